From an optimization exercise on the open Yosys and OpenROAD flow, aimed at small area and a short achievable clock period; shortcuts taken in it are not production practice.
Where RTL was checked, it was by simulation tests only, not by an equivalence proof against the original.
The runs stand in the order in which they began. Some may have run side by side, so a run need not build on the results above it, and the first need not be the original design.
Not every run is shown, and edits may drop behaviour that the tests do not exercise.
The RTL of runs 3 to 8, 14, 15, 20 to 22, 24 to 26, 33, 34, 36, 37, 40 and 41 was laid out without a check of its function.

$ cat flow/run.sh
#!/bin/bash
# synth_recipe.tcl (not shown) runs the flow's synth.tcl, then flattens the netlist and writes it again
# the make line also repeats each setting of config.mk as NAME=value (left out here)
make -C /OpenROAD-flow-scripts/flow DESIGN_CONFIG=/design/flow/config.mk WORK_HOME=/design/flow/orfs CLKGATE_MAP_FILE= SYNTH_SCRIPT=/design/flow/synth_recipe.tcl finish
$ cat flow/config.mk
export PLATFORM = sky130hd
export DESIGN_NAME = izhikevich_neuron
export DESIGN_NICKNAME = izhikevich_neuron
export VERILOG_FILES = /design/flow/design.v
export SDC_FILE = /design/flow/constraint.sdc
export NUM_CORES = 4
export LEC_CHECK = 0
export CAP_MARGIN = 20
export CORE_MARGIN = 2
export CORE_UTILIZATION = 40
export PLACE_DENSITY = 0.6
export SLEW_MARGIN = 20
$ cat flow/constraint.sdc
create_clock -name core_clock -period 12.0 [get_ports {clk}]
set_input_delay 2.4000 -clock core_clock [delete_from_list [all_inputs] [get_ports {clk}]]
set_output_delay 2.4000 -clock core_clock [all_outputs]
set_load 0.01 [all_outputs]
$ cat flow/design.v
module izhikevich_neuron #(parameter DT = 16'h0100)  
(
    input wire clk,
    input wire rst,
    input wire [15:0] I,           
    output reg spike               
);
    reg signed [15:0] v, u;
    wire signed [15:0] a = 16'h0051;    
    wire signed [15:0] b = 16'h0200;    
    wire signed [15:0] c = -16'sd16640;  
    wire signed [15:0] d = 16'h0800;    
    wire signed [15:0] v_sq;
    wire signed [15:0] term1, term2, term3, dv_raw, du_raw;
    wire signed [15:0] bv;
    localparam signed [15:0] V_THRESH = 16'd7680;  
    cordic_mult sq_v (.x(v), .y(v), .out(v_sq));
    cordic_mult mul_004 (.x(16'h0148), .y(v_sq), .out(term1));
    cordic_mult mul_5v (.x(16'h0500), .y(v), .out(term2));
    assign term3 = 16'd35840;  
    assign dv_raw = term1 + term2 + term3 - u + I;
    cordic_mult mul_bv (.x(b), .y(v), .out(bv));
    assign du_raw = (bv - u);
    wire signed [15:0] du;
    cordic_mult mul_a (.x(a), .y(du_raw), .out(du));
    wire signed [31:0] dv_dt = dv_raw * $signed(DT);
    wire signed [31:0] du_dt = du * $signed(DT);
    always @(posedge clk or posedge rst) begin
        if (rst) begin
            v <= c;
            u <= 0;
            spike <= 0;
        end else begin
            if (v >= V_THRESH) begin
                v <= c;
                u <= u + d;
                spike <= 1;
            end else begin
                v <= v + dv_dt[23:8];  
                u <= u + du_dt[23:8];
                spike <= 0;
            end
        end
    end
endmodule
module cordic_mult(
    input signed [15:0] x,
    input signed [15:0] y,
    output signed [15:0] out
);
    wire signed [31:0] temp;
    assign temp = x * y;
    assign out = temp[23:8];  
endmodule
==> results.txt, run 1 <==
Setup-failing EPs final: 0
Via count: 10,490
# placed instances: 2,136
Yosys reg bits: 33
Synth area leader: fa_1
First-pass GRT wire length: 55,880 um
CP top delay family: adder cells
TritonCTS clock tree: yes
R2r startpoint: v[5]$_DFF_PP0_
Run status: timing/DRC/antenna clean
Mapped Nets: 2,156
Via/cell ratio: 4.847
DRT Pass-1 Iters: 4
Max-slew violation count: 0
Hold Vio Cnt, Final: 0
Worst Path Buf+Inv: 9
Library cells used by synthesis: 56
Post-synthesis xor/xnor area fraction: 7.092%
GP Congestion: 0.8420
Dpl hpwl: 27,400 um
Final period util: 96.33%
Cell Area, Placed: 15,590 um^2
Largest family of logic cells by synthesized area: adder cells
Post-Route Utilization: 44.57%
RR Endpoint: v[15]$_DFF_PP1_
I/O Pins: 19
Async SR Flop Fraction: 100.0%
CTS Hold Bufs: 0
Slew margin rel.: 33.00%
DRT antenna net count: 0
Port buffer count: 18
Hold depth: 2
Worst Tran Pin Value: 0.9989 ns
Htree depth: 2
Die Footprint: 38,150 um^2
Mean Syn Cell Area: 8.945 um^2
Die Wd: 195.3 um
Synth area leaders: fa_1 (34%), ha_1 (21%), inv_1 (12%)
Starting Density: 40.29%
Reg2Reg Setup Slack: 0.44 ns
Yosys Warn Count: 1
Area Growth Syn to Fin: 10.64%
Finished Layout Cells: 2,164
Clk_skew: 0.007784 ns
Simple-Gate Fraction of Synth Area: 10.40%
Setup TNS: 0 ns
Mapped Cells: 1,637
CP Max Fanout: 5
TritonCTS Buffers: 5
Post-Synth Adder-Cell Area: 55.73%
Avg WL per Cell: 14.89 um
Max Clk Rate: 0.08651 GHz
CP Capture Type: flip-flop
Worst path max stage delay: 0.55 ns
Post-synthesis sequential area ratio: 5.699%
Startpoint types: flip-flop
Grt total ovfl: 0
WP data arrival: 11.77 ns
List of most frequent post-synthesis cells: inv_1 (467), fa_1 (252), ha_1 (249)
Synth top area share: 34.45%
Min-Delay Startpoint: u[9]$_DFFE_PP0P_
All-Layer GR Usage: 18.19%
Antenna diodes: 0
Vias in the first global route: 11,440
Root Driver: clkbuf_16
Mux contribution to synthesized area: 0.2905%
Post-route cell area: 16,200 um^2
Reg2reg path depth: 46
Fin crit period: 11.56 ns
Drt total wl: 32,220 um
DIE HEIGHT: 195.3 um
Largest net degree at the start of global routing: 34
Max clock buf depth: 2
Most frequent CP cell: fa_1
Synth Area in Compound Gates: 8.075%
Nets@finish: 2,214
Initial antenna violation count: 1
Clock Latency Late Sink: 0.29 ns
Fill cells: 3,557
Slowest cell on the critical path: fa_1
HP Class: flip-flop to flip-flop
Remaining DRCs: 0
Worst EP required: 12.21 ns
Worst Hold End: u[9]$_DFFE_PP0P_
Number of synthesized flops with an enable pin: 0
Synth Cell Area: 14,640 um^2
Max cap viols: 0
Row Count: 70
Most common cell in the netlist: inv_1
DR iter-0 viols: 419
Share of cells above drive strength 1: 7.842%
Post-synth top flop: dfrtp_1
Clock Pin Slew Worst Setup and Hold Paths: 0.06 ns
Clock Sinks: 33
Core region area: 36,350 um^2
Critical path type: flip-flop to flip-flop
## worst register-to-register path, delay by kind of cell (launching register included)
family                   cells  cell delay, ns
flip-flops                   1            0.42
buffers and inverters        9            0.63
AO/OA/AOI/OAI                8            1.25
XOR/XNOR                     4            0.64
adder cells (fa/ha/maj)     16            6.53
AND/OR/NAND/NOR              9            2.03
## flip-flops by register name, indices dropped and copies added, names as in the netlist
| register | count |
|---|---|
| spike | 1 |
| u | 16 |
| v | 16 |
## cell families after synthesis
logic type | after synthesis
buffers and inverters | 494
adders and majority gates | 501
AOI/OAI and AO/OA | 177
DFF | 33
and+or+nand+nor | 311
xor gates and xnor gates | 117
muxes | 4
## placed cells by master (no fill, tap or decap), drive strengths merged, types with 23 or more instances in the layout
master,synthesis,layout
a21o,23,23
xor2,25,25
nor2,64,64
xnor2,91,91
a21oi,53,53
and2,47,47
dfrtp,26,26
ha,249,249
inv,467,467
buf,1,58
fa,252,252
nand2,93,93
o21ai,30,30
## how the worst max path moves through the flow
stage	from	to	slack [ns]	depth (start not counted)
5_1_grt	v[1]$_DFF_PP0_	v[15]$_DFF_PP1_	-0.06	45
2_1_floorplan	v[11]$_DFF_PP1_	v[15]$_DFF_PP1_	0.45	46
4_1_cts	v[1]$_DFF_PP0_	v[15]$_DFF_PP1_	0.04	45
3_5_place_dp	v[3]$_DFF_PP0_	v[15]$_DFF_PP1_	0.03	44
6_report	v[5]$_DFF_PP0_	v[15]$_DFF_PP1_	0.44	46
3_3_place_gp	v[3]$_DFF_PP0_	v[15]$_DFF_PP1_	0.17	45
## cell type report
class | count | area, um^2 | area share, %
clock buffers | 8 | 136.4 | 0.8418
inverters | 469 | 1760 | 10.87
multi-input cells | 1110 | 12220 | 75.45
flip-flops and latches | 33 | 845.8 | 5.221
well taps | 468 | 585.6 | 3.614
repair buffers | 76 | 649.4 | 4.008
## stage by stage
| step | hold slack (ns) | worst slack, ns |
|---|---|---|
| 2_1_floorplan | 0.4772 | 0.4547 |
| 3_3_place_gp | 0.5126 | 0.1727 |
| 3_5_place_dp | 0.5202 | 0.03231 |
| 4_1_cts | 0.5327 | 0.03978 |
| 5_1_grt | 0.5569 | -0.05867 |
| 6_report | 0.5274 | 0.4408 |
## per-layer routing
metal | GRT usage (%) | part of all wire (%)
met4 | 4.015 | 2.3
met5 | 0 | 0
met2 | 32.16 | 50
met3 | 1.572 | 2.0
met1 | 24.28 | 46
## timing repair
item                                    4_1_cts  5_1_grt
resized for setup                             4       66
hold endpoints to repair                      0        0
endpoints found under the setup margin        1        3
pin swaps                                     0       22
buffers inserted                              0       20
Power of run 1 is left out: the tool's default activity adds up to more than one toggle a clock period on the data nets, which glitch-free logic cannot reach.
==> run 2, diff against run 1 <==
==> flow/design.v (replaced) <==
module izhikevich_neuron #(parameter DT = 16'h0100)
(
    input wire clk,
    input wire rst,
    input wire [15:0] I,
    output reg spike
);
    reg [15:0] v, u;
    wire sp = ~v[15] & (v[14:0] >= 15'd7680);
  wire pp1 = v[0] & v[1];
  wire pp2 = v[0] & v[2];
  wire pp3 = v[0] & v[3];
  wire pp4 = v[0] & v[4];
  wire pp5 = v[0] & v[5];
  wire pp6 = v[0] & v[6];
  wire pp7 = v[0] & v[7];
  wire pp8 = v[0] & v[8];
  wire pp9 = v[0] & v[9];
  wire pp10 = v[0] & v[10];
  wire pp11 = v[0] & v[11];
  wire pp12 = v[0] & v[12];
  wire pp13 = v[0] & v[13];
  wire pp14 = v[0] & v[14];
  wire pp15 = v[1] & v[2];
  wire pp16 = v[1] & v[3];
  wire pp17 = v[1] & v[4];
  wire pp18 = v[1] & v[5];
  wire pp19 = v[1] & v[6];
  wire pp20 = v[1] & v[7];
  wire pp21 = v[1] & v[8];
  wire pp22 = v[1] & v[9];
  wire pp23 = v[1] & v[10];
  wire pp24 = v[1] & v[11];
  wire pp25 = v[1] & v[12];
  wire pp26 = v[1] & v[13];
  wire pp27 = v[1] & v[14];
  wire pp28 = v[2] & v[3];
  wire pp29 = v[2] & v[4];
  wire pp30 = v[2] & v[5];
  wire pp31 = v[2] & v[6];
  wire pp32 = v[2] & v[7];
  wire pp33 = v[2] & v[8];
  wire pp34 = v[2] & v[9];
  wire pp35 = v[2] & v[10];
  wire pp36 = v[2] & v[11];
  wire pp37 = v[2] & v[12];
  wire pp38 = v[2] & v[13];
  wire pp39 = v[2] & v[14];
  wire pp40 = v[3] & v[4];
  wire pp41 = v[3] & v[5];
  wire pp42 = v[3] & v[6];
  wire pp43 = v[3] & v[7];
  wire pp44 = v[3] & v[8];
  wire pp45 = v[3] & v[9];
  wire pp46 = v[3] & v[10];
  wire pp47 = v[3] & v[11];
  wire pp48 = v[3] & v[12];
  wire pp49 = v[3] & v[13];
  wire pp50 = v[3] & v[14];
  wire pp51 = v[4] & v[5];
  wire pp52 = v[4] & v[6];
  wire pp53 = v[4] & v[7];
  wire pp54 = v[4] & v[8];
  wire pp55 = v[4] & v[9];
  wire pp56 = v[4] & v[10];
  wire pp57 = v[4] & v[11];
  wire pp58 = v[4] & v[12];
  wire pp59 = v[4] & v[13];
  wire pp60 = v[4] & v[14];
  wire pp61 = v[5] & v[6];
  wire pp62 = v[5] & v[7];
  wire pp63 = v[5] & v[8];
  wire pp64 = v[5] & v[9];
  wire pp65 = v[5] & v[10];
  wire pp66 = v[5] & v[11];
  wire pp67 = v[5] & v[12];
  wire pp68 = v[5] & v[13];
  wire pp69 = v[5] & v[14];
  wire pp70 = v[6] & v[7];
  wire pp71 = v[6] & v[8];
  wire pp72 = v[6] & v[9];
  wire pp73 = v[6] & v[10];
  wire pp74 = v[6] & v[11];
  wire pp75 = v[6] & v[12];
  wire pp76 = v[6] & v[13];
  wire pp77 = v[6] & v[14];
  wire pp78 = v[7] & v[8];
  wire pp79 = v[7] & v[9];
  wire pp80 = v[7] & v[10];
  wire pp81 = v[7] & v[11];
  wire pp82 = v[7] & v[12];
  wire pp83 = v[7] & v[13];
  wire pp84 = v[7] & v[14];
  wire pp85 = v[8] & v[9];
  wire pp86 = v[8] & v[10];
  wire pp87 = v[8] & v[11];
  wire pp88 = v[8] & v[12];
  wire pp89 = v[8] & v[13];
  wire pp90 = v[8] & v[14];
  wire pp91 = v[9] & v[10];
  wire pp92 = v[9] & v[11];
  wire pp93 = v[9] & v[12];
  wire pp94 = v[9] & v[13];
  wire pp95 = v[10] & v[11];
  wire pp96 = v[10] & v[12];
  wire pn97 = ~(v[15] & v[0]);
  wire pn98 = ~(v[15] & v[1]);
  wire pn99 = ~(v[15] & v[2]);
  wire pn100 = ~(v[15] & v[3]);
  wire pn101 = ~(v[15] & v[4]);
  wire pn102 = ~(v[15] & v[5]);
  wire pn103 = ~(v[15] & v[6]);
  wire pn104 = ~(v[15] & v[7]);
  wire qs105 = v[2] ^ pp3 ^ pp15;
  wire qc106 = (v[2] & pp3) | (v[2] & pp15) | (pp3 & pp15);
  wire qs107 = pp4 ^ pp16 ^ qc106;
  wire qc108 = (pp4 & pp16) | (pp4 & qc106) | (pp16 & qc106);
  wire qs109 = v[3] ^ pp5 ^ pp17;
  wire qc110 = (v[3] & pp5) | (v[3] & pp17) | (pp5 & pp17);
  wire qs111 = pp28 ^ qs109 ^ qc108;
  wire qc112 = (pp28 & qs109) | (pp28 & qc108) | (qs109 & qc108);
  wire qs113 = pp6 ^ pp18 ^ pp29;
  wire qc114 = (pp6 & pp18) | (pp6 & pp29) | (pp18 & pp29);
  wire qs115 = qc110 ^ qs113 ^ qc112;
  wire qc116 = (qc110 & qs113) | (qc110 & qc112) | (qs113 & qc112);
  wire qs117 = v[4] ^ pp7 ^ pp19;
  wire qc118 = (v[4] & pp7) | (v[4] & pp19) | (pp7 & pp19);
  wire qs119 = pp30 ^ pp40 ^ qc114;
  wire qc120 = (pp30 & pp40) | (pp30 & qc114) | (pp40 & qc114);
  wire qs121 = qs117 ^ qs119 ^ qc116;
  wire qc122 = (qs117 & qs119) | (qs117 & qc116) | (qs119 & qc116);
  wire qs123 = pp8 ^ pp20 ^ pp31;
  wire qc124 = (pp8 & pp20) | (pp8 & pp31) | (pp20 & pp31);
  wire qs125 = pp41 ^ qc118 ^ qs123;
  wire qc126 = (pp41 & qc118) | (pp41 & qs123) | (qc118 & qs123);
  wire qs127 = qc120 ^ qs125 ^ qc122;
  wire qc128 = (qc120 & qs125) | (qc120 & qc122) | (qs125 & qc122);
  wire qs129 = v[5] ^ pp9 ^ pp21;
  wire qc130 = (v[5] & pp9) | (v[5] & pp21) | (pp9 & pp21);
  wire qs131 = pp32 ^ pp42 ^ pp51;
  wire qc132 = (pp32 & pp42) | (pp32 & pp51) | (pp42 & pp51);
  wire qs133 = qc124 ^ qs129 ^ qs131;
  wire qc134 = (qc124 & qs129) | (qc124 & qs131) | (qs129 & qs131);
  wire qs135 = qc126 ^ qs133 ^ qc128;
  wire qc136 = (qc126 & qs133) | (qc126 & qc128) | (qs133 & qc128);
  wire qs137 = pp10 ^ pp22 ^ pp33;
  wire qc138 = (pp10 & pp22) | (pp10 & pp33) | (pp22 & pp33);
  wire qs139 = pp43 ^ pp52 ^ qc130;
  wire qc140 = (pp43 & pp52) | (pp43 & qc130) | (pp52 & qc130);
  wire qs141 = qc132 ^ qs137 ^ qc134;
  wire qc142 = (qc132 & qs137) | (qc132 & qc134) | (qs137 & qc134);
  wire qs143 = qs139 ^ qs141 ^ qc136;
  wire qc144 = (qs139 & qs141) | (qs139 & qc136) | (qs141 & qc136);
  wire qs145 = v[6] ^ pp11 ^ pp23;
  wire qc146 = (v[6] & pp11) | (v[6] & pp23) | (pp11 & pp23);
  wire qs147 = pp34 ^ pp44 ^ pp53;
  wire qc148 = (pp34 & pp44) | (pp34 & pp53) | (pp44 & pp53);
  wire qs149 = pp61 ^ qc138 ^ qs145;
  wire qc150 = (pp61 & qc138) | (pp61 & qs145) | (qc138 & qs145);
  wire qs151 = qs147 ^ qc140 ^ qs149;
  wire qc152 = (qs147 & qc140) | (qs147 & qs149) | (qc140 & qs149);
  wire qs153 = qc142 ^ qs151 ^ qc144;
  wire qc154 = (qc142 & qs151) | (qc142 & qc144) | (qs151 & qc144);
  wire qs155 = pp12 ^ pp24 ^ pp35;
  wire qc156 = (pp12 & pp24) | (pp12 & pp35) | (pp24 & pp35);
  wire qs157 = pp45 ^ pp54 ^ pp62;
  wire qc158 = (pp45 & pp54) | (pp45 & pp62) | (pp54 & pp62);
  wire qs159 = qc146 ^ qc148 ^ qs155;
  wire qc160 = (qc146 & qc148) | (qc146 & qs155) | (qc148 & qs155);
  wire qs161 = qs157 ^ qc150 ^ qs159;
  wire qc162 = (qs157 & qc150) | (qs157 & qs159) | (qc150 & qs159);
  wire qs163 = qc152 ^ qs161 ^ qc154;
  wire qc164 = (qc152 & qs161) | (qc152 & qc154) | (qs161 & qc154);
  wire qs165 = v[7] ^ pp13 ^ pp25;
  wire qc166 = (v[7] & pp13) | (v[7] & pp25) | (pp13 & pp25);
  wire qs167 = pp36 ^ pp46 ^ pp55;
  wire qc168 = (pp36 & pp46) | (pp36 & pp55) | (pp46 & pp55);
  wire qs169 = pp63 ^ pp70 ^ qc156;
  wire qc170 = (pp63 & pp70) | (pp63 & qc156) | (pp70 & qc156);
  wire qs171 = qc158 ^ qs165 ^ qs167;
  wire qc172 = (qc158 & qs165) | (qc158 & qs167) | (qs165 & qs167);
  wire qs173 = qc160 ^ qs169 ^ qs171;
  wire qc174 = (qc160 & qs169) | (qc160 & qs171) | (qs169 & qs171);
  wire qs175 = qc162 ^ qs173 ^ qc164;
  wire qc176 = (qc162 & qs173) | (qc162 & qc164) | (qs173 & qc164);
  wire qs177 = pp14 ^ pp26 ^ pp37;
  wire qc178 = (pp14 & pp26) | (pp14 & pp37) | (pp26 & pp37);
  wire qs179 = pp47 ^ pp56 ^ pp64;
  wire qc180 = (pp47 & pp56) | (pp47 & pp64) | (pp56 & pp64);
  wire qs181 = pp71 ^ qc166 ^ qc168;
  wire qc182 = (pp71 & qc166) | (pp71 & qc168) | (qc166 & qc168);
  wire qs183 = qs177 ^ qs179 ^ qc170;
  wire qc184 = (qs177 & qs179) | (qs177 & qc170) | (qs179 & qc170);
  wire qs185 = qc172 ^ qs181 ^ qc174;
  wire qc186 = (qc172 & qs181) | (qc172 & qc174) | (qs181 & qc174);
  wire qs187 = qs183 ^ qs185 ^ qc176;
  wire qc188 = (qs183 & qs185) | (qs183 & qc176) | (qs185 & qc176);
  wire qs189 = 1'b1 ^ v[8] ^ pp27;
  wire qc190 = (1'b1 & v[8]) | (1'b1 & pp27) | (v[8] & pp27);
  wire qs191 = pp38 ^ pp48 ^ pp57;
  wire qc192 = (pp38 & pp48) | (pp38 & pp57) | (pp48 & pp57);
  wire qs193 = pp65 ^ pp72 ^ pp78;
  wire qc194 = (pp65 & pp72) | (pp65 & pp78) | (pp72 & pp78);
  wire qs195 = pn97 ^ qc178 ^ qc180;
  wire qc196 = (pn97 & qc178) | (pn97 & qc180) | (qc178 & qc180);
  wire qs197 = qs189 ^ qs191 ^ qs193;
  wire qc198 = (qs189 & qs191) | (qs189 & qs193) | (qs191 & qs193);
  wire qs199 = qc182 ^ qs195 ^ qs197;
  wire qc200 = (qc182 & qs195) | (qc182 & qs197) | (qs195 & qs197);
  wire qs201 = qc184 ^ qs199 ^ qc186;
  wire qc202 = (qc184 & qs199) | (qc184 & qc186) | (qs199 & qc186);
  wire qs203 = pp39 ^ pp49 ^ pp58;
  wire qc204 = (pp39 & pp49) | (pp39 & pp58) | (pp49 & pp58);
  wire qs205 = pp66 ^ pp73 ^ pp79;
  wire qc206 = (pp66 & pp73) | (pp66 & pp79) | (pp73 & pp79);
  wire qs207 = pn98 ^ qc190 ^ qc192;
  wire qc208 = (pn98 & qc190) | (pn98 & qc192) | (qc190 & qc192);
  wire qs209 = qc194 ^ qs203 ^ qs205;
  wire qc210 = (qc194 & qs203) | (qc194 & qs205) | (qs203 & qs205);
  wire qs211 = qc196 ^ qc198 ^ qs207;
  wire qc212 = (qc196 & qc198) | (qc196 & qs207) | (qc198 & qs207);
  wire qs213 = qs209 ^ qc200 ^ qs211;
  wire qc214 = (qs209 & qc200) | (qs209 & qs211) | (qc200 & qs211);
  wire qs215 = v[9] ^ pp50 ^ pp59;
  wire qc216 = (v[9] & pp50) | (v[9] & pp59) | (pp50 & pp59);
  wire qs217 = pp67 ^ pp74 ^ pp80;
  wire qc218 = (pp67 & pp74) | (pp67 & pp80) | (pp74 & pp80);
  wire qs219 = pp85 ^ pn99 ^ qc204;
  wire qc220 = (pp85 & pn99) | (pp85 & qc204) | (pn99 & qc204);
  wire qs221 = qc206 ^ qs215 ^ qs217;
  wire qc222 = (qc206 & qs215) | (qc206 & qs217) | (qs215 & qs217);
  wire qs223 = qc208 ^ qc210 ^ qs219;
  wire qc224 = (qc208 & qc210) | (qc208 & qs219) | (qc210 & qs219);
  wire qs225 = qs221 ^ qc212 ^ qs223;
  wire qc226 = (qs221 & qc212) | (qs221 & qs223) | (qc212 & qs223);
  wire qs227 = pp60 ^ pp68 ^ pp75;
  wire qc228 = (pp60 & pp68) | (pp60 & pp75) | (pp68 & pp75);
  wire qs229 = pp81 ^ pp86 ^ pn100;
  wire qc230 = (pp81 & pp86) | (pp81 & pn100) | (pp86 & pn100);
  wire qs231 = qc216 ^ qc218 ^ qs227;
  wire qc232 = (qc216 & qc218) | (qc216 & qs227) | (qc218 & qs227);
  wire qs233 = qs229 ^ qc220 ^ qc222;
  wire qc234 = (qs229 & qc220) | (qs229 & qc222) | (qc220 & qc222);
  wire qs235 = qs231 ^ qc224 ^ qs233;
  wire qc236 = (qs231 & qc224) | (qs231 & qs233) | (qc224 & qs233);
  wire qs237 = v[10] ^ pp69 ^ pp76;
  wire qc238 = (v[10] & pp69) | (v[10] & pp76) | (pp69 & pp76);
  wire qs239 = pp82 ^ pp87 ^ pp91;
  wire qc240 = (pp82 & pp87) | (pp82 & pp91) | (pp87 & pp91);
  wire qs241 = pn101 ^ qc228 ^ qc230;
  wire qc242 = (pn101 & qc228) | (pn101 & qc230) | (qc228 & qc230);
  wire qs243 = qs237 ^ qs239 ^ qc232;
  wire qc244 = (qs237 & qs239) | (qs237 & qc232) | (qs239 & qc232);
  wire qs245 = qs241 ^ qc234 ^ qs243;
  wire qc246 = (qs241 & qc234) | (qs241 & qs243) | (qc234 & qs243);
  wire qs247 = pp77 ^ pp83 ^ pp88;
  wire qc248 = (pp77 & pp83) | (pp77 & pp88) | (pp83 & pp88);
  wire qs249 = pp92 ^ pn102 ^ qc238;
  wire qc250 = (pp92 & pn102) | (pp92 & qc238) | (pn102 & qc238);
  wire qs251 = qc240 ^ qs247 ^ qc242;
  wire qc252 = (qc240 & qs247) | (qc240 & qc242) | (qs247 & qc242);
  wire qs253 = qs249 ^ qc244 ^ qs251;
  wire qc254 = (qs249 & qc244) | (qs249 & qs251) | (qc244 & qs251);
  wire qs255 = v[11] ^ pp84 ^ pp89;
  wire qc256 = (v[11] & pp84) | (v[11] & pp89) | (pp84 & pp89);
  wire qs257 = pp93 ^ pp95 ^ pn103;
  wire qc258 = (pp93 & pp95) | (pp93 & pn103) | (pp95 & pn103);
  wire qs259 = qc248 ^ qs255 ^ qs257;
  wire qc260 = (qc248 & qs255) | (qc248 & qs257) | (qs255 & qs257);
  wire qs261 = qc250 ^ qs259 ^ qc252;
  wire qc262 = (qc250 & qs259) | (qc250 & qc252) | (qs259 & qc252);
  wire qs263 = pp90 ^ pp94 ^ pp96;
  wire qc264 = (pp90 & pp94) | (pp90 & pp96) | (pp94 & pp96);
  wire qs265 = pn104 ^ qc256 ^ qc258;
  wire qc266 = (pn104 & qc256) | (pn104 & qc258) | (qc256 & qc258);
  wire qs267 = qs263 ^ qc260 ^ qs265;
  wire qc268 = (qs263 & qc260) | (qs263 & qs265) | (qc260 & qs265);
  wire [23:0] psq = {qc262, qc254, qc246, qc236, qc226, qc214, qc202, qc188, qs187, qs175, qs163, qs153, qs143, qs135, qs127, qs121, qs115, qs111, qs107, qs105, pp2, pp1, 1'b0, v[0]} + {qs267, qs261, qs253, qs245, qs235, qs225, qs213, qs201, 1'b0, 1'b0, 1'b0, 1'b0, 1'b0, 1'b0, 1'b0, 1'b0, 1'b0, 1'b0, 1'b0, 1'b0, 1'b0, v[1], 1'b0, 1'b0};
  wire [15:0] vsq = psq[23:8];
  wire [15:0] x = {v[14:0], 1'b0} - u;
  wire ws269 = x[0] ^ I[0] ^ vsq[0];
  wire wc270 = (x[0] & I[0]) | (x[0] & vsq[0]) | (I[0] & vsq[0]);
  wire ws271 = vsq[2] ^ vsq[5] ^ ws269;
  wire wc272 = (vsq[2] & vsq[5]) | (vsq[2] & ws269) | (vsq[5] & ws269);
  wire ws273 = x[1] ^ I[1] ^ vsq[1];
  wire wc274 = (x[1] & I[1]) | (x[1] & vsq[1]) | (I[1] & vsq[1]);
  wire ws275 = vsq[3] ^ vsq[6] ^ wc270;
  wire wc276 = (vsq[3] & vsq[6]) | (vsq[3] & wc270) | (vsq[6] & wc270);
  wire ws277 = ws273 ^ wc272 ^ ws275;
  wire wc278 = (ws273 & wc272) | (ws273 & ws275) | (wc272 & ws275);
  wire ws279 = v[0] ^ x[2] ^ I[2];
  wire wc280 = (v[0] & x[2]) | (v[0] & I[2]) | (x[2] & I[2]);
  wire ws281 = ws279 ^ vsq[2] ^ vsq[4];
  wire wc282 = (ws279 & vsq[2]) | (ws279 & vsq[4]) | (vsq[2] & vsq[4]);
  wire ws283 = vsq[7] ^ wc274 ^ ws281;
  wire wc284 = (vsq[7] & wc274) | (vsq[7] & ws281) | (wc274 & ws281);
  wire ws285 = wc276 ^ ws283 ^ wc278;
  wire wc286 = (wc276 & ws283) | (wc276 & wc278) | (ws283 & wc278);
  wire ws287 = v[1] ^ x[3] ^ I[3];
  wire wc288 = (v[1] & x[3]) | (v[1] & I[3]) | (x[3] & I[3]);
  wire ws289 = wc280 ^ ws287 ^ vsq[3];
  wire wc290 = (wc280 & ws287) | (wc280 & vsq[3]) | (ws287 & vsq[3]);
  wire ws291 = vsq[5] ^ vsq[8] ^ wc282;
  wire wc292 = (vsq[5] & vsq[8]) | (vsq[5] & wc282) | (vsq[8] & wc282);
  wire ws293 = ws289 ^ wc284 ^ ws291;
  wire wc294 = (ws289 & wc284) | (ws289 & ws291) | (wc284 & ws291);
  wire ws295 = v[2] ^ x[4] ^ I[4];
  wire wc296 = (v[2] & x[4]) | (v[2] & I[4]) | (x[4] & I[4]);
  wire ws297 = wc288 ^ ws295 ^ vsq[4];
  wire wc298 = (wc288 & ws295) | (wc288 & vsq[4]) | (ws295 & vsq[4]);
  wire ws299 = vsq[6] ^ vsq[9] ^ wc290;
  wire wc300 = (vsq[6] & vsq[9]) | (vsq[6] & wc290) | (vsq[9] & wc290);
  wire ws301 = ws297 ^ wc292 ^ ws299;
  wire wc302 = (ws297 & wc292) | (ws297 & ws299) | (wc292 & ws299);
  wire ws303 = v[3] ^ x[5] ^ I[5];
  wire wc304 = (v[3] & x[5]) | (v[3] & I[5]) | (x[5] & I[5]);
  wire ws305 = wc296 ^ ws303 ^ vsq[5];
  wire wc306 = (wc296 & ws303) | (wc296 & vsq[5]) | (ws303 & vsq[5]);
  wire ws307 = vsq[7] ^ vsq[10] ^ wc298;
  wire wc308 = (vsq[7] & vsq[10]) | (vsq[7] & wc298) | (vsq[10] & wc298);
  wire ws309 = ws305 ^ wc300 ^ ws307;
  wire wc310 = (ws305 & wc300) | (ws305 & ws307) | (wc300 & ws307);
  wire ws311 = v[4] ^ x[6] ^ I[6];
  wire wc312 = (v[4] & x[6]) | (v[4] & I[6]) | (x[6] & I[6]);
  wire ws313 = wc304 ^ ws311 ^ vsq[6];
  wire wc314 = (wc304 & ws311) | (wc304 & vsq[6]) | (ws311 & vsq[6]);
  wire ws315 = vsq[8] ^ vsq[11] ^ wc306;
  wire wc316 = (vsq[8] & vsq[11]) | (vsq[8] & wc306) | (vsq[11] & wc306);
  wire ws317 = ws313 ^ wc308 ^ ws315;
  wire wc318 = (ws313 & wc308) | (ws313 & ws315) | (wc308 & ws315);
  wire ws319 = v[5] ^ x[7] ^ I[7];
  wire wc320 = (v[5] & x[7]) | (v[5] & I[7]) | (x[7] & I[7]);
  wire ws321 = wc312 ^ ws319 ^ vsq[7];
  wire wc322 = (wc312 & ws319) | (wc312 & vsq[7]) | (ws319 & vsq[7]);
  wire ws323 = vsq[9] ^ vsq[12] ^ wc314;
  wire wc324 = (vsq[9] & vsq[12]) | (vsq[9] & wc314) | (vsq[12] & wc314);
  wire ws325 = ws321 ^ wc316 ^ ws323;
  wire wc326 = (ws321 & wc316) | (ws321 & ws323) | (wc316 & ws323);
  wire ws327 = v[6] ^ x[8] ^ I[8];
  wire wc328 = (v[6] & x[8]) | (v[6] & I[8]) | (x[8] & I[8]);
  wire ws329 = wc320 ^ ws327 ^ vsq[8];
  wire wc330 = (wc320 & ws327) | (wc320 & vsq[8]) | (ws327 & vsq[8]);
  wire ws331 = vsq[10] ^ vsq[13] ^ wc322;
  wire wc332 = (vsq[10] & vsq[13]) | (vsq[10] & wc322) | (vsq[13] & wc322);
  wire ws333 = ws329 ^ wc324 ^ ws331;
  wire wc334 = (ws329 & wc324) | (ws329 & ws331) | (wc324 & ws331);
  wire ws335 = v[7] ^ x[9] ^ I[9];
  wire wc336 = (v[7] & x[9]) | (v[7] & I[9]) | (x[9] & I[9]);
  wire ws337 = wc328 ^ ws335 ^ vsq[9];
  wire wc338 = (wc328 & ws335) | (wc328 & vsq[9]) | (ws335 & vsq[9]);
  wire ws339 = vsq[11] ^ vsq[14] ^ wc330;
  wire wc340 = (vsq[11] & vsq[14]) | (vsq[11] & wc330) | (vsq[14] & wc330);
  wire ws341 = ws337 ^ wc332 ^ ws339;
  wire wc342 = (ws337 & wc332) | (ws337 & ws339) | (wc332 & ws339);
  wire ws343 = v[8] ^ x[10] ^ I[10];
  wire wc344 = (v[8] & x[10]) | (v[8] & I[10]) | (x[10] & I[10]);
  wire ws345 = wc336 ^ ws343 ^ vsq[10];
  wire wc346 = (wc336 & ws343) | (wc336 & vsq[10]) | (ws343 & vsq[10]);
  wire ws347 = vsq[12] ^ ~vsq[15] ^ wc338;
  wire wc348 = (vsq[12] & ~vsq[15]) | (vsq[12] & wc338) | (~vsq[15] & wc338);
  wire ws349 = ws345 ^ wc340 ^ ws347;
  wire wc350 = (ws345 & wc340) | (ws345 & ws347) | (wc340 & ws347);
  wire ws351 = 1'b1 ^ v[9] ^ x[11];
  wire wc352 = (1'b1 & v[9]) | (1'b1 & x[11]) | (v[9] & x[11]);
  wire ws353 = I[11] ^ ws351 ^ wc344;
  wire wc354 = (I[11] & ws351) | (I[11] & wc344) | (ws351 & wc344);
  wire ws355 = ws353 ^ vsq[11] ^ vsq[13];
  wire wc356 = (ws353 & vsq[11]) | (ws353 & vsq[13]) | (vsq[11] & vsq[13]);
  wire ws357 = wc346 ^ ws355 ^ wc348;
  wire wc358 = (wc346 & ws355) | (wc346 & wc348) | (ws355 & wc348);
  wire ws359 = v[10] ^ x[12] ^ I[12];
  wire wc360 = (v[10] & x[12]) | (v[10] & I[12]) | (x[12] & I[12]);
  wire ws361 = wc352 ^ ws359 ^ wc354;
  wire wc362 = (wc352 & ws359) | (wc352 & wc354) | (ws359 & wc354);
  wire ws363 = ws361 ^ vsq[12] ^ vsq[14];
  wire wc364 = (ws361 & vsq[12]) | (ws361 & vsq[14]) | (vsq[12] & vsq[14]);
  wire ws365 = wc356 ^ ws363 ^ wc358;
  wire wc366 = (wc356 & ws363) | (wc356 & wc358) | (ws363 & wc358);
  wire ws367 = 1'b1 ^ v[11] ^ x[13];
  wire wc368 = (1'b1 & v[11]) | (1'b1 & x[13]) | (v[11] & x[13]);
  wire ws369 = I[13] ^ ws367 ^ wc360;
  wire wc370 = (I[13] & ws367) | (I[13] & wc360) | (ws367 & wc360);
  wire ws371 = ws369 ^ wc362 ^ vsq[13];
  wire wc372 = (ws369 & wc362) | (ws369 & vsq[13]) | (wc362 & vsq[13]);
  wire ws373 = ~vsq[15] ^ wc364 ^ ws371;
  wire wc374 = (~vsq[15] & wc364) | (~vsq[15] & ws371) | (wc364 & ws371);
  wire ws375 = 1'b1 ^ v[12] ^ x[14];
  wire wc376 = (1'b1 & v[12]) | (1'b1 & x[14]) | (v[12] & x[14]);
  wire ws377 = I[14] ^ wc368 ^ ws375;
  wire wc378 = (I[14] & wc368) | (I[14] & ws375) | (wc368 & ws375);
  wire ws379 = ws377 ^ wc370 ^ vsq[14];
  wire wc380 = (ws377 & wc370) | (ws377 & vsq[14]) | (wc370 & vsq[14]);
  wire ws381 = wc372 ^ ws379 ^ wc374;
  wire wc382 = (wc372 & ws379) | (wc372 & wc374) | (ws379 & wc374);
  wire ws383 = 1'b1 ^ v[13] ^ x[15];
  wire wc384 = (1'b1 & v[13]) | (1'b1 & x[15]) | (v[13] & x[15]);
  wire ws385 = I[15] ^ wc376 ^ ws383;
  wire wc386 = (I[15] & wc376) | (I[15] & ws383) | (wc376 & ws383);
  wire ws387 = wc378 ^ ws385 ^ ~vsq[15];
  wire wc388 = (wc378 & ws385) | (wc378 & ~vsq[15]) | (ws385 & ~vsq[15]);
  wire ws389 = wc380 ^ ws387 ^ wc382;
  wire wc390 = (wc380 & ws387) | (wc380 & wc382) | (ws387 & wc382);
  wire [20:0] vt = {ws389, ws381, wc366, ws365, wc350, wc342, wc334, wc326, wc318, wc310, wc302, wc294, wc286, ws285, ws277, ws271, vsq[1], vsq[0], vsq[2], vsq[1], vsq[0]} + {1'b0, 1'b0, ws373, 1'b0, ws357, ws349, ws341, ws333, ws325, ws317, ws309, ws301, ws293, 1'b0, 1'b0, 1'b0, vsq[4], vsq[3], 1'b0, 1'b0, 1'b0};
  wire [15:0] vn = vt[20:5];
  wire [15:0] xg = x & {16{~sp}};
  wire ys391 = xg[0] ^ xg[2] ^ xg[6];
  wire yc392 = (xg[0] & xg[2]) | (xg[0] & xg[6]) | (xg[2] & xg[6]);
  wire ys393 = xg[1] ^ xg[3] ^ xg[7];
  wire yc394 = (xg[1] & xg[3]) | (xg[1] & xg[7]) | (xg[3] & xg[7]);
  wire ys395 = u[0] ^ xg[2] ^ xg[4];
  wire yc396 = (u[0] & xg[2]) | (u[0] & xg[4]) | (xg[2] & xg[4]);
  wire ys397 = xg[8] ^ yc394 ^ ys395;
  wire yc398 = (xg[8] & yc394) | (xg[8] & ys395) | (yc394 & ys395);
  wire ys399 = u[1] ^ xg[3] ^ xg[5];
  wire yc400 = (u[1] & xg[3]) | (u[1] & xg[5]) | (xg[3] & xg[5]);
  wire ys401 = xg[9] ^ yc396 ^ ys399;
  wire yc402 = (xg[9] & yc396) | (xg[9] & ys399) | (yc396 & ys399);
  wire ys403 = u[2] ^ xg[4] ^ xg[6];
  wire yc404 = (u[2] & xg[4]) | (u[2] & xg[6]) | (xg[4] & xg[6]);
  wire ys405 = xg[10] ^ yc400 ^ ys403;
  wire yc406 = (xg[10] & yc400) | (xg[10] & ys403) | (yc400 & ys403);
  wire ys407 = u[3] ^ xg[5] ^ xg[7];
  wire yc408 = (u[3] & xg[5]) | (u[3] & xg[7]) | (xg[5] & xg[7]);
  wire ys409 = xg[11] ^ yc404 ^ ys407;
  wire yc410 = (xg[11] & yc404) | (xg[11] & ys407) | (yc404 & ys407);
  wire ys411 = u[4] ^ xg[6] ^ xg[8];
  wire yc412 = (u[4] & xg[6]) | (u[4] & xg[8]) | (xg[6] & xg[8]);
  wire ys413 = xg[12] ^ yc408 ^ ys411;
  wire yc414 = (xg[12] & yc408) | (xg[12] & ys411) | (yc408 & ys411);
  wire ys415 = u[5] ^ xg[7] ^ xg[9];
  wire yc416 = (u[5] & xg[7]) | (u[5] & xg[9]) | (xg[7] & xg[9]);
  wire ys417 = xg[13] ^ yc412 ^ ys415;
  wire yc418 = (xg[13] & yc412) | (xg[13] & ys415) | (yc412 & ys415);
  wire ys419 = u[6] ^ xg[8] ^ xg[10];
  wire yc420 = (u[6] & xg[8]) | (u[6] & xg[10]) | (xg[8] & xg[10]);
  wire ys421 = xg[14] ^ yc416 ^ ys419;
  wire yc422 = (xg[14] & yc416) | (xg[14] & ys419) | (yc416 & ys419);
  wire ys423 = 1'b1 ^ u[7] ^ xg[9];
  wire yc424 = (1'b1 & u[7]) | (1'b1 & xg[9]) | (u[7] & xg[9]);
  wire ys425 = xg[11] ^ ~xg[15] ^ yc420;
  wire yc426 = (xg[11] & ~xg[15]) | (xg[11] & yc420) | (~xg[15] & yc420);
  wire ys427 = ys423 ^ yc422 ^ ys425;
  wire yc428 = (ys423 & yc422) | (ys423 & ys425) | (yc422 & ys425);
  wire ys429 = 1'b1 ^ u[8] ^ xg[10];
  wire yc430 = (1'b1 & u[8]) | (1'b1 & xg[10]) | (u[8] & xg[10]);
  wire ys431 = xg[12] ^ yc424 ^ ys429;
  wire yc432 = (xg[12] & yc424) | (xg[12] & ys429) | (yc424 & ys429);
  wire ys433 = yc426 ^ ys431 ^ yc428;
  wire yc434 = (yc426 & ys431) | (yc426 & yc428) | (ys431 & yc428);
  wire ys435 = 1'b1 ^ u[9] ^ xg[11];
  wire yc436 = (1'b1 & u[9]) | (1'b1 & xg[11]) | (u[9] & xg[11]);
  wire ys437 = xg[13] ^ yc430 ^ ys435;
  wire yc438 = (xg[13] & yc430) | (xg[13] & ys435) | (yc430 & ys435);
  wire ys439 = yc432 ^ ys437 ^ yc434;
  wire yc440 = (yc432 & ys437) | (yc432 & yc434) | (ys437 & yc434);
  wire ys441 = 1'b1 ^ u[10] ^ xg[12];
  wire yc442 = (1'b1 & u[10]) | (1'b1 & xg[12]) | (u[10] & xg[12]);
  wire ys443 = xg[14] ^ yc436 ^ ys441;
  wire yc444 = (xg[14] & yc436) | (xg[14] & ys441) | (yc436 & ys441);
  wire ys445 = yc438 ^ ys443 ^ yc440;
  wire yc446 = (yc438 & ys443) | (yc438 & yc440) | (ys443 & yc440);
  wire ys447 = u[11] ^ sp ^ xg[13];
  wire yc448 = (u[11] & sp) | (u[11] & xg[13]) | (sp & xg[13]);
  wire ys449 = ~xg[15] ^ yc442 ^ ys447;
  wire yc450 = (~xg[15] & yc442) | (~xg[15] & ys447) | (yc442 & ys447);
  wire ys451 = yc444 ^ ys449 ^ yc446;
  wire yc452 = (yc444 & ys449) | (yc444 & yc446) | (ys449 & yc446);
  wire ys453 = 1'b1 ^ u[12] ^ xg[14];
  wire yc454 = (1'b1 & u[12]) | (1'b1 & xg[14]) | (u[12] & xg[14]);
  wire ys455 = yc448 ^ ys453 ^ yc450;
  wire yc456 = (yc448 & ys453) | (yc448 & yc450) | (ys453 & yc450);
  wire ys457 = u[13] ^ ~xg[15] ^ yc454;
  wire yc458 = (u[13] & ~xg[15]) | (u[13] & yc454) | (~xg[15] & yc454);
  wire ys459 = 1'b1 ^ u[14] ^ yc458;
  wire yc460 = (1'b1 & u[14]) | (1'b1 & yc458) | (u[14] & yc458);
  wire ys461 = 1'b1 ^ u[15] ^ yc460;
  wire yc462 = (1'b1 & u[15]) | (1'b1 & yc460) | (u[15] & yc460);
  wire [23:0] ut = {ys461, ys459, yc456, yc452, ys451, ys445, ys439, ys433, ys427, yc418, yc414, yc410, yc406, yc402, yc398, ys397, yc392, ys391, xg[1], xg[0], xg[3], xg[2], xg[1], xg[0]} + {1'b0, 1'b0, ys457, ys455, 1'b0, 1'b0, 1'b0, 1'b0, 1'b0, ys421, ys417, ys413, ys409, ys405, ys401, 1'b0, ys393, 1'b0, xg[5], xg[4], 1'b0, 1'b0, 1'b0, 1'b0};
  wire [15:0] un = ut[23:8];
    always @(posedge clk or posedge rst) begin
        if (rst) begin
            v <= 16'hBF00;
            u <= 16'h0000;
            spike <= 1'b0;
        end else begin
            v <= sp ? 16'hBF00 : vn;
            u <= un;
            spike <= sp;
        end
    end
endmodule
==> results.txt, run 2 <==
DIE HEIGHT: 144.8 um (-26%)
Synth Area in Compound Gates: 7.697% (-0.38 points)
Vias in the first global route: 5,942 (-48%)
Post-Synth Adder-Cell Area: 48.99% (-6.7 points)
Critical path type: flip-flop to flip-flop
Post-synth top flop: dfrtp_1
Mean Syn Cell Area: 9.289 um^2 (+3.8%)
Yosys Warn Count: 1 (unchanged)
Remaining DRCs: 0 (unchanged)
Root Driver: clkbuf_16
Setup-failing EPs final: 0 (unchanged)
Max Clk Rate: 0.09578 GHz (+11%)
Worst EP required: 12.22 ns (about the same)
Drt total wl: 17,800 um (-45%)
Post-route cell area: 8526 um^2 (-47%)
Mux contribution to synthesized area: 0% (-0.29 points)
Library cells used by synthesis: 56 (unchanged)
Core region area: 19,460 um^2 (-46%)
Mapped Nets: 1,086 (-50%)
Dpl hpwl: 15,200 um (-45%)
GP Congestion: 0.8619 (+2.4%)
Most common cell after layout, fill and taps aside: inv_1
Via/cell ratio: 4.795 (-1.1%)
Via count: 5,414 (-48%)
Avg WL per Cell: 15.77 um (+5.9%)
Grt met3 use: 2.238% (+0.67 points)
Clock Sinks: 33 (unchanged)
CP Max Fanout: 13 (+8)
Max-slew violation count: 0 (unchanged)
Yosys reg bits: 33 (unchanged)
Largest family of logic cells by synthesized area: adder cells
Worst path max stage delay: 0.57 ns (+0.02 ns)
Antenna diodes: 0 (unchanged)
Row Count: 51 (-27%)
Async SR Flop Fraction: 100.0% (unchanged)
Clock Pin Slew Worst Setup and Hold Paths: 0.06 ns (about the same)
Cell Area, Placed: 8387 um^2 (-46%)
Worst Tran Pin Value: 0.9239 ns (-0.07494 ns)
Busiest grt layer: met2
Met1 usage in global routing: 27.89% (+3.6 points)
Initial antenna violation count: 0 (-1)
Post-synthesis sequential area ratio: 10.52% (+4.8 points)
Most frequent cells in the layout: inv_1 (219), fa_1 (161), nand2_1 (60)
Port buffer count: 18 (unchanged)
Hold Vio Cnt, Final: 0 (unchanged)
Clock Latency Late Sink: 0.29 ns (about the same)
TritonCTS Buffers: 5 (unchanged)
RSZ-0062 raised after global routing: false
DR iter-0 viols: 242 (-42%)
Run status: timing/DRC/antenna clean
R2r startpoint: v[3]$_DFF_PP0_
Mapped Cells: 854 (-48%)
Simple-Gate Fraction of Synth Area: 14.32% (+3.9 points)
Post-synthesis xor/xnor area fraction: 7.240% (+0.15 points)
Setup TNS: 0 ns (unchanged)
Max clock buf depth: 2 (unchanged)
Final period util: 87.01% (-9.3 points)
CTS Hold Bufs: 0 (unchanged)
Share of cells above drive strength 1: 3.009% (-4.8 points)
Largest net degree at the start of global routing: 34 (unchanged)
Grt total ovfl: 0 (unchanged)
Synth area leader: fa_1
Largest regs: u: 16 flops, v: 16 flops, spike: 1 flops
Slowest cell on the critical path: dfrtp_1
First-pass GRT wire length: 30,890 um (-45%)
DRT antenna net count: 0 (unchanged)
Fin crit period: 10.44 ns (-1.118 ns)
Min-Delay Startpoint: u[15]$_DFF_PP0_
Post-CTS sizing: 0 (-4)
Most frequent CP cell: fa_1
Number of synthesized flops with an enable pin: 0 (unchanged)
Most common cell in the netlist: inv_1
HP Class: flip-flop to flip-flop
Starting Density: 40.76% (+0.47 points)
Die Wd: 144.8 um (-26%)
Post-Route Utilization: 43.81% (-0.77 points)
Die Footprint: 20,970 um^2 (-45%)
Critical Path Source: v[3]$_DFF_PP0_
Clk_skew: 0.008445 ns (+0.0006607 ns)
List of most frequent post-synthesis cells: inv_1 (219), fa_1 (161), nand2_1 (60)
Nets@finish: 1,095 (-51%)
I/O Pins: 19 (unchanged)
TritonCTS clock tree: yes
Htree depth: 2 (unchanged)
Startpoint types: flip-flop
WP data arrival: 10.66 ns (-1.11 ns)
Synth area leaders: fa_1 (41%), inv_1 (10%), ha_1 (8.4%)
Slew margin rel.: 38.40% (+5.4 points)
All-Layer GR Usage: 19.22% (+1.0 points)
Synth Cell Area: 7933 um^2 (-46%)
DRT Pass-1 Iters: 4 (unchanged)
Area Growth Syn to Fin: 7.476%
Synth top area share: 40.63% (+6.2 points)
CP Capture Type: flip-flop
Max cap viols: 0 (unchanged)
Post-CTS Setup Bufs: 0 (unchanged)
Met2 usage in global routing: 31.73% (-0.43 points)
## run 2: changes by cell type in the layout (fill, tap and decap cells not counted), sizes merged, moves of 14 or more
cell	before	now
a21oi	53	18
buf	58	1
fa	252	161
ha	249	53
inv	467	220
nand2	93	60
nor2	64	50
nor2b	20	5
xnor2	91	37
## run 2: cell type report
class                      instances  area (um^2)
clock buffer                       6        128.9
clock inverter                     2        10.01
fill                            1923        10940
inverter                         220        825.8
multi-input combinational        584         6207
sequential                        33        834.6
tap                              265        331.6
timing repair buffer              19        187.7
## run 2: routing by layer
metal | part of all wire [%] | vias up
li1 | - | 2581
met1 | 47 | 2714
met2 | 48 | 103
met3 | 3.9 | 16
met4 | 1.1 | 0
met5 | 0 | -
## run 2: path summary, 6_finish.rpt
path                                   end  depth (start not counted)  slack [ns]
min                        u[15]$_DFF_PP0_                          2        0.62
min reg2reg                u[15]$_DFF_PP0_                          2        0.62
max in group asynchronous   v[8]$_DFF_PP1_                          3        9.13
min in group asynchronous  u[13]$_DFF_PP0_                          3        2.52
max reg2reg                v[15]$_DFF_PP1_                         41        1.56
max                        v[15]$_DFF_PP1_                         41        1.56
## run 2: logic make-up (layout without fill, tap and decap cells)
group           count (synthesis)  after routing
compound gates                 85             85
xor+xnor                       64             64
fa+ha+maj                     214            214
buf+inv                       237            247
flops                          33             33
simple gates                  221            221
## run 2: per-stage QoR
stage          setup slack [ns]  std cells  hold WS (ns)
3_5_place_dp              1.558       1121        0.6030
5_1_grt                  0.8939       1129        0.6767
3_3_place_gp              1.858       1121        0.6074
4_1_cts                   1.549       1129        0.6171
2_1_floorplan             2.367        854        0.5854
6_report                  1.559       1129        0.6153
## run 2: worst max-delay path, delay by kind of cell (launching register included)
family	cells	cell delay [ns]
adders and majority gates	15	5.29
and+or+nand+nor	9	1.60
DFF	1	0.57
xor gates and xnor gates	3	0.64
buffers and inverters	8	0.79
AOI/OAI and AO/OA	6	1.45
Power of run 2 is left out for the same reason.
--- run 3: outline of the changes from run 2 ---
flow/design.v: 491 -> 1045 lines; modules unchanged: 0
  izhikevich_neuron: edited, 491 -> 1045 lines, shown in part
==> module izhikevich_neuron as of run 3, first 53 of 1045 lines <==
module izhikevich_neuron #(parameter DT = 16'h0100)
(
    input wire clk,
    input wire rst,
    input wire [15:0] I,
    output reg spike
);
    reg [15:0] v, u;
    wire sp = ~v[15] & (v[14:0] >= 15'd7680);
  wire pp1 = v[0] & v[1];
  wire pp2 = v[0] & v[2];
  wire pp3 = v[0] & v[3];
  wire pp4 = v[0] & v[4];
  wire pp5 = v[0] & v[5];
  wire pp6 = v[0] & v[6];
  wire pp7 = v[0] & v[7];
  wire pp8 = v[0] & v[8];
  wire pp9 = v[0] & v[9];
  wire pp10 = v[0] & v[10];
  wire pp11 = v[0] & v[11];
  wire pp12 = v[0] & v[12];
  wire pp13 = v[0] & v[13];
  wire pp14 = v[0] & v[14];
  wire pp15 = v[1] & v[2];
  wire pp16 = v[1] & v[3];
  wire pp17 = v[1] & v[4];
  wire pp18 = v[1] & v[5];
  wire pp19 = v[1] & v[6];
  wire pp20 = v[1] & v[7];
  wire pp21 = v[1] & v[8];
  wire pp22 = v[1] & v[9];
  wire pp23 = v[1] & v[10];
  wire pp24 = v[1] & v[11];
  wire pp25 = v[1] & v[12];
  wire pp26 = v[1] & v[13];
  wire pp27 = v[1] & v[14];
  wire pp28 = v[2] & v[3];
  wire pp29 = v[2] & v[4];
  wire pp30 = v[2] & v[5];
  wire pp31 = v[2] & v[6];
  wire pp32 = v[2] & v[7];
  wire pp33 = v[2] & v[8];
  wire pp34 = v[2] & v[9];
  wire pp35 = v[2] & v[10];
  wire pp36 = v[2] & v[11];
  wire pp37 = v[2] & v[12];
  wire pp38 = v[2] & v[13];
  wire pp39 = v[2] & v[14];
  wire pp40 = v[3] & v[4];
  wire pp41 = v[3] & v[5];
  wire pp42 = v[3] & v[6];
  wire pp43 = v[3] & v[7];
  wire pp44 = v[3] & v[8];
==> results.txt, run 3 <==
Run status: timing/DRC/antenna clean
Fill cells: 2,046 (+6.4%)
Max Clk Rate: 0.1152 GHz (+20%)
Number of synthesized flops with an enable pin: 0 (unchanged)
Storage cell area: 834.6 um^2 (unchanged)
Htree depth: 2 (unchanged)
Clk_skew: 0.003583 ns (-0.004862 ns)
Share of cells above drive strength 1: 4.735% (+1.7 points)
Async SR Flop Fraction: 100.0% (unchanged)
Largest regs: u: 16 flops, v: 16 flops, spike: 1 flops
Drt total wl: 18,220 um (+2.3%)
Initial antenna violation count: 0 (unchanged)
Worst path depth: 28 (-32%)
Vias in the first global route: 6,145 (+3.4%)
CP Capture Type: flip-flop
GP Congestion: 0.8383 (-2.7%)
Clock Pin Slew Worst Setup and Hold Paths: 0.06 ns (about the same)
CP Max Fanout: 12 (-1)
Max cap viols: 0 (unchanged)
Most frequent cells in the layout: inv_1 (180), fa_1 (148), ha_1 (100)
Post-synth top flop: dfrtp_1
Starting Density: 41.01% (+0.25 points)
Area Growth Syn to Fin: 7.260%
CTS Hold Bufs: 0 (unchanged)
Setup TNS: 0 ns (unchanged)
Clock Sinks: 33 (unchanged)
Reg2Reg Setup Slack: 3.32 ns (+1.76 ns)
Via/cell ratio: 4.923 (+2.7%)
Critical Path Source: v[7]$_DFF_PP0_
Mapped Nets: 1,142 (+5.2%)
Synth top area share: 35.59% (-5.0 points)
Library cells used by synthesis: 66 (+18%)
CP top delay family: adder cells
Reg2reg path depth: 28 (-32%)
Max-slew violation count: 0 (unchanged)
Yosys reg bits: 33 (unchanged)
Startpoint types: flip-flop
Worst path max stage delay: 0.63 ns (+0.06 ns)
Critical path type: flip-flop to flip-flop
Root Driver: clkbuf_16
Row Count: 52 (+2.0%)
Most frequent CP cell: fa_1
Synth area leader: fa_1
Worst EP required: 12.20 ns (-0.02 ns)
Mapped Cells: 876 (+2.6%)
Largest net degree at the start of global routing: 34 (unchanged)
Nets@finish: 1,152 (+5.2%)
Crit path to: v[12]$_DFF_PP1_
Grt total ovfl: 0 (unchanged)
Hold Vio Cnt, Final: 0 (unchanged)
Synth Cell Area: 8324 um^2 (+4.9%)
Post-CTS Setup Bufs: 0 (unchanged)
All-Layer GR Usage: 18.26% (-0.96 points)
Worst Tran Pin Value: 0.8059 ns (-0.1180 ns)
Antenna diodes: 0 (unchanged)
Die Wd: 148.3 um (+2.4%)
Most common cell after layout, fill and taps aside: inv_1
Area occupied by multi-input gates: 6731 um^2 (+8.4%)
Yosys Warn Count: 1 (unchanged)
Most common cell in the netlist: inv_1
TritonCTS clock tree: yes
Fin crit period: 8.677 ns (-1.763 ns)
DRT antenna net count: 0 (unchanged)
Slowest cell on the critical path: dfrtp_1
Synth area leaders: fa_1 (36%), ha_1 (15%), inv_1 (8.1%)
Avg WL per Cell: 15.74 um (-0.15%)
Final period util: 72.31% (-15 points)
Port buffer count: 18 (unchanged)
First-pass GRT wire length: 31,450 um (+1.8%)
Slew margin rel.: 46.27% (+7.9 points)
Setup-failing EPs final: 0 (unchanged)
WP data arrival: 8.87 ns (-1.79 ns)
R2r startpoint: v[7]$_DFF_PP0_
Dpl hpwl: 15,520 um (+2.1%)
Worst Path Buf+Inv: 5 (-3)
Post-synthesis sequential area ratio: 10.03% (-0.49 points)
RSZ-0062 raised after global routing: false
DRT Pass-1 Iters: 4 (unchanged)
Via count: 5,696 (+5.2%)
DIE HEIGHT: 148.3 um (+2.4%)
Die Footprint: 21,980 um^2 (+4.8%)
Mean Syn Cell Area: 9.503 um^2 (+2.3%)
List of most frequent post-synthesis cells: inv_1 (180), fa_1 (148), ha_1 (100)
I/O Pins: 19 (unchanged)
HP Class: flip-flop to flip-flop
RR Endpoint: v[12]$_DFF_PP1_
DR iter-0 viols: 250 (+3.3%)
TritonCTS Buffers: 5 (unchanged)
Core region area: 20,300 um^2 (+4.3%)
Remaining DRCs: 0 (unchanged)
Post-CTS sizing: 0 (unchanged)
Clock Latency Late Sink: 0.29 ns (about the same)
Max clock buf depth: 2 (unchanged)
==> run 3: cell families after synthesis <==
family / Yosys count / synth area share [%]
XOR/XNOR: 59 / 6.553
AO/OA/AOI/OAI: 90 / 8.327
buffers and inverters: 200 / 9.109
flip-flops: 33 / 10.03
AND/OR/NAND/NOR: 244 / 15.11
multiplexers: 1 / 0.1203
adder cells (fa/ha/maj): 249 / 50.76
==> run 3: metrics by stage <==
step / cell area (um^2) / hold slack, ns / setup slack, ns / utilization (%) / instances
after floorplan: 8324 / 0.5720 / 3.930 / - / 876
after global placement: 8786 / 0.5998 / 3.529 / 43.28 / 1149
after detailed placement: 8786 / 0.5933 / 3.344 / 43.28 / 1149
after CTS: 8929 / 0.6110 / 3.309 / 43.98 / 1157
after global routing: 8929 / 0.6283 / 2.727 / 43.98 / 1157
final: 8929 / 0.6082 / 3.323 / 43.98 / 1157
==> run 3: how the worst min path moves through the flow <==
stage / from / endpoint / depth (start not counted)
floorplan: u[14]$_DFF_PP0_ / u[15]$_DFF_PP0_ / 2
global placement: u[14]$_DFF_PP0_ / u[15]$_DFF_PP0_ / 2
detailed placement: u[14]$_DFF_PP0_ / u[15]$_DFF_PP0_ / 2
CTS: u[14]$_DFF_PP0_ / u[15]$_DFF_PP0_ / 2
global route: u[14]$_DFF_PP0_ / u[15]$_DFF_PP0_ / 2
finish: u[14]$_DFF_PP0_ / u[15]$_DFF_PP0_ / 2
==> run 3: cell type report <==
type	instances	area share [%]
multi-input combinational	643	75.39
sequential	33	9.347
clock inverter	3	0.1962
inverter	183	7.693
tap	270	3.784
timing repair buffer	20	2.186
clock buffer	5	1.401
==> run 3: layer usage <==
layer	global-route usage (%)	wire [um]	vias up
met4	3.286	214	0
met2	30.58	8749	66
met1	25.96	8743	2859
met3	2.086	509	15
met5	0	0	-
li1	-	-	2756
==> run 3: worst register-to-register path: cells and delay by family, from the launching register on <==
family                     cells  cell delay, ns
adders and majority gates     11            5.11
AOI/OAI and AO/OA              6            1.31
and+or+nand+nor                5            0.78
buffers and inverters          5            0.64
DFF                            1            0.63
xor gates and xnor gates       1            0.14
Power of run 3 is left out for the same reason.
## Run 4: large edit since run 3, in outline
flow/design.v: 1045 -> 917 lines; modules unchanged: 0
  izhikevich_neuron: edited, 1045 -> 917 lines, shown in part
==> module izhikevich_neuron as of run 4, first 53 of 917 lines <==
module izhikevich_neuron #(parameter DT = 16'h0100)
(
    input wire clk,
    input wire rst,
    input wire [15:0] I,
    output reg spike
);
    reg [15:0] v, u;
    wire sp = ~v[15] & (v[14:0] >= 15'd7680);
  wire pp1 = v[0] & v[1];
  wire pp2 = v[0] & v[2];
  wire pp3 = v[0] & v[3];
  wire pp4 = v[0] & v[4];
  wire pp5 = v[0] & v[5];
  wire pp6 = v[0] & v[6];
  wire pp7 = v[0] & v[7];
  wire pp8 = v[0] & v[8];
  wire pp9 = v[0] & v[9];
  wire pp10 = v[0] & v[10];
  wire pp11 = v[0] & v[11];
  wire pp12 = v[0] & v[12];
  wire pp13 = v[0] & v[13];
  wire pp14 = v[0] & v[14];
  wire pp15 = v[1] & v[2];
  wire pp16 = v[1] & v[3];
  wire pp17 = v[1] & v[4];
  wire pp18 = v[1] & v[5];
  wire pp19 = v[1] & v[6];
  wire pp20 = v[1] & v[7];
  wire pp21 = v[1] & v[8];
  wire pp22 = v[1] & v[9];
  wire pp23 = v[1] & v[10];
  wire pp24 = v[1] & v[11];
  wire pp25 = v[1] & v[12];
  wire pp26 = v[1] & v[13];
  wire pp27 = v[1] & v[14];
  wire pp28 = v[2] & v[3];
  wire pp29 = v[2] & v[4];
  wire pp30 = v[2] & v[5];
  wire pp31 = v[2] & v[6];
  wire pp32 = v[2] & v[7];
  wire pp33 = v[2] & v[8];
  wire pp34 = v[2] & v[9];
  wire pp35 = v[2] & v[10];
  wire pp36 = v[2] & v[11];
  wire pp37 = v[2] & v[12];
  wire pp38 = v[2] & v[13];
  wire pp39 = v[2] & v[14];
  wire pp40 = v[3] & v[4];
  wire pp41 = v[3] & v[5];
  wire pp42 = v[3] & v[6];
  wire pp43 = v[3] & v[7];
  wire pp44 = v[3] & v[8];
==> results.txt, run 4 <==
Clock Pin Slew Worst Setup and Hold Paths: 0.06 ns (about the same)
Post-synthesis xor/xnor area fraction: 8.516% (+2.0 points)
Mean Syn Cell Area: 9.441 um^2 (-0.64%)
Via count: 5,162 (-9.4%)
Largest regs: u: 16 flops, v: 16 flops, spike: 1 flops
Vias in the first global route: 5,619 (-8.6%)
Setup-failing EPs final: 0 (unchanged)
Simple-Gate Fraction of Synth Area: 12.85% (-2.3 points)
Remaining DRCs: 0 (unchanged)
Port buffer count: 18 (unchanged)
Area Growth Syn to Fin: 7.818%
Reg2reg path depth: 36 (+29%)
Clk_skew: 0.005997 ns (+0.002413 ns)
Run status: timing/DRC/antenna clean
Mux contribution to synthesized area: 0.2758% (+0.16 points)
All-Layer GR Usage: 18.61% (+0.35 points)
Clock Latency Late Sink: 0.28 ns (about the same)
Initial antenna violation count: 0 (unchanged)
CTS Hold Bufs: 0 (unchanged)
Yosys Warn Count: 1 (unchanged)
Hold depth: 2 (unchanged)
Antenna diodes: 0 (unchanged)
Library cells used by synthesis: 56 (-15%)
Final period util: 79.13% (+6.8 points)
Slew margin rel.: 47.70% (+1.4 points)
Synth Cell Area: 7714 um^2 (-7.3%)
Most common cell after layout, fill and taps aside: inv_1
Synth area leader: fa_1
Avg WL per Cell: 15.59 um (-1.0%)
DRT antenna net count: 0 (unchanged)
GP Congestion: 0.8169 (-2.6%)
Synth top area share: 41.01% (+5.4 points)
CP Capture Type: flip-flop
Fin worst setup slack: 2.504 ns (-0.8184 ns)
Place WS: 2.553 ns (-0.7916 ns)
TritonCTS Buffers: 5 (unchanged)
Share of cells above drive strength 1: 3.507% (-1.2 points)
Starting Density: 40.96% (-0.044 points)
I/O Pins: 19 (unchanged)
DR iter-0 viols: 182 (-27%)
Worst path max stage delay: 0.83 ns (+0.20 ns)
Mapped Nets: 1,049 (-8.1%)
Max Clk Rate: 0.1053 GHz (-8.6%)
List of most frequent post-synthesis cells: inv_1 (206), fa_1 (158), nand2_1 (61)
Number of synthesized flops with an enable pin: 0 (unchanged)
Nets@finish: 1,058 (-8.2%)
TritonCTS clock tree: yes
Post-CTS sizing: 0 (unchanged)
Async SR Flop Fraction: 100.0% (unchanged)
Hold Vio Cnt, Final: 0 (unchanged)
CP Max Fanout: 18 (+6)
Max-slew violation count: 0 (unchanged)
Post-Synth Adder-Cell Area: 50.48% (-0.28 points)
DRT Pass-1 Iters: 4 (unchanged)
Dpl hpwl: 14,050 um (-9.5%)
RSZ-0062 raised after global routing: false
Clock Sinks: 33 (unchanged)
Die Footprint: 20,410 um^2 (-7.1%)
Post-synth top flop: dfrtp_1
Drt total wl: 16,940 um (-7.0%)
Mapped Cells: 817 (-6.7%)
Most frequent cells in the layout: inv_1 (206), fa_1 (158), nand2_1 (61)
Worst Tran Pin Value: 0.7844 ns (-0.02151 ns)
HP Class: flip-flop to flip-flop
First-pass GRT wire length: 29,370 um (-6.6%)
Critical path type: flip-flop to flip-flop
Yosys reg bits: 33 (unchanged)
Slowest cell on the critical path: dfrtp_1
Startpoint types: flip-flop
Die Wd: 142.9 um (-3.6%)
Grt total ovfl: 0 (unchanged)
Row Count: 50 (-3.8%)
Htree depth: 2 (unchanged)
Max cap viols: 0 (unchanged)
Post-CTS Setup Bufs: 0 (unchanged)
Fin crit period: 9.496 ns (+0.8184 ns)
Max clock buf depth: 2 (unchanged)
Synth area leaders: fa_1 (41%), inv_1 (10%), ha_1 (9.1%)
Core region area: 18,830 um^2 (-7.2%)
Via/cell ratio: 4.749 (-3.5%)
Post-Route Utilization: 44.17% (+0.18 points)
Worst EP required: 12.19 ns (about the same)
Setup TNS: 0 ns (unchanged)
Most common cell in the netlist: inv_1
Root Driver: clkbuf_16
WP data arrival: 9.68 ns (+0.81 ns)
DIE HEIGHT: 142.9 um (-3.6%)
Most frequent CP cell: fa_1
Largest family of logic cells by synthesized area: adder cells
Synth Area in Compound Gates: 6.115% (-2.2 points)
Post-synthesis sequential area ratio: 10.82% (+0.79 points)
Largest net degree at the start of global routing: 34 (unchanged)
[run 4: cell type report]
type                       instances  area (um^2)
sequential                        33        834.6
multi-input combinational        560         6035
timing repair buffer              19        187.7
fill                            1859        10510
clock inverter                     1        5.005
clock buffer                       7        152.6
tap                              260        325.3
inverter                         207        777.0
[run 4: critical path: cells and delay by family, from the launching register on]
kind / cells / cell delay, ns
adders and majority gates: 14 / 5.18
AOI/OAI and AO/OA: 7 / 1.45
and+or+nand+nor: 6 / 0.85
DFF: 1 / 0.83
xor gates and xnor gates: 2 / 0.57
buffers and inverters: 7 / 0.49
[run 4: cells by family after synthesis]
group / Yosys count
AO/OA/AOI/OAI: 69
buffers and inverters: 224
flip-flops: 33
multiplexers: 2
adder cells (fa/ha/maj): 217
XOR/XNOR: 71
AND/OR/NAND/NOR: 201
[run 4: worst paths after layout]
path / end / from / slack [ns]
max: v[12]$_DFF_PP1_ / v[5]$_DFF_PP0_ / 2.50
min: u[15]$_DFF_PP0_ / u[15]$_DFF_PP0_ / 0.62
max reg2reg: v[12]$_DFF_PP1_ / v[5]$_DFF_PP0_ / 2.50
min reg2reg: u[15]$_DFF_PP0_ / u[15]$_DFF_PP0_ / 0.62
max in group asynchronous: v[15]$_DFF_PP1_ / rst / 9.12
min in group asynchronous: u[6]$_DFF_PP0_ / rst / 2.52
[run 4: per-layer routing]
metal | share of wire, % | GRT usage, % | vias up
li1 | - | - | 2462
met1 | 48 | 27.00 | 2597
met2 | 47 | 30.92 | 90
met3 | 3.8 | 1.878 | 13
met4 | 1.1 | 2.970 | 0
met5 | 0 | 0 | -
[run 4: through the flow]
step / hold WS [ns] / cell area, um^2 / std cells
after global placement: 0.6190 / 8159 / 1079
after detailed placement: 0.6188 / 8159 / 1079
final: 0.6231 / 8317 / 1087
after global routing: 0.6700 / 8317 / 1087
after CTS: 0.6294 / 8317 / 1087
after floorplan: 0.5926 / 7714 / 817
Power of run 4 is left out for the same reason.
==> run 5, diff against run 4 <==
==> flow/design.v: back to that of run 3 <==
--- a/flow/config.mk
+++ b/flow/config.mk
@@ -9,4 +9,5 @@
 export CORE_MARGIN = 2
 export CORE_UTILIZATION = 40
 export PLACE_DENSITY = 0.6
+export SETUP_SLACK_MARGIN = 3
 export SLEW_MARGIN = 20
==> results.txt, run 5 <==
Run status: timing/DRC/antenna clean
Yosys Warn Count: 1 (unchanged)
Hold Vio Cnt, Final: 0 (unchanged)
Vias in the first global route: 6,145 (+9.4%)
Final period util: 70.77% (-8.4 points)
List of most frequent post-synthesis cells: inv_1 (180), fa_1 (148), ha_1 (100)
Worst Tran Pin Value: 0.7900 ns (+0.005545 ns)
DRT Pass-1 Iters: 4 (unchanged)
DRT antenna net count: 0 (unchanged)
Post-CTS Setup Bufs: 0 (unchanged)
Htree depth: 2 (unchanged)
RSZ-0062 raised after global routing: false
CP Capture Type: flip-flop
Most frequent CP cell: fa_1
Synth top area share: 35.59% (-5.4 points)
Avg WL per Cell: 15.74 um (+1.0%)
Async SR Flop Fraction: 100.0% (unchanged)
Fin crit period: 8.492 ns (-1.004 ns)
Row Count: 52 (+4.0%)
Core region area: 20,300 um^2 (+7.8%)
All-Layer GR Usage: 18.26% (-0.35 points)
Grt total ovfl: 0 (unchanged)
Storage cell area: 837.1 um^2 (+0.30%)
Root Driver: clkbuf_16
Clock Latency Late Sink: 0.29 ns (about the same)
Synth area leader: fa_1
Worst EP required: 12.20 ns (about the same)
Most common cell in the netlist: inv_1
Max-slew violation count: 0 (unchanged)
Largest net degree at the start of global routing: 34 (unchanged)
Via/cell ratio: 4.914 (+3.5%)
Max Clk Rate: 0.1178 GHz (+12%)
First-pass GRT wire length: 31,450 um (+7.1%)
Antenna diodes: 0 (unchanged)
CP Max Fanout: 12 (-6)
Startpoint types: flip-flop
Synth Area in Compound Gates: 8.327% (+2.2 points)
Setup-failing EPs final: 0 (unchanged)
TritonCTS clock tree: yes
Initial antenna violation count: 0 (unchanged)
Drt total wl: 18,220 um (+7.5%)
Cell Area, Placed: 8786 um^2 (+7.7%)
Post-Route Utilization: 44.05% (-0.11 points)
Simple-Gate Fraction of Synth Area: 15.11% (+2.3 points)
Largest family of logic cells by synthesized area: adder cells
Fill cells: 2,042 (+9.8%)
HP Class: flip-flop to flip-flop
Critical Path Source: v[7]$_DFF_PP0_
Worst path max stage delay: 0.59 ns (-0.24 ns)
Max clock buf depth: 2 (unchanged)
Slew margin rel.: 47.33% (-0.37 points)
DIE HEIGHT: 148.3 um (+3.8%)
Remaining DRCs: 0 (unchanged)
Synth Cell Area: 8324 um^2 (+7.9%)
Mux contribution to synthesized area: 0.1202% (-0.16 points)
Synth area leaders: fa_1 (36%), ha_1 (15%), inv_1 (8.1%)
GP Congestion: 0.8383 (+2.6%)
Mapped Nets: 1,142 (+8.9%)
Via count: 5,686 (+10%)
Setup TNS: 0 ns (unchanged)
Mapped Cells: 876 (+7.2%)
Yosys reg bits: 33 (unchanged)
I/O Pins: 19 (unchanged)
Area Growth Syn to Fin: 7.425%
Starting Density: 41.01% (+0.044 points)
Post-synthesis sequential area ratio: 10.03% (-0.79 points)
Die Footprint: 21,980 um^2 (+7.7%)
Post-synthesis xor/xnor area fraction: 6.553% (-2.0 points)
Clk_skew: 0.003206 ns (-0.002790 ns)
Number of synthesized flops with an enable pin: 0 (unchanged)
Mean Syn Cell Area: 9.503 um^2 (+0.65%)
Critical path type: flip-flop to flip-flop
Min-Delay Startpoint: u[14]$_DFF_PP0_
Die Wd: 148.3 um (+3.8%)
Post-route cell area: 8942 um^2 (+7.5%)
Max cap viols: 0 (unchanged)
Most common cell after layout, fill and taps aside: inv_1
Nets@finish: 1,152 (+8.9%)
TritonCTS Buffers: 5 (unchanged)
Clock Pin Slew Worst Setup and Hold Paths: 0.06 ns (about the same)
Share of cells above drive strength 1: 5.186% (+1.7 points)
Largest regs: u: 16 flops, v: 16 flops, spike: 1 flops
Port buffer count: 18 (unchanged)
Library cells used by synthesis: 66 (+18%)
Clock Sinks: 33 (unchanged)
Post-synth top flop: dfrtp_1
WP data arrival: 8.69 ns (-0.99 ns)
R2r startpoint: v[7]$_DFF_PP0_
Area occupied by multi-input gates: 6739 um^2 (+12%)
DR iter-0 viols: 233 (+28%)
Post-Synth Adder-Cell Area: 50.76% (+0.28 points)
Most frequent cells in the layout: inv_1 (180), fa_1 (148), ha_1 (100)
Dpl hpwl: 15,520 um (+10%)
Slowest cell on the critical path: fa_1
## run 5: cell count changes after synthesis, moves of 7 or more
cell      before  now
o21a_1         2   14
ha_1          56  100
nand2_1       61   51
fa_1         158  148
nor2_1        46   63
nand2b_1       4   11
inv_1        206  180
nor3_1        10   21
xor2_1        21   14
## run 5: timing repair
action	in CTS	in global routing
gates resized for setup	0	4
hold buffers	0	0
endpoints found under the setup margin	0	3
## run 5: per-stage QoR
| stage | hold WS [ns] | setup slack [ns] | instances |
|---|---|---|---|
| floorplan | 0.5720 | 3.930 | 876 |
| global placement | 0.5998 | 3.529 | 1149 |
| detailed placement | 0.5933 | 3.344 | 1149 |
| CTS | 0.6110 | 3.309 | 1157 |
| global route | 0.6283 | 3.028 | 1157 |
| finish | 0.6082 | 3.508 | 1157 |
## run 5: final timing paths
path                                   end  slack (ns)  depth (start not counted)
min in group asynchronous  spike$_DFF_PP0_        2.50                          3
max                        v[12]$_DFF_PP1_        3.51                         28
min reg2reg                u[15]$_DFF_PP0_        0.61                          2
max reg2reg                v[12]$_DFF_PP1_        3.51                         28
max in group asynchronous   v[3]$_DFF_PP0_        9.13                          3
min                        u[15]$_DFF_PP0_        0.61                          2
## run 5: cells by family (layout without fill, tap and decap cells)
| logic type | after synthesis | count (layout) |
|---|---|---|
| adder cells (fa/ha/maj) | 249 | 249 |
| AND/OR/NAND/NOR | 244 | 244 |
| buffers and inverters | 200 | 211 |
| AO/OA/AOI/OAI | 90 | 90 |
| XOR/XNOR | 59 | 59 |
| flip-flops | 33 | 33 |
| multiplexers | 1 | 1 |
## run 5: final cells by class
cell class              count  share of cell area [%]
well taps                 270                   3.778
clock buffers               5                   1.399
clock inverters             3                  0.1959
multi-input cells         643                   75.36
inverters                 183                   7.724
flip-flops and latches     33                   9.361
repair buffers             20                   2.183
## run 5: worst max-delay path, delay by kind of cell, from the launching register on
| family | cells | cell delay [ns] |
|---|---|---|
| buf+inv | 5 | 0.57 |
| compound gates | 6 | 1.31 |
| fa+ha+maj | 11 | 5.09 |
| xor+xnor | 1 | 0.14 |
| flops | 1 | 0.52 |
| simple gates | 5 | 0.78 |
## run 5: layer usage
layer  global-route usage (%)  part of all wire [%]
met2                    30.58                    48
met3                    2.086                   3.0
met5                        0                     0
met1                    25.96                    48
met4                    3.286                   1.2
Power of run 5 is left out for the same reason.
==> run 6, diff against run 5 <==
--- a/flow/config.mk
+++ b/flow/config.mk
@@ -9,5 +9,5 @@
 export CORE_MARGIN = 2
 export CORE_UTILIZATION = 40
 export PLACE_DENSITY = 0.6
-export SETUP_SLACK_MARGIN = 3
+export SETUP_SLACK_MARGIN = 5
 export SLEW_MARGIN = 20
==> results.txt, run 6 <==
Largest regs: u: 16 flops, v: 16 flops, spike: 1 flops
Most frequent CP cell: fa_1
Die Footprint: 21,980 um^2 (unchanged)
Dpl hpwl: 15,540 um (+0.14%)
Yosys reg bits: 33 (unchanged)
Final period util: 64.52% (-6.2 points)
First-pass GRT wire length: 32,710 um (+4.0%)
Reg2Reg Setup Slack: 4.26 ns (+0.75 ns)
Starting Density: 41.01% (unchanged)
Vias in the first global route: 6,370 (+3.7%)
CP Capture Type: flip-flop
DIE HEIGHT: 148.3 um (unchanged)
Largest net degree at the start of global routing: 34 (unchanged)
Mapped Cells: 876 (unchanged)
Share of cells above drive strength 1: 17.86% (+13 points)
Worst Tran Pin Value: 0.6508 ns (-0.1392 ns)
Min-Delay Startpoint: u[14]$_DFF_PP0_
R2r startpoint: v[12]$_DFF_PP1_
Initial antenna violation count: 0 (unchanged)
Max Clk Rate: 0.1292 GHz (+9.7%)
Fill cells: 1,983 (-2.9%)
Max-slew violation count: 0 (unchanged)
Reg2reg path depth: 27 (-3.6%)
Port buffer count: 18 (unchanged)
Yosys Warn Count: 1 (unchanged)
Async SR Flop Fraction: 100.0% (unchanged)
Grt total ovfl: 0 (unchanged)
Library cells used by synthesis: 66 (unchanged)
Hold_ws: 0.6064 ns (-0.001734 ns)
Startpoint types: flip-flop
All-Layer GR Usage: 19.15% (+0.89 points)
DRT antenna net count: 0 (unchanged)
GP Congestion: 0.8297 (-1.0%)
Area occupied by multi-input gates: 7092 um^2 (+5.2%)
Clock Sinks: 33 (unchanged)
WP data arrival: 7.96 ns (-0.73 ns)
Worst Hold End: u[15]$_DFF_PP0_
Via count: 6,026 (+6.0%)
Busiest grt layer: met2
Slowest cell on the critical path: dfstp_2
Drt total wl: 19,870 um (+9.1%)
CTS Hold Bufs: 0 (unchanged)
Synth area leaders: fa_1 (36%), ha_1 (15%), inv_1 (8.1%)
Row Count: 52 (unchanged)
List of most frequent post-synthesis cells: inv_1 (180), fa_1 (148), ha_1 (100)
Synth area leader: fa_1
Max cap viols: 0 (unchanged)
Remaining DRCs: 0 (unchanged)
Grt met3 use: 2.607% (+0.52 points)
Slew margin rel.: 56.62% (+9.3 points)
Worst path max stage delay: 0.62 ns (+0.03 ns)
Post-Route Utilization: 48.22% (+4.2 points)
Post-synthesis sequential area ratio: 10.03% (unchanged)
Post-route cell area: 9789 um^2 (+9.5%)
Synth top area share: 35.59% (unchanged)
Mean Syn Cell Area: 9.503 um^2 (unchanged)
Nets@finish: 1,211 (+5.1%)
I/O Pins: 19 (unchanged)
Post-synth top flop: dfrtp_1
Htree depth: 2 (unchanged)
Mapped Nets: 1,142 (unchanged)
Critical path type: flip-flop to flip-flop
Run status: timing/DRC/antenna clean
Via/cell ratio: 4.956 (+0.84%)
Setup TNS: 0 ns (unchanged)
Cell Area, Placed: 8843 um^2 (+0.66%)
Setup-failing EPs final: 0 (unchanged)
TritonCTS clock tree: yes
Fin crit period: 7.743 ns (-0.7497 ns)
RSZ-0062 raised after global routing: true
Root Driver: clkbuf_16
Clock Latency Late Sink: 0.29 ns (about the same)
TritonCTS Buffers: 5 (unchanged)
Clock Pin Slew Worst Setup and Hold Paths: 0.06 ns (about the same)
HP Class: flip-flop to flip-flop
Area Growth Syn to Fin: 17.60%
DRT Pass-1 Iters: 4 (unchanged)
Worst EP required: 12.22 ns (+0.02 ns)
Core region area: 20,300 um^2 (unchanged)
Most common cell in the netlist: inv_1
RR Endpoint: v[11]$_DFF_PP1_
Storage cell area: 864.6 um^2 (+3.3%)
Clk_skew: 0.005871 ns (+0.002664 ns)
Hold depth: 2 (unchanged)
Die Wd: 148.3 um (unchanged)
Most common cell after layout, fill and taps aside: inv_1
Number of synthesized flops with an enable pin: 0 (unchanged)
Synth Cell Area: 8324 um^2 (unchanged)
Met1 usage in global routing: 26.40% (+0.44 points)
Max clock buf depth: 2 (unchanged)
CP Max Fanout: 5 (-7)
Avg WL per Cell: 16.34 um (+3.8%)
Antenna diodes: 0 (unchanged)
Most frequent cells in the layout: inv_1 (167), fa_1 (142), ha_1 (85)
Met2 usage in global routing: 32.71% (+2.1 points)
DR iter-0 viols: 330 (+42%)
Hold Vio Cnt, Final: 0 (unchanged)
run 6: cell types whose count changed in the layout (fill, tap and decap cells not counted), sizes merged:
cell | before | now
inv | 182 | 179
clkinv | 2 | 3
clkbuf | 5 | 6
clkinvlp | 2 | 3
buf | 2 | 61
run 6: final cells by class:
class | instances | share of cell area (%)
Clock buffer | 6 | 1.316
Clock inverter | 2 | 0.1022
Inverter | 183 | 7.170
Multi-Input combinational cell | 643 | 72.44
Sequential cell | 33 | 8.832
Tap cell | 270 | 3.451
Timing Repair Buffer | 79 | 6.685
run 6: kinds of logic (layout without fill, tap and decap cells):
family          after synthesis  after routing  synth area share [%]
fa+ha+maj                   249            249                 50.76
xor+xnor                     59             59                 6.553
buf+inv                     200            270                 9.109
compound gates               90             90                 8.327
mux                           1              1                0.1203
flops                        33             33                 10.03
simple gates                244            244                 15.11
run 6: worst max path at each step:
stage               slack [ns]            start  depth (start not counted)         endpoint
finish                    4.26  v[12]$_DFF_PP1_                         27  v[11]$_DFF_PP1_
global route              4.04  v[11]$_DFF_PP1_                         29  v[11]$_DFF_PP1_
CTS                       4.19  v[12]$_DFF_PP1_                         27  v[11]$_DFF_PP1_
detailed placement        3.61   v[7]$_DFF_PP0_                         28  v[11]$_DFF_PP1_
global placement          3.67   v[7]$_DFF_PP0_                         28  v[11]$_DFF_PP1_
floorplan                 4.53  v[13]$_DFF_PP1_                         28  v[11]$_DFF_PP1_
run 6: repair_timing:
| item | 4_1_cts | 5_1_grt |
|---|---|---|
| buffers inserted | 33 | 27 |
| cloned | 0 | 0 |
| pin swaps | 15 | 20 |
| endpoints found under the setup margin | 12 | 12 |
| resized for setup | 43 | 32 |
run 6: critical path, delay by kind of cell (launching register included):
family	cells	cell delay (ns)
flip-flops	1	0.62
AO/OA/AOI/OAI	6	1.13
adder cells (fa/ha/maj)	11	4.78
buffers and inverters	4	0.25
AND/OR/NAND/NOR	6	0.86
run 6: metrics by stage:
stage	setup WS, ns	cells
global placement	3.668	1148
floorplan	4.527	876
detailed placement	3.609	1148
CTS	4.191	1189
global route	4.045	1216
finish	4.258	1216
run 6: metal layers:
metal  vias up  share of wire, %
met2       112                49
met1      3014                46
met4         0               1.5
li1       2881                 -
met5         -                 0
met3        19               3.9
Power of run 6 is left out for the same reason.
==> run 7: too many edits to list; what changed since run 6 <==
flow/design.v: 1045 -> 1013 lines; modules unchanged: 0
  izhikevich_neuron: edited, 1045 -> 1013 lines, shown in part
==> module izhikevich_neuron as of run 7, first 15 of 1013 lines <==
module izhikevich_neuron #(parameter DT = 16'h0100)
(
    input wire clk,
    input wire rst,
    input wire [15:0] I,
    output reg spike
);
    reg [15:0] v, u;
    wire sp = ~v[15] & (v[14:0] >= 15'd7680);
  wire pp1 = v[0] & v[1];
  wire pp2 = v[0] & v[2];
  wire pp3 = v[0] & v[3];
  wire pp4 = v[0] & v[4];
  wire pp5 = v[0] & v[5];
  wire pp6 = v[0] & v[6];
new, not shown: flow/flow/polar.py
removed: flow/run.sh
==> flow/flow/run.sh (new file) <==
#!/bin/bash
# Standard ORFS layout, plus one netlist pass between synthesis and floorplan:
# flow/polar.py re-chooses the polarity of the full-adder cells that Yosys's
# extract_fa left behind, removing redundant inverters (see polar.py).
set -euo pipefail
W=$(pwd)
R=$W/orfs/results/${FLOW_PLATFORM}/izhikevich_neuron/base
bash standard.sh synth > $W/log_synth.txt 2>&1
cp $R/1_2_yosys.v $W/netlist_standard.v
python3 $W/flow/polar.py $W/netlist_standard.v $W/netlist_polar.v > $W/log_polar.txt 2>&1
cp $W/netlist_polar.v $R/1_2_yosys.v
touch $R/1_2_yosys.v
bash standard.sh finish > $W/log_finish.txt 2>&1
==> flow/standard.sh (new file) <==
#!/bin/bash
# synth_recipe.tcl (not shown) runs the flow's synth.tcl, then flattens the netlist and writes it again
# the make line also repeats each setting of config.mk as NAME=value (left out here)
make -C /OpenROAD-flow-scripts/flow DESIGN_CONFIG=/design/flow/config.mk WORK_HOME=/design/flow/orfs CLKGATE_MAP_FILE= SYNTH_SCRIPT=/design/flow/synth_recipe.tcl "${@:-finish}"
--- a/flow/config.mk
+++ b/flow/config.mk
@@ -9,5 +9,4 @@
 export CORE_MARGIN = 2
 export CORE_UTILIZATION = 40
 export PLACE_DENSITY = 0.6
-export SETUP_SLACK_MARGIN = 5
 export SLEW_MARGIN = 20
==> results.txt, run 7 <==
GP Congestion: 0.8277 (-0.24%)
Grt total ovfl: 0 (unchanged)
All-Layer GR Usage: 19.03% (-0.11 points)
Hold Vio Cnt, Final: 0 (unchanged)
Max Clk Rate: 0.1190 GHz (-7.9%)
Reg2reg path depth: 24 (-11%)
Finished Layout Cells: 1,022 (-16%)
Mapped Nets: 1,020 (-11%)
Vias in the first global route: 5,698 (-11%)
Fin worst setup slack: 3.593 ns (-0.6644 ns)
Critical path type: flip-flop to flip-flop
Slew margin rel.: 42.10% (-15 points)
Run status: timing/DRC/antenna clean
Fin crit period: 8.407 ns (+0.6644 ns)
Most frequent cells in the layout: fa_1 (158), ha_1 (98), inv_1 (87)
Critical Path Source: v[7]$_DFF_PP0_
Mean Syn Cell Area: 10.48 um^2 (+10%)
# placed instances: 1,014 (-12%)
First-pass GRT wire length: 30,100 um (-8.0%)
Setup TNS: 0 ns (unchanged)
Final period util: 70.06% (+5.5 points)
Crit path to: v[15]$_DFF_PP1_
Max-slew violation count: 0 (unchanged)
Share of cells above drive strength 1: 3.303% (-15 points)
Remaining DRCs: 0 (unchanged)
CP Max Fanout: 13 (+8)
Largest net degree at the start of global routing: 34 (unchanged)
Die Wd: 143.8 um (-3.0%)
Root Driver: clkbuf_16
DRT antenna net count: 0 (unchanged)
Post-CTS sizing: 0 (-100%)
Yosys Warn Count: 1 (unchanged)
CTS Hold Bufs: 0 (unchanged)
I/O Pins: 19 (unchanged)
Reg2Reg Setup Slack: 3.59 ns (-0.66 ns)
Clock Latency Late Sink: 0.29 ns (about the same)
WP data arrival: 8.63 ns (+0.67 ns)
Hold_ws: 0.5804 ns (-0.02606 ns)
Initial antenna violation count: 0 (unchanged)
Drt total wl: 17,600 um (-11%)
Largest regs: u: 16 flops, v: 16 flops, spike: 1 flops
Row Count: 51 (-1.9%)
Clk_skew: 0.004310 ns (-0.001561 ns)
Max clock buf depth: 2 (unchanged)
R2r startpoint: v[7]$_DFF_PP0_
TritonCTS clock tree: yes
Setup-failing EPs final: 0 (unchanged)
Via/cell ratio: 5.047 (+1.8%)
DIE HEIGHT: 143.8 um (-3.0%)
TritonCTS Buffers: 5 (unchanged)
Most common cell after layout, fill and taps aside: fa_1
Dpl hpwl: 14,620 um (-5.9%)
Mapped Cells: 746 (-15%)
Antenna diodes: 0 (unchanged)
Synth Cell Area: 7820 um^2 (-6.1%)
CP Capture Type: flip-flop
Avg WL per Cell: 17.22 um (+5.4%)
Nets@finish: 1,030 (-15%)
Via count: 5,158 (-14%)
Core region area: 19,330 um^2 (-4.8%)
DRT Pass-1 Iters: 5 (+1)
Startpoint types: flip-flop
HP Class: flip-flop to flip-flop
Worst EP required: 12.22 ns (about the same)
RSZ-0062 raised after global routing: false
RR Endpoint: v[15]$_DFF_PP1_
Port buffer count: 18 (unchanged)
Area Growth Syn to Fin: 8.112%
Place WS: 3.660 ns (+0.05140 ns)
Clock Pin Slew Worst Setup and Hold Paths: 0.06 ns (about the same)
Die Footprint: 20,680 um^2 (-5.9%)
Post-CTS Setup Bufs: 0 (-100%)
Worst Tran Pin Value: 0.8684 ns (+0.2177 ns)
Starting Density: 40.45% (-0.56 points)
Clock Sinks: 33 (unchanged)
Max cap viols: 0 (unchanged)
DR iter-0 viols: 247 (-25%)
Htree depth: 2 (unchanged)
-- run 7: cell type report --
cell class | instances | area (um^2)
tap | 265 | 331.6
multi-input combinational | 609 | 6594
timing repair buffer | 20 | 195.2
clock inverter | 1 | 30.03
sequential | 33 | 834.6
fill | 1888 | 10880
clock buffer | 7 | 142.6
inverter | 87 | 326.6
-- run 7: per-stage QoR --
| stage | area [um^2] | util [%] |
|---|---|---|
| global route | 8454 | 43.73 |
| global placement | 8282 | 42.83 |
| finish | 8454 | 43.73 |
| CTS | 8454 | 43.73 |
| detailed placement | 8282 | 42.83 |
| floorplan | 7820 | - |
-- run 7: worst min-delay path by stage --
stage	from	endpoint	slack, ns	cells past startpoint
after floorplan	u[14]$_DFF_PP0_	u[15]$_DFF_PP0_	0.56	2
after global placement	u[14]$_DFF_PP0_	u[15]$_DFF_PP0_	0.58	2
after detailed placement	u[14]$_DFF_PP0_	u[15]$_DFF_PP0_	0.58	2
after CTS	u[14]$_DFF_PP0_	u[15]$_DFF_PP0_	0.59	2
after global routing	u[14]$_DFF_PP0_	u[15]$_DFF_PP0_	0.63	2
final	u[14]$_DFF_PP0_	u[15]$_DFF_PP0_	0.58	2
-- run 7: critical path, cell delays in order (launching register included) --
cell and delay, ns:
dfrtp_1 0.79, inv_1 0.33, fa_1 0.59, inv_1 0.05, fa_1 0.44, fa_1 0.51, fa_1 0.49, ha_1 0.37
a21oi_1 0.23, and2_1 0.18, inv_1 0.06, fa_1 0.61, fa_1 0.47, fa_1 0.51, fa_1 0.41, ha_1 0.34
a21o_1 0.21, a21o_1 0.19, a211o_1 0.32, a21o_1 0.22, a22oi_1 0.23, nand2_2 0.10, o41ai_4 0.24, xnor3_1 0.36
nand2_1 0.07
-- run 7: layer usage --
layer / GRT usage, % / vias to the layer above / part of all wire (%)
li1: - / 2426 / -
met1: 27.83 / 2629 / 49
met2: 31.15 / 86 / 47
met3: 2.066 / 17 / 3.1
met4: 3.096 / 0 / 1.1
met5: 0 / - / 0
Power of run 7 is left out for the same reason.
==> run 8, diff against run 7 <==
==> flow/run.sh (new file) <==
#!/bin/bash
# synth_recipe.tcl (not shown) runs the flow's synth.tcl, then flattens the netlist and writes it again
# the make line also repeats each setting of config.mk as NAME=value (left out here)
make -C /OpenROAD-flow-scripts/flow DESIGN_CONFIG=/design/flow/config.mk WORK_HOME=/design/flow/orfs CLKGATE_MAP_FILE= SYNTH_SCRIPT=/design/flow/synth_recipe.tcl finish
removed: flow/flow/run.sh
removed: flow/flow/polar.py
removed: flow/standard.sh
==> results.txt, run 8 <==
Library cells used by synthesis: 56
List of most frequent post-synthesis cells: inv_1 (183), fa_1 (158), ha_1 (98)
DRT antenna net count: 0 (unchanged)
Grt total ovfl: 0 (unchanged)
Via count: 5,492 (+6.5%)
CP top delay family: adder cells
Largest regs: u: 16 flops, v: 16 flops, spike: 1 flops
Post-CTS sizing: 0 (unchanged)
Most common cell after layout, fill and taps aside: inv_1
I/O Pins: 19 (unchanged)
Setup-failing EPs final: 0 (unchanged)
Clock Latency Late Sink: 0.29 ns (about the same)
Die Footprint: 21,620 um^2 (+4.5%)
Worst Tran Pin Value: 0.8016 ns (-0.06680 ns)
Critical path type: flip-flop to flip-flop
Port buffer count: 18 (unchanged)
TritonCTS Buffers: 5 (unchanged)
RSZ-0062 raised after global routing: false
Async SR Flop Fraction: 100.0%
Antenna diodes: 0 (unchanged)
Run status: timing/DRC/antenna clean
Synth area leaders: fa_1 (39%), ha_1 (15%), inv_1 (8.4%)
Post-synthesis sequential area ratio: 10.20%
Slew margin rel.: 46.56% (+4.5 points)
Clock Sinks: 33 (unchanged)
Worst EP required: 12.22 ns (about the same)
Final period util: 70.61% (+0.56 points)
Most common cell in the netlist: inv_1
All-Layer GR Usage: 18.46% (-0.57 points)
Yosys Warn Count: 1 (unchanged)
Max-slew violation count: 0 (unchanged)
Synth Cell Area: 8184 um^2 (+4.7%)
Dpl hpwl: 15,460 um (+5.7%)
DR iter-0 viols: 267 (+8.1%)
Drt total wl: 18,420 um (+4.6%)
Slowest cell on the critical path: dfrtp_1
HP Class: flip-flop to flip-flop
Area Growth Syn to Fin: 7.507%
Initial antenna violation count: 0 (unchanged)
Starting Density: 40.58% (+0.13 points)
CTS Hold Bufs: 0 (unchanged)
Post-synth top flop: dfrtp_1
Core region area: 20,170 um^2 (+4.3%)
Via/cell ratio: 4.882 (-3.3%)
Startpoint types: flip-flop
Synth top area share: 38.65%
Mapped Cells: 843 (+13%)
DRT Pass-1 Iters: 4 (-1)
Synth area leader: fa_1
CP Capture Type: flip-flop
DIE HEIGHT: 147.0 um (+2.2%)
Htree depth: 2 (unchanged)
Setup TNS: 0 ns (unchanged)
Fin crit period: 8.474 ns (+0.06682 ns)
Nets@finish: 1,128 (+9.5%)
Yosys reg bits: 33
Mapped Nets: 1,117 (+9.5%)
Largest net degree at the start of global routing: 34 (unchanged)
Fin worst setup slack: 3.526 ns (-0.06682 ns)
Max Clk Rate: 0.1180 GHz (-0.79%)
Worst path max stage delay: 0.72 ns (-0.07 ns)
Most frequent CP cell: fa_1
Remaining DRCs: 0 (unchanged)
Cell Area, Placed: 8660 um^2 (+4.6%)
Root Driver: clkbuf_16
Place WS: 3.464 ns (-0.1957 ns)
GP Congestion: 0.8689 (+5.0%)
Die Wd: 147.0 um (+2.2%)
Worst Path Buf+Inv: 3 (unchanged)
Row Count: 52 (+2.0%)
First-pass GRT wire length: 31,060 um (+3.2%)
Share of cells above drive strength 1: 3.041% (-0.26 points)
Finished Layout Cells: 1,125 (+10%)
# placed instances: 1,117 (+10%)
Post-route cell area: 8798 um^2 (+4.1%)
Post-CTS Setup Bufs: 0 (unchanged)
Mean Syn Cell Area: 9.708 um^2 (-7.4%)
Max clock buf depth: 2 (unchanged)
TritonCTS clock tree: yes
WP data arrival: 8.69 ns (+0.06 ns)
Number of synthesized flops with an enable pin: 0
CP Max Fanout: 12 (-1)
Avg WL per Cell: 16.37 um (-4.9%)
Max cap viols: 0 (unchanged)
Hold Vio Cnt, Final: 0 (unchanged)
Most frequent cells in the layout: inv_1 (183), fa_1 (158), ha_1 (98)
Clock Pin Slew Worst Setup and Hold Paths: 0.06 ns (about the same)
Clk_skew: 0.007312 ns (+0.003003 ns)
Vias in the first global route: 5,983 (+5.0%)
-- run 8: final timing paths --
| path | from | slack, ns | end | depth (start not counted) |
|---|---|---|---|---|
| worst max-delay path | v[7]$_DFF_PP0_ | 3.53 | v[15]$_DFF_PP1_ | 25 |
| worst min-delay path | u[14]$_DFF_PP0_ | 0.59 | u[15]$_DFF_PP0_ | 2 |
| worst max register to register | v[7]$_DFF_PP0_ | 3.53 | v[15]$_DFF_PP1_ | 25 |
| worst min register to register | u[14]$_DFF_PP0_ | 0.59 | u[15]$_DFF_PP0_ | 2 |
| max in group asynchronous | rst | 9.12 | v[8]$_DFF_PP1_ | 3 |
| min in group asynchronous | rst | 2.52 | u[10]$_DFF_PP0_ | 3 |
-- run 8: worst min-delay path, cell delays in order (launching register included) --
cell and delay, ns:
dfrtp_1 0.32, inv_1 0.09, xnor2_1 0.14
-- run 8: metal layers --
metal | GRT usage, % | up-vias | wire length, um
met3 | 1.646 | 18 | 745
met4 | 2.837 | 0 | 208
met2 | 32.13 | 83 | 9119
met5 | 0 | - | 0
met1 | 25.76 | 2767 | 8344
li1 | - | 2624 | -
-- run 8: layout make-up --
| cell class | instances | area (um^2) |
|---|---|---|
| flip-flops and latches | 33 | 834.6 |
| multi-input cells | 609 | 6594 |
| clock buffers | 6 | 128.9 |
| inverters | 184 | 690.7 |
| well taps | 270 | 337.8 |
| fillers | 2023 | 11370 |
| clock inverters | 2 | 10.01 |
| repair buffers | 21 | 202.7 |
-- run 8: metrics by stage --
step / util (%) / hold slack [ns]
floorplan: - / 0.5558
global placement: 42.93 / 0.5746
detailed placement: 42.93 / 0.5813
CTS: 43.62 / 0.5927
global route: 43.62 / 0.6416
finish: 43.62 / 0.5919
-- run 8: cells by family after synthesis --
group | share of synthesized area [%]
buffers and inverters | 9.234
AND/OR/NAND/NOR | 12.52
adder cells (fa/ha/maj) | 53.63
multiplexers | 0.3057
AO/OA/AOI/OAI | 7.843
XOR/XNOR | 6.268
flip-flops | 10.20
Power of run 8 is left out for the same reason.
## Run 9: large edit since run 8, in outline
flow/design.v: 1013 -> 962 lines; modules unchanged: 0
  izhikevich_neuron: edited, 1013 -> 962 lines, not shown
removed: flow/run.sh
==> flow/flow/run.sh (new file) <==
#!/bin/bash
# Standard ORFS layout, plus one netlist pass between synthesis and floorplan:
# flow/polar.py re-chooses the polarity of the full-adder cells that Yosys's
# extract_fa left behind, removing redundant inverters (see polar.py).
set -euo pipefail
W=$(pwd)
R=$W/orfs/results/${FLOW_PLATFORM}/izhikevich_neuron/base
bash standard.sh synth > $W/log_synth.txt 2>&1
cp $R/1_2_yosys.v $W/netlist_standard.v
python3 $W/flow/polar.py $W/netlist_standard.v $W/netlist_polar.v > $W/log_polar.txt 2>&1
cp $W/netlist_polar.v $R/1_2_yosys.v
touch $R/1_2_yosys.v
bash standard.sh finish > $W/log_finish.txt 2>&1
==> flow/flow/polar.py: back to that of run 7 <==
==> flow/standard.sh (new file) <==
#!/bin/bash
# synth_recipe.tcl (not shown) runs the flow's synth.tcl, then flattens the netlist and writes it again
# the make line also repeats each setting of config.mk as NAME=value (left out here)
make -C /OpenROAD-flow-scripts/flow DESIGN_CONFIG=/design/flow/config.mk WORK_HOME=/design/flow/orfs CLKGATE_MAP_FILE= SYNTH_SCRIPT=/design/flow/synth_recipe.tcl "${@:-finish}"
==> results.txt, run 9 <==
Starting Density: 40.45% (-0.12 points)
Most common cell after layout, fill and taps aside: fa_1
Most frequent CP cell: fa_1
RSZ-0062 raised after global routing: false
GP Congestion: 0.7782 (-10%)
Worst path max stage delay: 0.72 ns (about the same)
I/O Pins: 19 (unchanged)
Clock Sinks: 33 (unchanged)
Clk_skew: 0.005381 ns (-0.001931 ns)
Max clock buf depth: 2 (unchanged)
Reg2reg path depth: 28 (+12%)
First-pass GRT wire length: 28,630 um (-7.8%)
Mapped Cells: 717 (-15%)
Clock Pin Slew Worst Setup and Hold Paths: 0.06 ns (about the same)
Fin crit period: 8.272 ns (-0.2012 ns)
Grt total ovfl: 0 (unchanged)
Mapped Nets: 961 (-14%)
TritonCTS Buffers: 5 (unchanged)
CP Max Fanout: 16 (+4)
Finished Layout Cells: 959 (-15%)
Critical Path Source: v[3]$_DFF_PP0_
Post-CTS sizing: 0 (unchanged)
Max Clk Rate: 0.1209 GHz (+2.4%)
Antenna diodes: 0 (unchanged)
Reg2Reg Setup Slack: 3.73 ns (+0.20 ns)
CTS Hold Bufs: 0 (unchanged)
Worst EP required: 12.21 ns (about the same)
Root Driver: clkbuf_16
Final period util: 68.94% (-1.7 points)
Nets@finish: 968 (-14%)
Cell Area, Placed: 7893 um^2 (-8.9%)
Worst path depth: 28 (+12%)
# placed instances: 951 (-15%)
Largest regs: u: 16 flops, v: 16 flops, spike: 1 flops
Remaining DRCs: 0 (unchanged)
CP top delay family: adder cells
Dpl hpwl: 13,660 um (-12%)
Largest net degree at the start of global routing: 34 (unchanged)
DR iter-0 viols: 168 (-37%)
Drt total wl: 16,560 um (-10%)
All-Layer GR Usage: 18.52% (+0.057 points)
TritonCTS clock tree: yes
Max cap viols: 0 (unchanged)
HP Class: flip-flop to flip-flop
Most frequent cells in the layout: fa_1 (166), inv_1 (109), nand2_1 (60), ha_1 (60), and2_1 (53)
Via count: 4,777 (-13%)
RR Endpoint: v[15]$_DFF_PP1_
DIE HEIGHT: 140.8 um (-4.2%)
Yosys Warn Count: 1 (unchanged)
Share of cells above drive strength 1: 4.276% (+1.2 points)
Die Wd: 140.8 um (-4.2%)
Core region area: 18,520 um^2 (-8.2%)
Post-route cell area: 8035 um^2 (-8.7%)
Post-Route Utilization: 43.39% (-0.23 points)
Startpoint types: flip-flop
Initial antenna violation count: 0 (unchanged)
Setup-failing EPs final: 0 (unchanged)
Slowest cell on the critical path: dfrtp_1
CP Capture Type: flip-flop
Synth Cell Area: 7491 um^2 (-8.5%)
Avg WL per Cell: 17.26 um (+5.5%)
Vias in the first global route: 5,394 (-9.8%)
Row Count: 50 (-3.8%)
Hold Vio Cnt, Final: 0 (unchanged)
Clock Latency Late Sink: 0.28 ns (about the same)
Die Footprint: 19,840 um^2 (-8.2%)
DRT antenna net count: 0 (unchanged)
Critical path type: flip-flop to flip-flop
R2r startpoint: v[3]$_DFF_PP0_
WP data arrival: 8.49 ns (-0.20 ns)
Port buffer count: 18 (unchanged)
DRT Pass-1 Iters: 4 (unchanged)
Slew margin rel.: 43.44% (-3.1 points)
Max-slew violation count: 0 (unchanged)
Worst Tran Pin Value: 0.8484 ns (+0.04680 ns)
Via/cell ratio: 4.981 (+2.0%)
Crit path to: v[15]$_DFF_PP1_
Post-CTS Setup Bufs: 0 (unchanged)
Setup TNS: 0 ns (unchanged)
Mean Syn Cell Area: 10.45 um^2 (+7.6%)
Worst Path Buf+Inv: 4 (+1)
Area Growth Syn to Fin: 7.266%
Htree depth: 2 (unchanged)
Run status: timing/DRC/antenna clean
-- run 9: per-stage QoR --
step,hold WS (ns),setup WS (ns)
final,0.5887,3.728
after global placement,0.5848,3.732
after global routing,0.6119,3.170
after floorplan,0.5558,4.542
after detailed placement,0.5864,3.650
after CTS,0.5987,3.637
-- run 9: area by class of cell --
cell class / instances / area (um^2)
flip-flops and latches: 33 / 834.6
clock buffers: 5 / 125.1
repair buffers: 19 / 187.7
fillers: 1820 / 10480
inverters: 109 / 409.1
clock inverters: 3 / 17.52
multi-input cells: 556 / 6168
well taps: 234 / 292.8
-- run 9: tightest hold or removal path: cells and delay by family, from the launching register on --
kind	cells	cell delay, ns
XOR/XNOR	1	0.14
buffers and inverters	1	0.09
flip-flops	1	0.32
-- run 9: layer usage --
| metal | vias up | global-route usage (%) | wire [um] |
|---|---|---|---|
| met5 | - | 0 | 0 |
| li1 | 2234 | - | - |
| met4 | 0 | 2.579 | 200 |
| met2 | 63 | 31.73 | 8260 |
| met1 | 2465 | 26.10 | 7684 |
| met3 | 15 | 2.208 | 411 |
-- run 9: how the worst min path moves through the flow --
| stage | cells past startpoint | slack (ns) | endpoint | startpoint |
|---|---|---|---|---|
| floorplan | 2 | 0.56 | u[15]$_DFF_PP0_ | u[14]$_DFF_PP0_ |
| global placement | 2 | 0.58 | u[15]$_DFF_PP0_ | u[14]$_DFF_PP0_ |
| detailed placement | 2 | 0.59 | u[15]$_DFF_PP0_ | u[14]$_DFF_PP0_ |
| CTS | 2 | 0.60 | u[15]$_DFF_PP0_ | u[14]$_DFF_PP0_ |
| global route | 2 | 0.61 | u[15]$_DFF_PP0_ | u[14]$_DFF_PP0_ |
| finish | 2 | 0.59 | u[15]$_DFF_PP0_ | u[14]$_DFF_PP0_ |
Power of run 9 is left out for the same reason.
==> run 10, diff against run 9 <==
--- a/flow/config.mk
+++ b/flow/config.mk
@@ -9,4 +9,5 @@
 export CORE_MARGIN = 2
 export CORE_UTILIZATION = 40
 export PLACE_DENSITY = 0.6
+export SETUP_SLACK_MARGIN = 4
 export SLEW_MARGIN = 20
==> results.txt, run 10 <==
Run status: timing/DRC/antenna clean
Via count: 4,854 (+1.6%)
Max Clk Rate: 0.1303 GHz (+7.8%)
Htree depth: 2 (unchanged)
HP Class: flip-flop to flip-flop
Worst EP required: 12.21 ns (about the same)
Min-Delay Startpoint: u[14]$_DFF_PP0_
Yosys Warn Count: 1 (unchanged)
CTS Hold Bufs: 0 (unchanged)
Hold Vio Cnt, Final: 0 (unchanged)
CP Capture Type: flip-flop
Largest regs: u: 16 flops, v: 16 flops, spike: 1 flops
Setup TNS: 0 ns (unchanged)
Avg WL per Cell: 17.27 um (about the same)
Root Driver: clkbuf_16
Critical path type: flip-flop to flip-flop
Reg2reg path depth: 27 (-3.6%)
Final period util: 63.96% (-5.0 points)
# placed instances: 951 (unchanged)
TritonCTS clock tree: yes
Place WS: 3.650 ns (unchanged)
Grt total ovfl: 0 (unchanged)
Fin worst setup slack: 4.325 ns (+0.5973 ns)
Met1 usage in global routing: 25.99% (-0.11 points)
Synth Cell Area: 7491 um^2 (unchanged)
Worst Tran Pin Value: 0.6623 ns (-0.1861 ns)
Mapped Cells: 717 (unchanged)
Max clock buf depth: 2 (unchanged)
Antenna diodes: 0 (unchanged)
Hold depth: 2 (unchanged)
Slew margin rel.: 55.84% (+12 points)
GP Congestion: 0.7782 (unchanged)
Nets@finish: 989 (+2.2%)
Share of cells above drive strength 1: 10.19% (+5.9 points)
Met2 usage in global routing: 32.12% (+0.39 points)
Setup-failing EPs final: 0 (unchanged)
Reg2Reg Setup Slack: 4.32 ns (+0.60 ns)
Starting Density: 40.45% (unchanged)
Slowest cell on the critical path: fa_1
Most frequent CP cell: fa_1
Die Wd: 140.8 um (unchanged)
Busiest grt layer: met2
RSZ-0062 raised after global routing: true
TritonCTS Buffers: 5 (unchanged)
Startpoint types: flip-flop
Max-slew violation count: 0 (unchanged)
DR iter-0 viols: 204 (+21%)
R2r startpoint: v[9]$_DFF_PP1_
Most frequent cells in the layout: fa_1 (166), inv_1 (106), ha_1 (60)
DRT Pass-1 Iters: 4 (unchanged)
RR Endpoint: v[15]$_DFF_PP1_
Vias in the first global route: 5,432 (+0.70%)
Area Growth Syn to Fin: 11.64%
Worst path max stage delay: 0.58 ns (-0.14 ns)
Core region area: 18,520 um^2 (unchanged)
Mapped Nets: 961 (unchanged)
Clk_skew: 0.007003 ns (+0.001622 ns)
DIE HEIGHT: 140.8 um (unchanged)
Die Footprint: 19,840 um^2 (unchanged)
Clock Latency Late Sink: 0.28 ns (about the same)
Fin crit period: 7.675 ns (-0.5973 ns)
Clock Pin Slew Worst Setup and Hold Paths: 0.06 ns (about the same)
Grt met3 use: 2.310% (+0.10 points)
Fill cells: 1,792 (-1.5%)
Port buffer count: 18 (unchanged)
Largest net degree at the start of global routing: 34 (unchanged)
Worst Hold End: u[15]$_DFF_PP0_
Hold_ws: 0.5896 ns (+0.0008800 ns)
DRT antenna net count: 0 (unchanged)
Remaining DRCs: 0 (unchanged)
Finished Layout Cells: 980 (+2.2%)
Most common cell after layout, fill and taps aside: fa_1
Initial antenna violation count: 0 (unchanged)
Drt total wl: 16,920 um (+2.2%)
Mean Syn Cell Area: 10.45 um^2 (unchanged)
First-pass GRT wire length: 28,680 um (+0.19%)
All-Layer GR Usage: 18.55% (+0.037 points)
WP data arrival: 7.89 ns (-0.60 ns)
CP Max Fanout: 13 (-3)
Via/cell ratio: 4.953 (-0.57%)
Max cap viols: 0 (unchanged)
Clock Sinks: 33 (unchanged)
Dpl hpwl: 13,660 um (unchanged)
Row Count: 50 (unchanged)
I/O Pins: 19 (unchanged)
[run 10: worst max path at each step]
stage	startpoint	end	slack [ns]
after floorplan	v[10]$_DFF_PP1_	v[12]$_DFF_PP1_	4.54
after global placement	v[3]$_DFF_PP0_	v[15]$_DFF_PP1_	3.73
after detailed placement	v[3]$_DFF_PP0_	v[15]$_DFF_PP1_	3.65
after CTS	v[5]$_DFF_PP0_	v[15]$_DFF_PP1_	4.00
after global routing	v[8]$_DFF_PP1_	v[15]$_DFF_PP1_	3.99
final	v[9]$_DFF_PP1_	v[15]$_DFF_PP1_	4.32
[run 10: cell type report]
class	count	area, um^2	area share [%]
Inverter	109	416.7	4.982
Tap cell	234	292.8	3.501
Clock inverter	3	17.52	0.2095
Clock buffer	5	125.1	1.496
Multi-Input combinational cell	556	6267	74.94
Timing Repair Buffer	40	374.1	4.473
Sequential cell	33	869.6	10.40
[run 10: per-stage QoR]
step / cell area [um^2] / utilization [%]
after floorplan: 7491 / -
after global placement: 7893 / 42.62
after detailed placement: 7893 / 42.62
after CTS: 8122 / 43.86
after global routing: 8363 / 45.16
final: 8363 / 45.16
[run 10: per-layer routing]
layer | up-vias | share of wire, % | wire, um
met5 | - | 0 | 0
met4 | 0 | 0.46 | 78
met3 | 6 | 2.4 | 408
met2 | 60 | 51 | 8639
met1 | 2511 | 46 | 7794
li1 | 2277 | - | -
[run 10: worst max-delay path, delay by kind of cell (launching register included)]
| family | cells | cell delay, ns |
|---|---|---|
| AND/OR/NAND/NOR | 6 | 1.43 |
| adder cells (fa/ha/maj) | 10 | 3.94 |
| flip-flops | 1 | 0.55 |
| XOR/XNOR | 6 | 1.06 |
| multiplexers | 2 | 0.46 |
| buffers and inverters | 3 | 0.18 |
[run 10: repair_timing]
item,in CTS,in global routing
setup endpoints to repair,4,5
gates cloned,0,0
resized for setup,8,26
setup buffers,7,14
pin swaps,3,3
Power of run 10 is left out for the same reason.
==> run 11, diff against run 10 <==
--- a/flow/config.mk
+++ b/flow/config.mk
@@ -9,5 +9,5 @@
 export CORE_MARGIN = 2
 export CORE_UTILIZATION = 40
 export PLACE_DENSITY = 0.6
-export SETUP_SLACK_MARGIN = 4
+export SETUP_SLACK_MARGIN = 5
 export SLEW_MARGIN = 20
==> results.txt, run 11 <==
CP Capture Type: flip-flop
Clock Sinks: 33 (unchanged)
Max cap viols: 0 (unchanged)
Worst EP required: 12.21 ns (about the same)
Startpoint types: flip-flop
DR WL met2: 10,370 um (+20%)
Antenna diodes: 0 (unchanged)
Max-slew violation count: 0 (unchanged)
CTS Hold Bufs: 0 (unchanged)
Htree depth: 2 (unchanged)
Fill cells: 1,667 (-7.0%)
Worst path max stage delay: 0.71 ns (+0.13 ns)
DRT Pass-1 Iters: 4 (unchanged)
Nets@finish: 1,039 (+5.1%)
Vias in the first global route: 6,148 (+13%)
Mean Syn Cell Area: 10.45 um^2 (unchanged)
Via/cell ratio: 5.111 (+3.2%)
DRT antenna net count: 0 (unchanged)
Worst Path Buf+Inv: 3 (unchanged)
Starting Density: 40.45% (unchanged)
Hold Vio Cnt, Final: 0 (unchanged)
Run status: timing/DRC/antenna clean
Final period util: 60.06% (-3.9 points)
Setup TNS: 0 ns (unchanged)
Fin crit period: 7.207 ns (-0.4684 ns)
DRT met1 WL: 7716 um (-1.0%)
Dpl hpwl: 14,330 um (+4.9%)
Drt total wl: 19,180 um (+13%)
Critical path type: flip-flop to flip-flop
Worst Tran Pin Value: 0.6684 ns (+0.006060 ns)
RSZ-0062 raised after global routing: true
Grt total ovfl: 0 (unchanged)
TritonCTS clock tree: yes
Core region area: 18,520 um^2 (unchanged)
Area Growth Syn to Fin: 24.12%
Port buffer count: 18 (unchanged)
Max Clk Rate: 0.1388 GHz (+6.5%)
Area occupied by multi-input gates: 6764 um^2 (+7.9%)
Most frequent cells in the layout: fa_1 (141), inv_1 (102), buf_4 (61)
Avg WL per Cell: 18.62 um (+7.8%)
I/O Pins: 19 (unchanged)
Storage cell area: 877.1 um^2 (+0.86%)
Most common cell after layout, fill and taps aside: fa_1
DR top layer: met4
WP data arrival: 7.41 ns (-0.48 ns)
Row Count: 50 (unchanged)
DR iter-0 viols: 193 (-5.4%)
Max clock buf depth: 2 (unchanged)
DIE HEIGHT: 140.8 um (unchanged)
Die Wd: 140.8 um (unchanged)
Met3 Wirelength: 693 um (+70%)
Yosys Warn Count: 1 (unchanged)
All-Layer GR Usage: 20.77% (+2.2 points)
Mapped Nets: 961 (unchanged)
Initial antenna violation count: 0 (unchanged)
Mapped Cells: 717 (unchanged)
CP Max Fanout: 7 (-6)
Clock Latency Late Sink: 0.28 ns (about the same)
Root Driver: clkbuf_16
Most frequent CP cell: fa_1
Share of cells above drive strength 1: 26.26% (+16 points)
Largest regs: u: 16 flops, v: 16 flops, spike: 1 flops
TritonCTS Buffers: 5 (unchanged)
Setup-failing EPs final: 0 (unchanged)
Slew margin rel.: 55.39% (-0.45 points)
Clk_skew: 0.007065 ns (+0.00006162 ns)
Clock Pin Slew Worst Setup and Hold Paths: 0.06 ns (about the same)
GP Congestion: 0.8905 (+14%)
CP top delay family: adder cells
First-pass GRT wire length: 31,830 um (+11%)
Via count: 5,264 (+8.4%)
HP Class: flip-flop to flip-flop
Synth Cell Area: 7491 um^2 (unchanged)
Largest net degree at the start of global routing: 34 (unchanged)
Remaining DRCs: 0 (unchanged)
Die Footprint: 19,840 um^2 (unchanged)
Slowest cell on the critical path: dfstp_4
[run 11: changes by cell type in the layout (fill, tap and decap cells not counted), sizes merged]
cell / previous run / this run
clkbuf: 5 / 6
buf: 22 / 72
inv: 107 / 106
[run 11: worst register-to-register path: cells and delay by family, from the launching register on]
family / cells / cell delay (ns)
muxes: 1 / 0.27
AOI/OAI and AO/OA: 5 / 0.91
xor gates and xnor gates: 1 / 0.24
and+or+nand+nor: 6 / 1.15
buffers and inverters: 3 / 0.26
DFF: 1 / 0.71
adders and majority gates: 9 / 3.61
[run 11: path summary, 6_finish.rpt]
| path | to | from | slack [ns] | cells after the start |
|---|---|---|---|---|
| max in group asynchronous | v[3]$_DFF_PP0_ | rst | 9.07 | 3 |
| min in group asynchronous | u[12]$_DFF_PP0_ | rst | 2.55 | 3 |
| worst min-delay path | u[15]$_DFF_PP0_ | u[14]$_DFF_PP0_ | 0.60 | 2 |
| worst min register to register | u[15]$_DFF_PP0_ | u[14]$_DFF_PP0_ | 0.60 | 2 |
| worst max-delay path | v[15]$_DFF_PP1_ | v[9]$_DFF_PP1_ | 4.79 | 25 |
| worst max register to register | v[15]$_DFF_PP1_ | v[9]$_DFF_PP1_ | 4.79 | 25 |
[run 11: repair_timing]
item,CTS,global route
pin swaps,33,45
gates cloned,0,0
setup buffers,51,19
setup endpoints to repair,14,10
gates resized for setup,72,44
[run 11: metal layers]
metal  vias to the layer above  GRT usage, %
met5                         -             0
met4                         0         5.211
met3                        32         2.582
met2                       101         38.20
met1                      2750         26.00
li1                       2381             -
[run 11: cell type report]
| type | count | area share, % |
|---|---|---|
| Clock buffer | 6 | 1.386 |
| Clock inverter | 2 | 0.1077 |
| Inverter | 109 | 4.575 |
| Multi-Input combinational cell | 556 | 72.75 |
| Sequential cell | 33 | 9.433 |
| Tap cell | 234 | 3.149 |
| Timing Repair Buffer | 90 | 8.599 |
[run 11: stage by stage]
stage / util (%) / hold WS (ns) / instances / setup slack [ns] / instance area [um^2]
global route: 50.21 / 0.6699 / 1030 / 4.539 / 9298
detailed placement: 43.45 / 0.6302 / 952 / 3.845 / 8045
CTS: 48.39 / 0.6189 / 1011 / 4.791 / 8960
finish: 50.21 / 0.6034 / 1030 / 4.793 / 9298
global placement: 43.45 / 0.5825 / 952 / 3.911 / 8045
floorplan: - / 0.5558 / 717 / 5.001 / 7670
Power of run 11 is left out for the same reason.
==> run 12, diff against run 11 <==
==> flow/flow/run.sh (replaced) <==
#!/bin/bash
# Standard ORFS layout with two changes:
#  * between synthesis and floorplan, flow/polar.py re-chooses the polarity of
#    the full-adder cells that Yosys's extract_fa left behind, removing
#    redundant inverters (registers and all other cells untouched);
#  * ports are still all buffered, but with the small buf_1 cell.
# Each tool's output goes to a log file of its own in this folder.
set -euo pipefail
W=$(pwd)
R=$W/orfs/results/${FLOW_PLATFORM}/izhikevich_neuron/base
bash standard.sh synth > $W/log_synth.txt 2>&1
cp $R/1_2_yosys.v $W/netlist_standard.v
python3 $W/flow/polar.py $W/netlist_standard.v $W/netlist_polar.v > $W/log_polar.txt 2>&1
cp $W/netlist_polar.v $R/1_2_yosys.v
touch $R/1_2_yosys.v
export BUFFER_PORTS_ARGS="-buffer_cell sky130_fd_sc_hd__buf_1"
bash standard.sh finish > $W/log_finish.txt 2>&1
--- a/flow/config.mk
+++ b/flow/config.mk
@@ -8,6 +8,7 @@
 export CAP_MARGIN = 20
 export CORE_MARGIN = 2
 export CORE_UTILIZATION = 40
+export CTS_BUF_LIST = sky130_fd_sc_hd__clkbuf_4
 export PLACE_DENSITY = 0.6
-export SETUP_SLACK_MARGIN = 5
+export SETUP_SLACK_MARGIN = 4
 export SLEW_MARGIN = 20
==> results.txt, run 12 <==
Run status: timing/DRC/antenna clean
Clock Sinks: 33 (unchanged)
Clk_skew: 0.01539 ns (+0.008321 ns)
Clock Latency Late Sink: 0.37 ns (+0.09 ns)
Hold Vio Cnt, Final: 0 (unchanged)
Root Driver: clkbuf_4
Starting Density: 40.45% (unchanged)
Largest net degree at the start of global routing: 34 (unchanged)
CP Max Fanout: 13 (+6)
Dpl hpwl: 13,410 um (-6.4%)
WP data arrival: 7.94 ns (+0.53 ns)
I/O Pins: 19 (unchanged)
Yosys Warn Count: 1 (unchanged)
Die Footprint: 19,840 um^2 (unchanged)
Row Count: 50 (unchanged)
Grt total ovfl: 0 (unchanged)
GP Congestion: 0.7681 (-14%)
CTS Hold Bufs: 0 (unchanged)
Setup-failing EPs final: 0 (unchanged)
Core region area: 18,520 um^2 (unchanged)
Most frequent cells in the layout: fa_1 (166), inv_1 (106), ha_1 (60)
Max cap viols: 0 (unchanged)
Avg WL per Cell: 16.99 um (-8.8%)
Via/cell ratio: 4.992 (-2.3%)
Most common cell after layout, fill and taps aside: fa_1
Die Wd: 140.8 um (unchanged)
Max Clk Rate: 0.1311 GHz (-5.5%)
Max clock buf depth: 2 (unchanged)
Nets@finish: 990 (-4.7%)
Fin crit period: 7.626 ns (+0.4195 ns)
Via count: 4,902 (-6.9%)
First-pass GRT wire length: 28,590 um (-10%)
CP Capture Type: flip-flop
Area Growth Syn to Fin: 9.303%
Critical path type: flip-flop to flip-flop
Vias in the first global route: 5,457 (-11%)
All-Layer GR Usage: 18.45% (-2.3 points)
Slew margin rel.: 54.61% (-0.78 points)
Remaining DRCs: 0 (unchanged)
DRT Pass-1 Iters: 5 (+1)
Mapped Cells: 717 (unchanged)
Mapped Nets: 961 (unchanged)
Final period util: 63.55% (+3.5 points)
Initial antenna violation count: 1 (+1)
DR iter-0 viols: 169 (-12%)
Worst Tran Pin Value: 0.6801 ns (+0.01166 ns)
Worst EP required: 12.31 ns (+0.10 ns)
Htree depth: 2 (unchanged)
TritonCTS Buffers: 5 (unchanged)
HP Class: flip-flop to flip-flop
Drt total wl: 16,680 um (-13%)
Largest regs: u: 16 flops, v: 16 flops, spike: 1 flops
Startpoint types: flip-flop
Port buffer count: 18 (unchanged)
Max-slew violation count: 0 (unchanged)
DRT antenna net count: 0 (unchanged)
Synth Cell Area: 7491 um^2 (unchanged)
RSZ-0062 raised after global routing: false
Share of cells above drive strength 1: 10.31% (-16 points)
Clock Pin Slew Worst Setup and Hold Paths: 0.12 ns (+0.06 ns)
DIE HEIGHT: 140.8 um (unchanged)
Setup TNS: 0 ns (unchanged)
Mean Syn Cell Area: 10.45 um^2 (unchanged)
TritonCTS clock tree: yes
==> run 12: timing repair <==
action / 4_1_cts / 5_1_grt
setup buffers: 4 / 18
gates resized for setup: 9 / 29
setup endpoints to repair: 4 / 5
pin swaps: 2 / 4
==> run 12: layer usage <==
| layer | track usage [%] | vias to the layer above | wire [um] |
|---|---|---|---|
| met4 | 2.895 | 0 | 162 |
| met1 | 26.26 | 2544 | 7894 |
| met3 | 2.378 | 12 | 400 |
| li1 | - | 2286 | - |
| met2 | 31.01 | 60 | 8223 |
| met5 | 0 | - | 0 |
==> run 12: worst max-delay path, cell delays in order, from the launching register on <==
cell and delay [ns]:
dfrtp_4 0.60, clkinvlp_4 0.17, buf_4 0.15, nor2_1 0.07
fa_1 0.46, fa_1 0.48, fa_1 0.52, fa_1 0.47
fa_1 0.46, fa_1 0.55, and2_1 0.22, a32oi_2 0.34
nand2_4 0.15, xor2_4 0.20, maj3_1 0.37, fa_1 0.40
inv_1 0.08, fa_1 0.17, xor2_1 0.17, xnor2_1 0.10
xnor2_1 0.23, xnor2_2 0.15, nor3b_1 0.20, mux2i_1 0.10
and4b_1 0.19, xnor2_1 0.20, mux2_2 0.36
==> run 12: layout make-up <==
| cell class | instances | area (um^2) |
|---|---|---|
| inverter | 109 | 420.4 |
| antenna | 1 | 2.502 |
| fill | 1807 | 10330 |
| clock buffer | 6 | 45.04 |
| tap | 234 | 292.8 |
| clock inverter | 2 | 33.78 |
| timing repair buffer | 41 | 244.0 |
| sequential | 33 | 877.1 |
| multi-input combinational | 556 | 6272 |
==> run 12: path summary, 6_finish.rpt <==
path,cells after the start,slack [ns],to,start
setup / recovery,26,4.37,v[15]$_DFF_PP1_,v[7]$_DFF_PP0_
hold / removal,2,0.60,u[15]$_DFF_PP0_,u[14]$_DFF_PP0_
setup reg to reg,26,4.37,v[15]$_DFF_PP1_,v[7]$_DFF_PP0_
hold reg to reg,2,0.60,u[15]$_DFF_PP0_,u[14]$_DFF_PP0_
max in group asynchronous,3,9.54,v[7]$_DFF_PP0_,rst
min in group asynchronous,3,2.08,u[11]$_DFF_PP0_,rst
==> run 12: per-stage QoR <==
stage          util [%]  hold WS [ns]  worst slack, ns  cell area (um^2)  cells
6_report          44.22        0.6042            4.374              8188    982
5_1_grt           44.22        0.6546            3.997              8188    982
4_1_cts           42.79        0.6120            4.027              7924    963
3_5_place_dp      42.01        0.5925            3.703              7780    951
3_3_place_gp      42.01        0.5845            3.761              7780    951
2_1_floorplan         -        0.5558            4.542              7491    717
Power of run 12 is left out for the same reason.
==> run 13: too many edits to list; what changed since run 12 <==
flow/design.v: 962 -> 1031 lines; modules unchanged: 0
  izhikevich_neuron: edited, 962 -> 1031 lines, not shown
new, not shown: flow/flow/gen2.py
==> flow/flow/run.sh (replaced) <==
#!/bin/bash
# Layout flow for the hand-mapped datapath.
#  1. the standard synthesis of the RTL (kept for its flip-flops: their
#     names, cell types and reset nets are reused unchanged);
#  2. flow/gen2.py, the same generator that wrote the RTL (same options, see
#     flow/gen_args), writes the same circuit mapped by hand onto sky130 cells:
#     full-adder trees and parallel-prefix adders as designed, instead of
#     Yosys/ABC's re-mapping of them;
#  3. flow/polar.py re-chooses the polarity of the full-adder cells to drop
#     redundant inverters;
#  4. the standard ORFS flow from floorplan on, with every port buffered by a
#     buf_1 cell.
# Each tool's output goes to a log file of its own in this folder.
set -euo pipefail
W=$(pwd)
R=$W/orfs/results/${FLOW_PLATFORM}/izhikevich_neuron/base
bash standard.sh synth > $W/log_synth.txt 2>&1
cp $R/1_2_yosys.v $W/netlist_standard.v
python3 $W/flow/gen2.py $(cat $W/flow/gen_args) --net $W/netlist_hand.v --std $W/netlist_standard.v > $W/log_gen2.txt 2>&1
python3 $W/flow/polar.py $W/netlist_hand.v $W/netlist_polar.v > $W/log_polar.txt 2>&1
cp $W/netlist_polar.v $R/1_2_yosys.v
touch $R/1_2_yosys.v
export BUFFER_PORTS_ARGS="-buffer_cell sky130_fd_sc_hd__buf_1"
bash standard.sh finish > $W/log_finish.txt 2>&1
==> flow/flow/gen_args (new file) <==
--redq dadda
--- a/flow/config.mk
+++ b/flow/config.mk
@@ -8,7 +8,6 @@
 export CAP_MARGIN = 20
 export CORE_MARGIN = 2
 export CORE_UTILIZATION = 40
-export CTS_BUF_LIST = sky130_fd_sc_hd__clkbuf_4
 export PLACE_DENSITY = 0.6
 export SETUP_SLACK_MARGIN = 4
 export SLEW_MARGIN = 20
==> results.txt, run 13 <==
Remaining DRCs: 0 (unchanged)
Clock Pin Slew Worst Setup and Hold Paths: 0.06 ns (-0.06 ns)
Mean Syn Cell Area: 8.887 um^2 (-15%)
Share of cells above drive strength 1: 2.857% (-7.5 points)
WP data arrival: 7.57 ns (-0.37 ns)
CP Cell Sequence: nand2_1 -> fa_1 -> fa_1 -> fa_1 -> fa_1 -> xor2_1 -> nand2_1 -> nor2_1 -> nand2_1 -> o21ai_1 -> a21oi_1 -> xnor2_1 -> fa_1 -> fa_1 -> fa_1 -> xor2_1 -> nand2_1 -> nor2_1 -> nand2_1 -> o21bai_1 -> a21boi_0 -> xnor2_1 -> or2_1
Nets@finish: 1,045 (+5.6%)
GP Congestion: 0.7980 (+3.9%)
HP Class: flip-flop to flip-flop
Worst EP required: 12.23 ns (-0.08 ns)
Most frequent CP cell: fa_1
DR iter-0 viols: 224 (+33%)
Starting Density: 40.37% (-0.082 points)
Clk_skew: 0.01110 ns (-0.004290 ns)
Slowest cell on the critical path: dfstp_2
Worst Tran Pin Value: 0.9673 ns (+0.2872 ns)
Root Driver: clkbuf_16
Port buffer count: 18 (unchanged)
Clock Sinks: 33 (unchanged)
Hold depth: 2 (unchanged)
RSZ-0062 raised after global routing: false
Mapped Cells: 844 (+18%)
Finished Layout Cells: 1,109 (+13%)
Vias in the first global route: 5,679 (+4.1%)
Run status: timing/DRC/antenna clean
Antenna diodes: 0 (-1)
Max clock buf depth: 2 (unchanged)
Largest net degree at the start of global routing: 35 (+2.9%)
Largest regs: u: 16 flops, v: 16 flops, spike: 1 flops
CP Max Fanout: 14 (+1)
Core region area: 18,580 um^2 (+0.34%)
Via count: 5,452 (+11%)
Most frequent cells in the layout: nand2_1 (177), fa_1 (153), inv_1 (97)
Max cap viols: 0 (unchanged)
TritonCTS clock tree: yes
CP Capture Type: flip-flop
Htree depth: 2 (unchanged)
Synth Cell Area: 7501 um^2 (+0.13%)
Fin crit period: 7.335 ns (-0.2917 ns)
Post-CTS Setup Bufs: 0 (-4)
# placed instances: 1,101 (+16%)
Die Wd: 140.9 um (about the same)
Final period util: 61.12% (-2.4 points)
I/O Pins: 19 (unchanged)
Slew margin rel.: 35.52% (-19 points)
Initial antenna violation count: 0 (-1)
Drt total wl: 16,720 um (+0.23%)
Worst path max stage delay: 0.73 ns (+0.13 ns)
Row Count: 50 (unchanged)
All-Layer GR Usage: 18.38% (-0.064 points)
TritonCTS Buffers: 5 (unchanged)
Via/cell ratio: 4.916 (-1.5%)
Hold Vio Cnt, Final: 0 (unchanged)
DRT antenna net count: 0 (unchanged)
Critical path type: flip-flop to flip-flop
Setup TNS: 0 ns (unchanged)
Max-slew violation count: 0 (unchanged)
Clock Latency Late Sink: 0.30 ns (-0.07 ns)
Die Footprint: 19,860 um^2 (+0.14%)
Mapped Nets: 1,015 (+5.6%)
Avg WL per Cell: 15.08 um (-11%)
Yosys Warn Count: 1 (unchanged)
Max Clk Rate: 0.1363 GHz (+4.0%)
DIE HEIGHT: 140.9 um (about the same)
Grt total ovfl: 0 (unchanged)
DRT Pass-1 Iters: 4 (-1)
Startpoint types: flip-flop
Area Growth Syn to Fin: 7.590%
First-pass GRT wire length: 28,690 um (+0.34%)
Dpl hpwl: 13,450 um (+0.33%)
Setup-failing EPs final: 0 (unchanged)
Reg2reg path depth: 23 (-12%)
Most common cell after layout, fill and taps aside: nand2_1
==> run 13: final cells by class <==
class / instances / area (um^2)
well taps: 234 / 292.8
multi-input cells: 714 / 6312
clock inverters: 1 / 5.005
repair buffers: 23 / 105.1
clock buffers: 7 / 152.6
flip-flops and latches: 33 / 838.3
inverters: 97 / 364.1
fillers: 1826 / 10510
==> run 13: metrics by stage <==
stage	worst slack, ns	util, %	hold slack [ns]	cell area [um^2]
finish	4.665	43.43	0.6466	8070
global route	4.033	43.43	0.6910	8070
CTS	4.445	43.37	0.6518	8059
detailed placement	4.449	42.53	0.6335	7901
global placement	4.460	42.53	0.6223	7901
floorplan	5.529	-	0.6016	7501
==> run 13: worst paths after layout <==
| path | from | to | slack, ns |
|---|---|---|---|
| max reg2reg | v[13]$_DFF_PP1_ | v[12]$_DFF_PP1_ | 4.67 |
| min reg2reg | u[15]$_DFF_PP0_ | u[15]$_DFF_PP0_ | 0.65 |
| max in group asynchronous | rst | v[1]$_DFF_PP0_ | 9.44 |
| min | u[15]$_DFF_PP0_ | u[15]$_DFF_PP0_ | 0.65 |
| min in group asynchronous | rst | u[15]$_DFF_PP0_ | 2.18 |
| max | v[13]$_DFF_PP1_ | v[12]$_DFF_PP1_ | 4.67 |
==> run 13: critical path: cells and delay by family, from the launching register on <==
kind / cells / cell delay, ns
compound gates: 4 / 1.19
xor+xnor: 4 / 1.21
fa+ha+maj: 7 / 3.16
flops: 1 / 0.73
simple gates: 8 / 0.99
==> run 13: layer usage <==
layer / track usage [%] / part of all wire [%] / vias to the layer above
met5: 0 / 0 / -
met3: 2.412 / 2.4 / 15
met2: 32.58 / 51 / 51
met4: 3.158 / 0.98 / 0
li1: - / - / 2621
met1: 24.56 / 45 / 2765
==> run 13: timing repair <==
action,4_1_cts,5_1_grt
endpoints found under the setup margin,0,4
gates resized for setup,0,4
hold buffers,0,0
Power of run 13 is left out for the same reason.
==> run 14, diff against run 13 <==
--- a/flow/design.v
+++ b/flow/design.v
@@ -147,107 +147,107 @@
   wire w379 = ~w378;
   wire w382 = v[15] & v[7];
   wire w383 = ~w382;
-  wire w386 = w52 ^ w92;
-  wire w389 = w52 & w92;
+  wire w386 = w52 & w92;
+  wire w389 = w52 ^ w92;
   wire fs393 = w55 ^ w95 ^ w132;
   wire fc394 = (w55 & w95) | (w55 & w132) | (w95 & w132);
   wire fs398 = w58 ^ w98 ^ w135;
   wire fc399 = (w58 & w98) | (w58 & w135) | (w98 & w135);
-  wire w402 = w169 ^ w200;
-  wire w405 = w169 & w200;
+  wire w402 = w169 & w200;
+  wire w405 = w169 ^ w200;
   wire w408 = w101 ^ w138;
   wire w409 = ~w408;
   wire w412 = w101 | w138;
   wire fs416 = w172 ^ w203 ^ w231;
   wire fc417 = (w172 & w203) | (w172 & w231) | (w203 & w231);
-  wire w420 = w256 ^ w355;
-  wire w423 = w256 & w355;
+  wire w420 = w256 & w355;
+  wire w423 = w256 ^ w355;
   wire fs427 = w141 ^ w175 ^ w206;
   wire fc428 = (w141 & w175) | (w141 & w206) | (w175 & w206);
   wire fs432 = w234 ^ w259 ^ w281;
   wire fc433 = (w234 & w259) | (w234 & w281) | (w259 & w281);
-  wire w436 = w303 ^ w359;
-  wire w439 = w303 & w359;
+  wire w436 = w303 & w359;
+  wire w439 = w303 ^ w359;
   wire fs443 = w178 ^ w209 ^ w237;
   wire fc444 = (w178 & w209) | (w178 & w237) | (w209 & w237);
   wire fs450 = w262 ^ w284 ^ w363;
   wire fc451 = (w262 & w284) | (w262 & w363) | (w284 & w363);
   wire fs455 = w212 ^ w240 ^ w265;
   wire fc456 = (w212 & w240) | (w212 & w265) | (w240 & w265);
-  wire w459 = w287 ^ w306;
-  wire w462 = w287 & w306;
+  wire w459 = w287 & w306;
+  wire w462 = w287 ^ w306;
   wire fs466 = w243 ^ w268 ^ w290;
   wire fc467 = (w243 & w268) | (w243 & w290) | (w268 & w290);
-  wire w470 = w271 ^ w293;
-  wire w473 = w271 & w293;
-  wire w476 = w40 ^ w80;
-  wire w479 = w40 & w80;
+  wire w470 = w271 & w293;
+  wire w473 = w271 ^ w293;
+  wire w476 = w40 & w80;
+  wire w479 = w40 ^ w80;
   wire fs483 = w43 ^ w83 ^ w120;
   wire fc484 = (w43 & w83) | (w43 & w120) | (w83 & w120);
   wire fs488 = w46 ^ w86 ^ w123;
   wire fc489 = (w46 & w86) | (w46 & w123) | (w86 & w123);
-  wire w492 = w157 ^ w188;
-  wire w495 = w157 & w188;
+  wire w492 = w157 & w188;
+  wire w495 = w157 ^ w188;
   wire fs499 = w49 ^ w89 ^ w126;
   wire fc500 = (w49 & w89) | (w49 & w126) | (w89 & w126);
   wire fs506 = w160 ^ w191 ^ w247;
   wire fc507 = (w160 & w191) | (w160 & w247) | (w191 & w247);
   wire fs511 = w129 ^ w163 ^ w194;
   wire fc512 = (w129 & w163) | (w129 & w194) | (w163 & w194);
-  wire fs518 = w222 ^ w250 ^ w386;
-  wire fc519 = (w222 & w250) | (w222 & w386) | (w250 & w386);
+  wire fs518 = w222 ^ w250 ^ w389;
+  wire fc519 = (w222 & w250) | (w222 & w389) | (w250 & w389);
   wire fs523 = w166 ^ w197 ^ w225;
   wire fc524 = (w166 & w197) | (w166 & w225) | (w197 & w225);
-  wire fs530 = w275 ^ w389 ^ fs393;
-  wire fc531 = (w275 & w389) | (w275 & fs393) | (w389 & fs393);
+  wire fs530 = w275 ^ w386 ^ fs393;
+  wire fc531 = (w275 & w386) | (w275 & fs393) | (w386 & fs393);
   wire fs535 = w228 ^ w253 ^ w278;
   wire fc536 = (w228 & w253) | (w228 & w278) | (w253 & w278);
-  wire fs542 = w402 ^ fc394 ^ fs398;
-  wire fc543 = (w402 & fc394) | (w402 & fs398) | (fc394 & fs398);
-  wire fs549 = w300 ^ w405 ^ w409;
-  wire fc550 = (w300 & w405) | (w300 & w409) | (w405 & w409);
-  wire fs556 = w420 ^ fc399 ^ fs416;
-  wire fc557 = (w420 & fc399) | (w420 & fs416) | (fc399 & fs416);
-  wire fs561 = w412 ^ w423 ^ w436;
-  wire fc562 = (w412 & w423) | (w412 & w436) | (w423 & w436);
+  wire fs542 = w405 ^ fc394 ^ fs398;
+  wire fc543 = (w405 & fc394) | (w405 & fs398) | (fc394 & fs398);
+  wire fs549 = w300 ^ w402 ^ w409;
+  wire fc550 = (w300 & w402) | (w300 & w409) | (w402 & w409);
+  wire fs556 = w423 ^ fc399 ^ fs416;
+  wire fc557 = (w423 & fc399) | (w423 & fs416) | (fc399 & fs416);
+  wire fs561 = w412 ^ w420 ^ w439;
+  wire fc562 = (w412 & w420) | (w412 & w439) | (w420 & w439);
   wire fs566 = fc417 ^ fs427 ^ fs432;
   wire fc567 = (fc417 & fs427) | (fc417 & fs432) | (fs427 & fs432);
-  wire fs573 = w322 ^ w439 ^ fc428;
-  wire fc574 = (w322 & w439) | (w322 & fc428) | (w439 & fc428);
+  wire fs573 = w322 ^ w436 ^ fc428;
+  wire fc574 = (w322 & w436) | (w322 & fc428) | (w436 & fc428);
   wire fs578 = fc433 ^ fs443 ^ fs450;
   wire fc579 = (fc433 & fs443) | (fc433 & fs450) | (fs443 & fs450);
-  wire fs585 = w325 ^ w367 ^ w459;
-  wire fc586 = (w325 & w367) | (w325 & w459) | (w367 & w459);
+  wire fs585 = w325 ^ w367 ^ w462;
+  wire fc586 = (w325 & w367) | (w325 & w462) | (w367 & w462);
   wire fs590 = fc444 ^ fc451 ^ fs455;
   wire fc591 = (fc444 & fc451) | (fc444 & fs455) | (fc451 & fs455);
   wire fs597 = w309 ^ w371 ^ w338;
   wire fc598 = (w309 & w371) | (w309 & w338) | (w371 & w338);
-  wire fs604 = w462 ^ fc456 ^ fs466;
-  wire fc605 = (w462 & fc456) | (w462 & fs466) | (fc456 & fs466);
+  wire fs604 = w459 ^ fc456 ^ fs466;
+  wire fc605 = (w459 & fc456) | (w459 & fs466) | (fc456 & fs466);
   wire fs609 = w312 ^ w328 ^ w341;
   wire fc610 = (w312 & w328) | (w312 & w341) | (w328 & w341);
-  wire fs616 = w375 ^ w470 ^ fc467;
-  wire fc617 = (w375 & w470) | (w375 & fc467) | (w470 & fc467);
+  wire fs616 = w375 ^ w473 ^ fc467;
+  wire fc617 = (w375 & w473) | (w375 & fc467) | (w473 & fc467);
   wire fs621 = w296 ^ w315 ^ w331;
   wire fc622 = (w296 & w315) | (w296 & w331) | (w315 & w331);
-  wire fs626 = w379 ^ w348 ^ w473;
-  wire fc627 = (w379 & w348) | (w379 & w473) | (w348 & w473);
+  wire fs626 = w379 ^ w348 ^ w470;
+  wire fc627 = (w379 & w348) | (w379 & w470) | (w348 & w470);
   wire fs631 = w318 ^ w334 ^ w344;
   wire fc632 = (w318 & w334) | (w318 & w344) | (w334 & w344);
-  wire w635 = w351 ^ w383;
-  wire w638 = w351 & w383;
-  wire w641 = w34 ^ w74;
-  wire w644 = w34 & w74;
+  wire w635 = w351 & w383;
+  wire w638 = w351 ^ w383;
+  wire w641 = w34 & w74;
+  wire w644 = w34 ^ w74;
   wire fs648 = w37 ^ w77 ^ w114;
   wire fc649 = (w37 & w77) | (w37 & w114) | (w77 & w114);
   wire fs653 = w117 ^ w151 ^ w185;
   wire fc654 = (w117 & w151) | (w117 & w185) | (w151 & w185);
-  wire fs660 = w154 ^ w216 ^ w479;
-  wire fc661 = (w154 & w216) | (w154 & w479) | (w216 & w479);
-  wire fs667 = w219 ^ w492 ^ fc484;
-  wire fc668 = (w219 & w492) | (w219 & fc484) | (w492 & fc484);
-  wire fs674 = w495 ^ fc489 ^ fs499;
-  wire fc675 = (w495 & fc489) | (w495 & fs499) | (fc489 & fs499);
+  wire fs660 = w154 ^ w216 ^ w476;
+  wire fc661 = (w154 & w216) | (w154 & w476) | (w216 & w476);
+  wire fs667 = w219 ^ w495 ^ fc484;
+  wire fc668 = (w219 & w495) | (w219 & fc484) | (w495 & fc484);
+  wire fs674 = w492 ^ fc489 ^ fs499;
+  wire fc675 = (w492 & fc489) | (w492 & fs499) | (fc489 & fs499);
   wire fs679 = fc500 ^ fc507 ^ fs511;
   wire fc680 = (fc500 & fc507) | (fc500 & fs511) | (fc507 & fs511);
   wire fs684 = fc512 ^ fs523 ^ fc519;
@@ -268,18 +268,18 @@
   wire fc734 = (fc598 & fs609) | (fc598 & fc605) | (fs609 & fc605);
   wire fs740 = fc610 ^ fs621 ^ fs626;
   wire fc741 = (fc610 & fs621) | (fc610 & fs626) | (fs621 & fs626);
-  wire fs747 = w635 ^ fc622 ^ fc627;
-  wire fc748 = (w635 & fc622) | (w635 & fc627) | (fc622 & fc627);
-  wire w751 = w28 ^ w68;
-  wire w754 = w28 & w68;
+  wire fs747 = w638 ^ fc622 ^ fc627;
+  wire fc748 = (w638 & fc622) | (w638 & fc627) | (fc622 & fc627);
+  wire w751 = w28 & w68;
+  wire w754 = w28 ^ w68;
   wire fs760 = w31 ^ w71 ^ w145;
   wire fc761 = (w31 & w71) | (w31 & w145) | (w71 & w145);
-  wire fs767 = w111 ^ w148 ^ w641;
-  wire fc768 = (w111 & w148) | (w111 & w641) | (w148 & w641);
-  wire fs774 = w182 ^ w644 ^ fs648;
-  wire fc775 = (w182 & w644) | (w182 & fs648) | (w644 & fs648);
-  wire fs781 = w476 ^ fc649 ^ fs653;
-  wire fc782 = (w476 & fc649) | (w476 & fs653) | (fc649 & fs653);
+  wire fs767 = w111 ^ w148 ^ w644;
+  wire fc768 = (w111 & w148) | (w111 & w644) | (w148 & w644);
+  wire fs774 = w182 ^ w641 ^ fs648;
+  wire fc775 = (w182 & w641) | (w182 & fs648) | (w641 & fs648);
+  wire fs781 = w479 ^ fc649 ^ fs653;
+  wire fc782 = (w479 & fc649) | (w479 & fs653) | (fc649 & fs653);
   wire fs788 = fc654 ^ fs483 ^ fs660;
   wire fc789 = (fc654 & fs483) | (fc654 & fs660) | (fs483 & fs660);
   wire fs795 = fc661 ^ fs488 ^ fs667;
@@ -310,8 +310,8 @@
   wire fc872 = (fs631 & fc741) | (fs631 & fs747) | (fc741 & fs747);
   wire w875 = w22 & w65;
   wire w878 = w25 & w105;
-  wire w881 = w751 & w108;
-  wire w884 = w754 & fs760;
+  wire w881 = w754 & w108;
+  wire w884 = w751 & fs760;
   wire w887 = fc761 & fs767;
   wire w890 = fc768 & fs774;
   wire w893 = fc775 & fs781;
@@ -331,8 +331,8 @@
   wire w935 = fc865 & fs871;
   wire w938 = w22 ^ w65;
   wire w941 = w25 ^ w105;
-  wire w944 = w751 ^ w108;
-  wire w947 = w754 ^ fs760;
+  wire w944 = w754 ^ w108;
+  wire w947 = w751 ^ fs760;
   wire w950 = fc761 ^ fs767;
   wire w953 = fc768 ^ fs774;
   wire w956 = fc775 ^ fs781;
@@ -867,14 +867,14 @@
   wire w2504 = u[10] | w2342;
   wire fs2510 = w2348 ^ w2483 ^ w2501;
   wire fc2511 = (w2348 & w2483) | (w2348 & w2501) | (w2483 & w2501);
-  wire w2514 = fc2490 ^ fs2510;
-  wire w2517 = fc2490 & fs2510;
+  wire w2514 = fc2490 & fs2510;
+  wire w2517 = fc2490 ^ fs2510;
   wire fs2523 = u[11] ^ w19 ^ w2504;
   wire fc2524 = (u[11] & w19) | (u[11] & w2504) | (w19 & w2504);
   wire fs2528 = w2345 ^ w2353 ^ fs2523;
   wire fc2529 = (w2345 & w2353) | (w2345 & fs2523) | (w2353 & fs2523);
-  wire fs2535 = fc2511 ^ w2517 ^ fs2528;
-  wire fc2536 = (fc2511 & w2517) | (fc2511 & fs2528) | (w2517 & fs2528);
+  wire fs2535 = fc2511 ^ w2514 ^ fs2528;
+  wire fc2536 = (fc2511 & w2514) | (fc2511 & fs2528) | (w2514 & fs2528);
   wire w2539 = u[12] ^ w2348;
   wire w2540 = ~w2539;
   wire w2543 = u[12] | w2348;
@@ -895,7 +895,7 @@
   wire w2586 = fc2404 & fs2413;
   wire w2589 = fc2414 & fs2423;
   wire w2592 = fc2424 & fs2433;
-  wire w2595 = fc2497 & w2514;
+  wire w2595 = fc2497 & w2517;
   wire w2598 = fc2536 & fs2549;
   wire w2601 = fc2550 & fs2556;
   wire w2604 = fc2557 & w2558;
@@ -908,7 +908,7 @@
   wire w2625 = fc2404 ^ fs2413;
   wire w2628 = fc2414 ^ fs2423;
   wire w2631 = fc2424 ^ fs2433;
-  wire w2634 = fc2497 ^ w2514;
+  wire w2634 = fc2497 ^ w2517;
   wire w2637 = fc2536 ^ fs2549;
   wire w2640 = fc2550 ^ fs2556;
   wire w2643 = fc2557 ^ w2558;
--- a/flow/flow/run.sh
+++ b/flow/flow/run.sh
@@ -6,7 +6,8 @@
 #     flow/gen_args), writes the same circuit mapped by hand onto sky130 cells:
 #     full-adder trees and parallel-prefix adders as designed, instead of
 #     Yosys/ABC's re-mapping of them;
-#  3. flow/polar.py re-chooses the polarity of the full-adder cells to drop
+#  3. flow/polar.py re-chooses the polarity of the full-adder cells (and picks
+#     between a gate and its complement) to drop
 #     redundant inverters;
 #  4. the standard ORFS flow from floorplan on, with every port buffered by a
 #     buf_1 cell.
@@ -17,7 +18,7 @@
 bash standard.sh synth > $W/log_synth.txt 2>&1
 cp $R/1_2_yosys.v $W/netlist_standard.v
 python3 $W/flow/gen2.py $(cat $W/flow/gen_args) --net $W/netlist_hand.v --std $W/netlist_standard.v > $W/log_gen2.txt 2>&1
-python3 $W/flow/polar.py $W/netlist_hand.v $W/netlist_polar.v > $W/log_polar.txt 2>&1
+python3 $W/flow/polar.py --gates $W/netlist_hand.v $W/netlist_polar.v > $W/log_polar.txt 2>&1
 cp $W/netlist_polar.v $R/1_2_yosys.v
 touch $R/1_2_yosys.v
 export BUFFER_PORTS_ARGS="-buffer_cell sky130_fd_sc_hd__buf_1"
--- a/flow/flow/gen2.py
+++ b/flow/flow/gen2.py
@@ -28,6 +28,8 @@
 ap.add_argument('--haxor', type=int, default=1)
 ap.add_argument('--xpol', type=int, default=1)
 ap.add_argument('--redq', default='tdm')
+ap.add_argument('--stats', type=int, default=0)
+ap.add_argument('--hapol', type=int, default=1)
 args = ap.parse_args()
 
 # ----------------------------------------------------------------------------
@@ -94,7 +96,10 @@
     return f"{p}{cnt[0]}"
 def esc(n):
     return n + ' ' if n.startswith('\\') else n
+CTX = ['misc']
+STATS = {}
 def inst(cname, pins):
+    STATS[(CTX[0], cname)] = STATS.get((CTX[0], cname), 0) + 1
     AREA[0] += CELLS[cname]['area'] if cname in CELLS else {'inv_1': 3.754, 'fa_1': 20.019, 'ha_1': 12.512}[cname]
     nm = new('_h') + '_'
     ps = ", ".join(f".{p}({esc(n)})" for p, n in pins)
@@ -169,7 +174,7 @@
     name = new('w')
     R.append(f"  wire {name} = ~{a.rtl};")
     return Sig(name, a.net, not a.inv, a.t)
-def XOR(a, b):
+def XOR(a, b, want=None):
     if a in (0, 1) and b in (0, 1): return a ^ b
     if a == 0: return b
     if b == 0: return a
@@ -178,13 +183,15 @@
     # xor2 / xnor2 on the physical nets, polarity folded in
     o = newnet('x')
     t = max(a.t, b.t)
-    if a.inv ^ b.inv and args.xpol:
+    if want is None:
+        want = (a.inv ^ b.inv) and not args.xpol
+    if a.inv ^ b.inv ^ want:
         inst('xnor2_1', [('A', a.net), ('B', b.net), ('Y', o)])
     else:
         inst('xor2_1', [('A', a.net), ('B', b.net), ('X', o)])
     name = new('w')
     R.append(f"  wire {name} = {a.rtl} ^ {b.rtl};")
-    return Sig(name, o, (a.inv ^ b.inv) and not args.xpol, t + 0.22)
+    return Sig(name, o, want, t + 0.22)
 def AO21(a, b, c):   # (a & b) | c
     if c == 1: return 1
     if c == 0: return AND(a, b)
@@ -198,7 +205,8 @@
 def HA(a, b):
     if a in (0, 1) or b in (0, 1):
         return XOR(a, b), AND(a, b)
-    return XOR(a, b), AND(a, b)
+    co = AND(a, b)
+    return XOR(a, b, co.inv if args.hapol else None), co
 
 def FA(a, b, c):
     ins = [a, b, c]
@@ -340,6 +348,7 @@
 t1 = AND(AND(v[12], v[11]), AND(v[10], v[9]))
 sp = AND(NOT(v[15]), OR(OR(v[14], v[13]), t1))
 
+CTX[0] = 'sqpp'
 # squarer: P = v*v mod 2^24 (v = v_low - 2^15 v15)
 NS = 24
 cols = [[] for _ in range(NS)]
@@ -358,9 +367,12 @@
 const = 1 << 16
 for i in range(8):
     cols[16 + i].append(NOT(AND(v[15], v[i])))
+CTX[0] = 'sqtree'
 ra, rb = reduce(cols, NS, const, args.redq)
+CTX[0] = 'cpa_a'
 vsq = cpa(ra, rb, 8, args.ka)
 
+CTX[0] = 'x'
 # x = 2v - u = 2v + ~u + 1 ; x[0] = u[0], carry-in ~u[0]
 xs = cpa(v[0:15], [NOT(u[i + 1]) for i in range(15)], 0, args.kx, cin=NOT(u[0]))
 x = [u[0]] + xs
@@ -378,6 +390,7 @@
             cols[k].append(b)
     return c
 
+CTX[0] = 'vtree'
 # v tree
 NV = 21
 cols = [[] for _ in range(NV)]
@@ -390,8 +403,10 @@
 addrow(cols, NV, I, 5, False)
 const += 0x8C00 << 5
 ra, rb = reduce(cols, NV, const)
+CTX[0] = 'cpa_b'
 vn = cpa(ra, rb, 5, args.kb)
 
+CTX[0] = 'utree'
 # u tree (x gated off while spiking; then + d)
 NU = 24
 cols = [[] for _ in range(NU)]
@@ -404,8 +419,10 @@
 const += addrow(cols, NU, xg, 0, True)
 cols[19].append(sp)
 ra, rb = reduce(cols, NU, const)
+CTX[0] = 'cpa_c'
 un = cpa(ra, rb, 8, args.kc)
 
+CTX[0] = 'mux'
 # next v: c = 0xBF00 while spiking
 C = 0xBF00
 vnext = []
@@ -505,3 +522,5 @@
     open(args.net, 'w').write("\n".join(out) + "\n")
 
 print(f"area (no flops) {AREA[0]:.1f}", file=sys.stderr)
+if args.stats:
+    for k in sorted(STATS): print(k, STATS[k], file=sys.stderr)
--- a/flow/flow/polar.py
+++ b/flow/flow/polar.py
@@ -10,6 +10,9 @@
 """
 import re, sys, random
 
+GATEFLIP = '--gates' in sys.argv
+if GATEFLIP:
+    sys.argv.remove('--gates')
 src = open(sys.argv[1]).read()
 m = re.search(r'^\s*module\s+(\S+)\s*\(', src, re.M)
 body_start = src.index(';', m.end()) + 1
@@ -43,6 +46,22 @@
     else:
         out_ports.add(mm.group(4))
 
+A_ = {'and2_1': 6.256, 'nand2_1': 3.7536, 'or2_1': 6.256, 'nor2_1': 3.7536,
+      'and2b_1': 7.5072, 'nand2b_1': 6.256, 'or2b_1': 7.5072, 'nor2b_1': 6.256,
+      'xor2_1': 8.7584, 'xnor2_1': 8.7584, 'a21o_1': 7.5072, 'a21oi_1': 5.0048,
+      'o21a_1': 7.5072, 'o21ai_1': 5.0048, 'o21ai_0': 5.0048, 'a21bo_1': 10.0096,
+      'a21boi_0': 7.5072, 'o21ba_1': 10.0096, 'o21bai_1': 7.5072}
+PAIRS = [('and2_1', 'nand2_1'), ('or2_1', 'nor2_1'), ('and2b_1', 'nand2b_1'),
+         ('or2b_1', 'nor2b_1'), ('xor2_1', 'xnor2_1'), ('a21o_1', 'a21oi_1'),
+         ('o21a_1', 'o21ai_1'), ('o21a_1', 'o21ai_0'), ('a21bo_1', 'a21boi_0'),
+         ('o21ba_1', 'o21bai_1')]
+COMP = {}
+for x, y in PAIRS:
+    COMP.setdefault(x, y)
+    COMP.setdefault(y, x)
+def out_pin(t):
+    return 'X' if t in ('and2_1', 'or2_1', 'and2b_1', 'or2b_1', 'xor2_1', 'a21o_1', 'o21a_1', 'a21bo_1', 'o21ba_1') else 'Y'
+
 def is_inv(t):
     return re.fullmatch(r'sky130_fd_sc_hd__(clk)?inv_\d+', t) is not None
 
@@ -92,13 +111,23 @@
     assert par == 0 and r == net
     cons.setdefault(r, []).append((-1, 0))
 
+gate_idx = []
+if GATEFLIP:
+    for ci, (t, n, conns) in enumerate(cells):
+        short = t[len('sky130_fd_sc_hd__'):]
+        if ci not in removable and short in COMP:
+            gate_idx.append(ci)
+gate_set = set(gate_idx)
+def gdelta(ci):
+    short = cells[ci][0][len('sky130_fd_sc_hd__'):]
+    return A_[COMP[short]] - A_[short]
 def drv_fa(r):
     d = driver.get(r)
-    if d is not None and d[0] in fa_set:
+    if d is not None and (d[0] in fa_set or d[0] in gate_set):
         return d[0]
     return None
 
-flip = {ci: 0 for ci in fa_idx}
+flip = {ci: 0 for ci in fa_idx + gate_idx}
 def root_cost(r):
     f = drv_fa(r)
     nat = flip[f] if f is not None else 0
@@ -118,8 +147,14 @@
             rs.add(root(net)[0])
     roots_of_fa[ci] = rs
 all_roots = set(cons)
+for ci in gate_idx:
+    for p, net in cells[ci][2]:
+        if p in OUTPINS:
+            roots_of_fa[ci] = {net}
+def gcost():
+    return sum(gdelta(ci) / 3.7536 for ci in gate_idx if flip[ci])
 def total():
-    return sum(root_cost(r) for r in all_roots)
+    return sum(root_cost(r) for r in all_roots) + gcost()
 
 before = len(removable)
 best = total()
@@ -130,11 +165,12 @@
     improved = True
     while improved:
         improved = False
-        for ci in fa_idx:
+        for ci in fa_idx + gate_idx:
             rs = roots_of_fa[ci]
-            c0 = sum(root_cost(r) for r in rs)
+            gd = gdelta(ci) / 3.7536 if ci in gate_set else 0.0
+            c0 = sum(root_cost(r) for r in rs) + (gd if flip[ci] else 0.0)
             flip[ci] ^= 1
-            c1 = sum(root_cost(r) for r in rs)
+            c1 = sum(root_cost(r) for r in rs) + (gd if flip[ci] else 0.0)
             if c1 < c0:
                 cur += c1 - c0
                 improved = True
@@ -145,12 +181,13 @@
         best_flip = dict(flip)
     flip = dict(best_flip)
     cur = best
-    for ci in random.sample(fa_idx, max(1, len(fa_idx) // 10)):
+    pool = fa_idx + gate_idx
+    for ci in random.sample(pool, max(1, len(pool) // 10)):
         flip[ci] ^= 1
     cur = total()
 flip = best_flip
-print(f"polar: {len(fa_idx)} fa cells, {before} inverters removed, {best} inserted, "
-      f"{sum(flip.values())} fa cells flipped", file=sys.stderr)
+print(f"polar: {len(fa_idx)} fa cells, {len(gate_idx)} gates, {before} inverters removed, cost {best:.2f}, "
+      f"{sum(flip[c] for c in fa_idx)} fa cells and {sum(flip[c] for c in gate_idx)} gates flipped", file=sys.stderr)
 
 def esc(n):
     return n + ' ' if n.startswith('\\') else n
@@ -174,6 +211,14 @@
 out.append(''.join(decl_lines).rstrip('\n') + '\n')
 for nn in newnets:
     out.append(f"  wire {nn};\n")
+for ci in gate_idx:
+    if flip[ci]:
+        t = cells[ci][0]
+        short = t[len('sky130_fd_sc_hd__'):]
+        nt = 'sky130_fd_sc_hd__' + COMP[short]
+        op, np_ = out_pin(short), out_pin(COMP[short])
+        cells[ci][0] = nt
+        cells[ci][2] = [((np_ if p == op else p), net) for p, net in cells[ci][2]]
 for ci, (t, n, conns) in enumerate(cells):
     if ci in removable:
         continue
==> results.txt, run 14 <==
WP data arrival: 7.64 ns (+0.07 ns)
Fill cells: 1,745 (-4.4%)
Vias in the first global route: 5,730 (+0.90%)
Die Footprint: 19,640 um^2 (-1.1%)
Worst EP required: 12.22 ns (about the same)
Reg2reg path depth: 22 (-4.3%)
TritonCTS Buffers: 5 (unchanged)
Synth Cell Area: 7415 um^2 (-1.2%)
Worst path max stage delay: 0.97 ns (+0.24 ns)
Slew margin rel.: 35.93% (+0.41 points)
Mean Syn Cell Area: 9.165 um^2 (+3.1%)
Worst Tran Pin Value: 0.9611 ns (-0.006167 ns)
Clock Latency Late Sink: 0.29 ns (about the same)
Row Count: 49 (-2.0%)
CP Capture Type: flip-flop
Run status: timing/DRC/antenna clean
Nets@finish: 1,010 (-3.3%)
Max-slew violation count: 0 (unchanged)
Yosys Warn Count: 1 (unchanged)
Clock Pin Slew Worst Setup and Hold Paths: 0.06 ns (about the same)
Most common cell after layout, fill and taps aside: nand2_1
DIE HEIGHT: 140.2 um (-0.56%)
Reg2Reg Setup Slack: 4.58 ns (-0.09 ns)
Starting Density: 41.00% (+0.63 points)
Final period util: 61.86% (+0.74 points)
Fin crit period: 7.423 ns (+0.08845 ns)
Die Wd: 140.2 um (-0.56%)
Largest net degree at the start of global routing: 35 (unchanged)
Htree depth: 2 (unchanged)
I/O Pins: 19 (unchanged)
Share of cells above drive strength 1: 2.738% (-0.12 points)
Area occupied by multi-input gates: 6350 um^2 (+0.59%)
Max cap viols: 0 (unchanged)
Dpl hpwl: 12,990 um (-3.4%)
RR Endpoint: v[12]$_DFF_PP1_
Remaining DRCs: 0 (unchanged)
Max clock buf depth: 2 (unchanged)
Area Growth Syn to Fin: 7.695% (about the same)
Clock Sinks: 33 (unchanged)
Via/cell ratio: 4.931 (+0.30%)
CTS Hold Bufs: 0 (unchanged)
Max Clk Rate: 0.1347 GHz (-1.2%)
CP Cell Sequence: or2b_1 -> fa_1 -> fa_1 -> fa_1 -> xor2_1 -> nand2_1 -> nor2_1 -> nand2_1 -> o21ai_1 -> a21oi_1 -> xnor2_1 -> fa_1 -> fa_1 -> fa_1 -> xor2_1 -> nand2_1 -> nor2_1 -> nand2_1 -> o21bai_1 -> a21boi_0 -> xnor2_1 -> or2_1
HP Class: flip-flop to flip-flop
Most frequent CP cell: fa_1
Grt total ovfl: 0 (unchanged)
TritonCTS clock tree: yes
Avg WL per Cell: 15.10 um (+0.15%)
Clk_skew: 0.007575 ns (-0.003522 ns)
Initial antenna violation count: 0 (unchanged)
Crit path to: v[12]$_DFF_PP1_
Storage cell area: 838.3 um^2 (unchanged)
CP Max Fanout: 20 (+6)
R2r startpoint: v[6]$_DFF_PP0_
Mapped Cells: 809 (-4.1%)
DRT antenna net count: 0 (unchanged)
Hold Vio Cnt, Final: 0 (unchanged)
Slowest cell on the critical path: dfrtp_1
Most frequent cells in the layout: nand2_1 (172), fa_1 (153), xnor2_1 (79)
Largest regs: u: 16 flops, v: 16 flops, spike: 1 flops
First-pass GRT wire length: 28,410 um (-0.96%)
All-Layer GR Usage: 18.09% (-0.29 points)
DR iter-0 viols: 244 (+8.9%)
Antenna diodes: 0 (unchanged)
Critical path type: flip-flop to flip-flop
Setup-failing EPs final: 0 (unchanged)
Mapped Nets: 980 (-3.4%)
GP Congestion: 0.8168 (+2.4%)
Critical Path Source: v[6]$_DFF_PP0_
Setup TNS: 0 ns (unchanged)
Startpoint types: flip-flop
Core region area: 18,090 um^2 (-2.7%)
RSZ-0062 raised after global routing: false
Drt total wl: 16,140 um (-3.5%)
Port buffer count: 18 (unchanged)
Root Driver: clkbuf_16
Via count: 5,271 (-3.3%)
DRT Pass-1 Iters: 7 (+3)
==> run 14: metal layers <==
metal	GRT usage (%)	up-vias	wire, um
met1	24.74	2644	7459
met5	0	-	0
met3	2.120	10	409
met4	1.754	0	92
li1	-	2552	-
met2	32.22	65	8179
==> run 14: through the flow <==
step           worst slack (ns)  hold slack [ns]  util, %  instance area (um^2)  instances
2_1_floorplan             5.530           0.6016        -                  7415        809
3_3_place_gp              4.467           0.6232    43.18                  7809       1061
3_5_place_dp              4.391           0.6228    43.18                  7809       1061
4_1_cts                   4.379           0.6485    44.13                  7981       1069
5_1_grt                   4.008           0.6737    44.15                  7985       1069
6_report                  4.577           0.6468    44.15                  7985       1069
==> run 14: cell type report <==
type / count / share of cell area, %
clock inverters: 1 / 0.3761
multi-input cells: 714 / 79.52
inverters: 62 / 2.914
repair buffers: 23 / 1.316
flip-flops and latches: 33 / 10.50
clock buffers: 7 / 1.786
well taps: 229 / 3.588
==> run 14: worst max-delay path, delay by kind of cell, from the launching register on <==
kind	cells	cell delay, ns
compound gates	4	1.17
xor+xnor	4	1.30
fa+ha+maj	6	2.71
flops	1	0.97
simple gates	8	1.21
==> run 14: how the worst min path moves through the flow <==
stage | end | slack (ns) | startpoint | cells after the start
after global placement | u[15]$_DFF_PP0_ | 0.62 | u[15]$_DFF_PP0_ | 2
after CTS | u[15]$_DFF_PP0_ | 0.65 | u[15]$_DFF_PP0_ | 2
final | u[15]$_DFF_PP0_ | 0.65 | u[15]$_DFF_PP0_ | 2
after global routing | u[15]$_DFF_PP0_ | 0.67 | u[15]$_DFF_PP0_ | 2
after detailed placement | u[15]$_DFF_PP0_ | 0.62 | u[15]$_DFF_PP0_ | 2
after floorplan | u[15]$_DFF_PP0_ | 0.60 | u[15]$_DFF_PP0_ | 2
==> run 14: repair_timing <==
item / in CTS / in global routing
buffers inserted: 0 / 0
gates resized for setup: 0 / 3
endpoints found under the setup margin: 0 / 4
Power of run 14 is left out for the same reason.
==> run 15: too many edits to list; what changed since run 14 <==
flow/design.v: 1031 -> 971 lines; modules unchanged: 0
  izhikevich_neuron: edited, 1031 -> 971 lines, shown in part
==> module izhikevich_neuron as of run 15, first 17 of 971 lines <==
module izhikevich_neuron #(parameter DT = 16'h0100)
(
    input wire clk,
    input wire rst,
    input wire [15:0] I,
    output reg spike
);
    reg [15:0] v, u;
  wire w3 = v[12] & v[11];
  wire w6 = v[10] & v[9];
  wire w9 = w3 & w6;
  wire w10 = ~v[15];
  wire w13 = v[14] | v[13];
  wire w16 = w13 | w9;
  wire w19 = w10 & w16;
  wire w22 = v[0] & v[2];
  wire w25 = v[0] & v[3];
--- a/flow/flow/gen2.py
+++ b/flow/flow/gen2.py
@@ -30,6 +30,7 @@
 ap.add_argument('--redq', default='tdm')
 ap.add_argument('--stats', type=int, default=0)
 ap.add_argument('--hapol', type=int, default=1)
+ap.add_argument('--split', type=int, default=0)
 args = ap.parse_args()
 
 # ----------------------------------------------------------------------------
@@ -302,7 +303,25 @@
     rb = [c[1] if len(c) > 1 else 0 for c in cols]
     return ra, rb
 
+def carry_out(ra, rb):
+    """carry out of ra + rb (Sklansky group generate)"""
+    n = len(ra)
+    G = [AND(a, b) for a, b in zip(ra, rb)]
+    Pp = [XOR(a, b) for a, b in zip(ra, rb)]
+    d = 1
+    while d < n:
+        for i in range(n):
+            if (i // d) % 2 == 1:
+                j = (i // d) * d - 1
+                G[i] = AO21(Pp[i], G[j], G[i])
+                Pp[i] = AND(Pp[i], Pp[j])
+        d *= 2
+    return G[n - 1]
+
 def cpa(ra, rb, lo_keep, kind, cin=None):
+    if args.split and lo_keep > 0 and cin is None:
+        c = carry_out(ra[:lo_keep], rb[:lo_keep])
+        return cpa(ra[lo_keep:], rb[lo_keep:], 0, kind, cin=c)
     n = len(ra)
     g = [AND(a, b) for a, b in zip(ra, rb)]
     p = [XOR(a, b) for a, b in zip(ra, rb)]
==> flow/flow/gen_args (replaced) <==
--redq dadda --split 1
==> results.txt, run 15 <==
Mean Syn Cell Area: 9.250 um^2 (+0.93%)
Setup TNS: 0 ns (unchanged)
Port buffer count: 18 (unchanged)
TritonCTS Buffers: 5 (unchanged)
Most common cell after layout, fill and taps aside: nand2_1
Max clock buf depth: 2 (unchanged)
Starting Density: 40.73% (-0.26 points)
Post-route cell area: 7846 um^2 (-1.7%)
Max cap viols: 0 (unchanged)
WP data arrival: 7.39 ns (-0.25 ns)
Largest net degree at the start of global routing: 35 (unchanged)
Reg2Reg Setup Slack: 4.83 ns (+0.25 ns)
Finished Layout Cells: 1,048 (-2.0%)
Clk_skew: 0.003695 ns (-0.003879 ns)
Critical path type: flip-flop to flip-flop
Clock Sinks: 33 (unchanged)
Avg WL per Cell: 14.59 um (-3.3%)
Vias in the first global route: 5,476 (-4.4%)
Most frequent CP cell: fa_1
Core region area: 17,960 um^2 (-0.68%)
# placed instances: 1,040 (-2.0%)
Most frequent cells in the layout: nand2_1 (166), fa_1 (153), xnor2_1 (80)
GP Congestion: 0.8093 (-0.92%)
Final period util: 59.78% (-2.1 points)
Fin crit period: 7.173 ns (-0.2495 ns)
Mapped Nets: 962 (-1.8%)
All-Layer GR Usage: 17.08% (-1.0 points)
Dpl hpwl: 12,440 um (-4.3%)
Run status: timing/DRC/antenna clean
Mapped Cells: 791 (-2.2%)
CTS Hold Bufs: 0 (unchanged)
Die Wd: 139.3 um (-0.64%)
Worst EP required: 12.21 ns (about the same)
Worst Path Buf+Inv: 4 (+4)
Drt total wl: 15,290 um (-5.2%)
Remaining DRCs: 0 (unchanged)
Htree depth: 2 (unchanged)
Clock Pin Slew Worst Setup and Hold Paths: 0.06 ns (about the same)
Fill cells: 1,778 (+1.9%)
Post-CTS Setup Bufs: 0 (unchanged)
First-pass GRT wire length: 27,070 um (-4.7%)
DIE HEIGHT: 139.3 um (-0.64%)
Setup-failing EPs final: 0 (unchanged)
DRT Pass-1 Iters: 6 (-1)
Clock Latency Late Sink: 0.28 ns (about the same)
CP Capture Type: flip-flop
Yosys Warn Count: 1 (unchanged)
I/O Pins: 19 (unchanged)
Share of cells above drive strength 1: 2.198% (-0.54 points)
Via count: 5,141 (-2.5%)
CP top delay family: adder cells
Worst path max stage delay: 0.97 ns (about the same)
DR iter-0 viols: 188 (-23%)
Slowest cell on the critical path: dfrtp_1
Area Growth Syn to Fin: 7.233%
Via/cell ratio: 4.906 (-0.51%)
Initial antenna violation count: 0 (unchanged)
RSZ-0062 raised after global routing: false
Grt total ovfl: 0 (unchanged)
Hold Vio Cnt, Final: 0 (unchanged)
Worst Tran Pin Value: 0.9557 ns (-0.005382 ns)
Slew margin rel.: 36.29% (+0.36 points)
Hold_ws: 0.6238 ns (-0.02304 ns)
DRT antenna net count: 0 (unchanged)
Die Footprint: 19,390 um^2 (-1.3%)
CP Cell Sequence: nand2_1 -> fa_1 -> fa_1 -> inv_1 -> fa_1 -> inv_1 -> fa_1 -> xor2_1 -> nand2_1 -> o21ai_1 -> a21oi_1 -> xnor2_1 -> fa_1 -> fa_1 -> xor2_1 -> nand2_1 -> inv_1 -> a21oi_1 -> a21boi_1 -> inv_1 -> a21oi_1 -> xnor2_1 -> or2_1
Synth Cell Area: 7317 um^2 (-1.3%)
Cell Area, Placed: 7689 um^2 (-1.5%)
Post-CTS sizing: 0 (unchanged)
Startpoint types: flip-flop
Max-slew violation count: 0 (unchanged)
Antenna diodes: 0 (unchanged)
Max Clk Rate: 0.1394 GHz (+3.5%)
Row Count: 49 (unchanged)
CP Max Fanout: 20 (unchanged)
Root Driver: clkbuf_16
Nets@finish: 989 (-2.1%)
HP Class: flip-flop to flip-flop
TritonCTS clock tree: yes
Largest regs: u: 16 flops, v: 16 flops, spike: 1 flops
run 15: routing by layer:
layer,GRT usage (%),part of all wire (%)
met4,1.595,0.46
met3,1.755,2.5
met1,24.71,48
met2,29.02,49
met5,0,0
run 15: final timing paths:
check                                start              end  cells after the start
max in group asynchronous              rst   v[8]$_DFF_PP1_                      3
setup reg to reg            v[4]$_DFF_PP0_  v[13]$_DFF_PP1_                     23
hold / removal             u[15]$_DFF_PP0_  u[15]$_DFF_PP0_                      2
setup / recovery            v[4]$_DFF_PP0_  v[13]$_DFF_PP1_                     23
min in group asynchronous              rst  u[11]$_DFF_PP0_                      3
hold reg to reg            u[15]$_DFF_PP0_  u[15]$_DFF_PP0_                      2
run 15: area by class of cell:
type                       count  area (um^2)  share of cell area (%)
tap                          229        286.5                   3.652
sequential                    33        834.6                   10.64
timing repair buffer          20        82.58                   1.052
multi-input combinational    699         6264                   79.83
inverter                      59        221.5                   2.823
clock inverter                 1        5.005                 0.06379
clock buffer                   7        152.6                   1.945
run 15: metrics by stage:
step | utilization [%] | worst slack (ns)
finish | 43.68 | 4.827
detailed placement | 42.80 | 4.850
floorplan | - | 5.733
global placement | 42.80 | 4.506
CTS | 43.68 | 4.819
global route | 43.68 | 4.195
run 15: worst reg2reg max path, cell delays in order (launching register included):
cell,delay (ns)
dfrtp_1,0.97
nand2_1,0.17
fa_1,0.51
fa_1,0.37
inv_1,0.07
fa_1,0.40
inv_1,0.07
fa_1,0.43
xor2_1,0.32
nand2_1,0.12
o21ai_1,0.36
a21oi_1,0.10
xnor2_1,0.50
fa_1,0.53
fa_1,0.47
xor2_1,0.20
nand2_1,0.10
inv_1,0.04
a21oi_1,0.11
a21boi_1,0.69
inv_1,0.09
a21oi_1,0.20
xnor2_1,0.07
or2_1,0.21
Power of run 15 is left out for the same reason.
--- run 16: outline of the changes from run 15 ---
flow/design.v: 971 -> 947 lines; modules unchanged: 0
  izhikevich_neuron: edited, 971 -> 947 lines, shown in part
==> module izhikevich_neuron as of run 16, first 25 of 947 lines <==
module izhikevich_neuron #(parameter DT = 16'h0100)
(
    input wire clk,
    input wire rst,
    input wire [15:0] I,
    output reg spike
);
    reg [15:0] v, u;
  wire w3 = v[12] & v[11];
  wire w6 = v[10] & v[9];
  wire w9 = w3 & w6;
  wire w10 = ~v[15];
  wire w13 = v[14] | v[13];
  wire w16 = w13 | w9;
  wire w19 = w10 & w16;
  wire w22 = v[0] & v[2];
  wire w25 = v[0] & v[3];
  wire w28 = v[0] & v[4];
  wire w31 = v[0] & v[5];
  wire w34 = v[0] & v[6];
  wire w37 = v[0] & v[7];
  wire w40 = v[0] & v[8];
  wire w43 = v[0] & v[9];
  wire w46 = v[0] & v[10];
  wire w49 = v[0] & v[11];
--- a/flow/flow/gen2.py
+++ b/flow/flow/gen2.py
@@ -31,6 +31,8 @@
 ap.add_argument('--stats', type=int, default=0)
 ap.add_argument('--hapol', type=int, default=1)
 ap.add_argument('--split', type=int, default=0)
+ap.add_argument('--redv', default='tdm')
+ap.add_argument('--redu', default='tdm')
 args = ap.parse_args()
 
 # ----------------------------------------------------------------------------
@@ -421,7 +423,7 @@
 addrow(cols, NV, x, 5, False)
 addrow(cols, NV, I, 5, False)
 const += 0x8C00 << 5
-ra, rb = reduce(cols, NV, const)
+ra, rb = reduce(cols, NV, const, args.redv)
 CTX[0] = 'cpa_b'
 vn = cpa(ra, rb, 5, args.kb)
 
@@ -437,7 +439,7 @@
 const += addrow(cols, NU, xg, 4, True)
 const += addrow(cols, NU, xg, 0, True)
 cols[19].append(sp)
-ra, rb = reduce(cols, NU, const)
+ra, rb = reduce(cols, NU, const, args.redu)
 CTX[0] = 'cpa_c'
 un = cpa(ra, rb, 8, args.kc)
 
==> flow/flow/gen_args (replaced) <==
--redq dadda --split 1 --ka bk --kb bk
==> results.txt, run 16 <==
Largest net degree at the start of global routing: 35 (unchanged)
Remaining DRCs: 0 (unchanged)
Vias in the first global route: 5,369 (-2.0%)
Antenna diodes: 0 (unchanged)
CP Capture Type: flip-flop
Clock Latency Late Sink: 0.28 ns (about the same)
Run status: timing/DRC/antenna clean
Mean Syn Cell Area: 9.374 um^2 (+1.3%)
Slew margin rel.: 36.43% (+0.14 points)
Largest regs: u: 16 flops, v: 16 flops, spike: 1 flops
RSZ-0062 raised after global routing: false
Clock Pin Slew Worst Setup and Hold Paths: 0.06 ns (about the same)
Area Growth Syn to Fin: 7.530%
Mapped Nets: 935 (-2.8%)
Setup-failing EPs final: 0 (unchanged)
Via/cell ratio: 4.938 (+0.66%)
Setup TNS: 0 ns (unchanged)
Root Driver: clkbuf_16
Max cap viols: 0 (unchanged)
DRT antenna net count: 0 (unchanged)
Via count: 5,022 (-2.3%)
Die Wd: 137.8 um (-1.0%)
Reg2Reg Setup Slack: 4.67 ns (-0.16 ns)
Starting Density: 41.12% (+0.39 points)
Max clock buf depth: 2 (unchanged)
GP Congestion: 0.8135 (+0.52%)
Mapped Cells: 764 (-3.4%)
DRT Pass-1 Iters: 7 (+1)
Yosys Warn Count: 1 (unchanged)
Startpoint types: flip-flop
All-Layer GR Usage: 18.70% (+1.6 points)
TritonCTS Buffers: 5 (unchanged)
Critical path type: flip-flop to flip-flop
First-pass GRT wire length: 27,390 um (+1.2%)
Dpl hpwl: 12,750 um (+2.5%)
Hold Vio Cnt, Final: 0 (unchanged)
Most common cell after layout, fill and taps aside: nand2_1
Clock Sinks: 33 (unchanged)
Initial antenna violation count: 0 (unchanged)
TritonCTS clock tree: yes
Grt total ovfl: 0 (unchanged)
Port buffer count: 18 (unchanged)
Post-CTS Setup Bufs: 0 (unchanged)
Nets@finish: 962 (-2.7%)
HP Class: flip-flop to flip-flop
Max Clk Rate: 0.1364 GHz (-2.2%)
Core region area: 17,420 um^2 (-3.0%)
DIE HEIGHT: 137.8 um (-1.0%)
Final period util: 61.11% (+1.3 points)
Max-slew violation count: 0 (unchanged)
CTS Hold Bufs: 0 (unchanged)
Most frequent cells in the layout: nand2_1 (161), fa_1 (153), xnor2_1 (82)
Fin crit period: 7.334 ns (+0.1602 ns)
WP data arrival: 7.49 ns (+0.10 ns)
Clk_skew: 0.005696 ns (+0.002001 ns)
Avg WL per Cell: 15.56 um (+6.6%)
Die Footprint: 18,990 um^2 (-2.1%)
Worst Tran Pin Value: 0.9536 ns (-0.002129 ns)
I/O Pins: 19 (unchanged)
Post-CTS sizing: 0 (unchanged)
Worst EP required: 12.16 ns (-0.05 ns)
Row Count: 48 (-2.0%)
DR iter-0 viols: 298 (+59%)
Htree depth: 2 (unchanged)
Share of cells above drive strength 1: 2.146% (-0.051 points)
Drt total wl: 15,830 um (+3.5%)
CP Max Fanout: 20 (unchanged)
Synth Cell Area: 7162 um^2 (-2.1%)
## run 16: cell types whose count changed in the layout (fill, tap and decap cells not counted), moves of 2 or more
cell / change
a21boi_0: -5
nor2b_1: -6
inv_1: -3
o21ai_1: -3
xnor2_1: +2
o21bai_1: -3
nand2_1: -5
xor2_1: -2
## run 16: path summary, 6_finish.rpt
kind / startpoint / to / cells past startpoint
worst max-delay path: v[7]$_DFF_PP0_ / v[14]$_DFF_PP0_ / 23
worst min-delay path: u[15]$_DFF_PP0_ / u[15]$_DFF_PP0_ / 2
worst max register to register: v[7]$_DFF_PP0_ / v[14]$_DFF_PP0_ / 23
worst min register to register: u[15]$_DFF_PP0_ / u[15]$_DFF_PP0_ / 2
max in group asynchronous: rst / v[8]$_DFF_PP1_ / 3
min in group asynchronous: rst / u[12]$_DFF_PP0_ / 3
## run 16: final cells by class
type | count | area, um^2
Clock inverter | 1 | 30.03
Timing Repair Buffer | 20 | 82.58
Sequential cell | 33 | 834.6
Tap cell | 225 | 281.5
Clock buffer | 7 | 142.6
Multi-Input combinational cell | 675 | 6120
Fill cell | 1688 | 9716
Inverter | 56 | 210.2
## run 16: worst max-delay path: stages, from the launching register on
cell      delay [ns]
dfrtp_1         0.97
nand2_1         0.18
or2_1           0.26
fa_1            0.45
fa_1            0.53
xor2_1          0.25
nand2_1         0.08
o21ai_1         0.31
inv_1           0.07
o21ai_1         0.19
xor2_1          0.51
fa_1            0.53
fa_1            0.46
fa_1            0.42
xor2_1          0.21
inv_1           0.07
o21ai_1         0.08
a21oi_1         0.14
a21boi_0        0.66
o21ai_1         0.21
a21oi_1         0.28
o21ai_1         0.10
xor2_1          0.13
nor2b_1         0.12
## run 16: stage by stage
step	std cells	util [%]	worst slack [ns]	hold WS (ns)	instance area (um^2)
after CTS	1017	44.22	4.697	0.6328	7701
after detailed placement	1009	43.23	4.711	0.6196	7528
after floorplan	764	-	5.691	0.5873	7162
after global placement	1009	43.23	4.837	0.6200	7528
final	1017	44.22	4.666	0.6307	7701
after global routing	1017	44.22	4.092	0.6730	7701
## run 16: routing by layer
layer	track usage, %	share of wire, %
met2	32.70	50
met4	1.984	0.58
met1	26.03	47
met3	2.024	3.1
met5	0	0
Power of run 16 is left out for the same reason.
==> run 17, diff against run 16 <==
--- a/flow/config.mk
+++ b/flow/config.mk
@@ -9,5 +9,5 @@
 export CORE_MARGIN = 2
 export CORE_UTILIZATION = 40
 export PLACE_DENSITY = 0.6
-export SETUP_SLACK_MARGIN = 4
+export SETUP_SLACK_MARGIN = 5
 export SLEW_MARGIN = 20
==> results.txt, run 17 <==
Run status: timing/DRC/antenna clean
Antenna diodes: 0 (unchanged)
Finished Layout Cells: 1,021 (+0.39%)
RSZ-0062 raised after global routing: true
Grt total ovfl: 0 (unchanged)
Via/cell ratio: 4.946 (+0.16%)
HP Class: flip-flop to flip-flop
Die Footprint: 18,990 um^2 (unchanged)
Clock Pin Slew Worst Setup and Hold Paths: 0.06 ns (about the same)
Max clock buf depth: 2 (unchanged)
Via count: 5,050 (+0.56%)
Share of cells above drive strength 1: 6.030% (+3.9 points)
Largest regs: u: 16 flops, v: 16 flops, spike: 1 flops
Most frequent cells in the layout: nand2_1 (161), fa_1 (153), xnor2_1 (76)
CTS Hold Bufs: 0 (unchanged)
CP Capture Type: flip-flop
Reg2reg path depth: 22 (-4.3%)
Nets@finish: 966 (+0.42%)
DRT antenna net count: 0 (unchanged)
Mapped Nets: 935 (unchanged)
Area Growth Syn to Fin: 10.27%
Worst EP required: 12.21 ns (+0.05 ns)
Fin crit period: 6.557 ns (-0.7764 ns)
Setup-failing EPs final: 0 (unchanged)
Worst Hold End: u[15]$_DFF_PP0_
Clock Latency Late Sink: 0.28 ns (about the same)
Hold depth: 2 (unchanged)
Hold Vio Cnt, Final: 0 (unchanged)
Post-route cell area: 7898 um^2 (+2.6%)
Most frequent CP cell: fa_1
TritonCTS clock tree: yes
DR iter-0 viols: 273 (-8.4%)
Root Driver: clkbuf_16
All-Layer GR Usage: 18.72% (about the same)
Max-slew violation count: 0 (unchanged)
Worst path max stage delay: 0.75 ns (-0.22 ns)
Reg2Reg Setup Slack: 5.44 ns (+0.78 ns)
Clk_skew: 0.007081 ns (+0.001385 ns)
Initial antenna violation count: 0 (unchanged)
DRT Pass-1 Iters: 5 (-2)
Cell Area, Placed: 7528 um^2 (unchanged)
TritonCTS Buffers: 5 (unchanged)
CP Cell Sequence: nand2_1 -> fa_1 -> fa_1 -> fa_1 -> xor2_1 -> nand2_1 -> o21ai_1 -> a21oi_2 -> o21ai_1 -> xor2_2 -> fa_1 -> fa_1 -> fa_1 -> fa_1 -> xor2_1 -> nand2_1 -> nor2_1 -> inv_1 -> o21ai_1 -> o21bai_1 -> xor2_1 -> or2_1
Row Count: 48 (unchanged)
Drt total wl: 16,000 um (+1.1%)
Largest net degree at the start of global routing: 35 (unchanged)
RR Endpoint: v[15]$_DFF_PP1_
Worst Tran Pin Value: 0.7385 ns (-0.2151 ns)
Slew margin rel.: 50.32% (+14 points)
Vias in the first global route: 5,370 (+0.019%)
Max cap viols: 0 (unchanged)
Remaining DRCs: 0 (unchanged)
Die Wd: 137.8 um (unchanged)
I/O Pins: 19 (unchanged)
Mapped Cells: 764 (unchanged)
Fill cells: 1,675 (-0.77%)
Most common cell after layout, fill and taps aside: nand2_1
Mean Syn Cell Area: 9.374 um^2 (unchanged)
Final period util: 54.64% (-6.5 points)
Critical path type: flip-flop to flip-flop
WP data arrival: 6.77 ns (-0.72 ns)
Port buffer count: 18 (unchanged)
Htree depth: 2 (unchanged)
Startpoint types: flip-flop
Core region area: 17,420 um^2 (unchanged)
Min-Delay Startpoint: u[15]$_DFF_PP0_
Max Clk Rate: 0.1525 GHz (+12%)
Starting Density: 41.12% (unchanged)
Synth Cell Area: 7162 um^2 (unchanged)
# placed instances: 1,009 (unchanged)
Avg WL per Cell: 15.67 um (+0.70%)
Yosys Warn Count: 1 (unchanged)
Clock Sinks: 33 (unchanged)
DIE HEIGHT: 137.8 um (unchanged)
R2r startpoint: v[10]$_DFF_PP1_
First-pass GRT wire length: 27,400 um (about the same)
Dpl hpwl: 12,750 um (unchanged)
Setup TNS: 0 ns (unchanged)
Slowest cell on the critical path: dfstp_4
CP Max Fanout: 18 (-10%)
GP Congestion: 0.8135 (unchanged)
[run 17: cell count changes in the layout (fill, tap and decap cells not counted), sizes merged]
cell and delta:
buf +4
[run 17: worst max-delay path: cells and delay by family (launching register included)]
family	cells	cell delay (ns)
fa+ha+maj	7	3.23
buf+inv	1	0.05
simple gates	5	0.74
compound gates	5	0.78
flops	1	0.75
xor+xnor	4	0.93
[run 17: final cells by class]
| class | instances | area [um^2] | area share, % |
|---|---|---|---|
| multi-input combinational | 675 | 6251 | 79.15 |
| clock inverter | 1 | 30.03 | 0.3802 |
| clock buffer | 7 | 142.6 | 1.806 |
| tap | 225 | 281.5 | 3.565 |
| timing repair buffer | 24 | 112.6 | 1.426 |
| sequential | 33 | 869.6 | 11.01 |
| inverter | 56 | 210.2 | 2.662 |
[run 17: worst max path at each step]
stage                    startpoint              end  slack, ns  cells past startpoint
global route         v[4]$_DFF_PP0_  v[14]$_DFF_PP0_       4.97                     24
global placement     v[0]$_DFF_PP0_  v[14]$_DFF_PP0_       4.84                     21
floorplan            v[8]$_DFF_PP1_  v[14]$_DFF_PP0_       5.69                     23
CTS                  v[6]$_DFF_PP0_  v[15]$_DFF_PP1_       5.01                     23
detailed placement   v[7]$_DFF_PP0_  v[14]$_DFF_PP0_       4.71                     23
finish              v[10]$_DFF_PP1_  v[15]$_DFF_PP1_       5.44                     22
[run 17: layer usage]
layer / track usage, % / up-vias / part of all wire [%]
met5: 0 / - / 0
met4: 2.211 / 0 / 0.61
met2: 32.59 / 83 / 50
met3: 2.060 / 8 / 2.9
met1: 26.06 / 2551 / 46
li1: - / 2408 / -
[run 17: timing repair]
item | CTS | global route
pin swaps | 0 | 1
cloned | 0 | 0
buffers inserted | 0 | 4
resized for setup | 8 | 28
setup endpoints to repair | 7 | 8
[run 17: per-stage QoR]
step                utilization [%]  worst slack, ns  hold slack, ns
floorplan                         -            5.691          0.5873
global placement              43.23            4.837          0.6200
detailed placement            43.23            4.711          0.6196
CTS                           44.27            5.015          0.6328
global route                  45.34            4.975          0.6729
finish                        45.34            5.443          0.6325
Power of run 17 is left out for the same reason.
==> run 18, diff against run 17 <==
--- a/flow/flow/run.sh
+++ b/flow/flow/run.sh
@@ -10,7 +10,8 @@
 #     between a gate and its complement) to drop
 #     redundant inverters;
 #  4. the standard ORFS flow from floorplan on, with every port buffered by a
-#     buf_1 cell.
+#     buf_1 cell and the make settings in flow/make_args (the timing repair's
+#     setup-slack target).
 # Each tool's output goes to a log file of its own in this folder.
 set -euo pipefail
 W=$(pwd)
@@ -22,4 +23,5 @@
 cp $W/netlist_polar.v $R/1_2_yosys.v
 touch $R/1_2_yosys.v
 export BUFFER_PORTS_ARGS="-buffer_cell sky130_fd_sc_hd__buf_1"
-bash standard.sh finish > $W/log_finish.txt 2>&1
+# extra make settings for the layout steps (flow/make_args, may be empty)
+bash standard.sh $(cat $W/flow/make_args 2>/dev/null) finish > $W/log_finish.txt 2>&1
--- a/flow/flow/gen2.py
+++ b/flow/flow/gen2.py
@@ -31,6 +31,7 @@
 ap.add_argument('--stats', type=int, default=0)
 ap.add_argument('--hapol', type=int, default=1)
 ap.add_argument('--split', type=int, default=0)
+ap.add_argument('--vx', type=int, default=0)
 ap.add_argument('--redv', default='tdm')
 ap.add_argument('--redu', default='tdm')
 args = ap.parse_args()
@@ -361,7 +362,12 @@
 
 # ----------------------------------------------------------------------------
 T0 = 0.6
-v = [inp(f"v[{i}]", T0) for i in range(16)]
+VC = 0xBF00
+if args.vx:
+    # state register vx = v ^ c: every flip-flop resets to 0
+    v = [Sig(f"v[{i}]", f"vx[{i}]", bool((VC >> i) & 1), T0) for i in range(16)]
+else:
+    v = [inp(f"v[{i}]", T0) for i in range(16)]
 u = [inp(f"u[{i}]", T0) for i in range(16)]
 I = [inp(f"I[{i}]", 2.6) for i in range(16)]
 
@@ -449,16 +455,16 @@
 vnext = []
 for i in range(16):
     if (C >> i) & 1:
-        vnext.append(gate(lambda a, b: a | b, [sp, vn[i]], f"{sp.rtl} | {vn[i].rtl}", want=False))
+        vnext.append(gate(lambda a, b: a | b, [sp, vn[i]], f"{sp.rtl} | {vn[i].rtl}", want=bool(args.vx)))
     else:
         vnext.append(gate(lambda a, b: (1 - a) & b, [sp, vn[i]], f"~{sp.rtl} & {vn[i].rtl}", want=False))
 unext = un
 
-def dnet(s):
-    """true-polarity net for a flip-flop D pin"""
+def dnet(s, inv=False):
+    """net for a flip-flop D pin (inv: the register holds the complement)"""
     if s in (0, 1):
         raise SystemExit('constant next state')
-    return phys(s, False)[0]
+    return phys(s, inv)[0]
 
 # ----------------------------------------------------------------------------
 if args.rtl:
@@ -472,21 +478,25 @@
 );
     reg [15:0] v, u;
 """
+    if args.vx:
+        hdr = hdr.replace("    reg [15:0] v, u;\n", "    // state: vx = v ^ c, so that every register resets to 0\n"
+                          "    reg [15:0] vx, u;\n    wire [15:0] v = vx ^ 16'hBF00;\n")
     def r(s):
         return s.rtl if s not in (0, 1) else f"1'b{s}"
     body = "\n".join(R)
     vn_e = "{" + ", ".join(r(s) for s in reversed(vnext)) + "}"
     un_e = "{" + ", ".join(r(s) for s in reversed(unext)) + "}"
+    VREG, VRST, VNXT = ("vx", "16'h0000", "v_next ^ 16'hBF00") if args.vx else ("v", "16'hBF00", "v_next")
     ftr = f"""
     wire [15:0] v_next = {vn_e};
     wire [15:0] u_next = {un_e};
     always @(posedge clk or posedge rst) begin
         if (rst) begin
-            v <= 16'hBF00;
+            {VREG} <= {VRST};
             u <= 16'h0000;
             spike <= 1'b0;
         end else begin
-            v <= v_next;
+            {VREG} <= {VNXT};
             u <= u_next;
             spike <= {r(sp)};
         end
@@ -499,24 +509,34 @@
     std = open(args.std).read()
     flops = re.findall(r'^\s*(sky130_fd_sc_hd__df\w+)\s+(\S+)\s*\((.*?)\);', std, re.S | re.M)
     assert len(flops) == 33, len(flops)
+    # D nets wanted per register bit, keyed by the flip-flop's instance name
+    vname = 'vx' if args.vx else 'v'
     want = {}
     for i in range(16):
-        want[f"\\v[{i}]"] = dnet(vnext[i])
-        want[f"\\u[{i}]"] = dnet(unext[i])
+        if args.vx:
+            want[f"{vname}[{i}]"] = dnet(vnext[i], bool((VC >> i) & 1))
+        else:
+            want[f"{vname}[{i}]"] = dnet(vnext[i])
+        want[f"u[{i}]"] = dnet(unext[i])
     want["spike"] = dnet(sp)
+    qnet = {}
     rnets = set()
     lines = []
     for typ, name, pins in flops:
         pd = dict((p, n.strip()) for p, n in re.findall(r'\.(\w+)\(\s*(.*?)\s*\)', pins, re.S))
-        q = pd['Q']
-        assert q in want, q
+        m = re.fullmatch(r'\\?(\w+(?:\[\d+\])?)\$_DFF_\w+', name.strip())
+        assert m, name
+        key = m.group(1)
+        assert key in want, key
         assert pd['CLK'] == 'clk'
+        qnet[key] = pd['Q']
         rn = pd.get('RESET_B', pd.get('SET_B'))
         rnets.add(rn)
-        pd['D'] = want.pop(q)
+        pd['D'] = want.pop(key)
         ps = ", ".join(f".{p}({esc(n)})" for p, n in pd.items())
         lines.append(f"  {typ} {name} ({ps});")
-    assert not want
+    assert not want, want
+    assert qnet['spike'] == 'spike'
     for rn in rnets:
         # the standard netlist drives the flip-flops' reset pins with ~rst
         m = re.search(r'sky130_fd_sc_hd__(?:clk)?inv_\d+\s+\S+\s*\(\s*\.A\(rst\),\s*\.Y\(' + re.escape(rn.strip()) + r'\s*\)', std)
@@ -528,16 +548,16 @@
            "  wire [15:0] v;", "  wire [15:0] u;"]
     out = ["module izhikevich_neuron(clk, rst, I, spike);",
            "  input clk;", "  input rst;", "  input [15:0] I;", "  output spike;"]
-    for i in range(16):
-        out.append(f"  wire \\v[{i}] ;")
-        out.append(f"  wire \\u[{i}] ;")
+    for k, q in qnet.items():
+        if q != 'spike':
+            out.append(f"  wire {esc(q)};")
     for rn in rnets:
         out.append(f"  wire {esc(rn)};")
     for n in NETS:
         out.append(f"  wire {n};")
     body = "\n".join(N + lines)
-    # netlist refers to v[i]/u[i] as the flip-flop output nets
-    body = re.sub(r'\(([vu])\[(\d+)\]\)', r'(\\\1[\2] )', body)
+    # the datapath refers to the register outputs as v[i]/vx[i]/u[i]
+    body = re.sub(r'\((vx|v|u)\[(\d+)\]\)', lambda m: '(' + esc(qnet[f"{m.group(1)}[{m.group(2)}]"]) + ')', body)
     out.append(body)
     out.append("endmodule")
     open(args.net, 'w').write("\n".join(out) + "\n")
==> flow/flow/make_args (new file) <==
SETUP_SLACK_MARGIN=6.5
--- a/flow/config.mk
+++ b/flow/config.mk
@@ -9,5 +9,4 @@
 export CORE_MARGIN = 2
 export CORE_UTILIZATION = 40
 export PLACE_DENSITY = 0.6
-export SETUP_SLACK_MARGIN = 5
 export SLEW_MARGIN = 20
==> results.txt, run 18 <==
DR top layer: met4
Most common cell after layout, fill and taps aside: nand2_1
Via count: 5,551 (+9.9%)
Max-slew violation count: 0 (unchanged)
Max cap viols: 0 (unchanged)
Fin crit period: 6.361 ns (-0.1960 ns)
Root Driver: clkbuf_16
Run status: timing/DRC/antenna clean
RSZ-0062 raised after global routing: true
Core region area: 17,420 um^2 (unchanged)
Die Wd: 137.8 um (unchanged)
WP data arrival: 6.57 ns (-0.20 ns)
First-pass GRT wire length: 28,950 um (+5.6%)
Clk_skew: 0.008322 ns (+0.001241 ns)
DIE HEIGHT: 137.8 um (unchanged)
DR WL met2: 9760 um (+22%)
Port buffer count: 18 (unchanged)
Vias in the first global route: 5,732 (+6.7%)
Mean Syn Cell Area: 9.374 um^2 (unchanged)
Clock Latency Late Sink: 0.29 ns (about the same)
I/O Pins: 19 (unchanged)
Htree depth: 2 (unchanged)
All-Layer GR Usage: 20.10% (+1.4 points)
Critical path type: flip-flop to flip-flop
CP Capture Type: flip-flop
Clock Pin Slew Worst Setup and Hold Paths: 0.06 ns (about the same)
Die Footprint: 18,990 um^2 (unchanged)
Final period util: 53.01% (-1.6 points)
# placed instances: 1,009 (unchanged)
Slew margin rel.: 67.65% (+17 points)
Hold Vio Cnt, Final: 0 (unchanged)
Startpoint types: flip-flop
Starting Density: 41.12% (unchanged)
Mapped Nets: 935 (unchanged)
Share of cells above drive strength 1: 30.67% (+25 points)
Setup TNS: 0 ns (unchanged)
Most frequent cells in the layout: nand2_1 (144), fa_1 (126), buf_4 (81)
Dpl hpwl: 12,720 um (-0.23%)
Finished Layout Cells: 1,115 (+9.2%)
Largest regs: u: 16 flops, v: 16 flops, spike: 1 flops
HP Class: flip-flop to flip-flop
Synth Cell Area: 7162 um^2 (unchanged)
Via/cell ratio: 4.978 (+0.65%)
Row Count: 48 (unchanged)
DR iter-0 viols: 212 (-22%)
DRT Pass-1 Iters: 4 (-1)
Met3 Wirelength: 624 um (+33%)
Setup-failing EPs final: 0 (unchanged)
TritonCTS clock tree: yes
DRT antenna net count: 0 (unchanged)
Area Growth Syn to Fin: 32.20%
Drt total wl: 18,720 um (+17%)
Yosys Warn Count: 1 (unchanged)
Worst EP required: 12.21 ns (about the same)
Max Clk Rate: 0.1572 GHz (+3.1%)
TritonCTS Buffers: 5 (unchanged)
Avg WL per Cell: 16.79 um (+7.1%)
Grt total ovfl: 0 (unchanged)
Mapped Cells: 764 (unchanged)
Antenna diodes: 0 (unchanged)
CTS Hold Bufs: 0 (unchanged)
Initial antenna violation count: 0 (unchanged)
Worst Tran Pin Value: 0.4853 ns (-0.2532 ns)
GP Congestion: 0.7748 (-4.8%)
Clock Sinks: 33 (unchanged)
CP Max Fanout: 4 (-14)
Remaining DRCs: 0 (unchanged)
Nets@finish: 1,060 (+9.7%)
Largest net degree at the start of global routing: 35 (unchanged)
DRT met1 WL: 8101 um (+9.4%)
Max clock buf depth: 2 (unchanged)
-- run 18: layout make-up --
cell class	count	area, um^2
Timing Repair Buffer	118	950.9
Tap cell	225	281.5
Inverter	56	210.2
Clock buffer	7	142.6
Multi-Input combinational cell	675	6964
Fill cell	1530	7949
Sequential cell	33	888.4
Clock inverter	1	30.03
-- run 18: final timing paths --
kind / slack, ns / cells after the start / start / endpoint
worst max-delay path: 5.64 / 26 / v[12]$_DFF_PP1_ / v[15]$_DFF_PP1_
worst max register to register: 5.64 / 26 / v[12]$_DFF_PP1_ / v[15]$_DFF_PP1_
worst min register to register: 0.63 / 2 / u[15]$_DFF_PP0_ / u[15]$_DFF_PP0_
min in group asynchronous: 2.18 / 3 / rst / u[14]$_DFF_PP0_
max in group asynchronous: 9.43 / 3 / rst / v[2]$_DFF_PP0_
worst min-delay path: 0.63 / 2 / u[15]$_DFF_PP0_ / u[15]$_DFF_PP0_
-- run 18: metrics by stage --
stage | cell area, um^2 | util [%] | hold WS (ns) | worst slack (ns)
finish | 9468 | 54.36 | 0.6349 | 5.639
CTS | 8533 | 48.99 | 0.6433 | 5.767
global placement | 7736 | 44.42 | 0.6267 | 5.245
global route | 9468 | 54.36 | 0.6628 | 5.382
floorplan | 7370 | - | 0.5873 | 6.071
detailed placement | 7736 | 44.42 | 0.6314 | 5.294
-- run 18: worst max-delay path: stages, from the launching register on --
cell and delay [ns]:
dfstp_4 0.64, buf_12 0.11, buf_12 0.10, nand2_1 0.07, fa_2 0.44, fa_1 0.43
fa_2 0.56, fa_2 0.47, xor2_2 0.19, nand2_2 0.13, nor2_4 0.17, a21oi_4 0.10
buf_4 0.15, o21ai_4 0.16, xor2_4 0.25, fa_1 0.48, fa_2 0.60, xnor2_2 0.14
inv_2 0.07, nand2_2 0.10, inv_1 0.06, a21oi_2 0.17, buf_4 0.13, o21ai_1 0.06
o21bai_4 0.18, xor2_1 0.14, or2_1 0.20
-- run 18: routing by layer --
layer	track usage [%]	vias up
met5	0	-
met3	2.686	17
met1	27.53	2878
li1	-	2570
met2	35.38	86
met4	2.098	0
-- run 18: timing repair --
| item | CTS | global route |
|---|---|---|
| pin swaps | 46 | 94 |
| buffers inserted | 47 | 51 |
| setup endpoints to repair | 18 | 20 |
| resized for setup | 53 | 120 |
Power of run 18 is left out for the same reason.
==> run 19, diff against run 18 <==
==> flow/flow/make_args (replaced) <==
SETUP_SLACK_MARGIN=5.5
==> results.txt, run 19 <==
All-Layer GR Usage: 19.31% (-0.79 points)
Nets@finish: 1,004 (-5.3%)
Hold Vio Cnt, Final: 0 (unchanged)
Slew margin rel.: 50.62% (-17 points)
Most frequent cells in the layout: nand2_1 (156), fa_1 (142), xnor2_1 (70)
DR WL met2: 9144 um (-6.3%)
Htree depth: 2 (unchanged)
Place WS: 4.711 ns (-0.5837 ns)
Drt total wl: 17,810 um (-4.8%)
RSZ-0062 raised after global routing: true
Initial antenna violation count: 0 (unchanged)
Port buffer count: 18 (unchanged)
Startpoint types: flip-flop
Run status: timing/DRC/antenna clean
CTS Hold Bufs: 0 (unchanged)
DRT antenna net count: 0 (unchanged)
Setup TNS: 0 ns (unchanged)
Setup-failing EPs final: 0 (unchanged)
TritonCTS clock tree: yes
Dpl hpwl: 12,750 um (+0.23%)
Max-slew violation count: 0 (unchanged)
I/O Pins: 19 (unchanged)
Post-route cell area: 8591 um^2 (-9.3%)
GP Congestion: 0.8135 (+5.0%)
Met3 Wirelength: 698 um (+12%)
Synth Cell Area: 7162 um^2 (unchanged)
Die Wd: 137.8 um (unchanged)
Fin worst setup slack: 5.653 ns (+0.01390 ns)
CP top delay family: adder cells
Most common cell after layout, fill and taps aside: nand2_1
CP Max Fanout: 7 (+3)
Row Count: 48 (unchanged)
Grt total ovfl: 0 (unchanged)
WP data arrival: 6.56 ns (about the same)
Remaining DRCs: 0 (unchanged)
DIE HEIGHT: 137.8 um (unchanged)
First-pass GRT wire length: 28,100 um (-2.9%)
Mapped Nets: 935 (unchanged)
Max cap viols: 0 (unchanged)
Clock Latency Late Sink: 0.28 ns (about the same)
Core region area: 17,420 um^2 (unchanged)
CP Capture Type: flip-flop
Die Footprint: 18,990 um^2 (unchanged)
Critical path type: flip-flop to flip-flop
Largest net degree at the start of global routing: 35 (unchanged)
Mapped Cells: 764 (unchanged)
DR top layer: met4
Worst Tran Pin Value: 0.7341 ns (+0.2488 ns)
Fin crit period: 6.347 ns (-0.01390 ns)
Starting Density: 41.12% (unchanged)
Worst path max stage delay: 0.68 ns (+0.04 ns)
Vias in the first global route: 5,464 (-4.7%)
DRT met1 WL: 7784 um (-3.9%)
Final period util: 52.89% (-0.12 points)
Clk_skew: 0.006181 ns (-0.002141 ns)
Mean Syn Cell Area: 9.374 um^2 (unchanged)
Clock Pin Slew Worst Setup and Hold Paths: 0.06 ns (about the same)
Clock Sinks: 33 (unchanged)
Max clock buf depth: 2 (unchanged)
Area Growth Syn to Fin: 19.95%
Root Driver: clkbuf_16
DRT Pass-1 Iters: 5 (+1)
Via count: 5,321 (-4.1%)
Antenna diodes: 0 (unchanged)
HP Class: flip-flop to flip-flop
Worst Path Buf+Inv: 5 (-1)
Cell Area, Placed: 7528 um^2 (-2.7%)
Avg WL per Cell: 16.82 um (+0.20%)
Slowest cell on the critical path: dfstp_4
Worst EP required: 12.21 ns (about the same)
Share of cells above drive strength 1: 17.27% (-13 points)
Largest regs: u: 16 flops, v: 16 flops, spike: 1 flops
Yosys Warn Count: 1 (unchanged)
Via/cell ratio: 5.025 (+0.93%)
Most frequent CP cell: fa_1
TritonCTS Buffers: 5 (unchanged)
DR iter-0 viols: 258 (+22%)
Max Clk Rate: 0.1575 GHz (+0.22%)
[run 19: cell count changes in the layout (fill, tap and decap cells not counted), sizes merged]
cell / delta
buf: -57
clkbuf: +1
[run 19: tightest hold or removal path, stage by stage (launching register included)]
cell,delay (ns)
dfrtp_1,0.38
xor2_1,0.09
xnor2_1,0.12
[run 19: area by class of cell]
type                            count  area [um^2]
Clock buffer                        7        142.6
Clock inverter                      1        30.03
Fill cell                        1621         8826
Inverter                           56        210.2
Multi-Input combinational cell    675         6618
Sequential cell                    33        888.4
Tap cell                          225        281.5
Timing Repair Buffer               62        420.4
[run 19: routing by layer]
metal	global-route usage, %	up-vias
li1	-	2465
met1	26.88	2725
met2	33.69	114
met3	2.097	17
met4	2.268	0
met5	0	-
[run 19: worst paths after layout]
check / start / end / slack (ns) / cells after the start
max: v[13]$_DFF_PP1_ / v[13]$_DFF_PP1_ / 5.65 / 25
min: u[15]$_DFF_PP0_ / u[15]$_DFF_PP0_ / 0.63 / 2
max reg2reg: v[13]$_DFF_PP1_ / v[13]$_DFF_PP1_ / 5.65 / 25
min reg2reg: u[15]$_DFF_PP0_ / u[15]$_DFF_PP0_ / 0.63 / 2
max in group asynchronous: rst / v[4]$_DFF_PP0_ / 9.41 / 3
min in group asynchronous: rst / u[12]$_DFF_PP0_ / 2.19 / 3
[run 19: stage by stage]
| step | util [%] | std cells | hold WS [ns] |
|---|---|---|---|
| 2_1_floorplan | - | 764 | 0.5873 |
| 3_3_place_gp | 43.23 | 1009 | 0.6200 |
| 3_5_place_dp | 43.23 | 1009 | 0.6196 |
| 4_1_cts | 46.13 | 1031 | 0.6328 |
| 5_1_grt | 49.32 | 1059 | 0.6729 |
| 6_report | 49.32 | 1059 | 0.6326 |
[run 19: what timing repair did]
item | CTS | global route
hold endpoints to repair | 0 | 0
resized for setup | 45 | 72
buffers inserted | 14 | 28
setup endpoints to repair | 9 | 8
pin swaps | 2 | 41
Power of run 19 is left out for the same reason.
==> run 20, diff against run 19 <==
==> flow/design.v: back to that of run 15 <==
==> flow/flow/gen_args (replaced) <==
--redq dadda --split 1
==> flow/flow/make_args (replaced) <==
SETUP_SLACK_MARGIN=5
==> results.txt, run 20 <==
Run status: timing/DRC/antenna clean
DRT antenna net count: 0 (unchanged)
Core region area: 17,960 um^2 (+3.1%)
I/O Pins: 19 (unchanged)
Most frequent cells in the layout: nand2_1 (166), fa_1 (153), xnor2_1 (77)
Slew margin rel.: 52.76% (+2.1 points)
Max Clk Rate: 0.1513 GHz (-3.9%)
Hold Vio Cnt, Final: 0 (unchanged)
DIE HEIGHT: 139.3 um (+1.0%)
Critical Path Source: v[13]$_DFF_PP1_
TritonCTS clock tree: yes
Remaining DRCs: 0 (unchanged)
Clock Pin Slew Worst Setup and Hold Paths: 0.06 ns (about the same)
Grt total ovfl: 0 (unchanged)
Dpl hpwl: 12,440 um (-2.4%)
Post-Route Utilization: 44.41% (-4.9 points)
Row Count: 49 (+2.1%)
Yosys Warn Count: 1 (unchanged)
Crit path to: v[15]$_DFF_PP1_
RSZ-0062 raised after global routing: true
Htree depth: 2 (unchanged)
Clock Sinks: 33 (unchanged)
R2r startpoint: v[13]$_DFF_PP1_
Mean Syn Cell Area: 9.250 um^2 (-1.3%)
Die Footprint: 19,390 um^2 (+2.1%)
Avg WL per Cell: 14.63 um (-13%)
Fill cells: 1,755 (+8.3%)
Final period util: 55.06% (+2.2 points)
Mapped Cells: 791 (+3.5%)
Fin crit period: 6.608 ns (+0.2604 ns)
RR Endpoint: v[15]$_DFF_PP1_
Mapped Nets: 962 (+2.9%)
Max-slew violation count: 0 (unchanged)
Startpoint types: flip-flop
First-pass GRT wire length: 27,140 um (-3.4%)
Port buffer count: 18 (unchanged)
Drt total wl: 15,340 um (-14%)
Root Driver: clkbuf_16
Largest net degree at the start of global routing: 35 (unchanged)
Max cap viols: 0 (unchanged)
Via/cell ratio: 4.904 (-2.4%)
Worst EP required: 12.21 ns (about the same)
Synth Cell Area: 7317 um^2 (+2.2%)
Die Wd: 139.3 um (+1.0%)
CP Max Fanout: 14 (+7)
Via count: 5,139 (-3.4%)
Starting Density: 40.73% (-0.39 points)
Clk_skew: 0.003618 ns (-0.002564 ns)
GP Congestion: 0.8093 (-0.52%)
Most common cell after layout, fill and taps aside: nand2_1
Largest regs: u: 16 flops, v: 16 flops, spike: 1 flops
Reg2reg path depth: 22 (-12%)
Reg2Reg Setup Slack: 5.39 ns (-0.26 ns)
WP data arrival: 6.82 ns (+0.26 ns)
Vias in the first global route: 5,506 (+0.77%)
DR iter-0 viols: 203 (-21%)
HP Class: flip-flop to flip-flop
DRT Pass-1 Iters: 4 (-1)
Worst Tran Pin Value: 0.7035 ns (-0.03060 ns)
TritonCTS Buffers: 5 (unchanged)
All-Layer GR Usage: 17.10% (-2.2 points)
Setup TNS: 0 ns (unchanged)
Clock Latency Late Sink: 0.28 ns (about the same)
Area Growth Syn to Fin: 9.029%
Setup-failing EPs final: 0 (unchanged)
Post-CTS Setup Bufs: 0 (-14)
Share of cells above drive strength 1: 5.128% (-12 points)
Nets@finish: 989 (-1.5%)
Critical path type: flip-flop to flip-flop
Antenna diodes: 0 (unchanged)
Max clock buf depth: 2 (unchanged)
CP Capture Type: flip-flop
Initial antenna violation count: 0 (unchanged)
-- run 20: how the worst min path moves through the flow --
stage                          startpoint         endpoint  slack (ns)  depth (start not counted)
after global placement    u[15]$_DFF_PP0_  u[15]$_DFF_PP0_        0.61                          2
after CTS                 u[15]$_DFF_PP0_  u[15]$_DFF_PP0_        0.63                          2
final                     u[15]$_DFF_PP0_  u[15]$_DFF_PP0_        0.62                          2
after global routing      u[15]$_DFF_PP0_  u[15]$_DFF_PP0_        0.68                          2
after detailed placement  u[15]$_DFF_PP0_  u[15]$_DFF_PP0_        0.61                          2
after floorplan           u[15]$_DFF_PP0_  u[15]$_DFF_PP0_        0.59                          2
-- run 20: cell type report --
cell class / count / area (um^2) / share of cell area [%]
multi-input cells: 699 / 6366 / 79.80
flip-flops and latches: 33 / 863.3 / 10.82
well taps: 229 / 286.5 / 3.592
inverters: 59 / 221.5 / 2.776
clock buffers: 7 / 152.6 / 1.913
repair buffers: 20 / 82.58 / 1.035
clock inverters: 1 / 5.005 / 0.06274
-- run 20: worst max-delay path, cell delays in order, from the launching register on --
cell and delay (ns):
dfstp_2 0.74, nand2_1 0.13, fa_1 0.47, fa_1 0.44
fa_1 0.46, fa_1 0.53, xor2_1 0.33, a21oi_1 0.19
o21ai_2 0.26, a21oi_1 0.10, o21ai_1 0.14, xor2_2 0.29
fa_1 0.49, fa_1 0.41, fa_1 0.43, xor2_2 0.26
nand2_1 0.10, nor2_1 0.13, inv_1 0.05, o21ai_1 0.13
o21bai_1 0.14, xor2_1 0.08, or2_1 0.21
-- run 20: per-layer routing --
metal	track usage [%]	part of all wire (%)	routed length (um)	up-vias
li1	-	-	-	2490
met2	29.02	50	7691	52
met1	24.71	47	7140	2587
met3	1.755	2.7	408	10
met4	1.754	0.62	95	0
met5	0	0	0	-
-- run 20: through the flow --
stage                     cells  setup slack, ns  area [um^2]  hold slack [ns]
after floorplan             791            5.733         7317           0.5873
after global placement     1040            4.506         7689           0.6131
after detailed placement   1040            4.850         7689           0.6134
after CTS                  1048            5.011         7860           0.6273
after global routing       1048            4.990         7978           0.6824
final                      1048            5.392         7978           0.6238
-- run 20: timing repair --
action,CTS,global route
cloned,0,0
setup endpoints to repair,8,9
gates resized for setup,7,23
hold buffers,0,0
Power of run 20 is left out for the same reason.
==> run 21: too many edits to list; what changed since run 20 <==
flow/design.v: 971 -> 959 lines; modules unchanged: 0
  izhikevich_neuron: edited, 971 -> 959 lines, shown in part
==> module izhikevich_neuron as of run 21, first 53 of 959 lines <==
module izhikevich_neuron #(parameter DT = 16'h0100)
(
    input wire clk,
    input wire rst,
    input wire [15:0] I,
    output reg spike
);
    reg [15:0] v, u;
  wire w3 = v[12] & v[11];
  wire w6 = v[10] & v[9];
  wire w9 = w3 & w6;
  wire w10 = ~v[15];
  wire w13 = v[14] | v[13];
  wire w16 = w13 | w9;
  wire w19 = w10 & w16;
  wire w22 = v[0] & v[2];
  wire w25 = v[0] & v[3];
  wire w28 = v[0] & v[4];
  wire w31 = v[0] & v[5];
  wire w34 = v[0] & v[6];
  wire w37 = v[0] & v[7];
  wire w40 = v[0] & v[8];
  wire w43 = v[0] & v[9];
  wire w46 = v[0] & v[10];
  wire w49 = v[0] & v[11];
  wire w52 = v[0] & v[12];
  wire w55 = v[0] & v[13];
  wire w58 = v[0] & v[14];
  wire w59 = ~v[0];
  wire w62 = v[1] & w59;
  wire w65 = v[1] & v[0];
  wire w68 = v[1] & v[3];
  wire w71 = v[1] & v[4];
  wire w74 = v[1] & v[5];
  wire w77 = v[1] & v[6];
  wire w80 = v[1] & v[7];
  wire w83 = v[1] & v[8];
  wire w86 = v[1] & v[9];
  wire w89 = v[1] & v[10];
  wire w92 = v[1] & v[11];
  wire w95 = v[1] & v[12];
  wire w98 = v[1] & v[13];
  wire w101 = v[1] & v[14];
  wire w102 = ~v[1];
  wire w105 = v[2] & w102;
  wire w108 = v[2] & v[1];
  wire w111 = v[2] & v[4];
  wire w114 = v[2] & v[5];
  wire w117 = v[2] & v[6];
  wire w120 = v[2] & v[7];
  wire w123 = v[2] & v[8];
  wire w126 = v[2] & v[9];
  wire w129 = v[2] & v[10];
changed, not shown: flow/flow/gen2.py
==> flow/flow/gen_args (replaced) <==
--redq dadda --split 1 --ka bk --kb sk
==> results.txt, run 21 <==
GP Congestion: 0.8217 (+1.5%)
Mapped Cells: 776 (-1.9%)
Avg WL per Cell: 15.27 um (+4.3%)
Dpl hpwl: 12,570 um (+1.1%)
HP Class: flip-flop to flip-flop
Final period util: 54.58% (-0.49 points)
Max clock buf depth: 2 (unchanged)
Worst path max stage delay: 0.78 ns (+0.04 ns)
Most common cell after layout, fill and taps aside: nand2_1
Area occupied by multi-input gates: 6312 um^2 (-0.85%)
Fin crit period: 6.549 ns (-0.05844 ns)
Htree depth: 2 (unchanged)
Drt total wl: 15,790 um (+2.9%)
TritonCTS Buffers: 5 (unchanged)
Max-slew violation count: 0 (unchanged)
Startpoint types: flip-flop
Max cap viols: 0 (unchanged)
RSZ-0062 raised after global routing: false
First-pass GRT wire length: 27,180 um (+0.15%)
Most frequent cells in the layout: nand2_1 (163), fa_1 (153), xnor2_1 (77)
Synth Cell Area: 7238 um^2 (-1.1%)
DIE HEIGHT: 138.5 um (-0.52%)
Cell Area, Placed: 7610 um^2 (-1.0%)
# placed instances: 1,025 (-1.4%)
I/O Pins: 19 (unchanged)
Worst Path Buf+Inv: 2 (+1)
Slew margin rel.: 56.04% (+3.3 points)
All-Layer GR Usage: 17.56% (+0.46 points)
Clock Latency Late Sink: 0.28 ns (about the same)
Most frequent CP cell: fa_1
CP Max Fanout: 18 (+4)
Core region area: 17,840 um^2 (-0.68%)
Clock Sinks: 33 (unchanged)
WP data arrival: 6.76 ns (-0.06 ns)
Port buffer count: 18 (unchanged)
Fill cells: 1,729 (-1.5%)
Worst Tran Pin Value: 0.6548 ns (-0.04874 ns)
Starting Density: 40.57% (-0.16 points)
Mapped Nets: 947 (-1.6%)
Largest regs: u: 16 flops, v: 16 flops, spike: 1 flops
Yosys Warn Count: 1 (unchanged)
DR iter-0 viols: 195 (-3.9%)
Storage cell area: 870.8 um^2 (+0.87%)
Antenna diodes: 0 (unchanged)
Largest net degree at the start of global routing: 35 (unchanged)
Root Driver: clkbuf_16
Die Footprint: 19,190 um^2 (-1.0%)
Share of cells above drive strength 1: 5.590% (+0.46 points)
Clk_skew: 0.004115 ns (+0.0004976 ns)
Nets@finish: 975 (-1.4%)
TritonCTS clock tree: yes
Mean Syn Cell Area: 9.328 um^2 (+0.83%)
Setup TNS: 0 ns (unchanged)
CP top delay family: adder cells
Max Clk Rate: 0.1527 GHz (+0.89%)
CP Cell Sequence: nand2_1 -> fa_1 -> fa_1 -> fa_1 -> xor2_1 -> nand2_1 -> o21ai_1 -> a21oi_2 -> o21ai_1 -> xor2_2 -> fa_1 -> fa_1 -> fa_1 -> xnor2_1 -> inv_1 -> nand2_1 -> inv_1 -> a21oi_2 -> o21ai_1 -> o21bai_1 -> xor2_1 -> or2_1
Slowest cell on the critical path: dfstp_4
Hold Vio Cnt, Final: 0 (unchanged)
Remaining DRCs: 0 (unchanged)
Via count: 5,143 (+0.078%)
Finished Layout Cells: 1,034 (-1.3%)
Initial antenna violation count: 0 (unchanged)
DRT Pass-1 Iters: 5 (+1)
Run status: timing/DRC/antenna clean
Critical path type: flip-flop to flip-flop
Area Growth Syn to Fin: 9.265%
Worst EP required: 12.21 ns (about the same)
DRT antenna net count: 0 (unchanged)
Vias in the first global route: 5,447 (-1.1%)
Via/cell ratio: 4.974 (+1.4%)
CP Capture Type: flip-flop
Die Wd: 138.5 um (-0.52%)
Row Count: 49 (unchanged)
CTS Hold Bufs: 0 (unchanged)
Grt total ovfl: 0 (unchanged)
Post-route cell area: 7909 um^2 (-0.86%)
Setup-failing EPs final: 0 (unchanged)
Clock Pin Slew Worst Setup and Hold Paths: 0.06 ns (about the same)
## run 21: tightest hold or removal path, delay by kind of cell (launching register included)
| family | cells | cell delay (ns) |
|---|---|---|
| xor+xnor | 2 | 0.21 |
| flops | 1 | 0.37 |
## run 21: repair_timing
item	CTS	global route
cloned	0	0
setup buffers	0	1
gates resized for setup	8	26
setup endpoints to repair	8	9
pin swaps	0	1
## run 21: path summary, 6_finish.rpt
kind / from / end / slack, ns / cells after the start
min: u[15]$_DFF_PP0_ / u[15]$_DFF_PP0_ / 0.62 / 2
max in group asynchronous: rst / v[2]$_DFF_PP0_ / 9.44 / 3
max reg2reg: v[10]$_DFF_PP1_ / v[15]$_DFF_PP1_ / 5.45 / 22
min in group asynchronous: rst / u[15]$_DFF_PP0_ / 2.20 / 3
max: v[10]$_DFF_PP1_ / v[15]$_DFF_PP1_ / 5.45 / 22
min reg2reg: u[15]$_DFF_PP0_ / u[15]$_DFF_PP0_ / 0.62 / 2
## run 21: layer usage
metal / GRT usage (%) / vias up / wire length [um]
li1: - / 2436 / -
met1: 24.54 / 2637 / 7434
met2: 30.67 / 62 / 7947
met3: 1.732 / 8 / 326
met4: 2.148 / 0 / 80
met5: 0 / - / 0
## run 21: through the flow
step	worst slack, ns	hold slack (ns)	util [%]
6_report	5.451	0.6215	44.33
5_1_grt	4.996	0.6445	44.33
4_1_cts	5.034	0.6289	43.49
3_5_place_dp	4.919	0.6186	42.65
3_3_place_gp	4.738	0.6125	42.65
2_1_floorplan	5.740	0.5873	-
## run 21: layout make-up
type	instances	area share, %
multi-input combinational	687	79.81
sequential	33	11.01
tap	229	3.623
inverter	56	2.658
clock buffer	6	1.629
timing repair buffer	21	1.139
clock inverter	2	0.1266
Power of run 21 is left out for the same reason.
## Run 22: large edit since run 21, in outline
flow/design.v: 959 -> 965 lines; modules unchanged: 0
  izhikevich_neuron: edited, 959 -> 965 lines, shown in part
==> module izhikevich_neuron as of run 22, first 53 of 965 lines <==
module izhikevich_neuron #(parameter DT = 16'h0100)
(
    input wire clk,
    input wire rst,
    input wire [15:0] I,
    output reg spike
);
    reg [15:0] v, u;
  wire w3 = v[12] & v[11];
  wire w6 = v[10] & v[9];
  wire w9 = w3 & w6;
  wire w10 = ~v[15];
  wire w13 = v[14] | v[13];
  wire w16 = w13 | w9;
  wire w19 = w10 & w16;
  wire w22 = v[0] & v[2];
  wire w25 = v[0] & v[3];
  wire w28 = v[0] & v[4];
  wire w31 = v[0] & v[5];
  wire w34 = v[0] & v[6];
  wire w37 = v[0] & v[7];
  wire w40 = v[0] & v[8];
  wire w43 = v[0] & v[9];
  wire w46 = v[0] & v[10];
  wire w49 = v[0] & v[11];
  wire w52 = v[0] & v[12];
  wire w55 = v[0] & v[13];
  wire w58 = v[0] & v[14];
  wire w59 = ~v[0];
  wire w62 = v[1] & w59;
  wire w65 = v[1] & v[0];
  wire w68 = v[1] & v[3];
  wire w71 = v[1] & v[4];
  wire w74 = v[1] & v[5];
  wire w77 = v[1] & v[6];
  wire w80 = v[1] & v[7];
  wire w83 = v[1] & v[8];
  wire w86 = v[1] & v[9];
  wire w89 = v[1] & v[10];
  wire w92 = v[1] & v[11];
  wire w95 = v[1] & v[12];
  wire w98 = v[1] & v[13];
  wire w101 = v[1] & v[14];
  wire w102 = ~v[1];
  wire w105 = v[2] & w102;
  wire w108 = v[2] & v[1];
  wire w111 = v[2] & v[4];
  wire w114 = v[2] & v[5];
  wire w117 = v[2] & v[6];
  wire w120 = v[2] & v[7];
  wire w123 = v[2] & v[8];
  wire w126 = v[2] & v[9];
  wire w129 = v[2] & v[10];
==> flow/flow/gen_args (replaced) <==
--redq dadda --split 1 --ka bk --kb bk --redv two
==> results.txt, run 22 <==
Final period util: 55.31% (+0.74 points)
Via/cell ratio: 4.966 (-0.16%)
Drt total wl: 15,680 um (-0.67%)
Yosys Warn Count: 1 (unchanged)
GP Congestion: 0.7856 (-4.4%)
Reg2Reg Setup Slack: 5.36 ns (-0.09 ns)
Max cap viols: 0 (unchanged)
Initial antenna violation count: 0 (unchanged)
Largest regs: u: 16 flops, v: 16 flops, spike: 1 flops
Worst Tran Pin Value: 0.6584 ns (+0.003629 ns)
Grt total ovfl: 0 (unchanged)
Die Footprint: 19,180 um^2 (about the same)
First-pass GRT wire length: 27,040 um (-0.51%)
Slew margin rel.: 55.71% (-0.32 points)
RSZ-0062 raised after global routing: false
Setup TNS: 0 ns (unchanged)
Clock Sinks: 33 (unchanged)
Vias in the first global route: 5,523 (+1.4%)
Clock Pin Slew Worst Setup and Hold Paths: 0.06 ns (about the same)
RR Endpoint: v[14]$_DFF_PP0_
Share of cells above drive strength 1: 7.385% (+1.8 points)
Largest net degree at the start of global routing: 35 (unchanged)
Clock Latency Late Sink: 0.29 ns (about the same)
R2r startpoint: v[10]$_DFF_PP1_
Antenna diodes: 0 (unchanged)
Worst Hold End: u[15]$_DFF_PP0_
Hold Vio Cnt, Final: 0 (unchanged)
Startpoint types: flip-flop
Max-slew violation count: 0 (unchanged)
Area Growth Syn to Fin: 11.45%
Fin crit period: 6.638 ns (+0.08831 ns)
Mean Syn Cell Area: 9.184 um^2 (-1.5%)
All-Layer GR Usage: 17.32% (-0.23 points)
Dpl hpwl: 12,400 um (-1.4%)
TritonCTS Buffers: 5 (unchanged)
Clk_skew: 0.01328 ns (+0.009161 ns)
Row Count: 49 (unchanged)
DR iter-0 viols: 211 (+8.2%)
DRT antenna net count: 0 (unchanged)
Starting Density: 40.56% (about the same)
I/O Pins: 19 (unchanged)
TritonCTS clock tree: yes
Max Clk Rate: 0.1507 GHz (-1.3%)
Via count: 5,239 (+1.9%)
Htree depth: 2 (unchanged)
Core region area: 17,840 um^2 (unchanged)
Nets@finish: 990 (+1.5%)
HP Class: flip-flop to flip-flop
CP Capture Type: flip-flop
Root Driver: clkbuf_16
Setup-failing EPs final: 0 (unchanged)
Port buffer count: 18 (unchanged)
Die Wd: 138.5 um (about the same)
Fill cells: 1,713 (-0.93%)
CP Max Fanout: 18 (unchanged)
Worst EP required: 12.15 ns (-0.06 ns)
Mapped Cells: 788 (+1.5%)
DIE HEIGHT: 138.5 um (about the same)
Synth Cell Area: 7237 um^2 (about the same)
Hold depth: 2 (unchanged)
Reg2reg path depth: 24 (+9.1%)
Min-Delay Startpoint: u[15]$_DFF_PP0_
Most frequent cells in the layout: nand2_1 (163), fa_1 (147), xnor2_1 (87)
Remaining DRCs: 0 (unchanged)
DRT Pass-1 Iters: 4 (-1)
Mapped Nets: 953 (+0.63%)
Max clock buf depth: 2 (unchanged)
Most common cell after layout, fill and taps aside: nand2_1
Run status: timing/DRC/antenna clean
WP data arrival: 6.78 ns (+0.02 ns)
Critical path type: flip-flop to flip-flop
Avg WL per Cell: 14.86 um (-2.6%)
[run 22: changes by cell type in the layout (fill, tap and decap cells not counted), sizes merged, moves of 2 or more]
| cell | before | now |
|---|---|---|
| xnor2 | 83 | 94 |
| o21bai | 6 | 2 |
| fa | 153 | 147 |
| a21oi | 46 | 50 |
| clkinv | 2 | 0 |
| and2 | 6 | 8 |
| inv | 56 | 61 |
| buf | 21 | 30 |
| xor2 | 61 | 63 |
[run 22: worst max-delay path: stages (launching register included)]
cell	delay, ns
dfstp_4	0.75
nand2_1	0.11
fa_1	0.58
fa_1	0.43
fa_1	0.53
xor2_1	0.36
nand2_1	0.16
nor2_1	0.16
a21oi_2	0.12
o21ai_1	0.30
xor2_2	0.11
buf_4	0.17
fa_1	0.39
fa_1	0.49
fa_1	0.52
xor2_1	0.27
nand2_1	0.12
nor2_1	0.15
inv_1	0.06
o21ai_2	0.19
a21oi_1	0.12
inv_1	0.06
a21oi_1	0.07
xnor2_1	0.13
nor2b_1	0.13
[run 22: worst max-delay path by stage]
stage | endpoint | cells after the start | start
5_1_grt | v[14]$_DFF_PP0_ | 25 | v[8]$_DFF_PP1_
3_5_place_dp | v[14]$_DFF_PP0_ | 25 | v[7]$_DFF_PP0_
2_1_floorplan | v[14]$_DFF_PP0_ | 25 | v[8]$_DFF_PP1_
4_1_cts | v[14]$_DFF_PP0_ | 25 | v[9]$_DFF_PP1_
6_report | v[14]$_DFF_PP0_ | 24 | v[10]$_DFF_PP1_
3_3_place_gp | v[14]$_DFF_PP0_ | 25 | v[7]$_DFF_PP0_
[run 22: through the flow]
stage          util [%]  hold WS [ns]  cells  setup slack (ns)  cell area, um^2
5_1_grt           45.21        0.6394   1055             4.960             8065
3_3_place_gp      42.65        0.6052   1037             4.572             7609
3_5_place_dp      42.65        0.6066   1037             4.518             7609
4_1_cts           43.97        0.6196   1045             5.016             7844
2_1_floorplan         -        0.5873    788             5.525             7237
6_report          45.21        0.6174   1055             5.362             8065
[run 22: what timing repair did]
action	in CTS	in global routing
buffers inserted	0	10
pin swaps	0	4
setup endpoints to repair	8	6
gates resized for setup	17	27
hold buffers	0	0
[run 22: cell type report]
type                    instances  area (um^2)  share of cell area, %
flip-flops and latches         33        874.6                  10.84
well taps                     229        286.5                  3.553
clock buffers                   7        142.6                  1.769
multi-input cells             694         6345                  78.67
repair buffers                 30        157.7                  1.955
clock inverters                 1        30.03                 0.3723
inverters                      61        229.0                  2.839
[run 22: layer usage]
layer  vias up  global-route usage [%]  share of wire (%)
li1       2484                       -                  -
met1      2679                   24.16                 45
met2        62                   29.70                 51
met3        14                   1.870                2.6
met4         0                   3.276                1.3
met5         -                       0                  0
Power of run 22 is left out for the same reason.
==> run 23, diff against run 22 <==
==> flow/design.v: back to that of run 16 <==
==> flow/flow/gen_args (replaced) <==
--redq dadda --split 1 --ka bk --kb bk
--- a/flow/config.mk
+++ b/flow/config.mk
@@ -8,5 +8,5 @@
 export CAP_MARGIN = 20
 export CORE_MARGIN = 2
 export CORE_UTILIZATION = 40
-export PLACE_DENSITY = 0.6
+export PLACE_DENSITY = 0.8
 export SLEW_MARGIN = 20
==> results.txt, run 23 <==
Run status: timing/DRC/antenna clean
Reg2reg path depth: 25 (+4.2%)
DIE HEIGHT: 137.8 um (-0.50%)
Row Count: 48 (-2.0%)
Critical path type: flip-flop to flip-flop
CP Max Fanout: 16 (-2)
Most common cell after layout, fill and taps aside: nand2_1
Htree depth: 2 (unchanged)
Nets@finish: 968 (-2.2%)
Grt total ovfl: 0 (unchanged)
Via count: 5,246 (+0.13%)
Root Driver: clkbuf_16
Antenna diodes: 0 (unchanged)
Startpoint types: flip-flop
Area Growth Syn to Fin: 11.04%
Post-route cell area: 7953 um^2 (-1.4%)
Area occupied by multi-input gates: 6292 um^2 (-0.83%)
TritonCTS clock tree: yes
Hold depth: 2 (unchanged)
Most frequent CP cell: fa_1
Port buffer count: 18 (unchanged)
TritonCTS Buffers: 5 (unchanged)
Final period util: 55.54% (+0.23 points)
Share of cells above drive strength 1: 7.143% (-0.24 points)
Hold Vio Cnt, Final: 0 (unchanged)
Dpl hpwl: 12,570 um (+1.4%)
Clock Latency Late Sink: 0.29 ns (about the same)
HP Class: flip-flop to flip-flop
Max clock buf depth: 2 (unchanged)
Core region area: 17,420 um^2 (-2.4%)
Most frequent cells in the layout: nand2_1 (161), fa_1 (153), xnor2_1 (73)
Setup TNS: 0 ns (unchanged)
Yosys Warn Count: 1 (unchanged)
Largest regs: u: 16 flops, v: 16 flops, spike: 1 flops
Drt total wl: 16,030 um (+2.2%)
CTS Hold Bufs: 0 (unchanged)
Die Wd: 137.8 um (-0.50%)
Slowest cell on the critical path: dfstp_4
Max Clk Rate: 0.1500 GHz (-0.41%)
Largest net degree at the start of global routing: 35 (unchanged)
Storage cell area: 868.3 um^2 (-0.72%)
Fin crit period: 6.665 ns (+0.02740 ns)
WP data arrival: 6.88 ns (+0.10 ns)
Clock Pin Slew Worst Setup and Hold Paths: 0.06 ns (about the same)
Initial antenna violation count: 0 (unchanged)
Mapped Nets: 935 (-1.9%)
Clock Sinks: 33 (unchanged)
Worst Path Buf+Inv: 3 (unchanged)
GP Congestion: 0.8857 (+13%)
Starting Density: 41.12% (+0.56 points)
Worst Tran Pin Value: 0.6612 ns (+0.002766 ns)
CP top delay family: adder cells
Synth Cell Area: 7162 um^2 (-1.0%)
All-Layer GR Usage: 18.56% (+1.2 points)
Min-Delay Startpoint: u[15]$_DFF_PP0_
Clk_skew: 0.005314 ns (-0.007962 ns)
Fill cells: 1,619 (-5.5%)
Worst path max stage delay: 0.74 ns (about the same)
R2r startpoint: v[12]$_DFF_PP1_
Remaining DRCs: 0 (unchanged)
Slew margin rel.: 55.53% (-0.19 points)
Mapped Cells: 764 (-3.0%)
Worst Hold End: u[15]$_DFF_PP0_
I/O Pins: 19 (unchanged)
DRT antenna net count: 0 (unchanged)
Die Footprint: 18,990 um^2 (-1.0%)
Vias in the first global route: 5,632 (+2.0%)
Worst EP required: 12.22 ns (+0.07 ns)
DRT Pass-1 Iters: 5 (+1)
First-pass GRT wire length: 27,300 um (+0.97%)
Reg2Reg Setup Slack: 5.34 ns (-0.03 ns)
RSZ-0062 raised after global routing: false
Avg WL per Cell: 15.67 um (+5.4%)
Via/cell ratio: 5.128 (+3.3%)
CP Capture Type: flip-flop
DR iter-0 viols: 354 (+68%)
Max cap viols: 0 (unchanged)
Cell Area, Placed: 7528 um^2 (-1.1%)
Setup-failing EPs final: 0 (unchanged)
Max-slew violation count: 0 (unchanged)
RR Endpoint: v[14]$_DFF_PP0_
Mean Syn Cell Area: 9.374 um^2 (+2.1%)
[run 23: cell type report]
cell class                      instances  share of cell area (%)
Clock inverter                          1                  0.3776
Inverter                               56                   2.643
Clock buffer                            7                   1.794
Sequential cell                        33                   10.92
Tap cell                              225                   3.540
Timing Repair Buffer                   26                   1.605
Multi-Input combinational cell        675                   79.12
[run 23: through the flow]
stage	std cells	setup slack, ns	utilization (%)	hold slack [ns]
5_1_grt	1023	4.950	45.66	0.6682
6_report	1023	5.335	45.66	0.6331
3_3_place_gp	1009	4.839	43.23	0.6093
2_1_floorplan	764	5.691	-	0.5873
4_1_cts	1017	5.004	44.31	0.6303
3_5_place_dp	1009	4.704	43.23	0.6196
[run 23: worst max path at each step]
| stage | start | end | slack [ns] | cells after the start |
|---|---|---|---|---|
| 3_5_place_dp | v[7]$_DFF_PP0_ | v[14]$_DFF_PP0_ | 4.70 | 23 |
| 3_3_place_gp | v[7]$_DFF_PP0_ | v[14]$_DFF_PP0_ | 4.84 | 23 |
| 5_1_grt | v[12]$_DFF_PP1_ | v[15]$_DFF_PP1_ | 4.95 | 24 |
| 4_1_cts | v[6]$_DFF_PP0_ | v[14]$_DFF_PP0_ | 5.00 | 24 |
| 6_report | v[12]$_DFF_PP1_ | v[14]$_DFF_PP0_ | 5.34 | 25 |
| 2_1_floorplan | v[8]$_DFF_PP1_ | v[14]$_DFF_PP0_ | 5.69 | 23 |
[run 23: repair_timing]
| item | 4_1_cts | 5_1_grt |
|---|---|---|
| resized for setup | 9 | 33 |
| pin swaps | 0 | 2 |
| endpoints found under the setup margin | 6 | 9 |
| buffers inserted | 0 | 6 |
[run 23: worst min-delay path, cell delays in order, from the launching register on]
cell and delay [ns]:
dfrtp_1 0.38, xor2_1 0.09, xnor2_1 0.12
[run 23: metal layers]
metal | wire (um) | track usage [%]
met5 | 0 | 0
met3 | 808 | 2.539
met2 | 8040 | 31.21
met4 | 422 | 5.556
met1 | 6755 | 25.10
Power of run 23 is left out for the same reason.
--- run 24: outline of the changes from run 23 ---
flow/design.v: 947 -> 917 lines; modules unchanged: 0
  izhikevich_neuron: edited, 947 -> 917 lines, shown in part
==> module izhikevich_neuron as of run 24, first 41 of 917 lines <==
module izhikevich_neuron #(parameter DT = 16'h0100)
(
    input wire clk,
    input wire rst,
    input wire [15:0] I,
    output reg spike
);
    reg [15:0] v, u;
  wire w3 = v[12] & v[11];
  wire w6 = v[10] & v[9];
  wire w9 = w3 & w6;
  wire w10 = ~v[15];
  wire w13 = v[14] | v[13];
  wire w16 = w13 | w9;
  wire w19 = w10 & w16;
  wire w22 = v[0] & v[2];
  wire w25 = v[0] & v[3];
  wire w28 = v[0] & v[4];
  wire w31 = v[0] & v[5];
  wire w34 = v[0] & v[6];
  wire w37 = v[0] & v[7];
  wire w40 = v[0] & v[8];
  wire w43 = v[0] & v[9];
  wire w46 = v[0] & v[10];
  wire w49 = v[0] & v[11];
  wire w52 = v[0] & v[12];
  wire w55 = v[0] & v[13];
  wire w58 = v[0] & v[14];
  wire w59 = ~v[0];
  wire w62 = v[1] & w59;
  wire w65 = v[1] & v[0];
  wire w68 = v[1] & v[3];
  wire w71 = v[1] & v[4];
  wire w74 = v[1] & v[5];
  wire w77 = v[1] & v[6];
  wire w80 = v[1] & v[7];
  wire w83 = v[1] & v[8];
  wire w86 = v[1] & v[9];
  wire w89 = v[1] & v[10];
  wire w92 = v[1] & v[11];
  wire w95 = v[1] & v[12];
==> flow/flow/gen_args (replaced) <==
--redq tdm --split 1 --ka bk --kb bk
--- a/flow/config.mk
+++ b/flow/config.mk
@@ -8,5 +8,8 @@
 export CAP_MARGIN = 20
 export CORE_MARGIN = 2
 export CORE_UTILIZATION = 40
-export PLACE_DENSITY = 0.8
+export CTS_BUF_LIST = sky130_fd_sc_hd__clkbuf_8
+export CTS_CLUSTER_DIAMETER = 150
+export CTS_CLUSTER_SIZE = 40
+export PLACE_DENSITY = 0.6
 export SLEW_MARGIN = 20
==> results.txt, run 24 <==
Most frequent cells in the layout: fa_1 (149), nand2_1 (146), nor2b_1 (57), xnor2_1 (57), xor2_1 (42)
Row Count: 48 (unchanged)
Worst EP required: 12.21 ns (about the same)
GP Congestion: 0.8076 (-8.8%)
Max cap viols: 0 (unchanged)
Worst path max stage delay: 0.65 ns (-0.09 ns)
I/O Pins: 19 (unchanged)
Remaining DRCs: 0 (unchanged)
Clock Sinks: 33 (unchanged)
CP top delay family: adder cells
Max clock buf depth: 2 (unchanged)
CP Max Fanout: 4 (-12)
Grt total ovfl: 0 (unchanged)
Avg WL per Cell: 16.67 um (+6.4%)
R2r startpoint: v[10]$_DFF_PP1_
DRT antenna net count: 0 (unchanged)
Vias in the first global route: 5,497 (-2.4%)
Via count: 5,021 (-4.3%)
Slew margin rel.: 55.55% (about the same)
Run status: timing/DRC/antenna clean
CP Capture Type: flip-flop
DR iter-0 viols: 203 (-43%)
Most frequent CP cell: fa_1
Critical Path Source: v[10]$_DFF_PP1_
Max Clk Rate: 0.1440 GHz (-4.0%)
Share of cells above drive strength 1: 17.79% (+11 points)
Worst path depth: 24 (-4.0%)
Starting Density: 40.66% (-0.46 points)
Yosys Warn Count: 1 (unchanged)
Clock Pin Slew Worst Setup and Hold Paths: 0.07 ns (about the same)
Nets@finish: 968 (unchanged)
Hold Vio Cnt, Final: 0 (unchanged)
Crit path to: v[11]$_DFF_PP1_
Die Wd: 136.4 um (-1.0%)
Antenna diodes: 0 (unchanged)
CTS Hold Bufs: 0 (unchanged)
Drt total wl: 16,870 um (+5.2%)
Worst Tran Pin Value: 0.6609 ns (-0.0002803 ns)
Hold_ws: 0.6287 ns (-0.004388 ns)
Initial antenna violation count: 0 (unchanged)
Largest regs: u: 16 flops, v: 16 flops, spike: 1 flops
HP Class: flip-flop to flip-flop
Max-slew violation count: 0 (unchanged)
Core region area: 17,240 um^2 (-1.0%)
Slowest cell on the critical path: dfstp_4
Area Growth Syn to Fin: 18.96%
Reg2reg path depth: 24 (-4.0%)
CP Cell Sequence: buf_6 -> nand2_4 -> fa_1 -> fa_1 -> fa_1 -> fa_2 -> fa_2 -> fa_2 -> xor2_2 -> buf_4 -> xor2_4 -> fa_1 -> fa_1 -> fa_1 -> xor2_2 -> buf_4 -> inv_1 -> o21ai_2 -> a21oi_4 -> o21ai_4 -> buf_6 -> buf_6 -> xor2_2 -> or2_1
Startpoint types: flip-flop
Clock Latency Late Sink: 0.29 ns (about the same)
Root Driver: clkbuf_8
Via/cell ratio: 4.961 (-3.2%)
Largest net degree at the start of global routing: 34 (-2.9%)
Reg2Reg Setup Slack: 5.06 ns (-0.28 ns)
Mapped Nets: 891 (-4.7%)
Clk_skew: 0.01349 ns (+0.008176 ns)
Htree depth: 2 (unchanged)
Mapped Cells: 709 (-7.2%)
Most common cell after layout, fill and taps aside: fa_1
Die Footprint: 18,600 um^2 (-2.1%)
DRT Pass-1 Iters: 4 (-1)
Final period util: 57.86% (+2.3 points)
Worst Path Buf+Inv: 6 (+3)
RR Endpoint: v[11]$_DFF_PP1_
Mean Syn Cell Area: 9.886 um^2 (+5.5%)
Dpl hpwl: 13,050 um (+3.8%)
TritonCTS clock tree: yes
Fin crit period: 6.943 ns (+0.2777 ns)
WP data arrival: 7.16 ns (+0.28 ns)
Synth Cell Area: 7009 um^2 (-2.1%)
DIE HEIGHT: 136.4 um (-1.0%)
All-Layer GR Usage: 19.70% (+1.1 points)
Setup-failing EPs final: 0 (unchanged)
Critical path type: flip-flop to flip-flop
RSZ-0062 raised after global routing: true
Port buffer count: 18 (unchanged)
Post-Route Utilization: 48.37% (+2.7 points)
First-pass GRT wire length: 28,000 um (+2.6%)
Setup TNS: 0 ns (unchanged)
TritonCTS Buffers: 5 (unchanged)
run 24: what timing repair did:
action,4_1_cts,5_1_grt
endpoints found under the hold margin,0,0
setup endpoints to repair,8,8
setup buffers,27,22
resized for setup,52,59
pin swaps,14,32
run 24: area by class of cell:
type                       instances  area, um^2
inverter                          40       150.1
clock inverter                     3       12.51
tap                              225       281.5
sequential                        33       885.9
multi-input combinational        636        6425
timing repair buffer              70       514.2
clock buffer                       5       68.82
fill                            1628        8899
run 24: how the worst min path moves through the flow:
| stage | start | endpoint | cells after the start |
|---|---|---|---|
| 2_1_floorplan | u[15]$_DFF_PP0_ | u[15]$_DFF_PP0_ | 2 |
| 3_3_place_gp | u[15]$_DFF_PP0_ | u[15]$_DFF_PP0_ | 2 |
| 3_5_place_dp | u[15]$_DFF_PP0_ | u[15]$_DFF_PP0_ | 2 |
| 4_1_cts | u[15]$_DFF_PP0_ | u[15]$_DFF_PP0_ | 2 |
| 5_1_grt | u[15]$_DFF_PP0_ | u[15]$_DFF_PP0_ | 2 |
| 6_report | u[15]$_DFF_PP0_ | u[15]$_DFF_PP0_ | 2 |
run 24: per-layer routing:
layer  track usage, %  vias up  share of wire, %
li1                 -     2305                 -
met3            3.430       13               4.9
met1            25.87     2612                41
met5                0        -                 0
met4            4.051        0               1.2
met2            34.34       91                53
run 24: worst reg2reg max path: stages, from the launching register on:
cell	delay, ns
dfstp_4	0.65
buf_6	0.14
nand2_4	0.05
fa_1	0.53
fa_1	0.58
fa_1	0.45
fa_2	0.37
fa_2	0.37
fa_2	0.37
xor2_2	0.16
buf_4	0.16
xor2_4	0.22
fa_1	0.47
fa_1	0.57
fa_1	0.46
xor2_2	0.19
buf_4	0.14
inv_1	0.06
o21ai_2	0.08
a21oi_4	0.17
o21ai_4	0.10
buf_6	0.12
buf_6	0.10
xor2_2	0.14
or2_1	0.24
run 24: metrics by stage:
stage,cell area [um^2],worst slack (ns),cells
floorplan,7017,4.960,709
global placement,7391,4.208,955
detailed placement,7391,4.100,955
CTS,7911,5.024,990
global route,8338,4.839,1012
finish,8338,5.057,1012
Power of run 24 is left out for the same reason.
==> run 25: too many edits to list; what changed since run 24 <==
flow/design.v: 917 -> 948 lines; modules unchanged: 0
  izhikevich_neuron: edited, 917 -> 948 lines, shown in part
==> module izhikevich_neuron as of run 25, first 52 of 948 lines <==
module izhikevich_neuron #(parameter DT = 16'h0100)
(
    input wire clk,
    input wire rst,
    input wire [15:0] I,
    output reg spike
);
    reg [15:0] vx, u;
    wire [15:0] v = vx ^ 16'hBF00;
  wire w3 = v[12] & v[11];
  wire w6 = v[10] & v[9];
  wire w9 = w3 & w6;
  wire w10 = ~v[15];
  wire w13 = v[14] | v[13];
  wire w16 = w13 | w9;
  wire w19 = w10 & w16;
  wire w22 = v[0] & v[2];
  wire w25 = v[0] & v[3];
  wire w28 = v[0] & v[4];
  wire w31 = v[0] & v[5];
  wire w34 = v[0] & v[6];
  wire w37 = v[0] & v[7];
  wire w40 = v[0] & v[8];
  wire w43 = v[0] & v[9];
  wire w46 = v[0] & v[10];
  wire w49 = v[0] & v[11];
  wire w52 = v[0] & v[12];
  wire w55 = v[0] & v[13];
  wire w58 = v[0] & v[14];
  wire w59 = ~v[0];
  wire w62 = v[1] & w59;
  wire w65 = v[1] & v[0];
  wire w68 = v[1] & v[3];
  wire w71 = v[1] & v[4];
  wire w74 = v[1] & v[5];
  wire w77 = v[1] & v[6];
  wire w80 = v[1] & v[7];
  wire w83 = v[1] & v[8];
  wire w86 = v[1] & v[9];
  wire w89 = v[1] & v[10];
  wire w92 = v[1] & v[11];
  wire w95 = v[1] & v[12];
  wire w98 = v[1] & v[13];
  wire w101 = v[1] & v[14];
  wire w102 = ~v[1];
  wire w105 = v[2] & w102;
  wire w108 = v[2] & v[1];
  wire w111 = v[2] & v[4];
  wire w114 = v[2] & v[5];
  wire w117 = v[2] & v[6];
  wire w120 = v[2] & v[7];
  wire w123 = v[2] & v[8];
==> flow/flow/gen_args (replaced) <==
--redq dadda --split 1 --ka bk --kb bk --vx 1
==> results.txt, run 25 <==
Hold_ws: 0.6280 ns (-0.0007130 ns)
Reg2reg path depth: 23 (-4.2%)
Via count: 4,931 (-1.8%)
Nets@finish: 968 (unchanged)
Startpoint types: flip-flop
Drt total wl: 15,260 um (-9.5%)
Clock Sinks: 33 (unchanged)
Fill cells: 1,769 (+8.7%)
Max Clk Rate: 0.1522 GHz (+5.7%)
Largest net degree at the start of global routing: 34 (unchanged)
Worst path max stage delay: 0.57 ns (-0.08 ns)
Hold Vio Cnt, Final: 0 (unchanged)
Most frequent cells in the layout: fa_1 (153), nand2_1 (101), nor2b_1 (81)
Die Footprint: 19,220 um^2 (+3.4%)
Row Count: 49 (+2.1%)
CP Max Fanout: 19 (+15)
Vias in the first global route: 5,113 (-7.0%)
I/O Pins: 19 (unchanged)
Slew margin rel.: 40.56% (-15 points)
Yosys Warn Count: 1 (unchanged)
Final period util: 54.76% (-3.1 points)
Mean Syn Cell Area: 9.480 um^2 (-4.1%)
Max cap viols: 0 (unchanged)
Setup-failing EPs final: 0 (unchanged)
CTS Hold Bufs: 0 (unchanged)
Area Growth Syn to Fin: 9.161%
Worst Path Buf+Inv: 2 (-4)
All-Layer GR Usage: 16.89% (-2.8 points)
Avg WL per Cell: 14.86 um (-11%)
CP Capture Type: flip-flop
Core region area: 17,900 um^2 (+3.9%)
Clock Pin Slew Worst Setup and Hold Paths: 0.08 ns (about the same)
TritonCTS clock tree: yes
Die Wd: 138.6 um (+1.7%)
First-pass GRT wire length: 26,210 um (-6.4%)
Worst path depth: 23 (-4.2%)
Synth Cell Area: 7252 um^2 (+3.5%)
CP top delay family: adder cells
Hold depth: 2 (unchanged)
Finished Layout Cells: 1,027 (+1.5%)
Remaining DRCs: 0 (unchanged)
Antenna diodes: 0 (unchanged)
Most common cell after layout, fill and taps aside: fa_1
Worst Tran Pin Value: 0.8894 ns (+0.2286 ns)
CP Cell Sequence: or2b_1 -> fa_1 -> fa_1 -> fa_1 -> fa_1 -> xnor2_1 -> a21oi_1 -> o21ai_1 -> a21oi_2 -> o21bai_1 -> xor2_2 -> fa_1 -> fa_1 -> fa_1 -> xnor2_1 -> inv_1 -> nand2_1 -> inv_1 -> a21oi_1 -> o21ai_1 -> o21bai_1 -> xor2_1 -> nor2_1
TritonCTS Buffers: 5 (unchanged)
Htree depth: 2 (unchanged)
Setup TNS: 0 ns (unchanged)
Post-Route Utilization: 44.22% (-4.2 points)
Mapped Cells: 765 (+7.9%)
Initial antenna violation count: 0 (unchanged)
HP Class: flip-flop to flip-flop
Run status: timing/DRC/antenna clean
Mapped Nets: 936 (+5.1%)
Most frequent CP cell: fa_1
Port buffer count: 18 (unchanged)
Dpl hpwl: 12,550 um (-3.9%)
Max-slew violation count: 0 (unchanged)
GP Congestion: 0.7991 (-1.1%)
Max clock buf depth: 2 (unchanged)
Clk_skew: 0.004875 ns (-0.008616 ns)
Worst EP required: 12.17 ns (-0.04 ns)
Via/cell ratio: 4.801 (-3.2%)
Share of cells above drive strength 1: 6.140% (-12 points)
Largest regs: u: 16 flops, vx: 16 flops, spike: 1 flops
Root Driver: clkbuf_8
Grt total ovfl: 0 (unchanged)
Critical path type: flip-flop to flip-flop
DR iter-0 viols: 216 (+6.4%)
Slowest cell on the critical path: dfrtp_4
Starting Density: 40.51% (-0.16 points)
DRT Pass-1 Iters: 4 (unchanged)
# placed instances: 1,014 (+6.2%)
Clock Latency Late Sink: 0.29 ns (about the same)
Fin crit period: 6.571 ns (-0.3716 ns)
DIE HEIGHT: 138.6 um (+1.7%)
RSZ-0062 raised after global routing: false
WP data arrival: 6.74 ns (-0.42 ns)
DRT antenna net count: 0 (unchanged)
[run 25: final timing paths]
kind                                 start          endpoint  slack, ns
max in group asynchronous              rst   vx[2]$_DFF_PP0_       9.45
setup reg to reg           vx[1]$_DFF_PP0_  vx[15]$_DFF_PP0_       5.43
min in group asynchronous              rst   u[14]$_DFF_PP0_       2.18
hold reg to reg            u[15]$_DFF_PP0_   u[15]$_DFF_PP0_       0.63
hold / removal             u[15]$_DFF_PP0_   u[15]$_DFF_PP0_       0.63
setup / recovery           vx[1]$_DFF_PP0_  vx[15]$_DFF_PP0_       5.43
[run 25: per-layer routing]
layer	vias up	part of all wire [%]	global-route usage [%]
li1	2400	-	-
met1	2473	45	24.25
met2	52	51	29.36
met3	6	2.6	1.761
met4	0	0.65	1.010
met5	-	0	0
[run 25: area by class of cell]
type	count	area [um^2]	share of cell area, %
sequential	33	862.1	10.89
tap	229	286.5	3.619
timing repair buffer	25	120.1	1.517
clock inverter	3	17.52	0.2213
multi-input combinational	675	6347	80.18
clock buffer	5	68.82	0.8693
inverter	57	214.0	2.703
[run 25: worst min-delay path, cell delays in order, from the launching register on]
cell     delay, ns
dfrtp_1       0.38
xor2_1        0.09
xnor2_1       0.12
[run 25: per-stage QoR]
stage / worst slack, ns / instance area [um^2]
after floorplan: 5.740 / 7252
after global placement: 4.723 / 7621
after detailed placement: 4.681 / 7621
after CTS: 5.050 / 7746
after global routing: 4.996 / 7916
final: 5.429 / 7916
[run 25: repair_timing]
action / CTS / global route
setup endpoints to repair: 5 / 6
pin swaps: 0 / 0
gates resized for setup: 17 / 26
setup buffers: 0 / 5
hold endpoints to repair: 0 / 0
cloned: 0 / 0
Power of run 25 is left out for the same reason.
--- run 26: outline of the changes from run 25 ---
flow/design.v: 948 -> 977 lines; modules unchanged: 0
  izhikevich_neuron: edited, 948 -> 977 lines, shown in part
==> module izhikevich_neuron as of run 26, first 53 of 977 lines <==
module izhikevich_neuron #(parameter DT = 16'h0100)
(
    input wire clk,
    input wire rst,
    input wire [15:0] I,
    output reg spike
);
    reg [15:0] v, u;
  wire w3 = v[12] & v[11];
  wire w6 = v[10] & v[9];
  wire w9 = w3 & w6;
  wire w10 = ~v[15];
  wire w13 = v[14] | v[13];
  wire w16 = w13 | w9;
  wire w19 = w10 & w16;
  wire w22 = v[0] & v[2];
  wire w25 = v[0] & v[3];
  wire w28 = v[0] & v[4];
  wire w31 = v[0] & v[5];
  wire w34 = v[0] & v[6];
  wire w37 = v[0] & v[7];
  wire w40 = v[0] & v[8];
  wire w43 = v[0] & v[9];
  wire w46 = v[0] & v[10];
  wire w49 = v[0] & v[11];
  wire w52 = v[0] & v[12];
  wire w55 = v[0] & v[13];
  wire w58 = v[0] & v[14];
  wire w59 = ~v[0];
  wire w62 = v[1] & w59;
  wire w65 = v[1] & v[0];
  wire w68 = v[1] & v[3];
  wire w71 = v[1] & v[4];
  wire w74 = v[1] & v[5];
  wire w77 = v[1] & v[6];
  wire w80 = v[1] & v[7];
  wire w83 = v[1] & v[8];
  wire w86 = v[1] & v[9];
  wire w89 = v[1] & v[10];
  wire w92 = v[1] & v[11];
  wire w95 = v[1] & v[12];
  wire w98 = v[1] & v[13];
  wire w101 = v[1] & v[14];
  wire w102 = ~v[1];
  wire w105 = v[2] & w102;
  wire w108 = v[2] & v[1];
  wire w111 = v[2] & v[4];
  wire w114 = v[2] & v[5];
  wire w117 = v[2] & v[6];
  wire w120 = v[2] & v[7];
  wire w123 = v[2] & v[8];
  wire w126 = v[2] & v[9];
  wire w129 = v[2] & v[10];
changed, not shown: flow/flow/gen2.py
==> flow/flow/gen_args (replaced) <==
--redq dadda --split 1 --ka bk --kb sk --redv two
==> results.txt, run 26 <==
Startpoint types: flip-flop
Clk_skew: 0.01029 ns (+0.005416 ns)
Avg WL per Cell: 14.99 um (+0.88%)
Slew margin rel.: 49.26% (+8.7 points)
Critical path type: flip-flop to flip-flop
Root Driver: clkbuf_8
WP data arrival: 6.84 ns (+0.10 ns)
Vias in the first global route: 5,501 (+7.6%)
Clock Pin Slew Worst Setup and Hold Paths: 0.08 ns (about the same)
Htree depth: 2 (unchanged)
Initial antenna violation count: 0 (unchanged)
Clock Latency Late Sink: 0.30 ns (about the same)
Remaining DRCs: 0 (unchanged)
Setup-failing EPs final: 0 (unchanged)
Nets@finish: 995 (+2.8%)
Mapped Nets: 965 (+3.1%)
TritonCTS clock tree: yes
Max cap viols: 0 (unchanged)
CP Max Fanout: 16 (-3)
Antenna diodes: 0 (unchanged)
Largest regs: u: 16 flops, v: 16 flops, spike: 1 flops
Synth Cell Area: 7308 um^2 (+0.78%)
DR iter-0 viols: 256 (+19%)
TritonCTS Buffers: 5 (unchanged)
GP Congestion: 0.8530 (+6.7%)
DRT antenna net count: 0 (unchanged)
First-pass GRT wire length: 27,610 um (+5.3%)
Die Footprint: 19,370 um^2 (+0.76%)
Most common cell after layout, fill and taps aside: nand2_1
Dpl hpwl: 12,930 um (+3.1%)
Grt total ovfl: 0 (unchanged)
Setup TNS: 0 ns (unchanged)
Max clock buf depth: 2 (unchanged)
Final period util: 55.21% (+0.45 points)
Worst Tran Pin Value: 0.7557 ns (-0.1337 ns)
DRT Pass-1 Iters: 4 (unchanged)
Core region area: 17,960 um^2 (+0.34%)
Share of cells above drive strength 1: 5.054% (-1.1 points)
HP Class: flip-flop to flip-flop
I/O Pins: 19 (unchanged)
CP Capture Type: flip-flop
Drt total wl: 15,890 um (+4.1%)
Mapped Cells: 800 (+4.6%)
Via/cell ratio: 4.843 (+0.88%)
Row Count: 49 (unchanged)
Port buffer count: 18 (unchanged)
Run status: timing/DRC/antenna clean
Area Growth Syn to Fin: 8.731%
RSZ-0062 raised after global routing: false
Worst EP required: 12.22 ns (+0.05 ns)
Starting Density: 40.68% (+0.18 points)
Fill cells: 1,714 (-3.1%)
Max Clk Rate: 0.1509 GHz (-0.82%)
Mean Syn Cell Area: 9.135 um^2 (-3.6%)
Hold Vio Cnt, Final: 0 (unchanged)
Max-slew violation count: 0 (unchanged)
All-Layer GR Usage: 17.70% (+0.81 points)
Most frequent cells in the layout: nand2_1 (165), fa_1 (147), xnor2_1 (83)
Die Wd: 139.2 um (+0.38%)
Fin crit period: 6.625 ns (+0.05414 ns)
Clock Sinks: 33 (unchanged)
DIE HEIGHT: 139.2 um (+0.38%)
Largest net degree at the start of global routing: 35 (+2.9%)
Via count: 5,134 (+4.1%)
Yosys Warn Count: 1 (unchanged)
-- run 26: area by class of cell --
type / instances / area [um^2] / share of cell area, %
clock buffers: 6 / 82.58 / 1.039
multi-input cells: 706 / 6329 / 79.64
inverters: 61 / 229.0 / 2.881
clock inverters: 2 / 33.78 / 0.4251
well taps: 229 / 286.5 / 3.606
flip-flops and latches: 33 / 880.8 / 11.08
repair buffers: 23 / 105.1 / 1.323
-- run 26: worst max-delay path: stages (launching register included) --
cell      delay [ns]
dfstp_4         0.75
nand2_1         0.10
fa_1            0.46
fa_1            0.41
fa_1            0.49
inv_1           0.05
fa_1            0.52
xor2_1          0.36
nand2_1         0.13
nor2_1          0.23
nand2_1         0.07
o21ai_1         0.28
xor2_1          0.31
inv_1           0.17
fa_1            0.41
fa_1            0.54
xor2_1          0.33
nand2_1         0.17
nor2b_1         0.17
inv_1           0.05
o21ai_1         0.14
o21bai_1        0.13
xor2_1          0.14
nor2b_1         0.13
-- run 26: path summary, 6_finish.rpt --
kind / from / to / slack, ns / cells past startpoint
max: v[12]$_DFF_PP1_ / v[14]$_DFF_PP0_ / 5.37 / 23
min: u[15]$_DFF_PP0_ / u[15]$_DFF_PP0_ / 0.63 / 2
max reg2reg: v[12]$_DFF_PP1_ / v[14]$_DFF_PP0_ / 5.37 / 23
min reg2reg: u[15]$_DFF_PP0_ / u[15]$_DFF_PP0_ / 0.63 / 2
max in group asynchronous: rst / v[4]$_DFF_PP0_ / 9.45 / 3
min in group asynchronous: rst / u[6]$_DFF_PP0_ / 2.17 / 3
-- run 26: through the flow --
| stage | util (%) | instances | setup WS (ns) | hold WS [ns] | instance area (um^2) |
|---|---|---|---|---|---|
| after floorplan | - | 800 | 5.671 | 0.5873 | 7308 |
| after global placement | 42.79 | 1050 | 4.993 | 0.6159 | 7687 |
| after detailed placement | 42.79 | 1050 | 4.984 | 0.6173 | 7687 |
| after CTS | 43.52 | 1058 | 5.034 | 0.6337 | 7818 |
| after global routing | 44.24 | 1060 | 4.987 | 0.6507 | 7946 |
| final | 44.24 | 1060 | 5.375 | 0.6322 | 7946 |
-- run 26: layer usage --
| layer | global-route usage (%) | wire [um] | share of wire [%] | vias to the layer above |
|---|---|---|---|---|
| met5 | 0 | 0 | 0 | - |
| met4 | 2.233 | 90 | 0.57 | 0 |
| met3 | 2.037 | 467 | 2.9 | 9 |
| met2 | 29.79 | 7815 | 49 | 64 |
| met1 | 25.51 | 7518 | 47 | 2550 |
| li1 | - | - | - | 2511 |
-- run 26: timing repair --
item | CTS | global route
pin swaps | 0 | 1
gates resized for setup | 6 | 28
cloned | 0 | 0
hold buffers | 0 | 0
setup buffers | 0 | 2
endpoints found under the setup margin | 8 | 9
Power of run 26 is left out for the same reason.
==> run 27, diff against run 26 <==
==> flow/design.v: back to that of run 16 <==
==> flow/flow/gen_args (replaced) <==
--redq dadda --split 1 --ka bk --kb bk
==> flow/flow/make_args (replaced) <==
SETUP_SLACK_MARGIN=5.25
==> results.txt, run 27 <==
Run status: timing/DRC/antenna clean
WP data arrival: 6.67 ns (-0.17 ns)
Clock Pin Slew Worst Setup and Hold Paths: 0.08 ns (about the same)
Core region area: 17,420 um^2 (-3.0%)
Slew margin rel.: 50.45% (+1.2 points)
Initial antenna violation count: 0 (unchanged)
DRT Pass-1 Iters: 7 (+3)
Avg WL per Cell: 15.74 um (+5.0%)
Final period util: 53.58% (-1.6 points)
Via/cell ratio: 4.976 (+2.7%)
Share of cells above drive strength 1: 10.00% (+4.9 points)
Reg2Reg Setup Slack: 5.57 ns (+0.20 ns)
Dpl hpwl: 12,750 um (-1.4%)
Worst EP required: 12.24 ns (+0.02 ns)
GP Congestion: 0.8135 (-4.6%)
Yosys Warn Count: 1 (unchanged)
Worst path max stage delay: 0.66 ns (-0.09 ns)
Min-Delay Startpoint: u[15]$_DFF_PP0_
Clk_skew: 0.01107 ns (+0.0007758 ns)
Most frequent cells in the layout: nand2_1 (161), fa_1 (153), xnor2_1 (73)
Largest net degree at the start of global routing: 35 (unchanged)
HP Class: flip-flop to flip-flop
Max clock buf depth: 2 (unchanged)
RR Endpoint: v[15]$_DFF_PP1_
Mapped Cells: 764 (-4.5%)
Storage cell area: 874.6 um^2 (-0.71%)
Reg2reg path depth: 22 (-4.3%)
Area occupied by multi-input gates: 6374 um^2 (+0.71%)
Port buffer count: 18 (unchanged)
Area Growth Syn to Fin: 12.74%
Clock Sinks: 33 (unchanged)
Max-slew violation count: 0 (unchanged)
DR iter-0 viols: 265 (+3.5%)
Most frequent CP cell: fa_1
CP Max Fanout: 11 (-5)
TritonCTS Buffers: 5 (unchanged)
Die Footprint: 18,990 um^2 (-1.9%)
Worst Tran Pin Value: 0.7367 ns (-0.01902 ns)
Remaining DRCs: 0 (unchanged)
Slowest cell on the critical path: dfrtp_1
Via count: 5,150 (+0.31%)
Die Wd: 137.8 um (-0.98%)
Critical path type: flip-flop to flip-flop
Setup TNS: 0 ns (unchanged)
All-Layer GR Usage: 18.99% (+1.3 points)
Setup-failing EPs final: 0 (unchanged)
Fill cells: 1,671 (-2.5%)
Synth Cell Area: 7162 um^2 (-2.0%)
Htree depth: 2 (unchanged)
Row Count: 48 (-2.0%)
DRT antenna net count: 0 (unchanged)
Mean Syn Cell Area: 9.374 um^2 (+2.6%)
Grt total ovfl: 0 (unchanged)
TritonCTS clock tree: yes
Root Driver: clkbuf_8
Clock Latency Late Sink: 0.31 ns (about the same)
Largest regs: u: 16 flops, v: 16 flops, spike: 1 flops
Max cap viols: 0 (unchanged)
CP Cell Sequence: nand2_1 -> fa_1 -> fa_1 -> fa_1 -> fa_1 -> xor2_2 -> a21oi_1 -> o21ai_2 -> a21oi_4 -> o21ai_1 -> xor2_2 -> buf_4 -> fa_1 -> fa_1 -> fa_1 -> nand2_1 -> nor2_1 -> inv_1 -> o21ai_1 -> o21bai_1 -> xor2_1 -> or2_1
Vias in the first global route: 5,402 (-1.8%)
Mapped Nets: 935 (-3.1%)
I/O Pins: 19 (unchanged)
Antenna diodes: 0 (unchanged)
Startpoint types: flip-flop
R2r startpoint: v[14]$_DFF_PP0_
RSZ-0062 raised after global routing: true
Most common cell after layout, fill and taps aside: nand2_1
CP Capture Type: flip-flop
Drt total wl: 16,290 um (+2.5%)
First-pass GRT wire length: 27,610 um (about the same)
Starting Density: 41.12% (+0.44 points)
Worst Hold End: u[15]$_DFF_PP0_
DIE HEIGHT: 137.8 um (-0.98%)
CTS Hold Bufs: 0 (unchanged)
Hold depth: 2 (unchanged)
Max Clk Rate: 0.1555 GHz (+3.0%)
Fin crit period: 6.430 ns (-0.1952 ns)
Hold Vio Cnt, Final: 0 (unchanged)
Nets@finish: 980 (-1.5%)
-- run 27: critical path: cells and delay by family (launching register included) --
family | cells | cell delay (ns)
AO/OA/AOI/OAI | 6 | 1.00
flip-flops | 1 | 0.66
XOR/XNOR | 3 | 0.56
buffers and inverters | 2 | 0.22
adder cells (fa/ha/maj) | 7 | 3.33
AND/OR/NAND/NOR | 4 | 0.62
-- run 27: cell type report --
| type | instances | area share (%) |
|---|---|---|
| Multi-Input combinational cell | 675 | 78.94 |
| Clock inverter | 2 | 0.4184 |
| Clock buffer | 6 | 1.023 |
| Inverter | 56 | 2.603 |
| Timing Repair Buffer | 38 | 2.696 |
| Sequential cell | 33 | 10.83 |
| Tap cell | 225 | 3.487 |
-- run 27: through the flow --
| stage | setup WS [ns] | hold slack, ns | cells | utilization [%] | cell area, um^2 |
|---|---|---|---|---|---|
| after global placement | 4.837 | 0.6200 | 1009 | 43.23 | 7528 |
| after CTS | 5.227 | 0.6362 | 1018 | 44.58 | 7764 |
| final | 5.570 | 0.6322 | 1035 | 46.36 | 8074 |
| after floorplan | 5.691 | 0.5873 | 764 | - | 7162 |
| after global routing | 5.202 | 0.6766 | 1035 | 46.36 | 8074 |
| after detailed placement | 4.711 | 0.6196 | 1009 | 43.23 | 7528 |
-- run 27: layer usage --
layer  vias to the layer above  GRT usage, %  wire length, um
met3                        13         2.060              611
met2                       101         32.67             8147
met5                         -             0                0
met4                         0         3.515              157
li1                       2425             -                -
met1                      2611         26.28             7369
-- run 27: what timing repair did --
action / CTS / global route
resized for setup: 26 / 33
setup endpoints to repair: 9 / 9
buffers inserted: 1 / 17
pin swaps: 1 / 6
-- run 27: worst max-delay path by stage --
stage               startpoint         endpoint  cells past startpoint
2_1_floorplan   v[8]$_DFF_PP1_  v[14]$_DFF_PP0_                     23
3_3_place_gp    v[0]$_DFF_PP0_  v[14]$_DFF_PP0_                     21
3_5_place_dp    v[7]$_DFF_PP0_  v[14]$_DFF_PP0_                     23
4_1_cts        v[11]$_DFF_PP1_  v[14]$_DFF_PP0_                     21
5_1_grt         v[3]$_DFF_PP0_  v[14]$_DFF_PP0_                     24
6_report       v[14]$_DFF_PP0_  v[15]$_DFF_PP1_                     22
Power of run 27 is left out for the same reason.
==> run 28, diff against run 27 <==
==> flow/flow/make_args (replaced) <==
SETUP_SLACK_MARGIN=4.75
==> results.txt, run 28 <==
Nets@finish: 963 (-1.7%)
DR iter-0 viols: 281 (+6.0%)
Grt total ovfl: 0 (unchanged)
Run status: timing/DRC/antenna clean
Fin crit period: 6.701 ns (+0.2706 ns)
Mean Syn Cell Area: 9.374 um^2 (unchanged)
Setup-failing EPs final: 0 (unchanged)
Most common cell after layout, fill and taps aside: nand2_1
Worst path depth: 22 (unchanged)
Fin worst setup slack: 5.299 ns (-0.2706 ns)
Reg2Reg Setup Slack: 5.30 ns (-0.27 ns)
Most frequent cells in the layout: nand2_1 (161), fa_1 (153), xnor2_1 (77)
RSZ-0062 raised after global routing: false
Die Footprint: 18,990 um^2 (unchanged)
Avg WL per Cell: 15.65 um (-0.54%)
Max-slew violation count: 0 (unchanged)
Largest net degree at the start of global routing: 35 (unchanged)
Slew margin rel.: 50.92% (+0.47 points)
Starting Density: 41.12% (unchanged)
Share of cells above drive strength 1: 4.540% (-5.5 points)
Crit path to: v[15]$_DFF_PP1_
Most frequent CP cell: fa_1
DIE HEIGHT: 137.8 um (unchanged)
Clock Sinks: 33 (unchanged)
Initial antenna violation count: 0 (unchanged)
Area Growth Syn to Fin: 8.281%
R2r startpoint: v[13]$_DFF_PP1_
DRT antenna net count: 0 (unchanged)
Place WS: 4.711 ns (unchanged)
Remaining DRCs: 0 (unchanged)
Max clock buf depth: 2 (unchanged)
Core region area: 17,420 um^2 (unchanged)
Antenna diodes: 0 (unchanged)
Hold_ws: 0.6323 ns (+0.00008300 ns)
Port buffer count: 18 (unchanged)
Mapped Nets: 935 (unchanged)
Drt total wl: 15,930 um (-2.2%)
CP Max Fanout: 14 (+3)
Final period util: 55.84% (+2.3 points)
Critical Path Source: v[13]$_DFF_PP1_
First-pass GRT wire length: 27,520 um (-0.32%)
GP Congestion: 0.8135 (unchanged)
Clk_skew: 0.01121 ns (+0.0001446 ns)
Synth Cell Area: 7162 um^2 (unchanged)
CTS Hold Bufs: 0 (unchanged)
Worst Path Buf+Inv: 1 (-1)
Cell Area, Placed: 7528 um^2 (unchanged)
HP Class: flip-flop to flip-flop
Worst Tran Pin Value: 0.7297 ns (-0.006979 ns)
CP Capture Type: flip-flop
Worst path max stage delay: 0.74 ns (+0.08 ns)
Largest regs: u: 16 flops, v: 16 flops, spike: 1 flops
DRT Pass-1 Iters: 8 (+1)
TritonCTS Buffers: 5 (unchanged)
CP Cell Sequence: nand2_1 -> fa_1 -> fa_1 -> fa_1 -> fa_1 -> xor2_2 -> a21oi_1 -> o21ai_1 -> a21oi_1 -> o21ai_1 -> xor2_2 -> fa_1 -> fa_1 -> fa_1 -> xor2_1 -> nand2_1 -> nor2_1 -> inv_1 -> o21ai_1 -> o21bai_1 -> xor2_1 -> or2_1
Mapped Cells: 764 (unchanged)
Critical path type: flip-flop to flip-flop
Setup TNS: 0 ns (unchanged)
Row Count: 48 (unchanged)
Yosys Warn Count: 1 (unchanged)
Post-route cell area: 7755 um^2 (-4.0%)
Worst EP required: 12.24 ns (about the same)
RR Endpoint: v[15]$_DFF_PP1_
Via/cell ratio: 4.970 (-0.13%)
TritonCTS clock tree: yes
WP data arrival: 6.94 ns (+0.27 ns)
Via count: 5,059 (-1.8%)
Htree depth: 2 (unchanged)
Hold Vio Cnt, Final: 0 (unchanged)
Slowest cell on the critical path: dfstp_4
Dpl hpwl: 12,750 um (unchanged)
Die Wd: 137.8 um (unchanged)
Vias in the first global route: 5,365 (-0.68%)
Clock Pin Slew Worst Setup and Hold Paths: 0.08 ns (about the same)
All-Layer GR Usage: 18.93% (-0.061 points)
Reg2reg path depth: 22 (unchanged)
Root Driver: clkbuf_8
CP top delay family: adder cells
Max Clk Rate: 0.1492 GHz (-4.0%)
Max cap viols: 0 (unchanged)
Clock Latency Late Sink: 0.31 ns (about the same)
I/O Pins: 19 (unchanged)
Startpoint types: flip-flop
[run 28: layout make-up]
class                           instances  area [um^2]
Clock inverter                          2        33.78
Fill cell                            1695         9662
Sequential cell                        33        869.6
Timing Repair Buffer                   21        90.09
Clock buffer                            6        82.58
Inverter                               56        210.2
Multi-Input combinational cell        675         6187
Tap cell                              225        281.5
[run 28: layer usage]
layer / global-route usage, % / vias up / share of wire [%]
met5: 0 / - / 0
met4: 3.175 / 0 / 0.79
met3: 2.024 / 9 / 3.4
met2: 32.78 / 93 / 50
met1: 26.15 / 2547 / 46
li1: - / 2410 / -
[run 28: repair_timing]
action / CTS / global route
resized for setup: 1 / 25
endpoints found under the setup margin: 1 / 9
setup buffers: 0 / 1
hold endpoints to repair: 0 / 0
pin swaps: 0 / 1
[run 28: per-stage QoR]
step / cells / util [%]
2_1_floorplan: 764 / -
3_3_place_gp: 1009 / 43.23
3_5_place_dp: 1009 / 43.23
4_1_cts: 1017 / 43.90
5_1_grt: 1018 / 44.53
6_report: 1018 / 44.53
[run 28: worst reg2reg max path: cells and delay by family, from the launching register on]
kind,cells,cell delay [ns]
buffers and inverters,1,0.05
flip-flops,1,0.74
adder cells (fa/ha/maj),7,3.30
AND/OR/NAND/NOR,4,0.61
AO/OA/AOI/OAI,6,0.95
XOR/XNOR,4,0.97
[run 28: worst min-delay path by stage]
stage	end	slack (ns)	cells past startpoint	startpoint
6_report	u[15]$_DFF_PP0_	0.63	2	u[15]$_DFF_PP0_
5_1_grt	u[15]$_DFF_PP0_	0.68	2	u[15]$_DFF_PP0_
4_1_cts	u[15]$_DFF_PP0_	0.64	2	u[15]$_DFF_PP0_
3_5_place_dp	u[15]$_DFF_PP0_	0.62	2	u[15]$_DFF_PP0_
3_3_place_gp	u[15]$_DFF_PP0_	0.62	2	u[15]$_DFF_PP0_
2_1_floorplan	u[15]$_DFF_PP0_	0.59	2	u[15]$_DFF_PP0_
Power of run 28 is left out for the same reason.
==> run 29, diff against run 28 <==
==> flow/flow/make_args (replaced) <==
SETUP_SLACK_MARGIN=5
--- a/flow/config.mk
+++ b/flow/config.mk
@@ -11,5 +11,5 @@
 export CTS_BUF_LIST = sky130_fd_sc_hd__clkbuf_8
 export CTS_CLUSTER_DIAMETER = 150
 export CTS_CLUSTER_SIZE = 40
-export PLACE_DENSITY = 0.6
+export PLACE_DENSITY = 0.5
 export SLEW_MARGIN = 20
==> results.txt, run 29 <==
TritonCTS clock tree: yes
Most common cell after layout, fill and taps aside: nand2_1
Fin crit period: 6.631 ns (-0.06959 ns)
Startpoint types: flip-flop
DRT Pass-1 Iters: 4 (-4)
Clk_skew: 0.01575 ns (+0.004541 ns)
Largest net degree at the start of global routing: 35 (unchanged)
RSZ-0062 raised after global routing: true
GP Congestion: 0.8234 (+1.2%)
Clock Sinks: 33 (unchanged)
Largest regs: u: 16 flops, v: 16 flops, spike: 1 flops
Critical path type: flip-flop to flip-flop
Clock Latency Late Sink: 0.30 ns (about the same)
Clock Pin Slew Worst Setup and Hold Paths: 0.09 ns (about the same)
CP Max Fanout: 19 (+5)
Dpl hpwl: 13,500 um (+5.9%)
Htree depth: 2 (unchanged)
Nets@finish: 967 (+0.42%)
CP Capture Type: flip-flop
First-pass GRT wire length: 28,580 um (+3.9%)
Mapped Cells: 764 (unchanged)
WP data arrival: 6.80 ns (-0.14 ns)
Worst EP required: 12.17 ns (-0.07 ns)
All-Layer GR Usage: 19.46% (+0.53 points)
Starting Density: 41.12% (unchanged)
Root Driver: clkbuf_8
Synth Cell Area: 7162 um^2 (unchanged)
Setup TNS: 0 ns (unchanged)
Mapped Nets: 935 (unchanged)
Setup-failing EPs final: 0 (unchanged)
Final period util: 55.26% (-0.58 points)
Max Clk Rate: 0.1508 GHz (+1.0%)
DIE HEIGHT: 137.8 um (unchanged)
Most frequent cells in the layout: nand2_1 (161), fa_1 (153), xnor2_1 (76)
Via count: 5,123 (+1.3%)
Share of cells above drive strength 1: 6.650% (+2.1 points)
Worst Tran Pin Value: 0.6395 ns (-0.09019 ns)
Core region area: 17,420 um^2 (unchanged)
Remaining DRCs: 0 (unchanged)
Area Growth Syn to Fin: 9.836%
Antenna diodes: 0 (unchanged)
Hold Vio Cnt, Final: 0 (unchanged)
Run status: timing/DRC/antenna clean
Grt total ovfl: 0 (unchanged)
DR iter-0 viols: 206 (-27%)
Vias in the first global route: 5,674 (+5.8%)
DRT antenna net count: 0 (unchanged)
Via/cell ratio: 5.013 (+0.87%)
Avg WL per Cell: 16.04 um (+2.5%)
Port buffer count: 18 (unchanged)
Row Count: 48 (unchanged)
I/O Pins: 19 (unchanged)
Die Footprint: 18,990 um^2 (unchanged)
Max cap viols: 0 (unchanged)
Initial antenna violation count: 0 (unchanged)
TritonCTS Buffers: 5 (unchanged)
Die Wd: 137.8 um (unchanged)
HP Class: flip-flop to flip-flop
Max clock buf depth: 2 (unchanged)
Drt total wl: 16,390 um (+2.9%)
Slew margin rel.: 57.06% (+6.1 points)
Mean Syn Cell Area: 9.374 um^2 (unchanged)
Yosys Warn Count: 1 (unchanged)
Max-slew violation count: 0 (unchanged)
-- run 29: what timing repair did --
action                     4_1_cts  5_1_grt
setup buffers                    0        5
pin swaps                        0        3
hold buffers                     0        0
resized for setup               10       31
setup endpoints to repair        8        8
-- run 29: metal layers --
metal  vias up  wire length, um  GRT usage [%]
li1       2399                -              -
met1      2645             7696          26.74
met2        66             8211          33.67
met3        13              349          2.281
met4         0              135          3.288
met5         -                0              0
-- run 29: stage by stage --
step	instances	setup slack, ns	util, %	area [um^2]	hold WS (ns)
final	1022	5.369	45.17	7866	0.6417
after detailed placement	1009	4.637	43.23	7528	0.6259
after global placement	1009	4.823	43.23	7528	0.6114
after global routing	1022	4.972	45.17	7866	0.6688
after floorplan	764	5.691	-	7162	0.5873
after CTS	1017	5.042	44.03	7669	0.6443
-- run 29: worst paths after layout --
| check | startpoint | end | slack, ns | cells past startpoint |
|---|---|---|---|---|
| min reg2reg | u[15]$_DFF_PP0_ | u[15]$_DFF_PP0_ | 0.64 | 2 |
| min in group asynchronous | rst | u[7]$_DFF_PP0_ | 2.18 | 3 |
| max | v[8]$_DFF_PP1_ | v[14]$_DFF_PP0_ | 5.37 | 24 |
| max in group asynchronous | rst | v[3]$_DFF_PP0_ | 9.43 | 3 |
| min | u[15]$_DFF_PP0_ | u[15]$_DFF_PP0_ | 0.64 | 2 |
| max reg2reg | v[8]$_DFF_PP1_ | v[14]$_DFF_PP0_ | 5.37 | 24 |
-- run 29: area by class of cell --
| type | count | area [um^2] |
|---|---|---|
| multi-input combinational | 675 | 6262 |
| inverter | 56 | 210.2 |
| fill | 1728 | 9550 |
| clock inverter | 2 | 33.78 |
| sequential | 33 | 875.8 |
| timing repair buffer | 25 | 120.1 |
| clock buffer | 6 | 82.58 |
| tap | 225 | 281.5 |
-- run 29: worst max-delay path, cell delays in order, from the launching register on --
cell and delay (ns):
dfstp_4 0.78, nand2_1 0.12, or2_1 0.27, fa_1 0.45
fa_1 0.53, xor2_1 0.27, nand2_1 0.11, o21ai_2 0.26
inv_1 0.09, o21ai_2 0.19, a21oi_1 0.13, xnor2_2 0.24
fa_1 0.46, fa_1 0.55, fa_1 0.45, xor2_1 0.20
nand2_1 0.11, inv_1 0.05, a21oi_1 0.15, a21boi_2 0.34
o21ai_1 0.15, a21oi_1 0.25, o21ai_1 0.10, xor2_1 0.14
nor2b_1 0.13
Power of run 29 is left out for the same reason.
==> run 30, diff against run 29 <==
--- a/flow/config.mk
+++ b/flow/config.mk
@@ -11,5 +11,6 @@
 export CTS_BUF_LIST = sky130_fd_sc_hd__clkbuf_8
 export CTS_CLUSTER_DIAMETER = 150
 export CTS_CLUSTER_SIZE = 40
-export PLACE_DENSITY = 0.5
+export GPL_TIMING_DRIVEN = 1
+export PLACE_DENSITY = 0.6
 export SLEW_MARGIN = 20
==> results.txt, run 30 <==
Largest net degree at the start of global routing: 35 (unchanged)
RSZ-0062 raised after global routing: false
GP Congestion: 0.8135 (-1.2%)
Clock Latency Late Sink: 0.31 ns (about the same)
DRT Pass-1 Iters: 7 (+3)
First-pass GRT wire length: 27,490 um (-3.8%)
DIE HEIGHT: 137.8 um (unchanged)
Core region area: 17,420 um^2 (unchanged)
Post-route cell area: 7868 um^2 (about the same)
Run status: timing/DRC/antenna clean
Mapped Cells: 764 (unchanged)
Die Footprint: 18,990 um^2 (unchanged)
Root Driver: clkbuf_8
TritonCTS Buffers: 5 (unchanged)
Most frequent cells in the layout: nand2_1 (161), fa_1 (153), xnor2_1 (75)
Synth Cell Area: 7162 um^2 (unchanged)
I/O Pins: 19 (unchanged)
Drt total wl: 16,080 um (-1.9%)
Avg WL per Cell: 15.75 um (-1.8%)
Hold_ws: 0.6307 ns (-0.01098 ns)
Grt total ovfl: 0 (unchanged)
WP data arrival: 6.79 ns (about the same)
Worst Tran Pin Value: 0.7333 ns (+0.09374 ns)
Yosys Warn Count: 1 (unchanged)
Clock Pin Slew Worst Setup and Hold Paths: 0.08 ns (about the same)
Critical path type: flip-flop to flip-flop
Share of cells above drive strength 1: 6.407% (-0.24 points)
CP Max Fanout: 14 (-5)
Row Count: 48 (unchanged)
HP Class: flip-flop to flip-flop
Via/cell ratio: 4.956 (-1.1%)
TritonCTS clock tree: yes
Max-slew violation count: 0 (unchanged)
Port buffer count: 18 (unchanged)
Max clock buf depth: 2 (unchanged)
Clock Sinks: 33 (unchanged)
Initial antenna violation count: 0 (unchanged)
Slew margin rel.: 50.68% (-6.4 points)
Most common cell after layout, fill and taps aside: nand2_1
Hold Vio Cnt, Final: 0 (unchanged)
Final period util: 54.55% (-0.71 points)
Setup-failing EPs final: 0 (unchanged)
Via count: 5,060 (-1.2%)
Remaining DRCs: 0 (unchanged)
Starting Density: 41.12% (unchanged)
Max cap viols: 0 (unchanged)
Max Clk Rate: 0.1528 GHz (+1.3%)
Antenna diodes: 0 (unchanged)
Reg2reg path depth: 21 (-13%)
Vias in the first global route: 5,370 (-5.4%)
DRT antenna net count: 0 (unchanged)
DR iter-0 viols: 289 (+40%)
Die Wd: 137.8 um (unchanged)
Clk_skew: 0.01087 ns (-0.004881 ns)
Area Growth Syn to Fin: 9.853% (about the same)
Hold depth: 2 (unchanged)
Setup TNS: 0 ns (unchanged)
CP Capture Type: flip-flop
Worst EP required: 12.24 ns (+0.07 ns)
Cell Area, Placed: 7528 um^2 (unchanged)
All-Layer GR Usage: 18.90% (-0.55 points)
Fin crit period: 6.546 ns (-0.08528 ns)
Dpl hpwl: 12,750 um (-5.6%)
Startpoint types: flip-flop
Mapped Nets: 935 (unchanged)
Nets@finish: 966 (-0.10%)
Htree depth: 2 (unchanged)
Mean Syn Cell Area: 9.374 um^2 (unchanged)
Largest regs: u: 16 flops, v: 16 flops, spike: 1 flops
## run 30: through the flow
stage                     setup slack, ns  instances  util [%]
after CTS                           5.016       1017     43.94
after detailed placement            4.711       1009     43.23
final                               5.454       1021     45.17
after global placement              4.837       1009     43.23
after global routing                4.989       1021     45.17
after floorplan                     5.691        764         -
## run 30: worst paths after layout
check / from / end / slack [ns]
min in group asynchronous: rst / u[12]$_DFF_PP0_ / 2.17
hold / removal: u[15]$_DFF_PP0_ / u[15]$_DFF_PP0_ / 0.63
max in group asynchronous: rst / v[4]$_DFF_PP0_ / 9.44
setup reg to reg: v[13]$_DFF_PP1_ / v[15]$_DFF_PP1_ / 5.45
setup / recovery: v[13]$_DFF_PP1_ / v[15]$_DFF_PP1_ / 5.45
hold reg to reg: u[15]$_DFF_PP0_ / u[15]$_DFF_PP0_ / 0.63
## run 30: layer usage
metal / vias to the layer above / share of wire, % / global-route usage [%]
met3: 13 / 3.2 / 2.060
met1: 2558 / 46 / 26.13
met2: 82 / 50 / 32.59
met5: - / 0 / 0
li1: 2407 / - / -
met4: 0 / 1.0 / 3.401
## run 30: cell type report
cell class,count,area [um^2]
clock buffer,6,82.58
fill,1683,9549
tap,225,281.5
clock inverter,2,33.78
inverter,56,210.2
multi-input combinational,675,6277
sequential,33,869.6
timing repair buffer,24,112.6
## run 30: critical path: stages (launching register included)
cell and delay, ns:
dfstp_4 0.74, nand2_1 0.11, fa_1 0.52, fa_1 0.39
fa_1 0.45, fa_1 0.55, xor2_1 0.28, nand2_1 0.12
o21ai_1 0.26, xor2_2 0.19, fa_1 0.44, fa_1 0.42
fa_1 0.41, fa_1 0.42, xor2_1 0.27, nand2_1 0.11
nor2_1 0.16, inv_1 0.05, o21ai_1 0.11, o21bai_1 0.16
xor2_1 0.09, or2_1 0.21
## run 30: repair_timing
action                                  in CTS  in global routing
endpoints found under the setup margin       7                  8
setup buffers                                0                  4
gates resized for setup                      8                 31
pin swaps                                    0                  1
hold buffers                                 0                  0
Power of run 30 is left out for the same reason.
==> run 31, diff against run 30 <==
==> flow/flow/make_args (replaced) <==
SETUP_SLACK_MARGIN=5.5
--- a/flow/config.mk
+++ b/flow/config.mk
@@ -11,6 +11,6 @@
 export CTS_BUF_LIST = sky130_fd_sc_hd__clkbuf_8
 export CTS_CLUSTER_DIAMETER = 150
 export CTS_CLUSTER_SIZE = 40
-export GPL_TIMING_DRIVEN = 1
 export PLACE_DENSITY = 0.6
 export SLEW_MARGIN = 20
+export TNS_END_PERCENT = 5
==> results.txt, run 31 <==
Run status: timing/DRC/antenna clean
Most common cell after layout, fill and taps aside: nand2_1
Dpl hpwl: 12,750 um (unchanged)
Antenna diodes: 0 (unchanged)
Area occupied by multi-input gates: 6675 um^2 (+6.3%)
Hold Vio Cnt, Final: 0 (unchanged)
WP data arrival: 6.60 ns (-0.19 ns)
Yosys Warn Count: 1 (unchanged)
I/O Pins: 19 (unchanged)
Reg2reg path depth: 24 (+14%)
Core region area: 17,420 um^2 (unchanged)
Share of cells above drive strength 1: 18.04% (+12 points)
Most frequent cells in the layout: nand2_1 (156), fa_1 (136), xnor2_1 (71)
HP Class: flip-flop to flip-flop
Critical path type: flip-flop to flip-flop
GP Congestion: 0.8135 (unchanged)
Fill cells: 1,615 (-4.0%)
DR iter-0 viols: 238 (-18%)
Clock Latency Late Sink: 0.31 ns (about the same)
Mapped Cells: 764 (unchanged)
Fin crit period: 6.358 ns (-0.1878 ns)
DRT antenna net count: 0 (unchanged)
Worst Tran Pin Value: 0.7300 ns (-0.003218 ns)
Mean Syn Cell Area: 9.374 um^2 (unchanged)
Setup TNS: 0 ns (unchanged)
Avg WL per Cell: 16.78 um (+6.5%)
Slew margin rel.: 50.89% (+0.22 points)
Reg2Reg Setup Slack: 5.64 ns (+0.19 ns)
R2r startpoint: v[9]$_DFF_PP1_
First-pass GRT wire length: 28,190 um (+2.5%)
Max Clk Rate: 0.1573 GHz (+3.0%)
Critical Path Source: v[9]$_DFF_PP1_
Clock Pin Slew Worst Setup and Hold Paths: 0.08 ns (about the same)
CP Max Fanout: 6 (-8)
Mapped Nets: 935 (unchanged)
Via count: 5,319 (+5.1%)
RR Endpoint: v[13]$_DFF_PP1_
Post-route cell area: 8631 um^2 (+9.7%)
Place WS: 4.711 ns (unchanged)
Post-Route Utilization: 49.55% (+4.4 points)
Htree depth: 2 (unchanged)
Crit path to: v[13]$_DFF_PP1_
Drt total wl: 17,820 um (+11%)
Grt total ovfl: 0 (unchanged)
Clk_skew: 0.01066 ns (-0.0002130 ns)
Startpoint types: flip-flop
Initial antenna violation count: 0 (unchanged)
Storage cell area: 888.4 um^2 (+2.2%)
Max clock buf depth: 2 (unchanged)
CTS Hold Bufs: 0 (unchanged)
Row Count: 48 (unchanged)
Die Footprint: 18,990 um^2 (unchanged)
Largest regs: u: 16 flops, v: 16 flops, spike: 1 flops
CP Capture Type: flip-flop
DRT Pass-1 Iters: 6 (-1)
Cell Area, Placed: 7528 um^2 (unchanged)
Port buffer count: 18 (unchanged)
RSZ-0062 raised after global routing: true
TritonCTS clock tree: yes
Worst EP required: 12.24 ns (about the same)
Starting Density: 41.12% (unchanged)
Remaining DRCs: 0 (unchanged)
Final period util: 52.98% (-1.6 points)
DIE HEIGHT: 137.8 um (unchanged)
TritonCTS Buffers: 5 (unchanged)
Max cap viols: 0 (unchanged)
Via/cell ratio: 5.008 (+1.1%)
Largest net degree at the start of global routing: 35 (unchanged)
Max-slew violation count: 0 (unchanged)
Area Growth Syn to Fin: 20.51%
Vias in the first global route: 5,478 (+2.0%)
Setup-failing EPs final: 0 (unchanged)
Die Wd: 137.8 um (unchanged)
Fin worst setup slack: 5.642 ns (+0.1878 ns)
All-Layer GR Usage: 19.50% (+0.59 points)
Clock Sinks: 33 (unchanged)
Synth Cell Area: 7162 um^2 (unchanged)
Nets@finish: 1,007 (+4.2%)
Root Driver: clkbuf_8
## run 31: layer usage
layer	share of wire (%)	track usage, %	wire length (um)	up-vias
met5	0	0	0	-
met4	1.6	3.685	292	0
met3	4.3	2.281	774	21
met2	51	33.61	9085	120
met1	43	26.80	7668	2694
li1	-	-	-	2484
## run 31: how the worst min path moves through the flow
stage | startpoint | endpoint | slack [ns] | cells after the start
after floorplan | u[15]$_DFF_PP0_ | u[15]$_DFF_PP0_ | 0.59 | 2
after global placement | u[15]$_DFF_PP0_ | u[15]$_DFF_PP0_ | 0.62 | 2
after detailed placement | u[15]$_DFF_PP0_ | u[15]$_DFF_PP0_ | 0.62 | 2
after CTS | u[15]$_DFF_PP0_ | u[15]$_DFF_PP0_ | 0.64 | 2
after global routing | u[15]$_DFF_PP0_ | u[15]$_DFF_PP0_ | 0.68 | 2
final | u[15]$_DFF_PP0_ | u[15]$_DFF_PP0_ | 0.64 | 2
## run 31: layout make-up
type | instances | share of cell area (%)
Sequential cell | 33 | 10.29
Inverter | 56 | 2.435
Timing Repair Buffer | 65 | 5.320
Clock inverter | 2 | 0.3914
Multi-Input combinational cell | 675 | 77.34
Clock buffer | 6 | 0.9568
Tap cell | 225 | 3.262
## run 31: worst max-delay path: stages, from the launching register on
cell and delay [ns]:
dfstp_4 0.69, buf_6 0.15, nand2_1 0.08, fa_1 0.42, fa_1 0.54, fa_2 0.51, xor2_4 0.23, a21oi_2 0.17
o21ai_1 0.09, a21oi_2 0.31, inv_2 0.13, a21oi_4 0.20, xnor2_4 0.13, fa_2 0.38, fa_1 0.51, fa_2 0.59
xor2_2 0.19, nand2_2 0.10, nor2_4 0.12, inv_1 0.05, o21ai_2 0.17, a21oi_2 0.08, buf_4 0.14, xnor2_1 0.11
or2_1 0.21
## run 31: what timing repair did
action	in CTS	in global routing
hold endpoints to repair	0	0
endpoints found under the setup margin	9	8
cloned	0	0
buffers inserted	14	31
gates resized for setup	41	88
pin swaps	1	43
## run 31: metrics by stage
step	hold WS [ns]	cells
floorplan	0.5873	764
global placement	0.6200	1009
detailed placement	0.6196	1009
CTS	0.6362	1031
global route	0.6767	1062
finish	0.6390	1062
Power of run 31 is left out for the same reason.
==> run 32, diff against run 31 <==
--- a/flow/flow/gen2.py
+++ b/flow/flow/gen2.py
@@ -32,7 +32,6 @@
 ap.add_argument('--hapol', type=int, default=1)
 ap.add_argument('--split', type=int, default=0)
 ap.add_argument('--vx', type=int, default=0)
-ap.add_argument('--opol', type=int, default=0)
 ap.add_argument('--redv2', default='dadda')
 ap.add_argument('--dsc', type=float, default=0.42)
 ap.add_argument('--dcc', type=float, default=0.32)
@@ -325,10 +324,10 @@
         d *= 2
     return G[n - 1]
 
-def cpa(ra, rb, lo_keep, kind, cin=None, opol=None):
+def cpa(ra, rb, lo_keep, kind, cin=None):
     if args.split and lo_keep > 0 and cin is None:
         c = carry_out(ra[:lo_keep], rb[:lo_keep])
-        return cpa(ra[lo_keep:], rb[lo_keep:], 0, kind, cin=c, opol=opol)
+        return cpa(ra[lo_keep:], rb[lo_keep:], 0, kind, cin=c)
     n = len(ra)
     g = [AND(a, b) for a, b in zip(ra, rb)]
     p = [XOR(a, b) for a, b in zip(ra, rb)]
@@ -361,7 +360,7 @@
             comb(i, i - 1)
     out = []
     for i in range(lo_keep, n):
-        out.append(p[i] if i == 0 else XOR(p[i], G[i - 1], opol))
+        out.append(p[i] if i == 0 else XOR(p[i], G[i - 1]))
     return out
 
 # ----------------------------------------------------------------------------
@@ -377,11 +376,7 @@
 
 # spike condition: v >= 30.0 (signed) = ~v15 & (v14 | v13 | v12&v11&v10&v9)
 t1 = AND(AND(v[12], v[11]), AND(v[10], v[9]))
-if args.opol:
-    _a, _b = NOT(v[15]), OR(OR(v[14], v[13]), t1)
-    sp = gate(lambda a, b: a & b, [_a, _b], f"{_a.rtl} & {_b.rtl}", want=False)
-else:
-    sp = AND(NOT(v[15]), OR(OR(v[14], v[13]), t1))
+sp = AND(NOT(v[15]), OR(OR(v[14], v[13]), t1))
 
 CTX[0] = 'sqpp'
 # squarer: P = v*v mod 2^24 (v = v_low - 2^15 v15)
@@ -409,7 +404,7 @@
 
 CTX[0] = 'x'
 # x = 2v - u = 2v + ~u + 1 ; x[0] = u[0], carry-in ~u[0]
-xs = cpa(v[0:15], [NOT(u[i + 1]) for i in range(15)], 0, args.kx, cin=NOT(u[0]), opol=True if args.opol else None)
+xs = cpa(v[0:15], [NOT(u[i + 1]) for i in range(15)], 0, args.kx, cin=NOT(u[0]))
 x = [u[0]] + xs
 
 def addrow(cols, ncol, bits, shift, signed):
@@ -456,7 +451,7 @@
 else:
     ra, rb = reduce(cols, NV, const, args.redv)
 CTX[0] = 'cpa_b'
-vn = cpa(ra, rb, 5, args.kb, opol=True if args.opol else None)
+vn = cpa(ra, rb, 5, args.kb)
 
 CTX[0] = 'utree'
 # u tree (x gated off while spiking; then + d)
==> flow/flow/make_args (replaced) <==
SETUP_SLACK_MARGIN=5
--- a/flow/config.mk
+++ b/flow/config.mk
@@ -13,4 +13,3 @@
 export CTS_CLUSTER_SIZE = 40
 export PLACE_DENSITY = 0.6
 export SLEW_MARGIN = 20
-export TNS_END_PERCENT = 5
==> results.txt, run 32 <==
Run status: timing/DRC/antenna clean
Dpl hpwl: 12,750 um (unchanged)
Fill cells: 1,683 (+4.2%)
Grt total ovfl: 0 (unchanged)
Core region area: 17,420 um^2 (unchanged)
Worst EP required: 12.24 ns (about the same)
Hold_ws: 0.6307 ns (-0.008281 ns)
Antenna diodes: 0 (unchanged)
Synth Cell Area: 7162 um^2 (unchanged)
Via/cell ratio: 4.956 (-1.0%)
All-Layer GR Usage: 18.90% (-0.59 points)
Met1 usage in global routing: 26.13% (-0.67 points)
GP Congestion: 0.8135 (unchanged)
Clock Pin Slew Worst Setup and Hold Paths: 0.08 ns (about the same)
DRT Pass-1 Iters: 7 (+1)
Post-Route Utilization: 45.17% (-4.4 points)
Max-slew violation count: 0 (unchanged)
CP Capture Type: flip-flop
RSZ-0062 raised after global routing: false
Worst Tran Pin Value: 0.7333 ns (+0.003218 ns)
Mean Syn Cell Area: 9.374 um^2 (unchanged)
Slew margin rel.: 50.68% (-0.22 points)
Avg WL per Cell: 15.75 um (-6.1%)
Storage cell area: 869.6 um^2 (-2.1%)
Htree depth: 2 (unchanged)
Max cap viols: 0 (unchanged)
Critical path type: flip-flop to flip-flop
TritonCTS clock tree: yes
Max clock buf depth: 2 (unchanged)
Fin worst setup slack: 5.454 ns (-0.1878 ns)
DR iter-0 viols: 289 (+21%)
Mapped Cells: 764 (unchanged)
HP Class: flip-flop to flip-flop
Final period util: 54.55% (+1.6 points)
Largest regs: u: 16 flops, v: 16 flops, spike: 1 flops
Die Wd: 137.8 um (unchanged)
Remaining DRCs: 0 (unchanged)
Via count: 5,060 (-4.9%)
CP Max Fanout: 14 (+8)
Setup-failing EPs final: 0 (unchanged)
TritonCTS Buffers: 5 (unchanged)
Drt total wl: 16,080 um (-9.8%)
Port buffer count: 18 (unchanged)
Share of cells above drive strength 1: 6.407% (-12 points)
CTS Hold Bufs: 0 (unchanged)
Largest net degree at the start of global routing: 35 (unchanged)
Most frequent cells in the layout: nand2_1 (161), fa_1 (153), xnor2_1 (75)
Area occupied by multi-input gates: 6277 um^2 (-6.0%)
Yosys Warn Count: 1 (unchanged)
I/O Pins: 19 (unchanged)
DRT antenna net count: 0 (unchanged)
Hold Vio Cnt, Final: 0 (unchanged)
Setup TNS: 0 ns (unchanged)
Most common cell after layout, fill and taps aside: nand2_1
Area Growth Syn to Fin: 9.853%
Die Footprint: 18,990 um^2 (unchanged)
Clk_skew: 0.01087 ns (+0.0002130 ns)
Initial antenna violation count: 0 (unchanged)
Nets@finish: 966 (-4.1%)
WP data arrival: 6.79 ns (+0.19 ns)
Met2 usage in global routing: 32.59% (-1.0 points)
Clock Sinks: 33 (unchanged)
DIE HEIGHT: 137.8 um (unchanged)
Busiest grt layer: met2
Mapped Nets: 935 (unchanged)
Place WS: 4.711 ns (unchanged)
Starting Density: 41.12% (unchanged)
Max Clk Rate: 0.1528 GHz (-2.9%)
Vias in the first global route: 5,370 (-2.0%)
First-pass GRT wire length: 27,490 um (-2.5%)
Root Driver: clkbuf_8
Grt met3 use: 2.060% (-0.22 points)
Fin crit period: 6.546 ns (+0.1878 ns)
Row Count: 48 (unchanged)
Clock Latency Late Sink: 0.31 ns (about the same)
Startpoint types: flip-flop
run 32: what timing repair did:
action | 4_1_cts | 5_1_grt
endpoints found under the setup margin | 7 | 8
gates resized for setup | 8 | 31
pin swaps | 0 | 1
setup buffers | 0 | 4
run 32: worst paths after layout:
check                                start               to  slack (ns)  cells after the start
setup / recovery           v[13]$_DFF_PP1_  v[15]$_DFF_PP1_        5.45                     21
hold / removal             u[15]$_DFF_PP0_  u[15]$_DFF_PP0_        0.63                      2
setup reg to reg           v[13]$_DFF_PP1_  v[15]$_DFF_PP1_        5.45                     21
hold reg to reg            u[15]$_DFF_PP0_  u[15]$_DFF_PP0_        0.63                      2
max in group asynchronous              rst   v[4]$_DFF_PP0_        9.44                      3
min in group asynchronous              rst  u[12]$_DFF_PP0_        2.17                      3
run 32: area by class of cell:
type                       count  area share (%)
clock buffer                   6           1.050
clock inverter                 2          0.4294
inverter                      56           2.672
multi-input combinational    675           79.79
sequential                    33           11.05
tap                          225           3.578
timing repair buffer          24           1.431
run 32: critical path, cell delays in order, from the launching register on:
cell,delay (ns)
dfstp_4,0.74
nand2_1,0.11
fa_1,0.52
fa_1,0.39
fa_1,0.45
fa_1,0.55
xor2_1,0.28
nand2_1,0.12
o21ai_1,0.26
xor2_2,0.19
fa_1,0.44
fa_1,0.42
fa_1,0.41
fa_1,0.42
xor2_1,0.27
nand2_1,0.11
nor2_1,0.16
inv_1,0.05
o21ai_1,0.11
o21bai_1,0.16
xor2_1,0.09
or2_1,0.21
run 32: metrics by stage:
| stage | cell area (um^2) | cells |
|---|---|---|
| final | 7868 | 1021 |
| after global routing | 7868 | 1021 |
| after CTS | 7654 | 1017 |
| after detailed placement | 7528 | 1009 |
| after global placement | 7528 | 1009 |
| after floorplan | 7162 | 764 |
run 32: layer usage:
metal  part of all wire, %  routed length [um]  vias to the layer above
met5                     0                   0                        -
met2                    50                8038                       82
met1                    46                7364                     2558
li1                      -                   -                     2407
met4                   1.0                 168                        0
met3                   3.2                 510                       13
Power of run 32 is left out for the same reason.
--- run 33: outline of the changes from run 32 ---
flow/design.v: 947 -> 950 lines; modules unchanged: 0
  izhikevich_neuron: edited, 947 -> 950 lines, shown in part
==> module izhikevich_neuron as of run 33, first 52 of 950 lines <==
module izhikevich_neuron #(parameter DT = 16'h0100)
(
    input wire clk,
    input wire rst,
    input wire [15:0] I,
    output reg spike
);
    reg [15:0] v, u;
  wire w3 = v[12] & v[11];
  wire w6 = v[10] & v[9];
  wire w9 = w3 & w6;
  wire w10 = ~v[15];
  wire w13 = v[14] | v[13];
  wire w16 = w13 | w9;
  wire w19 = w10 & w16;
  wire w22 = v[0] & v[2];
  wire w25 = v[0] & v[3];
  wire w28 = v[0] & v[4];
  wire w31 = v[0] & v[5];
  wire w34 = v[0] & v[6];
  wire w37 = v[0] & v[7];
  wire w40 = v[0] & v[8];
  wire w43 = v[0] & v[9];
  wire w46 = v[0] & v[10];
  wire w49 = v[0] & v[11];
  wire w52 = v[0] & v[12];
  wire w55 = v[0] & v[13];
  wire w58 = v[0] & v[14];
  wire w59 = ~v[0];
  wire w62 = v[1] & w59;
  wire w65 = v[1] & v[0];
  wire w68 = v[1] & v[3];
  wire w71 = v[1] & v[4];
  wire w74 = v[1] & v[5];
  wire w77 = v[1] & v[6];
  wire w80 = v[1] & v[7];
  wire w83 = v[1] & v[8];
  wire w86 = v[1] & v[9];
  wire w89 = v[1] & v[10];
  wire w92 = v[1] & v[11];
  wire w95 = v[1] & v[12];
  wire w98 = v[1] & v[13];
  wire w101 = v[1] & v[14];
  wire w102 = ~v[1];
  wire w105 = v[2] & w102;
  wire w108 = v[2] & v[1];
  wire w111 = v[2] & v[4];
  wire w114 = v[2] & v[5];
  wire w117 = v[2] & v[6];
  wire w120 = v[2] & v[7];
  wire w123 = v[2] & v[8];
  wire w126 = v[2] & v[9];
changed, not shown: flow/flow/gen2.py
==> flow/flow/gen_args (replaced) <==
--redq dadda --split 1 --ka bk --kb bk --dcc 0.42 --dsc 0.45
==> results.txt, run 33 <==
Fill cells: 1,741 (+3.4%)
Clk_skew: 0.006826 ns (-0.004046 ns)
CP Capture Type: flip-flop
HP Class: flip-flop to flip-flop
Dpl hpwl: 12,320 um (-3.3%)
CP Cell Sequence: nand2_1 -> fa_1 -> fa_1 -> fa_1 -> fa_1 -> xor2_2 -> nand2_1 -> o21ai_2 -> xor2_2 -> fa_1 -> fa_1 -> fa_1 -> xor2_1 -> nand2_1 -> nor2_1 -> inv_1 -> o21ai_2 -> a21oi_1 -> o21ai_1 -> xor2_1 -> nor2b_1
CP Max Fanout: 14 (unchanged)
I/O Pins: 19 (unchanged)
Hold Vio Cnt, Final: 0 (unchanged)
Worst EP required: 12.23 ns (about the same)
Drt total wl: 15,530 um (-3.4%)
Share of cells above drive strength 1: 6.476% (+0.069 points)
TritonCTS clock tree: yes
DIE HEIGHT: 138.1 um (+0.20%)
Reg2Reg Setup Slack: 5.40 ns (-0.05 ns)
DRT antenna net count: 0 (unchanged)
Yosys Warn Count: 1 (unchanged)
Die Wd: 138.1 um (+0.20%)
Slowest cell on the critical path: dfstp_4
R2r startpoint: v[13]$_DFF_PP1_
Min-Delay Startpoint: u[15]$_DFF_PP0_
Avg WL per Cell: 15.05 um (-4.5%)
Die Footprint: 19,070 um^2 (+0.41%)
Run status: timing/DRC/antenna clean
Starting Density: 40.45% (-0.67 points)
Mapped Cells: 768 (+0.52%)
Critical path type: flip-flop to flip-flop
Initial antenna violation count: 0 (unchanged)
Clock Sinks: 33 (unchanged)
Via count: 5,102 (+0.83%)
Busiest grt layer: met2
DR iter-0 viols: 172 (-40%)
Clock Latency Late Sink: 0.30 ns (about the same)
Max Clk Rate: 0.1515 GHz (-0.82%)
Setup-failing EPs final: 0 (unchanged)
Vias in the first global route: 5,543 (+3.2%)
Worst path max stage delay: 0.72 ns (-0.02 ns)
Met2 usage in global routing: 30.46% (-2.1 points)
Final period util: 55.00% (+0.45 points)
Remaining DRCs: 0 (unchanged)
Port buffer count: 18 (unchanged)
Synth Cell Area: 7192 um^2 (+0.42%)
Htree depth: 2 (unchanged)
Worst Path Buf+Inv: 1 (unchanged)
Most common cell after layout, fill and taps aside: nand2_1
Root Driver: clkbuf_8
Max-slew violation count: 0 (unchanged)
Most frequent CP cell: fa_1
Area Growth Syn to Fin: 9.551%
Worst Hold End: u[15]$_DFF_PP0_
Met1 usage in global routing: 24.63% (-1.5 points)
Slew margin rel.: 57.50% (+6.8 points)
WP data arrival: 6.83 ns (+0.04 ns)
Largest net degree at the start of global routing: 35 (unchanged)
Setup TNS: 0 ns (unchanged)
All-Layer GR Usage: 17.56% (-1.3 points)
Nets@finish: 972 (+0.62%)
Core region area: 17,780 um^2 (+2.1%)
Startpoint types: flip-flop
Hold depth: 2 (unchanged)
Via/cell ratio: 4.944 (-0.24%)
Row Count: 49 (+2.1%)
DRT Pass-1 Iters: 4 (-3)
Max clock buf depth: 2 (unchanged)
Largest regs: u: 16 flops, v: 16 flops, spike: 1 flops
Worst Tran Pin Value: 0.6330 ns (-0.1003 ns)
Clock Pin Slew Worst Setup and Hold Paths: 0.07 ns (about the same)
First-pass GRT wire length: 27,280 um (-0.75%)
GP Congestion: 0.8155 (+0.25%)
Reg2reg path depth: 21 (unchanged)
Most frequent cells in the layout: nand2_1 (157), fa_1 (152), xnor2_1 (78)
Critical Path Source: v[13]$_DFF_PP1_
Fin crit period: 6.600 ns (+0.05381 ns)
Grt total ovfl: 0 (unchanged)
Grt met3 use: 1.974% (-0.086 points)
RR Endpoint: v[14]$_DFF_PP0_
CP top delay family: adder cells
Mapped Nets: 938 (+0.32%)
Area occupied by multi-input gates: 6274 um^2 (about the same)
Max cap viols: 0 (unchanged)
RSZ-0062 raised after global routing: false
Antenna diodes: 0 (unchanged)
TritonCTS Buffers: 5 (unchanged)
Mean Syn Cell Area: 9.364 um^2 (-0.10%)
CTS Hold Bufs: 0 (unchanged)
Storage cell area: 875.8 um^2 (+0.72%)
[run 33: layer usage]
layer  share of wire [%]  routed length (um)  up-vias
li1                    -                   -     2423
met1                  47                7236     2625
met2                  51                7868       43
met3                 2.0                 309       11
met4                0.73                 114        0
met5                   0                   0        -
[run 33: final cells by class]
type                       count  area share (%)
clock buffer                   6           1.048
sequential                    33           11.12
clock inverter                 2         0.09528
inverter                      58           2.763
timing repair buffer          27           1.715
tap                          229           3.637
multi-input combinational    677           79.63
[run 33: through the flow]
stage               utilization (%)  cells  worst slack, ns  hold slack, ns  cell area (um^2)
floorplan                         -    768            5.580          0.5873              7192
CTS                           43.27   1026            4.991          0.6275              7694
detailed placement            42.58   1018            4.664          0.6091              7571
global placement              42.58   1018            4.789          0.6109              7571
global route                  44.31   1032            4.945          0.6652              7879
finish                        44.31   1032            5.400          0.6175              7879
[run 33: how the worst max path moves through the flow]
stage | slack (ns) | to | depth (start not counted)
CTS | 4.99 | v[15]$_DFF_PP1_ | 24
global placement | 4.79 | v[14]$_DFF_PP0_ | 23
global route | 4.95 | v[14]$_DFF_PP0_ | 24
floorplan | 5.58 | v[14]$_DFF_PP0_ | 23
detailed placement | 4.66 | v[14]$_DFF_PP0_ | 24
finish | 5.40 | v[14]$_DFF_PP0_ | 21
[run 33: what timing repair did]
item | 4_1_cts | 5_1_grt
resized for setup | 12 | 28
endpoints found under the setup margin | 8 | 8
buffers inserted | 0 | 6
endpoints found under the hold margin | 0 | 0
pin swaps | 0 | 3
[run 33: worst register-to-register path: stages, from the launching register on]
cell	delay, ns
dfstp_4	0.72
nand2_1	0.10
fa_1	0.50
fa_1	0.52
fa_1	0.43
fa_1	0.57
xor2_2	0.26
nand2_1	0.13
o21ai_2	0.22
xor2_2	0.27
fa_1	0.49
fa_1	0.49
fa_1	0.52
xor2_1	0.25
nand2_1	0.12
nor2_1	0.15
inv_1	0.07
o21ai_2	0.18
a21oi_1	0.12
o21ai_1	0.15
xor2_1	0.14
nor2b_1	0.13
Power of run 33 is left out for the same reason.
==> run 34, diff against run 33 <==
==> flow/design.v: back to that of run 21 <==
==> flow/flow/gen_args (replaced) <==
--redq dadda --split 1 --ka bk --kb sk
==> results.txt, run 34 <==
Largest net degree at the start of global routing: 35 (unchanged)
Max Clk Rate: 0.1525 GHz (+0.63%)
Dpl hpwl: 12,570 um (+2.0%)
Grt total ovfl: 0 (unchanged)
DRT Pass-1 Iters: 4 (unchanged)
Nets@finish: 975 (+0.31%)
Worst Tran Pin Value: 0.6580 ns (+0.02504 ns)
Most frequent cells in the layout: nand2_1 (163), fa_1 (153), xnor2_1 (77)
Fin crit period: 6.558 ns (-0.04151 ns)
Mapped Nets: 947 (+0.96%)
Critical path type: flip-flop to flip-flop
Setup TNS: 0 ns (unchanged)
DR iter-0 viols: 204 (+19%)
Die Wd: 138.5 um (+0.31%)
GP Congestion: 0.8217 (+0.76%)
Vias in the first global route: 5,435 (-1.9%)
I/O Pins: 19 (unchanged)
Remaining DRCs: 0 (unchanged)
Starting Density: 40.57% (+0.12 points)
Run status: timing/DRC/antenna clean
CP Max Fanout: 18 (+4)
DIE HEIGHT: 138.5 um (+0.31%)
Htree depth: 2 (unchanged)
Worst EP required: 12.23 ns (about the same)
Avg WL per Cell: 15.19 um (+0.92%)
All-Layer GR Usage: 17.51% (-0.050 points)
Met2 usage in global routing: 30.48% (about the same)
Clock Latency Late Sink: 0.30 ns (about the same)
Reg2reg path depth: 22 (+4.8%)
Reg2Reg Setup Slack: 5.44 ns (+0.04 ns)
Mapped Cells: 776 (+1.0%)
Most common cell after layout, fill and taps aside: nand2_1
Grt met3 use: 1.732% (-0.24 points)
Min-Delay Startpoint: u[15]$_DFF_PP0_
Clock Pin Slew Worst Setup and Hold Paths: 0.08 ns (about the same)
WP data arrival: 6.79 ns (-0.04 ns)
R2r startpoint: v[10]$_DFF_PP1_
Final period util: 54.65% (-0.35 points)
Slew margin rel.: 55.82% (-1.7 points)
Initial antenna violation count: 0 (unchanged)
Via count: 5,142 (+0.78%)
Via/cell ratio: 4.973 (+0.59%)
Clk_skew: 0.007287 ns (+0.0004610 ns)
Busiest grt layer: met2
Max-slew violation count: 0 (unchanged)
Setup-failing EPs final: 0 (unchanged)
First-pass GRT wire length: 27,100 um (-0.66%)
Row Count: 49 (unchanged)
Drt total wl: 15,700 um (+1.1%)
Clock Sinks: 33 (unchanged)
Die Footprint: 19,190 um^2 (+0.62%)
Share of cells above drive strength 1: 5.590% (-0.89 points)
CP Capture Type: flip-flop
TritonCTS clock tree: yes
Antenna diodes: 0 (unchanged)
Root Driver: clkbuf_8
CTS Hold Bufs: 0 (unchanged)
TritonCTS Buffers: 5 (unchanged)
Max clock buf depth: 2 (unchanged)
HP Class: flip-flop to flip-flop
Largest regs: u: 16 flops, v: 16 flops, spike: 1 flops
Worst Hold End: u[15]$_DFF_PP0_
RR Endpoint: v[15]$_DFF_PP1_
Port buffer count: 18 (unchanged)
Yosys Warn Count: 1 (unchanged)
Core region area: 17,840 um^2 (+0.34%)
Area Growth Syn to Fin: 8.487%
Max cap viols: 0 (unchanged)
Hold depth: 2 (unchanged)
Met1 usage in global routing: 24.56% (-0.064 points)
Startpoint types: flip-flop
Hold Vio Cnt, Final: 0 (unchanged)
RSZ-0062 raised after global routing: false
Mean Syn Cell Area: 9.328 um^2 (-0.39%)
Synth Cell Area: 7238 um^2 (+0.64%)
DRT antenna net count: 0 (unchanged)
-- run 34: how the worst max path moves through the flow --
stage                         start  slack (ns)  cells past startpoint              end
global placement     v[5]$_DFF_PP0_        4.74                     23  v[13]$_DFF_PP1_
global route        v[10]$_DFF_PP1_        4.99                     24  v[15]$_DFF_PP1_
detailed placement   v[2]$_DFF_PP0_        4.92                     23  v[13]$_DFF_PP1_
floorplan            v[2]$_DFF_PP0_        5.74                     23  v[13]$_DFF_PP1_
CTS                 v[10]$_DFF_PP1_        5.03                     23  v[15]$_DFF_PP1_
finish              v[10]$_DFF_PP1_        5.44                     22  v[15]$_DFF_PP1_
-- run 34: what timing repair did --
item,CTS,global route
resized for setup,8,26
pin swaps,0,1
hold endpoints to repair,0,0
endpoints found under the setup margin,8,9
buffers inserted,0,1
-- run 34: worst max-delay path, stage by stage, from the launching register on --
cell and delay [ns]:
dfstp_4 0.79, nand2_1 0.12, fa_1 0.58, fa_1 0.44, fa_1 0.53, xor2_1 0.37
nand2_1 0.12, o21ai_1 0.19, a21oi_2 0.09, o21ai_1 0.26, xor2_2 0.20, fa_1 0.43
fa_1 0.54, fa_1 0.46, xnor2_1 0.19, inv_1 0.10, nand2_1 0.08, inv_1 0.05
a21oi_2 0.28, o21ai_1 0.10, o21bai_1 0.17, xor2_1 0.15, or2_1 0.22
-- run 34: layout make-up --
class | count | area [um^2]
fill | 1734 | 9988
multi-input combinational | 687 | 6312
sequential | 33 | 870.8
tap | 229 | 286.5
inverter | 56 | 210.2
timing repair buffer | 21 | 90.09
clock buffer | 5 | 68.82
clock inverter | 3 | 13.76
-- run 34: through the flow --
step	cell area (um^2)	cells	hold WS, ns	util [%]	setup WS (ns)
2_1_floorplan	7238	776	0.5873	-	5.740
3_3_place_gp	7610	1025	0.6125	42.65	4.738
3_5_place_dp	7610	1025	0.6186	42.65	4.919
4_1_cts	7702	1033	0.6320	43.17	5.031
5_1_grt	7853	1034	0.6477	44.01	4.993
6_report	7853	1034	0.6242	44.01	5.442
-- run 34: layer usage --
| layer | vias to the layer above | wire (um) |
|---|---|---|
| met1 | 2628 | 7389 |
| met2 | 66 | 7865 |
| met3 | 12 | 333 |
| met5 | - | 0 |
| li1 | 2436 | - |
| met4 | 0 | 114 |
Power of run 34 is left out for the same reason.
==> run 35, diff against run 34 <==
==> flow/design.v: back to that of run 16 <==
==> flow/flow/gen_args (replaced) <==
--redq dadda --split 1 --ka bk --kb bk
--- a/flow/config.mk
+++ b/flow/config.mk
@@ -5,11 +5,11 @@
 export SDC_FILE = /design/flow/constraint.sdc
 export NUM_CORES = 4
 export LEC_CHECK = 0
-export CAP_MARGIN = 20
+export CAP_MARGIN = 5
 export CORE_MARGIN = 2
 export CORE_UTILIZATION = 40
 export CTS_BUF_LIST = sky130_fd_sc_hd__clkbuf_8
 export CTS_CLUSTER_DIAMETER = 150
 export CTS_CLUSTER_SIZE = 40
 export PLACE_DENSITY = 0.6
-export SLEW_MARGIN = 20
+export SLEW_MARGIN = 5
==> results.txt, run 35 <==
Run status: timing/DRC/antenna clean
CP Capture Type: flip-flop
Max-slew violation count: 0 (unchanged)
Row Count: 48 (-2.0%)
Clock Sinks: 33 (unchanged)
Largest net degree at the start of global routing: 35 (unchanged)
Drt total wl: 16,080 um (+2.4%)
Clk_skew: 0.01087 ns (+0.003585 ns)
DRT Pass-1 Iters: 7 (+3)
Post-route cell area: 7868 um^2 (+0.19%)
Max cap viols: 0 (unchanged)
CP Max Fanout: 14 (-4)
Slew margin rel.: 50.68% (-5.1 points)
Synth Cell Area: 7162 um^2 (-1.1%)
Via/cell ratio: 4.956 (-0.34%)
DIE HEIGHT: 137.8 um (-0.51%)
Met3 Wirelength: 510 um (+53%)
Initial antenna violation count: 0 (unchanged)
I/O Pins: 19 (unchanged)
Startpoint types: flip-flop
GP Congestion: 0.8135 (-1.0%)
Dpl hpwl: 12,750 um (+1.4%)
Remaining DRCs: 0 (unchanged)
Area Growth Syn to Fin: 9.853%
Clock Latency Late Sink: 0.31 ns (about the same)
Avg WL per Cell: 15.75 um (+3.7%)
Setup-failing EPs final: 0 (unchanged)
Port buffer count: 18 (unchanged)
Final period util: 54.55% (-0.10 points)
Fin crit period: 6.546 ns (-0.01230 ns)
TritonCTS clock tree: yes
Most common cell after layout, fill and taps aside: nand2_1
Core region area: 17,420 um^2 (-2.4%)
Clock Pin Slew Worst Setup and Hold Paths: 0.08 ns (about the same)
Hold Vio Cnt, Final: 0 (unchanged)
Starting Density: 41.12% (+0.55 points)
Critical Path Source: v[13]$_DFF_PP1_
Share of cells above drive strength 1: 6.407% (+0.82 points)
Largest regs: u: 16 flops, v: 16 flops, spike: 1 flops
DR WL met2: 8038 um (+2.2%)
Most frequent cells in the layout: nand2_1 (161), fa_1 (153), xnor2_1 (75)
Vias in the first global route: 5,370 (-1.2%)
Die Wd: 137.8 um (-0.51%)
Root Driver: clkbuf_8
DR iter-0 viols: 289 (+42%)
Setup TNS: 0 ns (unchanged)
Die Footprint: 18,990 um^2 (-1.0%)
Mapped Nets: 935 (-1.3%)
Max clock buf depth: 2 (unchanged)
Cell Area, Placed: 7528 um^2 (-1.1%)
RSZ-0062 raised after global routing: false
Place WS: 4.711 ns (-0.2081 ns)
Grt total ovfl: 0 (unchanged)
Storage cell area: 869.6 um^2 (-0.14%)
Mean Syn Cell Area: 9.374 um^2 (+0.50%)
R2r startpoint: v[13]$_DFF_PP1_
DRT met1 WL: 7364 um (-0.34%)
Worst Tran Pin Value: 0.7333 ns (+0.07525 ns)
All-Layer GR Usage: 18.90% (+1.4 points)
DR top layer: met4
DRT antenna net count: 0 (unchanged)
Min-Delay Startpoint: u[15]$_DFF_PP0_
Area occupied by multi-input gates: 6277 um^2 (-0.55%)
Fin worst setup slack: 5.454 ns (+0.01230 ns)
CTS Hold Bufs: 0 (unchanged)
Nets@finish: 966 (-0.92%)
Reg2reg path depth: 21 (-4.5%)
Fill cells: 1,683 (-2.9%)
Hold depth: 2 (unchanged)
Critical path type: flip-flop to flip-flop
Yosys Warn Count: 1 (unchanged)
Mapped Cells: 764 (-1.5%)
First-pass GRT wire length: 27,490 um (+1.4%)
TritonCTS Buffers: 5 (unchanged)
Worst EP required: 12.24 ns (about the same)
Antenna diodes: 0 (unchanged)
Via count: 5,060 (-1.6%)
WP data arrival: 6.79 ns (about the same)
Max Clk Rate: 0.1528 GHz (+0.19%)
Htree depth: 2 (unchanged)
HP Class: flip-flop to flip-flop
==> run 35: layout make-up <==
cell class                      count  area share (%)
Clock buffer                        6           1.050
Timing Repair Buffer               24           1.431
Sequential cell                    33           11.05
Clock inverter                      2          0.4294
Inverter                           56           2.672
Multi-Input combinational cell    675           79.79
Tap cell                          225           3.578
==> run 35: final timing paths <==
| kind | endpoint | slack (ns) |
|---|---|---|
| max | v[15]$_DFF_PP1_ | 5.45 |
| min | u[15]$_DFF_PP0_ | 0.63 |
| max reg2reg | v[15]$_DFF_PP1_ | 5.45 |
| min reg2reg | u[15]$_DFF_PP0_ | 0.63 |
| max in group asynchronous | v[4]$_DFF_PP0_ | 9.44 |
| min in group asynchronous | u[12]$_DFF_PP0_ | 2.17 |
==> run 35: per-layer routing <==
metal / up-vias / track usage (%)
met2: 82 / 32.59
met1: 2558 / 26.13
met3: 13 / 2.060
li1: 2407 / -
met4: 0 / 3.401
met5: - / 0
==> run 35: through the flow <==
step | std cells | util (%) | hold WS, ns
after floorplan | 764 | - | 0.5873
after global placement | 1009 | 43.23 | 0.6200
after detailed placement | 1009 | 43.23 | 0.6196
after CTS | 1017 | 43.94 | 0.6363
after global routing | 1021 | 45.17 | 0.6766
final | 1021 | 45.17 | 0.6307
==> run 35: what timing repair did <==
action	in CTS	in global routing
setup buffers	0	4
setup endpoints to repair	7	8
pin swaps	0	1
gates resized for setup	8	31
==> run 35: worst max-delay path, cell delays in order (launching register included) <==
cell and delay, ns:
dfstp_4 0.74, nand2_1 0.11, fa_1 0.52, fa_1 0.39, fa_1 0.45, fa_1 0.55
xor2_1 0.28, nand2_1 0.12, o21ai_1 0.26, xor2_2 0.19, fa_1 0.44, fa_1 0.42
fa_1 0.41, fa_1 0.42, xor2_1 0.27, nand2_1 0.11, nor2_1 0.16, inv_1 0.05
o21ai_1 0.11, o21bai_1 0.16, xor2_1 0.09, or2_1 0.21
Power of run 35 is left out for the same reason.
==> run 36: too many edits to list; what changed since run 35 <==
flow/design.v: 947 -> 952 lines; modules unchanged: 0
  izhikevich_neuron: edited, 947 -> 952 lines, shown in part
==> module izhikevich_neuron, changes in run 36, first 23 of 594 lines <==
@@ -642,297 +642,302 @@
   wire fc1811 = (w1491 & w1801) | (w1491 & I[15]) | (w1801 & I[15]);
   wire fs1817 = fc1785 ^ fs1810 ^ w1492;
   wire fc1818 = (fc1785 & fs1810) | (fc1785 & w1492) | (fs1810 & w1492);
-  wire fs1824 = fc1792 ^ fs1817 ^ fc1797;
-  wire fc1825 = (fc1792 & fs1817) | (fc1792 & fc1797) | (fs1817 & fc1797);
-  wire w1828 = w1174 & w1183;
-  wire w1831 = w1177 & w1186;
-  wire w1834 = w1174 ^ w1183;
-  wire w1837 = w1177 ^ w1186;
-  wire w1840 = w1177 & w1174;
-  wire w1843 = w1834 & w1180;
-  wire w1846 = w1180 & w1840;
-  wire w1849 = w1843 & w1840;
-  wire w1854 = (w1837 & w1828) | w1831;
-  wire w1857 = w1837 & w1849;
-  wire w1860 = fc1539 & fs1558;
-  wire w1863 = fc1559 & fs1578;
-  wire w1866 = fc1579 & fs1598;
-  wire w1869 = fc1599 & fs1618;
-  wire w1872 = fc1619 & fs1638;
-  wire w1875 = fc1639 & fs1658;
-  wire w1878 = fc1659 & fs1678;
==> flow/flow/gen_args (replaced) <==
--redq dadda --split 1 --ka bk --kb bk --hsl 1
--- a/flow/config.mk
+++ b/flow/config.mk
@@ -5,11 +5,11 @@
 export SDC_FILE = /design/flow/constraint.sdc
 export NUM_CORES = 4
 export LEC_CHECK = 0
-export CAP_MARGIN = 5
+export CAP_MARGIN = 20
 export CORE_MARGIN = 2
 export CORE_UTILIZATION = 40
 export CTS_BUF_LIST = sky130_fd_sc_hd__clkbuf_8
 export CTS_CLUSTER_DIAMETER = 150
 export CTS_CLUSTER_SIZE = 40
 export PLACE_DENSITY = 0.6
-export SLEW_MARGIN = 5
+export SLEW_MARGIN = 20
==> results.txt, run 36 <==
DRT met1 WL: 6938 um (-5.8%)
Most frequent cells in the layout: nand2_1 (162), fa_1 (151), xnor2_1 (74)
Most common cell after layout, fill and taps aside: nand2_1
I/O Pins: 19 (unchanged)
Post-route cell area: 7925 um^2 (+0.73%)
Clock Pin Slew Worst Setup and Hold Paths: 0.07 ns (about the same)
Startpoint types: flip-flop
Max clock buf depth: 2 (unchanged)
Hold Vio Cnt, Final: 0 (unchanged)
Fill cells: 1,689 (+0.36%)
Largest net degree at the start of global routing: 35 (unchanged)
CP Capture Type: flip-flop
Clock Latency Late Sink: 0.30 ns (about the same)
Clk_skew: 0.006082 ns (-0.004790 ns)
Via/cell ratio: 4.934 (-0.45%)
Port buffer count: 18 (unchanged)
Area Growth Syn to Fin: 10.46%
Worst path max stage delay: 0.72 ns (-0.02 ns)
GP Congestion: 0.8572 (+5.4%)
Hold_ws: 0.6350 ns (+0.004313 ns)
TritonCTS clock tree: yes
Root Driver: clkbuf_8
RSZ-0062 raised after global routing: false
HP Class: flip-flop to flip-flop
DR top layer: met4
DRT antenna net count: 0 (unchanged)
Initial antenna violation count: 0 (unchanged)
Place WS: 4.510 ns (-0.2005 ns)
Setup-failing EPs final: 0 (unchanged)
Starting Density: 41.19% (+0.072 points)
DR WL met2: 8251 um (+2.6%)
Final period util: 54.72% (+0.17 points)
CP Cell Sequence: nand2_1 -> fa_1 -> fa_1 -> fa_1 -> fa_1 -> xor2_2 -> nand2_1 -> nor2_1 -> a21oi_2 -> o21ai_2 -> xor2_2 -> buf_4 -> fa_1 -> fa_1 -> fa_1 -> xnor2_1 -> inv_1 -> nand2_1 -> inv_1 -> a21oi_1 -> o21ai_1 -> o21bai_1 -> xor2_1 -> or2_1
Vias in the first global route: 5,550 (+3.4%)
Antenna diodes: 0 (unchanged)
Die Wd: 137.9 um (about the same)
Core region area: 17,420 um^2 (unchanged)
First-pass GRT wire length: 27,140 um (-1.3%)
Nets@finish: 970 (+0.41%)
Cell Area, Placed: 7541 um^2 (+0.17%)
Avg WL per Cell: 15.37 um (-2.4%)
Mean Syn Cell Area: 9.342 um^2 (-0.35%)
Run status: timing/DRC/antenna clean
Met3 Wirelength: 495 um (-2.9%)
Clock Sinks: 33 (unchanged)
Slew margin rel.: 58.78% (+8.1 points)
WP data arrival: 6.79 ns (about the same)
Setup TNS: 0 ns (unchanged)
Worst Tran Pin Value: 0.6128 ns (-0.1205 ns)
Yosys Warn Count: 1 (unchanged)
Synth Cell Area: 7174 um^2 (+0.17%)
TritonCTS Buffers: 5 (unchanged)
Max cap viols: 0 (unchanged)
Worst EP required: 12.23 ns (about the same)
CP Max Fanout: 14 (unchanged)
DR iter-0 viols: 188 (-35%)
Drt total wl: 15,790 um (-1.8%)
Mapped Nets: 937 (+0.21%)
DRT Pass-1 Iters: 4 (-3)
Most frequent CP cell: fa_1
Fin worst setup slack: 5.434 ns (-0.02011 ns)
Htree depth: 2 (unchanged)
Max Clk Rate: 0.1523 GHz (-0.31%)
Via count: 5,067 (+0.14%)
Remaining DRCs: 0 (unchanged)
Critical path type: flip-flop to flip-flop
Max-slew violation count: 0 (unchanged)
Fin crit period: 6.566 ns (+0.02011 ns)
Row Count: 48 (unchanged)
Share of cells above drive strength 1: 7.731% (+1.3 points)
Slowest cell on the critical path: dfstp_4
Grt total ovfl: 0 (unchanged)
All-Layer GR Usage: 18.53% (-0.38 points)
Dpl hpwl: 12,870 um (+0.98%)
Die Footprint: 19,020 um^2 (+0.17%)
Largest regs: u: 16 flops, v: 16 flops, spike: 1 flops
Mapped Cells: 768 (+0.52%)
DIE HEIGHT: 137.9 um (about the same)
==> run 36: layer usage <==
layer | GRT usage (%) | up-vias
li1 | - | 2413
met1 | 25.08 | 2572
met2 | 33.17 | 76
met3 | 2.047 | 6
met4 | 2.098 | 0
met5 | 0 | -
==> run 36: final timing paths <==
| path | startpoint | end | slack (ns) | cells after the start |
|---|---|---|---|---|
| worst min-delay path | u[15]$_DFF_PP0_ | u[15]$_DFF_PP0_ | 0.64 | 2 |
| worst max-delay path | v[13]$_DFF_PP1_ | v[15]$_DFF_PP1_ | 5.43 | 24 |
| min in group asynchronous | rst | u[14]$_DFF_PP0_ | 2.17 | 3 |
| max in group asynchronous | rst | v[4]$_DFF_PP0_ | 9.43 | 3 |
| worst min register to register | u[15]$_DFF_PP0_ | u[15]$_DFF_PP0_ | 0.64 | 2 |
| worst max register to register | v[13]$_DFF_PP1_ | v[15]$_DFF_PP1_ | 5.43 | 24 |
==> run 36: what timing repair did <==
item,4_1_cts,5_1_grt
hold buffers,0,0
pin swaps,0,3
setup buffers,0,6
setup endpoints to repair,8,6
resized for setup,11,39
==> run 36: stage by stage <==
stage,utilization (%),instances
detailed placement,43.30,1013
CTS,43.97,1021
global route,45.50,1027
global placement,43.30,1013
finish,45.50,1027
floorplan,-,768
==> run 36: area by class of cell <==
cell class | instances | area [um^2] | share of cell area [%]
clock buffers | 6 | 82.58 | 1.042
clock inverters | 2 | 7.507 | 0.09473
inverters | 55 | 206.4 | 2.605
multi-input cells | 680 | 6349 | 80.11
flip-flops and latches | 33 | 870.8 | 10.99
well taps | 225 | 281.5 | 3.552
repair buffers | 26 | 127.6 | 1.610
==> run 36: critical path, delay by kind of cell (launching register included) <==
| kind | cells | cell delay [ns] |
|---|---|---|
| xor+xnor | 4 | 0.86 |
| buf+inv | 3 | 0.29 |
| fa+ha+maj | 7 | 3.22 |
| simple gates | 5 | 0.74 |
| flops | 1 | 0.72 |
| compound gates | 5 | 0.67 |
Power of run 36 is left out for the same reason.
==> run 37, diff against run 36 <==
--- a/flow/design.v
+++ b/flow/design.v
@@ -642,302 +642,297 @@
   wire fc1811 = (w1491 & w1801) | (w1491 & I[15]) | (w1801 & I[15]);
   wire fs1817 = fc1785 ^ fs1810 ^ w1492;
   wire fc1818 = (fc1785 & fs1810) | (fc1785 & w1492) | (fs1810 & w1492);
-  wire w1821 = fc1792 & fs1817;
-  wire w1824 = fc1792 ^ fs1817;
-  wire w1827 = w1174 & w1183;
-  wire w1830 = w1177 & w1186;
-  wire w1833 = w1174 ^ w1183;
-  wire w1836 = w1177 ^ w1186;
-  wire w1839 = w1177 & w1174;
-  wire w1842 = w1833 & w1180;
-  wire w1845 = w1180 & w1839;
-  wire w1848 = w1842 & w1839;
-  wire w1853 = (w1836 & w1827) | w1830;
-  wire w1856 = w1836 & w1848;
-  wire w1859 = fc1539 & fs1558;
-  wire w1862 = fc1559 & fs1578;
-  wire w1865 = fc1579 & fs1598;
-  wire w1868 = fc1599 & fs1618;
-  wire w1871 = fc1619 & fs1638;
-  wire w1874 = fc1639 & fs1658;
-  wire w1877 = fc1659 & fs1678;
-  wire w1880 = fc1679 & fs1700;
-  wire w1883 = fc1701 & fs1724;
-  wire w1886 = fc1747 & fs1770;
-  wire w1889 = fc1797 & w1824;
-  wire w1892 = fc1539 ^ fs1558;
-  wire w1895 = fc1559 ^ fs1578;
-  wire w1898 = fc1579 ^ fs1598;
-  wire w1901 = fc1599 ^ fs1618;
-  wire w1904 = fc1619 ^ fs1638;
-  wire w1907 = fc1639 ^ fs1658;
-  wire w1910 = fc1659 ^ fs1678;
-  wire w1913 = fc1679 ^ fs1700;
-  wire w1916 = fc1701 ^ fs1724;
-  wire w1919 = fc1747 ^ fs1770;
-  wire w1922 = fc1797 ^ w1824;
-  wire w1925 = fs1503 & w1853;
-  wire w1928 = fs1538 & fs1518;
-  wire w1933 = (w1895 & w1859) | w1862;
-  wire w1936 = w1895 & w1892;
-  wire w1941 = (w1901 & w1865) | w1868;
-  wire w1944 = w1901 & w1898;
-  wire w1949 = (w1907 & w1871) | w1874;
-  wire w1952 = w1907 & w1904;
-  wire w1957 = (w1913 & w1877) | w1880;
-  wire w1960 = w1913 & w1910;
-  wire w1963 = fs1746 & w1883;
-  wire w1966 = fs1746 & w1916;
-  wire w1969 = fs1796 & w1886;
-  wire w1972 = fs1796 & w1919;
-  wire w1975 = w1928 & w1925;
-  wire w1980 = (w1944 & w1933) | w1941;
-  wire w1983 = w1944 & w1936;
-  wire w1988 = (w1960 & w1949) | w1957;
-  wire w1991 = w1960 & w1952;
-  wire w1996 = (w1972 & w1963) | w1969;
-  wire w1999 = w1972 & w1966;
-  wire w2002 = (w1983 & w1975) | w1980;
-  wire w2007 = (w1999 & w1988) | w1996;
-  wire w2010 = w1999 & w1991;
-  wire w2013 = (w2010 & w2002) | w2007;
-  wire w2018 = (w1991 & w2002) | w1988;
-  wire w2023 = (w1936 & w1975) | w1933;
-  wire w2026 = (w1952 & w2002) | w1949;
-  wire w2031 = (w1966 & w2018) | w1963;
-  wire w2034 = fs1518 & w1925;
-  wire w2037 = (w1892 & w1975) | w1859;
-  wire w2042 = (w1898 & w2023) | w1865;
-  wire w2047 = (w1904 & w2002) | w1871;
-  wire w2050 = (w1910 & w2026) | w1877;
-  wire w2053 = (w1916 & w2018) | w1883;
-  wire w2058 = (w1919 & w2031) | w1886;
-  wire w2061 = (w1922 & w2013) | w1889;
-  wire w2064 = fs1503 ^ w1853;
-  wire w2067 = fs1518 ^ w1925;
-  wire w2070 = fs1538 ^ w2034;
-  wire w2073 = w1892 ^ w1975;
-  wire w2076 = w1895 ^ w2037;
-  wire w2079 = w1898 ^ w2023;
-  wire w2082 = w1901 ^ w2042;
-  wire w2085 = w1904 ^ w2002;
-  wire w2088 = w1907 ^ w2047;
-  wire w2091 = w1910 ^ w2026;
-  wire w2094 = w1913 ^ w2050;
-  wire w2097 = w1916 ^ w2018;
-  wire w2100 = fs1746 ^ w2053;
-  wire w2103 = w1919 ^ w2031;
-  wire w2106 = fs1796 ^ w2058;
-  wire w2109 = w1922 ^ w2013;
-  wire w2110 = ~w19;
-  wire w2113 = u[0] & w2110;
-  wire w2116 = w1449 & w2110;
-  wire w2119 = w1452 & w2110;
-  wire w2122 = w1455 & w2110;
-  wire w2125 = w1458 & w2110;
-  wire w2128 = w1461 & w2110;
-  wire w2131 = w1464 & w2110;
-  wire w2134 = w1467 & w2110;
-  wire w2137 = w1470 & w2110;
-  wire w2140 = w1473 & w2110;
-  wire w2143 = w1476 & w2110;
-  wire w2146 = w1479 & w2110;
-  wire w2149 = w1482 & w2110;
-  wire w2152 = w1485 & w2110;
-  wire w2155 = w1488 & w2110;
-  wire w2158 = w1491 & w2110;
-  wire w2159 = ~w2158;
-  wire w2160 = ~w2158;
-  wire w2161 = ~w2158;
-  wire fs2165 = w2113 ^ w2119 ^ w2131;
-  wire fc2166 = (w2113 & w2119) | (w2113 & w2131) | (w2119 & w2131);
-  wire fs2170 = w2116 ^ w2122 ^ w2134;
-  wire fc2171 = (w2116 & w2122) | (w2116 & w2134) | (w2122 & w2134);
-  wire fs2175 = u[0] ^ w2119 ^ w2125;
-  wire fc2176 = (u[0] & w2119) | (u[0] & w2125) | (w2119 & w2125);
-  wire fs2180 = w2137 ^ fs2175 ^ fc2171;
-  wire fc2181 = (w2137 & fs2175) | (w2137 & fc2171) | (fs2175 & fc2171);
-  wire fs2185 = u[1] ^ w2122 ^ w2128;
-  wire fc2186 = (u[1] & w2122) | (u[1] & w2128) | (w2122 & w2128);
-  wire fs2190 = fc2176 ^ w2140 ^ fs2185;
-  wire fc2191 = (fc2176 & w2140) | (fc2176 & fs2185) | (w2140 & fs2185);
-  wire fs2195 = u[2] ^ w2125 ^ w2131;
-  wire fc2196 = (u[2] & w2125) | (u[2] & w2131) | (w2125 & w2131);
-  wire fs2200 = w2143 ^ fc2186 ^ fs2195;
-  wire fc2201 = (w2143 & fc2186) | (w2143 & fs2195) | (fc2186 & fs2195);
-  wire fs2205 = u[3] ^ w2128 ^ w2134;
-  wire fc2206 = (u[3] & w2128) | (u[3] & w2134) | (w2128 & w2134);
-  wire fs2210 = w2146 ^ fc2196 ^ fs2205;
-  wire fc2211 = (w2146 & fc2196) | (w2146 & fs2205) | (fc2196 & fs2205);
-  wire fs2215 = u[4] ^ w2137 ^ w2131;
-  wire fc2216 = (u[4] & w2137) | (u[4] & w2131) | (w2137 & w2131);
-  wire fs2220 = w2149 ^ fc2206 ^ fs2215;
-  wire fc2221 = (w2149 & fc2206) | (w2149 & fs2215) | (fc2206 & fs2215);
-  wire fs2225 = u[5] ^ w2134 ^ w2140;
-  wire fc2226 = (u[5] & w2134) | (u[5] & w2140) | (w2134 & w2140);
-  wire fs2230 = w2152 ^ fc2216 ^ fs2225;
-  wire fc2231 = (w2152 & fc2216) | (w2152 & fs2225) | (fc2216 & fs2225);
-  wire fs2235 = u[6] ^ w2137 ^ w2143;
-  wire fc2236 = (u[6] & w2137) | (u[6] & w2143) | (w2137 & w2143);
-  wire fs2240 = w2155 ^ fs2235 ^ fc2226;
-  wire fc2241 = (w2155 & fs2235) | (w2155 & fc2226) | (fs2235 & fc2226);
-  wire w2244 = u[7] ^ w2140;
-  wire w2245 = ~w2244;
-  wire w2248 = u[7] | w2140;
-  wire fs2254 = w2146 ^ w2245 ^ fc2236;
-  wire fc2255 = (w2146 & w2245) | (w2146 & fc2236) | (w2245 & fc2236);
-  wire fs2261 = w2161 ^ fc2241 ^ fs2254;
-  wire fc2262 = (w2161 & fc2241) | (w2161 & fs2254) | (fc2241 & fs2254);
-  wire w2265 = u[8] ^ w2143;
-  wire w2266 = ~w2265;
-  wire w2269 = u[8] | w2143;
-  wire fs2275 = w2149 ^ w2248 ^ w2266;
-  wire fc2276 = (w2149 & w2248) | (w2149 & w2266) | (w2248 & w2266);
-  wire w2279 = fs2275 & fc2255;
-  wire w2282 = fs2275 ^ fc2255;
-  wire w2285 = u[9] ^ w2146;
-  wire w2286 = ~w2285;
-  wire w2289 = u[9] | w2146;
-  wire fs2295 = w2269 ^ w2152 ^ w2286;
-  wire fc2296 = (w2269 & w2152) | (w2269 & w2286) | (w2152 & w2286);
-  wire fs2302 = fc2276 ^ fs2295 ^ w2279;
-  wire fc2303 = (fc2276 & fs2295) | (fc2276 & w2279) | (fs2295 & w2279);
-  wire w2306 = u[10] ^ w2149;
-  wire w2307 = ~w2306;
-  wire w2310 = u[10] | w2149;
-  wire fs2316 = w2155 ^ w2289 ^ w2307;
-  wire fc2317 = (w2155 & w2289) | (w2155 & w2307) | (w2289 & w2307);
-  wire w2320 = fc2296 & fs2316;
-  wire w2323 = fc2296 ^ fs2316;
-  wire fs2329 = u[11] ^ w19 ^ w2310;
-  wire fc2330 = (u[11] & w19) | (u[11] & w2310) | (w19 & w2310);
-  wire fs2334 = w2152 ^ w2160 ^ fs2329;
-  wire fc2335 = (w2152 & w2160) | (w2152 & fs2329) | (w2160 & fs2329);
-  wire fs2341 = fc2317 ^ w2320 ^ fs2334;
-  wire fc2342 = (fc2317 & w2320) | (fc2317 & fs2334) | (w2320 & fs2334);
-  wire w2345 = u[12] ^ w2155;
-  wire w2346 = ~w2345;
-  wire w2349 = u[12] | w2155;
-  wire fs2355 = w2346 ^ fc2330 ^ fc2335;
-  wire fc2356 = (w2346 & fc2330) | (w2346 & fc2335) | (fc2330 & fc2335);
-  wire fs2362 = u[13] ^ w2159 ^ w2349;
-  wire fc2363 = (u[13] & w2159) | (u[13] & w2349) | (w2159 & w2349);
-  wire w2364 = ~u[14];
-  wire w2367 = u[15] ^ u[14];
-  wire w2368 = ~w2367;
-  wire w2371 = u[15] | u[14];
-  wire w2374 = w2113 & w2125;
-  wire w2377 = w2116 & w2128;
-  wire w2380 = fc2166 & fs2170;
-  wire w2383 = w2113 ^ w2125;
-  wire w2386 = w2116 ^ w2128;
-  wire w2389 = fc2166 ^ fs2170;
-  wire w2392 = w2116 & w2113;
-  wire w2395 = w2122 & w2119;
-  wire w2400 = (w2386 & w2374) | w2377;
-  wire w2403 = w2386 & w2383;
-  wire w2406 = w2389 & fs2165;
-  wire w2409 = w2119 & w2392;
-  wire w2412 = w2395 & w2392;
-  wire w2415 = fs2165 & w2400;
-  wire w2418 = fs2165 & w2403;
-  wire w2423 = (w2406 & w2400) | w2380;
-  wire w2426 = w2406 & w2403;
-  wire w2429 = w2383 & w2412;
-  wire w2432 = w2403 & w2412;
-  wire w2435 = w2418 & w2412;
-  wire w2438 = w2426 & w2412;
-  wire w2441 = fc2181 & fs2190;
-  wire w2444 = fc2191 & fs2200;
-  wire w2447 = fc2201 & fs2210;
-  wire w2450 = fc2211 & fs2220;
-  wire w2453 = fc2221 & fs2230;
-  wire w2456 = fc2231 & fs2240;
-  wire w2459 = fc2262 & w2282;
-  wire w2462 = fc2303 & w2323;
-  wire w2465 = fc2342 & fs2355;
-  wire w2468 = fc2356 & fs2362;
-  wire w2471 = fc2363 & w2364;
-  wire w2474 = fc2181 ^ fs2190;
-  wire w2477 = fc2191 ^ fs2200;
-  wire w2480 = fc2201 ^ fs2210;
-  wire w2483 = fc2211 ^ fs2220;
-  wire w2486 = fc2221 ^ fs2230;
-  wire w2489 = fc2231 ^ fs2240;
-  wire w2492 = fc2262 ^ w2282;
-  wire w2495 = fc2303 ^ w2323;
-  wire w2498 = fc2342 ^ fs2355;
-  wire w2501 = fc2356 ^ fs2362;
-  wire w2504 = fc2363 ^ w2364;
-  wire w2507 = fs2180 & w2423;
-  wire w2512 = (w2477 & w2441) | w2444;
-  wire w2515 = w2477 & w2474;
-  wire w2520 = (w2483 & w2447) | w2450;
-  wire w2523 = w2483 & w2480;
-  wire w2528 = (w2489 & w2453) | w2456;
-  wire w2531 = w2489 & w2486;
-  wire w2534 = w2492 & fs2261;
-  wire w2537 = w2495 & fs2302;
-  wire w2540 = w2498 & fs2341;
-  wire w2543 = (w2504 & w2468) | w2471;
-  wire w2546 = w2504 & w2501;
-  wire w2549 = (w2515 & w2507) | w2512;
-  wire w2554 = (w2531 & w2520) | w2528;
-  wire w2557 = w2531 & w2523;
-  wire w2562 = (w2537 & w2459) | w2462;
-  wire w2565 = w2537 & w2534;
-  wire w2568 = (w2546 & w2465) | w2543;
-  wire w2571 = w2546 & w2540;
-  wire w2574 = (w2557 & w2549) | w2554;
-  wire w2579 = (w2571 & w2562) | w2568;
-  wire w2582 = w2571 & w2565;
-  wire w2585 = (w2582 & w2574) | w2579;
-  wire w2590 = (w2565 & w2574) | w2562;
-  wire w2595 = (w2523 & w2549) | w2520;
-  wire w2598 = (w2534 & w2574) | w2459;
-  wire w2601 = (w2540 & w2590) | w2465;
-  wire w2606 = (w2474 & w2507) | w2441;
-  wire w2609 = (w2480 & w2549) | w2447;
-  wire w2614 = (w2486 & w2595) | w2453;
-  wire w2617 = fs2261 & w2574;
-  wire w2620 = fs2302 & w2598;
-  wire w2623 = fs2341 & w2590;
-  wire w2626 = (w2501 & w2601) | w2468;
-  wire w2629 = w2368 & w2585;
-  wire w2632 = fs2180 ^ w2423;
-  wire w2635 = w2474 ^ w2507;
-  wire w2638 = w2477 ^ w2606;
-  wire w2641 = w2480 ^ w2549;
-  wire w2644 = w2483 ^ w2609;
-  wire w2647 = w2486 ^ w2595;
-  wire w2650 = w2489 ^ w2614;
-  wire w2653 = fs2261 ^ w2574;
-  wire w2656 = w2492 ^ w2617;
-  wire w2659 = fs2302 ^ w2598;
-  wire w2662 = w2495 ^ w2620;
-  wire w2665 = fs2341 ^ w2590;
-  wire w2668 = w2498 ^ w2623;
-  wire w2671 = w2501 ^ w2601;
-  wire w2674 = w2504 ^ w2626;
-  wire w2677 = w2368 ^ w2585;
-  wire w2680 = ~w19 & w2064;
-  wire w2683 = ~w19 & w2067;
-  wire w2686 = ~w19 & w2070;
-  wire w2689 = ~w19 & w2073;
-  wire w2692 = ~w19 & w2076;
-  wire w2695 = ~w19 & w2079;
-  wire w2698 = ~w19 & w2082;
-  wire w2701 = ~w19 & w2085;
-  wire w2704 = w19 | w2088;
-  wire w2707 = w19 | w2091;
-  wire w2710 = w19 | w2094;
-  wire w2713 = w19 | w2097;
-  wire w2716 = w19 | w2100;
-  wire w2719 = w19 | w2103;
-  wire w2722 = ~w19 & w2106;
-  wire w2725 = w19 | w2109;
-    wire [15:0] v_next = {w2725, w2722, w2719, w2716, w2713, w2710, w2707, w2704, w2701, w2698, w2695, w2692, w2689, w2686, w2683, w2680};
-    wire [15:0] u_next = {w2677, w2674, w2671, w2668, w2665, w2662, w2659, w2656, w2653, w2650, w2647, w2644, w2641, w2638, w2635, w2632};
+  wire fs1824 = fc1792 ^ fs1817 ^ fc1797;
+  wire fc1825 = (fc1792 & fs1817) | (fc1792 & fc1797) | (fs1817 & fc1797);
+  wire w1828 = w1174 & w1183;
+  wire w1831 = w1177 & w1186;
+  wire w1834 = w1174 ^ w1183;
+  wire w1837 = w1177 ^ w1186;
+  wire w1840 = w1177 & w1174;
+  wire w1843 = w1834 & w1180;
+  wire w1846 = w1180 & w1840;
+  wire w1849 = w1843 & w1840;
+  wire w1854 = (w1837 & w1828) | w1831;
+  wire w1857 = w1837 & w1849;
+  wire w1860 = fc1539 & fs1558;
+  wire w1863 = fc1559 & fs1578;
+  wire w1866 = fc1579 & fs1598;
+  wire w1869 = fc1599 & fs1618;
+  wire w1872 = fc1619 & fs1638;
+  wire w1875 = fc1639 & fs1658;
+  wire w1878 = fc1659 & fs1678;
+  wire w1881 = fc1679 & fs1700;
+  wire w1884 = fc1701 & fs1724;
+  wire w1887 = fc1747 & fs1770;
+  wire w1890 = fc1539 ^ fs1558;
+  wire w1893 = fc1559 ^ fs1578;
+  wire w1896 = fc1579 ^ fs1598;
+  wire w1899 = fc1599 ^ fs1618;
+  wire w1902 = fc1619 ^ fs1638;
+  wire w1905 = fc1639 ^ fs1658;
+  wire w1908 = fc1659 ^ fs1678;
+  wire w1911 = fc1679 ^ fs1700;
+  wire w1914 = fc1701 ^ fs1724;
+  wire w1917 = fc1747 ^ fs1770;
+  wire w1920 = fs1503 & w1854;
+  wire w1923 = fs1538 & fs1518;
+  wire w1928 = (w1893 & w1860) | w1863;
+  wire w1931 = w1893 & w1890;
+  wire w1936 = (w1899 & w1866) | w1869;
+  wire w1939 = w1899 & w1896;
+  wire w1944 = (w1905 & w1872) | w1875;
+  wire w1947 = w1905 & w1902;
+  wire w1952 = (w1911 & w1878) | w1881;
+  wire w1955 = w1911 & w1908;
+  wire w1958 = fs1746 & w1884;
+  wire w1961 = fs1746 & w1914;
+  wire w1964 = fs1796 & w1887;
+  wire w1967 = fs1796 & w1917;
+  wire w1970 = w1923 & w1920;
+  wire w1975 = (w1939 & w1928) | w1936;
+  wire w1978 = w1939 & w1931;
+  wire w1983 = (w1955 & w1944) | w1952;
+  wire w1986 = w1955 & w1947;
+  wire w1991 = (w1967 & w1958) | w1964;
+  wire w1994 = w1967 & w1961;
+  wire w1997 = (w1978 & w1970) | w1975;
+  wire w2002 = (w1994 & w1983) | w1991;
+  wire w2005 = w1994 & w1986;
+  wire w2008 = (w2005 & w1997) | w2002;
+  wire w2013 = (w1986 & w1997) | w1983;
+  wire w2018 = (w1931 & w1970) | w1928;
+  wire w2021 = (w1947 & w1997) | w1944;
+  wire w2026 = (w1961 & w2013) | w1958;
+  wire w2029 = fs1518 & w1920;
+  wire w2032 = (w1890 & w1970) | w1860;
+  wire w2037 = (w1896 & w2018) | w1866;
+  wire w2042 = (w1902 & w1997) | w1872;
+  wire w2045 = (w1908 & w2021) | w1878;
+  wire w2048 = (w1914 & w2013) | w1884;
+  wire w2053 = (w1917 & w2026) | w1887;
+  wire w2056 = fs1824 & w2008;
+  wire w2059 = fs1503 ^ w1854;
+  wire w2062 = fs1518 ^ w1920;
+  wire w2065 = fs1538 ^ w2029;
+  wire w2068 = w1890 ^ w1970;
+  wire w2071 = w1893 ^ w2032;
+  wire w2074 = w1896 ^ w2018;
+  wire w2077 = w1899 ^ w2037;
+  wire w2080 = w1902 ^ w1997;
+  wire w2083 = w1905 ^ w2042;
+  wire w2086 = w1908 ^ w2021;
+  wire w2089 = w1911 ^ w2045;
+  wire w2092 = w1914 ^ w2013;
+  wire w2095 = fs1746 ^ w2048;
+  wire w2098 = w1917 ^ w2026;
+  wire w2101 = fs1796 ^ w2053;
+  wire w2104 = fs1824 ^ w2008;
+  wire w2105 = ~w19;
+  wire w2108 = u[0] & w2105;
+  wire w2111 = w1449 & w2105;
+  wire w2114 = w1452 & w2105;
+  wire w2117 = w1455 & w2105;
+  wire w2120 = w1458 & w2105;
+  wire w2123 = w1461 & w2105;
+  wire w2126 = w1464 & w2105;
+  wire w2129 = w1467 & w2105;
+  wire w2132 = w1470 & w2105;
+  wire w2135 = w1473 & w2105;
+  wire w2138 = w1476 & w2105;
+  wire w2141 = w1479 & w2105;
+  wire w2144 = w1482 & w2105;
+  wire w2147 = w1485 & w2105;
+  wire w2150 = w1488 & w2105;
+  wire w2153 = w1491 & w2105;
+  wire w2154 = ~w2153;
+  wire w2155 = ~w2153;
+  wire w2156 = ~w2153;
+  wire fs2160 = w2108 ^ w2114 ^ w2126;
+  wire fc2161 = (w2108 & w2114) | (w2108 & w2126) | (w2114 & w2126);
+  wire fs2165 = w2111 ^ w2117 ^ w2129;
+  wire fc2166 = (w2111 & w2117) | (w2111 & w2129) | (w2117 & w2129);
+  wire fs2170 = u[0] ^ w2114 ^ w2120;
+  wire fc2171 = (u[0] & w2114) | (u[0] & w2120) | (w2114 & w2120);
+  wire fs2175 = w2132 ^ fs2170 ^ fc2166;
+  wire fc2176 = (w2132 & fs2170) | (w2132 & fc2166) | (fs2170 & fc2166);
+  wire fs2180 = u[1] ^ w2117 ^ w2123;
+  wire fc2181 = (u[1] & w2117) | (u[1] & w2123) | (w2117 & w2123);
+  wire fs2185 = fc2171 ^ w2135 ^ fs2180;
+  wire fc2186 = (fc2171 & w2135) | (fc2171 & fs2180) | (w2135 & fs2180);
+  wire fs2190 = u[2] ^ w2120 ^ w2126;
+  wire fc2191 = (u[2] & w2120) | (u[2] & w2126) | (w2120 & w2126);
+  wire fs2195 = w2138 ^ fc2181 ^ fs2190;
+  wire fc2196 = (w2138 & fc2181) | (w2138 & fs2190) | (fc2181 & fs2190);
+  wire fs2200 = u[3] ^ w2123 ^ w2129;
+  wire fc2201 = (u[3] & w2123) | (u[3] & w2129) | (w2123 & w2129);
+  wire fs2205 = w2141 ^ fc2191 ^ fs2200;
+  wire fc2206 = (w2141 & fc2191) | (w2141 & fs2200) | (fc2191 & fs2200);
+  wire fs2210 = u[4] ^ w2132 ^ w2126;
+  wire fc2211 = (u[4] & w2132) | (u[4] & w2126) | (w2132 & w2126);
+  wire fs2215 = w2144 ^ fc2201 ^ fs2210;
+  wire fc2216 = (w2144 & fc2201) | (w2144 & fs2210) | (fc2201 & fs2210);
+  wire fs2220 = u[5] ^ w2129 ^ w2135;
+  wire fc2221 = (u[5] & w2129) | (u[5] & w2135) | (w2129 & w2135);
+  wire fs2225 = w2147 ^ fc2211 ^ fs2220;
+  wire fc2226 = (w2147 & fc2211) | (w2147 & fs2220) | (fc2211 & fs2220);
+  wire fs2230 = u[6] ^ w2132 ^ w2138;
+  wire fc2231 = (u[6] & w2132) | (u[6] & w2138) | (w2132 & w2138);
+  wire fs2235 = w2150 ^ fs2230 ^ fc2221;
+  wire fc2236 = (w2150 & fs2230) | (w2150 & fc2221) | (fs2230 & fc2221);
+  wire w2239 = u[7] ^ w2135;
+  wire w2240 = ~w2239;
+  wire w2243 = u[7] | w2135;
+  wire fs2249 = w2141 ^ w2240 ^ fc2231;
+  wire fc2250 = (w2141 & w2240) | (w2141 & fc2231) | (w2240 & fc2231);
+  wire fs2256 = w2156 ^ fc2236 ^ fs2249;
+  wire fc2257 = (w2156 & fc2236) | (w2156 & fs2249) | (fc2236 & fs2249);
+  wire w2260 = u[8] ^ w2138;
+  wire w2261 = ~w2260;
+  wire w2264 = u[8] | w2138;
+  wire fs2270 = w2144 ^ w2243 ^ w2261;
+  wire fc2271 = (w2144 & w2243) | (w2144 & w2261) | (w2243 & w2261);
+  wire fs2277 = fs2270 ^ fc2250 ^ fc2257;
+  wire fc2278 = (fs2270 & fc2250) | (fs2270 & fc2257) | (fc2250 & fc2257);
+  wire w2281 = u[9] ^ w2141;
+  wire w2282 = ~w2281;
+  wire w2285 = u[9] | w2141;
+  wire fs2291 = w2264 ^ w2147 ^ w2282;
+  wire fc2292 = (w2264 & w2147) | (w2264 & w2282) | (w2147 & w2282);
+  wire fs2298 = fc2271 ^ fs2291 ^ fc2278;
+  wire fc2299 = (fc2271 & fs2291) | (fc2271 & fc2278) | (fs2291 & fc2278);
+  wire w2302 = u[10] ^ w2144;
+  wire w2303 = ~w2302;
+  wire w2306 = u[10] | w2144;
+  wire fs2312 = w2150 ^ w2285 ^ w2303;
+  wire fc2313 = (w2150 & w2285) | (w2150 & w2303) | (w2285 & w2303);
+  wire fs2317 = fc2292 ^ fs2312 ^ fc2299;
+  wire fc2318 = (fc2292 & fs2312) | (fc2292 & fc2299) | (fs2312 & fc2299);
+  wire fs2324 = u[11] ^ w19 ^ w2306;
+  wire fc2325 = (u[11] & w19) | (u[11] & w2306) | (w19 & w2306);
+  wire fs2329 = w2147 ^ w2155 ^ fs2324;
+  wire fc2330 = (w2147 & w2155) | (w2147 & fs2324) | (w2155 & fs2324);
+  wire w2333 = fc2313 & fs2329;
+  wire w2336 = fc2313 ^ fs2329;
+  wire w2339 = u[12] ^ w2150;
+  wire w2340 = ~w2339;
+  wire w2343 = u[12] | w2150;
+  wire fs2349 = w2340 ^ fc2325 ^ fc2330;
+  wire fc2350 = (w2340 & fc2325) | (w2340 & fc2330) | (fc2325 & fc2330);
+  wire fs2356 = u[13] ^ w2154 ^ w2343;
+  wire fc2357 = (u[13] & w2154) | (u[13] & w2343) | (w2154 & w2343);
+  wire w2358 = ~u[14];
+  wire w2361 = u[15] ^ u[14];
+  wire w2362 = ~w2361;
+  wire w2365 = u[15] | u[14];
+  wire w2368 = w2108 & w2120;
+  wire w2371 = w2111 & w2123;
+  wire w2374 = fc2161 & fs2165;
+  wire w2377 = w2108 ^ w2120;
+  wire w2380 = w2111 ^ w2123;
+  wire w2383 = fc2161 ^ fs2165;
+  wire w2386 = w2111 & w2108;
+  wire w2389 = w2117 & w2114;
+  wire w2394 = (w2380 & w2368) | w2371;
+  wire w2397 = w2380 & w2377;
+  wire w2400 = w2383 & fs2160;
+  wire w2403 = w2114 & w2386;
+  wire w2406 = w2389 & w2386;
+  wire w2409 = fs2160 & w2394;
+  wire w2412 = fs2160 & w2397;
+  wire w2417 = (w2400 & w2394) | w2374;
+  wire w2420 = w2400 & w2397;
+  wire w2423 = w2377 & w2406;
+  wire w2426 = w2397 & w2406;
+  wire w2429 = w2412 & w2406;
+  wire w2432 = w2420 & w2406;
+  wire w2435 = fc2176 & fs2185;
+  wire w2438 = fc2186 & fs2195;
+  wire w2441 = fc2196 & fs2205;
+  wire w2444 = fc2206 & fs2215;
+  wire w2447 = fc2216 & fs2225;
+  wire w2450 = fc2226 & fs2235;
+  wire w2453 = fc2318 & w2336;
+  wire w2456 = w2333 & fs2349;
+  wire w2459 = fc2350 & fs2356;
+  wire w2462 = fc2357 & w2358;
+  wire w2465 = fc2176 ^ fs2185;
+  wire w2468 = fc2186 ^ fs2195;
+  wire w2471 = fc2196 ^ fs2205;
+  wire w2474 = fc2206 ^ fs2215;
+  wire w2477 = fc2216 ^ fs2225;
+  wire w2480 = fc2226 ^ fs2235;
+  wire w2483 = fc2318 ^ w2336;
+  wire w2486 = w2333 ^ fs2349;
+  wire w2489 = fc2350 ^ fs2356;
+  wire w2492 = fc2357 ^ w2358;
+  wire w2495 = fs2175 & w2417;
+  wire w2500 = (w2468 & w2435) | w2438;
+  wire w2503 = w2468 & w2465;
+  wire w2508 = (w2474 & w2441) | w2444;
+  wire w2511 = w2474 & w2471;
+  wire w2516 = (w2480 & w2447) | w2450;
+  wire w2519 = w2480 & w2477;
+  wire w2522 = fs2277 & fs2256;
+  wire w2525 = fs2317 & fs2298;
+  wire w2528 = (w2486 & w2453) | w2456;
+  wire w2531 = w2486 & w2483;
+  wire w2534 = (w2492 & w2459) | w2462;
+  wire w2537 = w2492 & w2489;
+  wire w2540 = (w2503 & w2495) | w2500;
+  wire w2545 = (w2519 & w2508) | w2516;
+  wire w2548 = w2519 & w2511;
+  wire w2551 = w2525 & w2522;
+  wire w2554 = (w2537 & w2528) | w2534;
+  wire w2557 = w2537 & w2531;
+  wire w2560 = (w2548 & w2540) | w2545;
+  wire w2563 = w2557 & w2551;
+  wire w2566 = (w2563 & w2560) | w2554;
+  wire w2569 = w2551 & w2560;
+  wire w2574 = (w2511 & w2540) | w2508;
+  wire w2577 = w2522 & w2560;
+  wire w2582 = (w2531 & w2569) | w2528;
+  wire w2587 = (w2465 & w2495) | w2435;
+  wire w2590 = (w2471 & w2540) | w2441;
+  wire w2595 = (w2477 & w2574) | w2447;
+  wire w2598 = fs2256 & w2560;
+  wire w2601 = fs2298 & w2577;
+  wire w2604 = (w2483 & w2569) | w2453;
+  wire w2607 = (w2489 & w2582) | w2459;
+  wire w2610 = w2362 & w2566;
+  wire w2613 = fs2175 ^ w2417;
+  wire w2616 = w2465 ^ w2495;
+  wire w2619 = w2468 ^ w2587;
+  wire w2622 = w2471 ^ w2540;
+  wire w2625 = w2474 ^ w2590;
+  wire w2628 = w2477 ^ w2574;
+  wire w2631 = w2480 ^ w2595;
+  wire w2634 = fs2256 ^ w2560;
+  wire w2637 = fs2277 ^ w2598;
+  wire w2640 = fs2298 ^ w2577;
+  wire w2643 = fs2317 ^ w2601;
+  wire w2646 = w2483 ^ w2569;
+  wire w2649 = w2486 ^ w2604;
+  wire w2652 = w2489 ^ w2582;
+  wire w2655 = w2492 ^ w2607;
+  wire w2658 = w2362 ^ w2566;
+  wire w2661 = ~w19 & w2059;
+  wire w2664 = ~w19 & w2062;
+  wire w2667 = ~w19 & w2065;
+  wire w2670 = ~w19 & w2068;
+  wire w2673 = ~w19 & w2071;
+  wire w2676 = ~w19 & w2074;
+  wire w2679 = ~w19 & w2077;
+  wire w2682 = ~w19 & w2080;
+  wire w2685 = w19 | w2083;
+  wire w2688 = w19 | w2086;
+  wire w2691 = w19 | w2089;
+  wire w2694 = w19 | w2092;
+  wire w2697 = w19 | w2095;
+  wire w2700 = w19 | w2098;
+  wire w2703 = ~w19 & w2101;
+  wire w2706 = w19 | w2104;
+    wire [15:0] v_next = {w2706, w2703, w2700, w2697, w2694, w2691, w2688, w2685, w2682, w2679, w2676, w2673, w2670, w2667, w2664, w2661};
+    wire [15:0] u_next = {w2658, w2655, w2652, w2649, w2646, w2643, w2640, w2637, w2634, w2631, w2628, w2625, w2622, w2619, w2616, w2613};
     always @(posedge clk or posedge rst) begin
         if (rst) begin
             v <= 16'hBF00;
==> flow/flow/gen_args (replaced) <==
--redq dadda --split 1 --ka bk --kb bk --hsl 3
==> results.txt, run 37 <==
First-pass GRT wire length: 27,580 um (+1.6%)
Max Clk Rate: 0.1514 GHz (-0.58%)
Mapped Nets: 935 (-0.21%)
Clock Latency Late Sink: 0.30 ns (about the same)
TritonCTS clock tree: yes
Core region area: 17,420 um^2 (unchanged)
Clock Pin Slew Worst Setup and Hold Paths: 0.08 ns (about the same)
Setup TNS: 0 ns (unchanged)
Nets@finish: 971 (+0.10%)
Htree depth: 2 (unchanged)
Worst Tran Pin Value: 0.5891 ns (-0.02371 ns)
Root Driver: clkbuf_8
CP Max Fanout: 14 (unchanged)
Dpl hpwl: 12,890 um (+0.13%)
CP Capture Type: flip-flop
Hold Vio Cnt, Final: 0 (unchanged)
All-Layer GR Usage: 18.87% (+0.35 points)
RSZ-0062 raised after global routing: false
Mapped Cells: 764 (-0.52%)
Avg WL per Cell: 15.67 um (+2.0%)
Via count: 5,041 (-0.51%)
Setup-failing EPs final: 0 (unchanged)
WP data arrival: 6.78 ns (about the same)
TritonCTS Buffers: 5 (unchanged)
Die Footprint: 19,000 um^2 (-0.10%)
Via/cell ratio: 4.913 (-0.42%)
Slew margin rel.: 60.65% (+1.9 points)
Most common cell after layout, fill and taps aside: nand2_1
I/O Pins: 19 (unchanged)
HP Class: flip-flop to flip-flop
Antenna diodes: 0 (unchanged)
Critical path type: flip-flop to flip-flop
Clk_skew: 0.007869 ns (+0.001787 ns)
Row Count: 48 (unchanged)
Run status: timing/DRC/antenna clean
Area Growth Syn to Fin: 10.41% (about the same)
Yosys Warn Count: 1 (unchanged)
Most frequent cells in the layout: nand2_1 (160), fa_1 (153), xnor2_1 (74)
Largest net degree at the start of global routing: 35 (unchanged)
Die Wd: 137.9 um (about the same)
DIE HEIGHT: 137.9 um (about the same)
Drt total wl: 16,080 um (+1.9%)
CTS Hold Bufs: 0 (unchanged)
Fin crit period: 6.604 ns (+0.03839 ns)
DRT Pass-1 Iters: 4 (unchanged)
Max-slew violation count: 0 (unchanged)
Grt total ovfl: 0 (unchanged)
Worst EP required: 12.17 ns (-0.06 ns)
Port buffer count: 18 (unchanged)
GP Congestion: 0.8612 (+0.47%)
Final period util: 55.04% (+0.32 points)
DRT antenna net count: 0 (unchanged)
Startpoint types: flip-flop
Largest regs: u: 16 flops, v: 16 flops, spike: 1 flops
Max cap viols: 0 (unchanged)
Synth Cell Area: 7167 um^2 (-0.10%)
Remaining DRCs: 0 (unchanged)
Share of cells above drive strength 1: 7.366% (-0.36 points)
Max clock buf depth: 2 (unchanged)
Starting Density: 41.15% (-0.043 points)
DR iter-0 viols: 264 (+40%)
Vias in the first global route: 5,464 (-1.5%)
Initial antenna violation count: 0 (unchanged)
Mean Syn Cell Area: 9.381 um^2 (+0.42%)
Clock Sinks: 33 (unchanged)
==> run 37: final timing paths <==
path,slack (ns),to,startpoint,depth (start not counted)
max,5.40,v[14]$_DFF_PP0_,v[13]$_DFF_PP1_,22
min,0.62,u[15]$_DFF_PP0_,u[15]$_DFF_PP0_,2
max reg2reg,5.40,v[14]$_DFF_PP0_,v[13]$_DFF_PP1_,22
min reg2reg,0.62,u[15]$_DFF_PP0_,u[15]$_DFF_PP0_,2
max in group asynchronous,9.43,v[4]$_DFF_PP0_,rst,3
min in group asynchronous,2.18,u[12]$_DFF_PP0_,rst,3
==> run 37: layer usage <==
metal / wire length (um) / up-vias / GRT usage [%]
li1: - / 2402 / -
met1: 6883 / 2546 / 25.42
met2: 8450 / 84 / 33.44
met3: 678 / 9 / 2.778
met4: 70 / 0 / 2.041
met5: 0 / - / 0
==> run 37: timing repair <==
action | in CTS | in global routing
gates resized for setup | 10 | 33
setup buffers | 0 | 8
pin swaps | 0 | 2
setup endpoints to repair | 8 | 8
==> run 37: cell type report <==
cell class / instances / area (um^2)
Clock buffer: 6 / 82.58
Clock inverter: 2 / 33.78
Fill cell: 1715 / 9504
Inverter: 56 / 210.2
Multi-Input combinational cell: 675 / 6279
Sequential cell: 33 / 875.8
Tap cell: 225 / 281.5
Timing Repair Buffer: 29 / 150.1
==> run 37: through the flow <==
stage               utilization [%]  setup WS (ns)  std cells  hold slack, ns  instance area, um^2
detailed placement            43.30          4.626       1010          0.6095                 7541
finish                        45.43          5.396       1026          0.6197                 7913
global route                  45.43          5.011       1026          0.6630                 7913
floorplan                         -          5.691        764          0.5867                 7167
CTS                           44.07          5.006       1018          0.6290                 7675
global placement              43.30          4.672       1010          0.6190                 7541
==> run 37: worst max-delay path, cell delays in order (launching register included) <==
cell,delay (ns)
dfstp_4,0.74
nand2_1,0.11
fa_1,0.51
fa_1,0.39
fa_1,0.46
fa_1,0.55
xor2_2,0.31
nand2_1,0.11
o21ai_1,0.27
a21oi_1,0.16
xnor2_2,0.38
fa_1,0.54
fa_1,0.60
xnor2_1,0.15
inv_1,0.09
nand2_1,0.08
inv_1,0.04
a21oi_1,0.25
o21ai_2,0.13
a21oi_1,0.24
o21ai_1,0.10
xor2_1,0.14
nor2b_1,0.12
Power of run 37 is left out for the same reason.
==> run 38, diff against run 37 <==
==> flow/design.v: back to that of run 16 <==
==> flow/flow/gen_args (replaced) <==
--redq dadda --split 1 --ka bk --kb bk
--- a/flow/config.mk
+++ b/flow/config.mk
@@ -13,3 +13,4 @@
 export CTS_CLUSTER_SIZE = 40
 export PLACE_DENSITY = 0.6
 export SLEW_MARGIN = 20
+export TNS_END_PERCENT = 5
==> results.txt, run 38 <==
Run status: timing/DRC/antenna clean
Antenna diodes: 0 (unchanged)
Hold Vio Cnt, Final: 0 (unchanged)
Worst path max stage delay: 0.76 ns (+0.02 ns)
R2r startpoint: v[11]$_DFF_PP1_
Mean Syn Cell Area: 9.374 um^2 (about the same)
Slowest cell on the critical path: dfstp_4
Area occupied by multi-input gates: 6270 um^2 (-0.14%)
Largest net degree at the start of global routing: 35 (unchanged)
Grt total ovfl: 0 (unchanged)
Clock Latency Late Sink: 0.31 ns (about the same)
Place WS: 4.711 ns (+0.08503 ns)
Cell Area, Placed: 7528 um^2 (-0.17%)
Via count: 5,048 (+0.14%)
Setup-failing EPs final: 0 (unchanged)
TritonCTS Buffers: 5 (unchanged)
Mapped Cells: 764 (unchanged)
Post-route cell area: 7860 um^2 (-0.66%)
DRT antenna net count: 0 (unchanged)
CP Cell Sequence: nand2_1 -> fa_1 -> fa_1 -> fa_1 -> xor2_1 -> nand2_1 -> o21ai_1 -> xor2_2 -> fa_1 -> fa_1 -> fa_1 -> xor2_1 -> inv_1 -> o21ai_1 -> a21oi_1 -> a21boi_4 -> o21ai_1 -> a21oi_1 -> o21ai_1 -> xor2_1 -> nor2b_1
Die Wd: 137.8 um (about the same)
Most frequent cells in the layout: nand2_1 (161), fa_1 (153), xnor2_1 (75)
Worst Path Buf+Inv: 1 (-1)
Largest regs: u: 16 flops, v: 16 flops, spike: 1 flops
Share of cells above drive strength 1: 6.281% (-1.1 points)
TritonCTS clock tree: yes
Clock Sinks: 33 (unchanged)
Worst Tran Pin Value: 0.7333 ns (+0.1442 ns)
CP Max Fanout: 17 (+3)
Slew margin rel.: 50.68% (-10 points)
GP Congestion: 0.8135 (-5.5%)
Worst EP required: 12.24 ns (+0.07 ns)
Critical Path Source: v[11]$_DFF_PP1_
Remaining DRCs: 0 (unchanged)
Critical path type: flip-flop to flip-flop
First-pass GRT wire length: 27,490 um (-0.33%)
Starting Density: 41.12% (about the same)
RSZ-0062 raised after global routing: true
CP Capture Type: flip-flop
Final period util: 54.65% (-0.38 points)
Clk_skew: 0.01087 ns (+0.003003 ns)
Yosys Warn Count: 1 (unchanged)
HP Class: flip-flop to flip-flop
Via/cell ratio: 4.944 (+0.63%)
Fin crit period: 6.559 ns (-0.04572 ns)
Row Count: 48 (unchanged)
WP data arrival: 6.80 ns (+0.02 ns)
Core region area: 17,420 um^2 (unchanged)
DRT Pass-1 Iters: 7 (+3)
Die Footprint: 18,990 um^2 (about the same)
Port buffer count: 18 (unchanged)
All-Layer GR Usage: 18.90% (+0.030 points)
Drt total wl: 16,050 um (-0.19%)
Nets@finish: 966 (-0.51%)
Initial antenna violation count: 0 (unchanged)
Setup TNS: 0 ns (unchanged)
I/O Pins: 19 (unchanged)
Startpoint types: flip-flop
Most common cell after layout, fill and taps aside: nand2_1
Max cap viols: 0 (unchanged)
Max clock buf depth: 2 (unchanged)
CTS Hold Bufs: 0 (unchanged)
Min-Delay Startpoint: u[15]$_DFF_PP0_
Max Clk Rate: 0.1525 GHz (+0.70%)
CP top delay family: adder cells
DR iter-0 viols: 284 (+7.6%)
Vias in the first global route: 5,370 (-1.7%)
Area Growth Syn to Fin: 9.748%
Mapped Nets: 935 (unchanged)
Fin worst setup slack: 5.441 ns (+0.04572 ns)
Fill cells: 1,683 (-1.9%)
Storage cell area: 869.6 um^2 (-0.71%)
DIE HEIGHT: 137.8 um (about the same)
Avg WL per Cell: 15.72 um (+0.30%)
Max-slew violation count: 0 (unchanged)
Root Driver: clkbuf_8
Most frequent CP cell: fa_1
Synth Cell Area: 7162 um^2 (about the same)
Dpl hpwl: 12,750 um (-1.1%)
Clock Pin Slew Worst Setup and Hold Paths: 0.08 ns (about the same)
Htree depth: 2 (unchanged)
run 38: cell type report:
| cell class | count | share of cell area, % |
|---|---|---|
| multi-input cells | 675 | 79.77 |
| flip-flops and latches | 33 | 11.06 |
| well taps | 225 | 3.582 |
| inverters | 56 | 2.674 |
| repair buffers | 24 | 1.433 |
| clock buffers | 6 | 1.051 |
| clock inverters | 2 | 0.4298 |
run 38: what timing repair did:
item,in CTS,in global routing
endpoints found under the setup margin,7,8
resized for setup,8,30
pin swaps,0,1
setup buffers,0,4
run 38: stage by stage:
| step | hold WS [ns] | utilization, % | instances |
|---|---|---|---|
| 2_1_floorplan | 0.5873 | - | 764 |
| 3_5_place_dp | 0.6196 | 43.23 | 1009 |
| 3_3_place_gp | 0.6200 | 43.23 | 1009 |
| 5_1_grt | 0.6766 | 45.13 | 1021 |
| 4_1_cts | 0.6363 | 43.94 | 1017 |
| 6_report | 0.6307 | 45.13 | 1021 |
run 38: worst paths after layout:
kind / endpoint / slack, ns / cells after the start
worst min register to register: u[15]$_DFF_PP0_ / 0.63 / 2
min in group asynchronous: u[12]$_DFF_PP0_ / 2.17 / 3
max in group asynchronous: v[4]$_DFF_PP0_ / 9.44 / 3
worst max-delay path: v[14]$_DFF_PP0_ / 5.44 / 21
worst min-delay path: u[15]$_DFF_PP0_ / 0.63 / 2
worst max register to register: v[14]$_DFF_PP0_ / 5.44 / 21
run 38: worst min-delay path, delay by kind of cell, from the launching register on:
| kind | cells | cell delay (ns) |
|---|---|---|
| flops | 1 | 0.39 |
| xor+xnor | 2 | 0.21 |
run 38: per-layer routing:
metal,GRT usage [%],wire (um),vias to the layer above
met1,26.13,7353,2547
met3,2.060,520,11
met2,32.59,8026,83
li1,-,-,2407
met4,3.401,150,0
met5,0,0,-
Power of run 38 is left out for the same reason.
==> run 39, diff against run 38 <==
--- a/flow/config.mk
+++ b/flow/config.mk
@@ -13,4 +13,4 @@
 export CTS_CLUSTER_SIZE = 40
 export PLACE_DENSITY = 0.6
 export SLEW_MARGIN = 20
-export TNS_END_PERCENT = 5
+export TNS_END_PERCENT = 30
==> results.txt, run 39 <==
Run status: timing/DRC/antenna clean
I/O Pins: 19 (unchanged)
DRT antenna net count: 0 (unchanged)
Avg WL per Cell: 15.72 um (unchanged)
Share of cells above drive strength 1: 6.281% (unchanged)
Fin crit period: 6.559 ns (unchanged)
Max-slew violation count: 0 (unchanged)
Dpl hpwl: 12,750 um (unchanged)
Clock Pin Slew Worst Setup and Hold Paths: 0.08 ns (about the same)
CP Capture Type: flip-flop
Mapped Cells: 764 (unchanged)
Remaining DRCs: 0 (unchanged)
DRT Pass-1 Iters: 7 (unchanged)
Largest net degree at the start of global routing: 35 (unchanged)
Core region area: 17,420 um^2 (unchanged)
Htree depth: 2 (unchanged)
TritonCTS clock tree: yes
Mapped Nets: 935 (unchanged)
Die Wd: 137.8 um (unchanged)
Starting Density: 41.12% (unchanged)
Nets@finish: 966 (unchanged)
DIE HEIGHT: 137.8 um (unchanged)
CTS Hold Bufs: 0 (unchanged)
CP Max Fanout: 17 (unchanged)
Worst EP required: 12.24 ns (about the same)
Via/cell ratio: 4.944 (unchanged)
Place WS: 4.711 ns (unchanged)
Die Footprint: 18,990 um^2 (unchanged)
Max clock buf depth: 2 (unchanged)
Initial antenna violation count: 0 (unchanged)
Startpoint types: flip-flop
Mean Syn Cell Area: 9.374 um^2 (unchanged)
Worst path max stage delay: 0.76 ns (about the same)
Synth Cell Area: 7162 um^2 (unchanged)
Clock Sinks: 33 (unchanged)
WP data arrival: 6.80 ns (about the same)
Largest regs: u: 16 flops, v: 16 flops, spike: 1 flops
Yosys Warn Count: 1 (unchanged)
Port buffer count: 18 (unchanged)
Critical path type: flip-flop to flip-flop
Area Growth Syn to Fin: 9.748% (unchanged)
Clock Latency Late Sink: 0.31 ns (about the same)
GP Congestion: 0.8135 (unchanged)
Most frequent cells in the layout: nand2_1 (161), fa_1 (153), xnor2_1 (75)
Slowest cell on the critical path: dfstp_4
Max Clk Rate: 0.1525 GHz (unchanged)
Final period util: 54.65% (unchanged)
Grt total ovfl: 0 (unchanged)
CP top delay family: adder cells
Setup TNS: 0 ns (unchanged)
Clk_skew: 0.01087 ns (unchanged)
First-pass GRT wire length: 27,490 um (unchanged)
RSZ-0062 raised after global routing: true
Setup-failing EPs final: 0 (unchanged)
DR iter-0 viols: 284 (unchanged)
Via count: 5,048 (unchanged)
Most frequent CP cell: fa_1
TritonCTS Buffers: 5 (unchanged)
CP Cell Sequence: nand2_1 -> fa_1 -> fa_1 -> fa_1 -> xor2_1 -> nand2_1 -> o21ai_1 -> xor2_2 -> fa_1 -> fa_1 -> fa_1 -> xor2_1 -> inv_1 -> o21ai_1 -> a21oi_1 -> a21boi_4 -> o21ai_1 -> a21oi_1 -> o21ai_1 -> xor2_1 -> nor2b_1
Vias in the first global route: 5,370 (unchanged)
Drt total wl: 16,050 um (unchanged)
Worst Tran Pin Value: 0.7333 ns (unchanged)
Fin worst setup slack: 5.441 ns (unchanged)
Antenna diodes: 0 (unchanged)
Root Driver: clkbuf_8
All-Layer GR Usage: 18.90% (unchanged)
Worst Path Buf+Inv: 1 (unchanged)
Hold Vio Cnt, Final: 0 (unchanged)
Row Count: 48 (unchanged)
HP Class: flip-flop to flip-flop
Max cap viols: 0 (unchanged)
Slew margin rel.: 50.68% (unchanged)
Most common cell after layout, fill and taps aside: nand2_1
run 39: cell counts in the layout (fill, tap and decap cells not counted):
No cell type changed its count.
run 39: repair_timing:
item	in CTS	in global routing
endpoints found under the hold margin	0	0
pin swaps	0	1
gates resized for setup	8	30
setup buffers	0	4
endpoints found under the setup margin	7	8
gates cloned	0	0
run 39: layout make-up:
cell class              count  area (um^2)
fillers                  1683         9557
well taps                 225        281.5
flip-flops and latches     33        869.6
inverters                  56        210.2
repair buffers             24        112.6
clock inverters             2        33.78
multi-input cells         675         6270
clock buffers               6        82.58
run 39: worst register-to-register path, cell delays in order (launching register included):
cell and delay [ns]:
dfstp_4 0.76, nand2_1 0.12, fa_1 0.57, fa_1 0.44, fa_1 0.54, xor2_1 0.32, nand2_1 0.14, o21ai_1 0.27
xor2_2 0.33, fa_1 0.49, fa_1 0.40, fa_1 0.55, xor2_1 0.27, inv_1 0.07, o21ai_1 0.17, a21oi_1 0.09
a21boi_4 0.16, o21ai_1 0.24, a21oi_1 0.14, o21ai_1 0.16, xor2_1 0.14, nor2b_1 0.13
run 39: final timing paths:
| kind | start | endpoint | slack (ns) | cells after the start |
|---|---|---|---|---|
| setup / recovery | v[11]$_DFF_PP1_ | v[14]$_DFF_PP0_ | 5.44 | 21 |
| hold reg to reg | u[15]$_DFF_PP0_ | u[15]$_DFF_PP0_ | 0.63 | 2 |
| hold / removal | u[15]$_DFF_PP0_ | u[15]$_DFF_PP0_ | 0.63 | 2 |
| min in group asynchronous | rst | u[12]$_DFF_PP0_ | 2.17 | 3 |
| max in group asynchronous | rst | v[4]$_DFF_PP0_ | 9.44 | 3 |
| setup reg to reg | v[11]$_DFF_PP1_ | v[14]$_DFF_PP0_ | 5.44 | 21 |
run 39: through the flow:
stage               area (um^2)  std cells  hold slack [ns]  util (%)
finish                     7860       1021           0.6307     45.13
floorplan                  7162        764           0.5873         -
global route               7860       1021           0.6766     45.13
global placement           7528       1009           0.6200     43.23
CTS                        7654       1017           0.6363     43.94
detailed placement         7528       1009           0.6196     43.23
run 39: per-layer routing:
metal | track usage [%] | vias to the layer above | routed length [um]
met2 | 32.59 | 83 | 8026
met5 | 0 | - | 0
met3 | 2.060 | 11 | 520
met4 | 3.401 | 0 | 150
met1 | 26.13 | 2547 | 7353
li1 | - | 2407 | -
Power of run 39 is left out for the same reason.
==> run 40: too many edits to list; what changed since run 39 <==
flow/design.v: 947 -> 947 lines; modules unchanged: 0
  izhikevich_neuron: edited, 947 -> 947 lines, shown in part
==> module izhikevich_neuron as of run 40, first 47 of 947 lines <==
module izhikevich_neuron #(parameter DT = 16'h0100)
(
    input wire clk,
    input wire rst,
    input wire [15:0] I,
    output reg spike
);
    reg [15:0] v, u;
  wire w3 = v[12] & v[11];
  wire w6 = v[10] & v[9];
  wire w9 = w3 & w6;
  wire w10 = ~v[15];
  wire w13 = v[14] | v[13];
  wire w16 = w13 | w9;
  wire w19 = w10 & w16;
  wire w22 = v[0] & v[2];
  wire w25 = v[0] & v[3];
  wire w28 = v[0] & v[4];
  wire w31 = v[0] & v[5];
  wire w34 = v[0] & v[6];
  wire w37 = v[0] & v[7];
  wire w40 = v[0] & v[8];
  wire w43 = v[0] & v[9];
  wire w46 = v[0] & v[10];
  wire w49 = v[0] & v[11];
  wire w52 = v[0] & v[12];
  wire w55 = v[0] & v[13];
  wire w58 = v[0] & v[14];
  wire w59 = ~v[0];
  wire w62 = v[1] & w59;
  wire w65 = v[1] & v[0];
  wire w68 = v[1] & v[3];
  wire w71 = v[1] & v[4];
  wire w74 = v[1] & v[5];
  wire w77 = v[1] & v[6];
  wire w80 = v[1] & v[7];
  wire w83 = v[1] & v[8];
  wire w86 = v[1] & v[9];
  wire w89 = v[1] & v[10];
  wire w92 = v[1] & v[11];
  wire w95 = v[1] & v[12];
  wire w98 = v[1] & v[13];
  wire w101 = v[1] & v[14];
  wire w102 = ~v[1];
  wire w105 = v[2] & w102;
  wire w108 = v[2] & v[1];
  wire w111 = v[2] & v[4];
changed, not shown: flow/flow/polar.py
==> flow/flow/gen_args (replaced) <==
--redq dadda --split 1 --ka bk --kb bk --opol 1
--- a/flow/config.mk
+++ b/flow/config.mk
@@ -13,4 +13,3 @@
 export CTS_CLUSTER_SIZE = 40
 export PLACE_DENSITY = 0.6
 export SLEW_MARGIN = 20
-export TNS_END_PERCENT = 30
==> results.txt, run 40 <==
Row Count: 48 (unchanged)
Setup TNS: 0 ns (unchanged)
First-pass GRT wire length: 27,080 um (-1.5%)
Most frequent cells in the layout: nand2_1 (161), fa_1 (153), inv_1 (71)
Most frequent CP cell: fa_1
Largest regs: u: 16 flops, v: 16 flops, spike: 1 flops
All-Layer GR Usage: 18.60% (-0.30 points)
Starting Density: 41.07% (-0.050 points)
GP Congestion: 0.8137 (about the same)
Run status: timing/DRC/antenna clean
Max-slew violation count: 0 (unchanged)
Die Wd: 137.7 um (about the same)
DRT antenna net count: 0 (unchanged)
Clock Latency Late Sink: 0.30 ns (about the same)
Clock Sinks: 33 (unchanged)
Clock Pin Slew Worst Setup and Hold Paths: 0.08 ns (about the same)
Max clock buf depth: 2 (unchanged)
Avg WL per Cell: 15.34 um (-2.4%)
DIE HEIGHT: 137.7 um (about the same)
Remaining DRCs: 0 (unchanged)
CP Max Fanout: 19 (+2)
Antenna diodes: 0 (unchanged)
Mapped Nets: 948 (+1.4%)
Slowest cell on the critical path: dfstp_4
Clk_skew: 0.01214 ns (+0.001268 ns)
Fill cells: 1,754 (+4.2%)
Dpl hpwl: 12,540 um (-1.7%)
Mapped Cells: 777 (+1.7%)
CP Cell Sequence: nand2_1 -> fa_1 -> fa_1 -> fa_1 -> xor2_1 -> nand2_1 -> o21ai_1 -> a21oi_2 -> xnor2_1 -> fa_1 -> fa_1 -> fa_1 -> xor2_1 -> nand2_1 -> nor2_1 -> inv_1 -> o21ai_2 -> a21oi_1 -> o21ai_1 -> xnor2_1 -> nor2_1
Worst EP required: 12.17 ns (-0.07 ns)
Grt total ovfl: 0 (unchanged)
Worst path max stage delay: 0.77 ns (about the same)
Setup-failing EPs final: 0 (unchanged)
I/O Pins: 19 (unchanged)
CP Capture Type: flip-flop
Area Growth Syn to Fin: 9.848% (about the same)
Slew margin rel.: 46.66% (-4.0 points)
TritonCTS Buffers: 5 (unchanged)
Fin crit period: 6.587 ns (+0.02842 ns)
Vias in the first global route: 5,436 (+1.2%)
RSZ-0062 raised after global routing: false
Synth Cell Area: 7153 um^2 (-0.12%)
Startpoint types: flip-flop
Largest net degree at the start of global routing: 35 (unchanged)
Core region area: 17,420 um^2 (unchanged)
Area occupied by multi-input gates: 6216 um^2 (-0.86%)
Initial antenna violation count: 0 (unchanged)
Critical path type: flip-flop to flip-flop
DRT Pass-1 Iters: 4 (-3)
Post-route cell area: 7858 um^2 (about the same)
Storage cell area: 875.8 um^2 (+0.72%)
TritonCTS clock tree: yes
WP data arrival: 6.76 ns (-0.04 ns)
Port buffer count: 18 (unchanged)
Most common cell after layout, fill and taps aside: nand2_1
Drt total wl: 15,910 um (-0.88%)
Final period util: 54.89% (+0.24 points)
Yosys Warn Count: 1 (unchanged)
Htree depth: 2 (unchanged)
Via/cell ratio: 4.958 (+0.27%)
Via count: 5,141 (+1.8%)
Root Driver: clkbuf_8
Die Footprint: 18,970 um^2 (-0.12%)
Cell Area, Placed: 7520 um^2 (-0.12%)
Max Clk Rate: 0.1518 GHz (-0.43%)
Hold Vio Cnt, Final: 0 (unchanged)
Nets@finish: 982 (+1.7%)
Mean Syn Cell Area: 9.206 um^2 (-1.8%)
Worst Tran Pin Value: 0.7943 ns (+0.06108 ns)
Max cap viols: 0 (unchanged)
HP Class: flip-flop to flip-flop
DR iter-0 viols: 226 (-20%)
Share of cells above drive strength 1: 6.897% (+0.62 points)
-- run 40: cell type report --
type,count,area share [%]
inverter,69,3.296
clock inverter,2,0.09554
timing repair buffer,27,1.720
clock buffer,6,1.051
sequential,33,11.15
multi-input combinational,675,79.11
tap,225,3.583
-- run 40: through the flow --
step / worst slack, ns / std cells / util (%) / hold slack [ns]
final: 5.413 / 1037 / 45.11 / 0.6275
after global routing: 5.003 / 1037 / 45.11 / 0.6508
after CTS: 5.058 / 1030 / 43.86 / 0.6308
after global placement: 4.665 / 1022 / 43.18 / 0.6101
after floorplan: 5.732 / 777 / - / 0.5873
after detailed placement: 4.573 / 1022 / 43.18 / 0.6171
-- run 40: path summary, 6_finish.rpt --
check / to / from / cells past startpoint / slack, ns
max reg2reg: v[14]$_DFF_PP0_ / v[8]$_DFF_PP1_ / 21 / 5.41
max: v[14]$_DFF_PP0_ / v[8]$_DFF_PP1_ / 21 / 5.41
min in group asynchronous: u[4]$_DFF_PP0_ / rst / 3 / 2.17
min: u[15]$_DFF_PP0_ / u[15]$_DFF_PP0_ / 2 / 0.63
max in group asynchronous: v[5]$_DFF_PP0_ / rst / 3 / 9.45
min reg2reg: u[15]$_DFF_PP0_ / u[15]$_DFF_PP0_ / 2 / 0.63
-- run 40: critical path: cells and delay by family, from the launching register on --
family,cells,cell delay (ns)
XOR/XNOR,4,1.44
AND/OR/NAND/NOR,5,0.59
adder cells (fa/ha/maj),6,2.81
AO/OA/AOI/OAI,5,0.77
buffers and inverters,1,0.07
flip-flops,1,0.77
-- run 40: metal layers --
metal | vias up | GRT usage [%] | share of wire [%]
met4 | 0 | 3.401 | 1.4
met5 | - | 0 | 0
met2 | 66 | 32.17 | 50
met1 | 2631 | 25.79 | 46
met3 | 15 | 1.766 | 2.2
li1 | 2429 | - | -
-- run 40: what timing repair did --
action / CTS / global route
pin swaps: 0 / 2
buffers inserted: 0 / 7
endpoints found under the hold margin: 0 / 0
resized for setup: 12 / 31
gates cloned: 0 / 0
setup endpoints to repair: 7 / 8
hold buffers: 0 / 0
Power of run 40 is left out for the same reason.
==> run 41: too many edits to list; what changed since run 40 <==
flow/design.v: 947 -> 959 lines; modules unchanged: 0
  izhikevich_neuron: edited, 947 -> 959 lines, shown in part
==> module izhikevich_neuron as of run 41, first 53 of 959 lines <==
module izhikevich_neuron #(parameter DT = 16'h0100)
(
    input wire clk,
    input wire rst,
    input wire [15:0] I,
    output reg spike
);
    reg [15:0] v, u;
  wire w3 = v[12] & v[11];
  wire w6 = v[10] & v[9];
  wire w9 = w3 & w6;
  wire w10 = ~v[15];
  wire w13 = v[14] | v[13];
  wire w16 = w13 | w9;
  wire w19 = w10 & w16;
  wire w22 = v[0] & v[2];
  wire w25 = v[0] & v[3];
  wire w28 = v[0] & v[4];
  wire w31 = v[0] & v[5];
  wire w34 = v[0] & v[6];
  wire w37 = v[0] & v[7];
  wire w40 = v[0] & v[8];
  wire w43 = v[0] & v[9];
  wire w46 = v[0] & v[10];
  wire w49 = v[0] & v[11];
  wire w52 = v[0] & v[12];
  wire w55 = v[0] & v[13];
  wire w58 = v[0] & v[14];
  wire w59 = ~v[0];
  wire w62 = v[1] & w59;
  wire w65 = v[1] & v[0];
  wire w68 = v[1] & v[3];
  wire w71 = v[1] & v[4];
  wire w74 = v[1] & v[5];
  wire w77 = v[1] & v[6];
  wire w80 = v[1] & v[7];
  wire w83 = v[1] & v[8];
  wire w86 = v[1] & v[9];
  wire w89 = v[1] & v[10];
  wire w92 = v[1] & v[11];
  wire w95 = v[1] & v[12];
  wire w98 = v[1] & v[13];
  wire w101 = v[1] & v[14];
  wire w102 = ~v[1];
  wire w105 = v[2] & w102;
  wire w108 = v[2] & v[1];
  wire w111 = v[2] & v[4];
  wire w114 = v[2] & v[5];
  wire w117 = v[2] & v[6];
  wire w120 = v[2] & v[7];
  wire w123 = v[2] & v[8];
  wire w126 = v[2] & v[9];
  wire w129 = v[2] & v[10];
==> flow/flow/gen_args (replaced) <==
--redq dadda --split 1 --ka sk --kb bk
==> results.txt, run 41 <==
Clock Latency Late Sink: 0.30 ns (about the same)
Largest net degree at the start of global routing: 35 (unchanged)
Slew margin rel.: 50.36% (+3.7 points)
Setup TNS: 0 ns (unchanged)
All-Layer GR Usage: 16.92% (-1.7 points)
Share of cells above drive strength 1: 7.222% (+0.32 points)
Worst Tran Pin Value: 0.7394 ns (-0.05499 ns)
Initial antenna violation count: 0 (unchanged)
Drt total wl: 15,340 um (-3.6%)
Avg WL per Cell: 14.66 um (-4.4%)
HP Class: flip-flop to flip-flop
Largest regs: u: 16 flops, v: 16 flops, spike: 1 flops
Max clock buf depth: 2 (unchanged)
Most frequent cells in the layout: nand2_1 (164), fa_1 (153), xnor2_1 (73)
TritonCTS Buffers: 5 (unchanged)
Clk_skew: 0.01372 ns (+0.001581 ns)
Max-slew violation count: 0 (unchanged)
GP Congestion: 0.8491 (+4.4%)
Critical path type: flip-flop to flip-flop
Starting Density: 40.61% (-0.46 points)
DRT Pass-1 Iters: 5 (+1)
Worst EP required: 12.24 ns (+0.07 ns)
Mapped Nets: 951 (+0.32%)
I/O Pins: 19 (unchanged)
Max cap viols: 0 (unchanged)
Max Clk Rate: 0.1510 GHz (-0.55%)
Yosys Warn Count: 1 (unchanged)
Mapped Cells: 780 (+0.39%)
Clock Sinks: 33 (unchanged)
RSZ-0062 raised after global routing: false
Nets@finish: 987 (+0.51%)
DRT antenna net count: 0 (unchanged)
Synth Cell Area: 7244 um^2 (+1.3%)
Area Growth Syn to Fin: 10.14%
DR iter-0 viols: 238 (+5.3%)
Remaining DRCs: 0 (unchanged)
Row Count: 49 (+2.1%)
CP Capture Type: flip-flop
Most common cell after layout, fill and taps aside: nand2_1
Htree depth: 2 (unchanged)
CP Max Fanout: 16 (-3)
Antenna diodes: 0 (unchanged)
Fin crit period: 6.624 ns (+0.03663 ns)
Die Footprint: 19,200 um^2 (+1.2%)
Startpoint types: flip-flop
First-pass GRT wire length: 26,320 um (-2.8%)
Clock Pin Slew Worst Setup and Hold Paths: 0.08 ns (about the same)
Setup-failing EPs final: 0 (unchanged)
Die Wd: 138.6 um (+0.62%)
Via count: 5,090 (-0.99%)
DIE HEIGHT: 138.6 um (+0.62%)
WP data arrival: 6.86 ns (+0.10 ns)
Via/cell ratio: 4.866 (-1.8%)
TritonCTS clock tree: yes
Mean Syn Cell Area: 9.288 um^2 (+0.89%)
CTS Hold Bufs: 0 (unchanged)
Core region area: 17,840 um^2 (+2.4%)
Run status: timing/DRC/antenna clean
Port buffer count: 18 (unchanged)
Root Driver: clkbuf_8
Vias in the first global route: 5,308 (-2.4%)
Hold Vio Cnt, Final: 0 (unchanged)
Grt total ovfl: 0 (unchanged)
Final period util: 55.20% (+0.31 points)
Dpl hpwl: 12,670 um (+1.1%)
## run 41: worst max-delay path: stages, from the launching register on
cell and delay [ns]:
dfstp_4 0.73, nand2_1 0.11, fa_1 0.51, fa_1 0.38, inv_1 0.08, fa_1 0.40
inv_1 0.07, fa_1 0.46, xor2_2 0.28, nand2_1 0.15, nor2_2 0.23, nand2_1 0.08
o21ai_1 0.21, xor2_2 0.31, fa_1 0.49, fa_1 0.41, fa_1 0.40, xor2_1 0.29
nand2_1 0.12, nor2_1 0.16, inv_1 0.05, o21ai_1 0.11, o21bai_1 0.17, xor2_1 0.11
or2_1 0.22
## run 41: per-layer routing
| layer | part of all wire [%] | up-vias | global-route usage (%) |
|---|---|---|---|
| met3 | 2.7 | 14 | 1.830 |
| met4 | 0.80 | 0 | 2.578 |
| met5 | 0 | - | 0 |
| met2 | 52 | 76 | 29.70 |
| met1 | 44 | 2544 | 23.29 |
| li1 | - | 2456 | - |
## run 41: path summary, 6_finish.rpt
| kind | start | end | slack, ns | cells after the start |
|---|---|---|---|---|
| max in group asynchronous | rst | v[8]$_DFF_PP1_ | 9.48 | 3 |
| setup / recovery | v[12]$_DFF_PP1_ | v[15]$_DFF_PP1_ | 5.38 | 24 |
| hold / removal | u[15]$_DFF_PP0_ | u[15]$_DFF_PP0_ | 0.65 | 2 |
| setup reg to reg | v[12]$_DFF_PP1_ | v[15]$_DFF_PP1_ | 5.38 | 24 |
| min in group asynchronous | rst | u[11]$_DFF_PP0_ | 2.16 | 3 |
| hold reg to reg | u[15]$_DFF_PP0_ | u[15]$_DFF_PP0_ | 0.65 | 2 |
## run 41: what timing repair did
item,4_1_cts,5_1_grt
pin swaps,0,1
gates resized for setup,13,29
setup buffers,0,9
endpoints found under the setup margin,8,9
## run 41: final cells by class
type,instances,area (um^2)
Fill cell,1710,9862
Multi-Input combinational cell,687,6362
Sequential cell,33,868.3
Tap cell,229,286.5
Inverter,60,225.2
Timing Repair Buffer,29,150.1
Clock buffer,5,68.82
Clock inverter,3,17.52
## run 41: per-stage QoR
step / utilization (%) / area [um^2] / std cells / hold slack (ns) / setup WS (ns)
floorplan: - / 7244 / 780 / 0.5873 / 5.637
global placement: 42.69 / 7616 / 1029 / 0.6144 / 4.648
detailed placement: 42.69 / 7616 / 1029 / 0.6393 / 4.563
CTS: 43.40 / 7742 / 1037 / 0.6545 / 4.972
global route: 44.72 / 7979 / 1046 / 0.6671 / 4.962
finish: 44.72 / 7979 / 1046 / 0.6509 / 5.376
Power of run 41 is left out for the same reason.

[re-timing with driven ports]
How much do the figures lean on ideal ports? The routed layouts below were timed once more, with nothing changed but the port constraints.
Step 1: set_driving_cell puts a clkbuf_16 on clk and a buf_2 on each other input, an assumption about the parent block.
Step 2, shift: input delay + t, output delay - t, t = (earliest + latest rising clock arrival at the registers) / 2. This alone moves slack from input paths to output paths.
Three values: ideal ports, drivers, drivers and shift; two values: the first two.
| run | t (ns) | setup WS [ns] | hold slack, ns | latest minus earliest clock arrival (ns) |
|---|---|---|---|---|
| run 1 | 0.335 | 0.441 / 0.441 / 0.441 | 0.527 / 0.527 / 0.527 | 0.007 / 0.008 |
| run 2 | 0.316 | 1.559 / 1.559 / 1.559 | 0.615 / 0.615 / 0.615 | 0.008 / 0.008 |
| run 3 | 0.325 | 3.323 / 3.323 / 3.323 | 0.608 / 0.608 / 0.608 | 0.004 / 0.004 |
| run 4 | 0.313 | 2.504 / 2.504 / 2.504 | 0.623 / 0.623 / 0.623 | 0.006 / 0.006 |
| run 5 | 0.326 | 3.508 / 3.508 / 3.508 | 0.608 / 0.608 / 0.608 | 0.004 / 0.003 |
| run 6 | 0.317 | 4.257 / 4.257 / 4.257 | 0.606 / 0.606 / 0.606 | 0.006 / 0.006 |
| run 7 | 0.317 | 3.593 / 3.593 / 3.593 | 0.580 / 0.580 / 0.580 | 0.004 / 0.004 |
| run 8 | 0.321 | 3.526 / 3.526 / 3.526 | 0.592 / 0.592 / 0.592 | 0.008 / 0.007 |
| run 9 | 0.318 | 3.728 / 3.728 / 3.728 | 0.589 / 0.589 / 0.589 | 0.005 / 0.005 |
| run 10 | 0.317 | 4.325 / 4.325 / 4.325 | 0.590 / 0.590 / 0.590 | 0.007 / 0.007 |
| run 11 | 0.314 | 4.793 / 4.793 / 4.793 | 0.603 / 0.603 / 0.603 | 0.007 / 0.007 |
| run 12 | 0.395 | 4.374 / 4.374 / 4.374 | 0.604 / 0.604 / 0.604 | 0.015 / 0.016 |
| run 13 | 0.333 | 4.665 / 4.665 / 4.665 | 0.647 / 0.647 / 0.647 | 0.011 / 0.011 |
| run 14 | 0.319 | 4.577 / 4.577 / 4.577 | 0.647 / 0.647 / 0.647 | 0.007 / 0.007 |
| run 15 | 0.320 | 4.827 / 4.827 / 4.827 | 0.624 / 0.624 / 0.624 | 0.004 / 0.004 |
| run 16 | 0.316 | 4.666 / 4.666 / 4.666 | 0.631 / 0.631 / 0.631 | 0.005 / 0.005 |
| run 17 | 0.317 | 5.443 / 5.443 / 5.443 | 0.633 / 0.633 / 0.633 | 0.007 / 0.007 |
| run 18 | 0.319 | 5.639 / 5.639 / 5.639 | 0.635 / 0.635 / 0.635 | 0.009 / 0.008 |
| run 19 | 0.316 | 5.653 / 5.653 / 5.653 | 0.633 / 0.633 / 0.633 | 0.006 / 0.006 |
| run 20 | 0.320 | 5.392 / 5.392 / 5.392 | 0.624 / 0.624 / 0.624 | 0.004 / 0.003 |
| run 21 | 0.320 | 5.451 / 5.451 / 5.451 | 0.621 / 0.621 / 0.621 | 0.004 / 0.004 |
| run 22 | 0.316 | 5.362 / 5.362 / 5.362 | 0.617 / 0.617 / 0.617 | 0.014 / 0.013 |
| run 23 | 0.324 | 5.335 / 5.335 / 5.335 | 0.633 / 0.633 / 0.633 | 0.005 / 0.005 |
| run 24 | 0.318 | 5.057 / 5.057 / 5.057 | 0.629 / 0.629 / 0.629 | 0.014 / 0.013 |
| run 25 | 0.322 | 5.429 / 5.429 / 5.429 | 0.628 / 0.628 / 0.628 | 0.005 / 0.005 |
| run 26 | 0.327 | 5.375 / 5.375 / 5.375 | 0.632 / 0.632 / 0.632 | 0.010 / 0.010 |
| run 27 | 0.337 | 5.570 / 5.570 / 5.570 | 0.632 / 0.632 / 0.632 | 0.011 / 0.011 |
| run 28 | 0.336 | 5.299 / 5.299 / 5.299 | 0.632 / 0.632 / 0.632 | 0.011 / 0.011 |
| run 29 | 0.330 | 5.369 / 5.369 / 5.369 | 0.642 / 0.642 / 0.642 | 0.016 / 0.016 |
| run 30 | 0.336 | 5.454 / 5.454 / 5.454 | 0.631 / 0.631 / 0.631 | 0.010 / 0.010 |
| run 31 | 0.338 | 5.642 / 5.642 / 5.642 | 0.639 / 0.639 / 0.639 | 0.010 / 0.011 |
| run 32 | 0.336 | 5.454 / 5.454 / 5.454 | 0.631 / 0.631 / 0.631 | 0.010 / 0.010 |
| run 33 | 0.332 | 5.400 / 5.400 / 5.400 | 0.618 / 0.618 / 0.618 | 0.007 / 0.007 |
| run 34 | 0.330 | 5.442 / 5.442 / 5.442 | 0.624 / 0.624 / 0.624 | 0.007 / 0.008 |
| run 35 | 0.336 | 5.454 / 5.454 / 5.454 | 0.631 / 0.631 / 0.631 | 0.010 / 0.010 |
| run 36 | 0.326 | 5.434 / 5.434 / 5.434 | 0.635 / 0.635 / 0.635 | 0.006 / 0.006 |
| run 37 | 0.325 | 5.396 / 5.396 / 5.396 | 0.620 / 0.620 / 0.620 | 0.008 / 0.008 |
| run 38 | 0.336 | 5.441 / 5.441 / 5.441 | 0.631 / 0.631 / 0.631 | 0.010 / 0.011 |
| run 39 | 0.336 | 5.441 / 5.441 / 5.441 | 0.631 / 0.631 / 0.631 | 0.010 / 0.011 |
| run 40 | 0.328 | 5.413 / 5.413 / 5.413 | 0.628 / 0.628 / 0.628 | 0.013 / 0.012 |
| run 41 | 0.332 | 5.376 / 5.376 / 5.376 | 0.651 / 0.651 / 0.651 | 0.014 / 0.013 |
After both steps every run listed still meets setup and hold.
